Context: an optimization exercise on an open-source flow, tuned for small area, a short achievable clock period and few clock cycles. The choices shown serve that exercise and are no tape-out recipe.
RTL that was checked went through simulation tests only; none was proved equivalent to the original.
Runs are listed by start time; runs that overlapped did not see each other's results, and the first one shown may already differ from the original design.
Some runs may be left out. An edit can pass the tests and still lose a function that they never use.
Function not checked in runs 2 to 4, 8 to 15 and 22: the RTL went through the layout flow alone.
Power and IR drop assume default switching activity.

==> flow/design.v <==
module convolution(outr,outi,a,b);
    input [15:0] a, b;
    output [17:0] outr, outi;
    wire signed [7:0] a_rea, a_ima, b_rea, b_ima;
    assign a_rea = a[15:8]; assign a_ima = a[7:0];
    assign b_rea = b[15:8]; assign b_ima = b[7:0];
    assign outr = a_rea*b_rea - a_ima*b_ima;
    assign outi = a_rea*b_ima + a_ima*b_rea;
endmodule
module correlation(outr,outi,a,b);
    input [15:0] a, b;
    output signed [17:0] outr, outi;
    wire signed [7:0] a_rea, a_ima, b_rea, b_ima;
    assign a_rea = a[15:8]; assign a_ima = a[7:0];
    assign b_rea = b[15:8]; assign b_ima = b[7:0];
    assign outr = a_rea*b_rea + a_ima*b_ima;
    assign outi = a_ima*b_rea - a_rea*b_ima;
endmodule
module CONVCOR(
	clk,
	rst_n,
	in_valid,
	in_a,
	in_b,
	in_mode,
	out_valid,
	out
);
input              clk;
input              rst_n;
input              in_valid;
input 	[15:0]     in_a;
input 	[15:0]     in_b;
input 	           in_mode;
output  reg        out_valid;
output  reg [35:0] out;
reg signed [15:0] a0, a1, a2;
reg signed [15:0] b0, b1, b2;
reg sta;
reg [1:0] cnt;
reg [5:0] start;
reg rst;
wire signed [17:0] out11r, out21r, out22r, out31r, out32r, out33r, out41r, out42r, out51r;
wire signed [17:0] out11i, out21i, out22i, out31i, out32i, out33i, out41i, out42i, out51i;
wire signed [17:0] crrout1r, crrout2r, crrout3r, crrout1i, crrout2i, crrout3i;
convolution cnv11(out11r,out11i,a0,b0);
convolution cnv21(out21r,out21i,a0,b1);
convolution cnv22(out22r,out22i,a1,b0);
convolution cnv31(out31r,out31i,a0,b2);
convolution cnv32(out32r,out32i,a1,b1);
convolution cnv33(out33r,out33i,a2,b0);
convolution cnv41(out41r,out41i,a1,b2);
convolution cnv42(out42r,out42i,a2,b1);
convolution cnv51(out51r,out51i,a2,b2);
correlation crr1(crrout1r,crrout1i,a0,b0);
correlation crr2(crrout2r,crrout2i,a1,b1);
correlation crr3(crrout3r,crrout3i,a2,b2);
always@(posedge clk) begin
    if(in_mode) sta = 1;
    if(rst_n == 0 || rst) begin
        out_valid = 0;
        out = 0;
        a0 = 0; a1 = 0; a2 = 0;
        b0 = 0; b1 = 0; b2 = 0;
        sta = 0;
        cnt = 0;
        start = 0;
        rst = 0;
    end
    if(in_valid) begin
        cnt = cnt+1;
        case(cnt)
            1: begin a0 = in_a; b0 = in_b; end
            2: begin a1 = in_a; b1 = in_b; end
            3: begin a2 = in_a; b2 = in_b; end
        endcase
    end
    if(cnt >= 3) begin
        start = start+1;
        case(sta)
            0: begin
	        case(start)
                    2: begin
	                out_valid = 1;
	                out[35:18] = out11r;
	                out[17:0] = out11i;
	            end
	            3: begin
	                out_valid = 1;
	                out[35:18] = out21r+out22r;
	                out[17:0] = out21i+out22i;
	            end
	            4: begin
	                out_valid = 1;
	                out[35:18] = out31r+out32r+out33r;
	                out[17:0] = out31i+out32i+out33i;
	            end
	            5: begin
	                out_valid = 1;
	                out[35:18] = out41r+out42r;
	                out[17:0] = out41i+out42i;
	            end
	            6: begin
	                out_valid = 1;
	                out[35:18] = out51r;
	                out[17:0] = out51i;
	            end
                    7: begin
                        out_valid = 0;
                        rst = 1;
                    end
                endcase
            end
            1: begin
                if(start == 2) begin
                    out[35:18] = crrout1r+crrout2r+crrout3r;
                    out[17:0] = crrout1i+crrout2i+crrout3i;
                    out_valid = 1;
                end
                if(start == 3) begin
                    out_valid = 0;
                    rst = 1;
                end
            end
	endcase
    end
end
endmodule
==> flow/run.sh <==
#!/bin/bash
# synth_recipe.tcl (not shown) runs the flow's synth.tcl, then flattens the netlist and writes it again
# the make line also repeats each setting of config.mk as NAME=value (left out here)
make -C /OpenROAD-flow-scripts/flow DESIGN_CONFIG=/design/flow/config.mk WORK_HOME=/design/flow/orfs CLKGATE_MAP_FILE= SYNTH_SCRIPT=/design/flow/synth_recipe.tcl finish
==> flow/config.mk <==
export PLATFORM = sky130hd
export DESIGN_NAME = CONVCOR
export DESIGN_NICKNAME = CONVCOR
export VERILOG_FILES = /design/flow/design.v
export SDC_FILE = /design/flow/constraint.sdc
export NUM_CORES = 4
export LEC_CHECK = 0
export CAP_MARGIN = 20
export CORE_MARGIN = 2
export CORE_UTILIZATION = 35
export PLACE_DENSITY = 0.55
export SLEW_MARGIN = 20
==> flow/constraint.sdc <==
create_clock -name core_clock -period 10.0 [get_ports {clk}]
set_input_delay 2.0000 -clock core_clock [delete_from_list [all_inputs] [get_ports {clk}]]
set_output_delay 2.0000 -clock core_clock [all_outputs]
set_load 0.01 [all_outputs]
==> impl_metrics.env, run 1 <==
export IMPL_outcome="complete, no violations"
export IMPL_drc=0
export IMPL_max_vdd_ir_drop_uv=777
export IMPL_dp_hpwl_mm=327
export IMPL_cts_buffers=17
export IMPL_synth_fa_ha_area_frac=0.560
export IMPL_syn_nets=16680
export IMPL_core_area_um2=321000
export IMPL_synth_compound_area_share=0.0773
export IMPL_max_stage_delay_ns=0.81
export IMPL_grt_pass1_wl_mm=581
export IMPL_synth_warnings=1
export IMPL_multi_input_area_um2=95200
export IMPL_cts_setup_buffers=0
export IMPL_syn2layout_area_growth_pct=6.35
export IMPL_io_pins=73
export IMPL_row_count=208
export IMPL_cts_tree="done"
export IMPL_synth_edf_count=0
export IMPL_grt_pass1_vias=86230
export IMPL_p_leak_nw=59.9
export IMPL_synthSimpleGateAreaFrac=0.142
export IMPL_skew_ns=0.0285
export IMPL_hp_class="register to register"
export IMPL_path_class="register to register"
export IMPL_timing_rr_start="a1[10]$_DFF_P_"
export IMPL_min_to="out[3]$_DFF_P_"
export IMPL_ff2ff_setup_slack_ns=0.56
export IMPL_first_pass_iters=6
export IMPL_portBuffers=72
export IMPL_drtIter0Drc=6987
export IMPL_grt_setup_unrepaired="false"
export IMPL_die_area_um2=327000
export IMPL_syn_inst=12996
export IMPL_gp_congestion=0.975
export IMPL_postRouteAntennaNets=0
export IMPL_hold_path_depth=2
export IMPL_synthMuxAreaShare=0.000975
export IMPL_start_util=0.352
export IMPL_drt_total_wl_mm=389
export IMPL_synthDistinctLibCells=80
export IMPL_root_buffer="clkbuf_16"
export IMPL_max_freq_mhz=106
export IMPL_synth_top_family_by_area="adder cells"
export IMPL_grtUsageTotal=0.243
export IMPL_fin_crit_sh=0.944
export IMPL_vias=84349
export IMPL_vias_per_cell=4.92
export IMPL_worstSkewPairLatency_ns=0.55
export IMPL_htreeDepth=4
export IMPL_synth_xor_area_frac=0.0620
export IMPL_reg2reg_to="out[32]$_DFF_P_"
export IMPL_drv_slew=0
export IMPL_cp_max_fo=26
export IMPL_maxCapViolCount=0
export IMPL_die_w_um=572
export IMPL_cts_resized=0
export IMPL_layout_min_cycle_time_ns=9.44
export IMPL_netlist_area_um2=113000
export IMPL_regArea_um2=3010
export IMPL_clock_sinks=143
export IMPL_post_route_util=0.374
export IMPL_fillers=33323
export IMPL_end_kind="register"
export IMPL_reg2regPathDepth=31
export IMPL_crit_slowest_cell="dfxtp_2"
export IMPL_clk_path_buf_depth=2
export IMPL_fin_nets=16493
export IMPL_antenna_found_initial=35
export IMPL_grt_max_degree=50
export IMPL_p_per_area_nw_per_um2=189
export IMPL_routedWlPerCell_um=22.7
export IMPL_die_height_um=572
export IMPL_worst_hold_slack_ns=0.496
export IMPL_cts_hold_buffers_added=0
export IMPL_hold_viol=0
export IMPL_overflow=0
export IMPL_drive_gt1_frac=0.0344
export IMPL_synthFlopType="dfxtp_1"
export IMPL_cp_required_ns=10.43
export IMPL_worstPathArrival_ns=9.87
export IMPL_ys_seq_elements=143
export IMPL_slew_headroom=0.209
export IMPL_min_from="out[3]$_DFF_P_"
export IMPL_synth_area_per_cell_um2=8.69
export IMPL_worst_slew_pin_slew_ns=1.18
export IMPL_ys_seq_area_frac=0.0253
export IMPL_cpMostUsedCell="fa_1"
export IMPL_clkTransAtPathRegs_ns=0.10
export IMPL_fin_setup_tns_ns=0
export IMPL_total_power_w=0.0227
export IMPL_start_kind="register"
export IMPL_postSynth_asyncResetShare=0
export IMPL_finalSetupViolCount=0
-- layout by cell type (no fill, tap or decap), types with 16 or more instances in the layout --
master / synthesis / routed
a22oi_1: 17 / 17
and2_1: 1320 / 1320
o21a_1: 47 / 47
o21bai_1: 128 / 128
nor3_1: 93 / 91
xnor2_1: 643 / 640
o22ai_1: 32 / 31
a21oi_1: 366 / 366
a22o_1: 104 / 104
nand2_1: 891 / 891
a221oi_1: 17 / 17
dfxtp_1: 143 / 47
nand2b_1: 224 / 224
o41ai_1: 40 / 40
a21o_1: 117 / 117
dfxtp_2: 0 / 87
xor2_1: 155 / 154
ha_1: 1303 / 1303
and3_1: 17 / 16
clkbuf_16: 0 / 17
buf_4: 0 / 252
nand3_1: 56 / 54
a211oi_1: 42 / 42
nor2b_1: 47 / 46
o31ai_1: 17 / 16
o211ai_1: 23 / 23
fa_1: 2345 / 2345
o21ai_1: 149 / 147
a31oi_1: 32 / 32
buf_12: 0 / 19
inv_1: 3430 / 3430
nor2_1: 356 / 352
o21ai_0: 103 / 103
clkdlybuf4s50_1: 0 / 72
diode_2: 0 / 17
-- synthesized netlist by cell type (7+ instances only) --
master,number,area share
a22o_1,104,0.0081
and3_1,17,0.00094
nand2_1,891,0.030
o21bai_1,128,0.0085
o22ai_1,32,0.0018
o41ai_1,40,0.0031
a22oi_1,17,0.0011
o21ai_0,103,0.0046
inv_1,3430,0.11
clkbuf_1,518,0.017
a21oi_1,366,0.016
and2_1,1320,0.073
nand3_1,56,0.0025
a21o_1,117,0.0078
o211ai_1,23,0.0015
nand2b_1,224,0.012
mux2i_1,11,0.00097
a221oi_1,17,0.0013
fa_1,2345,0.42
a211o_1,8,0.00062
dfxtp_1,143,0.025
a221o_1,7,0.00062
or2_1,12,0.00066
buf_2,17,0.00075
nand4_1,7,0.00039
o31ai_1,17,0.0011
buf_1,16,0.00053
o21a_1,47,0.0031
nor2_1,356,0.012
xor2_1,155,0.012
o21ai_1,149,0.0066
xnor2_1,643,0.050
a211oi_1,42,0.0028
nor3_1,93,0.0041
a31oi_1,32,0.0018
nor2b_1,47,0.0026
a21boi_1,8,0.00053
o221ai_1,15,0.0012
nor4_1,15,0.00083
ha_1,1303,0.14
or3_1,15,0.00083
-- layer usage --
layer | track usage | vias up | wire length (um)
li1 | - | 38221 | -
met1 | 0.339 | 42717 | 171000
met2 | 0.379 | 2934 | 170000
met3 | 0.0431 | 461 | 31700
met4 | 0.0842 | 16 | 16400
met5 | 0 | - | 119
-- worst max path at each step --
stage                         startpoint              end
final                     a1[10]$_DFF_P_  out[32]$_DFF_P_
after global routing       b0[7]$_DFF_P_  out[35]$_DFF_P_
after global placement     b0[7]$_DFF_P_  out[32]$_DFF_P_
after detailed placement   b0[7]$_DFF_P_  out[35]$_DFF_P_
after CTS                  b0[7]$_DFF_P_  out[35]$_DFF_P_
after floorplan            b0[7]$_DFF_P_  out[17]$_DFF_P_
-- critical path: cells and delay by family, from the launching register on --
| family | cells | cell delay (ns) |
|---|---|---|
| buffers and inverters | 6 | 0.53 |
| xor gates and xnor gates | 2 | 0.48 |
| and+or+nand+nor | 2 | 0.20 |
| DFF | 1 | 0.81 |
| adders and majority gates | 9 | 3.89 |
| AOI/OAI and AO/OA | 12 | 3.40 |
-- layout make-up --
| type | count | share of cell area |
|---|---|---|
| tap | 4305 | 0.0448 |
| multi-input combinational | 8866 | 0.792 |
| clock inverter | 13 | 0.00122 |
| clock buffer | 19 | 0.00369 |
| inverter | 3436 | 0.107 |
| timing repair buffer | 345 | 0.0251 |
| sequential | 143 | 0.0250 |
| antenna | 17 | 0.000354 |
-- flip-flops by register name, summed over array words and instances, names as in the netlist, 2 cells and up --
register  count
start         6
b0           16
a2           16
a1           16
b1           16
out          36
cnt           2
a0           16
b2           16
-- per-stage QoR --
step,cell area [um2],instances,worst slack (ns)
finish,120000,17144,0.557
CTS,120000,17127,0.704
floorplan,113000,12996,2.03
detailed placement,119000,17095,0.749
global route,120000,17128,0.307
global placement,119000,17093,0.329
-- kinds of logic (layout without fill, tap and decap cells) --
group                    Yosys count  after routing
AO/OA/AOI/OAI                   1328           1328
adder cells (fa/ha/maj)         3648           3648
other                              0             17
XOR/XNOR                         799            799
flip-flops                       143            143
AND/OR/NAND/NOR                 3080           3080
buffers and inverters           3987           3813
multiplexers                      11             11
-- power breakdown --
part	internal [W]	total (W)	switching (W)
registers	0.000627	0.000997	0.000370
logic	0.00764	0.0209	0.0133
clock network	0.000360	0.000741	0.000381
total	0.00863	0.0227	0.0140
Testbench counts, summed over its fixed seeds: cycles 12,972.
==> run 2, diff against run 1 <==
==> flow/design.v (replaced) <==
module CONVCOR(
    clk,
    rst_n,
    in_valid,
    in_a,
    in_b,
    in_mode,
    out_valid,
    out
);
input              clk;
input              rst_n;
input              in_valid;
input      [15:0]  in_a;
input      [15:0]  in_b;
input              in_mode;
output reg         out_valid;
output reg [35:0]  out;
reg [15:0] a0, a1, a2, b0, b1, b2;
reg [1:0]  icnt;      
reg        mode;      
reg        run;       
reg [4:0]  step;      
wire [3:0] p = step[4:1];
wire       h = step[0];
reg [1:0] ia, ib;
reg       pfirst, plast, tdone;
always @(*) begin
    ia = 2'd0; ib = 2'd0; pfirst = 1'b0; plast = 1'b0; tdone = 1'b0;
    if (mode) begin
        case (p)
            4'd0: begin ia = 2'd0; ib = 2'd0; pfirst = 1'b1; end
            4'd1: begin ia = 2'd1; ib = 2'd1; end
            default: begin ia = 2'd2; ib = 2'd2; plast = 1'b1; tdone = 1'b1; end
        endcase
    end else begin
        case (p)
            4'd0: begin ia = 2'd0; ib = 2'd0; pfirst = 1'b1; plast = 1'b1; end
            4'd1: begin ia = 2'd0; ib = 2'd1; pfirst = 1'b1; end
            4'd2: begin ia = 2'd1; ib = 2'd0; plast = 1'b1; end
            4'd3: begin ia = 2'd0; ib = 2'd2; pfirst = 1'b1; end
            4'd4: begin ia = 2'd1; ib = 2'd1; end
            4'd5: begin ia = 2'd2; ib = 2'd0; plast = 1'b1; end
            4'd6: begin ia = 2'd1; ib = 2'd2; pfirst = 1'b1; end
            4'd7: begin ia = 2'd2; ib = 2'd1; plast = 1'b1; end
            default: begin ia = 2'd2; ib = 2'd2; pfirst = 1'b1; plast = 1'b1; tdone = 1'b1; end
        endcase
    end
end
wire [15:0] sa = (ia == 2'd0) ? a0 : (ia == 2'd1) ? a1 : a2;
wire [15:0] sb = (ib == 2'd0) ? b0 : (ib == 2'd1) ? b1 : b2;
wire signed [7:0] ar = sa[15:8];
wire signed [7:0] ai = sa[7:0];
wire signed [4:0] brs = h ? {sb[15], sb[15:12]} : {1'b0, sb[11:8]};
wire signed [4:0] bin = h ? {sb[7],  sb[7:4]}   : {1'b0, sb[3:0]};
wire signed [4:0] bis = mode ? -bin : bin;
wire signed [13:0] tre = ar * brs - ai * bis;
wire signed [13:0] tim = ar * bis + ai * brs;
wire signed [17:0] tre_s = h ? {tre, 4'b0} : {{4{tre[13]}}, tre};
wire signed [17:0] tim_s = h ? {tim, 4'b0} : {{4{tim[13]}}, tim};
wire clr = pfirst & ~h;
wire signed [17:0] acc_re = clr ? 18'sd0 : out[35:18];
wire signed [17:0] acc_im = clr ? 18'sd0 : out[17:0];
always @(posedge clk) begin
    if (!rst_n) begin
        icnt <= 2'd0;
        run <= 1'b0;
        out_valid <= 1'b0;
    end else begin
        out_valid <= run & h & plast;
        if (in_valid) begin
            icnt <= (icnt == 2'd2) ? 2'd0 : icnt + 2'd1;
            if (icnt == 2'd0) begin
                run <= 1'b1;
                step <= 5'd0;
            end
        end
        if (run) begin
            step <= step + 5'd1;
            if (h & tdone) run <= 1'b0;
        end
    end
end
always @(posedge clk) begin
    if (in_valid) begin
        case (icnt)
            2'd0: begin a0 <= in_a; b0 <= in_b; mode <= in_mode; end
            2'd1: begin a1 <= in_a; b1 <= in_b; end
            default: begin a2 <= in_a; b2 <= in_b; end
        endcase
    end
    if (run) begin
        out[35:18] <= acc_re + tre_s;
        out[17:0]  <= acc_im + tim_s;
    end
end
endmodule
==> impl_metrics.env, run 2 <==
export IMPL_critical_path_top_delay_family="adder cells"
export IMPL_mostFrequentLayoutCells="inv_1 (237), fa_1 (152), edfxtp_1 (138)"
export IMPL_postRouteAntennaNets=0
export IMPL_overflow=0
export IMPL_fin_nets=1759
export IMPL_reg2regPathDepth=36
export IMPL_htreeDepth=4
export IMPL_cts_resized=0
export IMPL_worst_slew_pin_slew_ns=0.940
export IMPL_max_freq_mhz=108
export IMPL_antenna_cells=0
export IMPL_postSynth_asyncResetShare=0
export IMPL_outcome="complete, no violations"
export IMPL_cts_tree="done"
export IMPL_largest_reg_flops=36
export IMPL_grtUsageTotal=0.166
export IMPL_grt_pass1_vias=10368
export IMPL_post_synth_top_count_cell="inv_1"
export IMPL_dp_hpwl_mm=24.9
export IMPL_cts_buffers=17
export IMPL_path_buf_inv=7
export IMPL_hold_path_depth=2
export IMPL_reg2reg_to="out[35]$_DFFE_PP_"
export IMPL_hold_viol=0
export IMPL_worst_hold_slack_ns=0.633
export IMPL_drive_gt1_frac=0.0681
export IMPL_grt_setup_unrepaired="false"
export IMPL_routedWlPerCell_um=16.0
export IMPL_path_class="register to register"
export IMPL_row_count=73
export IMPL_worstSkewPairLatency_ns=0.46
export IMPL_clk_path_buf_depth=2
export IMPL_min_to="icnt[0]$_SDFFE_PN0P_"
export IMPL_cp_required_ns=10.22
export IMPL_die_w_um=205
export IMPL_core_area_um2=39700
export IMPL_clkTransAtPathRegs_ns=0.07
export IMPL_start_kind="register"
export IMPL_cpMostUsedCell="fa_1"
export IMPL_syn_inst=1374
export IMPL_synthFlopType="edfxtp_1"
export IMPL_layout_min_cycle_time_ns=9.30
export IMPL_cts_setup_buffers=0
export IMPL_synthTopCellsByArea="edfxtp_1 (29%), fa_1 (22%), ha_1 (10%)"
export IMPL_drt_total_wl_mm=31.9
export IMPL_hp_class="register to register"
export IMPL_synth_largest_area_cell="edfxtp_1"
export IMPL_netlist_area_um2=14100
export IMPL_antenna_found_initial=0
export IMPL_max_stage_delay_ns=0.53
export IMPL_synth_top_area_share=0.294
export IMPL_min_from="icnt[0]$_SDFFE_PN0P_"
export IMPL_skew_ns=0.0190
export IMPL_cts_hold_buffers_added=0
export IMPL_synth_warnings=1
export IMPL_crit_slowest_cell="edfxtp_1"
export IMPL_die_height_um=205
export IMPL_start_util=0.355
export IMPL_root_buffer="clkbuf_16"
export IMPL_ff2ff_setup_slack_ns=0.70
export IMPL_drc=0
export IMPL_fin_setup_tns_ns=0
export IMPL_synth_area_per_cell_um2=10.3
export IMPL_slew_headroom=0.369
export IMPL_drv_slew=0
export IMPL_vias=9566
export IMPL_cp_max_fo=13
export IMPL_synth_common_cells="inv_1 (237), fa_1 (152), edfxtp_1 (138)"
export IMPL_clock_sinks=148
export IMPL_fin_crit_sh=0.930
export IMPL_finalSetupViolCount=0
export IMPL_ys_seq_elements=148
export IMPL_syn2layout_area_growth_pct=14.5
export IMPL_io_pins=73
export IMPL_synth_edf_count=138
export IMPL_ys_seq_area_frac=0.308
export IMPL_gp_congestion=0.885
export IMPL_vias_per_cell=4.80
export IMPL_grt_pass1_wl_mm=53.8
export IMPL_worstPathArrival_ns=9.52
export IMPL_drtIter0Drc=531
export IMPL_end_kind="register"
export IMPL_maxCapViolCount=0
export IMPL_grt_max_degree=49
export IMPL_timing_rr_start="mode$_DFFE_PP_"
export IMPL_first_pass_iters=5
export IMPL_syn_nets=1678
export IMPL_critPathLaunch="mode$_DFFE_PP_"
export IMPL_layout_cells_most_common="inv_1"
export IMPL_portBuffers=72
export IMPL_post_route_util=0.407
export IMPL_die_area_um2=41900
export IMPL_synthDistinctLibCells=69
## run 2: how the worst max path moves through the flow
stage                        end  slack (ns)  cells after the start
4_1_cts        out[35]$_DFFE_PP_        0.37                     33
2_1_floorplan  out[35]$_DFFE_PP_        1.45                     34
3_5_place_dp   out[35]$_DFFE_PP_        0.43                     34
6_report       out[35]$_DFFE_PP_        0.70                     36
5_1_grt        out[35]$_DFFE_PP_        0.04                     36
3_3_place_gp   out[35]$_DFFE_PP_        0.62                     32
## run 2: kinds of logic after synthesis
group           synth area share
xor+xnor                  0.0430
flops                      0.308
compound gates            0.0866
simple gates               0.129
fa+ha+maj                  0.319
buf+inv                   0.0729
mux                       0.0421
## run 2: routing by layer
| metal | wire (um) | global-route usage |
|---|---|---|
| met4 | 663 | 0.0489 |
| met2 | 15800 | 0.291 |
| met5 | 0 | 0 |
| met3 | 1170 | 0.0345 |
| met1 | 14200 | 0.204 |
## run 2: final cells by class
cell class | instances | area [um2]
Clock buffer | 20 | 447
Clock inverter | 12 | 144
Fill cell | 3903 | 23600
Inverter | 238 | 893
Multi-Input combinational cell | 958 | 8790
Sequential cell | 148 | 4350
Tap cell | 525 | 657
Timing Repair Buffer | 92 | 871
## run 2: metrics by stage
stage,std cells,setup WS (ns),cell area [um2]
finish,1993,0.699,16200
global route,1993,0.0386,16200
CTS,1993,0.368,16100
detailed placement,1961,0.431,15500
global placement,1961,0.620,15500
floorplan,1374,1.45,14100
## run 2: worst register-to-register path: cells and delay by family (launching register included)
| family | cells | cell delay [ns] |
|---|---|---|
| adders and majority gates | 8 | 3.14 |
| AOI/OAI and AO/OA | 12 | 2.85 |
| buffers and inverters | 7 | 1.03 |
| and+or+nand+nor | 5 | 0.83 |
| DFF | 1 | 0.53 |
| xor gates and xnor gates | 3 | 0.41 |
| muxes | 1 | 0.27 |
Power of run 2 is left out: the tool's default activity adds up to more than one toggle a clock period on the data nets, which glitch-free logic cannot reach.
==> run 3, diff against run 2 <==
==> flow/design.v (replaced) <==
module CONVCOR(
    clk,
    rst_n,
    in_valid,
    in_a,
    in_b,
    in_mode,
    out_valid,
    out
);
input              clk;
input              rst_n;
input              in_valid;
input      [15:0]  in_a;
input      [15:0]  in_b;
input              in_mode;
output reg         out_valid;
output reg [35:0]  out;
reg [15:0] a0, a1, a2, b0, b1, b2;
reg [1:0]  icnt;     
reg        mode;     
reg        busy;     
reg [3:0]  st;       
wire [3:0] cs = busy ? st : 4'd0;
wire       md = busy ? mode : in_mode;
reg  [1:0] ia, ib;
reg        sclr, svld, slast;
always @(*) begin
    ia = 2'd0; ib = 2'd0; sclr = 1'b0; svld = 1'b0; slast = 1'b0;
    if (md) begin
        case (cs)
            4'd0: begin ia = 2'd0; ib = 2'd0; sclr = 1'b1; end
            4'd1: begin ia = 2'd1; ib = 2'd1; end
            default: begin ia = 2'd2; ib = 2'd2; svld = 1'b1; slast = 1'b1; end
        endcase
    end else begin
        case (cs)
            4'd0: begin ia = 2'd0; ib = 2'd0; sclr = 1'b1; svld = 1'b1; end
            4'd1: begin ia = 2'd0; ib = 2'd1; sclr = 1'b1; end
            4'd2: begin ia = 2'd1; ib = 2'd0; svld = 1'b1; end
            4'd3: begin ia = 2'd0; ib = 2'd2; sclr = 1'b1; end
            4'd4: begin ia = 2'd1; ib = 2'd1; end
            4'd5: begin ia = 2'd2; ib = 2'd0; svld = 1'b1; end
            4'd6: begin ia = 2'd1; ib = 2'd2; sclr = 1'b1; end
            4'd7: begin ia = 2'd2; ib = 2'd1; svld = 1'b1; end
            default: begin ia = 2'd2; ib = 2'd2; sclr = 1'b1; svld = 1'b1; slast = 1'b1; end
        endcase
    end
end
wire pa = !busy | mode;
wire pb = !busy | mode | (st == 4'd1);
wire [15:0] sa = pa ? in_a : (ia == 2'd0) ? a0 : (ia == 2'd1) ? a1 : a2;
wire [15:0] sb = pb ? in_b : (ib == 2'd0) ? b0 : (ib == 2'd1) ? b1 : b2;
wire [8:0] ebr = {sb[15:8], 1'b0};
wire [8:0] ebi = {sb[7:0], 1'b0};
wire [3:0] br_n_d, br_o_d, br_t_d, bi_n_d, bi_o_d, bi_t_d;
genvar gk;
generate
    for (gk = 0; gk < 4; gk = gk + 1) begin : benc
        assign br_n_d[gk] = ebr[2*gk+2];
        assign br_o_d[gk] = ebr[2*gk+1] ^ ebr[2*gk];
        assign br_t_d[gk] = (ebr[2*gk+2] & ~ebr[2*gk+1] & ~ebr[2*gk]) | (~ebr[2*gk+2] & ebr[2*gk+1] & ebr[2*gk]);
        assign bi_n_d[gk] = ebi[2*gk+2] ^ md;
        assign bi_o_d[gk] = ebi[2*gk+1] ^ ebi[2*gk];
        assign bi_t_d[gk] = (ebi[2*gk+2] & ~ebi[2*gk+1] & ~ebi[2*gk]) | (~ebi[2*gk+2] & ebi[2*gk+1] & ebi[2*gk]);
    end
endgenerate
reg [7:0] xr, xi;
reg [3:0] br_n, br_o, br_t, bi_n, bi_o, bi_t;
reg       clr1, vld1;
always @(posedge clk) begin
    if (!rst_n) begin
        icnt <= 2'd0;
        busy <= 1'b0;
        vld1 <= 1'b0;
        out_valid <= 1'b0;
    end else begin
        if (in_valid)
            icnt <= (icnt == 2'd2) ? 2'd0 : icnt + 2'd1;
        if (busy | (in_valid & (icnt == 2'd0))) begin
            st <= cs + 4'd1;
            busy <= ~slast;
        end
        vld1 <= (busy | (in_valid & (icnt == 2'd0))) & svld;
        out_valid <= vld1;
    end
end
always @(posedge clk) begin
    if (in_valid) begin
        case (icnt)
            2'd0: begin a0 <= in_a; b0 <= in_b; mode <= in_mode; end
            2'd1: begin a1 <= in_a; b1 <= in_b; end
            default: begin a2 <= in_a; b2 <= in_b; end
        endcase
    end
    xr <= sa[15:8];
    xi <= sa[7:0];
    br_n <= br_n_d; br_o <= br_o_d; br_t <= br_t_d;
    bi_n <= bi_n_d; bi_o <= bi_o_d; bi_t <= bi_t_d;
    clr1 <= sclr;
end
wire [17:0] acc_re = clr1 ? 18'd0 : out[35:18];
wire [17:0] acc_im = clr1 ? 18'd0 : out[17:0];
wire [8:0] sum_re_xr_br_m0 = br_o[0] ? {xr[7], xr} : (br_t[0] ? {xr, 1'b0} : 9'd0);
wire sum_re_xr_br_g0 = br_n[0];
wire [8:0] sum_re_xr_br_r0 = sum_re_xr_br_m0 ^ {9{sum_re_xr_br_g0}};
wire [8:0] sum_re_xr_br_m1 = br_o[1] ? {xr[7], xr} : (br_t[1] ? {xr, 1'b0} : 9'd0);
wire sum_re_xr_br_g1 = br_n[1];
wire [8:0] sum_re_xr_br_r1 = sum_re_xr_br_m1 ^ {9{sum_re_xr_br_g1}};
wire [8:0] sum_re_xr_br_m2 = br_o[2] ? {xr[7], xr} : (br_t[2] ? {xr, 1'b0} : 9'd0);
wire sum_re_xr_br_g2 = br_n[2];
wire [8:0] sum_re_xr_br_r2 = sum_re_xr_br_m2 ^ {9{sum_re_xr_br_g2}};
wire [8:0] sum_re_xr_br_m3 = br_o[3] ? {xr[7], xr} : (br_t[3] ? {xr, 1'b0} : 9'd0);
wire sum_re_xr_br_g3 = br_n[3];
wire [8:0] sum_re_xr_br_r3 = sum_re_xr_br_m3 ^ {9{sum_re_xr_br_g3}};
wire [8:0] sum_re_xi_bi_m0 = bi_o[0] ? {xi[7], xi} : (bi_t[0] ? {xi, 1'b0} : 9'd0);
wire sum_re_xi_bi_g0 = ~bi_n[0];
wire [8:0] sum_re_xi_bi_r0 = sum_re_xi_bi_m0 ^ {9{sum_re_xi_bi_g0}};
wire [8:0] sum_re_xi_bi_m1 = bi_o[1] ? {xi[7], xi} : (bi_t[1] ? {xi, 1'b0} : 9'd0);
wire sum_re_xi_bi_g1 = ~bi_n[1];
wire [8:0] sum_re_xi_bi_r1 = sum_re_xi_bi_m1 ^ {9{sum_re_xi_bi_g1}};
wire [8:0] sum_re_xi_bi_m2 = bi_o[2] ? {xi[7], xi} : (bi_t[2] ? {xi, 1'b0} : 9'd0);
wire sum_re_xi_bi_g2 = ~bi_n[2];
wire [8:0] sum_re_xi_bi_r2 = sum_re_xi_bi_m2 ^ {9{sum_re_xi_bi_g2}};
wire [8:0] sum_re_xi_bi_m3 = bi_o[3] ? {xi[7], xi} : (bi_t[3] ? {xi, 1'b0} : 9'd0);
wire sum_re_xi_bi_g3 = ~bi_n[3];
wire [8:0] sum_re_xi_bi_r3 = sum_re_xi_bi_m3 ^ {9{sum_re_xi_bi_g3}};
wire sum_re_w1 = sum_re_xr_br_r0[6] ^ sum_re_xr_br_r1[4] ^ sum_re_xr_br_r2[2];
wire sum_re_w2 = (sum_re_xr_br_r0[6] & sum_re_xr_br_r1[4]) | (sum_re_xr_br_r0[6] & sum_re_xr_br_r2[2]) | (sum_re_xr_br_r1[4] & sum_re_xr_br_r2[2]);
wire sum_re_w3 = sum_re_xr_br_r0[7] ^ sum_re_xr_br_r1[5];
wire sum_re_w4 = sum_re_xr_br_r0[7] & sum_re_xr_br_r1[5];
wire sum_re_w5 = ~sum_re_xr_br_r0[8] ^ sum_re_xr_br_r1[6];
wire sum_re_w6 = ~sum_re_xr_br_r0[8] & sum_re_xr_br_r1[6];
wire sum_re_w7 = sum_re_xr_br_r0[2] ^ sum_re_xr_br_r1[0];
wire sum_re_w8 = sum_re_xr_br_r0[2] & sum_re_xr_br_r1[0];
wire sum_re_w9 = sum_re_xr_br_r0[4] ^ sum_re_xr_br_r1[2] ^ sum_re_xr_br_r2[0];
wire sum_re_w10 = (sum_re_xr_br_r0[4] & sum_re_xr_br_r1[2]) | (sum_re_xr_br_r0[4] & sum_re_xr_br_r2[0]) | (sum_re_xr_br_r1[2] & sum_re_xr_br_r2[0]);
wire sum_re_w11 = sum_re_xr_br_g2 ^ sum_re_xi_bi_r0[4];
wire sum_re_w12 = sum_re_xr_br_g2 & sum_re_xi_bi_r0[4];
wire sum_re_w13 = sum_re_xr_br_r0[5] ^ sum_re_xr_br_r1[3] ^ sum_re_xr_br_r2[1];
wire sum_re_w14 = (sum_re_xr_br_r0[5] & sum_re_xr_br_r1[3]) | (sum_re_xr_br_r0[5] & sum_re_xr_br_r2[1]) | (sum_re_xr_br_r1[3] & sum_re_xr_br_r2[1]);
wire sum_re_w15 = sum_re_xi_bi_r0[5] ^ sum_re_xi_bi_r1[3];
wire sum_re_w16 = sum_re_xi_bi_r0[5] & sum_re_xi_bi_r1[3];
wire sum_re_w17 = sum_re_w1 ^ sum_re_xr_br_r3[0] ^ sum_re_xr_br_g3;
wire sum_re_w18 = (sum_re_w1 & sum_re_xr_br_r3[0]) | (sum_re_w1 & sum_re_xr_br_g3) | (sum_re_xr_br_r3[0] & sum_re_xr_br_g3);
wire sum_re_w19 = sum_re_xi_bi_r0[6] ^ sum_re_xi_bi_r1[4] ^ sum_re_xi_bi_r2[2];
wire sum_re_w20 = (sum_re_xi_bi_r0[6] & sum_re_xi_bi_r1[4]) | (sum_re_xi_bi_r0[6] & sum_re_xi_bi_r2[2]) | (sum_re_xi_bi_r1[4] & sum_re_xi_bi_r2[2]);
wire sum_re_w21 = sum_re_xi_bi_r3[0] ^ sum_re_xi_bi_g3;
wire sum_re_w22 = sum_re_xi_bi_r3[0] & sum_re_xi_bi_g3;
wire sum_re_w23 = sum_re_w2 ^ sum_re_w3 ^ sum_re_xr_br_r2[3];
wire sum_re_w24 = (sum_re_w2 & sum_re_w3) | (sum_re_w2 & sum_re_xr_br_r2[3]) | (sum_re_w3 & sum_re_xr_br_r2[3]);
wire sum_re_w25 = sum_re_xr_br_r3[1] ^ sum_re_xi_bi_r0[7] ^ sum_re_xi_bi_r1[5];
wire sum_re_w26 = (sum_re_xr_br_r3[1] & sum_re_xi_bi_r0[7]) | (sum_re_xr_br_r3[1] & sum_re_xi_bi_r1[5]) | (sum_re_xi_bi_r0[7] & sum_re_xi_bi_r1[5]);
wire sum_re_w27 = sum_re_xi_bi_r2[3] ^ sum_re_xi_bi_r3[1] ^ acc_re[7];
wire sum_re_w28 = (sum_re_xi_bi_r2[3] & sum_re_xi_bi_r3[1]) | (sum_re_xi_bi_r2[3] & acc_re[7]) | (sum_re_xi_bi_r3[1] & acc_re[7]);
wire sum_re_w29 = sum_re_w4 ^ sum_re_w5 ^ sum_re_xr_br_r2[4];
wire sum_re_w30 = (sum_re_w4 & sum_re_w5) | (sum_re_w4 & sum_re_xr_br_r2[4]) | (sum_re_w5 & sum_re_xr_br_r2[4]);
wire sum_re_w31 = sum_re_xr_br_r3[2] ^ ~sum_re_xi_bi_r0[8] ^ sum_re_xi_bi_r1[6];
wire sum_re_w32 = (sum_re_xr_br_r3[2] & ~sum_re_xi_bi_r0[8]) | (sum_re_xr_br_r3[2] & sum_re_xi_bi_r1[6]) | (~sum_re_xi_bi_r0[8] & sum_re_xi_bi_r1[6]);
wire sum_re_w33 = sum_re_xi_bi_r2[4] ^ sum_re_xi_bi_r3[2] ^ acc_re[8];
wire sum_re_w34 = (sum_re_xi_bi_r2[4] & sum_re_xi_bi_r3[2]) | (sum_re_xi_bi_r2[4] & acc_re[8]) | (sum_re_xi_bi_r3[2] & acc_re[8]);
wire sum_re_w35 = sum_re_w6 ^ sum_re_xr_br_r1[7] ^ sum_re_xr_br_r2[5];
wire sum_re_w36 = (sum_re_w6 & sum_re_xr_br_r1[7]) | (sum_re_w6 & sum_re_xr_br_r2[5]) | (sum_re_xr_br_r1[7] & sum_re_xr_br_r2[5]);
wire sum_re_w37 = sum_re_xr_br_r3[3] ^ sum_re_xi_bi_r1[7] ^ sum_re_xi_bi_r2[5];
wire sum_re_w38 = (sum_re_xr_br_r3[3] & sum_re_xi_bi_r1[7]) | (sum_re_xr_br_r3[3] & sum_re_xi_bi_r2[5]) | (sum_re_xi_bi_r1[7] & sum_re_xi_bi_r2[5]);
wire sum_re_w39 = sum_re_xi_bi_r3[3] ^ acc_re[9] ^ 1'b1;
wire sum_re_w40 = (sum_re_xi_bi_r3[3] & acc_re[9]) | (sum_re_xi_bi_r3[3] & 1'b1) | (acc_re[9] & 1'b1);
wire sum_re_w41 = ~sum_re_xr_br_r1[8] ^ sum_re_xr_br_r2[6] ^ sum_re_xr_br_r3[4];
wire sum_re_w42 = (~sum_re_xr_br_r1[8] & sum_re_xr_br_r2[6]) | (~sum_re_xr_br_r1[8] & sum_re_xr_br_r3[4]) | (sum_re_xr_br_r2[6] & sum_re_xr_br_r3[4]);
wire sum_re_w43 = ~sum_re_xi_bi_r1[8] ^ sum_re_xi_bi_r2[6] ^ sum_re_xi_bi_r3[4];
wire sum_re_w44 = (~sum_re_xi_bi_r1[8] & sum_re_xi_bi_r2[6]) | (~sum_re_xi_bi_r1[8] & sum_re_xi_bi_r3[4]) | (sum_re_xi_bi_r2[6] & sum_re_xi_bi_r3[4]);
wire sum_re_w45 = acc_re[10] ^ 1'b1;
wire sum_re_w46 = acc_re[10] & 1'b1;
wire sum_re_w47 = sum_re_xr_br_r2[7] ^ sum_re_xr_br_r3[5] ^ sum_re_xi_bi_r2[7];
wire sum_re_w48 = (sum_re_xr_br_r2[7] & sum_re_xr_br_r3[5]) | (sum_re_xr_br_r2[7] & sum_re_xi_bi_r2[7]) | (sum_re_xr_br_r3[5] & sum_re_xi_bi_r2[7]);
wire sum_re_w49 = ~sum_re_xr_br_r2[8] ^ sum_re_xr_br_r3[6];
wire sum_re_w50 = ~sum_re_xr_br_r2[8] & sum_re_xr_br_r3[6];
wire sum_re_w51 = sum_re_xr_br_r0[0] ^ sum_re_xr_br_g0;
wire sum_re_w52 = sum_re_xr_br_r0[0] & sum_re_xr_br_g0;
wire sum_re_w53 = sum_re_w7 ^ sum_re_xr_br_g1 ^ sum_re_xi_bi_r0[2];
wire sum_re_w54 = (sum_re_w7 & sum_re_xr_br_g1) | (sum_re_w7 & sum_re_xi_bi_r0[2]) | (sum_re_xr_br_g1 & sum_re_xi_bi_r0[2]);
wire sum_re_w55 = sum_re_w8 ^ sum_re_xr_br_r0[3] ^ sum_re_xr_br_r1[1];
wire sum_re_w56 = (sum_re_w8 & sum_re_xr_br_r0[3]) | (sum_re_w8 & sum_re_xr_br_r1[1]) | (sum_re_xr_br_r0[3] & sum_re_xr_br_r1[1]);
wire sum_re_w57 = sum_re_xi_bi_r0[3] ^ sum_re_xi_bi_r1[1];
wire sum_re_w58 = sum_re_xi_bi_r0[3] & sum_re_xi_bi_r1[1];
wire sum_re_w59 = sum_re_w9 ^ sum_re_w11 ^ sum_re_xi_bi_r1[2];
wire sum_re_w60 = (sum_re_w9 & sum_re_w11) | (sum_re_w9 & sum_re_xi_bi_r1[2]) | (sum_re_w11 & sum_re_xi_bi_r1[2]);
wire sum_re_w61 = sum_re_xi_bi_r2[0] ^ sum_re_xi_bi_g2 ^ acc_re[4];
wire sum_re_w62 = (sum_re_xi_bi_r2[0] & sum_re_xi_bi_g2) | (sum_re_xi_bi_r2[0] & acc_re[4]) | (sum_re_xi_bi_g2 & acc_re[4]);
wire sum_re_w63 = sum_re_w10 ^ sum_re_w12 ^ sum_re_w13;
wire sum_re_w64 = (sum_re_w10 & sum_re_w12) | (sum_re_w10 & sum_re_w13) | (sum_re_w12 & sum_re_w13);
wire sum_re_w65 = sum_re_w15 ^ sum_re_xi_bi_r2[1] ^ acc_re[5];
wire sum_re_w66 = (sum_re_w15 & sum_re_xi_bi_r2[1]) | (sum_re_w15 & acc_re[5]) | (sum_re_xi_bi_r2[1] & acc_re[5]);
wire sum_re_w67 = sum_re_w14 ^ sum_re_w16 ^ sum_re_w17;
wire sum_re_w68 = (sum_re_w14 & sum_re_w16) | (sum_re_w14 & sum_re_w17) | (sum_re_w16 & sum_re_w17);
wire sum_re_w69 = sum_re_w19 ^ sum_re_w21 ^ acc_re[6];
wire sum_re_w70 = (sum_re_w19 & sum_re_w21) | (sum_re_w19 & acc_re[6]) | (sum_re_w21 & acc_re[6]);
wire sum_re_w71 = sum_re_w18 ^ sum_re_w20 ^ sum_re_w22;
wire sum_re_w72 = (sum_re_w18 & sum_re_w20) | (sum_re_w18 & sum_re_w22) | (sum_re_w20 & sum_re_w22);
wire sum_re_w73 = sum_re_w23 ^ sum_re_w25 ^ sum_re_w27;
wire sum_re_w74 = (sum_re_w23 & sum_re_w25) | (sum_re_w23 & sum_re_w27) | (sum_re_w25 & sum_re_w27);
wire sum_re_w75 = sum_re_w24 ^ sum_re_w26 ^ sum_re_w28;
wire sum_re_w76 = (sum_re_w24 & sum_re_w26) | (sum_re_w24 & sum_re_w28) | (sum_re_w26 & sum_re_w28);
wire sum_re_w77 = sum_re_w29 ^ sum_re_w31 ^ sum_re_w33;
wire sum_re_w78 = (sum_re_w29 & sum_re_w31) | (sum_re_w29 & sum_re_w33) | (sum_re_w31 & sum_re_w33);
wire sum_re_w79 = sum_re_w30 ^ sum_re_w32 ^ sum_re_w34;
wire sum_re_w80 = (sum_re_w30 & sum_re_w32) | (sum_re_w30 & sum_re_w34) | (sum_re_w32 & sum_re_w34);
wire sum_re_w81 = sum_re_w35 ^ sum_re_w37 ^ sum_re_w39;
wire sum_re_w82 = (sum_re_w35 & sum_re_w37) | (sum_re_w35 & sum_re_w39) | (sum_re_w37 & sum_re_w39);
wire sum_re_w83 = sum_re_w36 ^ sum_re_w38 ^ sum_re_w40;
wire sum_re_w84 = (sum_re_w36 & sum_re_w38) | (sum_re_w36 & sum_re_w40) | (sum_re_w38 & sum_re_w40);
wire sum_re_w85 = sum_re_w41 ^ sum_re_w43 ^ sum_re_w45;
wire sum_re_w86 = (sum_re_w41 & sum_re_w43) | (sum_re_w41 & sum_re_w45) | (sum_re_w43 & sum_re_w45);
wire sum_re_w87 = sum_re_w42 ^ sum_re_w44 ^ sum_re_w46;
wire sum_re_w88 = (sum_re_w42 & sum_re_w44) | (sum_re_w42 & sum_re_w46) | (sum_re_w44 & sum_re_w46);
wire sum_re_w89 = sum_re_w47 ^ sum_re_xi_bi_r3[5] ^ acc_re[11];
wire sum_re_w90 = (sum_re_w47 & sum_re_xi_bi_r3[5]) | (sum_re_w47 & acc_re[11]) | (sum_re_xi_bi_r3[5] & acc_re[11]);
wire sum_re_w91 = sum_re_w48 ^ sum_re_w49 ^ ~sum_re_xi_bi_r2[8];
wire sum_re_w92 = (sum_re_w48 & sum_re_w49) | (sum_re_w48 & ~sum_re_xi_bi_r2[8]) | (sum_re_w49 & ~sum_re_xi_bi_r2[8]);
wire sum_re_w93 = sum_re_xi_bi_r3[6] ^ acc_re[12] ^ 1'b1;
wire sum_re_w94 = (sum_re_xi_bi_r3[6] & acc_re[12]) | (sum_re_xi_bi_r3[6] & 1'b1) | (acc_re[12] & 1'b1);
wire sum_re_w95 = sum_re_w50 ^ sum_re_xr_br_r3[7] ^ sum_re_xi_bi_r3[7];
wire sum_re_w96 = (sum_re_w50 & sum_re_xr_br_r3[7]) | (sum_re_w50 & sum_re_xi_bi_r3[7]) | (sum_re_xr_br_r3[7] & sum_re_xi_bi_r3[7]);
wire sum_re_w97 = ~sum_re_xr_br_r3[8] ^ ~sum_re_xi_bi_r3[8];
wire sum_re_w98 = ~sum_re_xr_br_r3[8] & ~sum_re_xi_bi_r3[8];
wire sum_re_w99 = sum_re_w51 ^ sum_re_xi_bi_r0[0];
wire sum_re_w100 = sum_re_w51 & sum_re_xi_bi_r0[0];
wire sum_re_w101 = sum_re_w52 ^ sum_re_xr_br_r0[1] ^ sum_re_xi_bi_r0[1];
wire sum_re_w102 = (sum_re_w52 & sum_re_xr_br_r0[1]) | (sum_re_w52 & sum_re_xi_bi_r0[1]) | (sum_re_xr_br_r0[1] & sum_re_xi_bi_r0[1]);
wire sum_re_w103 = sum_re_w53 ^ sum_re_xi_bi_r1[0] ^ sum_re_xi_bi_g1;
wire sum_re_w104 = (sum_re_w53 & sum_re_xi_bi_r1[0]) | (sum_re_w53 & sum_re_xi_bi_g1) | (sum_re_xi_bi_r1[0] & sum_re_xi_bi_g1);
wire sum_re_w105 = sum_re_w54 ^ sum_re_w55 ^ sum_re_w57;
wire sum_re_w106 = (sum_re_w54 & sum_re_w55) | (sum_re_w54 & sum_re_w57) | (sum_re_w55 & sum_re_w57);
wire sum_re_w107 = sum_re_w56 ^ sum_re_w58 ^ sum_re_w59;
wire sum_re_w108 = (sum_re_w56 & sum_re_w58) | (sum_re_w56 & sum_re_w59) | (sum_re_w58 & sum_re_w59);
wire sum_re_w109 = sum_re_w60 ^ sum_re_w62 ^ sum_re_w63;
wire sum_re_w110 = (sum_re_w60 & sum_re_w62) | (sum_re_w60 & sum_re_w63) | (sum_re_w62 & sum_re_w63);
wire sum_re_w111 = sum_re_w64 ^ sum_re_w66 ^ sum_re_w67;
wire sum_re_w112 = (sum_re_w64 & sum_re_w66) | (sum_re_w64 & sum_re_w67) | (sum_re_w66 & sum_re_w67);
wire sum_re_w113 = sum_re_w68 ^ sum_re_w70 ^ sum_re_w71;
wire sum_re_w114 = (sum_re_w68 & sum_re_w70) | (sum_re_w68 & sum_re_w71) | (sum_re_w70 & sum_re_w71);
wire sum_re_w115 = sum_re_w72 ^ sum_re_w74 ^ sum_re_w75;
wire sum_re_w116 = (sum_re_w72 & sum_re_w74) | (sum_re_w72 & sum_re_w75) | (sum_re_w74 & sum_re_w75);
wire sum_re_w117 = sum_re_w76 ^ sum_re_w78 ^ sum_re_w79;
wire sum_re_w118 = (sum_re_w76 & sum_re_w78) | (sum_re_w76 & sum_re_w79) | (sum_re_w78 & sum_re_w79);
wire sum_re_w119 = sum_re_w80 ^ sum_re_w82 ^ sum_re_w83;
wire sum_re_w120 = (sum_re_w80 & sum_re_w82) | (sum_re_w80 & sum_re_w83) | (sum_re_w82 & sum_re_w83);
wire sum_re_w121 = sum_re_w84 ^ sum_re_w86 ^ sum_re_w87;
wire sum_re_w122 = (sum_re_w84 & sum_re_w86) | (sum_re_w84 & sum_re_w87) | (sum_re_w86 & sum_re_w87);
wire sum_re_w123 = sum_re_w88 ^ sum_re_w90 ^ sum_re_w91;
wire sum_re_w124 = (sum_re_w88 & sum_re_w90) | (sum_re_w88 & sum_re_w91) | (sum_re_w90 & sum_re_w91);
wire sum_re_w125 = sum_re_w92 ^ sum_re_w94 ^ sum_re_w95;
wire sum_re_w126 = (sum_re_w92 & sum_re_w94) | (sum_re_w92 & sum_re_w95) | (sum_re_w94 & sum_re_w95);
wire sum_re_w127 = sum_re_w96 ^ sum_re_w97 ^ acc_re[14];
wire sum_re_w128 = (sum_re_w96 & sum_re_w97) | (sum_re_w96 & acc_re[14]) | (sum_re_w97 & acc_re[14]);
wire sum_re_w129 = sum_re_w99 ^ sum_re_xi_bi_g0;
wire sum_re_w130 = sum_re_w99 & sum_re_xi_bi_g0;
wire sum_re_w131 = sum_re_w100 ^ sum_re_w101 ^ acc_re[1];
wire sum_re_w132 = (sum_re_w100 & sum_re_w101) | (sum_re_w100 & acc_re[1]) | (sum_re_w101 & acc_re[1]);
wire sum_re_w133 = sum_re_w102 ^ sum_re_w103 ^ acc_re[2];
wire sum_re_w134 = (sum_re_w102 & sum_re_w103) | (sum_re_w102 & acc_re[2]) | (sum_re_w103 & acc_re[2]);
wire sum_re_w135 = sum_re_w104 ^ sum_re_w105 ^ acc_re[3];
wire sum_re_w136 = (sum_re_w104 & sum_re_w105) | (sum_re_w104 & acc_re[3]) | (sum_re_w105 & acc_re[3]);
wire sum_re_w137 = sum_re_w106 ^ sum_re_w107 ^ sum_re_w61;
wire sum_re_w138 = (sum_re_w106 & sum_re_w107) | (sum_re_w106 & sum_re_w61) | (sum_re_w107 & sum_re_w61);
wire sum_re_w139 = sum_re_w108 ^ sum_re_w109 ^ sum_re_w65;
wire sum_re_w140 = (sum_re_w108 & sum_re_w109) | (sum_re_w108 & sum_re_w65) | (sum_re_w109 & sum_re_w65);
wire sum_re_w141 = sum_re_w110 ^ sum_re_w111 ^ sum_re_w69;
wire sum_re_w142 = (sum_re_w110 & sum_re_w111) | (sum_re_w110 & sum_re_w69) | (sum_re_w111 & sum_re_w69);
wire sum_re_w143 = sum_re_w112 ^ sum_re_w113 ^ sum_re_w73;
wire sum_re_w144 = (sum_re_w112 & sum_re_w113) | (sum_re_w112 & sum_re_w73) | (sum_re_w113 & sum_re_w73);
wire sum_re_w145 = sum_re_w114 ^ sum_re_w115 ^ sum_re_w77;
wire sum_re_w146 = (sum_re_w114 & sum_re_w115) | (sum_re_w114 & sum_re_w77) | (sum_re_w115 & sum_re_w77);
wire sum_re_w147 = sum_re_w116 ^ sum_re_w117 ^ sum_re_w81;
wire sum_re_w148 = (sum_re_w116 & sum_re_w117) | (sum_re_w116 & sum_re_w81) | (sum_re_w117 & sum_re_w81);
wire sum_re_w149 = sum_re_w118 ^ sum_re_w119 ^ sum_re_w85;
wire sum_re_w150 = (sum_re_w118 & sum_re_w119) | (sum_re_w118 & sum_re_w85) | (sum_re_w119 & sum_re_w85);
wire sum_re_w151 = sum_re_w120 ^ sum_re_w121 ^ sum_re_w89;
wire sum_re_w152 = (sum_re_w120 & sum_re_w121) | (sum_re_w120 & sum_re_w89) | (sum_re_w121 & sum_re_w89);
wire sum_re_w153 = sum_re_w122 ^ sum_re_w123 ^ sum_re_w93;
wire sum_re_w154 = (sum_re_w122 & sum_re_w123) | (sum_re_w122 & sum_re_w93) | (sum_re_w123 & sum_re_w93);
wire sum_re_w155 = sum_re_w124 ^ sum_re_w125 ^ acc_re[13];
wire sum_re_w156 = (sum_re_w124 & sum_re_w125) | (sum_re_w124 & acc_re[13]) | (sum_re_w125 & acc_re[13]);
wire sum_re_w157 = sum_re_w126 ^ sum_re_w127 ^ 1'b1;
wire sum_re_w158 = (sum_re_w126 & sum_re_w127) | (sum_re_w126 & 1'b1) | (sum_re_w127 & 1'b1);
wire sum_re_w159 = sum_re_w128 ^ sum_re_w98 ^ acc_re[15];
wire sum_re_w160 = (sum_re_w128 & sum_re_w98) | (sum_re_w128 & acc_re[15]) | (sum_re_w98 & acc_re[15]);
wire sum_re_w161 = acc_re[16] ^ 1'b1;
wire sum_re_w162 = acc_re[16] & 1'b1;
wire sum_re_w163 = acc_re[17] ^ 1'b1;
wire sum_re_w164 = acc_re[17] & 1'b1;
wire [17:0] sum_re_s = {sum_re_w162, sum_re_w160, sum_re_w158, sum_re_w156, sum_re_w154, sum_re_w152, sum_re_w150, sum_re_w148, sum_re_w146, sum_re_w144, sum_re_w142, sum_re_w140, sum_re_w138, sum_re_w136, sum_re_w134, sum_re_w132, sum_re_w130, sum_re_w129};
wire [17:0] sum_re_c = {sum_re_w163, sum_re_w161, sum_re_w159, sum_re_w157, sum_re_w155, sum_re_w153, sum_re_w151, sum_re_w149, sum_re_w147, sum_re_w145, sum_re_w143, sum_re_w141, sum_re_w139, sum_re_w137, sum_re_w135, sum_re_w133, sum_re_w131, acc_re[0]};
wire [17:0] sum_re = sum_re_s + sum_re_c;
wire [8:0] sum_im_xr_bi_m0 = bi_o[0] ? {xr[7], xr} : (bi_t[0] ? {xr, 1'b0} : 9'd0);
wire sum_im_xr_bi_g0 = bi_n[0];
wire [8:0] sum_im_xr_bi_r0 = sum_im_xr_bi_m0 ^ {9{sum_im_xr_bi_g0}};
wire [8:0] sum_im_xr_bi_m1 = bi_o[1] ? {xr[7], xr} : (bi_t[1] ? {xr, 1'b0} : 9'd0);
wire sum_im_xr_bi_g1 = bi_n[1];
wire [8:0] sum_im_xr_bi_r1 = sum_im_xr_bi_m1 ^ {9{sum_im_xr_bi_g1}};
wire [8:0] sum_im_xr_bi_m2 = bi_o[2] ? {xr[7], xr} : (bi_t[2] ? {xr, 1'b0} : 9'd0);
wire sum_im_xr_bi_g2 = bi_n[2];
wire [8:0] sum_im_xr_bi_r2 = sum_im_xr_bi_m2 ^ {9{sum_im_xr_bi_g2}};
wire [8:0] sum_im_xr_bi_m3 = bi_o[3] ? {xr[7], xr} : (bi_t[3] ? {xr, 1'b0} : 9'd0);
wire sum_im_xr_bi_g3 = bi_n[3];
wire [8:0] sum_im_xr_bi_r3 = sum_im_xr_bi_m3 ^ {9{sum_im_xr_bi_g3}};
wire [8:0] sum_im_xi_br_m0 = br_o[0] ? {xi[7], xi} : (br_t[0] ? {xi, 1'b0} : 9'd0);
wire sum_im_xi_br_g0 = br_n[0];
wire [8:0] sum_im_xi_br_r0 = sum_im_xi_br_m0 ^ {9{sum_im_xi_br_g0}};
wire [8:0] sum_im_xi_br_m1 = br_o[1] ? {xi[7], xi} : (br_t[1] ? {xi, 1'b0} : 9'd0);
wire sum_im_xi_br_g1 = br_n[1];
wire [8:0] sum_im_xi_br_r1 = sum_im_xi_br_m1 ^ {9{sum_im_xi_br_g1}};
wire [8:0] sum_im_xi_br_m2 = br_o[2] ? {xi[7], xi} : (br_t[2] ? {xi, 1'b0} : 9'd0);
wire sum_im_xi_br_g2 = br_n[2];
wire [8:0] sum_im_xi_br_r2 = sum_im_xi_br_m2 ^ {9{sum_im_xi_br_g2}};
wire [8:0] sum_im_xi_br_m3 = br_o[3] ? {xi[7], xi} : (br_t[3] ? {xi, 1'b0} : 9'd0);
wire sum_im_xi_br_g3 = br_n[3];
wire [8:0] sum_im_xi_br_r3 = sum_im_xi_br_m3 ^ {9{sum_im_xi_br_g3}};
wire sum_im_w1 = sum_im_xr_bi_r0[6] ^ sum_im_xr_bi_r1[4] ^ sum_im_xr_bi_r2[2];
wire sum_im_w2 = (sum_im_xr_bi_r0[6] & sum_im_xr_bi_r1[4]) | (sum_im_xr_bi_r0[6] & sum_im_xr_bi_r2[2]) | (sum_im_xr_bi_r1[4] & sum_im_xr_bi_r2[2]);
wire sum_im_w3 = sum_im_xr_bi_r0[7] ^ sum_im_xr_bi_r1[5];
wire sum_im_w4 = sum_im_xr_bi_r0[7] & sum_im_xr_bi_r1[5];
wire sum_im_w5 = ~sum_im_xr_bi_r0[8] ^ sum_im_xr_bi_r1[6];
wire sum_im_w6 = ~sum_im_xr_bi_r0[8] & sum_im_xr_bi_r1[6];
wire sum_im_w7 = sum_im_xr_bi_r0[2] ^ sum_im_xr_bi_r1[0];
wire sum_im_w8 = sum_im_xr_bi_r0[2] & sum_im_xr_bi_r1[0];
wire sum_im_w9 = sum_im_xr_bi_r0[4] ^ sum_im_xr_bi_r1[2] ^ sum_im_xr_bi_r2[0];
wire sum_im_w10 = (sum_im_xr_bi_r0[4] & sum_im_xr_bi_r1[2]) | (sum_im_xr_bi_r0[4] & sum_im_xr_bi_r2[0]) | (sum_im_xr_bi_r1[2] & sum_im_xr_bi_r2[0]);
wire sum_im_w11 = sum_im_xr_bi_g2 ^ sum_im_xi_br_r0[4];
wire sum_im_w12 = sum_im_xr_bi_g2 & sum_im_xi_br_r0[4];
wire sum_im_w13 = sum_im_xr_bi_r0[5] ^ sum_im_xr_bi_r1[3] ^ sum_im_xr_bi_r2[1];
wire sum_im_w14 = (sum_im_xr_bi_r0[5] & sum_im_xr_bi_r1[3]) | (sum_im_xr_bi_r0[5] & sum_im_xr_bi_r2[1]) | (sum_im_xr_bi_r1[3] & sum_im_xr_bi_r2[1]);
wire sum_im_w15 = sum_im_xi_br_r0[5] ^ sum_im_xi_br_r1[3];
wire sum_im_w16 = sum_im_xi_br_r0[5] & sum_im_xi_br_r1[3];
wire sum_im_w17 = sum_im_w1 ^ sum_im_xr_bi_r3[0] ^ sum_im_xr_bi_g3;
wire sum_im_w18 = (sum_im_w1 & sum_im_xr_bi_r3[0]) | (sum_im_w1 & sum_im_xr_bi_g3) | (sum_im_xr_bi_r3[0] & sum_im_xr_bi_g3);
wire sum_im_w19 = sum_im_xi_br_r0[6] ^ sum_im_xi_br_r1[4] ^ sum_im_xi_br_r2[2];
wire sum_im_w20 = (sum_im_xi_br_r0[6] & sum_im_xi_br_r1[4]) | (sum_im_xi_br_r0[6] & sum_im_xi_br_r2[2]) | (sum_im_xi_br_r1[4] & sum_im_xi_br_r2[2]);
wire sum_im_w21 = sum_im_xi_br_r3[0] ^ sum_im_xi_br_g3;
wire sum_im_w22 = sum_im_xi_br_r3[0] & sum_im_xi_br_g3;
wire sum_im_w23 = sum_im_w2 ^ sum_im_w3 ^ sum_im_xr_bi_r2[3];
wire sum_im_w24 = (sum_im_w2 & sum_im_w3) | (sum_im_w2 & sum_im_xr_bi_r2[3]) | (sum_im_w3 & sum_im_xr_bi_r2[3]);
wire sum_im_w25 = sum_im_xr_bi_r3[1] ^ sum_im_xi_br_r0[7] ^ sum_im_xi_br_r1[5];
wire sum_im_w26 = (sum_im_xr_bi_r3[1] & sum_im_xi_br_r0[7]) | (sum_im_xr_bi_r3[1] & sum_im_xi_br_r1[5]) | (sum_im_xi_br_r0[7] & sum_im_xi_br_r1[5]);
wire sum_im_w27 = sum_im_xi_br_r2[3] ^ sum_im_xi_br_r3[1] ^ acc_im[7];
wire sum_im_w28 = (sum_im_xi_br_r2[3] & sum_im_xi_br_r3[1]) | (sum_im_xi_br_r2[3] & acc_im[7]) | (sum_im_xi_br_r3[1] & acc_im[7]);
wire sum_im_w29 = sum_im_w4 ^ sum_im_w5 ^ sum_im_xr_bi_r2[4];
wire sum_im_w30 = (sum_im_w4 & sum_im_w5) | (sum_im_w4 & sum_im_xr_bi_r2[4]) | (sum_im_w5 & sum_im_xr_bi_r2[4]);
wire sum_im_w31 = sum_im_xr_bi_r3[2] ^ ~sum_im_xi_br_r0[8] ^ sum_im_xi_br_r1[6];
wire sum_im_w32 = (sum_im_xr_bi_r3[2] & ~sum_im_xi_br_r0[8]) | (sum_im_xr_bi_r3[2] & sum_im_xi_br_r1[6]) | (~sum_im_xi_br_r0[8] & sum_im_xi_br_r1[6]);
wire sum_im_w33 = sum_im_xi_br_r2[4] ^ sum_im_xi_br_r3[2] ^ acc_im[8];
wire sum_im_w34 = (sum_im_xi_br_r2[4] & sum_im_xi_br_r3[2]) | (sum_im_xi_br_r2[4] & acc_im[8]) | (sum_im_xi_br_r3[2] & acc_im[8]);
wire sum_im_w35 = sum_im_w6 ^ sum_im_xr_bi_r1[7] ^ sum_im_xr_bi_r2[5];
wire sum_im_w36 = (sum_im_w6 & sum_im_xr_bi_r1[7]) | (sum_im_w6 & sum_im_xr_bi_r2[5]) | (sum_im_xr_bi_r1[7] & sum_im_xr_bi_r2[5]);
wire sum_im_w37 = sum_im_xr_bi_r3[3] ^ sum_im_xi_br_r1[7] ^ sum_im_xi_br_r2[5];
wire sum_im_w38 = (sum_im_xr_bi_r3[3] & sum_im_xi_br_r1[7]) | (sum_im_xr_bi_r3[3] & sum_im_xi_br_r2[5]) | (sum_im_xi_br_r1[7] & sum_im_xi_br_r2[5]);
wire sum_im_w39 = sum_im_xi_br_r3[3] ^ acc_im[9] ^ 1'b1;
wire sum_im_w40 = (sum_im_xi_br_r3[3] & acc_im[9]) | (sum_im_xi_br_r3[3] & 1'b1) | (acc_im[9] & 1'b1);
wire sum_im_w41 = ~sum_im_xr_bi_r1[8] ^ sum_im_xr_bi_r2[6] ^ sum_im_xr_bi_r3[4];
wire sum_im_w42 = (~sum_im_xr_bi_r1[8] & sum_im_xr_bi_r2[6]) | (~sum_im_xr_bi_r1[8] & sum_im_xr_bi_r3[4]) | (sum_im_xr_bi_r2[6] & sum_im_xr_bi_r3[4]);
wire sum_im_w43 = ~sum_im_xi_br_r1[8] ^ sum_im_xi_br_r2[6] ^ sum_im_xi_br_r3[4];
wire sum_im_w44 = (~sum_im_xi_br_r1[8] & sum_im_xi_br_r2[6]) | (~sum_im_xi_br_r1[8] & sum_im_xi_br_r3[4]) | (sum_im_xi_br_r2[6] & sum_im_xi_br_r3[4]);
wire sum_im_w45 = acc_im[10] ^ 1'b1;
wire sum_im_w46 = acc_im[10] & 1'b1;
wire sum_im_w47 = sum_im_xr_bi_r2[7] ^ sum_im_xr_bi_r3[5] ^ sum_im_xi_br_r2[7];
wire sum_im_w48 = (sum_im_xr_bi_r2[7] & sum_im_xr_bi_r3[5]) | (sum_im_xr_bi_r2[7] & sum_im_xi_br_r2[7]) | (sum_im_xr_bi_r3[5] & sum_im_xi_br_r2[7]);
wire sum_im_w49 = ~sum_im_xr_bi_r2[8] ^ sum_im_xr_bi_r3[6];
wire sum_im_w50 = ~sum_im_xr_bi_r2[8] & sum_im_xr_bi_r3[6];
wire sum_im_w51 = sum_im_xr_bi_r0[0] ^ sum_im_xr_bi_g0;
wire sum_im_w52 = sum_im_xr_bi_r0[0] & sum_im_xr_bi_g0;
wire sum_im_w53 = sum_im_w7 ^ sum_im_xr_bi_g1 ^ sum_im_xi_br_r0[2];
wire sum_im_w54 = (sum_im_w7 & sum_im_xr_bi_g1) | (sum_im_w7 & sum_im_xi_br_r0[2]) | (sum_im_xr_bi_g1 & sum_im_xi_br_r0[2]);
wire sum_im_w55 = sum_im_w8 ^ sum_im_xr_bi_r0[3] ^ sum_im_xr_bi_r1[1];
wire sum_im_w56 = (sum_im_w8 & sum_im_xr_bi_r0[3]) | (sum_im_w8 & sum_im_xr_bi_r1[1]) | (sum_im_xr_bi_r0[3] & sum_im_xr_bi_r1[1]);
wire sum_im_w57 = sum_im_xi_br_r0[3] ^ sum_im_xi_br_r1[1];
wire sum_im_w58 = sum_im_xi_br_r0[3] & sum_im_xi_br_r1[1];
wire sum_im_w59 = sum_im_w9 ^ sum_im_w11 ^ sum_im_xi_br_r1[2];
wire sum_im_w60 = (sum_im_w9 & sum_im_w11) | (sum_im_w9 & sum_im_xi_br_r1[2]) | (sum_im_w11 & sum_im_xi_br_r1[2]);
wire sum_im_w61 = sum_im_xi_br_r2[0] ^ sum_im_xi_br_g2 ^ acc_im[4];
wire sum_im_w62 = (sum_im_xi_br_r2[0] & sum_im_xi_br_g2) | (sum_im_xi_br_r2[0] & acc_im[4]) | (sum_im_xi_br_g2 & acc_im[4]);
wire sum_im_w63 = sum_im_w10 ^ sum_im_w12 ^ sum_im_w13;
wire sum_im_w64 = (sum_im_w10 & sum_im_w12) | (sum_im_w10 & sum_im_w13) | (sum_im_w12 & sum_im_w13);
wire sum_im_w65 = sum_im_w15 ^ sum_im_xi_br_r2[1] ^ acc_im[5];
wire sum_im_w66 = (sum_im_w15 & sum_im_xi_br_r2[1]) | (sum_im_w15 & acc_im[5]) | (sum_im_xi_br_r2[1] & acc_im[5]);
wire sum_im_w67 = sum_im_w14 ^ sum_im_w16 ^ sum_im_w17;
wire sum_im_w68 = (sum_im_w14 & sum_im_w16) | (sum_im_w14 & sum_im_w17) | (sum_im_w16 & sum_im_w17);
wire sum_im_w69 = sum_im_w19 ^ sum_im_w21 ^ acc_im[6];
wire sum_im_w70 = (sum_im_w19 & sum_im_w21) | (sum_im_w19 & acc_im[6]) | (sum_im_w21 & acc_im[6]);
wire sum_im_w71 = sum_im_w18 ^ sum_im_w20 ^ sum_im_w22;
wire sum_im_w72 = (sum_im_w18 & sum_im_w20) | (sum_im_w18 & sum_im_w22) | (sum_im_w20 & sum_im_w22);
wire sum_im_w73 = sum_im_w23 ^ sum_im_w25 ^ sum_im_w27;
wire sum_im_w74 = (sum_im_w23 & sum_im_w25) | (sum_im_w23 & sum_im_w27) | (sum_im_w25 & sum_im_w27);
wire sum_im_w75 = sum_im_w24 ^ sum_im_w26 ^ sum_im_w28;
wire sum_im_w76 = (sum_im_w24 & sum_im_w26) | (sum_im_w24 & sum_im_w28) | (sum_im_w26 & sum_im_w28);
wire sum_im_w77 = sum_im_w29 ^ sum_im_w31 ^ sum_im_w33;
wire sum_im_w78 = (sum_im_w29 & sum_im_w31) | (sum_im_w29 & sum_im_w33) | (sum_im_w31 & sum_im_w33);
wire sum_im_w79 = sum_im_w30 ^ sum_im_w32 ^ sum_im_w34;
wire sum_im_w80 = (sum_im_w30 & sum_im_w32) | (sum_im_w30 & sum_im_w34) | (sum_im_w32 & sum_im_w34);
wire sum_im_w81 = sum_im_w35 ^ sum_im_w37 ^ sum_im_w39;
wire sum_im_w82 = (sum_im_w35 & sum_im_w37) | (sum_im_w35 & sum_im_w39) | (sum_im_w37 & sum_im_w39);
wire sum_im_w83 = sum_im_w36 ^ sum_im_w38 ^ sum_im_w40;
wire sum_im_w84 = (sum_im_w36 & sum_im_w38) | (sum_im_w36 & sum_im_w40) | (sum_im_w38 & sum_im_w40);
wire sum_im_w85 = sum_im_w41 ^ sum_im_w43 ^ sum_im_w45;
wire sum_im_w86 = (sum_im_w41 & sum_im_w43) | (sum_im_w41 & sum_im_w45) | (sum_im_w43 & sum_im_w45);
wire sum_im_w87 = sum_im_w42 ^ sum_im_w44 ^ sum_im_w46;
wire sum_im_w88 = (sum_im_w42 & sum_im_w44) | (sum_im_w42 & sum_im_w46) | (sum_im_w44 & sum_im_w46);
wire sum_im_w89 = sum_im_w47 ^ sum_im_xi_br_r3[5] ^ acc_im[11];
wire sum_im_w90 = (sum_im_w47 & sum_im_xi_br_r3[5]) | (sum_im_w47 & acc_im[11]) | (sum_im_xi_br_r3[5] & acc_im[11]);
wire sum_im_w91 = sum_im_w48 ^ sum_im_w49 ^ ~sum_im_xi_br_r2[8];
wire sum_im_w92 = (sum_im_w48 & sum_im_w49) | (sum_im_w48 & ~sum_im_xi_br_r2[8]) | (sum_im_w49 & ~sum_im_xi_br_r2[8]);
wire sum_im_w93 = sum_im_xi_br_r3[6] ^ acc_im[12] ^ 1'b1;
wire sum_im_w94 = (sum_im_xi_br_r3[6] & acc_im[12]) | (sum_im_xi_br_r3[6] & 1'b1) | (acc_im[12] & 1'b1);
wire sum_im_w95 = sum_im_w50 ^ sum_im_xr_bi_r3[7] ^ sum_im_xi_br_r3[7];
wire sum_im_w96 = (sum_im_w50 & sum_im_xr_bi_r3[7]) | (sum_im_w50 & sum_im_xi_br_r3[7]) | (sum_im_xr_bi_r3[7] & sum_im_xi_br_r3[7]);
wire sum_im_w97 = ~sum_im_xr_bi_r3[8] ^ ~sum_im_xi_br_r3[8];
wire sum_im_w98 = ~sum_im_xr_bi_r3[8] & ~sum_im_xi_br_r3[8];
wire sum_im_w99 = sum_im_w51 ^ sum_im_xi_br_r0[0];
wire sum_im_w100 = sum_im_w51 & sum_im_xi_br_r0[0];
wire sum_im_w101 = sum_im_w52 ^ sum_im_xr_bi_r0[1] ^ sum_im_xi_br_r0[1];
wire sum_im_w102 = (sum_im_w52 & sum_im_xr_bi_r0[1]) | (sum_im_w52 & sum_im_xi_br_r0[1]) | (sum_im_xr_bi_r0[1] & sum_im_xi_br_r0[1]);
wire sum_im_w103 = sum_im_w53 ^ sum_im_xi_br_r1[0] ^ sum_im_xi_br_g1;
wire sum_im_w104 = (sum_im_w53 & sum_im_xi_br_r1[0]) | (sum_im_w53 & sum_im_xi_br_g1) | (sum_im_xi_br_r1[0] & sum_im_xi_br_g1);
wire sum_im_w105 = sum_im_w54 ^ sum_im_w55 ^ sum_im_w57;
wire sum_im_w106 = (sum_im_w54 & sum_im_w55) | (sum_im_w54 & sum_im_w57) | (sum_im_w55 & sum_im_w57);
wire sum_im_w107 = sum_im_w56 ^ sum_im_w58 ^ sum_im_w59;
wire sum_im_w108 = (sum_im_w56 & sum_im_w58) | (sum_im_w56 & sum_im_w59) | (sum_im_w58 & sum_im_w59);
wire sum_im_w109 = sum_im_w60 ^ sum_im_w62 ^ sum_im_w63;
wire sum_im_w110 = (sum_im_w60 & sum_im_w62) | (sum_im_w60 & sum_im_w63) | (sum_im_w62 & sum_im_w63);
wire sum_im_w111 = sum_im_w64 ^ sum_im_w66 ^ sum_im_w67;
wire sum_im_w112 = (sum_im_w64 & sum_im_w66) | (sum_im_w64 & sum_im_w67) | (sum_im_w66 & sum_im_w67);
wire sum_im_w113 = sum_im_w68 ^ sum_im_w70 ^ sum_im_w71;
wire sum_im_w114 = (sum_im_w68 & sum_im_w70) | (sum_im_w68 & sum_im_w71) | (sum_im_w70 & sum_im_w71);
wire sum_im_w115 = sum_im_w72 ^ sum_im_w74 ^ sum_im_w75;
wire sum_im_w116 = (sum_im_w72 & sum_im_w74) | (sum_im_w72 & sum_im_w75) | (sum_im_w74 & sum_im_w75);
wire sum_im_w117 = sum_im_w76 ^ sum_im_w78 ^ sum_im_w79;
wire sum_im_w118 = (sum_im_w76 & sum_im_w78) | (sum_im_w76 & sum_im_w79) | (sum_im_w78 & sum_im_w79);
wire sum_im_w119 = sum_im_w80 ^ sum_im_w82 ^ sum_im_w83;
wire sum_im_w120 = (sum_im_w80 & sum_im_w82) | (sum_im_w80 & sum_im_w83) | (sum_im_w82 & sum_im_w83);
wire sum_im_w121 = sum_im_w84 ^ sum_im_w86 ^ sum_im_w87;
wire sum_im_w122 = (sum_im_w84 & sum_im_w86) | (sum_im_w84 & sum_im_w87) | (sum_im_w86 & sum_im_w87);
wire sum_im_w123 = sum_im_w88 ^ sum_im_w90 ^ sum_im_w91;
wire sum_im_w124 = (sum_im_w88 & sum_im_w90) | (sum_im_w88 & sum_im_w91) | (sum_im_w90 & sum_im_w91);
wire sum_im_w125 = sum_im_w92 ^ sum_im_w94 ^ sum_im_w95;
wire sum_im_w126 = (sum_im_w92 & sum_im_w94) | (sum_im_w92 & sum_im_w95) | (sum_im_w94 & sum_im_w95);
wire sum_im_w127 = sum_im_w96 ^ sum_im_w97 ^ acc_im[14];
wire sum_im_w128 = (sum_im_w96 & sum_im_w97) | (sum_im_w96 & acc_im[14]) | (sum_im_w97 & acc_im[14]);
wire sum_im_w129 = sum_im_w99 ^ sum_im_xi_br_g0;
wire sum_im_w130 = sum_im_w99 & sum_im_xi_br_g0;
wire sum_im_w131 = sum_im_w100 ^ sum_im_w101 ^ acc_im[1];
wire sum_im_w132 = (sum_im_w100 & sum_im_w101) | (sum_im_w100 & acc_im[1]) | (sum_im_w101 & acc_im[1]);
wire sum_im_w133 = sum_im_w102 ^ sum_im_w103 ^ acc_im[2];
wire sum_im_w134 = (sum_im_w102 & sum_im_w103) | (sum_im_w102 & acc_im[2]) | (sum_im_w103 & acc_im[2]);
wire sum_im_w135 = sum_im_w104 ^ sum_im_w105 ^ acc_im[3];
wire sum_im_w136 = (sum_im_w104 & sum_im_w105) | (sum_im_w104 & acc_im[3]) | (sum_im_w105 & acc_im[3]);
wire sum_im_w137 = sum_im_w106 ^ sum_im_w107 ^ sum_im_w61;
wire sum_im_w138 = (sum_im_w106 & sum_im_w107) | (sum_im_w106 & sum_im_w61) | (sum_im_w107 & sum_im_w61);
wire sum_im_w139 = sum_im_w108 ^ sum_im_w109 ^ sum_im_w65;
wire sum_im_w140 = (sum_im_w108 & sum_im_w109) | (sum_im_w108 & sum_im_w65) | (sum_im_w109 & sum_im_w65);
wire sum_im_w141 = sum_im_w110 ^ sum_im_w111 ^ sum_im_w69;
wire sum_im_w142 = (sum_im_w110 & sum_im_w111) | (sum_im_w110 & sum_im_w69) | (sum_im_w111 & sum_im_w69);
wire sum_im_w143 = sum_im_w112 ^ sum_im_w113 ^ sum_im_w73;
wire sum_im_w144 = (sum_im_w112 & sum_im_w113) | (sum_im_w112 & sum_im_w73) | (sum_im_w113 & sum_im_w73);
wire sum_im_w145 = sum_im_w114 ^ sum_im_w115 ^ sum_im_w77;
wire sum_im_w146 = (sum_im_w114 & sum_im_w115) | (sum_im_w114 & sum_im_w77) | (sum_im_w115 & sum_im_w77);
wire sum_im_w147 = sum_im_w116 ^ sum_im_w117 ^ sum_im_w81;
wire sum_im_w148 = (sum_im_w116 & sum_im_w117) | (sum_im_w116 & sum_im_w81) | (sum_im_w117 & sum_im_w81);
wire sum_im_w149 = sum_im_w118 ^ sum_im_w119 ^ sum_im_w85;
wire sum_im_w150 = (sum_im_w118 & sum_im_w119) | (sum_im_w118 & sum_im_w85) | (sum_im_w119 & sum_im_w85);
wire sum_im_w151 = sum_im_w120 ^ sum_im_w121 ^ sum_im_w89;
wire sum_im_w152 = (sum_im_w120 & sum_im_w121) | (sum_im_w120 & sum_im_w89) | (sum_im_w121 & sum_im_w89);
wire sum_im_w153 = sum_im_w122 ^ sum_im_w123 ^ sum_im_w93;
wire sum_im_w154 = (sum_im_w122 & sum_im_w123) | (sum_im_w122 & sum_im_w93) | (sum_im_w123 & sum_im_w93);
wire sum_im_w155 = sum_im_w124 ^ sum_im_w125 ^ acc_im[13];
wire sum_im_w156 = (sum_im_w124 & sum_im_w125) | (sum_im_w124 & acc_im[13]) | (sum_im_w125 & acc_im[13]);
wire sum_im_w157 = sum_im_w126 ^ sum_im_w127 ^ 1'b1;
wire sum_im_w158 = (sum_im_w126 & sum_im_w127) | (sum_im_w126 & 1'b1) | (sum_im_w127 & 1'b1);
wire sum_im_w159 = sum_im_w128 ^ sum_im_w98 ^ acc_im[15];
wire sum_im_w160 = (sum_im_w128 & sum_im_w98) | (sum_im_w128 & acc_im[15]) | (sum_im_w98 & acc_im[15]);
wire sum_im_w161 = acc_im[16] ^ 1'b1;
wire sum_im_w162 = acc_im[16] & 1'b1;
wire sum_im_w163 = acc_im[17] ^ 1'b1;
wire sum_im_w164 = acc_im[17] & 1'b1;
wire [17:0] sum_im_s = {sum_im_w162, sum_im_w160, sum_im_w158, sum_im_w156, sum_im_w154, sum_im_w152, sum_im_w150, sum_im_w148, sum_im_w146, sum_im_w144, sum_im_w142, sum_im_w140, sum_im_w138, sum_im_w136, sum_im_w134, sum_im_w132, sum_im_w130, sum_im_w129};
wire [17:0] sum_im_c = {sum_im_w163, sum_im_w161, sum_im_w159, sum_im_w157, sum_im_w155, sum_im_w153, sum_im_w151, sum_im_w149, sum_im_w147, sum_im_w145, sum_im_w143, sum_im_w141, sum_im_w139, sum_im_w137, sum_im_w135, sum_im_w133, sum_im_w131, acc_im[0]};
wire [17:0] sum_im = sum_im_s + sum_im_c;
always @(posedge clk) begin
    out <= {sum_re, sum_im};
end
endmodule
==> impl_metrics.env, run 3 <==
export IMPL_layout_cells_most_common="inv_1"
export IMPL_regArea_um2=4670
export IMPL_cts_hold_buffers_added=0
export IMPL_multi_input_area_um2=8850
export IMPL_fin_crit_sh=0.587
export IMPL_outcome="complete, no violations"
export IMPL_crit_slowest_cell="dfxtp_1"
export IMPL_cts_buffers=17
export IMPL_synth_largest_area_cell="edfxtp_1"
export IMPL_grtUsageTotal=0.172
export IMPL_clk_path_buf_depth=2
export IMPL_hold_path_depth=1
export IMPL_postRouteAntennaNets=0
export IMPL_maxCapViolCount=0
export IMPL_synth_warnings=1
export IMPL_grt_setup_unrepaired="false"
export IMPL_grt_pass1_vias=10317
export IMPL_grt_max_degree=37
export IMPL_synthFlopType="edfxtp_1"
export IMPL_synth_area_per_cell_um2=9.87
export IMPL_synth_top_area_share=0.207
export IMPL_gp_congestion=0.851
export IMPL_drive_gt1_frac=0.0554
export IMPL_vias_per_cell=4.95
export IMPL_ys_seq_elements=183
export IMPL_end_kind="register"
export IMPL_hp_class="register to register"
export IMPL_hold_viol=0
export IMPL_antenna_found_initial=1
export IMPL_cts_resized=0
export IMPL_vias=10170
export IMPL_synthDistinctLibCells=68
export IMPL_drc=0
export IMPL_postSynth_asyncResetShare=0
export IMPL_cpMostUsedCell="fa_1"
export IMPL_layout_min_cycle_time_ns=5.87
export IMPL_die_height_um=209
export IMPL_slew_headroom=0.249
export IMPL_cp_required_ns=10.38
export IMPL_synth_edf_count=101
export IMPL_first_pass_iters=6
export IMPL_routedWlPerCell_um=17.7
export IMPL_overflow=0
export IMPL_reg2regPathDepth=19
export IMPL_mostFrequentLayoutCells="inv_1 (201), nand2_1 (165), xnor2_1 (141)"
export IMPL_crit_chain="nor2b_1 > a22oi_1 > xnor2_1 > fa_1 > fa_1 > inv_1 > fa_1 > inv_1 > fa_1 > inv_1 > fa_1 > inv_1 > ha_1 > and4_1 > a21o_1 > a2111oi_0 > a311oi_1 > o41ai_1 > xnor2_1"
export IMPL_dp_hpwl_mm=26.7
export IMPL_start_util=0.352
export IMPL_antenna_cells=0
export IMPL_start_kind="register"
export IMPL_fin_nets=1733
export IMPL_drv_slew=0
export IMPL_cp_max_fo=29
export IMPL_netlist_area_um2=14700
export IMPL_finalSetupViolCount=0
export IMPL_fin_setup_tns_ns=0
export IMPL_drtIter0Drc=815
export IMPL_synthTopCellsByArea="edfxtp_1 (21%), fa_1 (17%), dfxtp_1 (11%)"
export IMPL_grt_pass1_wl_mm=58.6
export IMPL_clkTransAtPathRegs_ns=0.08
export IMPL_portBuffers=72
export IMPL_synth_common_cells="inv_1 (201), nand2_1 (165), xnor2_1 (141)"
export IMPL_fillers=4123
export IMPL_die_w_um=209
export IMPL_drt_total_wl_mm=36.4
export IMPL_max_stage_delay_ns=0.86
export IMPL_post_synth_top_count_cell="inv_1"
export IMPL_ys_seq_area_frac=0.318
export IMPL_worstPathArrival_ns=6.25
export IMPL_cts_setup_buffers=0
export IMPL_root_buffer="clkbuf_16"
export IMPL_die_area_um2=43600
export IMPL_worst_slew_pin_slew_ns=1.12
export IMPL_io_pins=73
export IMPL_path_class="register to register"
export IMPL_htreeDepth=4
export IMPL_max_freq_mhz=170
export IMPL_skew_ns=0.0127
export IMPL_clock_sinks=183
export IMPL_core_area_um2=41700
export IMPL_syn_inst=1488
export IMPL_cts_tree="done"
export IMPL_syn_nets=1717
export IMPL_largest_reg_flops=36
export IMPL_worstSkewPairLatency_ns=0.45
export IMPL_row_count=75
export IMPL_syn2layout_area_growth_pct=11.8
==> run 3: changes by cell type in the layout (fill, tap and decap cells not counted), sizes merged, moves of 12 or more <==
cell	previous run	this run
inv	243	213
fa	152	124
o21ai	43	97
nand2	103	166
xor2	12	47
xnor2	53	141
ha	116	69
dfxtp	10	82
nor2	132	41
a22oi	1	61
nor2b	50	35
a21oi	57	31
edfxtp	138	101
a211oi	8	20
==> run 3: cells by family after synthesis <==
group | Yosys count | synth area share
simple gates | 298 | 0.0932
buf+inv | 296 | 0.0798
compound gates | 281 | 0.133
fa+ha+maj | 193 | 0.228
xor+xnor | 188 | 0.112
flops | 183 | 0.318
mux | 49 | 0.0353
==> run 3: critical path, delay by kind of cell (launching register included) <==
| kind | cells | cell delay (ns) |
|---|---|---|
| adders and majority gates | 6 | 2.44 |
| AOI/OAI and AO/OA | 5 | 1.45 |
| DFF | 1 | 0.86 |
| and+or+nand+nor | 2 | 0.46 |
| buffers and inverters | 4 | 0.29 |
| xor gates and xnor gates | 2 | 0.28 |
==> run 3: final cells by class <==
class,instances,share of cell area
Multi-Input combinational cell,1009,0.539
Sequential cell,183,0.285
Timing Repair Buffer,88,0.0512
Inverter,205,0.0469
Tap cell,539,0.0411
Clock buffer,17,0.0259
Clock inverter,15,0.0106
==> run 3: final timing paths <==
check	start	endpoint	slack [ns]
hold reg to reg	vld1$_SDFF_PN0_	out_valid$_SDFF_PN0_	0.44
hold / removal	vld1$_SDFF_PN0_	out_valid$_SDFF_PN0_	0.44
setup reg to reg	bi_o[2]$_DFF_P_	out[15]$_DFF_P_	4.13
setup / recovery	bi_o[2]$_DFF_P_	out[15]$_DFF_P_	4.13
==> run 3: layer usage <==
metal | up-vias | routed length (um) | track usage
met5 | - | 0 | 0
li1 | 4917 | - | -
met1 | 4968 | 16900 | 0.238
met3 | 36 | 1710 | 0.0287
met4 | 0 | 587 | 0.0399
met2 | 249 | 17200 | 0.283
==> run 3: per-stage QoR <==
step | std cells | setup WS [ns] | instance area (um2) | utilization | hold WS, ns
after floorplan | 1488 | 4.45 | 14700 | - | 0.412
after global placement | 2024 | 4.39 | 15800 | 0.379 | 0.436
after detailed placement | 2024 | 4.28 | 15800 | 0.379 | 0.444
after CTS | 2056 | 4.24 | 16400 | 0.394 | 0.453
after global routing | 2056 | 3.73 | 16400 | 0.394 | 0.469
final | 2056 | 4.13 | 16400 | 0.394 | 0.445
Power of run 3 is left out for the same reason.
==> run 4, diff against run 3 <==
--- a/flow/config.mk
+++ b/flow/config.mk
@@ -5,8 +5,10 @@
 export SDC_FILE = /design/flow/constraint.sdc
 export NUM_CORES = 4
 export LEC_CHECK = 0
+export ABC_CLOCK_PERIOD_IN_PS = 3000
 export CAP_MARGIN = 20
 export CORE_MARGIN = 2
 export CORE_UTILIZATION = 35
 export PLACE_DENSITY = 0.55
+export SETUP_SLACK_MARGIN = 5
 export SLEW_MARGIN = 20
==> impl_metrics.env, run 4 <==
export IMPL_outcome="complete, no violations"
export IMPL_vias_per_cell=4.95
export IMPL_fin_crit_sh=0.484
export IMPL_overflow=0
export IMPL_layout_cells_most_common="inv_1"
export IMPL_drive_gt1_frac=0.120
export IMPL_syn_nets=1717
export IMPL_row_count=75
export IMPL_synth_edf_count=101
export IMPL_cts_tree="done"
export IMPL_synth_area_per_cell_um2=9.87
export IMPL_design_area_um2=17000
export IMPL_layout_min_cycle_time_ns=4.84
export IMPL_path_class="register to register"
export IMPL_io_pins=73
export IMPL_worstPathArrival_ns=5.18
export IMPL_synthTopCellsByArea="edfxtp_1 (21%), fa_1 (17%), dfxtp_1 (11%)"
export IMPL_cp_required_ns=10.34
export IMPL_grt_pass1_vias=10537
export IMPL_start_util=0.352
export IMPL_skew_ns=0.0213
export IMPL_ys_seq_area_frac=0.318
export IMPL_fin_setup_tns_ns=0
export IMPL_drt_total_wl_mm=37.1
export IMPL_clock_sinks=183
export IMPL_postSynth_asyncResetShare=0
export IMPL_die_height_um=209
export IMPL_end_kind="register"
export IMPL_synthDistinctLibCells=68
export IMPL_synth_largest_area_cell="edfxtp_1"
export IMPL_first_pass_iters=5
export IMPL_max_freq_mhz=207
export IMPL_htreeDepth=4
export IMPL_portBuffers=72
export IMPL_syn2layout_area_growth_pct=16.1
export IMPL_slew_headroom=0.492
export IMPL_synth_warnings=1
export IMPL_synthFlopType="edfxtp_1"
export IMPL_root_buffer="clkbuf_16"
export IMPL_largest_reg_flops=36
export IMPL_grt_max_degree=37
export IMPL_cp_max_fo=16
export IMPL_grt_pass1_wl_mm=58.7
export IMPL_fin_nets=1772
export IMPL_routedWlPerCell_um=17.7
export IMPL_grt_setup_unrepaired="true"
export IMPL_start_kind="register"
export IMPL_synth_top_area_share=0.207
export IMPL_antenna_found_initial=0
export IMPL_netlist_area_um2=14700
export IMPL_syn_inst=1488
export IMPL_antenna_cells=0
export IMPL_cts_buffers=17
export IMPL_die_w_um=209
export IMPL_placed_area_um2=15800
export IMPL_synth_common_cells="inv_1 (201), nand2_1 (165), xnor2_1 (141)"
export IMPL_postRouteAntennaNets=0
export IMPL_hold_viol=0
export IMPL_worstSkewPairLatency_ns=0.47
export IMPL_preCtsSetupSlack_ns=4.14
export IMPL_clkTransAtPathRegs_ns=0.07
export IMPL_worst_slew_pin_slew_ns=0.759
export IMPL_core_area_um2=41700
export IMPL_maxCapViolCount=0
export IMPL_hp_class="register to register"
export IMPL_die_area_um2=43600
export IMPL_vias=10370
export IMPL_finalSetupViolCount=0
export IMPL_fin_ws_ns=5.16
export IMPL_gp_congestion=0.824
export IMPL_dp_hpwl_mm=26.3
export IMPL_fillers=4121
export IMPL_ys_seq_elements=183
export IMPL_clk_path_buf_depth=2
export IMPL_drv_slew=0
export IMPL_mostFrequentLayoutCells="inv_1 (201), nand2_1 (165), xnor2_1 (139)"
export IMPL_drc=0
export IMPL_drtIter0Drc=752
export IMPL_post_synth_top_count_cell="inv_1"
export IMPL_grtUsageTotal=0.173
## run 4: cell types whose count changed in the layout (fill, tap and decap cells not counted), sizes merged
cell	previous run	this run
clkbuf	17	19
inv	213	212
clkinvlp	2	0
clkinv	5	7
buf	16	54
## run 4: final timing paths
path                   startpoint              endpoint  slack (ns)  cells after the start
hold / removal    vld1$_SDFF_PN0_  out_valid$_SDFF_PN0_        0.45                      1
setup reg to reg    xr[0]$_DFF_P_       out[17]$_DFF_P_        5.16                     15
hold reg to reg   vld1$_SDFF_PN0_  out_valid$_SDFF_PN0_        0.45                      1
setup / recovery    xr[0]$_DFF_P_       out[17]$_DFF_P_        5.16                     15
## run 4: logic make-up (layout without fill, tap and decap cells)
family / Yosys count / count (layout) / share of synthesized area
buffers and inverters: 296 / 364 / 0.0798
adder cells (fa/ha/maj): 193 / 193 / 0.228
multiplexers: 49 / 49 / 0.0353
AND/OR/NAND/NOR: 298 / 298 / 0.0932
AO/OA/AOI/OAI: 281 / 281 / 0.133
XOR/XNOR: 188 / 188 / 0.112
flip-flops: 183 / 183 / 0.318
## run 4: per-stage QoR
| stage | hold slack (ns) | util | instances |
|---|---|---|---|
| global route | 0.471 | 0.409 | 2095 |
| detailed placement | 0.439 | 0.379 | 2022 |
| global placement | 0.430 | 0.379 | 2022 |
| finish | 0.447 | 0.409 | 2095 |
| CTS | 0.455 | 0.399 | 2068 |
| floorplan | 0.412 | - | 1488 |
## run 4: critical path, stage by stage, from the launching register on
cell	delay (ns)
dfxtp_2	0.58
nand2_1	0.08
o21ai_0	0.21
xnor2_1	0.13
fa_1	0.54
fa_1	0.54
fa_1	0.55
inv_1	0.05
fa_1	0.45
ha_1	0.38
and4_4	0.28
a21o_1	0.18
a2111oi_4	0.06
a311oi_4	0.38
o221ai_2	0.14
xor2_1	0.17
## run 4: layer usage
layer	track usage	up-vias	routed length, um
li1	-	4986	-
met1	0.233	5092	17300
met2	0.286	234	17600
met3	0.0239	58	1340
met4	0.0603	0	890
met5	0	-	0
## run 4: area by class of cell
type                    instances  area, um2  area share
inverters                     205        772      0.0453
multi-input cells            1009       9080       0.533
repair buffers                127       1150      0.0676
flip-flops and latches        183       4780       0.280
clock inverters                14        134     0.00786
well taps                     539        674      0.0396
clock buffers                  18        450      0.0264
## run 4: what timing repair did
action                                  CTS  global route
endpoints found under the setup margin   20            16
buffers inserted                         14            27
hold buffers                              0             0
gates resized for setup                  62            50
pin swaps                                 2            15
Power of run 4 is left out for the same reason.
==> run 5, diff against run 4 <==
==> flow/design.v (replaced) <==
module CONVCOR(
    clk,
    rst_n,
    in_valid,
    in_a,
    in_b,
    in_mode,
    out_valid,
    out
);
input              clk;
input              rst_n;
input              in_valid;
input      [15:0]  in_a;
input      [15:0]  in_b;
input              in_mode;
output reg         out_valid;
output reg [35:0]  out;
reg [15:0] ra0, ra1, ra2, rb0, rb1, rb2;
reg [1:0]  icnt;     
reg        mode;     
reg        busy;     
reg [3:0]  st;       
wire [3:0] cs = busy ? st : 4'd0;
wire       md = busy ? mode : in_mode;
reg  [1:0] ia, ib;
reg        sclr, svld, slast;
always @(*) begin
    ia = 2'd0; ib = 2'd0; sclr = 1'b0; svld = 1'b0; slast = 1'b0;
    if (md) begin
        case (cs)
            4'd0: sclr = 1'b1;
            4'd1: ;
            default: begin svld = 1'b1; slast = 1'b1; end
        endcase
    end else begin
        case (cs)
            4'd0: begin ia = 2'd0; ib = 2'd0; sclr = 1'b1; svld = 1'b1; end   
            4'd1: begin ia = 2'd3; ib = 2'd0; sclr = 1'b1; end                
            4'd2: begin ia = 2'd3; ib = 2'd2; svld = 1'b1; end                
            4'd3: begin ia = 2'd1; ib = 2'd3; sclr = 1'b1; end                
            4'd4: begin ia = 2'd1; ib = 2'd1; end                             
            4'd5: begin ia = 2'd1; ib = 2'd2; svld = 1'b1; end                
            4'd6: begin ia = 2'd2; ib = 2'd3; sclr = 1'b1; end                
            4'd7: begin ia = 2'd2; ib = 2'd1; svld = 1'b1; end                
            default: begin ia = 2'd1; ib = 2'd1; sclr = 1'b1; svld = 1'b1; slast = 1'b1; end  
        endcase
    end
end
reg [15:0] sa, sb;
always @(*) begin
    case (ia)
        2'd0: sa = in_a;
        2'd1: sa = ra0;
        2'd2: sa = ra1;
        default: sa = ra2;
    endcase
    case (ib)
        2'd0: sb = in_b;
        2'd1: sb = rb0;
        2'd2: sb = rb1;
        default: sb = rb2;
    endcase
end
wire [8:0] ebr = {sb[15:8], 1'b0};
wire [8:0] ebi = {sb[7:0], 1'b0};
wire [3:0] br_n_d, br_o_d, br_t_d, bi_n_d, bi_o_d, bi_t_d;
wire [7:0] nre_d, nim_d;
genvar gk;
generate
    for (gk = 0; gk < 4; gk = gk + 1) begin : benc
        assign br_n_d[gk] = ebr[2*gk+2];
        assign br_o_d[gk] = ebr[2*gk+1] ^ ebr[2*gk];
        assign br_t_d[gk] = (ebr[2*gk+2] & ~ebr[2*gk+1] & ~ebr[2*gk]) | (~ebr[2*gk+2] & ebr[2*gk+1] & ebr[2*gk]);
        assign bi_n_d[gk] = ebi[2*gk+2] ^ md;
        assign bi_o_d[gk] = ebi[2*gk+1] ^ ebi[2*gk];
        assign bi_t_d[gk] = (ebi[2*gk+2] & ~ebi[2*gk+1] & ~ebi[2*gk]) | (~ebi[2*gk+2] & ebi[2*gk+1] & ebi[2*gk]);
        assign nre_d[2*gk]   = br_n_d[gk] ^ ~bi_n_d[gk];
        assign nre_d[2*gk+1] = br_n_d[gk] & ~bi_n_d[gk];
        assign nim_d[2*gk]   = bi_n_d[gk] ^ br_n_d[gk];
        assign nim_d[2*gk+1] = bi_n_d[gk] & br_n_d[gk];
    end
endgenerate
reg [7:0] xr, xi;
reg [3:0] br_n, br_o, br_t, bi_n, bi_o, bi_t;
reg [7:0] nre, nim;
reg       clr1, vld1, clr2, vld2;
wire step = busy | (in_valid & (icnt == 2'd0));
always @(posedge clk) begin
    if (!rst_n) begin
        icnt <= 2'd0;
        busy <= 1'b0;
        vld1 <= 1'b0;
        vld2 <= 1'b0;
        out_valid <= 1'b0;
    end else begin
        if (in_valid)
            icnt <= (icnt == 2'd2) ? 2'd0 : icnt + 2'd1;
        if (step) begin
            st <= cs + 4'd1;
            busy <= ~slast;
        end
        vld1 <= step & svld;
        vld2 <= vld1;
        out_valid <= vld2;
    end
end
always @(posedge clk) begin
    if (in_valid & (icnt == 2'd0))
        mode <= in_mode;
    ra0 <= ra1; ra1 <= ra2; ra2 <= in_valid ? in_a : ra0;
    rb0 <= rb1; rb1 <= rb2; rb2 <= in_valid ? in_b : rb0;
    xr <= sa[15:8];
    xi <= sa[7:0];
    br_n <= br_n_d; br_o <= br_o_d; br_t <= br_t_d;
    bi_n <= bi_n_d; bi_o <= bi_o_d; bi_t <= bi_t_d;
    nre <= nre_d; nim <= nim_d;
    clr1 <= sclr;
    clr2 <= clr1;
end
wire [8:0] sre_xr_br_r0 = (br_o[0] ? {xr[7], xr} : br_t[0] ? {xr, 1'b0} : 9'd0) ^ {9{br_n[0]}};
wire [8:0] sre_xr_br_r1 = (br_o[1] ? {xr[7], xr} : br_t[1] ? {xr, 1'b0} : 9'd0) ^ {9{br_n[1]}};
wire [8:0] sre_xr_br_r2 = (br_o[2] ? {xr[7], xr} : br_t[2] ? {xr, 1'b0} : 9'd0) ^ {9{br_n[2]}};
wire [8:0] sre_xr_br_r3 = (br_o[3] ? {xr[7], xr} : br_t[3] ? {xr, 1'b0} : 9'd0) ^ {9{br_n[3]}};
wire [8:0] sre_xi_bi_r0 = (bi_o[0] ? {xi[7], xi} : bi_t[0] ? {xi, 1'b0} : 9'd0) ^ {9{~bi_n[0]}};
wire [8:0] sre_xi_bi_r1 = (bi_o[1] ? {xi[7], xi} : bi_t[1] ? {xi, 1'b0} : 9'd0) ^ {9{~bi_n[1]}};
wire [8:0] sre_xi_bi_r2 = (bi_o[2] ? {xi[7], xi} : bi_t[2] ? {xi, 1'b0} : 9'd0) ^ {9{~bi_n[2]}};
wire [8:0] sre_xi_bi_r3 = (bi_o[3] ? {xi[7], xi} : bi_t[3] ? {xi, 1'b0} : 9'd0) ^ {9{~bi_n[3]}};
wire sre_w1 = sre_xr_br_r0[4] ^ sre_xr_br_r1[2];
wire sre_w2 = sre_xr_br_r0[4] & sre_xr_br_r1[2];
wire sre_w3 = sre_xr_br_r0[5] ^ sre_xr_br_r1[3] ^ sre_xr_br_r2[1];
wire sre_w4 = (sre_xr_br_r0[5] & sre_xr_br_r1[3]) | (sre_xr_br_r0[5] & sre_xr_br_r2[1]) | (sre_xr_br_r1[3] & sre_xr_br_r2[1]);
wire sre_w5 = sre_xr_br_r0[6] ^ sre_xr_br_r1[4] ^ sre_xr_br_r2[2];
wire sre_w6 = (sre_xr_br_r0[6] & sre_xr_br_r1[4]) | (sre_xr_br_r0[6] & sre_xr_br_r2[2]) | (sre_xr_br_r1[4] & sre_xr_br_r2[2]);
wire sre_w7 = sre_xr_br_r3[0] ^ sre_xi_bi_r0[6] ^ sre_xi_bi_r1[4];
wire sre_w8 = (sre_xr_br_r3[0] & sre_xi_bi_r0[6]) | (sre_xr_br_r3[0] & sre_xi_bi_r1[4]) | (sre_xi_bi_r0[6] & sre_xi_bi_r1[4]);
wire sre_w9 = sre_xr_br_r0[7] ^ sre_xr_br_r1[5] ^ sre_xr_br_r2[3];
wire sre_w10 = (sre_xr_br_r0[7] & sre_xr_br_r1[5]) | (sre_xr_br_r0[7] & sre_xr_br_r2[3]) | (sre_xr_br_r1[5] & sre_xr_br_r2[3]);
wire sre_w11 = sre_xr_br_r3[1] ^ sre_xi_bi_r0[7] ^ sre_xi_bi_r1[5];
wire sre_w12 = (sre_xr_br_r3[1] & sre_xi_bi_r0[7]) | (sre_xr_br_r3[1] & sre_xi_bi_r1[5]) | (sre_xi_bi_r0[7] & sre_xi_bi_r1[5]);
wire sre_w13 = sre_xi_bi_r2[3] ^ sre_xi_bi_r3[1];
wire sre_w14 = sre_xi_bi_r2[3] & sre_xi_bi_r3[1];
wire sre_w15 = ~sre_xr_br_r0[8] ^ sre_xr_br_r1[6] ^ sre_xr_br_r2[4];
wire sre_w16 = (~sre_xr_br_r0[8] & sre_xr_br_r1[6]) | (~sre_xr_br_r0[8] & sre_xr_br_r2[4]) | (sre_xr_br_r1[6] & sre_xr_br_r2[4]);
wire sre_w17 = sre_xr_br_r3[2] ^ ~sre_xi_bi_r0[8] ^ sre_xi_bi_r1[6];
wire sre_w18 = (sre_xr_br_r3[2] & ~sre_xi_bi_r0[8]) | (sre_xr_br_r3[2] & sre_xi_bi_r1[6]) | (~sre_xi_bi_r0[8] & sre_xi_bi_r1[6]);
wire sre_w19 = sre_xi_bi_r2[4] ^ sre_xi_bi_r3[2];
wire sre_w20 = sre_xi_bi_r2[4] & sre_xi_bi_r3[2];
wire sre_w21 = sre_xr_br_r1[7] ^ sre_xr_br_r2[5] ^ sre_xr_br_r3[3];
wire sre_w22 = (sre_xr_br_r1[7] & sre_xr_br_r2[5]) | (sre_xr_br_r1[7] & sre_xr_br_r3[3]) | (sre_xr_br_r2[5] & sre_xr_br_r3[3]);
wire sre_w23 = sre_xi_bi_r1[7] ^ sre_xi_bi_r2[5] ^ sre_xi_bi_r3[3];
wire sre_w24 = (sre_xi_bi_r1[7] & sre_xi_bi_r2[5]) | (sre_xi_bi_r1[7] & sre_xi_bi_r3[3]) | (sre_xi_bi_r2[5] & sre_xi_bi_r3[3]);
wire sre_w25 = ~sre_xr_br_r1[8] ^ sre_xr_br_r2[6] ^ sre_xr_br_r3[4];
wire sre_w26 = (~sre_xr_br_r1[8] & sre_xr_br_r2[6]) | (~sre_xr_br_r1[8] & sre_xr_br_r3[4]) | (sre_xr_br_r2[6] & sre_xr_br_r3[4]);
wire sre_w27 = ~sre_xi_bi_r1[8] ^ sre_xi_bi_r2[6];
wire sre_w28 = ~sre_xi_bi_r1[8] & sre_xi_bi_r2[6];
wire sre_w29 = sre_xr_br_r0[2] ^ sre_xr_br_r1[0];
wire sre_w30 = sre_xr_br_r0[2] & sre_xr_br_r1[0];
wire sre_w31 = sre_xr_br_r0[3] ^ sre_xr_br_r1[1] ^ sre_xi_bi_r0[3];
wire sre_w32 = (sre_xr_br_r0[3] & sre_xr_br_r1[1]) | (sre_xr_br_r0[3] & sre_xi_bi_r0[3]) | (sre_xr_br_r1[1] & sre_xi_bi_r0[3]);
wire sre_w33 = sre_w1 ^ sre_xr_br_r2[0] ^ sre_xi_bi_r0[4];
wire sre_w34 = (sre_w1 & sre_xr_br_r2[0]) | (sre_w1 & sre_xi_bi_r0[4]) | (sre_xr_br_r2[0] & sre_xi_bi_r0[4]);
wire sre_w35 = sre_xi_bi_r1[2] ^ sre_xi_bi_r2[0];
wire sre_w36 = sre_xi_bi_r1[2] & sre_xi_bi_r2[0];
wire sre_w37 = sre_w2 ^ sre_w3 ^ sre_xi_bi_r0[5];
wire sre_w38 = (sre_w2 & sre_w3) | (sre_w2 & sre_xi_bi_r0[5]) | (sre_w3 & sre_xi_bi_r0[5]);
wire sre_w39 = sre_xi_bi_r1[3] ^ sre_xi_bi_r2[1] ^ nre[5];
wire sre_w40 = (sre_xi_bi_r1[3] & sre_xi_bi_r2[1]) | (sre_xi_bi_r1[3] & nre[5]) | (sre_xi_bi_r2[1] & nre[5]);
wire sre_w41 = sre_w4 ^ sre_w5 ^ sre_w7;
wire sre_w42 = (sre_w4 & sre_w5) | (sre_w4 & sre_w7) | (sre_w5 & sre_w7);
wire sre_w43 = sre_xi_bi_r2[2] ^ sre_xi_bi_r3[0] ^ nre[6];
wire sre_w44 = (sre_xi_bi_r2[2] & sre_xi_bi_r3[0]) | (sre_xi_bi_r2[2] & nre[6]) | (sre_xi_bi_r3[0] & nre[6]);
wire sre_w45 = sre_w6 ^ sre_w8 ^ sre_w9;
wire sre_w46 = (sre_w6 & sre_w8) | (sre_w6 & sre_w9) | (sre_w8 & sre_w9);
wire sre_w47 = sre_w11 ^ sre_w13 ^ nre[7];
wire sre_w48 = (sre_w11 & sre_w13) | (sre_w11 & nre[7]) | (sre_w13 & nre[7]);
wire sre_w49 = sre_w10 ^ sre_w12 ^ sre_w14;
wire sre_w50 = (sre_w10 & sre_w12) | (sre_w10 & sre_w14) | (sre_w12 & sre_w14);
wire sre_w51 = sre_w15 ^ sre_w17 ^ sre_w19;
wire sre_w52 = (sre_w15 & sre_w17) | (sre_w15 & sre_w19) | (sre_w17 & sre_w19);
wire sre_w53 = sre_w16 ^ sre_w18 ^ sre_w20;
wire sre_w54 = (sre_w16 & sre_w18) | (sre_w16 & sre_w20) | (sre_w18 & sre_w20);
wire sre_w55 = sre_w21 ^ sre_w23 ^ 1'b1;
wire sre_w56 = (sre_w21 & sre_w23) | (sre_w21 & 1'b1) | (sre_w23 & 1'b1);
wire sre_w57 = sre_w22 ^ sre_w24 ^ sre_w25;
wire sre_w58 = (sre_w22 & sre_w24) | (sre_w22 & sre_w25) | (sre_w24 & sre_w25);
wire sre_w59 = sre_w27 ^ sre_xi_bi_r3[4] ^ 1'b1;
wire sre_w60 = (sre_w27 & sre_xi_bi_r3[4]) | (sre_w27 & 1'b1) | (sre_xi_bi_r3[4] & 1'b1);
wire sre_w61 = sre_w26 ^ sre_w28 ^ sre_xr_br_r2[7];
wire sre_w62 = (sre_w26 & sre_w28) | (sre_w26 & sre_xr_br_r2[7]) | (sre_w28 & sre_xr_br_r2[7]);
wire sre_w63 = sre_xr_br_r3[5] ^ sre_xi_bi_r2[7] ^ sre_xi_bi_r3[5];
wire sre_w64 = (sre_xr_br_r3[5] & sre_xi_bi_r2[7]) | (sre_xr_br_r3[5] & sre_xi_bi_r3[5]) | (sre_xi_bi_r2[7] & sre_xi_bi_r3[5]);
wire sre_w65 = ~sre_xr_br_r2[8] ^ sre_xr_br_r3[6] ^ ~sre_xi_bi_r2[8];
wire sre_w66 = (~sre_xr_br_r2[8] & sre_xr_br_r3[6]) | (~sre_xr_br_r2[8] & ~sre_xi_bi_r2[8]) | (sre_xr_br_r3[6] & ~sre_xi_bi_r2[8]);
wire sre_w67 = sre_xi_bi_r3[6] ^ 1'b1;
wire sre_w68 = sre_xi_bi_r3[6] & 1'b1;
wire sre_w69 = sre_w29 ^ sre_xi_bi_r0[2];
wire sre_w70 = sre_w29 & sre_xi_bi_r0[2];
wire sre_w71 = sre_w30 ^ sre_w31 ^ sre_xi_bi_r1[1];
wire sre_w72 = (sre_w30 & sre_w31) | (sre_w30 & sre_xi_bi_r1[1]) | (sre_w31 & sre_xi_bi_r1[1]);
wire sre_w73 = sre_w32 ^ sre_w33 ^ sre_w35;
wire sre_w74 = (sre_w32 & sre_w33) | (sre_w32 & sre_w35) | (sre_w33 & sre_w35);
wire sre_w75 = sre_w34 ^ sre_w36 ^ sre_w37;
wire sre_w76 = (sre_w34 & sre_w36) | (sre_w34 & sre_w37) | (sre_w36 & sre_w37);
wire sre_w77 = sre_w38 ^ sre_w40 ^ sre_w41;
wire sre_w78 = (sre_w38 & sre_w40) | (sre_w38 & sre_w41) | (sre_w40 & sre_w41);
wire sre_w79 = sre_w42 ^ sre_w44 ^ sre_w45;
wire sre_w80 = (sre_w42 & sre_w44) | (sre_w42 & sre_w45) | (sre_w44 & sre_w45);
wire sre_w81 = sre_w46 ^ sre_w48 ^ sre_w49;
wire sre_w82 = (sre_w46 & sre_w48) | (sre_w46 & sre_w49) | (sre_w48 & sre_w49);
wire sre_w83 = sre_w50 ^ sre_w52 ^ sre_w53;
wire sre_w84 = (sre_w50 & sre_w52) | (sre_w50 & sre_w53) | (sre_w52 & sre_w53);
wire sre_w85 = sre_w54 ^ sre_w56 ^ sre_w57;
wire sre_w86 = (sre_w54 & sre_w56) | (sre_w54 & sre_w57) | (sre_w56 & sre_w57);
wire sre_w87 = sre_w58 ^ sre_w60 ^ sre_w61;
wire sre_w88 = (sre_w58 & sre_w60) | (sre_w58 & sre_w61) | (sre_w60 & sre_w61);
wire sre_w89 = sre_w62 ^ sre_w64 ^ sre_w65;
wire sre_w90 = (sre_w62 & sre_w64) | (sre_w62 & sre_w65) | (sre_w64 & sre_w65);
wire sre_w91 = sre_w66 ^ sre_w68 ^ sre_xr_br_r3[7];
wire sre_w92 = (sre_w66 & sre_w68) | (sre_w66 & sre_xr_br_r3[7]) | (sre_w68 & sre_xr_br_r3[7]);
wire sre_w93 = ~sre_xr_br_r3[8] ^ ~sre_xi_bi_r3[8];
wire sre_w94 = ~sre_xr_br_r3[8] & ~sre_xi_bi_r3[8];
wire sre_w95 = sre_xr_br_r0[0] ^ sre_xi_bi_r0[0];
wire sre_w96 = sre_xr_br_r0[0] & sre_xi_bi_r0[0];
wire sre_w97 = sre_xr_br_r0[1] ^ sre_xi_bi_r0[1] ^ nre[1];
wire sre_w98 = (sre_xr_br_r0[1] & sre_xi_bi_r0[1]) | (sre_xr_br_r0[1] & nre[1]) | (sre_xi_bi_r0[1] & nre[1]);
wire sre_w99 = sre_w69 ^ sre_xi_bi_r1[0] ^ nre[2];
wire sre_w100 = (sre_w69 & sre_xi_bi_r1[0]) | (sre_w69 & nre[2]) | (sre_xi_bi_r1[0] & nre[2]);
wire sre_w101 = sre_w70 ^ sre_w71 ^ nre[3];
wire sre_w102 = (sre_w70 & sre_w71) | (sre_w70 & nre[3]) | (sre_w71 & nre[3]);
wire sre_w103 = sre_w72 ^ sre_w73 ^ nre[4];
wire sre_w104 = (sre_w72 & sre_w73) | (sre_w72 & nre[4]) | (sre_w73 & nre[4]);
wire sre_w105 = sre_w74 ^ sre_w75 ^ sre_w39;
wire sre_w106 = (sre_w74 & sre_w75) | (sre_w74 & sre_w39) | (sre_w75 & sre_w39);
wire sre_w107 = sre_w76 ^ sre_w77 ^ sre_w43;
wire sre_w108 = (sre_w76 & sre_w77) | (sre_w76 & sre_w43) | (sre_w77 & sre_w43);
wire sre_w109 = sre_w78 ^ sre_w79 ^ sre_w47;
wire sre_w110 = (sre_w78 & sre_w79) | (sre_w78 & sre_w47) | (sre_w79 & sre_w47);
wire sre_w111 = sre_w80 ^ sre_w81 ^ sre_w51;
wire sre_w112 = (sre_w80 & sre_w81) | (sre_w80 & sre_w51) | (sre_w81 & sre_w51);
wire sre_w113 = sre_w82 ^ sre_w83 ^ sre_w55;
wire sre_w114 = (sre_w82 & sre_w83) | (sre_w82 & sre_w55) | (sre_w83 & sre_w55);
wire sre_w115 = sre_w84 ^ sre_w85 ^ sre_w59;
wire sre_w116 = (sre_w84 & sre_w85) | (sre_w84 & sre_w59) | (sre_w85 & sre_w59);
wire sre_w117 = sre_w86 ^ sre_w87 ^ sre_w63;
wire sre_w118 = (sre_w86 & sre_w87) | (sre_w86 & sre_w63) | (sre_w87 & sre_w63);
wire sre_w119 = sre_w88 ^ sre_w89 ^ sre_w67;
wire sre_w120 = (sre_w88 & sre_w89) | (sre_w88 & sre_w67) | (sre_w89 & sre_w67);
wire sre_w121 = sre_w90 ^ sre_w91 ^ sre_xi_bi_r3[7];
wire sre_w122 = (sre_w90 & sre_w91) | (sre_w90 & sre_xi_bi_r3[7]) | (sre_w91 & sre_xi_bi_r3[7]);
wire sre_w123 = sre_w92 ^ sre_w93 ^ 1'b1;
wire sre_w124 = (sre_w92 & sre_w93) | (sre_w92 & 1'b1) | (sre_w93 & 1'b1);
wire [17:0] sre_s = {1'b1, 1'b1, sre_w124, sre_w122, sre_w120, sre_w118, sre_w116, sre_w114, sre_w112, sre_w110, sre_w108, sre_w106, sre_w104, sre_w102, sre_w100, sre_w98, sre_w96, sre_w95};
wire [17:0] sre_c = {1'b0, 1'b0, sre_w94, sre_w123, sre_w121, sre_w119, sre_w117, sre_w115, sre_w113, sre_w111, sre_w109, sre_w107, sre_w105, sre_w103, sre_w101, sre_w99, sre_w97, nre[0]};
wire [8:0] sim_xr_bi_r0 = (bi_o[0] ? {xr[7], xr} : bi_t[0] ? {xr, 1'b0} : 9'd0) ^ {9{bi_n[0]}};
wire [8:0] sim_xr_bi_r1 = (bi_o[1] ? {xr[7], xr} : bi_t[1] ? {xr, 1'b0} : 9'd0) ^ {9{bi_n[1]}};
wire [8:0] sim_xr_bi_r2 = (bi_o[2] ? {xr[7], xr} : bi_t[2] ? {xr, 1'b0} : 9'd0) ^ {9{bi_n[2]}};
wire [8:0] sim_xr_bi_r3 = (bi_o[3] ? {xr[7], xr} : bi_t[3] ? {xr, 1'b0} : 9'd0) ^ {9{bi_n[3]}};
wire [8:0] sim_xi_br_r0 = (br_o[0] ? {xi[7], xi} : br_t[0] ? {xi, 1'b0} : 9'd0) ^ {9{br_n[0]}};
wire [8:0] sim_xi_br_r1 = (br_o[1] ? {xi[7], xi} : br_t[1] ? {xi, 1'b0} : 9'd0) ^ {9{br_n[1]}};
wire [8:0] sim_xi_br_r2 = (br_o[2] ? {xi[7], xi} : br_t[2] ? {xi, 1'b0} : 9'd0) ^ {9{br_n[2]}};
wire [8:0] sim_xi_br_r3 = (br_o[3] ? {xi[7], xi} : br_t[3] ? {xi, 1'b0} : 9'd0) ^ {9{br_n[3]}};
wire sim_w1 = sim_xr_bi_r0[4] ^ sim_xr_bi_r1[2];
wire sim_w2 = sim_xr_bi_r0[4] & sim_xr_bi_r1[2];
wire sim_w3 = sim_xr_bi_r0[5] ^ sim_xr_bi_r1[3] ^ sim_xr_bi_r2[1];
wire sim_w4 = (sim_xr_bi_r0[5] & sim_xr_bi_r1[3]) | (sim_xr_bi_r0[5] & sim_xr_bi_r2[1]) | (sim_xr_bi_r1[3] & sim_xr_bi_r2[1]);
wire sim_w5 = sim_xr_bi_r0[6] ^ sim_xr_bi_r1[4] ^ sim_xr_bi_r2[2];
wire sim_w6 = (sim_xr_bi_r0[6] & sim_xr_bi_r1[4]) | (sim_xr_bi_r0[6] & sim_xr_bi_r2[2]) | (sim_xr_bi_r1[4] & sim_xr_bi_r2[2]);
wire sim_w7 = sim_xr_bi_r3[0] ^ sim_xi_br_r0[6] ^ sim_xi_br_r1[4];
wire sim_w8 = (sim_xr_bi_r3[0] & sim_xi_br_r0[6]) | (sim_xr_bi_r3[0] & sim_xi_br_r1[4]) | (sim_xi_br_r0[6] & sim_xi_br_r1[4]);
wire sim_w9 = sim_xr_bi_r0[7] ^ sim_xr_bi_r1[5] ^ sim_xr_bi_r2[3];
wire sim_w10 = (sim_xr_bi_r0[7] & sim_xr_bi_r1[5]) | (sim_xr_bi_r0[7] & sim_xr_bi_r2[3]) | (sim_xr_bi_r1[5] & sim_xr_bi_r2[3]);
wire sim_w11 = sim_xr_bi_r3[1] ^ sim_xi_br_r0[7] ^ sim_xi_br_r1[5];
wire sim_w12 = (sim_xr_bi_r3[1] & sim_xi_br_r0[7]) | (sim_xr_bi_r3[1] & sim_xi_br_r1[5]) | (sim_xi_br_r0[7] & sim_xi_br_r1[5]);
wire sim_w13 = sim_xi_br_r2[3] ^ sim_xi_br_r3[1];
wire sim_w14 = sim_xi_br_r2[3] & sim_xi_br_r3[1];
wire sim_w15 = ~sim_xr_bi_r0[8] ^ sim_xr_bi_r1[6] ^ sim_xr_bi_r2[4];
wire sim_w16 = (~sim_xr_bi_r0[8] & sim_xr_bi_r1[6]) | (~sim_xr_bi_r0[8] & sim_xr_bi_r2[4]) | (sim_xr_bi_r1[6] & sim_xr_bi_r2[4]);
wire sim_w17 = sim_xr_bi_r3[2] ^ ~sim_xi_br_r0[8] ^ sim_xi_br_r1[6];
wire sim_w18 = (sim_xr_bi_r3[2] & ~sim_xi_br_r0[8]) | (sim_xr_bi_r3[2] & sim_xi_br_r1[6]) | (~sim_xi_br_r0[8] & sim_xi_br_r1[6]);
wire sim_w19 = sim_xi_br_r2[4] ^ sim_xi_br_r3[2];
wire sim_w20 = sim_xi_br_r2[4] & sim_xi_br_r3[2];
wire sim_w21 = sim_xr_bi_r1[7] ^ sim_xr_bi_r2[5] ^ sim_xr_bi_r3[3];
wire sim_w22 = (sim_xr_bi_r1[7] & sim_xr_bi_r2[5]) | (sim_xr_bi_r1[7] & sim_xr_bi_r3[3]) | (sim_xr_bi_r2[5] & sim_xr_bi_r3[3]);
wire sim_w23 = sim_xi_br_r1[7] ^ sim_xi_br_r2[5] ^ sim_xi_br_r3[3];
wire sim_w24 = (sim_xi_br_r1[7] & sim_xi_br_r2[5]) | (sim_xi_br_r1[7] & sim_xi_br_r3[3]) | (sim_xi_br_r2[5] & sim_xi_br_r3[3]);
wire sim_w25 = ~sim_xr_bi_r1[8] ^ sim_xr_bi_r2[6] ^ sim_xr_bi_r3[4];
wire sim_w26 = (~sim_xr_bi_r1[8] & sim_xr_bi_r2[6]) | (~sim_xr_bi_r1[8] & sim_xr_bi_r3[4]) | (sim_xr_bi_r2[6] & sim_xr_bi_r3[4]);
wire sim_w27 = ~sim_xi_br_r1[8] ^ sim_xi_br_r2[6];
wire sim_w28 = ~sim_xi_br_r1[8] & sim_xi_br_r2[6];
wire sim_w29 = sim_xr_bi_r0[2] ^ sim_xr_bi_r1[0];
wire sim_w30 = sim_xr_bi_r0[2] & sim_xr_bi_r1[0];
wire sim_w31 = sim_xr_bi_r0[3] ^ sim_xr_bi_r1[1] ^ sim_xi_br_r0[3];
wire sim_w32 = (sim_xr_bi_r0[3] & sim_xr_bi_r1[1]) | (sim_xr_bi_r0[3] & sim_xi_br_r0[3]) | (sim_xr_bi_r1[1] & sim_xi_br_r0[3]);
wire sim_w33 = sim_w1 ^ sim_xr_bi_r2[0] ^ sim_xi_br_r0[4];
wire sim_w34 = (sim_w1 & sim_xr_bi_r2[0]) | (sim_w1 & sim_xi_br_r0[4]) | (sim_xr_bi_r2[0] & sim_xi_br_r0[4]);
wire sim_w35 = sim_xi_br_r1[2] ^ sim_xi_br_r2[0];
wire sim_w36 = sim_xi_br_r1[2] & sim_xi_br_r2[0];
wire sim_w37 = sim_w2 ^ sim_w3 ^ sim_xi_br_r0[5];
wire sim_w38 = (sim_w2 & sim_w3) | (sim_w2 & sim_xi_br_r0[5]) | (sim_w3 & sim_xi_br_r0[5]);
wire sim_w39 = sim_xi_br_r1[3] ^ sim_xi_br_r2[1] ^ nim[5];
wire sim_w40 = (sim_xi_br_r1[3] & sim_xi_br_r2[1]) | (sim_xi_br_r1[3] & nim[5]) | (sim_xi_br_r2[1] & nim[5]);
wire sim_w41 = sim_w4 ^ sim_w5 ^ sim_w7;
wire sim_w42 = (sim_w4 & sim_w5) | (sim_w4 & sim_w7) | (sim_w5 & sim_w7);
wire sim_w43 = sim_xi_br_r2[2] ^ sim_xi_br_r3[0] ^ nim[6];
wire sim_w44 = (sim_xi_br_r2[2] & sim_xi_br_r3[0]) | (sim_xi_br_r2[2] & nim[6]) | (sim_xi_br_r3[0] & nim[6]);
wire sim_w45 = sim_w6 ^ sim_w8 ^ sim_w9;
wire sim_w46 = (sim_w6 & sim_w8) | (sim_w6 & sim_w9) | (sim_w8 & sim_w9);
wire sim_w47 = sim_w11 ^ sim_w13 ^ nim[7];
wire sim_w48 = (sim_w11 & sim_w13) | (sim_w11 & nim[7]) | (sim_w13 & nim[7]);
wire sim_w49 = sim_w10 ^ sim_w12 ^ sim_w14;
wire sim_w50 = (sim_w10 & sim_w12) | (sim_w10 & sim_w14) | (sim_w12 & sim_w14);
wire sim_w51 = sim_w15 ^ sim_w17 ^ sim_w19;
wire sim_w52 = (sim_w15 & sim_w17) | (sim_w15 & sim_w19) | (sim_w17 & sim_w19);
wire sim_w53 = sim_w16 ^ sim_w18 ^ sim_w20;
wire sim_w54 = (sim_w16 & sim_w18) | (sim_w16 & sim_w20) | (sim_w18 & sim_w20);
wire sim_w55 = sim_w21 ^ sim_w23 ^ 1'b1;
wire sim_w56 = (sim_w21 & sim_w23) | (sim_w21 & 1'b1) | (sim_w23 & 1'b1);
wire sim_w57 = sim_w22 ^ sim_w24 ^ sim_w25;
wire sim_w58 = (sim_w22 & sim_w24) | (sim_w22 & sim_w25) | (sim_w24 & sim_w25);
wire sim_w59 = sim_w27 ^ sim_xi_br_r3[4] ^ 1'b1;
wire sim_w60 = (sim_w27 & sim_xi_br_r3[4]) | (sim_w27 & 1'b1) | (sim_xi_br_r3[4] & 1'b1);
wire sim_w61 = sim_w26 ^ sim_w28 ^ sim_xr_bi_r2[7];
wire sim_w62 = (sim_w26 & sim_w28) | (sim_w26 & sim_xr_bi_r2[7]) | (sim_w28 & sim_xr_bi_r2[7]);
wire sim_w63 = sim_xr_bi_r3[5] ^ sim_xi_br_r2[7] ^ sim_xi_br_r3[5];
wire sim_w64 = (sim_xr_bi_r3[5] & sim_xi_br_r2[7]) | (sim_xr_bi_r3[5] & sim_xi_br_r3[5]) | (sim_xi_br_r2[7] & sim_xi_br_r3[5]);
wire sim_w65 = ~sim_xr_bi_r2[8] ^ sim_xr_bi_r3[6] ^ ~sim_xi_br_r2[8];
wire sim_w66 = (~sim_xr_bi_r2[8] & sim_xr_bi_r3[6]) | (~sim_xr_bi_r2[8] & ~sim_xi_br_r2[8]) | (sim_xr_bi_r3[6] & ~sim_xi_br_r2[8]);
wire sim_w67 = sim_xi_br_r3[6] ^ 1'b1;
wire sim_w68 = sim_xi_br_r3[6] & 1'b1;
wire sim_w69 = sim_w29 ^ sim_xi_br_r0[2];
wire sim_w70 = sim_w29 & sim_xi_br_r0[2];
wire sim_w71 = sim_w30 ^ sim_w31 ^ sim_xi_br_r1[1];
wire sim_w72 = (sim_w30 & sim_w31) | (sim_w30 & sim_xi_br_r1[1]) | (sim_w31 & sim_xi_br_r1[1]);
wire sim_w73 = sim_w32 ^ sim_w33 ^ sim_w35;
wire sim_w74 = (sim_w32 & sim_w33) | (sim_w32 & sim_w35) | (sim_w33 & sim_w35);
wire sim_w75 = sim_w34 ^ sim_w36 ^ sim_w37;
wire sim_w76 = (sim_w34 & sim_w36) | (sim_w34 & sim_w37) | (sim_w36 & sim_w37);
wire sim_w77 = sim_w38 ^ sim_w40 ^ sim_w41;
wire sim_w78 = (sim_w38 & sim_w40) | (sim_w38 & sim_w41) | (sim_w40 & sim_w41);
wire sim_w79 = sim_w42 ^ sim_w44 ^ sim_w45;
wire sim_w80 = (sim_w42 & sim_w44) | (sim_w42 & sim_w45) | (sim_w44 & sim_w45);
wire sim_w81 = sim_w46 ^ sim_w48 ^ sim_w49;
wire sim_w82 = (sim_w46 & sim_w48) | (sim_w46 & sim_w49) | (sim_w48 & sim_w49);
wire sim_w83 = sim_w50 ^ sim_w52 ^ sim_w53;
wire sim_w84 = (sim_w50 & sim_w52) | (sim_w50 & sim_w53) | (sim_w52 & sim_w53);
wire sim_w85 = sim_w54 ^ sim_w56 ^ sim_w57;
wire sim_w86 = (sim_w54 & sim_w56) | (sim_w54 & sim_w57) | (sim_w56 & sim_w57);
wire sim_w87 = sim_w58 ^ sim_w60 ^ sim_w61;
wire sim_w88 = (sim_w58 & sim_w60) | (sim_w58 & sim_w61) | (sim_w60 & sim_w61);
wire sim_w89 = sim_w62 ^ sim_w64 ^ sim_w65;
wire sim_w90 = (sim_w62 & sim_w64) | (sim_w62 & sim_w65) | (sim_w64 & sim_w65);
wire sim_w91 = sim_w66 ^ sim_w68 ^ sim_xr_bi_r3[7];
wire sim_w92 = (sim_w66 & sim_w68) | (sim_w66 & sim_xr_bi_r3[7]) | (sim_w68 & sim_xr_bi_r3[7]);
wire sim_w93 = ~sim_xr_bi_r3[8] ^ ~sim_xi_br_r3[8];
wire sim_w94 = ~sim_xr_bi_r3[8] & ~sim_xi_br_r3[8];
wire sim_w95 = sim_xr_bi_r0[0] ^ sim_xi_br_r0[0];
wire sim_w96 = sim_xr_bi_r0[0] & sim_xi_br_r0[0];
wire sim_w97 = sim_xr_bi_r0[1] ^ sim_xi_br_r0[1] ^ nim[1];
wire sim_w98 = (sim_xr_bi_r0[1] & sim_xi_br_r0[1]) | (sim_xr_bi_r0[1] & nim[1]) | (sim_xi_br_r0[1] & nim[1]);
wire sim_w99 = sim_w69 ^ sim_xi_br_r1[0] ^ nim[2];
wire sim_w100 = (sim_w69 & sim_xi_br_r1[0]) | (sim_w69 & nim[2]) | (sim_xi_br_r1[0] & nim[2]);
wire sim_w101 = sim_w70 ^ sim_w71 ^ nim[3];
wire sim_w102 = (sim_w70 & sim_w71) | (sim_w70 & nim[3]) | (sim_w71 & nim[3]);
wire sim_w103 = sim_w72 ^ sim_w73 ^ nim[4];
wire sim_w104 = (sim_w72 & sim_w73) | (sim_w72 & nim[4]) | (sim_w73 & nim[4]);
wire sim_w105 = sim_w74 ^ sim_w75 ^ sim_w39;
wire sim_w106 = (sim_w74 & sim_w75) | (sim_w74 & sim_w39) | (sim_w75 & sim_w39);
wire sim_w107 = sim_w76 ^ sim_w77 ^ sim_w43;
wire sim_w108 = (sim_w76 & sim_w77) | (sim_w76 & sim_w43) | (sim_w77 & sim_w43);
wire sim_w109 = sim_w78 ^ sim_w79 ^ sim_w47;
wire sim_w110 = (sim_w78 & sim_w79) | (sim_w78 & sim_w47) | (sim_w79 & sim_w47);
wire sim_w111 = sim_w80 ^ sim_w81 ^ sim_w51;
wire sim_w112 = (sim_w80 & sim_w81) | (sim_w80 & sim_w51) | (sim_w81 & sim_w51);
wire sim_w113 = sim_w82 ^ sim_w83 ^ sim_w55;
wire sim_w114 = (sim_w82 & sim_w83) | (sim_w82 & sim_w55) | (sim_w83 & sim_w55);
wire sim_w115 = sim_w84 ^ sim_w85 ^ sim_w59;
wire sim_w116 = (sim_w84 & sim_w85) | (sim_w84 & sim_w59) | (sim_w85 & sim_w59);
wire sim_w117 = sim_w86 ^ sim_w87 ^ sim_w63;
wire sim_w118 = (sim_w86 & sim_w87) | (sim_w86 & sim_w63) | (sim_w87 & sim_w63);
wire sim_w119 = sim_w88 ^ sim_w89 ^ sim_w67;
wire sim_w120 = (sim_w88 & sim_w89) | (sim_w88 & sim_w67) | (sim_w89 & sim_w67);
wire sim_w121 = sim_w90 ^ sim_w91 ^ sim_xi_br_r3[7];
wire sim_w122 = (sim_w90 & sim_w91) | (sim_w90 & sim_xi_br_r3[7]) | (sim_w91 & sim_xi_br_r3[7]);
wire sim_w123 = sim_w92 ^ sim_w93 ^ 1'b1;
wire sim_w124 = (sim_w92 & sim_w93) | (sim_w92 & 1'b1) | (sim_w93 & 1'b1);
wire [17:0] sim_s = {1'b1, 1'b1, sim_w124, sim_w122, sim_w120, sim_w118, sim_w116, sim_w114, sim_w112, sim_w110, sim_w108, sim_w106, sim_w104, sim_w102, sim_w100, sim_w98, sim_w96, sim_w95};
wire [17:0] sim_c = {1'b0, 1'b0, sim_w94, sim_w123, sim_w121, sim_w119, sim_w117, sim_w115, sim_w113, sim_w111, sim_w109, sim_w107, sim_w105, sim_w103, sim_w101, sim_w99, sim_w97, nim[0]};
reg [17:0] pre_s, pre_c, pim_s, pim_c;
always @(posedge clk) begin
    pre_s <= sre_s; pre_c <= sre_c;
    pim_s <= sim_s; pim_c <= sim_c;
end
wire [17:0] acc_re = clr2 ? 18'd0 : out[35:18];
wire [17:0] acc_im = clr2 ? 18'd0 : out[17:0];
always @(posedge clk) begin
    out[35:18] <= acc_re + pre_s + pre_c;
    out[17:0]  <= acc_im + pim_s + pim_c;
end
endmodule
==> impl_metrics.env, run 5 <==
export IMPL_fin_crit_sh=0.413
export IMPL_clock_sinks=265
export IMPL_grt_pass1_vias=11207
export IMPL_cp_required_ns=10.43
export IMPL_routedWlPerCell_um=17.5
export IMPL_synth_common_cells="dfxtp_1 (260), inv_1 (141), nand2_1 (141)"
export IMPL_die_w_um=213
export IMPL_netlist_area_um2=15200
export IMPL_critical_path_top_delay_family="adder cells"
export IMPL_synth_largest_area_cell="dfxtp_1"
export IMPL_worstSkewPairLatency_ns=0.59
export IMPL_clkTransAtPathRegs_ns=0.06
export IMPL_die_height_um=213
export IMPL_io_pins=73
export IMPL_portBuffers=72
export IMPL_slew_headroom=0.296
export IMPL_row_count=76
export IMPL_crit_chain="nor2b_1 > a22oi_1 > xor2_1 > fa_1 > inv_1 > fa_1 > inv_1 > fa_1 > inv_1 > fa_1"
export IMPL_start_util=0.354
export IMPL_vias=10527
export IMPL_cp_max_fo=23
export IMPL_layout_min_cycle_time_ns=4.13
export IMPL_max_freq_mhz=242
export IMPL_fin_nets=1784
export IMPL_cts_resized=0
export IMPL_synthFlopType="dfxtp_1"
export IMPL_start_kind="register"
export IMPL_gp_congestion=0.838
export IMPL_cts_buffers=30
export IMPL_fillers=4289
export IMPL_htreeDepth=1
export IMPL_syn_inst=1520
export IMPL_core_area_um2=43000
export IMPL_worst_slew_pin_slew_ns=1.06
export IMPL_cts_tree="done"
export IMPL_skew_ns=0.0435
export IMPL_maxCapViolCount=0
export IMPL_drive_gt1_frac=0.0760
export IMPL_syn_nets=1761
export IMPL_hp_class="register to register"
export IMPL_grt_setup_unrepaired="false"
export IMPL_dp_hpwl_mm=26.5
export IMPL_die_area_um2=45200
export IMPL_hold_viol=0
export IMPL_syn2layout_area_growth_pct=14.4
export IMPL_drt_total_wl_mm=37.6
export IMPL_vias_per_cell=4.90
export IMPL_fin_setup_tns_ns=0
export IMPL_ys_seq_elements=265
export IMPL_post_synth_top_count_cell="dfxtp_1"
export IMPL_finalSetupViolCount=0
export IMPL_grt_pass1_wl_mm=61.2
export IMPL_drtIter0Drc=644
export IMPL_cpMostUsedCell="fa_1"
export IMPL_end_kind="register"
export IMPL_antenna_cells=0
export IMPL_mostFrequentLayoutCells="dfxtp_1 (259), nand2_1 (141), inv_1 (141)"
export IMPL_outcome="complete, no violations"
export IMPL_drc=0
export IMPL_largest_reg_flops=36
export IMPL_synth_area_per_cell_um2=10.0
export IMPL_synthTopCellsByArea="dfxtp_1 (34%), fa_1 (17%), ha_1 (6.0%)"
export IMPL_synth_warnings=1
export IMPL_root_buffer="clkbuf_16"
export IMPL_synth_edf_count=5
export IMPL_drv_slew=0
export IMPL_postSynth_asyncResetShare=0
export IMPL_path_class="register to register"
export IMPL_cts_hold_buffers_added=0
export IMPL_grt_max_degree=41
export IMPL_antenna_found_initial=0
export IMPL_grtUsageTotal=0.173
export IMPL_max_stage_delay_ns=0.80
export IMPL_ys_seq_area_frac=0.352
export IMPL_crit_slowest_cell="nor2b_1"
export IMPL_layout_cells_most_common="dfxtp_1"
export IMPL_synthDistinctLibCells=63
export IMPL_postRouteAntennaNets=0
export IMPL_clk_path_buf_depth=3
export IMPL_path_buf_inv=3
export IMPL_worstPathArrival_ns=4.56
export IMPL_synth_top_area_share=0.342
export IMPL_cts_setup_buffers=0
export IMPL_first_pass_iters=5
export IMPL_overflow=0
==> run 5: changes by cell type after synthesis, sizes merged, moves of 16 or more <==
| cell | previous run | this run |
|---|---|---|
| nand2b | 30 | 14 |
| xnor2 | 141 | 96 |
| a211oi | 20 | 4 |
| edfxtp | 101 | 5 |
| nand2 | 166 | 142 |
| a222oi | 0 | 16 |
| xor2 | 47 | 87 |
| inv | 205 | 141 |
| a21o | 26 | 6 |
| mux2i | 42 | 8 |
| mux2 | 7 | 32 |
| dfxtp | 82 | 260 |
==> run 5: through the flow <==
step / instances / hold slack (ns) / worst slack, ns / instance area, um2 / util
3_3_place_gp: 2096 / 0.319 / 5.73 / 16400 / 0.382
4_1_cts: 2150 / 0.332 / 5.92 / 17400 / 0.405
6_report: 2150 / 0.330 / 5.87 / 17400 / 0.405
5_1_grt: 2150 / 0.334 / 5.70 / 17400 / 0.405
2_1_floorplan: 1520 / 0.310 / 6.43 / 15200 / -
3_5_place_dp: 2096 / 0.321 / 5.94 / 16400 / 0.382
==> run 5: final timing paths <==
kind	start	endpoint	slack (ns)	cells past startpoint
setup / recovery	bi_o[2]$_DFF_P_	pim_c[6]$_DFF_P_	5.87	10
hold / removal	clr1$_DFF_P_	clr2$_DFF_P_	0.33	0
setup reg to reg	bi_o[2]$_DFF_P_	pim_c[6]$_DFF_P_	5.87	10
hold reg to reg	clr1$_DFF_P_	clr2$_DFF_P_	0.33	0
==> run 5: area by class of cell <==
class / instances / area (um2) / share of cell area
Multi-Input combinational cell: 1015 / 8970 / 0.515
Sequential cell: 265 / 5360 / 0.307
Clock buffer: 42 / 886 / 0.0508
Timing Repair Buffer: 90 / 856 / 0.0491
Tap cell: 585 / 732 / 0.0420
Inverter: 141 / 529 / 0.0304
Clock inverter: 12 / 98.8 / 0.00567
==> run 5: routing by layer <==
metal,GRT usage,vias up,routed length [um],part of all wire
met2,0.291,308,17300,0.46
met3,0.0260,63,2140,0.057
met5,0,-,0,0
met4,0.0511,0,1060,0.028
li1,-,5035,-,-
met1,0.231,5121,17100,0.46
==> run 5: kinds of logic (layout without fill, tap and decap cells) <==
group / after synthesis / in the layout / synth area share
flip-flops: 265 / 265 / 0.352
buffers and inverters: 240 / 285 / 0.0601
adder cells (fa/ha/maj): 205 / 205 / 0.233
AND/OR/NAND/NOR: 294 / 294 / 0.0909
XOR/XNOR: 183 / 183 / 0.105
AO/OA/AOI/OAI: 293 / 293 / 0.130
multiplexers: 40 / 40 / 0.0289
Testbench counts for the RTL of run 5, summed over its fixed seeds: cycles 16,262.
Power of run 5 is not shown: the default activity estimate is doubtful for this run.
==> run 6, diff against run 5 <==
==> flow/flow/run.sh (new file) <==
#!/bin/bash
set -euo pipefail
SETUP_MARGIN=${SETUP_MARGIN:-7}
sed "s/SETUP_SLACK_MARGIN=[0-9.]*/SETUP_SLACK_MARGIN=${SETUP_MARGIN}/" standard.sh > standard_margin.sh
grep -q "SETUP_SLACK_MARGIN=${SETUP_MARGIN}" standard_margin.sh
bash standard_margin.sh > standard.log 2>&1
==> flow/standard.sh (new file) <==
#!/bin/bash
# synth_recipe.tcl (not shown) runs the flow's synth.tcl, then flattens the netlist and writes it again
# the make line also repeats each setting of config.mk as NAME=value (left out here)
make -C /OpenROAD-flow-scripts/flow DESIGN_CONFIG=/design/flow/config.mk WORK_HOME=/design/flow/orfs CLKGATE_MAP_FILE= SYNTH_SCRIPT=/design/flow/synth_recipe.tcl "${@:-finish}"
removed: flow/run.sh
==> impl_metrics.env, run 6 <==
export IMPL_outcome="complete, no violations"
export IMPL_cts_buffers=31
export IMPL_die_area_um2=45200
export IMPL_synth_area_per_cell_um2=10.0
export IMPL_die_height_um=213
export IMPL_layout_min_cycle_time_ns=3.15
export IMPL_drt_total_wl_mm=41.4
export IMPL_skew_ns=0.0139
export IMPL_synth_warnings=1
export IMPL_grt_pass1_wl_mm=64.7
export IMPL_crit_chain="buf_4 > o21ai_1 > xor2_1 > fa_1 > inv_1 > fa_1 > inv_1 > fa_1 > inv_1 > fa_2"
export IMPL_clk_path_buf_depth=3
export IMPL_dp_cells=2092
export IMPL_synthDistinctLibCells=63
export IMPL_synthFlopType="dfxtp_1"
export IMPL_vias_per_cell=5.01
export IMPL_syn_inst=1520
export IMPL_root_buffer="clkbuf_16"
export IMPL_synth_top_family_by_area="adder cells"
export IMPL_start_util=0.354
export IMPL_max_freq_mhz=317
export IMPL_post_route_util=0.466
export IMPL_antenna_found_initial=0
export IMPL_io_pins=73
export IMPL_finalSetupViolCount=0
export IMPL_synth_edf_count=5
export IMPL_ys_seq_area_frac=0.352
export IMPL_fin_setup_tns_ns=0
export IMPL_synth_compound_area_share=0.130
export IMPL_overflow=0
export IMPL_postSynth_asyncResetShare=0
export IMPL_grt_max_degree=33
export IMPL_fin_crit_sh=0.315
export IMPL_die_w_um=213
export IMPL_grtUsageTotal=0.184
export IMPL_synth_largest_area_cell="dfxtp_1"
export IMPL_regArea_um2=5520
export IMPL_portBuffers=72
export IMPL_largest_reg_flops=36
export IMPL_synth_xor_area_frac=0.105
export IMPL_drive_gt1_frac=0.315
export IMPL_hp_class="register to register"
export IMPL_post_synth_top_count_cell="dfxtp_1"
export IMPL_syn_nets=1761
export IMPL_multi_input_area_um2=9840
export IMPL_drc=0
export IMPL_fillers=4012
export IMPL_layout_cells_most_common="dfxtp_1"
export IMPL_synthTopCellsByArea="dfxtp_1 (34%), fa_1 (17%), ha_1 (6.0%)"
export IMPL_slew_headroom=0.646
export IMPL_mostFrequentLayoutCells="dfxtp_1 (190), nand2_1 (135), inv_1 (119)"
export IMPL_start_kind="register"
export IMPL_syn2layout_area_growth_pct=31.5
export IMPL_routedWlPerCell_um=18.1
export IMPL_max_stage_delay_ns=0.55
export IMPL_synthMuxAreaShare=0.0289
export IMPL_grt_pass1_vias=11956
export IMPL_crit_slowest_cell="fa_1"
export IMPL_critical_path_top_delay_family="adder cells"
export IMPL_ff2ff_setup_slack_ns=6.85
export IMPL_clkTransAtPathRegs_ns=0.06
export IMPL_end_kind="register"
export IMPL_design_area_um2=20000
export IMPL_netlist_area_um2=15200
export IMPL_gp_congestion=0.818
export IMPL_clock_sinks=265
export IMPL_synthSimpleGateAreaFrac=0.0909
export IMPL_path_buf_inv=4
export IMPL_dp_hpwl_mm=25.8
export IMPL_row_count=76
export IMPL_antenna_cells=0
export IMPL_synth_common_cells="dfxtp_1 (260), inv_1 (141), nand2_1 (141)"
export IMPL_grt_setup_unrepaired="true"
export IMPL_vias=11472
export IMPL_drtIter0Drc=862
export IMPL_fin_cells=2292
export IMPL_postRouteAntennaNets=0
export IMPL_core_area_um2=43000
export IMPL_synth_fa_ha_area_frac=0.233
export IMPL_hold_viol=0
export IMPL_drv_slew=0
export IMPL_worstPathArrival_ns=3.68
export IMPL_path_class="register to register"
export IMPL_maxCapViolCount=0
export IMPL_htreeDepth=1
export IMPL_worstSkewPairLatency_ns=0.59
export IMPL_cp_required_ns=10.53
export IMPL_placed_area_um2=16500
export IMPL_fin_nets=1924
export IMPL_cts_tree="done"
export IMPL_synth_top_area_share=0.342
export IMPL_first_pass_iters=7
export IMPL_worst_slew_pin_slew_ns=0.526
export IMPL_cp_max_fo=6
export IMPL_ys_seq_elements=265
run 6: cell type report:
type	count	share of cell area
multi-input combinational	1015	0.491
clock buffer	47	0.0463
clock inverter	10	0.00475
timing repair buffer	229	0.119
sequential	265	0.276
inverter	141	0.0264
tap	585	0.0365
run 6: path summary, 6_finish.rpt:
| check | start | to | depth (start not counted) |
|---|---|---|---|
| worst max-delay path | bi_o[0]$_DFF_P_ | pre_c[6]$_DFF_P_ | 10 |
| worst min-delay path | clr1$_DFF_P_ | clr2$_DFF_P_ | 0 |
| worst max register to register | bi_o[0]$_DFF_P_ | pre_c[6]$_DFF_P_ | 10 |
| worst min register to register | clr1$_DFF_P_ | clr2$_DFF_P_ | 0 |
run 6: cells by family (layout without fill, tap and decap cells):
group	Yosys count	count (layout)
compound gates	293	293
xor+xnor	183	183
fa+ha+maj	205	205
buf+inv	240	427
flops	265	265
mux	40	40
simple gates	294	294
run 6: metrics by stage:
stage	hold slack, ns	setup WS (ns)
6_report	0.322	6.85
5_1_grt	0.332	6.76
4_1_cts	0.323	6.89
3_5_place_dp	0.312	5.18
3_3_place_gp	0.309	5.24
2_1_floorplan	0.309	6.95
run 6: repair_timing:
action / CTS / global route
gates cloned: 4 / 2
buffers inserted: 91 / 46
setup endpoints to repair: 154 / 96
resized for setup: 362 / 166
pin swaps: 32 / 93
hold buffers: 0 / 0
run 6: metal layers:
metal | track usage | share of wire
met1 | 0.236 | 0.42
met2 | 0.299 | 0.46
met3 | 0.0326 | 0.066
met4 | 0.0883 | 0.045
met5 | 0 | 0
run 6: worst register-to-register path: stages (launching register included):
cell	delay (ns)
dfxtp_4	0.41
buf_4	0.19
o21ai_1	0.10
xor2_1	0.19
fa_1	0.55
inv_1	0.06
fa_1	0.53
inv_1	0.05
fa_1	0.47
inv_1	0.05
fa_2	0.51
Power of run 6 is not shown: the default activity estimate is doubtful for this run.
==> run 7, diff against run 6 <==
==> flow/flow/run.sh (replaced) <==
#!/bin/bash
set -euo pipefail
SETUP_MARGIN=${SETUP_MARGIN:-6.6}
sed "s/SETUP_SLACK_MARGIN=[0-9.]*/SETUP_SLACK_MARGIN=${SETUP_MARGIN}/" standard.sh > standard_margin.sh
grep -q "SETUP_SLACK_MARGIN=${SETUP_MARGIN}" standard_margin.sh
bash standard_margin.sh > standard.log 2>&1
==> impl_metrics.env, run 7 <==
export IMPL_maxCapViolCount=0
export IMPL_hold_viol=0
export IMPL_first_pass_iters=6
export IMPL_antenna_found_initial=1
export IMPL_worstPathArrival_ns=3.83
export IMPL_die_w_um=213
export IMPL_synth_common_cells="dfxtp_1 (260), inv_1 (141), nand2_1 (141)"
export IMPL_multi_input_area_um2=9070
export IMPL_met1_usage=0.223
export IMPL_cp_required_ns=10.50
export IMPL_synth_warnings=1
export IMPL_cts_hold_buffers_added=0
export IMPL_synth_area_per_cell_um2=10.0
export IMPL_drc=0
export IMPL_path_class="register to register"
export IMPL_die_area_um2=45200
export IMPL_grt_pass1_vias=10953
export IMPL_synth_edf_count=5
export IMPL_synth_top_area_share=0.342
export IMPL_overflow=0
export IMPL_grtUsageTotal=0.168
export IMPL_worstSkewPairLatency_ns=0.58
export IMPL_drtIter0Drc=763
export IMPL_clock_sinks=265
export IMPL_postSynth_asyncResetShare=0
export IMPL_core_area_um2=43000
export IMPL_worst_slew_pin_slew_ns=0.648
export IMPL_routedWlPerCell_um=17.2
export IMPL_synthFlopType="dfxtp_1"
export IMPL_vias=10684
export IMPL_drt_total_wl_mm=37.2
export IMPL_end_kind="register"
export IMPL_drv_slew=0
export IMPL_antenna_cells=0
export IMPL_synthDistinctLibCells=63
export IMPL_drive_gt1_frac=0.115
export IMPL_syn_nets=1761
export IMPL_ys_seq_area_frac=0.352
export IMPL_use_met3=0.0217
export IMPL_io_pins=73
export IMPL_postRouteAntennaNets=0
export IMPL_regArea_um2=5440
export IMPL_cp_max_fo=4
export IMPL_post_synth_top_count_cell="dfxtp_1"
export IMPL_gp_congestion=0.832
export IMPL_synthTopCellsByArea="dfxtp_1 (34%), fa_1 (17%), ha_1 (6.0%)"
export IMPL_dp_hpwl_mm=26.1
export IMPL_fin_crit_sh=0.333
export IMPL_fin_setup_tns_ns=0
export IMPL_outcome="complete, no violations"
export IMPL_row_count=76
export IMPL_start_util=0.354
export IMPL_portBuffers=72
export IMPL_netlist_area_um2=15200
export IMPL_syn_inst=1520
export IMPL_die_height_um=213
export IMPL_syn2layout_area_growth_pct=16.8
export IMPL_top_usage_layer="met2"
export IMPL_synth_largest_area_cell="dfxtp_1"
export IMPL_root_buffer="clkbuf_16"
export IMPL_use_met2=0.284
export IMPL_largest_reg_flops=36
export IMPL_fin_nets=1803
export IMPL_clk_path_buf_depth=3
export IMPL_cts_tree="done"
export IMPL_ys_seq_elements=265
export IMPL_fillers=4221
export IMPL_finalSetupViolCount=0
export IMPL_max_freq_mhz=300
export IMPL_start_kind="register"
export IMPL_vias_per_cell=4.93
export IMPL_grt_setup_unrepaired="true"
export IMPL_layout_min_cycle_time_ns=3.33
export IMPL_skew_ns=0.0170
export IMPL_mostFrequentLayoutCells="dfxtp_1 (228), inv_1 (141), nand2_1 (140)"
export IMPL_htreeDepth=1
export IMPL_grt_pass1_wl_mm=59.7
export IMPL_clkTransAtPathRegs_ns=0.07
export IMPL_hp_class="register to register"
export IMPL_slew_headroom=0.563
export IMPL_grt_max_degree=41
export IMPL_layout_cells_most_common="dfxtp_1"
export IMPL_cts_buffers=29
run 7: repair_timing:
action                     CTS  global route
gates resized for setup     85            33
buffers inserted            10            12
cloned                       0             0
setup endpoints to repair  146            64
run 7: through the flow:
| stage | instances | worst slack (ns) | hold slack [ns] | utilization | instance area [um2] |
|---|---|---|---|---|---|
| final | 2169 | 6.67 | 0.328 | 0.414 | 17800 |
| after floorplan | 1520 | 6.56 | 0.310 | - | 15200 |
| after global placement | 2094 | 5.76 | 0.319 | 0.382 | 16400 |
| after detailed placement | 2094 | 5.74 | 0.312 | 0.382 | 16400 |
| after CTS | 2157 | 6.61 | 0.328 | 0.409 | 17600 |
| after global routing | 2169 | 6.55 | 0.336 | 0.414 | 17800 |
run 7: routing by layer:
layer  up-vias  part of all wire
met1      5200              0.45
met3        66             0.054
li1       5085                 -
met5         -                 0
met4         0             0.032
met2       333              0.47
run 7: path summary, 6_finish.rpt:
kind	slack [ns]	startpoint	endpoint	cells past startpoint
worst min register to register	0.33	nre[0]$_DFF_P_	pre_c[0]$_DFF_P_	0
worst max register to register	6.67	out[1]$_DFF_P_	out[17]$_DFF_P_	10
worst min-delay path	0.33	nre[0]$_DFF_P_	pre_c[0]$_DFF_P_	0
worst max-delay path	6.67	out[1]$_DFF_P_	out[17]$_DFF_P_	10
run 7: layout make-up:
| class | count | area share |
|---|---|---|
| Clock inverter | 14 | 0.0128 |
| Multi-Input combinational cell | 1015 | 0.510 |
| Tap cell | 585 | 0.0412 |
| Inverter | 141 | 0.0298 |
| Clock buffer | 39 | 0.0446 |
| Sequential cell | 265 | 0.306 |
| Timing Repair Buffer | 110 | 0.0556 |
run 7: kinds of logic (layout without fill, tap and decap cells):
family / after synthesis / count (layout) / share of synthesized area
AND/OR/NAND/NOR: 294 / 294 / 0.0909
AO/OA/AOI/OAI: 293 / 293 / 0.130
flip-flops: 265 / 265 / 0.352
buffers and inverters: 240 / 304 / 0.0601
adder cells (fa/ha/maj): 205 / 205 / 0.233
XOR/XNOR: 183 / 183 / 0.105
multiplexers: 40 / 40 / 0.0289
run 7: worst max-delay path, cell delays in order (launching register included):
cell and delay (ns):
dfxtp_1 0.38, nor2b_2 0.17, fa_1 0.46, ha_4 0.21, fa_1 0.47, a21o_1 0.19, a311o_1 0.38, o31a_1 0.34
a211o_1 0.29, a31oi_1 0.21, xor2_1 0.15
Power of run 7 is not shown: the default activity estimate is doubtful for this run.
==> run 8, diff against run 7 <==
--- a/flow/design.v
+++ b/flow/design.v
@@ -65,7 +65,6 @@
 wire [8:0] ebr = {sb[15:8], 1'b0};
 wire [8:0] ebi = {sb[7:0], 1'b0};
 wire [3:0] br_n_d, br_o_d, br_t_d, bi_n_d, bi_o_d, bi_t_d;
-wire [7:0] nre_d, nim_d;
 genvar gk;
 generate
     for (gk = 0; gk < 4; gk = gk + 1) begin : benc
@@ -75,15 +74,10 @@
         assign bi_n_d[gk] = ebi[2*gk+2] ^ md;
         assign bi_o_d[gk] = ebi[2*gk+1] ^ ebi[2*gk];
         assign bi_t_d[gk] = (ebi[2*gk+2] & ~ebi[2*gk+1] & ~ebi[2*gk]) | (~ebi[2*gk+2] & ebi[2*gk+1] & ebi[2*gk]);
-        assign nre_d[2*gk]   = br_n_d[gk] ^ ~bi_n_d[gk];
-        assign nre_d[2*gk+1] = br_n_d[gk] & ~bi_n_d[gk];
-        assign nim_d[2*gk]   = bi_n_d[gk] ^ br_n_d[gk];
-        assign nim_d[2*gk+1] = bi_n_d[gk] & br_n_d[gk];
     end
 endgenerate
 reg [7:0] xr, xi;
 reg [3:0] br_n, br_o, br_t, bi_n, bi_o, bi_t;
-reg [7:0] nre, nim;
 reg       clr1, vld1, clr2, vld2;
 wire step = busy | (in_valid & (icnt == 2'd0));
 always @(posedge clk) begin
@@ -114,10 +108,18 @@
     xi <= sa[7:0];
     br_n <= br_n_d; br_o <= br_o_d; br_t <= br_t_d;
     bi_n <= bi_n_d; bi_o <= bi_o_d; bi_t <= bi_t_d;
-    nre <= nre_d; nim <= nim_d;
     clr1 <= sclr;
     clr2 <= clr1;
 end
+wire [7:0] nre, nim;
+generate
+    for (gk = 0; gk < 4; gk = gk + 1) begin : nrow
+        assign nre[2*gk]   = br_n[gk] ^ ~bi_n[gk];
+        assign nre[2*gk+1] = br_n[gk] & ~bi_n[gk];
+        assign nim[2*gk]   = bi_n[gk] ^ br_n[gk];
+        assign nim[2*gk+1] = bi_n[gk] & br_n[gk];
+    end
+endgenerate
 wire [8:0] sre_xr_br_r0 = (br_o[0] ? {xr[7], xr} : br_t[0] ? {xr, 1'b0} : 9'd0) ^ {9{br_n[0]}};
 wire [8:0] sre_xr_br_r1 = (br_o[1] ? {xr[7], xr} : br_t[1] ? {xr, 1'b0} : 9'd0) ^ {9{br_n[1]}};
 wire [8:0] sre_xr_br_r2 = (br_o[2] ? {xr[7], xr} : br_t[2] ? {xr, 1'b0} : 9'd0) ^ {9{br_n[2]}};
==> flow/flow/run.sh (replaced) <==
#!/bin/bash
set -euo pipefail
SETUP_MARGIN=${SETUP_MARGIN:-6.3}
sed "s/SETUP_SLACK_MARGIN=[0-9.]*/SETUP_SLACK_MARGIN=${SETUP_MARGIN}/" standard.sh > standard_margin.sh
grep -q "SETUP_SLACK_MARGIN=${SETUP_MARGIN}" standard_margin.sh
bash standard_margin.sh > standard.log 2>&1
==> impl_metrics.env, run 8 <==
export IMPL_hp_class="register to register"
export IMPL_die_height_um=211
export IMPL_synth_edf_count=5
export IMPL_end_kind="register"
export IMPL_cts_buffers=28
export IMPL_netlist_area_um2=15000
export IMPL_grt_max_degree=37
export IMPL_ys_seq_area_frac=0.336
export IMPL_layout_cells_most_common="dfxtp_1"
export IMPL_first_pass_iters=7
export IMPL_grt_pass1_vias=10884
export IMPL_reg2reg_to="pre_c[6]$_DFF_P_"
export IMPL_fin_setup_tns_ns=0
export IMPL_cts_hold_buffers_added=0
export IMPL_start_kind="register"
export IMPL_cp_required_ns=10.43
export IMPL_portBuffers=72
export IMPL_slew_headroom=0.369
export IMPL_core_area_um2=42100
export IMPL_dp_hpwl_mm=24.9
export IMPL_htreeDepth=1
export IMPL_timing_rr_start="bi_n[1]$_DFF_P_"
export IMPL_routedWlPerCell_um=16.9
export IMPL_drtIter0Drc=711
export IMPL_cts_tree="done"
export IMPL_drc=0
export IMPL_preCtsSetupSlack_ns=5.70
export IMPL_worstSkewPairLatency_ns=0.59
export IMPL_max_stage_delay_ns=0.56
export IMPL_synth_common_cells="dfxtp_1 (244), inv_1 (152), nand2_1 (142)"
export IMPL_hold_viol=0
export IMPL_ys_seq_elements=249
export IMPL_antenna_found_initial=0
export IMPL_outcome="complete, no violations"
export IMPL_overflow=0
export IMPL_start_util=0.355
export IMPL_grtUsageTotal=0.163
export IMPL_finalSetupViolCount=0
export IMPL_reg2regPathDepth=10
export IMPL_worst_slew_pin_slew_ns=0.945
export IMPL_die_w_um=211
export IMPL_critical_path_top_delay_family="adder cells"
export IMPL_crit_chain="buf_4 > inv_1 > xnor2_1 > fa_1 > inv_1 > fa_1 > inv_1 > fa_1 > inv_1 > fa_1"
export IMPL_cp_max_fo=11
export IMPL_fin_cells=2084
export IMPL_synthDistinctLibCells=69
export IMPL_postSynth_asyncResetShare=0
export IMPL_fin_ws_ns=6.42
export IMPL_vias_per_cell=5.02
export IMPL_clock_sinks=249
export IMPL_syn2layout_area_growth_pct=14.6
export IMPL_synth_top_area_share=0.326
export IMPL_drt_total_wl_mm=35.3
export IMPL_largest_reg_flops=36
export IMPL_post_synth_top_count_cell="dfxtp_1"
export IMPL_layout_min_cycle_time_ns=3.58
export IMPL_min_from="clr1$_DFF_P_"
export IMPL_skew_ns=0.0436
export IMPL_max_freq_mhz=279
export IMPL_row_count=75
export IMPL_synthTopCellsByArea="dfxtp_1 (33%), fa_1 (18%), xnor2_1 (8.2%)"
export IMPL_syn_nets=1742
export IMPL_drv_slew=0
export IMPL_worstPathArrival_ns=4.01
export IMPL_synth_largest_area_cell="dfxtp_1"
export IMPL_path_class="register to register"
export IMPL_ff2ff_setup_slack_ns=6.42
export IMPL_mostFrequentLayoutCells="dfxtp_1 (227), inv_1 (151), nand2_1 (141), xnor2_1 (141), fa_1 (132)"
export IMPL_synth_warnings=1
export IMPL_postRouteAntennaNets=0
export IMPL_grt_setup_unrepaired="true"
export IMPL_syn_inst=1504
export IMPL_synth_area_per_cell_um2=9.96
export IMPL_io_pins=73
export IMPL_hold_path_depth=0
export IMPL_root_buffer="clkbuf_16"
export IMPL_dp_cells=2032
export IMPL_worst_hold_slack_ns=0.334
export IMPL_grt_pass1_wl_mm=57.9
export IMPL_gp_congestion=0.797
export IMPL_clkTransAtPathRegs_ns=0.06
export IMPL_path_buf_inv=5
export IMPL_drive_gt1_frac=0.0945
export IMPL_fin_nets=1763
export IMPL_synthFlopType="dfxtp_1"
export IMPL_antenna_cells=0
export IMPL_maxCapViolCount=0
export IMPL_die_area_um2=44500
export IMPL_vias=10452
export IMPL_fin_crit_sh=0.358
export IMPL_min_to="clr2$_DFF_P_"
export IMPL_crit_slowest_cell="fa_1"
export IMPL_clk_path_buf_depth=3
-- run 8: cell types whose count changed after synthesis, moves of 5 or more --
cell | before | now
xnor2_1 | 96 | 141
o22ai_1 | 7 | 2
inv_1 | 141 | 152
dfxtp_1 | 260 | 244
and2_1 | 13 | 8
xor2_1 | 87 | 40
a21o_1 | 6 | 13
buf_2 | 8 | 3
-- run 8: cell families after synthesis --
family / Yosys count / share of synthesized area
buffers and inverters: 251 / 0.0650
DFF: 249 / 0.336
and+or+nand+nor: 286 / 0.0891
adders and majority gates: 202 / 0.235
AOI/OAI and AO/OA: 289 / 0.135
muxes: 46 / 0.0338
xor gates and xnor gates: 181 / 0.106
-- run 8: worst max-delay path by stage --
stage	slack, ns	depth (start not counted)	endpoint	start
2_1_floorplan	6.38	10	pim_c[6]$_DFF_P_	br_n[0]$_DFF_P_
3_3_place_gp	5.70	5	xi[1]$_DFF_P_	in_mode
3_5_place_dp	5.70	5	xi[1]$_DFF_P_	in_mode
4_1_cts	6.30	8	pre_c[5]$_DFF_P_	xr[0]$_DFF_P_
5_1_grt	6.26	10	pre_c[6]$_DFF_P_	bi_n[0]$_DFF_P_
6_report	6.42	10	pre_c[6]$_DFF_P_	bi_n[1]$_DFF_P_
-- run 8: metrics by stage --
| stage | instance area [um2] | utilization |
|---|---|---|
| floorplan | 15000 | - |
| global placement | 16100 | 0.382 |
| detailed placement | 16100 | 0.382 |
| CTS | 17100 | 0.407 |
| global route | 17200 | 0.407 |
| finish | 17200 | 0.407 |
-- run 8: routing by layer --
layer / GRT usage / share of wire / routed length [um] / vias up
met5: 0 / 0 / 0 / -
met4: 0.0420 / 0.023 / 825 / 0
met3: 0.0257 / 0.051 / 1800 / 57
met2: 0.273 / 0.47 / 16600 / 261
met1: 0.219 / 0.46 / 16100 / 5145
li1: - / - / - / 4989
-- run 8: layout make-up --
class | instances | area (um2)
fill | 4123 | 25000
multi-input combinational | 1004 | 9020
sequential | 249 | 5060
timing repair buffer | 88 | 845
clock buffer | 39 | 823
tap | 539 | 674
inverter | 154 | 587
clock inverter | 11 | 161
-- run 8: worst reg2reg max path, delay by kind of cell (launching register included) --
family,cells,cell delay [ns]
xor gates and xnor gates,1,0.21
adders and majority gates,4,2.04
buffers and inverters,5,0.86
DFF,1,0.30
-- run 8: repair_timing --
item / 4_1_cts / 5_1_grt
gates resized for setup: 17 / 18
setup buffers: 2 / 0
setup endpoints to repair: 33 / 24
Power of run 8 is not shown: the default activity estimate is doubtful for this run.
==> run 9, diff against run 8 <==
==> flow/flow/run.sh (replaced) <==
#!/bin/bash
set -euo pipefail
SETUP_MARGIN=${SETUP_MARGIN:-6.6}
sed "s/SETUP_SLACK_MARGIN=[0-9.]*/SETUP_SLACK_MARGIN=${SETUP_MARGIN}/" standard.sh > standard_margin.sh
grep -q "SETUP_SLACK_MARGIN=${SETUP_MARGIN}" standard_margin.sh
bash standard_margin.sh > standard.log 2>&1
==> impl_metrics.env, run 9 <==
export IMPL_drc=0
export IMPL_ys_seq_elements=249
export IMPL_synth_largest_area_cell="dfxtp_1"
export IMPL_drtIter0Drc=986
export IMPL_placed_area_um2=16100
export IMPL_ys_seq_area_frac=0.336
export IMPL_max_freq_mhz=301
export IMPL_grtUsageTotal=0.169
export IMPL_reg2reg_to="pre_c[6]$_DFF_P_"
export IMPL_grt_pass1_wl_mm=59.4
export IMPL_mostFrequentLayoutCells="dfxtp_1 (218), inv_1 (150), nand2_1 (141)"
export IMPL_syn_nets=1742
export IMPL_cpMostUsedCell="fa_1"
export IMPL_synthSimpleGateAreaFrac=0.0891
export IMPL_synthDistinctLibCells=69
export IMPL_layout_cells_most_common="dfxtp_1"
export IMPL_reg2regPathDepth=11
export IMPL_clkTransAtPathRegs_ns=0.06
export IMPL_io_pins=73
export IMPL_synthMuxAreaShare=0.0338
export IMPL_vias=10624
export IMPL_hold_path_depth=0
export IMPL_crit_chain="buf_12 > nor2b_4 > a22oi_1 > xor2_1 > fa_1 > inv_1 > fa_1 > inv_1 > fa_1 > inv_1 > fa_1"
export IMPL_max_stage_delay_ns=0.55
export IMPL_antenna_found_initial=0
export IMPL_use_met2=0.279
export IMPL_synth_top_family_by_area="adder cells"
export IMPL_met1_usage=0.234
export IMPL_cts_tree="done"
export IMPL_fin_cells=2117
export IMPL_clk_path_buf_depth=3
export IMPL_row_count=75
export IMPL_outcome="complete, no violations"
export IMPL_post_synth_top_count_cell="dfxtp_1"
export IMPL_fin_crit_sh=0.332
export IMPL_top_usage_layer="met2"
export IMPL_dp_cells=2035
export IMPL_min_to="clr2$_DFF_P_"
export IMPL_synthTopCellsByArea="dfxtp_1 (33%), fa_1 (18%), xnor2_1 (8.2%)"
export IMPL_layout_min_cycle_time_ns=3.32
export IMPL_min_from="clr1$_DFF_P_"
export IMPL_fin_setup_tns_ns=0
export IMPL_synth_compound_area_share=0.135
export IMPL_hp_class="register to register"
export IMPL_routedWlPerCell_um=17.7
export IMPL_vias_per_cell=5.02
export IMPL_grt_max_degree=37
export IMPL_timing_rr_start="br_o[2]$_DFF_P_"
export IMPL_dp_hpwl_mm=25.6
export IMPL_synth_fa_ha_area_frac=0.235
export IMPL_worst_slew_pin_slew_ns=0.912
export IMPL_portBuffers=72
export IMPL_largest_reg_flops=36
export IMPL_drv_slew=0
export IMPL_die_height_um=211
export IMPL_drt_total_wl_mm=37.5
export IMPL_syn_inst=1504
export IMPL_cts_buffers=28
export IMPL_cp_max_fo=21
export IMPL_skew_ns=0.0286
export IMPL_cp_required_ns=10.43
export IMPL_worstPathArrival_ns=3.75
export IMPL_synth_edf_count=5
export IMPL_synth_warnings=1
export IMPL_gp_congestion=0.822
export IMPL_synth_xor_area_frac=0.106
export IMPL_die_w_um=211
export IMPL_hold_viol=0
export IMPL_syn2layout_area_growth_pct=17.9
export IMPL_first_pass_iters=6
export IMPL_start_util=0.355
export IMPL_fin_nets=1794
export IMPL_postSynth_asyncResetShare=0
export IMPL_cts_hold_buffers_added=0
export IMPL_start_kind="register"
export IMPL_root_buffer="clkbuf_16"
export IMPL_drive_gt1_frac=0.125
export IMPL_synthFlopType="dfxtp_1"
export IMPL_worstSkewPairLatency_ns=0.57
export IMPL_overflow=0
export IMPL_crit_slowest_cell="fa_1"
export IMPL_die_area_um2=44500
export IMPL_synth_area_per_cell_um2=9.96
export IMPL_ff2ff_setup_slack_ns=6.68
export IMPL_grt_pass1_vias=10778
export IMPL_postRouteAntennaNets=0
export IMPL_grt_setup_unrepaired="true"
export IMPL_slew_headroom=0.391
export IMPL_design_area_um2=17700
export IMPL_end_kind="register"
export IMPL_finalSetupViolCount=0
export IMPL_path_class="register to register"
export IMPL_maxCapViolCount=0
export IMPL_synth_top_area_share=0.326
export IMPL_use_met3=0.0260
export IMPL_clock_sinks=249
export IMPL_core_area_um2=42100
export IMPL_synth_common_cells="dfxtp_1 (244), inv_1 (152), nand2_1 (142)"
export IMPL_htreeDepth=1
export IMPL_antenna_cells=0
export IMPL_netlist_area_um2=15000
==> run 9: cell counts after synthesis <==
No cell type changed its count.
==> run 9: worst max-delay path by stage <==
| stage | cells past startpoint | startpoint | endpoint | slack (ns) |
|---|---|---|---|---|
| 2_1_floorplan | 11 | bi_n[3]$_DFF_P_ | pim_c[6]$_DFF_P_ | 6.54 |
| 3_3_place_gp | 5 | in_mode | xr[7]$_DFF_P_ | 5.66 |
| 3_5_place_dp | 5 | in_mode | xi[0]$_DFF_P_ | 5.69 |
| 4_1_cts | 9 | bi_o[0]$_DFF_P_ | pre_c[6]$_DFF_P_ | 6.60 |
| 5_1_grt | 9 | bi_t[2]$_DFF_P_ | pim_c[7]$_DFF_P_ | 6.60 |
| 6_report | 11 | br_o[2]$_DFF_P_ | pre_c[6]$_DFF_P_ | 6.68 |
==> run 9: repair_timing <==
item,4_1_cts,5_1_grt
endpoints found under the setup margin,101,37
pin swaps,2,3
gates resized for setup,86,32
cloned,0,1
setup buffers,18,11
==> run 9: cell families (layout without fill, tap and decap cells) <==
| kind of cell | count (synthesis) | in the layout |
|---|---|---|
| AOI/OAI and AO/OA | 289 | 289 |
| xor gates and xnor gates | 181 | 181 |
| adders and majority gates | 202 | 202 |
| buffers and inverters | 251 | 325 |
| DFF | 249 | 249 |
| muxes | 46 | 46 |
| and+or+nand+nor | 286 | 286 |
==> run 9: critical path: cells and delay by family (launching register included) <==
| family | cells | cell delay, ns |
|---|---|---|
| adder cells (fa/ha/maj) | 4 | 2.02 |
| buffers and inverters | 4 | 0.31 |
| XOR/XNOR | 1 | 0.18 |
| AO/OA/AOI/OAI | 1 | 0.11 |
| flip-flops | 1 | 0.32 |
| AND/OR/NAND/NOR | 1 | 0.21 |
==> run 9: layout make-up <==
| type | instances | area [um2] |
|---|---|---|
| clock inverter | 19 | 305 |
| clock buffer | 33 | 759 |
| tap | 539 | 674 |
| multi-input combinational | 1004 | 9070 |
| sequential | 249 | 5100 |
| timing repair buffer | 119 | 1140 |
| inverter | 154 | 596 |
| fill | 4097 | 24500 |
==> run 9: layer usage <==
metal / part of all wire / wire length, um
met4: 0.025 / 924
met3: 0.056 / 2120
met2: 0.46 / 17200
met1: 0.46 / 17300
met5: 0 / 0
==> run 9: through the flow <==
step / util / hold slack [ns] / setup slack [ns]
6_report: 0.419 / 0.332 / 6.68
5_1_grt: 0.419 / 0.343 / 6.60
4_1_cts: 0.413 / 0.330 / 6.60
3_5_place_dp: 0.383 / 0.328 / 5.69
3_3_place_gp: 0.382 / 0.311 / 5.66
2_1_floorplan: - / 0.310 / 6.54
Power of run 9 is not shown: the default activity estimate is doubtful for this run.
==> run 10, diff against run 9 <==
--- a/flow/config.mk
+++ b/flow/config.mk
@@ -8,7 +8,7 @@
 export ABC_CLOCK_PERIOD_IN_PS = 3000
 export CAP_MARGIN = 20
 export CORE_MARGIN = 2
-export CORE_UTILIZATION = 35
-export PLACE_DENSITY = 0.55
+export CORE_UTILIZATION = 50
+export PLACE_DENSITY = 0.7
 export SETUP_SLACK_MARGIN = 5
 export SLEW_MARGIN = 20
==> impl_metrics.env, run 10 <==
export IMPL_layout_cells_most_common="dfxtp_1"
export IMPL_grt_setup_unrepaired="true"
export IMPL_synthFlopType="dfxtp_1"
export IMPL_clkTransAtPathRegs_ns=0.06
export IMPL_cts_buffers=26
export IMPL_crit_slowest_cell="dfxtp_2"
export IMPL_max_freq_mhz=302
export IMPL_fin_crit_sh=0.332
export IMPL_cp_max_fo=10
export IMPL_synth_area_per_cell_um2=9.96
export IMPL_syn_nets=1742
export IMPL_reg2reg_to="pre_c[6]$_DFF_P_"
export IMPL_critical_path_top_delay_family="adder cells"
export IMPL_start_util=0.507
export IMPL_hold_viol=0
export IMPL_drive_gt1_frac=0.118
export IMPL_synth_largest_area_cell="dfxtp_1"
export IMPL_postRouteAntennaNets=0
export IMPL_outcome="complete, no violations"
export IMPL_min_to="clr2$_DFF_P_"
export IMPL_synthDistinctLibCells=69
export IMPL_syn2layout_area_growth_pct=15.4
export IMPL_vias=10684
export IMPL_max_stage_delay_ns=0.58
export IMPL_maxCapViolCount=0
export IMPL_synth_warnings=1
export IMPL_timing_rr_start="bi_n[0]$_DFF_P_"
export IMPL_dp_hpwl_mm=23.0
export IMPL_io_pins=73
export IMPL_root_buffer="clkbuf_16"
export IMPL_synth_top_area_share=0.326
export IMPL_multi_input_area_um2=9050
export IMPL_path_buf_inv=5
export IMPL_ys_seq_elements=249
export IMPL_vias_per_cell=5.47
export IMPL_ff2ff_setup_slack_ns=6.68
export IMPL_htreeDepth=1
export IMPL_synthTopCellsByArea="dfxtp_1 (33%), fa_1 (18%), xnor2_1 (8.2%)"
export IMPL_largest_reg_flops=36
export IMPL_skew_ns=0.0154
export IMPL_row_count=63
export IMPL_fin_nets=1782
export IMPL_drc=0
export IMPL_mostFrequentLayoutCells="dfxtp_1 (216), inv_1 (150), nand2_1 (141), xnor2_1 (141), fa_1 (132)"
export IMPL_grt_pass1_wl_mm=54.2
export IMPL_grtUsageTotal=0.215
export IMPL_post_synth_top_count_cell="dfxtp_1"
export IMPL_cpMostUsedCell="fa_1"
export IMPL_end_kind="register"
export IMPL_finalSetupViolCount=0
export IMPL_critPathLaunch="bi_n[0]$_DFF_P_"
export IMPL_grt_max_degree=37
export IMPL_cp_required_ns=10.43
export IMPL_start_kind="register"
export IMPL_die_height_um=177
export IMPL_fillers=2478
export IMPL_portBuffers=72
export IMPL_worst_slew_pin_slew_ns=0.869
export IMPL_worstSkewPairLatency_ns=0.56
export IMPL_clk_path_buf_depth=3
export IMPL_syn_inst=1504
export IMPL_crit_chain="clkinvlp_4 > buf_4 > xnor2_1 > fa_1 > inv_1 > fa_1 > inv_1 > fa_1 > inv_1 > fa_1"
export IMPL_fin_setup_tns_ns=0
export IMPL_drv_slew=0
export IMPL_cts_hold_buffers_added=0
export IMPL_die_area_um2=31400
export IMPL_clock_sinks=249
export IMPL_routedWlPerCell_um=17.0
export IMPL_slew_headroom=0.420
export IMPL_antenna_found_initial=0
export IMPL_synth_edf_count=5
export IMPL_hp_class="register to register"
export IMPL_ys_seq_area_frac=0.336
export IMPL_drtIter0Drc=969
export IMPL_postSynth_asyncResetShare=0
export IMPL_path_class="register to register"
export IMPL_layout_min_cycle_time_ns=3.32
export IMPL_drt_total_wl_mm=33.3
export IMPL_hold_path_depth=0
export IMPL_worstPathArrival_ns=3.75
export IMPL_core_area_um2=29600
export IMPL_grt_pass1_vias=10658
export IMPL_cts_tree="done"
export IMPL_synth_common_cells="dfxtp_1 (244), inv_1 (152), nand2_1 (142)"
export IMPL_antenna_cells=0
export IMPL_regArea_um2=5100
export IMPL_first_pass_iters=8
export IMPL_gp_congestion=0.882
export IMPL_netlist_area_um2=15000
export IMPL_overflow=0
export IMPL_min_from="clr1$_DFF_P_"
export IMPL_reg2regPathDepth=10
export IMPL_die_w_um=177
[run 10: cell types whose count changed in the layout (fill, tap and decap cells not counted), sizes merged]
cell      before  now
buf           46   37
clkinv         9    7
inv          151  152
bufinv         7    8
clkbuf        34   31
clkinvlp       6    4
[run 10: stage by stage]
step,worst slack (ns),hold WS [ns],util,instance area (um2),instances
after global placement,5.77,0.316,0.538,15900,1883
after floorplan,6.54,0.310,-,15000,1504
after global routing,6.56,0.348,0.585,17300,1954
after CTS,6.56,0.338,0.580,17200,1947
final,6.68,0.344,0.585,17300,1954
after detailed placement,5.81,0.318,0.538,15900,1884
[run 10: what timing repair did]
item                                    in CTS  in global routing
gates resized for setup                     84                 26
endpoints found under the setup margin     100                 44
gates cloned                                 0                  0
pin swaps                                    0                  2
buffers inserted                            15                  7
[run 10: final cells by class]
cell class | instances | share of cell area
multi-input combinational | 1004 | 0.524
sequential | 249 | 0.295
timing repair buffer | 109 | 0.0576
clock buffer | 31 | 0.0416
inverter | 154 | 0.0345
tap | 390 | 0.0282
clock inverter | 17 | 0.0193
[run 10: worst register-to-register path, stage by stage (launching register included)]
cell	delay [ns]
dfxtp_2	0.58
clkinvlp_4	0.17
buf_4	0.17
xnor2_1	0.14
fa_1	0.51
inv_1	0.06
fa_1	0.52
inv_1	0.05
fa_1	0.52
inv_1	0.05
fa_1	0.43
[run 10: routing by layer]
metal / GRT usage / vias to the layer above / routed length, um / share of wire
li1: - / 5027 / - / -
met1: 0.286 / 5184 / 14000 / 0.42
met2: 0.365 / 406 / 16000 / 0.48
met3: 0.0322 / 67 / 2360 / 0.071
met4: 0.0589 / 0 / 939 / 0.028
met5: 0 / - / 0 / 0
[run 10: how the worst max path moves through the flow]
stage,endpoint,depth (start not counted),slack (ns)
6_report,pre_c[6]$_DFF_P_,10,6.68
5_1_grt,pre_c[6]$_DFF_P_,10,6.56
4_1_cts,pim_c[6]$_DFF_P_,10,6.56
3_5_place_dp,xi[5]$_DFF_P_,5,5.81
3_3_place_gp,xr[2]$_DFF_P_,5,5.77
2_1_floorplan,pim_c[6]$_DFF_P_,11,6.54
[run 10: logic make-up after synthesis]
kind of cell | after synthesis | synth area share
muxes | 46 | 0.0338
DFF | 249 | 0.336
buffers and inverters | 251 | 0.0650
AOI/OAI and AO/OA | 289 | 0.135
and+or+nand+nor | 286 | 0.0891
xor gates and xnor gates | 181 | 0.106
adders and majority gates | 202 | 0.235
Power of run 10 is not shown: the default activity estimate is doubtful for this run.
==> run 11, diff against run 10 <==
--- a/flow/config.mk
+++ b/flow/config.mk
@@ -8,7 +8,8 @@
 export ABC_CLOCK_PERIOD_IN_PS = 3000
 export CAP_MARGIN = 20
 export CORE_MARGIN = 2
-export CORE_UTILIZATION = 50
-export PLACE_DENSITY = 0.7
+export CORE_UTILIZATION = 35
+export CTS_BUF_LIST = sky130_fd_sc_hd__clkbuf_4 sky130_fd_sc_hd__clkbuf_8
+export PLACE_DENSITY = 0.55
 export SETUP_SLACK_MARGIN = 5
 export SLEW_MARGIN = 20
==> impl_metrics.env, run 11 <==
export IMPL_outcome="complete, no violations"
export IMPL_dp_cells=2035
export IMPL_post_synth_top_count_cell="dfxtp_1"
export IMPL_critPathLaunch="bi_n[1]$_DFF_P_"
export IMPL_fin_setup_tns_ns=0
export IMPL_die_w_um=211
export IMPL_syn_inst=1504
export IMPL_die_area_um2=44500
export IMPL_drv_slew=0
export IMPL_fin_crit_sh=0.337
export IMPL_drtIter0Drc=906
export IMPL_timing_rr_start="bi_n[1]$_DFF_P_"
export IMPL_cp_max_fo=10
export IMPL_syn_nets=1742
export IMPL_grt_pass1_wl_mm=60.1
export IMPL_antenna_found_initial=0
export IMPL_grt_setup_unrepaired="true"
export IMPL_ff2ff_setup_slack_ns=6.63
export IMPL_maxCapViolCount=0
export IMPL_synth_common_cells="dfxtp_1 (244), inv_1 (152), nand2_1 (142)"
export IMPL_vias=10779
export IMPL_cp_required_ns=10.46
export IMPL_cts_hold_buffers_added=0
export IMPL_htreeDepth=2
export IMPL_routedWlPerCell_um=17.7
export IMPL_postRouteAntennaNets=0
export IMPL_hp_class="register to register"
export IMPL_endpoint="pim_c[10]$_DFF_P_"
export IMPL_clock_sinks=249
export IMPL_fin_nets=1810
export IMPL_synthDistinctLibCells=69
export IMPL_synthFlopType="dfxtp_1"
export IMPL_postSynth_asyncResetShare=0
export IMPL_mostFrequentLayoutCells="dfxtp_1 (217), inv_1 (150), nand2_1 (141)"
export IMPL_ys_seq_area_frac=0.336
export IMPL_first_pass_iters=7
export IMPL_end_kind="register"
export IMPL_largest_reg_flops=36
export IMPL_die_height_um=211
export IMPL_netlist_area_um2=15000
export IMPL_cts_tree="done"
export IMPL_grt_max_degree=37
export IMPL_skew_ns=0.0212
export IMPL_ys_seq_elements=249
export IMPL_worst_slew_pin_slew_ns=0.887
export IMPL_finalSetupViolCount=0
export IMPL_clkTransAtPathRegs_ns=0.06
export IMPL_synth_area_per_cell_um2=9.96
export IMPL_io_pins=73
export IMPL_vias_per_cell=5.03
export IMPL_synth_largest_area_cell="dfxtp_1"
export IMPL_syn2layout_area_growth_pct=16.8
export IMPL_synth_edf_count=5
export IMPL_gp_congestion=0.822
export IMPL_reg2regPathDepth=10
export IMPL_worstSkewPairLatency_ns=0.60
export IMPL_clk_path_buf_depth=3
export IMPL_layout_min_cycle_time_ns=3.37
export IMPL_grt_pass1_vias=10934
export IMPL_drt_total_wl_mm=37.9
export IMPL_row_count=75
export IMPL_core_area_um2=42100
export IMPL_drc=0
export IMPL_start_kind="register"
export IMPL_overflow=0
export IMPL_antenna_cells=0
export IMPL_reg2reg_to="pim_c[10]$_DFF_P_"
export IMPL_fin_cells=2142
export IMPL_synth_top_area_share=0.326
export IMPL_fin_ws_ns=6.63
export IMPL_preCtsSetupSlack_ns=5.69
export IMPL_path_class="register to register"
export IMPL_min_from="clr1$_DFF_P_"
export IMPL_synth_warnings=1
export IMPL_cts_buffers=43
export IMPL_post_route_util=0.415
export IMPL_max_freq_mhz=297
export IMPL_start_util=0.355
export IMPL_hold_viol=0
export IMPL_dp_hpwl_mm=25.6
export IMPL_root_buffer="clkbuf_8"
export IMPL_worstPathArrival_ns=3.82
export IMPL_layout_cells_most_common="dfxtp_1"
export IMPL_synthTopCellsByArea="dfxtp_1 (33%), fa_1 (18%), xnor2_1 (8.2%)"
export IMPL_slew_headroom=0.408
export IMPL_portBuffers=72
export IMPL_grtUsageTotal=0.173
export IMPL_drive_gt1_frac=0.140
run 11: cell counts after synthesis:
No cell type changed its count.
run 11: layout make-up:
type | count | area [um2]
fill | 4150 | 24600
multi-input combinational | 1005 | 9080
sequential | 249 | 5100
timing repair buffer | 119 | 1130
clock buffer | 65 | 801
tap | 539 | 674
inverter | 154 | 596
clock inverter | 11 | 113
run 11: worst min path at each step:
stage / slack [ns] / depth (start not counted) / to
2_1_floorplan: 0.31 / 0 / clr2$_DFF_P_
3_3_place_gp: 0.31 / 0 / clr2$_DFF_P_
3_5_place_dp: 0.33 / 0 / clr2$_DFF_P_
4_1_cts: 0.34 / 0 / clr2$_DFF_P_
5_1_grt: 0.34 / 0 / clr2$_DFF_P_
6_report: 0.33 / 0 / clr2$_DFF_P_
run 11: worst max-delay path, stage by stage (launching register included):
cell and delay, ns:
dfxtp_1 0.33, buf_6 0.23, clkinvlp_4 0.22, buf_12 0.18, xnor2_1 0.13, fa_1 0.49, inv_1 0.06, fa_1 0.51
fa_1 0.56, inv_1 0.05, fa_1 0.44
run 11: cells by family after synthesis:
kind of cell | after synthesis | synth area share
AO/OA/AOI/OAI | 289 | 0.135
AND/OR/NAND/NOR | 286 | 0.0891
buffers and inverters | 251 | 0.0650
flip-flops | 249 | 0.336
adder cells (fa/ha/maj) | 202 | 0.235
XOR/XNOR | 181 | 0.106
multiplexers | 46 | 0.0338
run 11: stage by stage:
step / hold WS (ns) / cell area (um2)
final: 0.332 / 17500
after global routing: 0.341 / 17500
after CTS: 0.338 / 17200
after detailed placement: 0.328 / 16100
after global placement: 0.311 / 16100
after floorplan: 0.310 / 15000
run 11: repair_timing:
action | CTS | global route
pin swaps | 2 | 3
gates cloned | 0 | 2
setup buffers | 15 | 14
setup endpoints to repair | 100 | 47
resized for setup | 82 | 35
run 11: layer usage:
layer | wire length [um] | vias up | GRT usage
met1 | 17300 | 5272 | 0.235
met3 | 2260 | 55 | 0.0296
met2 | 17500 | 352 | 0.278
met5 | 0 | - | 0
met4 | 853 | 0 | 0.0566
li1 | - | 5100 | -
Power of run 11 is not shown: the default activity estimate is doubtful for this run.
==> run 12, diff against run 11 <==
==> flow/flow/run.sh (replaced) <==
#!/bin/bash
# The standard layout (standard.sh, with the standard synthesis
# unchanged), with two make variables changed:
#  - BUFFER_PORTS_ARGS: every input and output port still gets a buffer, but a
#    plain buffer cell instead of the delay buffer that buffer_ports picks.
# Each tool's output goes to the ORFS logs under orfs/ and to standard.log here.
set -euo pipefail
SETUP_MARGIN=${SETUP_MARGIN:-6.6}
PORT_BUF=${PORT_BUF:-sky130_fd_sc_hd__buf_2}
sed -e "s/SETUP_SLACK_MARGIN=[0-9.]*/SETUP_SLACK_MARGIN=${SETUP_MARGIN} BUFFER_PORTS_ARGS='-buffer_cell ${PORT_BUF}'/" standard.sh > standard_margin.sh
grep -q "SETUP_SLACK_MARGIN=${SETUP_MARGIN} " standard_margin.sh
bash standard_margin.sh > standard.log 2>&1
--- a/flow/config.mk
+++ b/flow/config.mk
@@ -9,7 +9,6 @@
 export CAP_MARGIN = 20
 export CORE_MARGIN = 2
 export CORE_UTILIZATION = 35
-export CTS_BUF_LIST = sky130_fd_sc_hd__clkbuf_4 sky130_fd_sc_hd__clkbuf_8
 export PLACE_DENSITY = 0.55
 export SETUP_SLACK_MARGIN = 5
 export SLEW_MARGIN = 20
==> impl_metrics.env, run 12 <==
export IMPL_grt_pass1_vias=10611
export IMPL_clock_sinks=249
export IMPL_synth_edf_count=5
export IMPL_met1_usage=0.231
export IMPL_worstSkewPairLatency_ns=0.57
export IMPL_worstPathArrival_ns=3.75
export IMPL_layout_min_cycle_time_ns=3.32
export IMPL_synth_largest_area_cell="dfxtp_1"
export IMPL_min_to="clr2$_DFF_P_"
export IMPL_drc=0
export IMPL_cts_buffers=28
export IMPL_critical_path_top_delay_family="adder cells"
export IMPL_min_from="clr1$_DFF_P_"
export IMPL_first_pass_iters=8
export IMPL_mostFrequentLayoutCells="dfxtp_1 (215), inv_1 (150), nand2_1 (141)"
export IMPL_antenna_cells=0
export IMPL_synth_warnings=1
export IMPL_drtIter0Drc=704
export IMPL_reg2regPathDepth=10
export IMPL_fin_setup_tns_ns=0
export IMPL_postSynth_asyncResetShare=0
export IMPL_ff2ff_setup_slack_ns=6.68
export IMPL_synth_common_cells="dfxtp_1 (244), inv_1 (152), nand2_1 (142)"
export IMPL_fin_crit_sh=0.332
export IMPL_largest_reg_flops=36
export IMPL_core_area_um2=42100
export IMPL_grtUsageTotal=0.167
export IMPL_hp_class="register to register"
export IMPL_start_kind="register"
export IMPL_layout_cells_most_common="dfxtp_1"
export IMPL_reg2reg_to="pim_c[6]$_DFF_P_"
export IMPL_hold_path_depth=0
export IMPL_drt_total_wl_mm=37.1
export IMPL_maxCapViolCount=0
export IMPL_vias_per_cell=5.03
export IMPL_crit_chain="nor2b_4 > a22oi_1 > xnor2_1 > fa_1 > inv_1 > fa_1 > inv_1 > fa_1 > inv_1 > fa_1"
export IMPL_cts_hold_buffers_added=0
export IMPL_gp_congestion=0.862
export IMPL_worst_slew_pin_slew_ns=0.882
export IMPL_slew_headroom=0.409
export IMPL_routedWlPerCell_um=17.6
export IMPL_max_freq_mhz=301
export IMPL_dp_hpwl_mm=25.4
export IMPL_synth_area_per_cell_um2=9.96
export IMPL_max_stage_delay_ns=0.53
export IMPL_synthTopCellsByArea="dfxtp_1 (33%), fa_1 (18%), xnor2_1 (8.2%)"
export IMPL_fillers=4107
export IMPL_use_met2=0.274
export IMPL_start_util=0.355
export IMPL_grt_max_degree=37
export IMPL_vias=10601
export IMPL_end_kind="register"
export IMPL_netlist_area_um2=15000
export IMPL_ys_seq_elements=249
export IMPL_synthFlopType="dfxtp_1"
export IMPL_cpMostUsedCell="fa_1"
export IMPL_post_synth_top_count_cell="dfxtp_1"
export IMPL_outcome="complete, no violations"
export IMPL_cp_max_fo=7
export IMPL_path_class="register to register"
export IMPL_clk_path_buf_depth=3
export IMPL_cp_required_ns=10.43
export IMPL_syn_nets=1742
export IMPL_die_height_um=211
export IMPL_drv_slew=0
export IMPL_postRouteAntennaNets=0
export IMPL_synth_top_area_share=0.326
export IMPL_synthDistinctLibCells=69
export IMPL_finalSetupViolCount=0
export IMPL_use_met3=0.0274
export IMPL_portBuffers=72
export IMPL_skew_ns=0.0224
export IMPL_timing_rr_start="bi_t[2]$_DFF_P_"
export IMPL_overflow=0
export IMPL_drive_gt1_frac=0.167
export IMPL_cts_tree="done"
export IMPL_hold_viol=0
export IMPL_syn_inst=1504
export IMPL_grt_pass1_wl_mm=58.5
export IMPL_row_count=75
export IMPL_grt_setup_unrepaired="true"
export IMPL_antenna_found_initial=0
export IMPL_ys_seq_area_frac=0.336
export IMPL_io_pins=73
export IMPL_root_buffer="clkbuf_16"
export IMPL_clkTransAtPathRegs_ns=0.07
export IMPL_die_area_um2=44500
export IMPL_path_buf_inv=3
export IMPL_crit_slowest_cell="fa_1"
export IMPL_htreeDepth=1
export IMPL_syn2layout_area_growth_pct=14.0
export IMPL_top_usage_layer="met2"
export IMPL_fin_nets=1785
export IMPL_die_w_um=211
[run 12: cell counts after synthesis]
No cell type changed its count.
[run 12: kinds of logic (layout without fill, tap and decap cells)]
group                      count (synthesis)  in the layout  synth area share
AOI/OAI and AO/OA                        289            289             0.135
muxes                                     46             46            0.0338
DFF                                      249            249             0.336
and+or+nand+nor                          286            286            0.0891
adders and majority gates                202            202             0.235
buffers and inverters                    251            314            0.0650
xor gates and xnor gates                 181            181             0.106
[run 12: how the worst max path moves through the flow]
stage,start,to,slack (ns),depth (start not counted)
6_report,bi_t[2]$_DFF_P_,pim_c[6]$_DFF_P_,6.68,10
5_1_grt,bi_t[2]$_DFF_P_,pim_c[6]$_DFF_P_,6.52,10
4_1_cts,bi_n[3]$_DFF_P_,pim_c[6]$_DFF_P_,6.55,9
3_5_place_dp,in_mode,xr[2]$_DFF_P_,5.96,5
3_3_place_gp,br_o[3]$_DFF_P_,pre_c[10]$_DFF_P_,5.75,9
2_1_floorplan,bi_n[3]$_DFF_P_,pim_c[6]$_DFF_P_,6.54,11
[run 12: layout make-up]
cell class,count,area [um2],share of cell area
inverters,154,596,0.0349
repair buffers,110,721,0.0422
multi-input cells,1004,9070,0.531
flip-flops and latches,249,5110,0.299
clock inverters,12,113,0.00659
clock buffers,38,788,0.0462
well taps,539,674,0.0395
[run 12: routing by layer]
layer | vias to the layer above | share of wire | wire (um)
li1 | 5027 | - | -
met1 | 5165 | 0.45 | 16800
met2 | 363 | 0.47 | 17300
met3 | 46 | 0.061 | 2250
met4 | 0 | 0.019 | 712
met5 | - | 0 | 0
[run 12: worst register-to-register path: stages (launching register included)]
cell     delay, ns
dfxtp_1       0.46
nor2b_4       0.30
a22oi_1       0.11
xnor2_1       0.17
fa_1          0.53
inv_1         0.05
fa_1          0.49
inv_1         0.05
fa_1          0.52
inv_1         0.05
fa_1          0.45
[run 12: timing repair]
action,in CTS,in global routing
resized for setup,48,31
gates cloned,0,1
setup buffers,16,9
pin swaps,1,0
endpoints found under the setup margin,54,27
[run 12: metrics by stage]
step,hold WS [ns],setup WS [ns],instances,util,area (um2)
final,0.327,6.68,2106,0.405,17100
after global routing,0.341,6.52,2106,0.405,17100
after CTS,0.331,6.55,2096,0.401,16900
after detailed placement,0.316,5.96,2030,0.373,15700
after global placement,0.316,5.75,2030,0.373,15700
after floorplan,0.310,6.54,1504,-,15000
Power of run 12 is not shown: the default activity estimate is doubtful for this run.
==> run 13, diff against run 12 <==
--- a/flow/design.v
+++ b/flow/design.v
@@ -78,6 +78,7 @@
 endgenerate
 reg [7:0] xr, xi;
 reg [3:0] br_n, br_o, br_t, bi_n, bi_o, bi_t;
+reg [3:0] br_m_n, br_m_o, br_m_t, bi_m_n, bi_m_o, bi_m_t;
 reg       clr1, vld1, clr2, vld2;
 wire step = busy | (in_valid & (icnt == 2'd0));
 always @(posedge clk) begin
@@ -108,6 +109,8 @@
     xi <= sa[7:0];
     br_n <= br_n_d; br_o <= br_o_d; br_t <= br_t_d;
     bi_n <= bi_n_d; bi_o <= bi_o_d; bi_t <= bi_t_d;
+    br_m_n <= ~br_n_d; br_m_o <= ~br_o_d; br_m_t <= ~br_t_d;
+    bi_m_n <= ~bi_n_d; bi_m_o <= ~bi_o_d; bi_m_t <= ~bi_t_d;
     clr1 <= sclr;
     clr2 <= clr1;
 end
@@ -116,18 +119,18 @@
     for (gk = 0; gk < 4; gk = gk + 1) begin : nrow
         assign nre[2*gk]   = br_n[gk] ^ ~bi_n[gk];
         assign nre[2*gk+1] = br_n[gk] & ~bi_n[gk];
-        assign nim[2*gk]   = bi_n[gk] ^ br_n[gk];
-        assign nim[2*gk+1] = bi_n[gk] & br_n[gk];
+        assign nim[2*gk]   = bi_m_n[gk] ^ br_m_n[gk];
+        assign nim[2*gk+1] = ~bi_m_n[gk] & ~br_m_n[gk];
     end
 endgenerate
-wire [8:0] sre_xr_br_r0 = (br_o[0] ? {xr[7], xr} : br_t[0] ? {xr, 1'b0} : 9'd0) ^ {9{br_n[0]}};
-wire [8:0] sre_xr_br_r1 = (br_o[1] ? {xr[7], xr} : br_t[1] ? {xr, 1'b0} : 9'd0) ^ {9{br_n[1]}};
-wire [8:0] sre_xr_br_r2 = (br_o[2] ? {xr[7], xr} : br_t[2] ? {xr, 1'b0} : 9'd0) ^ {9{br_n[2]}};
-wire [8:0] sre_xr_br_r3 = (br_o[3] ? {xr[7], xr} : br_t[3] ? {xr, 1'b0} : 9'd0) ^ {9{br_n[3]}};
-wire [8:0] sre_xi_bi_r0 = (bi_o[0] ? {xi[7], xi} : bi_t[0] ? {xi, 1'b0} : 9'd0) ^ {9{~bi_n[0]}};
-wire [8:0] sre_xi_bi_r1 = (bi_o[1] ? {xi[7], xi} : bi_t[1] ? {xi, 1'b0} : 9'd0) ^ {9{~bi_n[1]}};
-wire [8:0] sre_xi_bi_r2 = (bi_o[2] ? {xi[7], xi} : bi_t[2] ? {xi, 1'b0} : 9'd0) ^ {9{~bi_n[2]}};
-wire [8:0] sre_xi_bi_r3 = (bi_o[3] ? {xi[7], xi} : bi_t[3] ? {xi, 1'b0} : 9'd0) ^ {9{~bi_n[3]}};
+wire [8:0] sre_xr_br_r0 = (br_o[0] ? {xr[7], xr} : br_t[0] ? {xr, 1'b0} : 9'd0) ^ {9{(br_n[0])}};
+wire [8:0] sre_xr_br_r1 = (br_o[1] ? {xr[7], xr} : br_t[1] ? {xr, 1'b0} : 9'd0) ^ {9{(br_n[1])}};
+wire [8:0] sre_xr_br_r2 = (br_o[2] ? {xr[7], xr} : br_t[2] ? {xr, 1'b0} : 9'd0) ^ {9{(br_n[2])}};
+wire [8:0] sre_xr_br_r3 = (br_o[3] ? {xr[7], xr} : br_t[3] ? {xr, 1'b0} : 9'd0) ^ {9{(br_n[3])}};
+wire [8:0] sre_xi_bi_r0 = (bi_o[0] ? {xi[7], xi} : bi_t[0] ? {xi, 1'b0} : 9'd0) ^ {9{(~bi_n[0])}};
+wire [8:0] sre_xi_bi_r1 = (bi_o[1] ? {xi[7], xi} : bi_t[1] ? {xi, 1'b0} : 9'd0) ^ {9{(~bi_n[1])}};
+wire [8:0] sre_xi_bi_r2 = (bi_o[2] ? {xi[7], xi} : bi_t[2] ? {xi, 1'b0} : 9'd0) ^ {9{(~bi_n[2])}};
+wire [8:0] sre_xi_bi_r3 = (bi_o[3] ? {xi[7], xi} : bi_t[3] ? {xi, 1'b0} : 9'd0) ^ {9{(~bi_n[3])}};
 wire sre_w1 = sre_xr_br_r0[4] ^ sre_xr_br_r1[2];
 wire sre_w2 = sre_xr_br_r0[4] & sre_xr_br_r1[2];
 wire sre_w3 = sre_xr_br_r0[5] ^ sre_xr_br_r1[3] ^ sre_xr_br_r2[1];
@@ -254,58 +257,58 @@
 wire sre_w124 = (sre_w92 & sre_w93) | (sre_w92 & 1'b1) | (sre_w93 & 1'b1);
 wire [17:0] sre_s = {1'b1, 1'b1, sre_w124, sre_w122, sre_w120, sre_w118, sre_w116, sre_w114, sre_w112, sre_w110, sre_w108, sre_w106, sre_w104, sre_w102, sre_w100, sre_w98, sre_w96, sre_w95};
 wire [17:0] sre_c = {1'b0, 1'b0, sre_w94, sre_w123, sre_w121, sre_w119, sre_w117, sre_w115, sre_w113, sre_w111, sre_w109, sre_w107, sre_w105, sre_w103, sre_w101, sre_w99, sre_w97, nre[0]};
-wire [8:0] sim_xr_bi_r0 = (bi_o[0] ? {xr[7], xr} : bi_t[0] ? {xr, 1'b0} : 9'd0) ^ {9{bi_n[0]}};
-wire [8:0] sim_xr_bi_r1 = (bi_o[1] ? {xr[7], xr} : bi_t[1] ? {xr, 1'b0} : 9'd0) ^ {9{bi_n[1]}};
-wire [8:0] sim_xr_bi_r2 = (bi_o[2] ? {xr[7], xr} : bi_t[2] ? {xr, 1'b0} : 9'd0) ^ {9{bi_n[2]}};
-wire [8:0] sim_xr_bi_r3 = (bi_o[3] ? {xr[7], xr} : bi_t[3] ? {xr, 1'b0} : 9'd0) ^ {9{bi_n[3]}};
-wire [8:0] sim_xi_br_r0 = (br_o[0] ? {xi[7], xi} : br_t[0] ? {xi, 1'b0} : 9'd0) ^ {9{br_n[0]}};
-wire [8:0] sim_xi_br_r1 = (br_o[1] ? {xi[7], xi} : br_t[1] ? {xi, 1'b0} : 9'd0) ^ {9{br_n[1]}};
-wire [8:0] sim_xi_br_r2 = (br_o[2] ? {xi[7], xi} : br_t[2] ? {xi, 1'b0} : 9'd0) ^ {9{br_n[2]}};
-wire [8:0] sim_xi_br_r3 = (br_o[3] ? {xi[7], xi} : br_t[3] ? {xi, 1'b0} : 9'd0) ^ {9{br_n[3]}};
-wire sim_w1 = sim_xr_bi_r0[4] ^ sim_xr_bi_r1[2];
-wire sim_w2 = sim_xr_bi_r0[4] & sim_xr_bi_r1[2];
-wire sim_w3 = sim_xr_bi_r0[5] ^ sim_xr_bi_r1[3] ^ sim_xr_bi_r2[1];
-wire sim_w4 = (sim_xr_bi_r0[5] & sim_xr_bi_r1[3]) | (sim_xr_bi_r0[5] & sim_xr_bi_r2[1]) | (sim_xr_bi_r1[3] & sim_xr_bi_r2[1]);
-wire sim_w5 = sim_xr_bi_r0[6] ^ sim_xr_bi_r1[4] ^ sim_xr_bi_r2[2];
-wire sim_w6 = (sim_xr_bi_r0[6] & sim_xr_bi_r1[4]) | (sim_xr_bi_r0[6] & sim_xr_bi_r2[2]) | (sim_xr_bi_r1[4] & sim_xr_bi_r2[2]);
-wire sim_w7 = sim_xr_bi_r3[0] ^ sim_xi_br_r0[6] ^ sim_xi_br_r1[4];
-wire sim_w8 = (sim_xr_bi_r3[0] & sim_xi_br_r0[6]) | (sim_xr_bi_r3[0] & sim_xi_br_r1[4]) | (sim_xi_br_r0[6] & sim_xi_br_r1[4]);
-wire sim_w9 = sim_xr_bi_r0[7] ^ sim_xr_bi_r1[5] ^ sim_xr_bi_r2[3];
-wire sim_w10 = (sim_xr_bi_r0[7] & sim_xr_bi_r1[5]) | (sim_xr_bi_r0[7] & sim_xr_bi_r2[3]) | (sim_xr_bi_r1[5] & sim_xr_bi_r2[3]);
-wire sim_w11 = sim_xr_bi_r3[1] ^ sim_xi_br_r0[7] ^ sim_xi_br_r1[5];
-wire sim_w12 = (sim_xr_bi_r3[1] & sim_xi_br_r0[7]) | (sim_xr_bi_r3[1] & sim_xi_br_r1[5]) | (sim_xi_br_r0[7] & sim_xi_br_r1[5]);
-wire sim_w13 = sim_xi_br_r2[3] ^ sim_xi_br_r3[1];
-wire sim_w14 = sim_xi_br_r2[3] & sim_xi_br_r3[1];
-wire sim_w15 = ~sim_xr_bi_r0[8] ^ sim_xr_bi_r1[6] ^ sim_xr_bi_r2[4];
-wire sim_w16 = (~sim_xr_bi_r0[8] & sim_xr_bi_r1[6]) | (~sim_xr_bi_r0[8] & sim_xr_bi_r2[4]) | (sim_xr_bi_r1[6] & sim_xr_bi_r2[4]);
-wire sim_w17 = sim_xr_bi_r3[2] ^ ~sim_xi_br_r0[8] ^ sim_xi_br_r1[6];
-wire sim_w18 = (sim_xr_bi_r3[2] & ~sim_xi_br_r0[8]) | (sim_xr_bi_r3[2] & sim_xi_br_r1[6]) | (~sim_xi_br_r0[8] & sim_xi_br_r1[6]);
-wire sim_w19 = sim_xi_br_r2[4] ^ sim_xi_br_r3[2];
-wire sim_w20 = sim_xi_br_r2[4] & sim_xi_br_r3[2];
-wire sim_w21 = sim_xr_bi_r1[7] ^ sim_xr_bi_r2[5] ^ sim_xr_bi_r3[3];
-wire sim_w22 = (sim_xr_bi_r1[7] & sim_xr_bi_r2[5]) | (sim_xr_bi_r1[7] & sim_xr_bi_r3[3]) | (sim_xr_bi_r2[5] & sim_xr_bi_r3[3]);
-wire sim_w23 = sim_xi_br_r1[7] ^ sim_xi_br_r2[5] ^ sim_xi_br_r3[3];
-wire sim_w24 = (sim_xi_br_r1[7] & sim_xi_br_r2[5]) | (sim_xi_br_r1[7] & sim_xi_br_r3[3]) | (sim_xi_br_r2[5] & sim_xi_br_r3[3]);
-wire sim_w25 = ~sim_xr_bi_r1[8] ^ sim_xr_bi_r2[6] ^ sim_xr_bi_r3[4];
-wire sim_w26 = (~sim_xr_bi_r1[8] & sim_xr_bi_r2[6]) | (~sim_xr_bi_r1[8] & sim_xr_bi_r3[4]) | (sim_xr_bi_r2[6] & sim_xr_bi_r3[4]);
-wire sim_w27 = ~sim_xi_br_r1[8] ^ sim_xi_br_r2[6];
-wire sim_w28 = ~sim_xi_br_r1[8] & sim_xi_br_r2[6];
-wire sim_w29 = sim_xr_bi_r0[2] ^ sim_xr_bi_r1[0];
-wire sim_w30 = sim_xr_bi_r0[2] & sim_xr_bi_r1[0];
-wire sim_w31 = sim_xr_bi_r0[3] ^ sim_xr_bi_r1[1] ^ sim_xi_br_r0[3];
-wire sim_w32 = (sim_xr_bi_r0[3] & sim_xr_bi_r1[1]) | (sim_xr_bi_r0[3] & sim_xi_br_r0[3]) | (sim_xr_bi_r1[1] & sim_xi_br_r0[3]);
-wire sim_w33 = sim_w1 ^ sim_xr_bi_r2[0] ^ sim_xi_br_r0[4];
-wire sim_w34 = (sim_w1 & sim_xr_bi_r2[0]) | (sim_w1 & sim_xi_br_r0[4]) | (sim_xr_bi_r2[0] & sim_xi_br_r0[4]);
-wire sim_w35 = sim_xi_br_r1[2] ^ sim_xi_br_r2[0];
-wire sim_w36 = sim_xi_br_r1[2] & sim_xi_br_r2[0];
-wire sim_w37 = sim_w2 ^ sim_w3 ^ sim_xi_br_r0[5];
-wire sim_w38 = (sim_w2 & sim_w3) | (sim_w2 & sim_xi_br_r0[5]) | (sim_w3 & sim_xi_br_r0[5]);
-wire sim_w39 = sim_xi_br_r1[3] ^ sim_xi_br_r2[1] ^ nim[5];
-wire sim_w40 = (sim_xi_br_r1[3] & sim_xi_br_r2[1]) | (sim_xi_br_r1[3] & nim[5]) | (sim_xi_br_r2[1] & nim[5]);
+wire [8:0] sim_xr_bi_m_r0 = (~bi_m_o[0] ? {xr[7], xr} : ~bi_m_t[0] ? {xr, 1'b0} : 9'd0) ^ {9{(~bi_m_n[0])}};
+wire [8:0] sim_xr_bi_m_r1 = (~bi_m_o[1] ? {xr[7], xr} : ~bi_m_t[1] ? {xr, 1'b0} : 9'd0) ^ {9{(~bi_m_n[1])}};
+wire [8:0] sim_xr_bi_m_r2 = (~bi_m_o[2] ? {xr[7], xr} : ~bi_m_t[2] ? {xr, 1'b0} : 9'd0) ^ {9{(~bi_m_n[2])}};
+wire [8:0] sim_xr_bi_m_r3 = (~bi_m_o[3] ? {xr[7], xr} : ~bi_m_t[3] ? {xr, 1'b0} : 9'd0) ^ {9{(~bi_m_n[3])}};
+wire [8:0] sim_xi_br_m_r0 = (~br_m_o[0] ? {xi[7], xi} : ~br_m_t[0] ? {xi, 1'b0} : 9'd0) ^ {9{(~br_m_n[0])}};
+wire [8:0] sim_xi_br_m_r1 = (~br_m_o[1] ? {xi[7], xi} : ~br_m_t[1] ? {xi, 1'b0} : 9'd0) ^ {9{(~br_m_n[1])}};
+wire [8:0] sim_xi_br_m_r2 = (~br_m_o[2] ? {xi[7], xi} : ~br_m_t[2] ? {xi, 1'b0} : 9'd0) ^ {9{(~br_m_n[2])}};
+wire [8:0] sim_xi_br_m_r3 = (~br_m_o[3] ? {xi[7], xi} : ~br_m_t[3] ? {xi, 1'b0} : 9'd0) ^ {9{(~br_m_n[3])}};
+wire sim_w1 = sim_xr_bi_m_r0[4] ^ sim_xr_bi_m_r1[2];
+wire sim_w2 = sim_xr_bi_m_r0[4] & sim_xr_bi_m_r1[2];
+wire sim_w3 = sim_xr_bi_m_r0[5] ^ sim_xr_bi_m_r1[3] ^ sim_xr_bi_m_r2[1];
+wire sim_w4 = (sim_xr_bi_m_r0[5] & sim_xr_bi_m_r1[3]) | (sim_xr_bi_m_r0[5] & sim_xr_bi_m_r2[1]) | (sim_xr_bi_m_r1[3] & sim_xr_bi_m_r2[1]);
+wire sim_w5 = sim_xr_bi_m_r0[6] ^ sim_xr_bi_m_r1[4] ^ sim_xr_bi_m_r2[2];
+wire sim_w6 = (sim_xr_bi_m_r0[6] & sim_xr_bi_m_r1[4]) | (sim_xr_bi_m_r0[6] & sim_xr_bi_m_r2[2]) | (sim_xr_bi_m_r1[4] & sim_xr_bi_m_r2[2]);
+wire sim_w7 = sim_xr_bi_m_r3[0] ^ sim_xi_br_m_r0[6] ^ sim_xi_br_m_r1[4];
+wire sim_w8 = (sim_xr_bi_m_r3[0] & sim_xi_br_m_r0[6]) | (sim_xr_bi_m_r3[0] & sim_xi_br_m_r1[4]) | (sim_xi_br_m_r0[6] & sim_xi_br_m_r1[4]);
+wire sim_w9 = sim_xr_bi_m_r0[7] ^ sim_xr_bi_m_r1[5] ^ sim_xr_bi_m_r2[3];
+wire sim_w10 = (sim_xr_bi_m_r0[7] & sim_xr_bi_m_r1[5]) | (sim_xr_bi_m_r0[7] & sim_xr_bi_m_r2[3]) | (sim_xr_bi_m_r1[5] & sim_xr_bi_m_r2[3]);
+wire sim_w11 = sim_xr_bi_m_r3[1] ^ sim_xi_br_m_r0[7] ^ sim_xi_br_m_r1[5];
+wire sim_w12 = (sim_xr_bi_m_r3[1] & sim_xi_br_m_r0[7]) | (sim_xr_bi_m_r3[1] & sim_xi_br_m_r1[5]) | (sim_xi_br_m_r0[7] & sim_xi_br_m_r1[5]);
+wire sim_w13 = sim_xi_br_m_r2[3] ^ sim_xi_br_m_r3[1];
+wire sim_w14 = sim_xi_br_m_r2[3] & sim_xi_br_m_r3[1];
+wire sim_w15 = ~sim_xr_bi_m_r0[8] ^ sim_xr_bi_m_r1[6] ^ sim_xr_bi_m_r2[4];
+wire sim_w16 = (~sim_xr_bi_m_r0[8] & sim_xr_bi_m_r1[6]) | (~sim_xr_bi_m_r0[8] & sim_xr_bi_m_r2[4]) | (sim_xr_bi_m_r1[6] & sim_xr_bi_m_r2[4]);
+wire sim_w17 = sim_xr_bi_m_r3[2] ^ ~sim_xi_br_m_r0[8] ^ sim_xi_br_m_r1[6];
+wire sim_w18 = (sim_xr_bi_m_r3[2] & ~sim_xi_br_m_r0[8]) | (sim_xr_bi_m_r3[2] & sim_xi_br_m_r1[6]) | (~sim_xi_br_m_r0[8] & sim_xi_br_m_r1[6]);
+wire sim_w19 = sim_xi_br_m_r2[4] ^ sim_xi_br_m_r3[2];
+wire sim_w20 = sim_xi_br_m_r2[4] & sim_xi_br_m_r3[2];
+wire sim_w21 = sim_xr_bi_m_r1[7] ^ sim_xr_bi_m_r2[5] ^ sim_xr_bi_m_r3[3];
+wire sim_w22 = (sim_xr_bi_m_r1[7] & sim_xr_bi_m_r2[5]) | (sim_xr_bi_m_r1[7] & sim_xr_bi_m_r3[3]) | (sim_xr_bi_m_r2[5] & sim_xr_bi_m_r3[3]);
+wire sim_w23 = sim_xi_br_m_r1[7] ^ sim_xi_br_m_r2[5] ^ sim_xi_br_m_r3[3];
+wire sim_w24 = (sim_xi_br_m_r1[7] & sim_xi_br_m_r2[5]) | (sim_xi_br_m_r1[7] & sim_xi_br_m_r3[3]) | (sim_xi_br_m_r2[5] & sim_xi_br_m_r3[3]);
+wire sim_w25 = ~sim_xr_bi_m_r1[8] ^ sim_xr_bi_m_r2[6] ^ sim_xr_bi_m_r3[4];
+wire sim_w26 = (~sim_xr_bi_m_r1[8] & sim_xr_bi_m_r2[6]) | (~sim_xr_bi_m_r1[8] & sim_xr_bi_m_r3[4]) | (sim_xr_bi_m_r2[6] & sim_xr_bi_m_r3[4]);
+wire sim_w27 = ~sim_xi_br_m_r1[8] ^ sim_xi_br_m_r2[6];
+wire sim_w28 = ~sim_xi_br_m_r1[8] & sim_xi_br_m_r2[6];
+wire sim_w29 = sim_xr_bi_m_r0[2] ^ sim_xr_bi_m_r1[0];
+wire sim_w30 = sim_xr_bi_m_r0[2] & sim_xr_bi_m_r1[0];
+wire sim_w31 = sim_xr_bi_m_r0[3] ^ sim_xr_bi_m_r1[1] ^ sim_xi_br_m_r0[3];
+wire sim_w32 = (sim_xr_bi_m_r0[3] & sim_xr_bi_m_r1[1]) | (sim_xr_bi_m_r0[3] & sim_xi_br_m_r0[3]) | (sim_xr_bi_m_r1[1] & sim_xi_br_m_r0[3]);
+wire sim_w33 = sim_w1 ^ sim_xr_bi_m_r2[0] ^ sim_xi_br_m_r0[4];
+wire sim_w34 = (sim_w1 & sim_xr_bi_m_r2[0]) | (sim_w1 & sim_xi_br_m_r0[4]) | (sim_xr_bi_m_r2[0] & sim_xi_br_m_r0[4]);
+wire sim_w35 = sim_xi_br_m_r1[2] ^ sim_xi_br_m_r2[0];
+wire sim_w36 = sim_xi_br_m_r1[2] & sim_xi_br_m_r2[0];
+wire sim_w37 = sim_w2 ^ sim_w3 ^ sim_xi_br_m_r0[5];
+wire sim_w38 = (sim_w2 & sim_w3) | (sim_w2 & sim_xi_br_m_r0[5]) | (sim_w3 & sim_xi_br_m_r0[5]);
+wire sim_w39 = sim_xi_br_m_r1[3] ^ sim_xi_br_m_r2[1] ^ nim[5];
+wire sim_w40 = (sim_xi_br_m_r1[3] & sim_xi_br_m_r2[1]) | (sim_xi_br_m_r1[3] & nim[5]) | (sim_xi_br_m_r2[1] & nim[5]);
 wire sim_w41 = sim_w4 ^ sim_w5 ^ sim_w7;
 wire sim_w42 = (sim_w4 & sim_w5) | (sim_w4 & sim_w7) | (sim_w5 & sim_w7);
-wire sim_w43 = sim_xi_br_r2[2] ^ sim_xi_br_r3[0] ^ nim[6];
-wire sim_w44 = (sim_xi_br_r2[2] & sim_xi_br_r3[0]) | (sim_xi_br_r2[2] & nim[6]) | (sim_xi_br_r3[0] & nim[6]);
+wire sim_w43 = sim_xi_br_m_r2[2] ^ sim_xi_br_m_r3[0] ^ nim[6];
+wire sim_w44 = (sim_xi_br_m_r2[2] & sim_xi_br_m_r3[0]) | (sim_xi_br_m_r2[2] & nim[6]) | (sim_xi_br_m_r3[0] & nim[6]);
 wire sim_w45 = sim_w6 ^ sim_w8 ^ sim_w9;
 wire sim_w46 = (sim_w6 & sim_w8) | (sim_w6 & sim_w9) | (sim_w8 & sim_w9);
 wire sim_w47 = sim_w11 ^ sim_w13 ^ nim[7];
@@ -320,20 +323,20 @@
 wire sim_w56 = (sim_w21 & sim_w23) | (sim_w21 & 1'b1) | (sim_w23 & 1'b1);
 wire sim_w57 = sim_w22 ^ sim_w24 ^ sim_w25;
 wire sim_w58 = (sim_w22 & sim_w24) | (sim_w22 & sim_w25) | (sim_w24 & sim_w25);
-wire sim_w59 = sim_w27 ^ sim_xi_br_r3[4] ^ 1'b1;
-wire sim_w60 = (sim_w27 & sim_xi_br_r3[4]) | (sim_w27 & 1'b1) | (sim_xi_br_r3[4] & 1'b1);
-wire sim_w61 = sim_w26 ^ sim_w28 ^ sim_xr_bi_r2[7];
-wire sim_w62 = (sim_w26 & sim_w28) | (sim_w26 & sim_xr_bi_r2[7]) | (sim_w28 & sim_xr_bi_r2[7]);
-wire sim_w63 = sim_xr_bi_r3[5] ^ sim_xi_br_r2[7] ^ sim_xi_br_r3[5];
-wire sim_w64 = (sim_xr_bi_r3[5] & sim_xi_br_r2[7]) | (sim_xr_bi_r3[5] & sim_xi_br_r3[5]) | (sim_xi_br_r2[7] & sim_xi_br_r3[5]);
-wire sim_w65 = ~sim_xr_bi_r2[8] ^ sim_xr_bi_r3[6] ^ ~sim_xi_br_r2[8];
-wire sim_w66 = (~sim_xr_bi_r2[8] & sim_xr_bi_r3[6]) | (~sim_xr_bi_r2[8] & ~sim_xi_br_r2[8]) | (sim_xr_bi_r3[6] & ~sim_xi_br_r2[8]);
-wire sim_w67 = sim_xi_br_r3[6] ^ 1'b1;
-wire sim_w68 = sim_xi_br_r3[6] & 1'b1;
-wire sim_w69 = sim_w29 ^ sim_xi_br_r0[2];
-wire sim_w70 = sim_w29 & sim_xi_br_r0[2];
-wire sim_w71 = sim_w30 ^ sim_w31 ^ sim_xi_br_r1[1];
-wire sim_w72 = (sim_w30 & sim_w31) | (sim_w30 & sim_xi_br_r1[1]) | (sim_w31 & sim_xi_br_r1[1]);
+wire sim_w59 = sim_w27 ^ sim_xi_br_m_r3[4] ^ 1'b1;
+wire sim_w60 = (sim_w27 & sim_xi_br_m_r3[4]) | (sim_w27 & 1'b1) | (sim_xi_br_m_r3[4] & 1'b1);
+wire sim_w61 = sim_w26 ^ sim_w28 ^ sim_xr_bi_m_r2[7];
+wire sim_w62 = (sim_w26 & sim_w28) | (sim_w26 & sim_xr_bi_m_r2[7]) | (sim_w28 & sim_xr_bi_m_r2[7]);
+wire sim_w63 = sim_xr_bi_m_r3[5] ^ sim_xi_br_m_r2[7] ^ sim_xi_br_m_r3[5];
+wire sim_w64 = (sim_xr_bi_m_r3[5] & sim_xi_br_m_r2[7]) | (sim_xr_bi_m_r3[5] & sim_xi_br_m_r3[5]) | (sim_xi_br_m_r2[7] & sim_xi_br_m_r3[5]);
+wire sim_w65 = ~sim_xr_bi_m_r2[8] ^ sim_xr_bi_m_r3[6] ^ ~sim_xi_br_m_r2[8];
+wire sim_w66 = (~sim_xr_bi_m_r2[8] & sim_xr_bi_m_r3[6]) | (~sim_xr_bi_m_r2[8] & ~sim_xi_br_m_r2[8]) | (sim_xr_bi_m_r3[6] & ~sim_xi_br_m_r2[8]);
+wire sim_w67 = sim_xi_br_m_r3[6] ^ 1'b1;
+wire sim_w68 = sim_xi_br_m_r3[6] & 1'b1;
+wire sim_w69 = sim_w29 ^ sim_xi_br_m_r0[2];
+wire sim_w70 = sim_w29 & sim_xi_br_m_r0[2];
+wire sim_w71 = sim_w30 ^ sim_w31 ^ sim_xi_br_m_r1[1];
+wire sim_w72 = (sim_w30 & sim_w31) | (sim_w30 & sim_xi_br_m_r1[1]) | (sim_w31 & sim_xi_br_m_r1[1]);
 wire sim_w73 = sim_w32 ^ sim_w33 ^ sim_w35;
 wire sim_w74 = (sim_w32 & sim_w33) | (sim_w32 & sim_w35) | (sim_w33 & sim_w35);
 wire sim_w75 = sim_w34 ^ sim_w36 ^ sim_w37;
@@ -352,16 +355,16 @@
 wire sim_w88 = (sim_w58 & sim_w60) | (sim_w58 & sim_w61) | (sim_w60 & sim_w61);
 wire sim_w89 = sim_w62 ^ sim_w64 ^ sim_w65;
 wire sim_w90 = (sim_w62 & sim_w64) | (sim_w62 & sim_w65) | (sim_w64 & sim_w65);
-wire sim_w91 = sim_w66 ^ sim_w68 ^ sim_xr_bi_r3[7];
-wire sim_w92 = (sim_w66 & sim_w68) | (sim_w66 & sim_xr_bi_r3[7]) | (sim_w68 & sim_xr_bi_r3[7]);
-wire sim_w93 = ~sim_xr_bi_r3[8] ^ ~sim_xi_br_r3[8];
-wire sim_w94 = ~sim_xr_bi_r3[8] & ~sim_xi_br_r3[8];
-wire sim_w95 = sim_xr_bi_r0[0] ^ sim_xi_br_r0[0];
-wire sim_w96 = sim_xr_bi_r0[0] & sim_xi_br_r0[0];
-wire sim_w97 = sim_xr_bi_r0[1] ^ sim_xi_br_r0[1] ^ nim[1];
-wire sim_w98 = (sim_xr_bi_r0[1] & sim_xi_br_r0[1]) | (sim_xr_bi_r0[1] & nim[1]) | (sim_xi_br_r0[1] & nim[1]);
-wire sim_w99 = sim_w69 ^ sim_xi_br_r1[0] ^ nim[2];
-wire sim_w100 = (sim_w69 & sim_xi_br_r1[0]) | (sim_w69 & nim[2]) | (sim_xi_br_r1[0] & nim[2]);
+wire sim_w91 = sim_w66 ^ sim_w68 ^ sim_xr_bi_m_r3[7];
+wire sim_w92 = (sim_w66 & sim_w68) | (sim_w66 & sim_xr_bi_m_r3[7]) | (sim_w68 & sim_xr_bi_m_r3[7]);
+wire sim_w93 = ~sim_xr_bi_m_r3[8] ^ ~sim_xi_br_m_r3[8];
+wire sim_w94 = ~sim_xr_bi_m_r3[8] & ~sim_xi_br_m_r3[8];
+wire sim_w95 = sim_xr_bi_m_r0[0] ^ sim_xi_br_m_r0[0];
+wire sim_w96 = sim_xr_bi_m_r0[0] & sim_xi_br_m_r0[0];
+wire sim_w97 = sim_xr_bi_m_r0[1] ^ sim_xi_br_m_r0[1] ^ nim[1];
+wire sim_w98 = (sim_xr_bi_m_r0[1] & sim_xi_br_m_r0[1]) | (sim_xr_bi_m_r0[1] & nim[1]) | (sim_xi_br_m_r0[1] & nim[1]);
+wire sim_w99 = sim_w69 ^ sim_xi_br_m_r1[0] ^ nim[2];
+wire sim_w100 = (sim_w69 & sim_xi_br_m_r1[0]) | (sim_w69 & nim[2]) | (sim_xi_br_m_r1[0] & nim[2]);
 wire sim_w101 = sim_w70 ^ sim_w71 ^ nim[3];
 wire sim_w102 = (sim_w70 & sim_w71) | (sim_w70 & nim[3]) | (sim_w71 & nim[3]);
 wire sim_w103 = sim_w72 ^ sim_w73 ^ nim[4];
@@ -382,8 +385,8 @@
 wire sim_w118 = (sim_w86 & sim_w87) | (sim_w86 & sim_w63) | (sim_w87 & sim_w63);
 wire sim_w119 = sim_w88 ^ sim_w89 ^ sim_w67;
 wire sim_w120 = (sim_w88 & sim_w89) | (sim_w88 & sim_w67) | (sim_w89 & sim_w67);
-wire sim_w121 = sim_w90 ^ sim_w91 ^ sim_xi_br_r3[7];
-wire sim_w122 = (sim_w90 & sim_w91) | (sim_w90 & sim_xi_br_r3[7]) | (sim_w91 & sim_xi_br_r3[7]);
+wire sim_w121 = sim_w90 ^ sim_w91 ^ sim_xi_br_m_r3[7];
+wire sim_w122 = (sim_w90 & sim_w91) | (sim_w90 & sim_xi_br_m_r3[7]) | (sim_w91 & sim_xi_br_m_r3[7]);
 wire sim_w123 = sim_w92 ^ sim_w93 ^ 1'b1;
 wire sim_w124 = (sim_w92 & sim_w93) | (sim_w92 & 1'b1) | (sim_w93 & 1'b1);
 wire [17:0] sim_s = {1'b1, 1'b1, sim_w124, sim_w122, sim_w120, sim_w118, sim_w116, sim_w114, sim_w112, sim_w110, sim_w108, sim_w106, sim_w104, sim_w102, sim_w100, sim_w98, sim_w96, sim_w95};
==> impl_metrics.env, run 13 <==
export IMPL_fin_nets=1865
export IMPL_routedWlPerCell_um=16.6
export IMPL_hp_class="register to register"
export IMPL_drc=0
export IMPL_worst_slew_pin_slew_ns=0.897
export IMPL_post_synth_top_count_cell="dfxtp_1"
export IMPL_grt_pass1_wl_mm=59.3
export IMPL_crit_slowest_cell="fa_1"
export IMPL_cts_tree="done"
export IMPL_portBuffers=72
export IMPL_fillers=4488
export IMPL_drt_total_wl_mm=37.3
export IMPL_drive_gt1_frac=0.149
export IMPL_use_met3=0.0211
export IMPL_largest_reg_flops=36
export IMPL_cpMostUsedCell="fa_1"
export IMPL_drtIter0Drc=626
export IMPL_use_met2=0.257
export IMPL_start_util=0.352
export IMPL_skew_ns=0.0116
export IMPL_core_area_um2=45100
export IMPL_regArea_um2=5590
export IMPL_synth_edf_count=5
export IMPL_gp_congestion=0.861
export IMPL_postSynth_asyncResetShare=0
export IMPL_max_stage_delay_ns=0.59
export IMPL_vias=10828
export IMPL_start_kind="register"
export IMPL_syn_nets=1835
export IMPL_synthTopCellsByArea="dfxtp_1 (34%), fa_1 (17%), xnor2_1 (8.4%)"
export IMPL_die_area_um2=47000
export IMPL_die_height_um=217
export IMPL_multi_input_area_um2=9390
export IMPL_fin_setup_tns_ns=0
export IMPL_reg2regPathDepth=8
export IMPL_worstSkewPairLatency_ns=0.57
export IMPL_syn_inst=1597
export IMPL_synth_largest_area_cell="dfxtp_1"
export IMPL_cp_num_cells=8
export IMPL_ff2ff_setup_slack_ns=6.70
export IMPL_synthDistinctLibCells=86
export IMPL_worstPathArrival_ns=3.75
export IMPL_met1_usage=0.220
export IMPL_synth_top_area_share=0.338
export IMPL_antenna_found_initial=0
export IMPL_path_class="register to register"
export IMPL_first_pass_iters=5
export IMPL_grt_pass1_vias=10828
export IMPL_layout_cells_most_common="dfxtp_1"
export IMPL_drv_slew=0
export IMPL_preCtsSetupSlack_ns=5.97
export IMPL_clkTransAtPathRegs_ns=0.06
export IMPL_hold_viol=0
export IMPL_cp_required_ns=10.45
export IMPL_clk_path_buf_depth=3
export IMPL_synthFlopType="dfxtp_1"
export IMPL_clock_sinks=273
export IMPL_io_pins=73
export IMPL_slew_headroom=0.402
export IMPL_mostFrequentLayoutCells="dfxtp_1 (235), inv_1 (169), xnor2_1 (153)"
export IMPL_maxCapViolCount=0
export IMPL_critical_path_top_delay_family="adder cells"
export IMPL_outcome="complete, no violations"
export IMPL_vias_per_cell=4.81
export IMPL_crit_chain="nand2_1 > o21ai_0 > xnor2_1 > fa_1 > inv_1 > fa_1 > fa_1 > fa_1"
export IMPL_root_buffer="clkbuf_16"
export IMPL_max_freq_mhz=303
export IMPL_hold_path_depth=0
export IMPL_htreeDepth=1
export IMPL_netlist_area_um2=15900
export IMPL_synth_common_cells="dfxtp_1 (268), inv_1 (169), nand2_1 (153), xnor2_1 (153), fa_1 (132)"
export IMPL_fin_ws_ns=6.70
export IMPL_ys_seq_area_frac=0.348
export IMPL_synth_warnings=1
export IMPL_path_buf_inv=1
export IMPL_worst_hold_slack_ns=0.342
export IMPL_grt_setup_unrepaired="true"
export IMPL_ys_seq_elements=273
export IMPL_cp_max_fo=16
export IMPL_grt_max_degree=37
export IMPL_syn2layout_area_growth_pct=12.9
export IMPL_synth_area_per_cell_um2=9.93
export IMPL_cts_buffers=30
export IMPL_dp_hpwl_mm=28.5
export IMPL_grtUsageTotal=0.158
export IMPL_layout_min_cycle_time_ns=3.30
export IMPL_top_usage_layer="met2"
export IMPL_finalSetupViolCount=0
export IMPL_end_kind="register"
export IMPL_row_count=78
export IMPL_overflow=0
export IMPL_fin_crit_sh=0.330
export IMPL_die_w_um=217
export IMPL_postRouteAntennaNets=0
export IMPL_antenna_cells=0
run 13: timing repair:
item | 4_1_cts | 5_1_grt
cloned | 0 | 1
pin swaps | 0 | 2
hold endpoints to repair | 0 | 0
resized for setup | 27 | 43
setup buffers | 0 | 6
endpoints found under the setup margin | 55 | 57
hold buffers | 0 | 0
run 13: worst paths after layout:
check | startpoint | to
worst min register to register | rb1[5]$_DFF_P_ | rb0[5]$_DFF_P_
worst min-delay path | rb1[5]$_DFF_P_ | rb0[5]$_DFF_P_
worst max-delay path | xr[0]$_DFF_P_ | pre_c[5]$_DFF_P_
worst max register to register | xr[0]$_DFF_P_ | pre_c[5]$_DFF_P_
run 13: cell families (layout without fill, tap and decap cells):
logic type,after synthesis,in the layout,share of synthesized area
buffers and inverters,263,315,0.0650
and+or+nand+nor,333,333,0.101
xor gates and xnor gates,187,187,0.104
DFF,273,273,0.348
AOI/OAI and AO/OA,299,299,0.132
adders and majority gates,202,202,0.222
muxes,40,40,0.0288
run 13: layout make-up:
cell class	instances	share of cell area
clock buffer	39	0.0478
clock inverter	15	0.00901
inverter	179	0.0379
multi-input combinational	1061	0.524
sequential	273	0.312
tap	600	0.0419
timing repair buffer	82	0.0274
run 13: worst reg2reg max path, stage by stage (launching register included):
cell and delay (ns):
dfxtp_2 0.55, nand2_1 0.09, o21ai_0 0.28, xnor2_1 0.14
fa_1 0.55, inv_1 0.05, fa_1 0.52, fa_1 0.59
fa_1 0.41
run 13: metal layers:
| metal | vias to the layer above | wire [um] |
|---|---|---|
| met2 | 248 | 16800 |
| li1 | 5323 | - |
| met5 | - | 0 |
| met4 | 0 | 901 |
| met3 | 60 | 1680 |
| met1 | 5197 | 17900 |
run 13: per-stage QoR:
step | area, um2 | util | cells
detailed placement | 16600 | 0.369 | 2188
finish | 17900 | 0.397 | 2249
floorplan | 15900 | - | 1597
global placement | 16600 | 0.369 | 2188
global route | 17900 | 0.397 | 2249
CTS | 17700 | 0.393 | 2242
Power of run 13 is not shown: the default activity estimate is doubtful for this run.
==> run 14, diff against run 13 <==
==> flow/design.v: back to that of run 8 <==
--- a/flow/flow/run.sh
+++ b/flow/flow/run.sh
@@ -5,7 +5,7 @@
 #    plain buffer cell instead of the delay buffer that buffer_ports picks.
 # Each tool's output goes to the ORFS logs under orfs/ and to standard.log here.
 set -euo pipefail
-SETUP_MARGIN=${SETUP_MARGIN:-6.6}
+SETUP_MARGIN=${SETUP_MARGIN:-6.8}
 PORT_BUF=${PORT_BUF:-sky130_fd_sc_hd__buf_2}
 sed -e "s/SETUP_SLACK_MARGIN=[0-9.]*/SETUP_SLACK_MARGIN=${SETUP_MARGIN} BUFFER_PORTS_ARGS='-buffer_cell ${PORT_BUF}'/" standard.sh > standard_margin.sh
 grep -q "SETUP_SLACK_MARGIN=${SETUP_MARGIN} " standard_margin.sh
==> impl_metrics.env, run 14 <==
export IMPL_fin_crit_sh=0.315
export IMPL_portBuffers=72
export IMPL_vias=11054
export IMPL_reg2regPathDepth=11
export IMPL_drive_gt1_frac=0.245
export IMPL_drt_total_wl_mm=40.6
export IMPL_grtUsageTotal=0.181
export IMPL_cp_required_ns=10.49
export IMPL_antenna_found_initial=2
export IMPL_synth_compound_area_share=0.135
export IMPL_grt_pass1_wl_mm=63.0
export IMPL_ff2ff_setup_slack_ns=6.85
export IMPL_synth_warnings=1
export IMPL_synth_top_family_by_area="adder cells"
export IMPL_largest_reg_flops=36
export IMPL_syn2layout_area_growth_pct=21.7
export IMPL_die_w_um=211
export IMPL_routedWlPerCell_um=18.5
export IMPL_hold_viol=0
export IMPL_layout_min_cycle_time_ns=3.15
export IMPL_clock_sinks=249
export IMPL_drv_slew=0
export IMPL_hp_class="register to register"
export IMPL_reg2reg_to="out[33]$_DFF_P_"
export IMPL_synthMuxAreaShare=0.0338
export IMPL_core_area_um2=42100
export IMPL_synth_xor_area_frac=0.106
export IMPL_outcome="complete, no violations"
export IMPL_clkTransAtPathRegs_ns=0.06
export IMPL_die_area_um2=44500
export IMPL_mostFrequentLayoutCells="dfxtp_1 (209), inv_1 (143), nand2_1 (139)"
export IMPL_overflow=0
export IMPL_synth_fa_ha_area_frac=0.235
export IMPL_synthDistinctLibCells=69
export IMPL_cp_max_fo=18
export IMPL_synthTopCellsByArea="dfxtp_1 (33%), fa_1 (18%), xnor2_1 (8.2%)"
export IMPL_cts_buffers=28
export IMPL_ys_seq_area_frac=0.336
export IMPL_grt_pass1_vias=11269
export IMPL_ys_seq_elements=249
export IMPL_path_class="register to register"
export IMPL_io_pins=73
export IMPL_synthFlopType="dfxtp_1"
export IMPL_synth_top_area_share=0.326
export IMPL_synth_common_cells="dfxtp_1 (244), inv_1 (152), nand2_1 (142)"
export IMPL_crit_chain="buf_12 > nor2b_1 > fa_1 > ha_2 > fa_2 > nand3_2 > a211o_1 > a31o_4 > o21ai_2 > or4b_2 > nand4b_1"
export IMPL_post_synth_top_count_cell="dfxtp_1"
export IMPL_finalSetupViolCount=0
export IMPL_wl_met3_mm=2.60
export IMPL_start_util=0.355
export IMPL_synth_edf_count=5
export IMPL_synthSimpleGateAreaFrac=0.0891
export IMPL_row_count=75
export IMPL_timing_rr_start="clr2$_DFF_P_"
export IMPL_fin_setup_tns_ns=0
export IMPL_antenna_cells=0
export IMPL_worstSkewPairLatency_ns=0.58
export IMPL_maxCapViolCount=0
export IMPL_fin_nets=1869
export IMPL_met1_length_mm=18.1
export IMPL_clk_path_buf_depth=3
export IMPL_hold_path_depth=0
export IMPL_grt_max_degree=37
export IMPL_end_kind="register"
export IMPL_drc=0
export IMPL_layout_cells_most_common="dfxtp_1"
export IMPL_postRouteAntennaNets=0
export IMPL_postSynth_asyncResetShare=0
export IMPL_gp_congestion=0.845
export IMPL_first_pass_iters=8
export IMPL_worstPathArrival_ns=3.64
export IMPL_syn_nets=1742
export IMPL_cts_hold_buffers_added=0
export IMPL_critical_path_top_delay_family="adder cells"
export IMPL_syn_inst=1504
export IMPL_root_buffer="clkbuf_16"
export IMPL_fillers=3993
export IMPL_routed_top_layer="met5"
export IMPL_drtIter0Drc=851
export IMPL_max_freq_mhz=317
export IMPL_min_to="clr2$_DFF_P_"
export IMPL_synth_area_per_cell_um2=9.96
export IMPL_wl_met2_mm=18.6
export IMPL_grt_setup_unrepaired="true"
export IMPL_vias_per_cell=5.04
export IMPL_synth_largest_area_cell="dfxtp_1"
export IMPL_path_buf_inv=1
export IMPL_worst_slew_pin_slew_ns=0.933
export IMPL_crit_slowest_cell="or4b_2"
export IMPL_die_height_um=211
export IMPL_netlist_area_um2=15000
export IMPL_start_kind="register"
export IMPL_max_stage_delay_ns=0.63
export IMPL_cts_tree="done"
export IMPL_dp_hpwl_mm=26.8
export IMPL_skew_ns=0.0325
export IMPL_min_from="clr1$_DFF_P_"
export IMPL_slew_headroom=0.375
export IMPL_htreeDepth=1
[run 14: cell types whose count changed in the layout (fill, tap and decap cells not counted), moves of 15 or more]
cell     change
inv_1       -26
nor2b_1     -16
dfxtp_4     +15
buf_4       +90
xnor2_1     -18
o22ai_1     -34
dfxtp_1     -26
a22oi_1     +29
[run 14: area by class of cell]
cell class,instances,area [um2],share of cell area
Inverter,154,606,0.0332
Sequential cell,249,5150,0.283
Clock buffer,34,763,0.0419
Clock inverter,18,253,0.0139
Tap cell,539,674,0.0370
Multi-Input combinational cell,1004,9290,0.510
Timing Repair Buffer,194,1480,0.0814
[run 14: worst register-to-register path, cell delays in order, from the launching register on]
cell and delay [ns]:
dfxtp_4 0.38, buf_12 0.16, nor2b_1 0.16, fa_1 0.43
ha_2 0.21, fa_2 0.41, nand3_2 0.11, a211o_1 0.17
a31o_4 0.19, o21ai_2 0.11, or4b_2 0.63, nand4b_1 0.11
[run 14: how the worst max path moves through the flow]
stage,from,end,slack [ns],cells after the start
detailed placement,bi_o[2]$_DFF_P_,pim_c[6]$_DFF_P_,5.92,10
global placement,bi_o[2]$_DFF_P_,pim_c[6]$_DFF_P_,6.03,10
floorplan,bi_n[2]$_DFF_P_,pim_c[6]$_DFF_P_,6.75,11
CTS,xr[3]$_DFF_P_,pim_c[6]$_DFF_P_,6.75,10
global route,clr2$_DFF_P_,out[15]$_DFF_P_,6.75,11
finish,clr2$_DFF_P_,out[33]$_DFF_P_,6.85,11
[run 14: cells by family (layout without fill, tap and decap cells)]
group | count (synthesis) | after routing
adder cells (fa/ha/maj) | 202 | 202
AO/OA/AOI/OAI | 289 | 289
flip-flops | 249 | 249
XOR/XNOR | 181 | 181
AND/OR/NAND/NOR | 286 | 286
multiplexers | 46 | 46
buffers and inverters | 251 | 400
[run 14: through the flow]
stage          setup WS, ns  utilization  hold slack [ns]  std cells  cell area [um2]
2_1_floorplan          6.75            -            0.310       1504            15100
3_3_place_gp           6.03        0.374            0.317       2032            15800
3_5_place_dp           5.92        0.374            0.323       2032            15800
4_1_cts                6.75        0.416            0.333       2141            17500
5_1_grt                6.75        0.433            0.335       2192            18200
6_report               6.85        0.433            0.330       2192            18200
[run 14: routing by layer]
layer	vias to the layer above	global-route usage
met2	377	0.299
met1	5378	0.239
met4	2	0.0576
met3	91	0.0351
li1	5206	-
met5	-	0
[run 14: timing repair]
action / CTS / global route
setup buffers: 56 / 51
setup endpoints to repair: 58 / 44
gates resized for setup: 96 / 83
pin swaps: 3 / 32
gates cloned: 1 / 0
Power of run 14 is not shown: the default activity estimate is doubtful for this run.
==> run 15, diff against run 14 <==
--- a/flow/design.v
+++ b/flow/design.v
@@ -21,21 +21,17 @@
 reg        mode;     
 reg        busy;     
 reg [3:0]  st;       
-wire [3:0] cs = busy ? st : 4'd0;
 wire       md = busy ? mode : in_mode;
 reg  [1:0] ia, ib;
 reg        sclr, svld, slast;
 always @(*) begin
     ia = 2'd0; ib = 2'd0; sclr = 1'b0; svld = 1'b0; slast = 1'b0;
-    if (md) begin
-        case (cs)
-            4'd0: sclr = 1'b1;
-            4'd1: ;
-            default: begin svld = 1'b1; slast = 1'b1; end
-        endcase
+    if (!busy) begin
+        sclr = 1'b1; svld = ~in_mode;
+    end else if (mode) begin
+        if (st != 4'd1) begin svld = 1'b1; slast = 1'b1; end
     end else begin
-        case (cs)
-            4'd0: begin ia = 2'd0; ib = 2'd0; sclr = 1'b1; svld = 1'b1; end   
+        case (st)
             4'd1: begin ia = 2'd3; ib = 2'd0; sclr = 1'b1; end                
             4'd2: begin ia = 2'd3; ib = 2'd2; svld = 1'b1; end                
             4'd3: begin ia = 2'd1; ib = 2'd3; sclr = 1'b1; end                
@@ -78,6 +74,7 @@
 endgenerate
 reg [7:0] xr, xi;
 reg [3:0] br_n, br_o, br_t, bi_n, bi_o, bi_t;
+reg [3:0] br_m_n, br_m_o, br_m_t, bi_m_n, bi_m_o, bi_m_t;
 reg       clr1, vld1, clr2, vld2;
 wire step = busy | (in_valid & (icnt == 2'd0));
 always @(posedge clk) begin
@@ -91,7 +88,7 @@
         if (in_valid)
             icnt <= (icnt == 2'd2) ? 2'd0 : icnt + 2'd1;
         if (step) begin
-            st <= cs + 4'd1;
+            st <= busy ? st + 4'd1 : 4'd1;
             busy <= ~slast;
         end
         vld1 <= step & svld;
@@ -108,6 +105,8 @@
     xi <= sa[7:0];
     br_n <= br_n_d; br_o <= br_o_d; br_t <= br_t_d;
     bi_n <= bi_n_d; bi_o <= bi_o_d; bi_t <= bi_t_d;
+    br_m_n <= ~br_n_d; br_m_o <= ~br_o_d; br_m_t <= ~br_t_d;
+    bi_m_n <= ~bi_n_d; bi_m_o <= ~bi_o_d; bi_m_t <= ~bi_t_d;
     clr1 <= sclr;
     clr2 <= clr1;
 end
@@ -116,18 +115,18 @@
     for (gk = 0; gk < 4; gk = gk + 1) begin : nrow
         assign nre[2*gk]   = br_n[gk] ^ ~bi_n[gk];
         assign nre[2*gk+1] = br_n[gk] & ~bi_n[gk];
-        assign nim[2*gk]   = bi_n[gk] ^ br_n[gk];
-        assign nim[2*gk+1] = bi_n[gk] & br_n[gk];
+        assign nim[2*gk]   = bi_m_n[gk] ^ br_m_n[gk];
+        assign nim[2*gk+1] = ~bi_m_n[gk] & ~br_m_n[gk];
     end
 endgenerate
-wire [8:0] sre_xr_br_r0 = (br_o[0] ? {xr[7], xr} : br_t[0] ? {xr, 1'b0} : 9'd0) ^ {9{br_n[0]}};
-wire [8:0] sre_xr_br_r1 = (br_o[1] ? {xr[7], xr} : br_t[1] ? {xr, 1'b0} : 9'd0) ^ {9{br_n[1]}};
-wire [8:0] sre_xr_br_r2 = (br_o[2] ? {xr[7], xr} : br_t[2] ? {xr, 1'b0} : 9'd0) ^ {9{br_n[2]}};
-wire [8:0] sre_xr_br_r3 = (br_o[3] ? {xr[7], xr} : br_t[3] ? {xr, 1'b0} : 9'd0) ^ {9{br_n[3]}};
-wire [8:0] sre_xi_bi_r0 = (bi_o[0] ? {xi[7], xi} : bi_t[0] ? {xi, 1'b0} : 9'd0) ^ {9{~bi_n[0]}};
-wire [8:0] sre_xi_bi_r1 = (bi_o[1] ? {xi[7], xi} : bi_t[1] ? {xi, 1'b0} : 9'd0) ^ {9{~bi_n[1]}};
-wire [8:0] sre_xi_bi_r2 = (bi_o[2] ? {xi[7], xi} : bi_t[2] ? {xi, 1'b0} : 9'd0) ^ {9{~bi_n[2]}};
-wire [8:0] sre_xi_bi_r3 = (bi_o[3] ? {xi[7], xi} : bi_t[3] ? {xi, 1'b0} : 9'd0) ^ {9{~bi_n[3]}};
+wire [8:0] sre_xr_br_r0 = (br_o[0] ? {xr[7], xr} : br_t[0] ? {xr, 1'b0} : 9'd0) ^ {9{(br_n[0])}};
+wire [8:0] sre_xr_br_r1 = (br_o[1] ? {xr[7], xr} : br_t[1] ? {xr, 1'b0} : 9'd0) ^ {9{(br_n[1])}};
+wire [8:0] sre_xr_br_r2 = (br_o[2] ? {xr[7], xr} : br_t[2] ? {xr, 1'b0} : 9'd0) ^ {9{(br_n[2])}};
+wire [8:0] sre_xr_br_r3 = (br_o[3] ? {xr[7], xr} : br_t[3] ? {xr, 1'b0} : 9'd0) ^ {9{(br_n[3])}};
+wire [8:0] sre_xi_bi_r0 = (bi_o[0] ? {xi[7], xi} : bi_t[0] ? {xi, 1'b0} : 9'd0) ^ {9{(~bi_n[0])}};
+wire [8:0] sre_xi_bi_r1 = (bi_o[1] ? {xi[7], xi} : bi_t[1] ? {xi, 1'b0} : 9'd0) ^ {9{(~bi_n[1])}};
+wire [8:0] sre_xi_bi_r2 = (bi_o[2] ? {xi[7], xi} : bi_t[2] ? {xi, 1'b0} : 9'd0) ^ {9{(~bi_n[2])}};
+wire [8:0] sre_xi_bi_r3 = (bi_o[3] ? {xi[7], xi} : bi_t[3] ? {xi, 1'b0} : 9'd0) ^ {9{(~bi_n[3])}};
 wire sre_w1 = sre_xr_br_r0[4] ^ sre_xr_br_r1[2];
 wire sre_w2 = sre_xr_br_r0[4] & sre_xr_br_r1[2];
 wire sre_w3 = sre_xr_br_r0[5] ^ sre_xr_br_r1[3] ^ sre_xr_br_r2[1];
@@ -254,58 +253,58 @@
 wire sre_w124 = (sre_w92 & sre_w93) | (sre_w92 & 1'b1) | (sre_w93 & 1'b1);
 wire [17:0] sre_s = {1'b1, 1'b1, sre_w124, sre_w122, sre_w120, sre_w118, sre_w116, sre_w114, sre_w112, sre_w110, sre_w108, sre_w106, sre_w104, sre_w102, sre_w100, sre_w98, sre_w96, sre_w95};
 wire [17:0] sre_c = {1'b0, 1'b0, sre_w94, sre_w123, sre_w121, sre_w119, sre_w117, sre_w115, sre_w113, sre_w111, sre_w109, sre_w107, sre_w105, sre_w103, sre_w101, sre_w99, sre_w97, nre[0]};
-wire [8:0] sim_xr_bi_r0 = (bi_o[0] ? {xr[7], xr} : bi_t[0] ? {xr, 1'b0} : 9'd0) ^ {9{bi_n[0]}};
-wire [8:0] sim_xr_bi_r1 = (bi_o[1] ? {xr[7], xr} : bi_t[1] ? {xr, 1'b0} : 9'd0) ^ {9{bi_n[1]}};
-wire [8:0] sim_xr_bi_r2 = (bi_o[2] ? {xr[7], xr} : bi_t[2] ? {xr, 1'b0} : 9'd0) ^ {9{bi_n[2]}};
-wire [8:0] sim_xr_bi_r3 = (bi_o[3] ? {xr[7], xr} : bi_t[3] ? {xr, 1'b0} : 9'd0) ^ {9{bi_n[3]}};
-wire [8:0] sim_xi_br_r0 = (br_o[0] ? {xi[7], xi} : br_t[0] ? {xi, 1'b0} : 9'd0) ^ {9{br_n[0]}};
-wire [8:0] sim_xi_br_r1 = (br_o[1] ? {xi[7], xi} : br_t[1] ? {xi, 1'b0} : 9'd0) ^ {9{br_n[1]}};
-wire [8:0] sim_xi_br_r2 = (br_o[2] ? {xi[7], xi} : br_t[2] ? {xi, 1'b0} : 9'd0) ^ {9{br_n[2]}};
-wire [8:0] sim_xi_br_r3 = (br_o[3] ? {xi[7], xi} : br_t[3] ? {xi, 1'b0} : 9'd0) ^ {9{br_n[3]}};
-wire sim_w1 = sim_xr_bi_r0[4] ^ sim_xr_bi_r1[2];
-wire sim_w2 = sim_xr_bi_r0[4] & sim_xr_bi_r1[2];
-wire sim_w3 = sim_xr_bi_r0[5] ^ sim_xr_bi_r1[3] ^ sim_xr_bi_r2[1];
-wire sim_w4 = (sim_xr_bi_r0[5] & sim_xr_bi_r1[3]) | (sim_xr_bi_r0[5] & sim_xr_bi_r2[1]) | (sim_xr_bi_r1[3] & sim_xr_bi_r2[1]);
-wire sim_w5 = sim_xr_bi_r0[6] ^ sim_xr_bi_r1[4] ^ sim_xr_bi_r2[2];
-wire sim_w6 = (sim_xr_bi_r0[6] & sim_xr_bi_r1[4]) | (sim_xr_bi_r0[6] & sim_xr_bi_r2[2]) | (sim_xr_bi_r1[4] & sim_xr_bi_r2[2]);
-wire sim_w7 = sim_xr_bi_r3[0] ^ sim_xi_br_r0[6] ^ sim_xi_br_r1[4];
-wire sim_w8 = (sim_xr_bi_r3[0] & sim_xi_br_r0[6]) | (sim_xr_bi_r3[0] & sim_xi_br_r1[4]) | (sim_xi_br_r0[6] & sim_xi_br_r1[4]);
-wire sim_w9 = sim_xr_bi_r0[7] ^ sim_xr_bi_r1[5] ^ sim_xr_bi_r2[3];
-wire sim_w10 = (sim_xr_bi_r0[7] & sim_xr_bi_r1[5]) | (sim_xr_bi_r0[7] & sim_xr_bi_r2[3]) | (sim_xr_bi_r1[5] & sim_xr_bi_r2[3]);
-wire sim_w11 = sim_xr_bi_r3[1] ^ sim_xi_br_r0[7] ^ sim_xi_br_r1[5];
-wire sim_w12 = (sim_xr_bi_r3[1] & sim_xi_br_r0[7]) | (sim_xr_bi_r3[1] & sim_xi_br_r1[5]) | (sim_xi_br_r0[7] & sim_xi_br_r1[5]);
-wire sim_w13 = sim_xi_br_r2[3] ^ sim_xi_br_r3[1];
-wire sim_w14 = sim_xi_br_r2[3] & sim_xi_br_r3[1];
-wire sim_w15 = ~sim_xr_bi_r0[8] ^ sim_xr_bi_r1[6] ^ sim_xr_bi_r2[4];
-wire sim_w16 = (~sim_xr_bi_r0[8] & sim_xr_bi_r1[6]) | (~sim_xr_bi_r0[8] & sim_xr_bi_r2[4]) | (sim_xr_bi_r1[6] & sim_xr_bi_r2[4]);
-wire sim_w17 = sim_xr_bi_r3[2] ^ ~sim_xi_br_r0[8] ^ sim_xi_br_r1[6];
-wire sim_w18 = (sim_xr_bi_r3[2] & ~sim_xi_br_r0[8]) | (sim_xr_bi_r3[2] & sim_xi_br_r1[6]) | (~sim_xi_br_r0[8] & sim_xi_br_r1[6]);
-wire sim_w19 = sim_xi_br_r2[4] ^ sim_xi_br_r3[2];
-wire sim_w20 = sim_xi_br_r2[4] & sim_xi_br_r3[2];
-wire sim_w21 = sim_xr_bi_r1[7] ^ sim_xr_bi_r2[5] ^ sim_xr_bi_r3[3];
-wire sim_w22 = (sim_xr_bi_r1[7] & sim_xr_bi_r2[5]) | (sim_xr_bi_r1[7] & sim_xr_bi_r3[3]) | (sim_xr_bi_r2[5] & sim_xr_bi_r3[3]);
-wire sim_w23 = sim_xi_br_r1[7] ^ sim_xi_br_r2[5] ^ sim_xi_br_r3[3];
-wire sim_w24 = (sim_xi_br_r1[7] & sim_xi_br_r2[5]) | (sim_xi_br_r1[7] & sim_xi_br_r3[3]) | (sim_xi_br_r2[5] & sim_xi_br_r3[3]);
-wire sim_w25 = ~sim_xr_bi_r1[8] ^ sim_xr_bi_r2[6] ^ sim_xr_bi_r3[4];
-wire sim_w26 = (~sim_xr_bi_r1[8] & sim_xr_bi_r2[6]) | (~sim_xr_bi_r1[8] & sim_xr_bi_r3[4]) | (sim_xr_bi_r2[6] & sim_xr_bi_r3[4]);
-wire sim_w27 = ~sim_xi_br_r1[8] ^ sim_xi_br_r2[6];
-wire sim_w28 = ~sim_xi_br_r1[8] & sim_xi_br_r2[6];
-wire sim_w29 = sim_xr_bi_r0[2] ^ sim_xr_bi_r1[0];
-wire sim_w30 = sim_xr_bi_r0[2] & sim_xr_bi_r1[0];
-wire sim_w31 = sim_xr_bi_r0[3] ^ sim_xr_bi_r1[1] ^ sim_xi_br_r0[3];
-wire sim_w32 = (sim_xr_bi_r0[3] & sim_xr_bi_r1[1]) | (sim_xr_bi_r0[3] & sim_xi_br_r0[3]) | (sim_xr_bi_r1[1] & sim_xi_br_r0[3]);
-wire sim_w33 = sim_w1 ^ sim_xr_bi_r2[0] ^ sim_xi_br_r0[4];
-wire sim_w34 = (sim_w1 & sim_xr_bi_r2[0]) | (sim_w1 & sim_xi_br_r0[4]) | (sim_xr_bi_r2[0] & sim_xi_br_r0[4]);
-wire sim_w35 = sim_xi_br_r1[2] ^ sim_xi_br_r2[0];
-wire sim_w36 = sim_xi_br_r1[2] & sim_xi_br_r2[0];
-wire sim_w37 = sim_w2 ^ sim_w3 ^ sim_xi_br_r0[5];
-wire sim_w38 = (sim_w2 & sim_w3) | (sim_w2 & sim_xi_br_r0[5]) | (sim_w3 & sim_xi_br_r0[5]);
-wire sim_w39 = sim_xi_br_r1[3] ^ sim_xi_br_r2[1] ^ nim[5];
-wire sim_w40 = (sim_xi_br_r1[3] & sim_xi_br_r2[1]) | (sim_xi_br_r1[3] & nim[5]) | (sim_xi_br_r2[1] & nim[5]);
+wire [8:0] sim_xr_bi_m_r0 = (~bi_m_o[0] ? {xr[7], xr} : ~bi_m_t[0] ? {xr, 1'b0} : 9'd0) ^ {9{(~bi_m_n[0])}};
+wire [8:0] sim_xr_bi_m_r1 = (~bi_m_o[1] ? {xr[7], xr} : ~bi_m_t[1] ? {xr, 1'b0} : 9'd0) ^ {9{(~bi_m_n[1])}};
+wire [8:0] sim_xr_bi_m_r2 = (~bi_m_o[2] ? {xr[7], xr} : ~bi_m_t[2] ? {xr, 1'b0} : 9'd0) ^ {9{(~bi_m_n[2])}};
+wire [8:0] sim_xr_bi_m_r3 = (~bi_m_o[3] ? {xr[7], xr} : ~bi_m_t[3] ? {xr, 1'b0} : 9'd0) ^ {9{(~bi_m_n[3])}};
+wire [8:0] sim_xi_br_m_r0 = (~br_m_o[0] ? {xi[7], xi} : ~br_m_t[0] ? {xi, 1'b0} : 9'd0) ^ {9{(~br_m_n[0])}};
+wire [8:0] sim_xi_br_m_r1 = (~br_m_o[1] ? {xi[7], xi} : ~br_m_t[1] ? {xi, 1'b0} : 9'd0) ^ {9{(~br_m_n[1])}};
+wire [8:0] sim_xi_br_m_r2 = (~br_m_o[2] ? {xi[7], xi} : ~br_m_t[2] ? {xi, 1'b0} : 9'd0) ^ {9{(~br_m_n[2])}};
+wire [8:0] sim_xi_br_m_r3 = (~br_m_o[3] ? {xi[7], xi} : ~br_m_t[3] ? {xi, 1'b0} : 9'd0) ^ {9{(~br_m_n[3])}};
+wire sim_w1 = sim_xr_bi_m_r0[4] ^ sim_xr_bi_m_r1[2];
+wire sim_w2 = sim_xr_bi_m_r0[4] & sim_xr_bi_m_r1[2];
+wire sim_w3 = sim_xr_bi_m_r0[5] ^ sim_xr_bi_m_r1[3] ^ sim_xr_bi_m_r2[1];
+wire sim_w4 = (sim_xr_bi_m_r0[5] & sim_xr_bi_m_r1[3]) | (sim_xr_bi_m_r0[5] & sim_xr_bi_m_r2[1]) | (sim_xr_bi_m_r1[3] & sim_xr_bi_m_r2[1]);
+wire sim_w5 = sim_xr_bi_m_r0[6] ^ sim_xr_bi_m_r1[4] ^ sim_xr_bi_m_r2[2];
+wire sim_w6 = (sim_xr_bi_m_r0[6] & sim_xr_bi_m_r1[4]) | (sim_xr_bi_m_r0[6] & sim_xr_bi_m_r2[2]) | (sim_xr_bi_m_r1[4] & sim_xr_bi_m_r2[2]);
+wire sim_w7 = sim_xr_bi_m_r3[0] ^ sim_xi_br_m_r0[6] ^ sim_xi_br_m_r1[4];
+wire sim_w8 = (sim_xr_bi_m_r3[0] & sim_xi_br_m_r0[6]) | (sim_xr_bi_m_r3[0] & sim_xi_br_m_r1[4]) | (sim_xi_br_m_r0[6] & sim_xi_br_m_r1[4]);
+wire sim_w9 = sim_xr_bi_m_r0[7] ^ sim_xr_bi_m_r1[5] ^ sim_xr_bi_m_r2[3];
+wire sim_w10 = (sim_xr_bi_m_r0[7] & sim_xr_bi_m_r1[5]) | (sim_xr_bi_m_r0[7] & sim_xr_bi_m_r2[3]) | (sim_xr_bi_m_r1[5] & sim_xr_bi_m_r2[3]);
+wire sim_w11 = sim_xr_bi_m_r3[1] ^ sim_xi_br_m_r0[7] ^ sim_xi_br_m_r1[5];
+wire sim_w12 = (sim_xr_bi_m_r3[1] & sim_xi_br_m_r0[7]) | (sim_xr_bi_m_r3[1] & sim_xi_br_m_r1[5]) | (sim_xi_br_m_r0[7] & sim_xi_br_m_r1[5]);
+wire sim_w13 = sim_xi_br_m_r2[3] ^ sim_xi_br_m_r3[1];
+wire sim_w14 = sim_xi_br_m_r2[3] & sim_xi_br_m_r3[1];
+wire sim_w15 = ~sim_xr_bi_m_r0[8] ^ sim_xr_bi_m_r1[6] ^ sim_xr_bi_m_r2[4];
+wire sim_w16 = (~sim_xr_bi_m_r0[8] & sim_xr_bi_m_r1[6]) | (~sim_xr_bi_m_r0[8] & sim_xr_bi_m_r2[4]) | (sim_xr_bi_m_r1[6] & sim_xr_bi_m_r2[4]);
+wire sim_w17 = sim_xr_bi_m_r3[2] ^ ~sim_xi_br_m_r0[8] ^ sim_xi_br_m_r1[6];
+wire sim_w18 = (sim_xr_bi_m_r3[2] & ~sim_xi_br_m_r0[8]) | (sim_xr_bi_m_r3[2] & sim_xi_br_m_r1[6]) | (~sim_xi_br_m_r0[8] & sim_xi_br_m_r1[6]);
+wire sim_w19 = sim_xi_br_m_r2[4] ^ sim_xi_br_m_r3[2];
+wire sim_w20 = sim_xi_br_m_r2[4] & sim_xi_br_m_r3[2];
+wire sim_w21 = sim_xr_bi_m_r1[7] ^ sim_xr_bi_m_r2[5] ^ sim_xr_bi_m_r3[3];
+wire sim_w22 = (sim_xr_bi_m_r1[7] & sim_xr_bi_m_r2[5]) | (sim_xr_bi_m_r1[7] & sim_xr_bi_m_r3[3]) | (sim_xr_bi_m_r2[5] & sim_xr_bi_m_r3[3]);
+wire sim_w23 = sim_xi_br_m_r1[7] ^ sim_xi_br_m_r2[5] ^ sim_xi_br_m_r3[3];
+wire sim_w24 = (sim_xi_br_m_r1[7] & sim_xi_br_m_r2[5]) | (sim_xi_br_m_r1[7] & sim_xi_br_m_r3[3]) | (sim_xi_br_m_r2[5] & sim_xi_br_m_r3[3]);
+wire sim_w25 = ~sim_xr_bi_m_r1[8] ^ sim_xr_bi_m_r2[6] ^ sim_xr_bi_m_r3[4];
+wire sim_w26 = (~sim_xr_bi_m_r1[8] & sim_xr_bi_m_r2[6]) | (~sim_xr_bi_m_r1[8] & sim_xr_bi_m_r3[4]) | (sim_xr_bi_m_r2[6] & sim_xr_bi_m_r3[4]);
+wire sim_w27 = ~sim_xi_br_m_r1[8] ^ sim_xi_br_m_r2[6];
+wire sim_w28 = ~sim_xi_br_m_r1[8] & sim_xi_br_m_r2[6];
+wire sim_w29 = sim_xr_bi_m_r0[2] ^ sim_xr_bi_m_r1[0];
+wire sim_w30 = sim_xr_bi_m_r0[2] & sim_xr_bi_m_r1[0];
+wire sim_w31 = sim_xr_bi_m_r0[3] ^ sim_xr_bi_m_r1[1] ^ sim_xi_br_m_r0[3];
+wire sim_w32 = (sim_xr_bi_m_r0[3] & sim_xr_bi_m_r1[1]) | (sim_xr_bi_m_r0[3] & sim_xi_br_m_r0[3]) | (sim_xr_bi_m_r1[1] & sim_xi_br_m_r0[3]);
+wire sim_w33 = sim_w1 ^ sim_xr_bi_m_r2[0] ^ sim_xi_br_m_r0[4];
+wire sim_w34 = (sim_w1 & sim_xr_bi_m_r2[0]) | (sim_w1 & sim_xi_br_m_r0[4]) | (sim_xr_bi_m_r2[0] & sim_xi_br_m_r0[4]);
+wire sim_w35 = sim_xi_br_m_r1[2] ^ sim_xi_br_m_r2[0];
+wire sim_w36 = sim_xi_br_m_r1[2] & sim_xi_br_m_r2[0];
+wire sim_w37 = sim_w2 ^ sim_w3 ^ sim_xi_br_m_r0[5];
+wire sim_w38 = (sim_w2 & sim_w3) | (sim_w2 & sim_xi_br_m_r0[5]) | (sim_w3 & sim_xi_br_m_r0[5]);
+wire sim_w39 = sim_xi_br_m_r1[3] ^ sim_xi_br_m_r2[1] ^ nim[5];
+wire sim_w40 = (sim_xi_br_m_r1[3] & sim_xi_br_m_r2[1]) | (sim_xi_br_m_r1[3] & nim[5]) | (sim_xi_br_m_r2[1] & nim[5]);
 wire sim_w41 = sim_w4 ^ sim_w5 ^ sim_w7;
 wire sim_w42 = (sim_w4 & sim_w5) | (sim_w4 & sim_w7) | (sim_w5 & sim_w7);
-wire sim_w43 = sim_xi_br_r2[2] ^ sim_xi_br_r3[0] ^ nim[6];
-wire sim_w44 = (sim_xi_br_r2[2] & sim_xi_br_r3[0]) | (sim_xi_br_r2[2] & nim[6]) | (sim_xi_br_r3[0] & nim[6]);
+wire sim_w43 = sim_xi_br_m_r2[2] ^ sim_xi_br_m_r3[0] ^ nim[6];
+wire sim_w44 = (sim_xi_br_m_r2[2] & sim_xi_br_m_r3[0]) | (sim_xi_br_m_r2[2] & nim[6]) | (sim_xi_br_m_r3[0] & nim[6]);
 wire sim_w45 = sim_w6 ^ sim_w8 ^ sim_w9;
 wire sim_w46 = (sim_w6 & sim_w8) | (sim_w6 & sim_w9) | (sim_w8 & sim_w9);
 wire sim_w47 = sim_w11 ^ sim_w13 ^ nim[7];
@@ -320,20 +319,20 @@
 wire sim_w56 = (sim_w21 & sim_w23) | (sim_w21 & 1'b1) | (sim_w23 & 1'b1);
 wire sim_w57 = sim_w22 ^ sim_w24 ^ sim_w25;
 wire sim_w58 = (sim_w22 & sim_w24) | (sim_w22 & sim_w25) | (sim_w24 & sim_w25);
-wire sim_w59 = sim_w27 ^ sim_xi_br_r3[4] ^ 1'b1;
-wire sim_w60 = (sim_w27 & sim_xi_br_r3[4]) | (sim_w27 & 1'b1) | (sim_xi_br_r3[4] & 1'b1);
-wire sim_w61 = sim_w26 ^ sim_w28 ^ sim_xr_bi_r2[7];
-wire sim_w62 = (sim_w26 & sim_w28) | (sim_w26 & sim_xr_bi_r2[7]) | (sim_w28 & sim_xr_bi_r2[7]);
-wire sim_w63 = sim_xr_bi_r3[5] ^ sim_xi_br_r2[7] ^ sim_xi_br_r3[5];
-wire sim_w64 = (sim_xr_bi_r3[5] & sim_xi_br_r2[7]) | (sim_xr_bi_r3[5] & sim_xi_br_r3[5]) | (sim_xi_br_r2[7] & sim_xi_br_r3[5]);
-wire sim_w65 = ~sim_xr_bi_r2[8] ^ sim_xr_bi_r3[6] ^ ~sim_xi_br_r2[8];
-wire sim_w66 = (~sim_xr_bi_r2[8] & sim_xr_bi_r3[6]) | (~sim_xr_bi_r2[8] & ~sim_xi_br_r2[8]) | (sim_xr_bi_r3[6] & ~sim_xi_br_r2[8]);
-wire sim_w67 = sim_xi_br_r3[6] ^ 1'b1;
-wire sim_w68 = sim_xi_br_r3[6] & 1'b1;
-wire sim_w69 = sim_w29 ^ sim_xi_br_r0[2];
-wire sim_w70 = sim_w29 & sim_xi_br_r0[2];
-wire sim_w71 = sim_w30 ^ sim_w31 ^ sim_xi_br_r1[1];
-wire sim_w72 = (sim_w30 & sim_w31) | (sim_w30 & sim_xi_br_r1[1]) | (sim_w31 & sim_xi_br_r1[1]);
+wire sim_w59 = sim_w27 ^ sim_xi_br_m_r3[4] ^ 1'b1;
+wire sim_w60 = (sim_w27 & sim_xi_br_m_r3[4]) | (sim_w27 & 1'b1) | (sim_xi_br_m_r3[4] & 1'b1);
+wire sim_w61 = sim_w26 ^ sim_w28 ^ sim_xr_bi_m_r2[7];
+wire sim_w62 = (sim_w26 & sim_w28) | (sim_w26 & sim_xr_bi_m_r2[7]) | (sim_w28 & sim_xr_bi_m_r2[7]);
+wire sim_w63 = sim_xr_bi_m_r3[5] ^ sim_xi_br_m_r2[7] ^ sim_xi_br_m_r3[5];
+wire sim_w64 = (sim_xr_bi_m_r3[5] & sim_xi_br_m_r2[7]) | (sim_xr_bi_m_r3[5] & sim_xi_br_m_r3[5]) | (sim_xi_br_m_r2[7] & sim_xi_br_m_r3[5]);
+wire sim_w65 = ~sim_xr_bi_m_r2[8] ^ sim_xr_bi_m_r3[6] ^ ~sim_xi_br_m_r2[8];
+wire sim_w66 = (~sim_xr_bi_m_r2[8] & sim_xr_bi_m_r3[6]) | (~sim_xr_bi_m_r2[8] & ~sim_xi_br_m_r2[8]) | (sim_xr_bi_m_r3[6] & ~sim_xi_br_m_r2[8]);
+wire sim_w67 = sim_xi_br_m_r3[6] ^ 1'b1;
+wire sim_w68 = sim_xi_br_m_r3[6] & 1'b1;
+wire sim_w69 = sim_w29 ^ sim_xi_br_m_r0[2];
+wire sim_w70 = sim_w29 & sim_xi_br_m_r0[2];
+wire sim_w71 = sim_w30 ^ sim_w31 ^ sim_xi_br_m_r1[1];
+wire sim_w72 = (sim_w30 & sim_w31) | (sim_w30 & sim_xi_br_m_r1[1]) | (sim_w31 & sim_xi_br_m_r1[1]);
 wire sim_w73 = sim_w32 ^ sim_w33 ^ sim_w35;
 wire sim_w74 = (sim_w32 & sim_w33) | (sim_w32 & sim_w35) | (sim_w33 & sim_w35);
 wire sim_w75 = sim_w34 ^ sim_w36 ^ sim_w37;
@@ -352,16 +351,16 @@
 wire sim_w88 = (sim_w58 & sim_w60) | (sim_w58 & sim_w61) | (sim_w60 & sim_w61);
 wire sim_w89 = sim_w62 ^ sim_w64 ^ sim_w65;
 wire sim_w90 = (sim_w62 & sim_w64) | (sim_w62 & sim_w65) | (sim_w64 & sim_w65);
-wire sim_w91 = sim_w66 ^ sim_w68 ^ sim_xr_bi_r3[7];
-wire sim_w92 = (sim_w66 & sim_w68) | (sim_w66 & sim_xr_bi_r3[7]) | (sim_w68 & sim_xr_bi_r3[7]);
-wire sim_w93 = ~sim_xr_bi_r3[8] ^ ~sim_xi_br_r3[8];
-wire sim_w94 = ~sim_xr_bi_r3[8] & ~sim_xi_br_r3[8];
-wire sim_w95 = sim_xr_bi_r0[0] ^ sim_xi_br_r0[0];
-wire sim_w96 = sim_xr_bi_r0[0] & sim_xi_br_r0[0];
-wire sim_w97 = sim_xr_bi_r0[1] ^ sim_xi_br_r0[1] ^ nim[1];
-wire sim_w98 = (sim_xr_bi_r0[1] & sim_xi_br_r0[1]) | (sim_xr_bi_r0[1] & nim[1]) | (sim_xi_br_r0[1] & nim[1]);
-wire sim_w99 = sim_w69 ^ sim_xi_br_r1[0] ^ nim[2];
-wire sim_w100 = (sim_w69 & sim_xi_br_r1[0]) | (sim_w69 & nim[2]) | (sim_xi_br_r1[0] & nim[2]);
+wire sim_w91 = sim_w66 ^ sim_w68 ^ sim_xr_bi_m_r3[7];
+wire sim_w92 = (sim_w66 & sim_w68) | (sim_w66 & sim_xr_bi_m_r3[7]) | (sim_w68 & sim_xr_bi_m_r3[7]);
+wire sim_w93 = ~sim_xr_bi_m_r3[8] ^ ~sim_xi_br_m_r3[8];
+wire sim_w94 = ~sim_xr_bi_m_r3[8] & ~sim_xi_br_m_r3[8];
+wire sim_w95 = sim_xr_bi_m_r0[0] ^ sim_xi_br_m_r0[0];
+wire sim_w96 = sim_xr_bi_m_r0[0] & sim_xi_br_m_r0[0];
+wire sim_w97 = sim_xr_bi_m_r0[1] ^ sim_xi_br_m_r0[1] ^ nim[1];
+wire sim_w98 = (sim_xr_bi_m_r0[1] & sim_xi_br_m_r0[1]) | (sim_xr_bi_m_r0[1] & nim[1]) | (sim_xi_br_m_r0[1] & nim[1]);
+wire sim_w99 = sim_w69 ^ sim_xi_br_m_r1[0] ^ nim[2];
+wire sim_w100 = (sim_w69 & sim_xi_br_m_r1[0]) | (sim_w69 & nim[2]) | (sim_xi_br_m_r1[0] & nim[2]);
 wire sim_w101 = sim_w70 ^ sim_w71 ^ nim[3];
 wire sim_w102 = (sim_w70 & sim_w71) | (sim_w70 & nim[3]) | (sim_w71 & nim[3]);
 wire sim_w103 = sim_w72 ^ sim_w73 ^ nim[4];
@@ -382,8 +381,8 @@
 wire sim_w118 = (sim_w86 & sim_w87) | (sim_w86 & sim_w63) | (sim_w87 & sim_w63);
 wire sim_w119 = sim_w88 ^ sim_w89 ^ sim_w67;
 wire sim_w120 = (sim_w88 & sim_w89) | (sim_w88 & sim_w67) | (sim_w89 & sim_w67);
-wire sim_w121 = sim_w90 ^ sim_w91 ^ sim_xi_br_r3[7];
-wire sim_w122 = (sim_w90 & sim_w91) | (sim_w90 & sim_xi_br_r3[7]) | (sim_w91 & sim_xi_br_r3[7]);
+wire sim_w121 = sim_w90 ^ sim_w91 ^ sim_xi_br_m_r3[7];
+wire sim_w122 = (sim_w90 & sim_w91) | (sim_w90 & sim_xi_br_m_r3[7]) | (sim_w91 & sim_xi_br_m_r3[7]);
 wire sim_w123 = sim_w92 ^ sim_w93 ^ 1'b1;
 wire sim_w124 = (sim_w92 & sim_w93) | (sim_w92 & 1'b1) | (sim_w93 & 1'b1);
 wire [17:0] sim_s = {1'b1, 1'b1, sim_w124, sim_w122, sim_w120, sim_w118, sim_w116, sim_w114, sim_w112, sim_w110, sim_w108, sim_w106, sim_w104, sim_w102, sim_w100, sim_w98, sim_w96, sim_w95};
--- a/flow/flow/run.sh
+++ b/flow/flow/run.sh
@@ -5,7 +5,7 @@
 #    plain buffer cell instead of the delay buffer that buffer_ports picks.
 # Each tool's output goes to the ORFS logs under orfs/ and to standard.log here.
 set -euo pipefail
-SETUP_MARGIN=${SETUP_MARGIN:-6.8}
+SETUP_MARGIN=${SETUP_MARGIN:-6.6}
 PORT_BUF=${PORT_BUF:-sky130_fd_sc_hd__buf_2}
 sed -e "s/SETUP_SLACK_MARGIN=[0-9.]*/SETUP_SLACK_MARGIN=${SETUP_MARGIN} BUFFER_PORTS_ARGS='-buffer_cell ${PORT_BUF}'/" standard.sh > standard_margin.sh
 grep -q "SETUP_SLACK_MARGIN=${SETUP_MARGIN} " standard_margin.sh
==> impl_metrics.env, run 15 <==
export IMPL_outcome="complete, no violations"
export IMPL_grtUsageTotal=0.153
export IMPL_drive_gt1_frac=0.152
export IMPL_end_kind="register"
export IMPL_regArea_um2=5570
export IMPL_drt_total_wl_mm=35.7
export IMPL_syn2layout_area_growth_pct=14.1
export IMPL_synthMuxAreaShare=0.0423
export IMPL_layout_min_cycle_time_ns=3.30
export IMPL_cts_buffers=31
export IMPL_layout_cells_most_common="dfxtp_1"
export IMPL_ys_seq_elements=273
export IMPL_fillers=4381
export IMPL_dp_hpwl_mm=27.2
export IMPL_worst_hold_slack_ns=0.345
export IMPL_synth_top_area_share=0.344
export IMPL_post_synth_top_count_cell="dfxtp_1"
export IMPL_maxCapViolCount=0
export IMPL_synth_compound_area_share=0.118
export IMPL_root_buffer="clkbuf_16"
export IMPL_design_area_um2=17800
export IMPL_die_w_um=215
export IMPL_die_area_um2=46300
export IMPL_ys_seq_area_frac=0.353
export IMPL_min_to="ra1[10]$_DFF_P_"
export IMPL_slew_headroom=0.361
export IMPL_vias_per_cell=4.73
export IMPL_path_class="register to register"
export IMPL_fin_setup_tns_ns=0
export IMPL_reg2regPathDepth=12
export IMPL_grt_max_degree=37
export IMPL_finalSetupViolCount=0
export IMPL_use_met3=0.0235
export IMPL_top_usage_layer="met2"
export IMPL_crit_slowest_cell="fa_1"
export IMPL_multi_input_area_um2=9190
export IMPL_postSynth_asyncResetShare=0
export IMPL_met1_usage=0.219
export IMPL_cp_required_ns=10.47
export IMPL_synth_common_cells="dfxtp_1 (268), inv_1 (178), nand2_1 (177)"
export IMPL_routedWlPerCell_um=16.0
export IMPL_syn_inst=1574
export IMPL_placed_area_um2=16500
export IMPL_worstPathArrival_ns=3.76
export IMPL_drtIter0Drc=585
export IMPL_min_from="ra2[10]$_DFF_P_"
export IMPL_syn_nets=1810
export IMPL_hp_class="register to register"
export IMPL_synthSimpleGateAreaFrac=0.0923
export IMPL_fin_nets=1852
export IMPL_synth_warnings=1
export IMPL_synth_largest_area_cell="dfxtp_1"
export IMPL_start_kind="register"
export IMPL_htreeDepth=1
export IMPL_synth_edf_count=5
export IMPL_synthFlopType="dfxtp_1"
export IMPL_clk_path_buf_depth=3
export IMPL_cp_max_fo=6
export IMPL_grt_pass1_vias=10670
export IMPL_synthDistinctLibCells=60
export IMPL_first_pass_iters=5
export IMPL_start_util=0.354
export IMPL_grt_pass1_wl_mm=57.7
export IMPL_max_stage_delay_ns=0.47
export IMPL_use_met2=0.241
export IMPL_row_count=77
export IMPL_io_pins=73
export IMPL_antenna_found_initial=0
export IMPL_skew_ns=0.0149
export IMPL_core_area_um2=44100
export IMPL_synth_xor_area_frac=0.105
export IMPL_drc=0
export IMPL_ff2ff_setup_slack_ns=6.70
export IMPL_fin_crit_sh=0.330
export IMPL_hold_path_depth=0
export IMPL_vias=10565
export IMPL_crit_chain="buf_12 > nand2b_1 > fa_1 > inv_1 > ha_2 > fa_2 > a211o_1 > a2111oi_4 > o31ai_4 > a31oi_4 > mux2i_1 > a2111oi_2"
export IMPL_synth_area_per_cell_um2=9.92
export IMPL_reg2reg_to="out[35]$_DFF_P_"
export IMPL_clkTransAtPathRegs_ns=0.06
export IMPL_timing_rr_start="clr2$_DFF_P_"
export IMPL_post_route_util=0.404
export IMPL_die_height_um=215
export IMPL_portBuffers=72
export IMPL_cts_tree="done"
export IMPL_synth_fa_ha_area_frac=0.224
export IMPL_worst_slew_pin_slew_ns=0.958
export IMPL_worstSkewPairLatency_ns=0.58
export IMPL_postRouteAntennaNets=0
export IMPL_hold_viol=0
export IMPL_mostFrequentLayoutCells="dfxtp_1 (236), inv_1 (178), nand2_1 (177)"
export IMPL_largest_reg_flops=36
export IMPL_synthTopCellsByArea="dfxtp_1 (34%), fa_1 (17%), xnor2_1 (9.0%)"
export IMPL_clock_sinks=273
export IMPL_netlist_area_um2=15600
export IMPL_grt_setup_unrepaired="true"
export IMPL_synth_top_family_by_area="adder cells"
export IMPL_gp_congestion=0.900
export IMPL_antenna_cells=0
export IMPL_drv_slew=0
export IMPL_overflow=0
export IMPL_max_freq_mhz=303
[run 15: cell count changes in the layout (fill, tap and decap cells not counted), sizes merged, moves of 24 or more]
cell,change
a22oi,-41
buf,-108
dfxtp,+24
inv,+36
nand2,+34
nor2,-30
o22ai,+34
[run 15: worst max-delay path by stage]
stage | to | slack, ns | startpoint | depth (start not counted)
after global placement | st[3]$_SDFFCE_PN0P_ | 6.18 | in_valid | 4
final | out[35]$_DFF_P_ | 6.70 | clr2$_DFF_P_ | 12
after detailed placement | st[3]$_SDFFCE_PN0P_ | 6.18 | in_valid | 4
after CTS | out[35]$_DFF_P_ | 6.59 | clr2$_DFF_P_ | 12
after global routing | out[35]$_DFF_P_ | 6.54 | clr2$_DFF_P_ | 12
after floorplan | out[35]$_DFF_P_ | 6.61 | clr2$_DFF_P_ | 12
[run 15: kinds of logic (layout without fill, tap and decap cells)]
kind of cell | Yosys count | in the layout
muxes | 61 | 61
buffers and inverters | 265 | 331
DFF | 273 | 273
AOI/OAI and AO/OA | 281 | 281
and+or+nand+nor | 306 | 306
adders and majority gates | 200 | 200
xor gates and xnor gates | 188 | 188
[run 15: layout make-up]
class,count,share of cell area
Tap cell,592,0.0416
Sequential cell,273,0.313
Inverter,188,0.0397
Clock buffer,38,0.0497
Clock inverter,19,0.0115
Multi-Input combinational cell,1036,0.516
Timing Repair Buffer,86,0.0289
[run 15: worst max-delay path: cells and delay by family, from the launching register on]
kind	cells	cell delay (ns)
AO/OA/AOI/OAI	5	1.37
adder cells (fa/ha/maj)	3	1.02
flip-flops	1	0.36
AND/OR/NAND/NOR	1	0.15
multiplexers	1	0.11
buffers and inverters	2	0.18
[run 15: metrics by stage]
step,worst slack (ns),cells
floorplan,6.61,1574
global placement,6.18,2167
detailed placement,6.18,2167
CTS,6.59,2230
global route,6.54,2232
finish,6.70,2232
[run 15: what timing repair did]
item / CTS / global route
endpoints found under the setup margin: 25 / 30
gates resized for setup: 29 / 36
endpoints found under the hold margin: 0 / 0
setup buffers: 5 / 2
gates cloned: 1 / 0
pin swaps: 6 / 4
hold buffers: 0 / 0
[run 15: per-layer routing]
layer	up-vias	routed length [um]
met3	51	1650
met1	5025	17700
met2	268	15600
met4	0	776
met5	-	0
li1	5221	-
Power of run 15 is not shown: the default activity estimate is doubtful for this run.
==> run 16, diff against run 15 <==
--- a/flow/design.v
+++ b/flow/design.v
@@ -74,7 +74,6 @@
 endgenerate
 reg [7:0] xr, xi;
 reg [3:0] br_n, br_o, br_t, bi_n, bi_o, bi_t;
-reg [3:0] br_m_n, br_m_o, br_m_t, bi_m_n, bi_m_o, bi_m_t;
 reg       clr1, vld1, clr2, vld2;
 wire step = busy | (in_valid & (icnt == 2'd0));
 always @(posedge clk) begin
@@ -105,8 +104,6 @@
     xi <= sa[7:0];
     br_n <= br_n_d; br_o <= br_o_d; br_t <= br_t_d;
     bi_n <= bi_n_d; bi_o <= bi_o_d; bi_t <= bi_t_d;
-    br_m_n <= ~br_n_d; br_m_o <= ~br_o_d; br_m_t <= ~br_t_d;
-    bi_m_n <= ~bi_n_d; bi_m_o <= ~bi_o_d; bi_m_t <= ~bi_t_d;
     clr1 <= sclr;
     clr2 <= clr1;
 end
@@ -115,18 +112,18 @@
     for (gk = 0; gk < 4; gk = gk + 1) begin : nrow
         assign nre[2*gk]   = br_n[gk] ^ ~bi_n[gk];
         assign nre[2*gk+1] = br_n[gk] & ~bi_n[gk];
-        assign nim[2*gk]   = bi_m_n[gk] ^ br_m_n[gk];
-        assign nim[2*gk+1] = ~bi_m_n[gk] & ~br_m_n[gk];
+        assign nim[2*gk]   = bi_n[gk] ^ br_n[gk];
+        assign nim[2*gk+1] = bi_n[gk] & br_n[gk];
     end
 endgenerate
-wire [8:0] sre_xr_br_r0 = (br_o[0] ? {xr[7], xr} : br_t[0] ? {xr, 1'b0} : 9'd0) ^ {9{(br_n[0])}};
-wire [8:0] sre_xr_br_r1 = (br_o[1] ? {xr[7], xr} : br_t[1] ? {xr, 1'b0} : 9'd0) ^ {9{(br_n[1])}};
-wire [8:0] sre_xr_br_r2 = (br_o[2] ? {xr[7], xr} : br_t[2] ? {xr, 1'b0} : 9'd0) ^ {9{(br_n[2])}};
-wire [8:0] sre_xr_br_r3 = (br_o[3] ? {xr[7], xr} : br_t[3] ? {xr, 1'b0} : 9'd0) ^ {9{(br_n[3])}};
-wire [8:0] sre_xi_bi_r0 = (bi_o[0] ? {xi[7], xi} : bi_t[0] ? {xi, 1'b0} : 9'd0) ^ {9{(~bi_n[0])}};
-wire [8:0] sre_xi_bi_r1 = (bi_o[1] ? {xi[7], xi} : bi_t[1] ? {xi, 1'b0} : 9'd0) ^ {9{(~bi_n[1])}};
-wire [8:0] sre_xi_bi_r2 = (bi_o[2] ? {xi[7], xi} : bi_t[2] ? {xi, 1'b0} : 9'd0) ^ {9{(~bi_n[2])}};
-wire [8:0] sre_xi_bi_r3 = (bi_o[3] ? {xi[7], xi} : bi_t[3] ? {xi, 1'b0} : 9'd0) ^ {9{(~bi_n[3])}};
+wire [8:0] sre_xr_br_r0 = (br_o[0] ? {xr[7], xr} : br_t[0] ? {xr, 1'b0} : 9'd0) ^ {9{br_n[0]}};
+wire [8:0] sre_xr_br_r1 = (br_o[1] ? {xr[7], xr} : br_t[1] ? {xr, 1'b0} : 9'd0) ^ {9{br_n[1]}};
+wire [8:0] sre_xr_br_r2 = (br_o[2] ? {xr[7], xr} : br_t[2] ? {xr, 1'b0} : 9'd0) ^ {9{br_n[2]}};
+wire [8:0] sre_xr_br_r3 = (br_o[3] ? {xr[7], xr} : br_t[3] ? {xr, 1'b0} : 9'd0) ^ {9{br_n[3]}};
+wire [8:0] sre_xi_bi_r0 = (bi_o[0] ? {xi[7], xi} : bi_t[0] ? {xi, 1'b0} : 9'd0) ^ {9{~bi_n[0]}};
+wire [8:0] sre_xi_bi_r1 = (bi_o[1] ? {xi[7], xi} : bi_t[1] ? {xi, 1'b0} : 9'd0) ^ {9{~bi_n[1]}};
+wire [8:0] sre_xi_bi_r2 = (bi_o[2] ? {xi[7], xi} : bi_t[2] ? {xi, 1'b0} : 9'd0) ^ {9{~bi_n[2]}};
+wire [8:0] sre_xi_bi_r3 = (bi_o[3] ? {xi[7], xi} : bi_t[3] ? {xi, 1'b0} : 9'd0) ^ {9{~bi_n[3]}};
 wire sre_w1 = sre_xr_br_r0[4] ^ sre_xr_br_r1[2];
 wire sre_w2 = sre_xr_br_r0[4] & sre_xr_br_r1[2];
 wire sre_w3 = sre_xr_br_r0[5] ^ sre_xr_br_r1[3] ^ sre_xr_br_r2[1];
@@ -253,58 +250,58 @@
 wire sre_w124 = (sre_w92 & sre_w93) | (sre_w92 & 1'b1) | (sre_w93 & 1'b1);
 wire [17:0] sre_s = {1'b1, 1'b1, sre_w124, sre_w122, sre_w120, sre_w118, sre_w116, sre_w114, sre_w112, sre_w110, sre_w108, sre_w106, sre_w104, sre_w102, sre_w100, sre_w98, sre_w96, sre_w95};
 wire [17:0] sre_c = {1'b0, 1'b0, sre_w94, sre_w123, sre_w121, sre_w119, sre_w117, sre_w115, sre_w113, sre_w111, sre_w109, sre_w107, sre_w105, sre_w103, sre_w101, sre_w99, sre_w97, nre[0]};
-wire [8:0] sim_xr_bi_m_r0 = (~bi_m_o[0] ? {xr[7], xr} : ~bi_m_t[0] ? {xr, 1'b0} : 9'd0) ^ {9{(~bi_m_n[0])}};
-wire [8:0] sim_xr_bi_m_r1 = (~bi_m_o[1] ? {xr[7], xr} : ~bi_m_t[1] ? {xr, 1'b0} : 9'd0) ^ {9{(~bi_m_n[1])}};
-wire [8:0] sim_xr_bi_m_r2 = (~bi_m_o[2] ? {xr[7], xr} : ~bi_m_t[2] ? {xr, 1'b0} : 9'd0) ^ {9{(~bi_m_n[2])}};
-wire [8:0] sim_xr_bi_m_r3 = (~bi_m_o[3] ? {xr[7], xr} : ~bi_m_t[3] ? {xr, 1'b0} : 9'd0) ^ {9{(~bi_m_n[3])}};
-wire [8:0] sim_xi_br_m_r0 = (~br_m_o[0] ? {xi[7], xi} : ~br_m_t[0] ? {xi, 1'b0} : 9'd0) ^ {9{(~br_m_n[0])}};
-wire [8:0] sim_xi_br_m_r1 = (~br_m_o[1] ? {xi[7], xi} : ~br_m_t[1] ? {xi, 1'b0} : 9'd0) ^ {9{(~br_m_n[1])}};
-wire [8:0] sim_xi_br_m_r2 = (~br_m_o[2] ? {xi[7], xi} : ~br_m_t[2] ? {xi, 1'b0} : 9'd0) ^ {9{(~br_m_n[2])}};
-wire [8:0] sim_xi_br_m_r3 = (~br_m_o[3] ? {xi[7], xi} : ~br_m_t[3] ? {xi, 1'b0} : 9'd0) ^ {9{(~br_m_n[3])}};
-wire sim_w1 = sim_xr_bi_m_r0[4] ^ sim_xr_bi_m_r1[2];
-wire sim_w2 = sim_xr_bi_m_r0[4] & sim_xr_bi_m_r1[2];
-wire sim_w3 = sim_xr_bi_m_r0[5] ^ sim_xr_bi_m_r1[3] ^ sim_xr_bi_m_r2[1];
-wire sim_w4 = (sim_xr_bi_m_r0[5] & sim_xr_bi_m_r1[3]) | (sim_xr_bi_m_r0[5] & sim_xr_bi_m_r2[1]) | (sim_xr_bi_m_r1[3] & sim_xr_bi_m_r2[1]);
-wire sim_w5 = sim_xr_bi_m_r0[6] ^ sim_xr_bi_m_r1[4] ^ sim_xr_bi_m_r2[2];
-wire sim_w6 = (sim_xr_bi_m_r0[6] & sim_xr_bi_m_r1[4]) | (sim_xr_bi_m_r0[6] & sim_xr_bi_m_r2[2]) | (sim_xr_bi_m_r1[4] & sim_xr_bi_m_r2[2]);
-wire sim_w7 = sim_xr_bi_m_r3[0] ^ sim_xi_br_m_r0[6] ^ sim_xi_br_m_r1[4];
-wire sim_w8 = (sim_xr_bi_m_r3[0] & sim_xi_br_m_r0[6]) | (sim_xr_bi_m_r3[0] & sim_xi_br_m_r1[4]) | (sim_xi_br_m_r0[6] & sim_xi_br_m_r1[4]);
-wire sim_w9 = sim_xr_bi_m_r0[7] ^ sim_xr_bi_m_r1[5] ^ sim_xr_bi_m_r2[3];
-wire sim_w10 = (sim_xr_bi_m_r0[7] & sim_xr_bi_m_r1[5]) | (sim_xr_bi_m_r0[7] & sim_xr_bi_m_r2[3]) | (sim_xr_bi_m_r1[5] & sim_xr_bi_m_r2[3]);
-wire sim_w11 = sim_xr_bi_m_r3[1] ^ sim_xi_br_m_r0[7] ^ sim_xi_br_m_r1[5];
-wire sim_w12 = (sim_xr_bi_m_r3[1] & sim_xi_br_m_r0[7]) | (sim_xr_bi_m_r3[1] & sim_xi_br_m_r1[5]) | (sim_xi_br_m_r0[7] & sim_xi_br_m_r1[5]);
-wire sim_w13 = sim_xi_br_m_r2[3] ^ sim_xi_br_m_r3[1];
-wire sim_w14 = sim_xi_br_m_r2[3] & sim_xi_br_m_r3[1];
-wire sim_w15 = ~sim_xr_bi_m_r0[8] ^ sim_xr_bi_m_r1[6] ^ sim_xr_bi_m_r2[4];
-wire sim_w16 = (~sim_xr_bi_m_r0[8] & sim_xr_bi_m_r1[6]) | (~sim_xr_bi_m_r0[8] & sim_xr_bi_m_r2[4]) | (sim_xr_bi_m_r1[6] & sim_xr_bi_m_r2[4]);
-wire sim_w17 = sim_xr_bi_m_r3[2] ^ ~sim_xi_br_m_r0[8] ^ sim_xi_br_m_r1[6];
-wire sim_w18 = (sim_xr_bi_m_r3[2] & ~sim_xi_br_m_r0[8]) | (sim_xr_bi_m_r3[2] & sim_xi_br_m_r1[6]) | (~sim_xi_br_m_r0[8] & sim_xi_br_m_r1[6]);
-wire sim_w19 = sim_xi_br_m_r2[4] ^ sim_xi_br_m_r3[2];
-wire sim_w20 = sim_xi_br_m_r2[4] & sim_xi_br_m_r3[2];
-wire sim_w21 = sim_xr_bi_m_r1[7] ^ sim_xr_bi_m_r2[5] ^ sim_xr_bi_m_r3[3];
-wire sim_w22 = (sim_xr_bi_m_r1[7] & sim_xr_bi_m_r2[5]) | (sim_xr_bi_m_r1[7] & sim_xr_bi_m_r3[3]) | (sim_xr_bi_m_r2[5] & sim_xr_bi_m_r3[3]);
-wire sim_w23 = sim_xi_br_m_r1[7] ^ sim_xi_br_m_r2[5] ^ sim_xi_br_m_r3[3];
-wire sim_w24 = (sim_xi_br_m_r1[7] & sim_xi_br_m_r2[5]) | (sim_xi_br_m_r1[7] & sim_xi_br_m_r3[3]) | (sim_xi_br_m_r2[5] & sim_xi_br_m_r3[3]);
-wire sim_w25 = ~sim_xr_bi_m_r1[8] ^ sim_xr_bi_m_r2[6] ^ sim_xr_bi_m_r3[4];
-wire sim_w26 = (~sim_xr_bi_m_r1[8] & sim_xr_bi_m_r2[6]) | (~sim_xr_bi_m_r1[8] & sim_xr_bi_m_r3[4]) | (sim_xr_bi_m_r2[6] & sim_xr_bi_m_r3[4]);
-wire sim_w27 = ~sim_xi_br_m_r1[8] ^ sim_xi_br_m_r2[6];
-wire sim_w28 = ~sim_xi_br_m_r1[8] & sim_xi_br_m_r2[6];
-wire sim_w29 = sim_xr_bi_m_r0[2] ^ sim_xr_bi_m_r1[0];
-wire sim_w30 = sim_xr_bi_m_r0[2] & sim_xr_bi_m_r1[0];
-wire sim_w31 = sim_xr_bi_m_r0[3] ^ sim_xr_bi_m_r1[1] ^ sim_xi_br_m_r0[3];
-wire sim_w32 = (sim_xr_bi_m_r0[3] & sim_xr_bi_m_r1[1]) | (sim_xr_bi_m_r0[3] & sim_xi_br_m_r0[3]) | (sim_xr_bi_m_r1[1] & sim_xi_br_m_r0[3]);
-wire sim_w33 = sim_w1 ^ sim_xr_bi_m_r2[0] ^ sim_xi_br_m_r0[4];
-wire sim_w34 = (sim_w1 & sim_xr_bi_m_r2[0]) | (sim_w1 & sim_xi_br_m_r0[4]) | (sim_xr_bi_m_r2[0] & sim_xi_br_m_r0[4]);
-wire sim_w35 = sim_xi_br_m_r1[2] ^ sim_xi_br_m_r2[0];
-wire sim_w36 = sim_xi_br_m_r1[2] & sim_xi_br_m_r2[0];
-wire sim_w37 = sim_w2 ^ sim_w3 ^ sim_xi_br_m_r0[5];
-wire sim_w38 = (sim_w2 & sim_w3) | (sim_w2 & sim_xi_br_m_r0[5]) | (sim_w3 & sim_xi_br_m_r0[5]);
-wire sim_w39 = sim_xi_br_m_r1[3] ^ sim_xi_br_m_r2[1] ^ nim[5];
-wire sim_w40 = (sim_xi_br_m_r1[3] & sim_xi_br_m_r2[1]) | (sim_xi_br_m_r1[3] & nim[5]) | (sim_xi_br_m_r2[1] & nim[5]);
+wire [8:0] sim_xr_bi_r0 = (bi_o[0] ? {xr[7], xr} : bi_t[0] ? {xr, 1'b0} : 9'd0) ^ {9{bi_n[0]}};
+wire [8:0] sim_xr_bi_r1 = (bi_o[1] ? {xr[7], xr} : bi_t[1] ? {xr, 1'b0} : 9'd0) ^ {9{bi_n[1]}};
+wire [8:0] sim_xr_bi_r2 = (bi_o[2] ? {xr[7], xr} : bi_t[2] ? {xr, 1'b0} : 9'd0) ^ {9{bi_n[2]}};
+wire [8:0] sim_xr_bi_r3 = (bi_o[3] ? {xr[7], xr} : bi_t[3] ? {xr, 1'b0} : 9'd0) ^ {9{bi_n[3]}};
+wire [8:0] sim_xi_br_r0 = (br_o[0] ? {xi[7], xi} : br_t[0] ? {xi, 1'b0} : 9'd0) ^ {9{br_n[0]}};
+wire [8:0] sim_xi_br_r1 = (br_o[1] ? {xi[7], xi} : br_t[1] ? {xi, 1'b0} : 9'd0) ^ {9{br_n[1]}};
+wire [8:0] sim_xi_br_r2 = (br_o[2] ? {xi[7], xi} : br_t[2] ? {xi, 1'b0} : 9'd0) ^ {9{br_n[2]}};
+wire [8:0] sim_xi_br_r3 = (br_o[3] ? {xi[7], xi} : br_t[3] ? {xi, 1'b0} : 9'd0) ^ {9{br_n[3]}};
+wire sim_w1 = sim_xr_bi_r0[4] ^ sim_xr_bi_r1[2];
+wire sim_w2 = sim_xr_bi_r0[4] & sim_xr_bi_r1[2];
+wire sim_w3 = sim_xr_bi_r0[5] ^ sim_xr_bi_r1[3] ^ sim_xr_bi_r2[1];
+wire sim_w4 = (sim_xr_bi_r0[5] & sim_xr_bi_r1[3]) | (sim_xr_bi_r0[5] & sim_xr_bi_r2[1]) | (sim_xr_bi_r1[3] & sim_xr_bi_r2[1]);
+wire sim_w5 = sim_xr_bi_r0[6] ^ sim_xr_bi_r1[4] ^ sim_xr_bi_r2[2];
+wire sim_w6 = (sim_xr_bi_r0[6] & sim_xr_bi_r1[4]) | (sim_xr_bi_r0[6] & sim_xr_bi_r2[2]) | (sim_xr_bi_r1[4] & sim_xr_bi_r2[2]);
+wire sim_w7 = sim_xr_bi_r3[0] ^ sim_xi_br_r0[6] ^ sim_xi_br_r1[4];
+wire sim_w8 = (sim_xr_bi_r3[0] & sim_xi_br_r0[6]) | (sim_xr_bi_r3[0] & sim_xi_br_r1[4]) | (sim_xi_br_r0[6] & sim_xi_br_r1[4]);
+wire sim_w9 = sim_xr_bi_r0[7] ^ sim_xr_bi_r1[5] ^ sim_xr_bi_r2[3];
+wire sim_w10 = (sim_xr_bi_r0[7] & sim_xr_bi_r1[5]) | (sim_xr_bi_r0[7] & sim_xr_bi_r2[3]) | (sim_xr_bi_r1[5] & sim_xr_bi_r2[3]);
+wire sim_w11 = sim_xr_bi_r3[1] ^ sim_xi_br_r0[7] ^ sim_xi_br_r1[5];
+wire sim_w12 = (sim_xr_bi_r3[1] & sim_xi_br_r0[7]) | (sim_xr_bi_r3[1] & sim_xi_br_r1[5]) | (sim_xi_br_r0[7] & sim_xi_br_r1[5]);
+wire sim_w13 = sim_xi_br_r2[3] ^ sim_xi_br_r3[1];
+wire sim_w14 = sim_xi_br_r2[3] & sim_xi_br_r3[1];
+wire sim_w15 = ~sim_xr_bi_r0[8] ^ sim_xr_bi_r1[6] ^ sim_xr_bi_r2[4];
+wire sim_w16 = (~sim_xr_bi_r0[8] & sim_xr_bi_r1[6]) | (~sim_xr_bi_r0[8] & sim_xr_bi_r2[4]) | (sim_xr_bi_r1[6] & sim_xr_bi_r2[4]);
+wire sim_w17 = sim_xr_bi_r3[2] ^ ~sim_xi_br_r0[8] ^ sim_xi_br_r1[6];
+wire sim_w18 = (sim_xr_bi_r3[2] & ~sim_xi_br_r0[8]) | (sim_xr_bi_r3[2] & sim_xi_br_r1[6]) | (~sim_xi_br_r0[8] & sim_xi_br_r1[6]);
+wire sim_w19 = sim_xi_br_r2[4] ^ sim_xi_br_r3[2];
+wire sim_w20 = sim_xi_br_r2[4] & sim_xi_br_r3[2];
+wire sim_w21 = sim_xr_bi_r1[7] ^ sim_xr_bi_r2[5] ^ sim_xr_bi_r3[3];
+wire sim_w22 = (sim_xr_bi_r1[7] & sim_xr_bi_r2[5]) | (sim_xr_bi_r1[7] & sim_xr_bi_r3[3]) | (sim_xr_bi_r2[5] & sim_xr_bi_r3[3]);
+wire sim_w23 = sim_xi_br_r1[7] ^ sim_xi_br_r2[5] ^ sim_xi_br_r3[3];
+wire sim_w24 = (sim_xi_br_r1[7] & sim_xi_br_r2[5]) | (sim_xi_br_r1[7] & sim_xi_br_r3[3]) | (sim_xi_br_r2[5] & sim_xi_br_r3[3]);
+wire sim_w25 = ~sim_xr_bi_r1[8] ^ sim_xr_bi_r2[6] ^ sim_xr_bi_r3[4];
+wire sim_w26 = (~sim_xr_bi_r1[8] & sim_xr_bi_r2[6]) | (~sim_xr_bi_r1[8] & sim_xr_bi_r3[4]) | (sim_xr_bi_r2[6] & sim_xr_bi_r3[4]);
+wire sim_w27 = ~sim_xi_br_r1[8] ^ sim_xi_br_r2[6];
+wire sim_w28 = ~sim_xi_br_r1[8] & sim_xi_br_r2[6];
+wire sim_w29 = sim_xr_bi_r0[2] ^ sim_xr_bi_r1[0];
+wire sim_w30 = sim_xr_bi_r0[2] & sim_xr_bi_r1[0];
+wire sim_w31 = sim_xr_bi_r0[3] ^ sim_xr_bi_r1[1] ^ sim_xi_br_r0[3];
+wire sim_w32 = (sim_xr_bi_r0[3] & sim_xr_bi_r1[1]) | (sim_xr_bi_r0[3] & sim_xi_br_r0[3]) | (sim_xr_bi_r1[1] & sim_xi_br_r0[3]);
+wire sim_w33 = sim_w1 ^ sim_xr_bi_r2[0] ^ sim_xi_br_r0[4];
+wire sim_w34 = (sim_w1 & sim_xr_bi_r2[0]) | (sim_w1 & sim_xi_br_r0[4]) | (sim_xr_bi_r2[0] & sim_xi_br_r0[4]);
+wire sim_w35 = sim_xi_br_r1[2] ^ sim_xi_br_r2[0];
+wire sim_w36 = sim_xi_br_r1[2] & sim_xi_br_r2[0];
+wire sim_w37 = sim_w2 ^ sim_w3 ^ sim_xi_br_r0[5];
+wire sim_w38 = (sim_w2 & sim_w3) | (sim_w2 & sim_xi_br_r0[5]) | (sim_w3 & sim_xi_br_r0[5]);
+wire sim_w39 = sim_xi_br_r1[3] ^ sim_xi_br_r2[1] ^ nim[5];
+wire sim_w40 = (sim_xi_br_r1[3] & sim_xi_br_r2[1]) | (sim_xi_br_r1[3] & nim[5]) | (sim_xi_br_r2[1] & nim[5]);
 wire sim_w41 = sim_w4 ^ sim_w5 ^ sim_w7;
 wire sim_w42 = (sim_w4 & sim_w5) | (sim_w4 & sim_w7) | (sim_w5 & sim_w7);
-wire sim_w43 = sim_xi_br_m_r2[2] ^ sim_xi_br_m_r3[0] ^ nim[6];
-wire sim_w44 = (sim_xi_br_m_r2[2] & sim_xi_br_m_r3[0]) | (sim_xi_br_m_r2[2] & nim[6]) | (sim_xi_br_m_r3[0] & nim[6]);
+wire sim_w43 = sim_xi_br_r2[2] ^ sim_xi_br_r3[0] ^ nim[6];
+wire sim_w44 = (sim_xi_br_r2[2] & sim_xi_br_r3[0]) | (sim_xi_br_r2[2] & nim[6]) | (sim_xi_br_r3[0] & nim[6]);
 wire sim_w45 = sim_w6 ^ sim_w8 ^ sim_w9;
 wire sim_w46 = (sim_w6 & sim_w8) | (sim_w6 & sim_w9) | (sim_w8 & sim_w9);
 wire sim_w47 = sim_w11 ^ sim_w13 ^ nim[7];
@@ -319,20 +316,20 @@
 wire sim_w56 = (sim_w21 & sim_w23) | (sim_w21 & 1'b1) | (sim_w23 & 1'b1);
 wire sim_w57 = sim_w22 ^ sim_w24 ^ sim_w25;
 wire sim_w58 = (sim_w22 & sim_w24) | (sim_w22 & sim_w25) | (sim_w24 & sim_w25);
-wire sim_w59 = sim_w27 ^ sim_xi_br_m_r3[4] ^ 1'b1;
-wire sim_w60 = (sim_w27 & sim_xi_br_m_r3[4]) | (sim_w27 & 1'b1) | (sim_xi_br_m_r3[4] & 1'b1);
-wire sim_w61 = sim_w26 ^ sim_w28 ^ sim_xr_bi_m_r2[7];
-wire sim_w62 = (sim_w26 & sim_w28) | (sim_w26 & sim_xr_bi_m_r2[7]) | (sim_w28 & sim_xr_bi_m_r2[7]);
-wire sim_w63 = sim_xr_bi_m_r3[5] ^ sim_xi_br_m_r2[7] ^ sim_xi_br_m_r3[5];
-wire sim_w64 = (sim_xr_bi_m_r3[5] & sim_xi_br_m_r2[7]) | (sim_xr_bi_m_r3[5] & sim_xi_br_m_r3[5]) | (sim_xi_br_m_r2[7] & sim_xi_br_m_r3[5]);
-wire sim_w65 = ~sim_xr_bi_m_r2[8] ^ sim_xr_bi_m_r3[6] ^ ~sim_xi_br_m_r2[8];
-wire sim_w66 = (~sim_xr_bi_m_r2[8] & sim_xr_bi_m_r3[6]) | (~sim_xr_bi_m_r2[8] & ~sim_xi_br_m_r2[8]) | (sim_xr_bi_m_r3[6] & ~sim_xi_br_m_r2[8]);
-wire sim_w67 = sim_xi_br_m_r3[6] ^ 1'b1;
-wire sim_w68 = sim_xi_br_m_r3[6] & 1'b1;
-wire sim_w69 = sim_w29 ^ sim_xi_br_m_r0[2];
-wire sim_w70 = sim_w29 & sim_xi_br_m_r0[2];
-wire sim_w71 = sim_w30 ^ sim_w31 ^ sim_xi_br_m_r1[1];
-wire sim_w72 = (sim_w30 & sim_w31) | (sim_w30 & sim_xi_br_m_r1[1]) | (sim_w31 & sim_xi_br_m_r1[1]);
+wire sim_w59 = sim_w27 ^ sim_xi_br_r3[4] ^ 1'b1;
+wire sim_w60 = (sim_w27 & sim_xi_br_r3[4]) | (sim_w27 & 1'b1) | (sim_xi_br_r3[4] & 1'b1);
+wire sim_w61 = sim_w26 ^ sim_w28 ^ sim_xr_bi_r2[7];
+wire sim_w62 = (sim_w26 & sim_w28) | (sim_w26 & sim_xr_bi_r2[7]) | (sim_w28 & sim_xr_bi_r2[7]);
+wire sim_w63 = sim_xr_bi_r3[5] ^ sim_xi_br_r2[7] ^ sim_xi_br_r3[5];
+wire sim_w64 = (sim_xr_bi_r3[5] & sim_xi_br_r2[7]) | (sim_xr_bi_r3[5] & sim_xi_br_r3[5]) | (sim_xi_br_r2[7] & sim_xi_br_r3[5]);
+wire sim_w65 = ~sim_xr_bi_r2[8] ^ sim_xr_bi_r3[6] ^ ~sim_xi_br_r2[8];
+wire sim_w66 = (~sim_xr_bi_r2[8] & sim_xr_bi_r3[6]) | (~sim_xr_bi_r2[8] & ~sim_xi_br_r2[8]) | (sim_xr_bi_r3[6] & ~sim_xi_br_r2[8]);
+wire sim_w67 = sim_xi_br_r3[6] ^ 1'b1;
+wire sim_w68 = sim_xi_br_r3[6] & 1'b1;
+wire sim_w69 = sim_w29 ^ sim_xi_br_r0[2];
+wire sim_w70 = sim_w29 & sim_xi_br_r0[2];
+wire sim_w71 = sim_w30 ^ sim_w31 ^ sim_xi_br_r1[1];
+wire sim_w72 = (sim_w30 & sim_w31) | (sim_w30 & sim_xi_br_r1[1]) | (sim_w31 & sim_xi_br_r1[1]);
 wire sim_w73 = sim_w32 ^ sim_w33 ^ sim_w35;
 wire sim_w74 = (sim_w32 & sim_w33) | (sim_w32 & sim_w35) | (sim_w33 & sim_w35);
 wire sim_w75 = sim_w34 ^ sim_w36 ^ sim_w37;
@@ -351,16 +348,16 @@
 wire sim_w88 = (sim_w58 & sim_w60) | (sim_w58 & sim_w61) | (sim_w60 & sim_w61);
 wire sim_w89 = sim_w62 ^ sim_w64 ^ sim_w65;
 wire sim_w90 = (sim_w62 & sim_w64) | (sim_w62 & sim_w65) | (sim_w64 & sim_w65);
-wire sim_w91 = sim_w66 ^ sim_w68 ^ sim_xr_bi_m_r3[7];
-wire sim_w92 = (sim_w66 & sim_w68) | (sim_w66 & sim_xr_bi_m_r3[7]) | (sim_w68 & sim_xr_bi_m_r3[7]);
-wire sim_w93 = ~sim_xr_bi_m_r3[8] ^ ~sim_xi_br_m_r3[8];
-wire sim_w94 = ~sim_xr_bi_m_r3[8] & ~sim_xi_br_m_r3[8];
-wire sim_w95 = sim_xr_bi_m_r0[0] ^ sim_xi_br_m_r0[0];
-wire sim_w96 = sim_xr_bi_m_r0[0] & sim_xi_br_m_r0[0];
-wire sim_w97 = sim_xr_bi_m_r0[1] ^ sim_xi_br_m_r0[1] ^ nim[1];
-wire sim_w98 = (sim_xr_bi_m_r0[1] & sim_xi_br_m_r0[1]) | (sim_xr_bi_m_r0[1] & nim[1]) | (sim_xi_br_m_r0[1] & nim[1]);
-wire sim_w99 = sim_w69 ^ sim_xi_br_m_r1[0] ^ nim[2];
-wire sim_w100 = (sim_w69 & sim_xi_br_m_r1[0]) | (sim_w69 & nim[2]) | (sim_xi_br_m_r1[0] & nim[2]);
+wire sim_w91 = sim_w66 ^ sim_w68 ^ sim_xr_bi_r3[7];
+wire sim_w92 = (sim_w66 & sim_w68) | (sim_w66 & sim_xr_bi_r3[7]) | (sim_w68 & sim_xr_bi_r3[7]);
+wire sim_w93 = ~sim_xr_bi_r3[8] ^ ~sim_xi_br_r3[8];
+wire sim_w94 = ~sim_xr_bi_r3[8] & ~sim_xi_br_r3[8];
+wire sim_w95 = sim_xr_bi_r0[0] ^ sim_xi_br_r0[0];
+wire sim_w96 = sim_xr_bi_r0[0] & sim_xi_br_r0[0];
+wire sim_w97 = sim_xr_bi_r0[1] ^ sim_xi_br_r0[1] ^ nim[1];
+wire sim_w98 = (sim_xr_bi_r0[1] & sim_xi_br_r0[1]) | (sim_xr_bi_r0[1] & nim[1]) | (sim_xi_br_r0[1] & nim[1]);
+wire sim_w99 = sim_w69 ^ sim_xi_br_r1[0] ^ nim[2];
+wire sim_w100 = (sim_w69 & sim_xi_br_r1[0]) | (sim_w69 & nim[2]) | (sim_xi_br_r1[0] & nim[2]);
 wire sim_w101 = sim_w70 ^ sim_w71 ^ nim[3];
 wire sim_w102 = (sim_w70 & sim_w71) | (sim_w70 & nim[3]) | (sim_w71 & nim[3]);
 wire sim_w103 = sim_w72 ^ sim_w73 ^ nim[4];
@@ -381,8 +378,8 @@
 wire sim_w118 = (sim_w86 & sim_w87) | (sim_w86 & sim_w63) | (sim_w87 & sim_w63);
 wire sim_w119 = sim_w88 ^ sim_w89 ^ sim_w67;
 wire sim_w120 = (sim_w88 & sim_w89) | (sim_w88 & sim_w67) | (sim_w89 & sim_w67);
-wire sim_w121 = sim_w90 ^ sim_w91 ^ sim_xi_br_m_r3[7];
-wire sim_w122 = (sim_w90 & sim_w91) | (sim_w90 & sim_xi_br_m_r3[7]) | (sim_w91 & sim_xi_br_m_r3[7]);
+wire sim_w121 = sim_w90 ^ sim_w91 ^ sim_xi_br_r3[7];
+wire sim_w122 = (sim_w90 & sim_w91) | (sim_w90 & sim_xi_br_r3[7]) | (sim_w91 & sim_xi_br_r3[7]);
 wire sim_w123 = sim_w92 ^ sim_w93 ^ 1'b1;
 wire sim_w124 = (sim_w92 & sim_w93) | (sim_w92 & 1'b1) | (sim_w93 & 1'b1);
 wire [17:0] sim_s = {1'b1, 1'b1, sim_w124, sim_w122, sim_w120, sim_w118, sim_w116, sim_w114, sim_w112, sim_w110, sim_w108, sim_w106, sim_w104, sim_w102, sim_w100, sim_w98, sim_w96, sim_w95};
==> impl_metrics.env, run 16 <==
export IMPL_drtIter0Drc=646
export IMPL_drive_gt1_frac=0.162
export IMPL_synthFlopType="dfxtp_1"
export IMPL_die_area_um2=44300
export IMPL_syn_nets=1735
export IMPL_synthTopCellsByArea="dfxtp_1 (33%), fa_1 (18%), xnor2_1 (8.3%)"
export IMPL_cp_required_ns=10.43
export IMPL_io_pins=73
export IMPL_fin_setup_tns_ns=0
export IMPL_vias=10365
export IMPL_hold_viol=0
export IMPL_syn2layout_area_growth_pct=14.2
export IMPL_antenna_found_initial=0
export IMPL_overflow=0
export IMPL_synth_largest_area_cell="dfxtp_1"
export IMPL_maxCapViolCount=0
export IMPL_drt_total_wl_mm=36.2
export IMPL_cts_buffers=28
export IMPL_fin_crit_sh=0.327
export IMPL_largest_reg_flops=36
export IMPL_start_kind="register"
export IMPL_layout_cells_most_common="dfxtp_1"
export IMPL_drv_slew=0
export IMPL_mostFrequentLayoutCells="dfxtp_1 (212), nand2_1 (150), xnor2_1 (142)"
export IMPL_synthDistinctLibCells=62
export IMPL_grt_pass1_vias=10545
export IMPL_fin_nets=1777
export IMPL_cp_max_fo=10
export IMPL_cts_tree="done"
export IMPL_synth_warnings=1
export IMPL_worst_slew_pin_slew_ns=1.03
export IMPL_gp_congestion=0.860
export IMPL_end_kind="register"
export IMPL_start_util=0.355
export IMPL_first_pass_iters=6
export IMPL_postSynth_asyncResetShare=0
export IMPL_clock_sinks=249
export IMPL_antenna_cells=0
export IMPL_layout_min_cycle_time_ns=3.27
export IMPL_worstSkewPairLatency_ns=0.58
export IMPL_ys_seq_elements=249
export IMPL_postRouteAntennaNets=0
export IMPL_finalSetupViolCount=0
export IMPL_synth_top_area_share=0.327
export IMPL_die_w_um=211
export IMPL_synth_area_per_cell_um2=9.96
export IMPL_outcome="complete, no violations"
export IMPL_worstPathArrival_ns=3.70
export IMPL_drc=0
export IMPL_hp_class="register to register"
export IMPL_root_buffer="clkbuf_16"
export IMPL_die_height_um=211
export IMPL_syn_inst=1499
export IMPL_grt_setup_unrepaired="true"
export IMPL_routedWlPerCell_um=17.3
export IMPL_dp_hpwl_mm=25.8
export IMPL_row_count=75
export IMPL_grtUsageTotal=0.165
export IMPL_post_synth_top_count_cell="dfxtp_1"
export IMPL_synth_edf_count=5
export IMPL_portBuffers=72
export IMPL_path_class="register to register"
export IMPL_netlist_area_um2=14900
export IMPL_ys_seq_area_frac=0.337
export IMPL_max_freq_mhz=306
export IMPL_core_area_um2=42000
export IMPL_slew_headroom=0.312
export IMPL_clk_path_buf_depth=3
export IMPL_skew_ns=0.0341
export IMPL_cts_hold_buffers_added=0
export IMPL_grt_max_degree=44
export IMPL_vias_per_cell=4.95
export IMPL_synth_common_cells="dfxtp_1 (244), nand2_1 (150), xnor2_1 (142)"
export IMPL_clkTransAtPathRegs_ns=0.06
export IMPL_htreeDepth=1
export IMPL_grt_pass1_wl_mm=57.9
## run 16: final timing paths
| check | from | endpoint | slack (ns) | cells past startpoint |
|---|---|---|---|---|
| max | br_t[1]$_DFF_P_ | pim_c[6]$_DFF_P_ | 6.73 | 10 |
| min | clr1$_SDFF_PN1_ | clr2$_DFF_P_ | 0.32 | 0 |
| max reg2reg | br_t[1]$_DFF_P_ | pim_c[6]$_DFF_P_ | 6.73 | 10 |
| min reg2reg | clr1$_SDFF_PN1_ | clr2$_DFF_P_ | 0.32 | 0 |
## run 16: what timing repair did
| item | in CTS | in global routing |
|---|---|---|
| setup buffers | 15 | 19 |
| setup endpoints to repair | 47 | 27 |
| resized for setup | 54 | 29 |
| pin swaps | 0 | 2 |
| gates cloned | 0 | 0 |
## run 16: layout make-up
type | count | area [um2]
clock inverter | 9 | 129
fill | 4108 | 25000
inverter | 135 | 524
timing repair buffer | 114 | 717
sequential | 249 | 5130
clock buffer | 37 | 807
multi-input combinational | 1013 | 9070
tap | 539 | 674
## run 16: cell families (layout without fill, tap and decap cells)
family / Yosys count / after routing / synth area share
xor gates and xnor gates: 183 / 183 / 0.107
buffers and inverters: 237 / 295 / 0.0618
adders and majority gates: 200 / 200 / 0.234
and+or+nand+nor: 293 / 293 / 0.0937
DFF: 249 / 249 / 0.337
AOI/OAI and AO/OA: 283 / 283 / 0.127
muxes: 54 / 54 / 0.0389
## run 16: worst max-delay path, stage by stage (launching register included)
cell and delay, ns:
dfxtp_4 0.43, nor2b_2 0.22, a22oi_1 0.09, xor2_1 0.17, fa_1 0.54, inv_1 0.05, fa_1 0.53, inv_1 0.05
fa_1 0.53, inv_1 0.06, fa_1 0.44
## run 16: routing by layer
metal	up-vias	part of all wire	GRT usage
met5	-	0	0
met4	0	0.037	0.0510
met3	66	0.060	0.0276
met2	321	0.44	0.264
met1	4983	0.46	0.227
li1	4995	-	-
## run 16: per-stage QoR
| step | instance area, um2 | std cells | hold WS (ns) | setup WS (ns) | util |
|---|---|---|---|---|---|
| final | 17000 | 2096 | 0.325 | 6.73 | 0.406 |
| after global routing | 17000 | 2096 | 0.352 | 6.57 | 0.406 |
| after CTS | 16800 | 2077 | 0.328 | 6.60 | 0.399 |
| after detailed placement | 15600 | 2016 | 0.316 | 6.05 | 0.371 |
| after global placement | 15600 | 2016 | 0.314 | 6.09 | 0.371 |
| after floorplan | 14900 | 1499 | 0.310 | 6.54 | - |
Testbench counts for the RTL of run 16, summed over its fixed seeds: cycles 16,262.
Power of run 16 is not shown: the default activity estimate is doubtful for this run.
==> run 17, diff against run 16 <==
--- a/flow/config.mk
+++ b/flow/config.mk
@@ -5,7 +5,7 @@
 export SDC_FILE = /design/flow/constraint.sdc
 export NUM_CORES = 4
 export LEC_CHECK = 0
-export ABC_CLOCK_PERIOD_IN_PS = 3000
+export ABC_AREA = 1
 export CAP_MARGIN = 20
 export CORE_MARGIN = 2
 export CORE_UTILIZATION = 35
==> impl_metrics.env, run 17 <==
export IMPL_cp_required_ns=10.45
export IMPL_worstPathArrival_ns=3.82
export IMPL_synthTopCellsByArea="dfxtp_1 (32%), fa_1 (17%), xor2_1 (9.7%)"
export IMPL_drv_slew=0
export IMPL_cts_tree="done"
export IMPL_grt_pass1_wl_mm=67.0
export IMPL_overflow=0
export IMPL_worst_slew_pin_slew_ns=0.900
export IMPL_cts_hold_buffers_added=0
export IMPL_synth_edf_count=5
export IMPL_fin_crit_sh=0.337
export IMPL_dp_hpwl_mm=29.4
export IMPL_start_kind="register"
export IMPL_synthDistinctLibCells=34
export IMPL_postRouteAntennaNets=0
export IMPL_ff2ff_setup_slack_ns=6.63
export IMPL_slew_headroom=0.400
export IMPL_first_pass_iters=6
export IMPL_hold_viol=0
export IMPL_vias_per_cell=4.81
export IMPL_cpMostUsedCell="fa_1"
export IMPL_io_pins=73
export IMPL_maxCapViolCount=0
export IMPL_clk_path_buf_depth=3
export IMPL_fin_setup_tns_ns=0
export IMPL_gp_congestion=0.920
export IMPL_dp_cells=2411
export IMPL_fillers=4283
export IMPL_antenna_cells=0
export IMPL_clkTransAtPathRegs_ns=0.06
export IMPL_row_count=76
export IMPL_core_area_um2=43100
export IMPL_finalSetupViolCount=0
export IMPL_portBuffers=72
export IMPL_regArea_um2=5130
export IMPL_netlist_area_um2=15300
export IMPL_syn2layout_area_growth_pct=18.6
export IMPL_clock_sinks=249
export IMPL_vias=12311
export IMPL_reg2reg_to="pre_c[6]$_DFF_P_"
export IMPL_skew_ns=0.0151
export IMPL_layout_cells_most_common="nand2_1"
export IMPL_grt_max_degree=36
export IMPL_antenna_found_initial=0
export IMPL_reg2regPathDepth=11
export IMPL_routedWlPerCell_um=16.8
export IMPL_synth_top_area_share=0.319
export IMPL_multi_input_area_um2=8770
export IMPL_die_w_um=213
export IMPL_worstSkewPairLatency_ns=0.58
export IMPL_worst_hold_slack_ns=0.331
export IMPL_crit_slowest_cell="fa_1"
export IMPL_grtUsageTotal=0.191
export IMPL_fin_cells=2559
export IMPL_timing_rr_start="br_o[2]$_DFF_P_"
export IMPL_syn_inst=1822
export IMPL_hp_class="register to register"
export IMPL_max_freq_mhz=297
export IMPL_largest_reg_flops=36
export IMPL_synth_area_per_cell_um2=8.40
export IMPL_min_to="clr2$_DFF_P_"
export IMPL_ys_seq_elements=249
export IMPL_mostFrequentLayoutCells="nand2_1 (306), inv_1 (282), dfxtp_1 (209)"
export IMPL_root_buffer="clkbuf_16"
export IMPL_die_height_um=213
export IMPL_start_util=0.355
export IMPL_synth_warnings=1
export IMPL_synth_common_cells="inv_1 (312), nand2_1 (306), dfxtp_1 (244)"
export IMPL_end_kind="register"
export IMPL_outcome="complete, no violations"
export IMPL_syn_nets=2058
export IMPL_min_from="clr1$_SDFF_PN1_"
export IMPL_layout_min_cycle_time_ns=3.37
export IMPL_hold_path_depth=0
export IMPL_drc=0
export IMPL_postSynth_asyncResetShare=0
export IMPL_grt_setup_unrepaired="true"
export IMPL_synthFlopType="dfxtp_1"
export IMPL_die_area_um2=45400
export IMPL_max_stage_delay_ns=0.56
export IMPL_drt_total_wl_mm=43.0
export IMPL_post_synth_top_count_cell="inv_1"
export IMPL_htreeDepth=1
export IMPL_drive_gt1_frac=0.171
export IMPL_crit_chain="clkinvlp_4 > o21ai_1 > o21ai_1 > xor2_1 > fa_1 > inv_1 > fa_1 > inv_1 > fa_1 > inv_1 > fa_1"
export IMPL_path_class="register to register"
export IMPL_grt_pass1_vias=12167
export IMPL_drtIter0Drc=900
export IMPL_ys_seq_area_frac=0.329
export IMPL_fin_nets=2187
export IMPL_cp_max_fo=6
export IMPL_synth_largest_area_cell="dfxtp_1"
export IMPL_cts_buffers=29
run 17: critical path: cells and delay by family (launching register included):
family                   cells  cell delay [ns]
AO/OA/AOI/OAI                2             0.23
XOR/XNOR                     1             0.20
buffers and inverters        4             0.38
adder cells (fa/ha/maj)      4             2.01
flip-flops                   1             0.41
run 17: routing by layer:
layer / wire (um) / vias to the layer above / track usage
met4: 1900 / 0 / 0.0786
met5: 0 / - / 0
met1: 18800 / 5790 / 0.255
li1: - / 5901 / -
met3: 3050 / 137 / 0.0319
met2: 19200 / 483 / 0.306
run 17: final cells by class:
class / instances / area share
clock inverters: 15 / 0.00869
well taps: 585 / 0.0403
repair inverters: 15 / 0.00538
inverters: 329 / 0.0735
clock buffers: 39 / 0.0454
repair buffers: 159 / 0.0602
multi-input cells: 1168 / 0.483
flip-flops and latches: 249 / 0.283
run 17: worst max-delay path by stage:
stage / from / end / slack (ns) / depth (start not counted)
final: br_o[2]$_DFF_P_ / pre_c[6]$_DFF_P_ / 6.63 / 11
after global placement: in_valid / st[0]$_SDFFCE_PN1P_ / 6.09 / 5
after floorplan: bi_o[1]$_DFF_P_ / pre_c[6]$_DFF_P_ / 6.62 / 13
after global routing: bi_t[1]$_DFF_P_ / pim_c[10]$_DFF_P_ / 6.55 / 11
after CTS: bi_n[1]$_DFF_P_ / pre_c[6]$_DFF_P_ / 6.58 / 9
after detailed placement: in_valid / st[3]$_SDFFCE_PN0P_ / 6.05 / 5
run 17: repair_timing:
item / in CTS / in global routing
gates cloned: 13 / 2
pin swaps: 0 / 21
setup buffers: 38 / 41
resized for setup: 61 / 120
endpoints found under the setup margin: 39 / 36
run 17: cell families (layout without fill, tap and decap cells):
kind of cell	count (synthesis)	after routing	synth area share
simple gates	494	494	0.139
buf+inv	405	557	0.102
compound gates	292	292	0.0977
flops	249	249	0.329
fa+ha+maj	200	200	0.228
xor+xnor	182	182	0.104
run 17: through the flow:
step,cell area [um2],setup WS (ns),utilization
after detailed placement,16100,6.05,0.374
after CTS,17600,6.58,0.409
after floorplan,15300,6.62,-
after global placement,16100,6.09,0.374
final,18100,6.63,0.421
after global routing,18100,6.55,0.421
Power of run 17 is not shown: the default activity estimate is doubtful for this run.
==> run 18, diff against run 17 <==
--- a/flow/config.mk
+++ b/flow/config.mk
@@ -5,7 +5,7 @@
 export SDC_FILE = /design/flow/constraint.sdc
 export NUM_CORES = 4
 export LEC_CHECK = 0
-export ABC_AREA = 1
+export ABC_CLOCK_PERIOD_IN_PS = 2000
 export CAP_MARGIN = 20
 export CORE_MARGIN = 2
 export CORE_UTILIZATION = 35
==> impl_metrics.env, run 18 <==
export IMPL_synth_common_cells="dfxtp_1 (244), nand2_1 (150), xnor2_1 (142)"
export IMPL_drive_gt1_frac=0.162
export IMPL_grt_pass1_vias=10545
export IMPL_timing_rr_start="br_t[1]$_DFF_P_"
export IMPL_design_area_um2=17000
export IMPL_vias=10365
export IMPL_synth_warnings=1
export IMPL_cts_buffers=28
export IMPL_row_count=75
export IMPL_syn2layout_area_growth_pct=14.2
export IMPL_skew_ns=0.0341
export IMPL_syn_inst=1499
export IMPL_min_from="clr1$_SDFF_PN1_"
export IMPL_ys_seq_area_frac=0.337
export IMPL_postRouteAntennaNets=0
export IMPL_worstSkewPairLatency_ns=0.58
export IMPL_clock_sinks=249
export IMPL_layout_min_cycle_time_ns=3.27
export IMPL_hold_viol=0
export IMPL_synth_edf_count=5
export IMPL_core_area_um2=42000
export IMPL_slew_headroom=0.312
export IMPL_worst_slew_pin_slew_ns=1.03
export IMPL_routedWlPerCell_um=17.3
export IMPL_placed_area_um2=15600
export IMPL_worstPathArrival_ns=3.70
export IMPL_antenna_cells=0
export IMPL_start_util=0.355
export IMPL_largest_reg_flops=36
export IMPL_die_w_um=211
export IMPL_grt_setup_unrepaired="true"
export IMPL_end_kind="register"
export IMPL_hp_class="register to register"
export IMPL_fin_nets=1777
export IMPL_root_buffer="clkbuf_16"
export IMPL_max_freq_mhz=306
export IMPL_fin_crit_sh=0.327
export IMPL_clkTransAtPathRegs_ns=0.06
export IMPL_synth_area_per_cell_um2=9.96
export IMPL_mostFrequentLayoutCells="dfxtp_1 (212), nand2_1 (150), xnor2_1 (142)"
export IMPL_cp_max_fo=10
export IMPL_drtIter0Drc=646
export IMPL_postSynth_asyncResetShare=0
export IMPL_vias_per_cell=4.95
export IMPL_portBuffers=72
export IMPL_start_kind="register"
export IMPL_synthFlopType="dfxtp_1"
export IMPL_synth_largest_area_cell="dfxtp_1"
export IMPL_grt_max_degree=44
export IMPL_clk_path_buf_depth=3
export IMPL_fillers=4108
export IMPL_drv_slew=0
export IMPL_htreeDepth=1
export IMPL_cts_hold_buffers_added=0
export IMPL_maxCapViolCount=0
export IMPL_ff2ff_setup_slack_ns=6.73
export IMPL_overflow=0
export IMPL_outcome="complete, no violations"
export IMPL_grt_pass1_wl_mm=57.9
export IMPL_synthDistinctLibCells=62
export IMPL_die_area_um2=44300
export IMPL_grtUsageTotal=0.165
export IMPL_first_pass_iters=6
export IMPL_netlist_area_um2=14900
export IMPL_synthTopCellsByArea="dfxtp_1 (33%), fa_1 (18%), xnor2_1 (8.3%)"
export IMPL_cp_required_ns=10.43
export IMPL_syn_nets=1735
export IMPL_drc=0
export IMPL_io_pins=73
export IMPL_post_synth_top_count_cell="dfxtp_1"
export IMPL_ys_seq_elements=249
export IMPL_path_class="register to register"
export IMPL_finalSetupViolCount=0
export IMPL_dp_hpwl_mm=25.8
export IMPL_fin_setup_tns_ns=0
export IMPL_critPathLaunch="br_t[1]$_DFF_P_"
export IMPL_cts_tree="done"
export IMPL_gp_congestion=0.860
export IMPL_drt_total_wl_mm=36.2
export IMPL_layout_cells_most_common="dfxtp_1"
export IMPL_synth_top_area_share=0.327
export IMPL_antenna_found_initial=0
export IMPL_die_height_um=211
## run 18: logic make-up after synthesis
family,Yosys count,synth area share
adder cells (fa/ha/maj),200,0.234
XOR/XNOR,183,0.107
multiplexers,54,0.0389
AO/OA/AOI/OAI,283,0.127
flip-flops,249,0.337
AND/OR/NAND/NOR,293,0.0937
buffers and inverters,237,0.0618
## run 18: cell type report
| class | instances | area (um2) | area share |
|---|---|---|---|
| Timing Repair Buffer | 114 | 717 | 0.0421 |
| Clock inverter | 9 | 129 | 0.00756 |
| Sequential cell | 249 | 5130 | 0.301 |
| Inverter | 135 | 524 | 0.0308 |
| Clock buffer | 37 | 807 | 0.0473 |
| Tap cell | 539 | 674 | 0.0396 |
| Multi-Input combinational cell | 1013 | 9070 | 0.532 |
## run 18: path summary, 6_finish.rpt
check / cells after the start / to
max: 10 / pim_c[6]$_DFF_P_
min: 0 / clr2$_DFF_P_
max reg2reg: 10 / pim_c[6]$_DFF_P_
min reg2reg: 0 / clr2$_DFF_P_
## run 18: critical path, cell delays in order, from the launching register on
cell	delay, ns
dfxtp_4	0.43
nor2b_2	0.22
a22oi_1	0.09
xor2_1	0.17
fa_1	0.54
inv_1	0.05
fa_1	0.53
inv_1	0.05
fa_1	0.53
inv_1	0.06
fa_1	0.44
## run 18: layer usage
layer / share of wire / wire length (um) / up-vias / GRT usage
met2: 0.44 / 16100 / 321 / 0.264
met4: 0.037 / 1350 / 0 / 0.0510
li1: - / - / 4995 / -
met3: 0.060 / 2170 / 66 / 0.0276
met5: 0 / 0 / - / 0
met1: 0.46 / 16600 / 4983 / 0.227
## run 18: per-stage QoR
step	instances	hold WS [ns]	utilization	setup slack, ns
after floorplan	1499	0.310	-	6.54
after global placement	2016	0.314	0.371	6.09
after detailed placement	2016	0.316	0.371	6.05
after CTS	2077	0.328	0.399	6.60
after global routing	2096	0.352	0.406	6.57
final	2096	0.325	0.406	6.73
## run 18: repair_timing
action                     CTS  global route
setup buffers               15            19
pin swaps                    0             2
gates resized for setup     54            29
setup endpoints to repair   47            27
Power of run 18 is not shown: the default activity estimate is doubtful for this run.
==> run 19, diff against run 18 <==
--- a/flow/flow/run.sh
+++ b/flow/flow/run.sh
@@ -5,7 +5,7 @@
 #    plain buffer cell instead of the delay buffer that buffer_ports picks.
 # Each tool's output goes to the ORFS logs under orfs/ and to standard.log here.
 set -euo pipefail
-SETUP_MARGIN=${SETUP_MARGIN:-6.6}
+SETUP_MARGIN=${SETUP_MARGIN:-6.5}
 PORT_BUF=${PORT_BUF:-sky130_fd_sc_hd__buf_2}
 sed -e "s/SETUP_SLACK_MARGIN=[0-9.]*/SETUP_SLACK_MARGIN=${SETUP_MARGIN} BUFFER_PORTS_ARGS='-buffer_cell ${PORT_BUF}'/" standard.sh > standard_margin.sh
 grep -q "SETUP_SLACK_MARGIN=${SETUP_MARGIN} " standard_margin.sh
--- a/flow/config.mk
+++ b/flow/config.mk
@@ -5,7 +5,7 @@
 export SDC_FILE = /design/flow/constraint.sdc
 export NUM_CORES = 4
 export LEC_CHECK = 0
-export ABC_CLOCK_PERIOD_IN_PS = 2000
+export ABC_CLOCK_PERIOD_IN_PS = 3000
 export CAP_MARGIN = 20
 export CORE_MARGIN = 2
 export CORE_UTILIZATION = 35
==> impl_metrics.env, run 19 <==
export IMPL_die_height_um=211
export IMPL_end_kind="register"
export IMPL_layout_cells_most_common="dfxtp_1"
export IMPL_start_util=0.355
export IMPL_synth_common_cells="dfxtp_1 (244), nand2_1 (150), xnor2_1 (142)"
export IMPL_post_synth_top_count_cell="dfxtp_1"
export IMPL_io_pins=73
export IMPL_hp_class="register to register"
export IMPL_min_from="clr1$_SDFF_PN1_"
export IMPL_synth_top_area_share=0.327
export IMPL_hold_viol=0
export IMPL_overflow=0
export IMPL_reg2reg_to="pim_c[6]$_DFF_P_"
export IMPL_grtUsageTotal=0.166
export IMPL_drc=0
export IMPL_postSynth_asyncResetShare=0
export IMPL_row_count=75
export IMPL_clk_path_buf_depth=3
export IMPL_drt_total_wl_mm=36.1
export IMPL_worst_slew_pin_slew_ns=1.00
export IMPL_die_area_um2=44300
export IMPL_max_stage_delay_ns=0.60
export IMPL_cts_buffers=28
export IMPL_antenna_found_initial=0
export IMPL_clkTransAtPathRegs_ns=0.06
export IMPL_portBuffers=72
export IMPL_ff2ff_setup_slack_ns=6.60
export IMPL_drive_gt1_frac=0.154
export IMPL_placed_area_um2=15600
export IMPL_worstPathArrival_ns=3.82
export IMPL_core_area_um2=42000
export IMPL_synth_area_per_cell_um2=9.96
export IMPL_post_route_util=0.401
export IMPL_drtIter0Drc=632
export IMPL_grt_pass1_vias=10484
export IMPL_fin_setup_tns_ns=0
export IMPL_reg2regPathDepth=10
export IMPL_cts_hold_buffers_added=0
export IMPL_critPathLaunch="xr[3]$_DFF_P_"
export IMPL_dp_hpwl_mm=26.2
export IMPL_postRouteAntennaNets=0
export IMPL_endpoint="pim_c[6]$_DFF_P_"
export IMPL_cts_tree="done"
export IMPL_syn2layout_area_growth_pct=13.1
export IMPL_synth_edf_count=5
export IMPL_path_buf_inv=3
export IMPL_layout_min_cycle_time_ns=3.40
export IMPL_first_pass_iters=5
export IMPL_synth_warnings=1
export IMPL_drv_slew=0
export IMPL_fin_nets=1764
export IMPL_ys_seq_elements=249
export IMPL_grt_pass1_wl_mm=57.7
export IMPL_cp_max_fo=16
export IMPL_antenna_cells=0
export IMPL_path_class="register to register"
export IMPL_mostFrequentLayoutCells="dfxtp_1 (215), nand2_1 (150), xnor2_1 (142)"
export IMPL_critical_path_top_delay_family="adder cells"
export IMPL_vias_per_cell=4.92
export IMPL_synth_largest_area_cell="dfxtp_1"
export IMPL_ys_seq_area_frac=0.337
export IMPL_root_buffer="clkbuf_16"
export IMPL_die_w_um=211
export IMPL_synthTopCellsByArea="dfxtp_1 (33%), fa_1 (18%), xnor2_1 (8.3%)"
export IMPL_hold_path_depth=0
export IMPL_timing_rr_start="xr[3]$_DFF_P_"
export IMPL_crit_slowest_cell="dfxtp_2"
export IMPL_fin_crit_sh=0.340
export IMPL_grt_setup_unrepaired="true"
export IMPL_outcome="complete, no violations"
export IMPL_syn_nets=1735
export IMPL_crit_chain="nand2_1 > o21ai_0 > xnor2_1 > fa_1 > inv_1 > fa_1 > inv_1 > fa_1 > inv_1 > fa_1"
export IMPL_vias=10272
export IMPL_worstSkewPairLatency_ns=0.59
export IMPL_synthFlopType="dfxtp_1"
export IMPL_maxCapViolCount=0
export IMPL_skew_ns=0.0458
export IMPL_htreeDepth=1
export IMPL_cp_required_ns=10.42
export IMPL_max_freq_mhz=294
export IMPL_finalSetupViolCount=0
export IMPL_netlist_area_um2=14900
export IMPL_grt_max_degree=44
export IMPL_routedWlPerCell_um=17.3
export IMPL_syn_inst=1499
export IMPL_cpMostUsedCell="fa_1"
export IMPL_synthDistinctLibCells=62
export IMPL_gp_congestion=0.889
export IMPL_design_area_um2=16900
export IMPL_start_kind="register"
export IMPL_largest_reg_flops=36
export IMPL_slew_headroom=0.333
export IMPL_clock_sinks=249
export IMPL_cp_num_cells=10
## run 19: logic make-up after synthesis
family	Yosys count	share of synthesized area
XOR/XNOR	183	0.107
multiplexers	54	0.0389
AND/OR/NAND/NOR	293	0.0937
buffers and inverters	237	0.0618
adder cells (fa/ha/maj)	200	0.234
flip-flops	249	0.337
AO/OA/AOI/OAI	283	0.127
## run 19: how the worst min path moves through the flow
stage,to
floorplan,clr2$_DFF_P_
global placement,clr2$_DFF_P_
detailed placement,clr2$_DFF_P_
CTS,clr2$_DFF_P_
global route,clr2$_DFF_P_
finish,clr2$_DFF_P_
## run 19: stage by stage
stage | instances | setup slack [ns] | hold WS (ns)
final | 2087 | 6.60 | 0.328
after global routing | 2087 | 6.48 | 0.331
after CTS | 2079 | 6.51 | 0.326
after detailed placement | 2019 | 5.95 | 0.312
after global placement | 2019 | 6.04 | 0.313
after floorplan | 1499 | 6.51 | 0.310
## run 19: layer usage
metal	vias to the layer above	share of wire	global-route usage	routed length [um]
met5	-	0	0	0
met2	279	0.45	0.274	16200
li1	4977	-	-	-
met1	4947	0.46	0.221	16600
met4	0	0.032	0.0478	1160
met3	69	0.059	0.0319	2130
## run 19: area by class of cell
type / count / area (um2)
Tap cell: 539 / 674
Clock buffer: 37 / 795
Clock inverter: 13 / 149
Sequential cell: 249 / 5090
Multi-Input combinational cell: 1013 / 9040
Timing Repair Buffer: 101 / 607
Fill cell: 4131 / 25200
Inverter: 135 / 524
## run 19: repair_timing
action,4_1_cts,5_1_grt
endpoints found under the setup margin,41,24
resized for setup,40,22
buffers inserted,10,8
Power of run 19 is not shown: the default activity estimate is doubtful for this run.
==> run 20, diff against run 19 <==
--- a/flow/flow/run.sh
+++ b/flow/flow/run.sh
@@ -5,7 +5,7 @@
 #    plain buffer cell instead of the delay buffer that buffer_ports picks.
 # Each tool's output goes to the ORFS logs under orfs/ and to standard.log here.
 set -euo pipefail
-SETUP_MARGIN=${SETUP_MARGIN:-6.5}
+SETUP_MARGIN=${SETUP_MARGIN:-6.6}
 PORT_BUF=${PORT_BUF:-sky130_fd_sc_hd__buf_2}
 sed -e "s/SETUP_SLACK_MARGIN=[0-9.]*/SETUP_SLACK_MARGIN=${SETUP_MARGIN} BUFFER_PORTS_ARGS='-buffer_cell ${PORT_BUF}'/" standard.sh > standard_margin.sh
 grep -q "SETUP_SLACK_MARGIN=${SETUP_MARGIN} " standard_margin.sh
--- a/flow/config.mk
+++ b/flow/config.mk
@@ -9,6 +9,8 @@
 export CAP_MARGIN = 20
 export CORE_MARGIN = 2
 export CORE_UTILIZATION = 35
+export CTS_CLUSTER_DIAMETER = 100
+export CTS_CLUSTER_SIZE = 24
 export PLACE_DENSITY = 0.55
 export SETUP_SLACK_MARGIN = 5
 export SLEW_MARGIN = 20
==> impl_metrics.env, run 20 <==
export IMPL_grtUsageTotal=0.163
export IMPL_ff2ff_setup_slack_ns=6.65
export IMPL_crit_slowest_cell="dfxtp_2"
export IMPL_fin_setup_tns_ns=0
export IMPL_max_stage_delay_ns=0.67
export IMPL_slew_headroom=0.323
export IMPL_hp_class="register to register"
export IMPL_ys_seq_elements=249
export IMPL_drive_gt1_frac=0.145
export IMPL_synthTopCellsByArea="dfxtp_1 (33%), fa_1 (18%), xnor2_1 (8.3%)"
export IMPL_grt_max_degree=44
export IMPL_post_route_util=0.391
export IMPL_synth_top_area_share=0.327
export IMPL_worstSkewPairLatency_ns=0.51
export IMPL_dp_hpwl_mm=25.8
export IMPL_crit_chain="a22oi_1 > xnor2_1 > fa_1 > inv_1 > fa_1 > inv_1 > fa_1 > inv_1 > fa_1"
export IMPL_synth_common_cells="dfxtp_1 (244), nand2_1 (150), xnor2_1 (142)"
export IMPL_htreeDepth=1
export IMPL_skew_ns=0.0255
export IMPL_grt_pass1_vias=10400
export IMPL_fin_crit_sh=0.335
export IMPL_syn2layout_area_growth_pct=10.2
export IMPL_synthFlopType="dfxtp_1"
export IMPL_layout_min_cycle_time_ns=3.35
export IMPL_worst_slew_pin_slew_ns=1.01
export IMPL_clock_sinks=249
export IMPL_start_util=0.355
export IMPL_core_area_um2=42000
export IMPL_antenna_cells=0
export IMPL_syn_nets=1735
export IMPL_netlist_area_um2=14900
export IMPL_finalSetupViolCount=0
export IMPL_synth_warnings=1
export IMPL_synthDistinctLibCells=62
export IMPL_hold_viol=0
export IMPL_largest_reg_flops=36
export IMPL_drtIter0Drc=684
export IMPL_post_synth_top_count_cell="dfxtp_1"
export IMPL_drc=0
export IMPL_routedWlPerCell_um=17.3
export IMPL_postSynth_asyncResetShare=0
export IMPL_vias=10220
export IMPL_root_buffer="clkbuf_16"
export IMPL_die_area_um2=44300
export IMPL_synth_largest_area_cell="dfxtp_1"
export IMPL_outcome="complete, no violations"
export IMPL_antenna_found_initial=0
export IMPL_synth_edf_count=5
export IMPL_mostFrequentLayoutCells="dfxtp_1 (212), nand2_1 (150), xnor2_1 (142)"
export IMPL_die_w_um=211
export IMPL_clk_path_buf_depth=3
export IMPL_grt_pass1_wl_mm=57.3
export IMPL_postRouteAntennaNets=0
export IMPL_cts_buffers=15
export IMPL_drv_slew=0
export IMPL_first_pass_iters=6
export IMPL_end_kind="register"
export IMPL_io_pins=73
export IMPL_die_height_um=211
export IMPL_cpMostUsedCell="fa_1"
export IMPL_worstPathArrival_ns=3.74
export IMPL_overflow=0
export IMPL_cp_max_fo=16
export IMPL_cts_tree="done"
export IMPL_fin_nets=1754
export IMPL_synth_area_per_cell_um2=9.96
export IMPL_ys_seq_area_frac=0.337
export IMPL_maxCapViolCount=0
export IMPL_layout_cells_most_common="dfxtp_1"
export IMPL_drt_total_wl_mm=35.6
export IMPL_design_area_um2=16400
export IMPL_start_kind="register"
export IMPL_placed_area_um2=15600
export IMPL_gp_congestion=0.860
export IMPL_grt_setup_unrepaired="true"
export IMPL_cp_required_ns=10.40
export IMPL_max_freq_mhz=299
export IMPL_syn_inst=1499
export IMPL_vias_per_cell=4.96
export IMPL_row_count=75
export IMPL_portBuffers=72
export IMPL_clkTransAtPathRegs_ns=0.10
export IMPL_path_class="register to register"
-- run 20: cell counts after synthesis --
Identical to the previous run, type by type.
-- run 20: worst paths after layout --
kind | startpoint | endpoint | depth (start not counted)
worst max-delay path | xr[1]$_DFF_P_ | pim_c[6]$_DFF_P_ | 9
worst min-delay path | clr1$_SDFF_PN1_ | clr2$_DFF_P_ | 0
worst max register to register | xr[1]$_DFF_P_ | pim_c[6]$_DFF_P_ | 9
worst min register to register | clr1$_SDFF_PN1_ | clr2$_DFF_P_ | 0
-- run 20: kinds of logic (layout without fill, tap and decap cells) --
family,after synthesis,in the layout,synth area share
AOI/OAI and AO/OA,283,283,0.127
xor gates and xnor gates,183,183,0.107
adders and majority gates,200,200,0.234
buffers and inverters,237,260,0.0618
DFF,249,249,0.337
muxes,54,54,0.0389
and+or+nand+nor,293,293,0.0937
-- run 20: layout make-up --
| cell class | count | area (um2) |
|---|---|---|
| fillers | 4162 | 25600 |
| flip-flops and latches | 249 | 5120 |
| clock buffers | 17 | 393 |
| well taps | 539 | 674 |
| repair buffers | 104 | 619 |
| inverters | 135 | 524 |
| multi-input cells | 1013 | 9060 |
| clock inverters | 4 | 50.0 |
-- run 20: metal layers --
| layer | vias to the layer above | track usage | share of wire |
|---|---|---|---|
| met5 | - | 0 | 0 |
| met4 | 0 | 0.0469 | 0.029 |
| met3 | 44 | 0.0240 | 0.056 |
| met2 | 290 | 0.264 | 0.45 |
| met1 | 4956 | 0.227 | 0.47 |
| li1 | 4930 | - | - |
-- run 20: critical path: cells and delay by family (launching register included) --
family / cells / cell delay [ns]
adder cells (fa/ha/maj): 4 / 2.01
buffers and inverters: 3 / 0.16
XOR/XNOR: 1 / 0.19
flip-flops: 1 / 0.67
AO/OA/AOI/OAI: 1 / 0.19
-- run 20: per-stage QoR --
| stage | hold slack, ns | setup WS (ns) | instances |
|---|---|---|---|
| after floorplan | 0.310 | 6.54 | 1499 |
| after global placement | 0.314 | 6.09 | 2016 |
| after global routing | 0.361 | 6.56 | 2061 |
| final | 0.337 | 6.65 | 2061 |
| after detailed placement | 0.316 | 6.05 | 2016 |
| after CTS | 0.341 | 6.58 | 2050 |
-- run 20: what timing repair did --
item / in CTS / in global routing
endpoints found under the hold margin: 0 / 0
hold buffers: 0 / 0
resized for setup: 47 / 31
setup buffers: 13 / 11
pin swaps: 0 / 2
endpoints found under the setup margin: 45 / 32
gates cloned: 0 / 0
Power of run 20 is not shown: the default activity estimate is doubtful for this run.
==> run 21, diff against run 20 <==
--- a/flow/config.mk
+++ b/flow/config.mk
@@ -9,8 +9,8 @@
 export CAP_MARGIN = 20
 export CORE_MARGIN = 2
 export CORE_UTILIZATION = 35
-export CTS_CLUSTER_DIAMETER = 100
-export CTS_CLUSTER_SIZE = 24
+export CTS_CLUSTER_DIAMETER = 80
+export CTS_CLUSTER_SIZE = 18
 export PLACE_DENSITY = 0.55
 export SETUP_SLACK_MARGIN = 5
 export SLEW_MARGIN = 20
==> impl_metrics.env, run 21 <==
export IMPL_mostFrequentLayoutCells="dfxtp_1 (212), nand2_1 (150), xnor2_1 (142)"
export IMPL_start_kind="register"
export IMPL_worstSkewPairLatency_ns=0.53
export IMPL_die_height_um=211
export IMPL_ys_seq_area_frac=0.337
export IMPL_drv_slew=0
export IMPL_postSynth_asyncResetShare=0
export IMPL_synth_top_area_share=0.327
export IMPL_grt_max_degree=44
export IMPL_end_kind="register"
export IMPL_row_count=75
export IMPL_synth_common_cells="dfxtp_1 (244), nand2_1 (150), xnor2_1 (142)"
export IMPL_reg2regPathDepth=10
export IMPL_syn_nets=1735
export IMPL_overflow=0
export IMPL_start_util=0.355
export IMPL_postRouteAntennaNets=0
export IMPL_fin_crit_sh=0.331
export IMPL_cp_max_fo=10
export IMPL_slew_headroom=0.318
export IMPL_outcome="complete, no violations"
export IMPL_antenna_cells=0
export IMPL_synth_area_per_cell_um2=9.96
export IMPL_skew_ns=0.0214
export IMPL_routedWlPerCell_um=17.3
export IMPL_synth_edf_count=5
export IMPL_max_freq_mhz=302
export IMPL_antenna_found_initial=0
export IMPL_fillers=4137
export IMPL_die_w_um=211
export IMPL_layout_min_cycle_time_ns=3.31
export IMPL_syn2layout_area_growth_pct=11.6
export IMPL_dp_hpwl_mm=25.8
export IMPL_synthDistinctLibCells=62
export IMPL_drt_total_wl_mm=35.9
export IMPL_ys_seq_elements=249
export IMPL_largest_reg_flops=36
export IMPL_post_synth_top_count_cell="dfxtp_1"
export IMPL_worst_slew_pin_slew_ns=1.02
export IMPL_cts_buffers=21
export IMPL_clk_path_buf_depth=3
export IMPL_ff2ff_setup_slack_ns=6.69
export IMPL_synth_warnings=1
export IMPL_synthTopCellsByArea="dfxtp_1 (33%), fa_1 (18%), xnor2_1 (8.3%)"
export IMPL_first_pass_iters=5
export IMPL_cts_tree="done"
export IMPL_hold_viol=0
export IMPL_fin_nets=1761
export IMPL_hp_class="register to register"
export IMPL_synth_largest_area_cell="dfxtp_1"
export IMPL_cts_hold_buffers_added=0
export IMPL_layout_cells_most_common="dfxtp_1"
export IMPL_clkTransAtPathRegs_ns=0.07
export IMPL_path_class="register to register"
export IMPL_gp_congestion=0.860
export IMPL_io_pins=73
export IMPL_drive_gt1_frac=0.153
export IMPL_drc=0
export IMPL_reg2reg_to="pre_c[6]$_DFF_P_"
export IMPL_critPathLaunch="bi_n[0]$_DFF_P_"
export IMPL_drtIter0Drc=744
export IMPL_netlist_area_um2=14900
export IMPL_timing_rr_start="bi_n[0]$_DFF_P_"
export IMPL_endpoint="pre_c[6]$_DFF_P_"
export IMPL_finalSetupViolCount=0
export IMPL_worstPathArrival_ns=3.70
export IMPL_clock_sinks=249
export IMPL_vias=10316
export IMPL_grt_pass1_vias=10492
export IMPL_grtUsageTotal=0.164
export IMPL_die_area_um2=44300
export IMPL_grt_setup_unrepaired="true"
export IMPL_synthFlopType="dfxtp_1"
export IMPL_fin_setup_tns_ns=0
export IMPL_grt_pass1_wl_mm=57.6
export IMPL_syn_inst=1499
export IMPL_vias_per_cell=4.98
export IMPL_portBuffers=72
export IMPL_root_buffer="clkbuf_16"
export IMPL_cp_required_ns=10.40
export IMPL_htreeDepth=1
export IMPL_core_area_um2=42000
export IMPL_maxCapViolCount=0
[run 21: repair_timing]
action / 4_1_cts / 5_1_grt
gates resized for setup: 52 / 30
setup buffers: 16 / 9
pin swaps: 0 / 2
setup endpoints to repair: 47 / 29
hold endpoints to repair: 0 / 0
[run 21: cell families (layout without fill, tap and decap cells)]
| group | after synthesis | count (layout) | synth area share |
|---|---|---|---|
| adders and majority gates | 200 | 200 | 0.234 |
| muxes | 54 | 54 | 0.0389 |
| and+or+nand+nor | 293 | 293 | 0.0937 |
| DFF | 249 | 249 | 0.337 |
| AOI/OAI and AO/OA | 283 | 283 | 0.127 |
| buffers and inverters | 237 | 272 | 0.0618 |
| xor gates and xnor gates | 183 | 183 | 0.107 |
[run 21: how the worst min path moves through the flow]
stage                     from           end  cells past startpoint
3_5_place_dp   clr1$_SDFF_PN1_  clr2$_DFF_P_                      0
5_1_grt        clr1$_SDFF_PN1_  clr2$_DFF_P_                      0
2_1_floorplan  clr1$_SDFF_PN1_  clr2$_DFF_P_                      0
3_3_place_gp   clr1$_SDFF_PN1_  clr2$_DFF_P_                      0
6_report       clr1$_SDFF_PN1_  clr2$_DFF_P_                      0
4_1_cts        clr1$_SDFF_PN1_  clr2$_DFF_P_                      0
[run 21: metal layers]
| metal | track usage | share of wire | vias up |
|---|---|---|---|
| li1 | - | - | 4956 |
| met5 | 0 | 0 | - |
| met2 | 0.262 | 0.44 | 288 |
| met4 | 0.0520 | 0.034 | 0 |
| met3 | 0.0244 | 0.057 | 53 |
| met1 | 0.229 | 0.47 | 5019 |
[run 21: area by class of cell]
type,instances,area [um2],share of cell area
multi-input cells,1013,9080,0.545
inverters,135,524,0.0315
clock inverters,11,101,0.00609
repair buffers,105,627,0.0376
clock buffers,21,526,0.0316
well taps,539,674,0.0405
flip-flops and latches,249,5120,0.308
[run 21: worst max-delay path, cell delays in order (launching register included)]
cell,delay (ns)
dfxtp_2,0.51
clkinvlp_4,0.14
buf_4,0.19
xnor2_1,0.16
fa_1,0.51
inv_1,0.06
fa_1,0.53
inv_1,0.05
fa_1,0.53
inv_1,0.05
fa_1,0.44
[run 21: stage by stage]
| step | setup WS [ns] | hold WS, ns | cell area, um2 | cells | utilization |
|---|---|---|---|---|---|
| 4_1_cts | 6.61 | 0.331 | 16500 | 2064 | 0.392 |
| 5_1_grt | 6.55 | 0.350 | 16700 | 2073 | 0.396 |
| 6_report | 6.69 | 0.327 | 16700 | 2073 | 0.396 |
| 3_5_place_dp | 6.05 | 0.316 | 15600 | 2016 | 0.371 |
| 2_1_floorplan | 6.54 | 0.310 | 14900 | 1499 | - |
| 3_3_place_gp | 6.09 | 0.314 | 15600 | 2016 | 0.371 |
Power of run 21 is not shown: the default activity estimate is doubtful for this run.
==> run 22, diff against run 21 <==
==> flow/design.v (replaced) <==
module CONVCOR(
    clk,
    rst_n,
    in_valid,
    in_a,
    in_b,
    in_mode,
    out_valid,
    out
);
input              clk;
input              rst_n;
input              in_valid;
input      [15:0]  in_a;
input      [15:0]  in_b;
input              in_mode;
output reg         out_valid;
output reg [35:0]  out;
reg [15:0] ra0, ra1, ra2, rb0, rb1, rb2;
reg [1:0]  icnt;     
reg        mode;     
reg        busy;     
reg [3:0]  st;       
wire       md = busy ? mode : in_mode;
reg  [1:0] ia, ib;
reg        sclr, svld, slast;
always @(*) begin
    ia = 2'd0; ib = 2'd0; sclr = 1'b0; svld = 1'b0; slast = 1'b0;
    if (!busy) begin
        sclr = 1'b1; svld = ~in_mode;
    end else if (mode) begin
        if (st != 4'd1) begin svld = 1'b1; slast = 1'b1; end
    end else begin
        case (st)
            4'd1: begin ia = 2'd3; ib = 2'd0; sclr = 1'b1; end                
            4'd2: begin ia = 2'd3; ib = 2'd2; svld = 1'b1; end                
            4'd3: begin ia = 2'd1; ib = 2'd3; sclr = 1'b1; end                
            4'd4: begin ia = 2'd1; ib = 2'd1; end                             
            4'd5: begin ia = 2'd1; ib = 2'd2; svld = 1'b1; end                
            4'd6: begin ia = 2'd2; ib = 2'd3; sclr = 1'b1; end                
            4'd7: begin ia = 2'd2; ib = 2'd1; svld = 1'b1; end                
            default: begin ia = 2'd1; ib = 2'd1; sclr = 1'b1; svld = 1'b1; slast = 1'b1; end  
        endcase
    end
end
reg [15:0] sa, sb;
always @(*) begin
    case (ia)
        2'd0: sa = in_a;
        2'd1: sa = ra0;
        2'd2: sa = ra1;
        default: sa = ra2;
    endcase
    case (ib)
        2'd0: sb = in_b;
        2'd1: sb = rb0;
        2'd2: sb = rb1;
        default: sb = rb2;
    endcase
end
wire [8:0] ebr = {sb[15:8], 1'b0};
wire [8:0] ebi = {sb[7:0], 1'b0};
wire [3:0] br_n_d, br_o_d, br_t_d, bi_n_d, bi_o_d, bi_t_d;
genvar gk;
generate
    for (gk = 0; gk < 4; gk = gk + 1) begin : benc
        assign br_n_d[gk] = ebr[2*gk+2];
        assign br_o_d[gk] = ebr[2*gk+1] ^ ebr[2*gk];
        assign br_t_d[gk] = (ebr[2*gk+2] & ~ebr[2*gk+1] & ~ebr[2*gk]) | (~ebr[2*gk+2] & ebr[2*gk+1] & ebr[2*gk]);
        assign bi_n_d[gk] = ebi[2*gk+2] ^ md;
        assign bi_o_d[gk] = ebi[2*gk+1] ^ ebi[2*gk];
        assign bi_t_d[gk] = (ebi[2*gk+2] & ~ebi[2*gk+1] & ~ebi[2*gk]) | (~ebi[2*gk+2] & ebi[2*gk+1] & ebi[2*gk]);
    end
endgenerate
reg [7:0] xr, xi;
reg [3:0] br_n, br_o, br_t, bi_n, bi_o, bi_t;
reg       clr1, vld1;
wire step = busy | (in_valid & (icnt == 2'd0));
always @(posedge clk) begin
    if (!rst_n) begin
        icnt <= 2'd0;
        busy <= 1'b0;
        vld1 <= 1'b0;
        out_valid <= 1'b0;
    end else begin
        if (in_valid)
            icnt <= (icnt == 2'd2) ? 2'd0 : icnt + 2'd1;
        if (step) begin
            st <= busy ? st + 4'd1 : 4'd1;
            busy <= ~slast;
        end
        vld1 <= step & svld;
        out_valid <= vld1;
    end
end
always @(posedge clk) begin
    if (in_valid & (icnt == 2'd0))
        mode <= in_mode;
    ra0 <= ra1; ra1 <= ra2; ra2 <= in_valid ? in_a : ra0;
    rb0 <= rb1; rb1 <= rb2; rb2 <= in_valid ? in_b : rb0;
    xr <= sa[15:8];
    xi <= sa[7:0];
    br_n <= br_n_d; br_o <= br_o_d; br_t <= br_t_d;
    bi_n <= bi_n_d; bi_o <= bi_o_d; bi_t <= bi_t_d;
    clr1 <= sclr;
end
wire [17:0] acc_re = clr1 ? 18'd0 : out[35:18];
wire [17:0] acc_im = clr1 ? 18'd0 : out[17:0];
wire [7:0] nre, nim;
generate
    for (gk = 0; gk < 4; gk = gk + 1) begin : nrow
        assign nre[2*gk]   = br_n[gk] ^ ~bi_n[gk];
        assign nre[2*gk+1] = br_n[gk] & ~bi_n[gk];
        assign nim[2*gk]   = bi_n[gk] ^ br_n[gk];
        assign nim[2*gk+1] = bi_n[gk] & br_n[gk];
    end
endgenerate
wire [8:0] sre_xr_br_r0 = (br_o[0] ? {xr[7], xr} : br_t[0] ? {xr, 1'b0} : 9'd0) ^ {9{br_n[0]}};
wire [8:0] sre_xr_br_r1 = (br_o[1] ? {xr[7], xr} : br_t[1] ? {xr, 1'b0} : 9'd0) ^ {9{br_n[1]}};
wire [8:0] sre_xr_br_r2 = (br_o[2] ? {xr[7], xr} : br_t[2] ? {xr, 1'b0} : 9'd0) ^ {9{br_n[2]}};
wire [8:0] sre_xr_br_r3 = (br_o[3] ? {xr[7], xr} : br_t[3] ? {xr, 1'b0} : 9'd0) ^ {9{br_n[3]}};
wire [8:0] sre_xi_bi_r0 = (bi_o[0] ? {xi[7], xi} : bi_t[0] ? {xi, 1'b0} : 9'd0) ^ {9{~bi_n[0]}};
wire [8:0] sre_xi_bi_r1 = (bi_o[1] ? {xi[7], xi} : bi_t[1] ? {xi, 1'b0} : 9'd0) ^ {9{~bi_n[1]}};
wire [8:0] sre_xi_bi_r2 = (bi_o[2] ? {xi[7], xi} : bi_t[2] ? {xi, 1'b0} : 9'd0) ^ {9{~bi_n[2]}};
wire [8:0] sre_xi_bi_r3 = (bi_o[3] ? {xi[7], xi} : bi_t[3] ? {xi, 1'b0} : 9'd0) ^ {9{~bi_n[3]}};
wire sre_w1 = sre_xr_br_r0[6] ^ sre_xr_br_r1[4];
wire sre_w2 = sre_xr_br_r0[6] & sre_xr_br_r1[4];
wire sre_w3 = sre_xr_br_r0[7] ^ sre_xr_br_r1[5] ^ sre_xr_br_r2[3];
wire sre_w4 = (sre_xr_br_r0[7] & sre_xr_br_r1[5]) | (sre_xr_br_r0[7] & sre_xr_br_r2[3]) | (sre_xr_br_r1[5] & sre_xr_br_r2[3]);
wire sre_w5 = ~sre_xr_br_r0[8] ^ sre_xr_br_r1[6];
wire sre_w6 = ~sre_xr_br_r0[8] & sre_xr_br_r1[6];
wire sre_w7 = sre_xr_br_r0[4] ^ sre_xr_br_r1[2] ^ sre_xr_br_r2[0];
wire sre_w8 = (sre_xr_br_r0[4] & sre_xr_br_r1[2]) | (sre_xr_br_r0[4] & sre_xr_br_r2[0]) | (sre_xr_br_r1[2] & sre_xr_br_r2[0]);
wire sre_w9 = sre_xr_br_r0[5] ^ sre_xr_br_r1[3] ^ sre_xr_br_r2[1];
wire sre_w10 = (sre_xr_br_r0[5] & sre_xr_br_r1[3]) | (sre_xr_br_r0[5] & sre_xr_br_r2[1]) | (sre_xr_br_r1[3] & sre_xr_br_r2[1]);
wire sre_w11 = sre_xi_bi_r0[5] ^ sre_xi_bi_r1[3];
wire sre_w12 = sre_xi_bi_r0[5] & sre_xi_bi_r1[3];
wire sre_w13 = sre_w1 ^ sre_xr_br_r2[2] ^ sre_xr_br_r3[0];
wire sre_w14 = (sre_w1 & sre_xr_br_r2[2]) | (sre_w1 & sre_xr_br_r3[0]) | (sre_xr_br_r2[2] & sre_xr_br_r3[0]);
wire sre_w15 = sre_xi_bi_r0[6] ^ sre_xi_bi_r1[4] ^ sre_xi_bi_r2[2];
wire sre_w16 = (sre_xi_bi_r0[6] & sre_xi_bi_r1[4]) | (sre_xi_bi_r0[6] & sre_xi_bi_r2[2]) | (sre_xi_bi_r1[4] & sre_xi_bi_r2[2]);
wire sre_w17 = sre_xi_bi_r3[0] ^ nre[6];
wire sre_w18 = sre_xi_bi_r3[0] & nre[6];
wire sre_w19 = sre_w2 ^ sre_w3 ^ sre_xr_br_r3[1];
wire sre_w20 = (sre_w2 & sre_w3) | (sre_w2 & sre_xr_br_r3[1]) | (sre_w3 & sre_xr_br_r3[1]);
wire sre_w21 = sre_xi_bi_r0[7] ^ sre_xi_bi_r1[5] ^ sre_xi_bi_r2[3];
wire sre_w22 = (sre_xi_bi_r0[7] & sre_xi_bi_r1[5]) | (sre_xi_bi_r0[7] & sre_xi_bi_r2[3]) | (sre_xi_bi_r1[5] & sre_xi_bi_r2[3]);
wire sre_w23 = sre_xi_bi_r3[1] ^ nre[7] ^ acc_re[7];
wire sre_w24 = (sre_xi_bi_r3[1] & nre[7]) | (sre_xi_bi_r3[1] & acc_re[7]) | (nre[7] & acc_re[7]);
wire sre_w25 = sre_w4 ^ sre_w5 ^ sre_xr_br_r2[4];
wire sre_w26 = (sre_w4 & sre_w5) | (sre_w4 & sre_xr_br_r2[4]) | (sre_w5 & sre_xr_br_r2[4]);
wire sre_w27 = sre_xr_br_r3[2] ^ ~sre_xi_bi_r0[8] ^ sre_xi_bi_r1[6];
wire sre_w28 = (sre_xr_br_r3[2] & ~sre_xi_bi_r0[8]) | (sre_xr_br_r3[2] & sre_xi_bi_r1[6]) | (~sre_xi_bi_r0[8] & sre_xi_bi_r1[6]);
wire sre_w29 = sre_xi_bi_r2[4] ^ sre_xi_bi_r3[2] ^ acc_re[8];
wire sre_w30 = (sre_xi_bi_r2[4] & sre_xi_bi_r3[2]) | (sre_xi_bi_r2[4] & acc_re[8]) | (sre_xi_bi_r3[2] & acc_re[8]);
wire sre_w31 = sre_w6 ^ sre_xr_br_r1[7] ^ sre_xr_br_r2[5];
wire sre_w32 = (sre_w6 & sre_xr_br_r1[7]) | (sre_w6 & sre_xr_br_r2[5]) | (sre_xr_br_r1[7] & sre_xr_br_r2[5]);
wire sre_w33 = sre_xr_br_r3[3] ^ sre_xi_bi_r1[7] ^ sre_xi_bi_r2[5];
wire sre_w34 = (sre_xr_br_r3[3] & sre_xi_bi_r1[7]) | (sre_xr_br_r3[3] & sre_xi_bi_r2[5]) | (sre_xi_bi_r1[7] & sre_xi_bi_r2[5]);
wire sre_w35 = sre_xi_bi_r3[3] ^ acc_re[9] ^ 1'b1;
wire sre_w36 = (sre_xi_bi_r3[3] & acc_re[9]) | (sre_xi_bi_r3[3] & 1'b1) | (acc_re[9] & 1'b1);
wire sre_w37 = ~sre_xr_br_r1[8] ^ sre_xr_br_r2[6] ^ sre_xr_br_r3[4];
wire sre_w38 = (~sre_xr_br_r1[8] & sre_xr_br_r2[6]) | (~sre_xr_br_r1[8] & sre_xr_br_r3[4]) | (sre_xr_br_r2[6] & sre_xr_br_r3[4]);
wire sre_w39 = ~sre_xi_bi_r1[8] ^ sre_xi_bi_r2[6] ^ sre_xi_bi_r3[4];
wire sre_w40 = (~sre_xi_bi_r1[8] & sre_xi_bi_r2[6]) | (~sre_xi_bi_r1[8] & sre_xi_bi_r3[4]) | (sre_xi_bi_r2[6] & sre_xi_bi_r3[4]);
wire sre_w41 = acc_re[10] ^ 1'b1;
wire sre_w42 = acc_re[10] & 1'b1;
wire sre_w43 = sre_xr_br_r2[7] ^ sre_xr_br_r3[5] ^ sre_xi_bi_r2[7];
wire sre_w44 = (sre_xr_br_r2[7] & sre_xr_br_r3[5]) | (sre_xr_br_r2[7] & sre_xi_bi_r2[7]) | (sre_xr_br_r3[5] & sre_xi_bi_r2[7]);
wire sre_w45 = ~sre_xr_br_r2[8] ^ sre_xr_br_r3[6];
wire sre_w46 = ~sre_xr_br_r2[8] & sre_xr_br_r3[6];
wire sre_w47 = sre_xr_br_r0[2] ^ sre_xr_br_r1[0] ^ sre_xi_bi_r0[2];
wire sre_w48 = (sre_xr_br_r0[2] & sre_xr_br_r1[0]) | (sre_xr_br_r0[2] & sre_xi_bi_r0[2]) | (sre_xr_br_r1[0] & sre_xi_bi_r0[2]);
wire sre_w49 = sre_xr_br_r0[3] ^ sre_xr_br_r1[1] ^ sre_xi_bi_r0[3];
wire sre_w50 = (sre_xr_br_r0[3] & sre_xr_br_r1[1]) | (sre_xr_br_r0[3] & sre_xi_bi_r0[3]) | (sre_xr_br_r1[1] & sre_xi_bi_r0[3]);
wire sre_w51 = sre_xi_bi_r1[1] ^ nre[3];
wire sre_w52 = sre_xi_bi_r1[1] & nre[3];
wire sre_w53 = sre_w7 ^ sre_xi_bi_r0[4] ^ sre_xi_bi_r1[2];
wire sre_w54 = (sre_w7 & sre_xi_bi_r0[4]) | (sre_w7 & sre_xi_bi_r1[2]) | (sre_xi_bi_r0[4] & sre_xi_bi_r1[2]);
wire sre_w55 = sre_xi_bi_r2[0] ^ nre[4] ^ acc_re[4];
wire sre_w56 = (sre_xi_bi_r2[0] & nre[4]) | (sre_xi_bi_r2[0] & acc_re[4]) | (nre[4] & acc_re[4]);
wire sre_w57 = sre_w8 ^ sre_w9 ^ sre_w11;
wire sre_w58 = (sre_w8 & sre_w9) | (sre_w8 & sre_w11) | (sre_w9 & sre_w11);
wire sre_w59 = sre_xi_bi_r2[1] ^ nre[5] ^ acc_re[5];
wire sre_w60 = (sre_xi_bi_r2[1] & nre[5]) | (sre_xi_bi_r2[1] & acc_re[5]) | (nre[5] & acc_re[5]);
wire sre_w61 = sre_w10 ^ sre_w12 ^ sre_w13;
wire sre_w62 = (sre_w10 & sre_w12) | (sre_w10 & sre_w13) | (sre_w12 & sre_w13);
wire sre_w63 = sre_w15 ^ sre_w17 ^ acc_re[6];
wire sre_w64 = (sre_w15 & sre_w17) | (sre_w15 & acc_re[6]) | (sre_w17 & acc_re[6]);
wire sre_w65 = sre_w14 ^ sre_w16 ^ sre_w18;
wire sre_w66 = (sre_w14 & sre_w16) | (sre_w14 & sre_w18) | (sre_w16 & sre_w18);
wire sre_w67 = sre_w19 ^ sre_w21 ^ sre_w23;
wire sre_w68 = (sre_w19 & sre_w21) | (sre_w19 & sre_w23) | (sre_w21 & sre_w23);
wire sre_w69 = sre_w20 ^ sre_w22 ^ sre_w24;
wire sre_w70 = (sre_w20 & sre_w22) | (sre_w20 & sre_w24) | (sre_w22 & sre_w24);
wire sre_w71 = sre_w25 ^ sre_w27 ^ sre_w29;
wire sre_w72 = (sre_w25 & sre_w27) | (sre_w25 & sre_w29) | (sre_w27 & sre_w29);
wire sre_w73 = sre_w26 ^ sre_w28 ^ sre_w30;
wire sre_w74 = (sre_w26 & sre_w28) | (sre_w26 & sre_w30) | (sre_w28 & sre_w30);
wire sre_w75 = sre_w31 ^ sre_w33 ^ sre_w35;
wire sre_w76 = (sre_w31 & sre_w33) | (sre_w31 & sre_w35) | (sre_w33 & sre_w35);
wire sre_w77 = sre_w32 ^ sre_w34 ^ sre_w36;
wire sre_w78 = (sre_w32 & sre_w34) | (sre_w32 & sre_w36) | (sre_w34 & sre_w36);
wire sre_w79 = sre_w37 ^ sre_w39 ^ sre_w41;
wire sre_w80 = (sre_w37 & sre_w39) | (sre_w37 & sre_w41) | (sre_w39 & sre_w41);
wire sre_w81 = sre_w38 ^ sre_w40 ^ sre_w42;
wire sre_w82 = (sre_w38 & sre_w40) | (sre_w38 & sre_w42) | (sre_w40 & sre_w42);
wire sre_w83 = sre_w43 ^ sre_xi_bi_r3[5] ^ acc_re[11];
wire sre_w84 = (sre_w43 & sre_xi_bi_r3[5]) | (sre_w43 & acc_re[11]) | (sre_xi_bi_r3[5] & acc_re[11]);
wire sre_w85 = sre_w44 ^ sre_w45 ^ ~sre_xi_bi_r2[8];
wire sre_w86 = (sre_w44 & sre_w45) | (sre_w44 & ~sre_xi_bi_r2[8]) | (sre_w45 & ~sre_xi_bi_r2[8]);
wire sre_w87 = sre_xi_bi_r3[6] ^ acc_re[12] ^ 1'b1;
wire sre_w88 = (sre_xi_bi_r3[6] & acc_re[12]) | (sre_xi_bi_r3[6] & 1'b1) | (acc_re[12] & 1'b1);
wire sre_w89 = sre_w46 ^ sre_xr_br_r3[7] ^ sre_xi_bi_r3[7];
wire sre_w90 = (sre_w46 & sre_xr_br_r3[7]) | (sre_w46 & sre_xi_bi_r3[7]) | (sre_xr_br_r3[7] & sre_xi_bi_r3[7]);
wire sre_w91 = ~sre_xr_br_r3[8] ^ ~sre_xi_bi_r3[8];
wire sre_w92 = ~sre_xr_br_r3[8] & ~sre_xi_bi_r3[8];
wire sre_w93 = sre_xr_br_r0[0] ^ sre_xi_bi_r0[0];
wire sre_w94 = sre_xr_br_r0[0] & sre_xi_bi_r0[0];
wire sre_w95 = sre_xr_br_r0[1] ^ sre_xi_bi_r0[1] ^ nre[1];
wire sre_w96 = (sre_xr_br_r0[1] & sre_xi_bi_r0[1]) | (sre_xr_br_r0[1] & nre[1]) | (sre_xi_bi_r0[1] & nre[1]);
wire sre_w97 = sre_w47 ^ sre_xi_bi_r1[0] ^ nre[2];
wire sre_w98 = (sre_w47 & sre_xi_bi_r1[0]) | (sre_w47 & nre[2]) | (sre_xi_bi_r1[0] & nre[2]);
wire sre_w99 = sre_w48 ^ sre_w49 ^ sre_w51;
wire sre_w100 = (sre_w48 & sre_w49) | (sre_w48 & sre_w51) | (sre_w49 & sre_w51);
wire sre_w101 = sre_w50 ^ sre_w52 ^ sre_w53;
wire sre_w102 = (sre_w50 & sre_w52) | (sre_w50 & sre_w53) | (sre_w52 & sre_w53);
wire sre_w103 = sre_w54 ^ sre_w56 ^ sre_w57;
wire sre_w104 = (sre_w54 & sre_w56) | (sre_w54 & sre_w57) | (sre_w56 & sre_w57);
wire sre_w105 = sre_w58 ^ sre_w60 ^ sre_w61;
wire sre_w106 = (sre_w58 & sre_w60) | (sre_w58 & sre_w61) | (sre_w60 & sre_w61);
wire sre_w107 = sre_w62 ^ sre_w64 ^ sre_w65;
wire sre_w108 = (sre_w62 & sre_w64) | (sre_w62 & sre_w65) | (sre_w64 & sre_w65);
wire sre_w109 = sre_w66 ^ sre_w68 ^ sre_w69;
wire sre_w110 = (sre_w66 & sre_w68) | (sre_w66 & sre_w69) | (sre_w68 & sre_w69);
wire sre_w111 = sre_w70 ^ sre_w72 ^ sre_w73;
wire sre_w112 = (sre_w70 & sre_w72) | (sre_w70 & sre_w73) | (sre_w72 & sre_w73);
wire sre_w113 = sre_w74 ^ sre_w76 ^ sre_w77;
wire sre_w114 = (sre_w74 & sre_w76) | (sre_w74 & sre_w77) | (sre_w76 & sre_w77);
wire sre_w115 = sre_w78 ^ sre_w80 ^ sre_w81;
wire sre_w116 = (sre_w78 & sre_w80) | (sre_w78 & sre_w81) | (sre_w80 & sre_w81);
wire sre_w117 = sre_w82 ^ sre_w84 ^ sre_w85;
wire sre_w118 = (sre_w82 & sre_w84) | (sre_w82 & sre_w85) | (sre_w84 & sre_w85);
wire sre_w119 = sre_w86 ^ sre_w88 ^ sre_w89;
wire sre_w120 = (sre_w86 & sre_w88) | (sre_w86 & sre_w89) | (sre_w88 & sre_w89);
wire sre_w121 = sre_w90 ^ sre_w91 ^ acc_re[14];
wire sre_w122 = (sre_w90 & sre_w91) | (sre_w90 & acc_re[14]) | (sre_w91 & acc_re[14]);
wire sre_w123 = sre_w93 ^ nre[0];
wire sre_w124 = sre_w93 & nre[0];
wire sre_w125 = sre_w94 ^ sre_w95 ^ acc_re[1];
wire sre_w126 = (sre_w94 & sre_w95) | (sre_w94 & acc_re[1]) | (sre_w95 & acc_re[1]);
wire sre_w127 = sre_w96 ^ sre_w97 ^ acc_re[2];
wire sre_w128 = (sre_w96 & sre_w97) | (sre_w96 & acc_re[2]) | (sre_w97 & acc_re[2]);
wire sre_w129 = sre_w98 ^ sre_w99 ^ acc_re[3];
wire sre_w130 = (sre_w98 & sre_w99) | (sre_w98 & acc_re[3]) | (sre_w99 & acc_re[3]);
wire sre_w131 = sre_w100 ^ sre_w101 ^ sre_w55;
wire sre_w132 = (sre_w100 & sre_w101) | (sre_w100 & sre_w55) | (sre_w101 & sre_w55);
wire sre_w133 = sre_w102 ^ sre_w103 ^ sre_w59;
wire sre_w134 = (sre_w102 & sre_w103) | (sre_w102 & sre_w59) | (sre_w103 & sre_w59);
wire sre_w135 = sre_w104 ^ sre_w105 ^ sre_w63;
wire sre_w136 = (sre_w104 & sre_w105) | (sre_w104 & sre_w63) | (sre_w105 & sre_w63);
wire sre_w137 = sre_w106 ^ sre_w107 ^ sre_w67;
wire sre_w138 = (sre_w106 & sre_w107) | (sre_w106 & sre_w67) | (sre_w107 & sre_w67);
wire sre_w139 = sre_w108 ^ sre_w109 ^ sre_w71;
wire sre_w140 = (sre_w108 & sre_w109) | (sre_w108 & sre_w71) | (sre_w109 & sre_w71);
wire sre_w141 = sre_w110 ^ sre_w111 ^ sre_w75;
wire sre_w142 = (sre_w110 & sre_w111) | (sre_w110 & sre_w75) | (sre_w111 & sre_w75);
wire sre_w143 = sre_w112 ^ sre_w113 ^ sre_w79;
wire sre_w144 = (sre_w112 & sre_w113) | (sre_w112 & sre_w79) | (sre_w113 & sre_w79);
wire sre_w145 = sre_w114 ^ sre_w115 ^ sre_w83;
wire sre_w146 = (sre_w114 & sre_w115) | (sre_w114 & sre_w83) | (sre_w115 & sre_w83);
wire sre_w147 = sre_w116 ^ sre_w117 ^ sre_w87;
wire sre_w148 = (sre_w116 & sre_w117) | (sre_w116 & sre_w87) | (sre_w117 & sre_w87);
wire sre_w149 = sre_w118 ^ sre_w119 ^ acc_re[13];
wire sre_w150 = (sre_w118 & sre_w119) | (sre_w118 & acc_re[13]) | (sre_w119 & acc_re[13]);
wire sre_w151 = sre_w120 ^ sre_w121 ^ 1'b1;
wire sre_w152 = (sre_w120 & sre_w121) | (sre_w120 & 1'b1) | (sre_w121 & 1'b1);
wire sre_w153 = sre_w122 ^ sre_w92 ^ acc_re[15];
wire sre_w154 = (sre_w122 & sre_w92) | (sre_w122 & acc_re[15]) | (sre_w92 & acc_re[15]);
wire sre_w155 = acc_re[16] ^ 1'b1;
wire sre_w156 = acc_re[16] & 1'b1;
wire sre_w157 = acc_re[17] ^ 1'b1;
wire sre_w158 = acc_re[17] & 1'b1;
wire [17:0] sre_s = {sre_w156, sre_w154, sre_w152, sre_w150, sre_w148, sre_w146, sre_w144, sre_w142, sre_w140, sre_w138, sre_w136, sre_w134, sre_w132, sre_w130, sre_w128, sre_w126, sre_w124, sre_w123};
wire [17:0] sre_c = {sre_w157, sre_w155, sre_w153, sre_w151, sre_w149, sre_w147, sre_w145, sre_w143, sre_w141, sre_w139, sre_w137, sre_w135, sre_w133, sre_w131, sre_w129, sre_w127, sre_w125, acc_re[0]};
wire [8:0] sim_xr_bi_r0 = (bi_o[0] ? {xr[7], xr} : bi_t[0] ? {xr, 1'b0} : 9'd0) ^ {9{bi_n[0]}};
wire [8:0] sim_xr_bi_r1 = (bi_o[1] ? {xr[7], xr} : bi_t[1] ? {xr, 1'b0} : 9'd0) ^ {9{bi_n[1]}};
wire [8:0] sim_xr_bi_r2 = (bi_o[2] ? {xr[7], xr} : bi_t[2] ? {xr, 1'b0} : 9'd0) ^ {9{bi_n[2]}};
wire [8:0] sim_xr_bi_r3 = (bi_o[3] ? {xr[7], xr} : bi_t[3] ? {xr, 1'b0} : 9'd0) ^ {9{bi_n[3]}};
wire [8:0] sim_xi_br_r0 = (br_o[0] ? {xi[7], xi} : br_t[0] ? {xi, 1'b0} : 9'd0) ^ {9{br_n[0]}};
wire [8:0] sim_xi_br_r1 = (br_o[1] ? {xi[7], xi} : br_t[1] ? {xi, 1'b0} : 9'd0) ^ {9{br_n[1]}};
wire [8:0] sim_xi_br_r2 = (br_o[2] ? {xi[7], xi} : br_t[2] ? {xi, 1'b0} : 9'd0) ^ {9{br_n[2]}};
wire [8:0] sim_xi_br_r3 = (br_o[3] ? {xi[7], xi} : br_t[3] ? {xi, 1'b0} : 9'd0) ^ {9{br_n[3]}};
wire sim_w1 = sim_xr_bi_r0[6] ^ sim_xr_bi_r1[4];
wire sim_w2 = sim_xr_bi_r0[6] & sim_xr_bi_r1[4];
wire sim_w3 = sim_xr_bi_r0[7] ^ sim_xr_bi_r1[5] ^ sim_xr_bi_r2[3];
wire sim_w4 = (sim_xr_bi_r0[7] & sim_xr_bi_r1[5]) | (sim_xr_bi_r0[7] & sim_xr_bi_r2[3]) | (sim_xr_bi_r1[5] & sim_xr_bi_r2[3]);
wire sim_w5 = ~sim_xr_bi_r0[8] ^ sim_xr_bi_r1[6];
wire sim_w6 = ~sim_xr_bi_r0[8] & sim_xr_bi_r1[6];
wire sim_w7 = sim_xr_bi_r0[4] ^ sim_xr_bi_r1[2] ^ sim_xr_bi_r2[0];
wire sim_w8 = (sim_xr_bi_r0[4] & sim_xr_bi_r1[2]) | (sim_xr_bi_r0[4] & sim_xr_bi_r2[0]) | (sim_xr_bi_r1[2] & sim_xr_bi_r2[0]);
wire sim_w9 = sim_xr_bi_r0[5] ^ sim_xr_bi_r1[3] ^ sim_xr_bi_r2[1];
wire sim_w10 = (sim_xr_bi_r0[5] & sim_xr_bi_r1[3]) | (sim_xr_bi_r0[5] & sim_xr_bi_r2[1]) | (sim_xr_bi_r1[3] & sim_xr_bi_r2[1]);
wire sim_w11 = sim_xi_br_r0[5] ^ sim_xi_br_r1[3];
wire sim_w12 = sim_xi_br_r0[5] & sim_xi_br_r1[3];
wire sim_w13 = sim_w1 ^ sim_xr_bi_r2[2] ^ sim_xr_bi_r3[0];
wire sim_w14 = (sim_w1 & sim_xr_bi_r2[2]) | (sim_w1 & sim_xr_bi_r3[0]) | (sim_xr_bi_r2[2] & sim_xr_bi_r3[0]);
wire sim_w15 = sim_xi_br_r0[6] ^ sim_xi_br_r1[4] ^ sim_xi_br_r2[2];
wire sim_w16 = (sim_xi_br_r0[6] & sim_xi_br_r1[4]) | (sim_xi_br_r0[6] & sim_xi_br_r2[2]) | (sim_xi_br_r1[4] & sim_xi_br_r2[2]);
wire sim_w17 = sim_xi_br_r3[0] ^ nim[6];
wire sim_w18 = sim_xi_br_r3[0] & nim[6];
wire sim_w19 = sim_w2 ^ sim_w3 ^ sim_xr_bi_r3[1];
wire sim_w20 = (sim_w2 & sim_w3) | (sim_w2 & sim_xr_bi_r3[1]) | (sim_w3 & sim_xr_bi_r3[1]);
wire sim_w21 = sim_xi_br_r0[7] ^ sim_xi_br_r1[5] ^ sim_xi_br_r2[3];
wire sim_w22 = (sim_xi_br_r0[7] & sim_xi_br_r1[5]) | (sim_xi_br_r0[7] & sim_xi_br_r2[3]) | (sim_xi_br_r1[5] & sim_xi_br_r2[3]);
wire sim_w23 = sim_xi_br_r3[1] ^ nim[7] ^ acc_im[7];
wire sim_w24 = (sim_xi_br_r3[1] & nim[7]) | (sim_xi_br_r3[1] & acc_im[7]) | (nim[7] & acc_im[7]);
wire sim_w25 = sim_w4 ^ sim_w5 ^ sim_xr_bi_r2[4];
wire sim_w26 = (sim_w4 & sim_w5) | (sim_w4 & sim_xr_bi_r2[4]) | (sim_w5 & sim_xr_bi_r2[4]);
wire sim_w27 = sim_xr_bi_r3[2] ^ ~sim_xi_br_r0[8] ^ sim_xi_br_r1[6];
wire sim_w28 = (sim_xr_bi_r3[2] & ~sim_xi_br_r0[8]) | (sim_xr_bi_r3[2] & sim_xi_br_r1[6]) | (~sim_xi_br_r0[8] & sim_xi_br_r1[6]);
wire sim_w29 = sim_xi_br_r2[4] ^ sim_xi_br_r3[2] ^ acc_im[8];
wire sim_w30 = (sim_xi_br_r2[4] & sim_xi_br_r3[2]) | (sim_xi_br_r2[4] & acc_im[8]) | (sim_xi_br_r3[2] & acc_im[8]);
wire sim_w31 = sim_w6 ^ sim_xr_bi_r1[7] ^ sim_xr_bi_r2[5];
wire sim_w32 = (sim_w6 & sim_xr_bi_r1[7]) | (sim_w6 & sim_xr_bi_r2[5]) | (sim_xr_bi_r1[7] & sim_xr_bi_r2[5]);
wire sim_w33 = sim_xr_bi_r3[3] ^ sim_xi_br_r1[7] ^ sim_xi_br_r2[5];
wire sim_w34 = (sim_xr_bi_r3[3] & sim_xi_br_r1[7]) | (sim_xr_bi_r3[3] & sim_xi_br_r2[5]) | (sim_xi_br_r1[7] & sim_xi_br_r2[5]);
wire sim_w35 = sim_xi_br_r3[3] ^ acc_im[9] ^ 1'b1;
wire sim_w36 = (sim_xi_br_r3[3] & acc_im[9]) | (sim_xi_br_r3[3] & 1'b1) | (acc_im[9] & 1'b1);
wire sim_w37 = ~sim_xr_bi_r1[8] ^ sim_xr_bi_r2[6] ^ sim_xr_bi_r3[4];
wire sim_w38 = (~sim_xr_bi_r1[8] & sim_xr_bi_r2[6]) | (~sim_xr_bi_r1[8] & sim_xr_bi_r3[4]) | (sim_xr_bi_r2[6] & sim_xr_bi_r3[4]);
wire sim_w39 = ~sim_xi_br_r1[8] ^ sim_xi_br_r2[6] ^ sim_xi_br_r3[4];
wire sim_w40 = (~sim_xi_br_r1[8] & sim_xi_br_r2[6]) | (~sim_xi_br_r1[8] & sim_xi_br_r3[4]) | (sim_xi_br_r2[6] & sim_xi_br_r3[4]);
wire sim_w41 = acc_im[10] ^ 1'b1;
wire sim_w42 = acc_im[10] & 1'b1;
wire sim_w43 = sim_xr_bi_r2[7] ^ sim_xr_bi_r3[5] ^ sim_xi_br_r2[7];
wire sim_w44 = (sim_xr_bi_r2[7] & sim_xr_bi_r3[5]) | (sim_xr_bi_r2[7] & sim_xi_br_r2[7]) | (sim_xr_bi_r3[5] & sim_xi_br_r2[7]);
wire sim_w45 = ~sim_xr_bi_r2[8] ^ sim_xr_bi_r3[6];
wire sim_w46 = ~sim_xr_bi_r2[8] & sim_xr_bi_r3[6];
wire sim_w47 = sim_xr_bi_r0[2] ^ sim_xr_bi_r1[0] ^ sim_xi_br_r0[2];
wire sim_w48 = (sim_xr_bi_r0[2] & sim_xr_bi_r1[0]) | (sim_xr_bi_r0[2] & sim_xi_br_r0[2]) | (sim_xr_bi_r1[0] & sim_xi_br_r0[2]);
wire sim_w49 = sim_xr_bi_r0[3] ^ sim_xr_bi_r1[1] ^ sim_xi_br_r0[3];
wire sim_w50 = (sim_xr_bi_r0[3] & sim_xr_bi_r1[1]) | (sim_xr_bi_r0[3] & sim_xi_br_r0[3]) | (sim_xr_bi_r1[1] & sim_xi_br_r0[3]);
wire sim_w51 = sim_xi_br_r1[1] ^ nim[3];
wire sim_w52 = sim_xi_br_r1[1] & nim[3];
wire sim_w53 = sim_w7 ^ sim_xi_br_r0[4] ^ sim_xi_br_r1[2];
wire sim_w54 = (sim_w7 & sim_xi_br_r0[4]) | (sim_w7 & sim_xi_br_r1[2]) | (sim_xi_br_r0[4] & sim_xi_br_r1[2]);
wire sim_w55 = sim_xi_br_r2[0] ^ nim[4] ^ acc_im[4];
wire sim_w56 = (sim_xi_br_r2[0] & nim[4]) | (sim_xi_br_r2[0] & acc_im[4]) | (nim[4] & acc_im[4]);
wire sim_w57 = sim_w8 ^ sim_w9 ^ sim_w11;
wire sim_w58 = (sim_w8 & sim_w9) | (sim_w8 & sim_w11) | (sim_w9 & sim_w11);
wire sim_w59 = sim_xi_br_r2[1] ^ nim[5] ^ acc_im[5];
wire sim_w60 = (sim_xi_br_r2[1] & nim[5]) | (sim_xi_br_r2[1] & acc_im[5]) | (nim[5] & acc_im[5]);
wire sim_w61 = sim_w10 ^ sim_w12 ^ sim_w13;
wire sim_w62 = (sim_w10 & sim_w12) | (sim_w10 & sim_w13) | (sim_w12 & sim_w13);
wire sim_w63 = sim_w15 ^ sim_w17 ^ acc_im[6];
wire sim_w64 = (sim_w15 & sim_w17) | (sim_w15 & acc_im[6]) | (sim_w17 & acc_im[6]);
wire sim_w65 = sim_w14 ^ sim_w16 ^ sim_w18;
wire sim_w66 = (sim_w14 & sim_w16) | (sim_w14 & sim_w18) | (sim_w16 & sim_w18);
wire sim_w67 = sim_w19 ^ sim_w21 ^ sim_w23;
wire sim_w68 = (sim_w19 & sim_w21) | (sim_w19 & sim_w23) | (sim_w21 & sim_w23);
wire sim_w69 = sim_w20 ^ sim_w22 ^ sim_w24;
wire sim_w70 = (sim_w20 & sim_w22) | (sim_w20 & sim_w24) | (sim_w22 & sim_w24);
wire sim_w71 = sim_w25 ^ sim_w27 ^ sim_w29;
wire sim_w72 = (sim_w25 & sim_w27) | (sim_w25 & sim_w29) | (sim_w27 & sim_w29);
wire sim_w73 = sim_w26 ^ sim_w28 ^ sim_w30;
wire sim_w74 = (sim_w26 & sim_w28) | (sim_w26 & sim_w30) | (sim_w28 & sim_w30);
wire sim_w75 = sim_w31 ^ sim_w33 ^ sim_w35;
wire sim_w76 = (sim_w31 & sim_w33) | (sim_w31 & sim_w35) | (sim_w33 & sim_w35);
wire sim_w77 = sim_w32 ^ sim_w34 ^ sim_w36;
wire sim_w78 = (sim_w32 & sim_w34) | (sim_w32 & sim_w36) | (sim_w34 & sim_w36);
wire sim_w79 = sim_w37 ^ sim_w39 ^ sim_w41;
wire sim_w80 = (sim_w37 & sim_w39) | (sim_w37 & sim_w41) | (sim_w39 & sim_w41);
wire sim_w81 = sim_w38 ^ sim_w40 ^ sim_w42;
wire sim_w82 = (sim_w38 & sim_w40) | (sim_w38 & sim_w42) | (sim_w40 & sim_w42);
wire sim_w83 = sim_w43 ^ sim_xi_br_r3[5] ^ acc_im[11];
wire sim_w84 = (sim_w43 & sim_xi_br_r3[5]) | (sim_w43 & acc_im[11]) | (sim_xi_br_r3[5] & acc_im[11]);
wire sim_w85 = sim_w44 ^ sim_w45 ^ ~sim_xi_br_r2[8];
wire sim_w86 = (sim_w44 & sim_w45) | (sim_w44 & ~sim_xi_br_r2[8]) | (sim_w45 & ~sim_xi_br_r2[8]);
wire sim_w87 = sim_xi_br_r3[6] ^ acc_im[12] ^ 1'b1;
wire sim_w88 = (sim_xi_br_r3[6] & acc_im[12]) | (sim_xi_br_r3[6] & 1'b1) | (acc_im[12] & 1'b1);
wire sim_w89 = sim_w46 ^ sim_xr_bi_r3[7] ^ sim_xi_br_r3[7];
wire sim_w90 = (sim_w46 & sim_xr_bi_r3[7]) | (sim_w46 & sim_xi_br_r3[7]) | (sim_xr_bi_r3[7] & sim_xi_br_r3[7]);
wire sim_w91 = ~sim_xr_bi_r3[8] ^ ~sim_xi_br_r3[8];
wire sim_w92 = ~sim_xr_bi_r3[8] & ~sim_xi_br_r3[8];
wire sim_w93 = sim_xr_bi_r0[0] ^ sim_xi_br_r0[0];
wire sim_w94 = sim_xr_bi_r0[0] & sim_xi_br_r0[0];
wire sim_w95 = sim_xr_bi_r0[1] ^ sim_xi_br_r0[1] ^ nim[1];
wire sim_w96 = (sim_xr_bi_r0[1] & sim_xi_br_r0[1]) | (sim_xr_bi_r0[1] & nim[1]) | (sim_xi_br_r0[1] & nim[1]);
wire sim_w97 = sim_w47 ^ sim_xi_br_r1[0] ^ nim[2];
wire sim_w98 = (sim_w47 & sim_xi_br_r1[0]) | (sim_w47 & nim[2]) | (sim_xi_br_r1[0] & nim[2]);
wire sim_w99 = sim_w48 ^ sim_w49 ^ sim_w51;
wire sim_w100 = (sim_w48 & sim_w49) | (sim_w48 & sim_w51) | (sim_w49 & sim_w51);
wire sim_w101 = sim_w50 ^ sim_w52 ^ sim_w53;
wire sim_w102 = (sim_w50 & sim_w52) | (sim_w50 & sim_w53) | (sim_w52 & sim_w53);
wire sim_w103 = sim_w54 ^ sim_w56 ^ sim_w57;
wire sim_w104 = (sim_w54 & sim_w56) | (sim_w54 & sim_w57) | (sim_w56 & sim_w57);
wire sim_w105 = sim_w58 ^ sim_w60 ^ sim_w61;
wire sim_w106 = (sim_w58 & sim_w60) | (sim_w58 & sim_w61) | (sim_w60 & sim_w61);
wire sim_w107 = sim_w62 ^ sim_w64 ^ sim_w65;
wire sim_w108 = (sim_w62 & sim_w64) | (sim_w62 & sim_w65) | (sim_w64 & sim_w65);
wire sim_w109 = sim_w66 ^ sim_w68 ^ sim_w69;
wire sim_w110 = (sim_w66 & sim_w68) | (sim_w66 & sim_w69) | (sim_w68 & sim_w69);
wire sim_w111 = sim_w70 ^ sim_w72 ^ sim_w73;
wire sim_w112 = (sim_w70 & sim_w72) | (sim_w70 & sim_w73) | (sim_w72 & sim_w73);
wire sim_w113 = sim_w74 ^ sim_w76 ^ sim_w77;
wire sim_w114 = (sim_w74 & sim_w76) | (sim_w74 & sim_w77) | (sim_w76 & sim_w77);
wire sim_w115 = sim_w78 ^ sim_w80 ^ sim_w81;
wire sim_w116 = (sim_w78 & sim_w80) | (sim_w78 & sim_w81) | (sim_w80 & sim_w81);
wire sim_w117 = sim_w82 ^ sim_w84 ^ sim_w85;
wire sim_w118 = (sim_w82 & sim_w84) | (sim_w82 & sim_w85) | (sim_w84 & sim_w85);
wire sim_w119 = sim_w86 ^ sim_w88 ^ sim_w89;
wire sim_w120 = (sim_w86 & sim_w88) | (sim_w86 & sim_w89) | (sim_w88 & sim_w89);
wire sim_w121 = sim_w90 ^ sim_w91 ^ acc_im[14];
wire sim_w122 = (sim_w90 & sim_w91) | (sim_w90 & acc_im[14]) | (sim_w91 & acc_im[14]);
wire sim_w123 = sim_w93 ^ nim[0];
wire sim_w124 = sim_w93 & nim[0];
wire sim_w125 = sim_w94 ^ sim_w95 ^ acc_im[1];
wire sim_w126 = (sim_w94 & sim_w95) | (sim_w94 & acc_im[1]) | (sim_w95 & acc_im[1]);
wire sim_w127 = sim_w96 ^ sim_w97 ^ acc_im[2];
wire sim_w128 = (sim_w96 & sim_w97) | (sim_w96 & acc_im[2]) | (sim_w97 & acc_im[2]);
wire sim_w129 = sim_w98 ^ sim_w99 ^ acc_im[3];
wire sim_w130 = (sim_w98 & sim_w99) | (sim_w98 & acc_im[3]) | (sim_w99 & acc_im[3]);
wire sim_w131 = sim_w100 ^ sim_w101 ^ sim_w55;
wire sim_w132 = (sim_w100 & sim_w101) | (sim_w100 & sim_w55) | (sim_w101 & sim_w55);
wire sim_w133 = sim_w102 ^ sim_w103 ^ sim_w59;
wire sim_w134 = (sim_w102 & sim_w103) | (sim_w102 & sim_w59) | (sim_w103 & sim_w59);
wire sim_w135 = sim_w104 ^ sim_w105 ^ sim_w63;
wire sim_w136 = (sim_w104 & sim_w105) | (sim_w104 & sim_w63) | (sim_w105 & sim_w63);
wire sim_w137 = sim_w106 ^ sim_w107 ^ sim_w67;
wire sim_w138 = (sim_w106 & sim_w107) | (sim_w106 & sim_w67) | (sim_w107 & sim_w67);
wire sim_w139 = sim_w108 ^ sim_w109 ^ sim_w71;
wire sim_w140 = (sim_w108 & sim_w109) | (sim_w108 & sim_w71) | (sim_w109 & sim_w71);
wire sim_w141 = sim_w110 ^ sim_w111 ^ sim_w75;
wire sim_w142 = (sim_w110 & sim_w111) | (sim_w110 & sim_w75) | (sim_w111 & sim_w75);
wire sim_w143 = sim_w112 ^ sim_w113 ^ sim_w79;
wire sim_w144 = (sim_w112 & sim_w113) | (sim_w112 & sim_w79) | (sim_w113 & sim_w79);
wire sim_w145 = sim_w114 ^ sim_w115 ^ sim_w83;
wire sim_w146 = (sim_w114 & sim_w115) | (sim_w114 & sim_w83) | (sim_w115 & sim_w83);
wire sim_w147 = sim_w116 ^ sim_w117 ^ sim_w87;
wire sim_w148 = (sim_w116 & sim_w117) | (sim_w116 & sim_w87) | (sim_w117 & sim_w87);
wire sim_w149 = sim_w118 ^ sim_w119 ^ acc_im[13];
wire sim_w150 = (sim_w118 & sim_w119) | (sim_w118 & acc_im[13]) | (sim_w119 & acc_im[13]);
wire sim_w151 = sim_w120 ^ sim_w121 ^ 1'b1;
wire sim_w152 = (sim_w120 & sim_w121) | (sim_w120 & 1'b1) | (sim_w121 & 1'b1);
wire sim_w153 = sim_w122 ^ sim_w92 ^ acc_im[15];
wire sim_w154 = (sim_w122 & sim_w92) | (sim_w122 & acc_im[15]) | (sim_w92 & acc_im[15]);
wire sim_w155 = acc_im[16] ^ 1'b1;
wire sim_w156 = acc_im[16] & 1'b1;
wire sim_w157 = acc_im[17] ^ 1'b1;
wire sim_w158 = acc_im[17] & 1'b1;
wire [17:0] sim_s = {sim_w156, sim_w154, sim_w152, sim_w150, sim_w148, sim_w146, sim_w144, sim_w142, sim_w140, sim_w138, sim_w136, sim_w134, sim_w132, sim_w130, sim_w128, sim_w126, sim_w124, sim_w123};
wire [17:0] sim_c = {sim_w157, sim_w155, sim_w153, sim_w151, sim_w149, sim_w147, sim_w145, sim_w143, sim_w141, sim_w139, sim_w137, sim_w135, sim_w133, sim_w131, sim_w129, sim_w127, sim_w125, acc_im[0]};
always @(posedge clk) begin
    out[35:18] <= sre_s + sre_c;
    out[17:0]  <= sim_s + sim_c;
end
endmodule
--- a/flow/flow/run.sh
+++ b/flow/flow/run.sh
@@ -5,7 +5,7 @@
 #    plain buffer cell instead of the delay buffer that buffer_ports picks.
 # Each tool's output goes to the ORFS logs under orfs/ and to standard.log here.
 set -euo pipefail
-SETUP_MARGIN=${SETUP_MARGIN:-6.6}
+SETUP_MARGIN=${SETUP_MARGIN:-5.6}
 PORT_BUF=${PORT_BUF:-sky130_fd_sc_hd__buf_2}
 sed -e "s/SETUP_SLACK_MARGIN=[0-9.]*/SETUP_SLACK_MARGIN=${SETUP_MARGIN} BUFFER_PORTS_ARGS='-buffer_cell ${PORT_BUF}'/" standard.sh > standard_margin.sh
 grep -q "SETUP_SLACK_MARGIN=${SETUP_MARGIN} " standard_margin.sh
==> impl_metrics.env, run 22 <==
export IMPL_outcome="complete, no violations"
export IMPL_overflow=0
export IMPL_synth_top_area_share=0.260
export IMPL_maxCapViolCount=0
export IMPL_die_height_um=202
export IMPL_post_synth_top_count_cell="inv_1"
export IMPL_max_freq_mhz=212
export IMPL_die_area_um2=40700
export IMPL_core_area_um2=38600
export IMPL_postSynth_asyncResetShare=0
export IMPL_grt_pass1_wl_mm=59.6
export IMPL_grt_setup_unrepaired="true"
export IMPL_largest_reg_flops=36
export IMPL_design_area_um2=16800
export IMPL_worst_slew_pin_slew_ns=1.01
export IMPL_dp_hpwl_mm=25.8
export IMPL_syn2layout_area_growth_pct=22.5
export IMPL_fin_nets=1853
export IMPL_vias_per_cell=4.92
export IMPL_syn_inst=1502
export IMPL_ys_seq_elements=183
export IMPL_finalSetupViolCount=0
export IMPL_grt_pass1_vias=10836
export IMPL_mostFrequentLayoutCells="inv_1 (182), nand2_1 (149), dfxtp_1 (146)"
export IMPL_fillers=3674
export IMPL_preCtsSetupSlack_ns=4.50
export IMPL_clock_sinks=183
export IMPL_vias=10566
export IMPL_root_buffer="clkbuf_16"
export IMPL_crit_slowest_cell="fa_1"
export IMPL_drc=0
export IMPL_crit_chain="inv_2 > xnor2_2 > fa_1 > fa_1 > fa_1 > inv_1 > fa_1 > ha_1 > o21a_4 > o21ai_4 > o31ai_4 > a41o_1 > a211oi_2 > o21bai_2 > xnor2_1"
export IMPL_critical_path_top_delay_family="adder cells"
export IMPL_drive_gt1_frac=0.272
export IMPL_post_route_util=0.434
export IMPL_synth_common_cells="inv_1 (204), dfxtp_1 (178), nand2_1 (155)"
export IMPL_reg2regPathDepth=15
export IMPL_gp_congestion=0.875
export IMPL_synth_warnings=1
export IMPL_netlist_area_um2=13700
export IMPL_cp_max_fo=11
export IMPL_io_pins=73
export IMPL_die_w_um=202
export IMPL_antenna_found_initial=1
export IMPL_htreeDepth=4
export IMPL_grtUsageTotal=0.189
export IMPL_grt_max_degree=37
export IMPL_hold_path_depth=0
export IMPL_postRouteAntennaNets=0
export IMPL_cts_hold_buffers_added=0
export IMPL_fin_ws_ns=5.28
export IMPL_end_kind="register"
export IMPL_worstSkewPairLatency_ns=0.45
export IMPL_skew_ns=0.0126
export IMPL_cts_tree="done"
export IMPL_first_pass_iters=6
export IMPL_cpMostUsedCell="fa_1"
export IMPL_ys_seq_area_frac=0.271
export IMPL_synth_area_per_cell_um2=9.11
export IMPL_synthFlopType="dfxtp_1"
export IMPL_syn_nets=1738
export IMPL_path_class="register to register"
export IMPL_drv_slew=0
export IMPL_layout_cells_most_common="inv_1"
export IMPL_hp_class="register to register"
export IMPL_cp_num_cells=15
export IMPL_clk_path_buf_depth=2
export IMPL_slew_headroom=0.324
export IMPL_start_kind="register"
export IMPL_path_buf_inv=2
export IMPL_worstPathArrival_ns=5.06
export IMPL_fin_setup_tns_ns=0
export IMPL_max_stage_delay_ns=0.57
export IMPL_routedWlPerCell_um=17.6
export IMPL_cp_required_ns=10.34
export IMPL_cts_buffers=17
export IMPL_start_util=0.354
export IMPL_portBuffers=72
export IMPL_drt_total_wl_mm=37.8
export IMPL_placed_area_um2=14600
export IMPL_layout_min_cycle_time_ns=4.72
export IMPL_drtIter0Drc=913
export IMPL_fin_crit_sh=0.472
export IMPL_synth_edf_count=5
export IMPL_synth_largest_area_cell="dfxtp_1"
export IMPL_synthDistinctLibCells=58
export IMPL_hold_viol=0
export IMPL_row_count=72
export IMPL_clkTransAtPathRegs_ns=0.08
export IMPL_synthTopCellsByArea="dfxtp_1 (26%), fa_1 (19%), xnor2_1 (9.0%)"
[run 22: changes by cell type after synthesis, sizes merged, moves of 22 or more]
cell | before | now
mux2i | 22 | 0
inv | 133 | 206
o21ai | 110 | 83
nor2 | 27 | 50
nor2b | 51 | 27
dfxtp | 244 | 178
[run 22: timing repair]
| item | in CTS | in global routing |
|---|---|---|
| setup endpoints to repair | 25 | 21 |
| gates resized for setup | 148 | 69 |
| buffers inserted | 88 | 21 |
| pin swaps | 63 | 55 |
| gates cloned | 1 | 0 |
[run 22: worst reg2reg max path, delay by kind of cell, from the launching register on]
| kind | cells | cell delay, ns |
|---|---|---|
| xor gates and xnor gates | 2 | 0.34 |
| DFF | 1 | 0.49 |
| buffers and inverters | 2 | 0.24 |
| AOI/OAI and AO/OA | 6 | 1.17 |
| adders and majority gates | 5 | 2.36 |
[run 22: final timing paths]
kind	start	slack, ns	to
max	bi_n[2]$_DFF_P_	5.28	out[17]$_DFF_P_
min	rb2[15]$_DFF_P_	0.35	rb1[15]$_DFF_P_
max reg2reg	bi_n[2]$_DFF_P_	5.28	out[17]$_DFF_P_
min reg2reg	rb2[15]$_DFF_P_	0.35	rb1[15]$_DFF_P_
[run 22: cell type report]
type | instances | area, um2 | share of cell area
antenna | 1 | 2.50 | 0.000149
clock inverter | 12 | 184 | 0.0110
multi-input combinational | 1014 | 9510 | 0.567
tap | 518 | 648 | 0.0387
sequential | 183 | 3830 | 0.229
clock buffer | 20 | 437 | 0.0260
inverter | 206 | 781 | 0.0466
timing repair buffer | 195 | 1370 | 0.0818
[run 22: per-stage QoR]
step / hold WS, ns / instances
global route: 0.356 / 2149
detailed placement: 0.335 / 2006
CTS: 0.353 / 2127
global placement: 0.332 / 2006
finish: 0.351 / 2149
floorplan: 0.331 / 1502
[run 22: kinds of logic (layout without fill, tap and decap cells)]
family          after synthesis  in the layout  share of synthesized area
simple gates                307            307                      0.105
buf+inv                     305            433                     0.0850
compound gates              288            288                      0.139
fa+ha+maj                   200            200                      0.254
xor+xnor                    187            187                      0.120
flops                       183            183                      0.271
mux                          32             32                     0.0263
other cells                   0              1                          0
[run 22: routing by layer]
layer	GRT usage	part of all wire	routed length, um	vias up
met4	0.0825	0.043	1630	0
li1	-	-	-	5068
met1	0.240	0.44	16700	5122
met3	0.0387	0.052	1960	75
met5	0	0	0	-
met2	0.311	0.47	17600	301
Power of run 22 is left out: the tool's default activity adds up to more than one toggle a clock period on the data nets, which glitch-free logic cannot reach.
==> run 23, diff against run 22 <==
==> flow/design.v: back to that of run 16 <==
--- a/flow/flow/run.sh
+++ b/flow/flow/run.sh
@@ -5,7 +5,7 @@
 #    plain buffer cell instead of the delay buffer that buffer_ports picks.
 # Each tool's output goes to the ORFS logs under orfs/ and to standard.log here.
 set -euo pipefail
-SETUP_MARGIN=${SETUP_MARGIN:-5.6}
+SETUP_MARGIN=${SETUP_MARGIN:-6.6}
 PORT_BUF=${PORT_BUF:-sky130_fd_sc_hd__buf_2}
 sed -e "s/SETUP_SLACK_MARGIN=[0-9.]*/SETUP_SLACK_MARGIN=${SETUP_MARGIN} BUFFER_PORTS_ARGS='-buffer_cell ${PORT_BUF}'/" standard.sh > standard_margin.sh
 grep -q "SETUP_SLACK_MARGIN=${SETUP_MARGIN} " standard_margin.sh
--- a/flow/config.mk
+++ b/flow/config.mk
@@ -8,9 +8,9 @@
 export ABC_CLOCK_PERIOD_IN_PS = 3000
 export CAP_MARGIN = 20
 export CORE_MARGIN = 2
-export CORE_UTILIZATION = 35
+export CORE_UTILIZATION = 40
 export CTS_CLUSTER_DIAMETER = 80
 export CTS_CLUSTER_SIZE = 18
-export PLACE_DENSITY = 0.55
+export PLACE_DENSITY = 0.62
 export SETUP_SLACK_MARGIN = 5
 export SLEW_MARGIN = 20
==> impl_metrics.env, run 23 <==
export IMPL_drc=0
export IMPL_worst_slew_pin_slew_ns=0.876
export IMPL_cp_required_ns=10.38
export IMPL_reg2reg_to="pre_c[10]$_DFF_P_"
export IMPL_cp_max_fo=19
export IMPL_portBuffers=72
export IMPL_fin_crit_sh=0.336
export IMPL_reg2regPathDepth=9
export IMPL_die_height_um=197
export IMPL_regArea_um2=5110
export IMPL_fin_nets=1757
export IMPL_first_pass_iters=6
export IMPL_drive_gt1_frac=0.148
export IMPL_maxCapViolCount=0
export IMPL_synth_top_area_share=0.327
export IMPL_hold_viol=0
export IMPL_syn_nets=1735
export IMPL_worstPathArrival_ns=3.74
export IMPL_layout_min_cycle_time_ns=3.36
export IMPL_routedWlPerCell_um=17.5
export IMPL_synth_area_per_cell_um2=9.96
export IMPL_synthDistinctLibCells=62
export IMPL_drt_total_wl_mm=34.9
export IMPL_slew_headroom=0.416
export IMPL_grt_setup_unrepaired="true"
export IMPL_outcome="complete, no violations"
export IMPL_endpoint="pre_c[10]$_DFF_P_"
export IMPL_ff2ff_setup_slack_ns=6.64
export IMPL_vias=10321
export IMPL_root_buffer="clkbuf_16"
export IMPL_path_class="register to register"
export IMPL_end_kind="register"
export IMPL_worstSkewPairLatency_ns=0.52
export IMPL_multi_input_area_um2=9050
export IMPL_die_area_um2=38900
export IMPL_critPathLaunch="br_o[3]$_DFF_P_"
export IMPL_clk_path_buf_depth=3
export IMPL_clkTransAtPathRegs_ns=0.08
export IMPL_antenna_found_initial=0
export IMPL_grt_pass1_vias=10503
export IMPL_syn2layout_area_growth_pct=10.7
export IMPL_netlist_area_um2=14900
export IMPL_post_synth_top_count_cell="dfxtp_1"
export IMPL_start_util=0.407
export IMPL_ys_seq_area_frac=0.337
export IMPL_clock_sinks=249
export IMPL_postRouteAntennaNets=0
export IMPL_drtIter0Drc=508
export IMPL_synth_common_cells="dfxtp_1 (244), nand2_1 (150), xnor2_1 (142)"
export IMPL_grtUsageTotal=0.184
export IMPL_postSynth_asyncResetShare=0
export IMPL_cts_tree="done"
export IMPL_cts_buffers=20
export IMPL_hp_class="register to register"
export IMPL_syn_inst=1499
export IMPL_vias_per_cell=5.17
export IMPL_fillers=3446
export IMPL_mostFrequentLayoutCells="dfxtp_1 (214), nand2_1 (150), xnor2_1 (142)"
export IMPL_gp_congestion=0.909
export IMPL_skew_ns=0.0159
export IMPL_grt_pass1_wl_mm=56.3
export IMPL_row_count=70
export IMPL_fin_setup_tns_ns=0
export IMPL_dp_hpwl_mm=25.4
export IMPL_start_kind="register"
export IMPL_drv_slew=0
export IMPL_io_pins=73
export IMPL_grt_max_degree=44
export IMPL_max_freq_mhz=298
export IMPL_htreeDepth=1
export IMPL_finalSetupViolCount=0
export IMPL_die_w_um=197
export IMPL_synthFlopType="dfxtp_1"
export IMPL_layout_cells_most_common="dfxtp_1"
export IMPL_ys_seq_elements=249
export IMPL_core_area_um2=36700
export IMPL_synth_edf_count=5
export IMPL_largest_reg_flops=36
export IMPL_synth_warnings=1
export IMPL_synth_largest_area_cell="dfxtp_1"
export IMPL_synthTopCellsByArea="dfxtp_1 (33%), fa_1 (18%), xnor2_1 (8.3%)"
export IMPL_timing_rr_start="br_o[3]$_DFF_P_"
export IMPL_overflow=0
export IMPL_antenna_cells=0
-- run 23: cell types whose count changed after synthesis, sizes merged, moves of 11 or more --
cell,previous run,this run
a21oi,47,27
a221oi,13,1
dfxtp,178,244
inv,206,133
mux2i,0,22
nand2b,31,20
nor2,50,27
nor2b,27,51
o21ai,83,110
o22ai,23,11
-- run 23: cell families (layout without fill, tap and decap cells) --
logic type,count (synthesis),in the layout,synth area share
adders and majority gates,200,200,0.234
buffers and inverters,237,268,0.0618
DFF,249,249,0.337
xor gates and xnor gates,183,183,0.107
AOI/OAI and AO/OA,283,283,0.127
muxes,54,54,0.0389
and+or+nand+nor,293,293,0.0937
-- run 23: how the worst min path moves through the flow --
stage / start / to / slack (ns) / cells after the start
2_1_floorplan: clr1$_SDFF_PN1_ / clr2$_DFF_P_ / 0.31 / 0
3_3_place_gp: clr1$_SDFF_PN1_ / clr2$_DFF_P_ / 0.32 / 0
3_5_place_dp: clr1$_SDFF_PN1_ / clr2$_DFF_P_ / 0.31 / 0
4_1_cts: clr1$_SDFF_PN1_ / clr2$_DFF_P_ / 0.33 / 0
5_1_grt: ra1[12]$_DFF_P_ / ra0[12]$_DFF_P_ / 0.35 / 0
6_report: clr1$_SDFF_PN1_ / clr2$_DFF_P_ / 0.33 / 0
-- run 23: per-stage QoR --
| stage | utilization | hold slack (ns) | instances | worst slack [ns] | instance area [um2] |
|---|---|---|---|---|---|
| floorplan | - | 0.310 | 1499 | 6.54 | 14900 |
| global placement | 0.424 | 0.316 | 1948 | 6.21 | 15500 |
| detailed placement | 0.424 | 0.312 | 1948 | 6.09 | 15500 |
| CTS | 0.447 | 0.331 | 1993 | 6.55 | 16400 |
| global route | 0.450 | 0.352 | 1998 | 6.54 | 16500 |
| finish | 0.450 | 0.331 | 1998 | 6.64 | 16500 |
-- run 23: what timing repair did --
action,4_1_cts,5_1_grt
buffers inserted,14,5
endpoints found under the setup margin,44,27
gates resized for setup,44,31
hold buffers,0,0
-- run 23: worst max-delay path, stage by stage, from the launching register on --
cell	delay (ns)
dfxtp_2	0.43
nor2b_4	0.33
a22oi_1	0.13
xnor2_1	0.18
fa_1	0.56
inv_1	0.06
fa_1	0.50
fa_1	0.54
inv_1	0.05
fa_1	0.44
-- run 23: layer usage --
metal  wire, um  vias up  global-route usage  share of wire
li1           -     4961                   -              -
met1      15900     4970               0.253           0.46
met2      15500      328               0.292           0.44
met3       2310       62              0.0280          0.066
met4       1180        0              0.0685          0.034
met5          0        -                   0              0
-- run 23: cell type report --
type,instances,share of cell area
clock buffers,25,0.0345
flip-flops and latches,249,0.309
repair buffers,102,0.0370
multi-input cells,1013,0.548
clock inverters,6,0.00401
inverters,135,0.0317
well taps,468,0.0354
Testbench counts for the RTL of run 23, summed over its fixed seeds: cycles 16,262.
Power of run 23 is not shown: the default activity estimate is doubtful for this run.
==> run 24, diff against run 23 <==
--- a/flow/flow/run.sh
+++ b/flow/flow/run.sh
@@ -5,7 +5,7 @@
 #    plain buffer cell instead of the delay buffer that buffer_ports picks.
 # Each tool's output goes to the ORFS logs under orfs/ and to standard.log here.
 set -euo pipefail
-SETUP_MARGIN=${SETUP_MARGIN:-6.6}
+SETUP_MARGIN=${SETUP_MARGIN:-6.7}
 PORT_BUF=${PORT_BUF:-sky130_fd_sc_hd__buf_2}
 sed -e "s/SETUP_SLACK_MARGIN=[0-9.]*/SETUP_SLACK_MARGIN=${SETUP_MARGIN} BUFFER_PORTS_ARGS='-buffer_cell ${PORT_BUF}'/" standard.sh > standard_margin.sh
 grep -q "SETUP_SLACK_MARGIN=${SETUP_MARGIN} " standard_margin.sh
--- a/flow/config.mk
+++ b/flow/config.mk
@@ -8,9 +8,10 @@
 export ABC_CLOCK_PERIOD_IN_PS = 3000
 export CAP_MARGIN = 20
 export CORE_MARGIN = 2
-export CORE_UTILIZATION = 40
+export CORE_UTILIZATION = 35
 export CTS_CLUSTER_DIAMETER = 80
 export CTS_CLUSTER_SIZE = 18
-export PLACE_DENSITY = 0.62
+export PLACE_DENSITY = 0.55
 export SETUP_SLACK_MARGIN = 5
 export SLEW_MARGIN = 20
+export TNS_END_PERCENT = 60
==> impl_metrics.env, run 24 <==
export IMPL_portBuffers=72
export IMPL_io_pins=73
export IMPL_fin_crit_sh=0.319
export IMPL_worstPathArrival_ns=3.59
export IMPL_layout_cells_most_common="dfxtp_1"
export IMPL_postRouteAntennaNets=0
export IMPL_cts_buffers=19
export IMPL_syn_inst=1499
export IMPL_synthFlopType="dfxtp_1"
export IMPL_mostFrequentLayoutCells="dfxtp_1 (211), nand2_1 (150), xnor2_1 (141)"
export IMPL_netlist_area_um2=14900
export IMPL_crit_chain="nor2b_4 > a22oi_1 > xor2_1 > fa_1 > inv_1 > fa_1 > inv_1 > fa_1 > inv_1 > fa_1"
export IMPL_synth_warnings=1
export IMPL_slew_headroom=0.487
export IMPL_crit_slowest_cell="fa_1"
export IMPL_row_count=75
export IMPL_cts_hold_buffers_added=0
export IMPL_worstSkewPairLatency_ns=0.52
export IMPL_die_area_um2=44300
export IMPL_cpMostUsedCell="fa_1"
export IMPL_clock_sinks=249
export IMPL_drc=0
export IMPL_finalSetupViolCount=0
export IMPL_core_area_um2=42000
export IMPL_fin_setup_tns_ns=0
export IMPL_start_util=0.355
export IMPL_clk_path_buf_depth=3
export IMPL_routedWlPerCell_um=17.7
export IMPL_layout_min_cycle_time_ns=3.19
export IMPL_first_pass_iters=5
export IMPL_vias_per_cell=4.95
export IMPL_grt_pass1_wl_mm=58.3
export IMPL_ys_seq_area_frac=0.337
export IMPL_synth_largest_area_cell="dfxtp_1"
export IMPL_synthTopCellsByArea="dfxtp_1 (33%), fa_1 (18%), xnor2_1 (8.3%)"
export IMPL_htreeDepth=1
export IMPL_skew_ns=0.0127
export IMPL_max_freq_mhz=314
export IMPL_ff2ff_setup_slack_ns=6.81
export IMPL_gp_congestion=0.871
export IMPL_die_w_um=211
export IMPL_post_synth_top_count_cell="dfxtp_1"
export IMPL_root_buffer="clkbuf_16"
export IMPL_hp_class="register to register"
export IMPL_synth_edf_count=5
export IMPL_syn2layout_area_growth_pct=13.6
export IMPL_drive_gt1_frac=0.173
export IMPL_path_class="register to register"
export IMPL_overflow=0
export IMPL_fin_nets=1795
export IMPL_largest_reg_flops=36
export IMPL_vias=10430
export IMPL_cp_required_ns=10.41
export IMPL_worst_slew_pin_slew_ns=0.769
export IMPL_antenna_found_initial=0
export IMPL_synth_area_per_cell_um2=9.96
export IMPL_hold_viol=0
export IMPL_synth_top_area_share=0.327
export IMPL_postSynth_asyncResetShare=0
export IMPL_die_height_um=211
export IMPL_cp_max_fo=7
export IMPL_cts_tree="done"
export IMPL_grtUsageTotal=0.166
export IMPL_syn_nets=1735
export IMPL_grt_pass1_vias=10443
export IMPL_drtIter0Drc=642
export IMPL_drv_slew=0
export IMPL_ys_seq_elements=249
export IMPL_clkTransAtPathRegs_ns=0.08
export IMPL_outcome="complete, no violations"
export IMPL_synthDistinctLibCells=62
export IMPL_grt_setup_unrepaired="true"
export IMPL_grt_max_degree=44
export IMPL_antenna_cells=0
export IMPL_max_stage_delay_ns=0.55
export IMPL_end_kind="register"
export IMPL_start_kind="register"
export IMPL_maxCapViolCount=0
export IMPL_synth_common_cells="dfxtp_1 (244), nand2_1 (150), xnor2_1 (142)"
export IMPL_drt_total_wl_mm=37.2
export IMPL_dp_hpwl_mm=26.0
run 24: cell counts after synthesis:
No cell type changed its count.
run 24: kinds of logic (layout without fill, tap and decap cells):
| kind of cell | after synthesis | after routing | synth area share |
|---|---|---|---|
| DFF | 249 | 249 | 0.337 |
| buffers and inverters | 237 | 304 | 0.0618 |
| muxes | 54 | 54 | 0.0389 |
| and+or+nand+nor | 293 | 293 | 0.0937 |
| xor gates and xnor gates | 183 | 183 | 0.107 |
| adders and majority gates | 200 | 200 | 0.234 |
| AOI/OAI and AO/OA | 283 | 283 | 0.127 |
run 24: final cells by class:
| type | count | area [um2] |
|---|---|---|
| clock buffer | 22 | 487 |
| clock inverter | 6 | 85.1 |
| fill | 4172 | 25100 |
| inverter | 135 | 527 |
| multi-input combinational | 1013 | 9090 |
| sequential | 249 | 5140 |
| tap | 539 | 674 |
| timing repair buffer | 141 | 950 |
run 24: repair_timing:
| action | in CTS | in global routing |
|---|---|---|
| buffers inserted | 18 | 40 |
| pin swaps | 0 | 3 |
| endpoints found under the setup margin | 48 | 39 |
| gates resized for setup | 60 | 47 |
run 24: routing by layer:
metal | GRT usage | wire (um) | vias up
met1 | 0.232 | 17400 | 5052
met2 | 0.277 | 16900 | 303
met5 | 0 | 0 | -
met4 | 0.0367 | 981 | 0
met3 | 0.0201 | 1910 | 42
li1 | - | - | 5033
run 24: path summary, 6_finish.rpt:
| check | from | endpoint | cells past startpoint |
|---|---|---|---|
| worst max-delay path | br_t[2]$_DFF_P_ | pre_c[6]$_DFF_P_ | 10 |
| worst min-delay path | clr1$_SDFF_PN1_ | clr2$_DFF_P_ | 0 |
| worst max register to register | br_t[2]$_DFF_P_ | pre_c[6]$_DFF_P_ | 10 |
| worst min register to register | clr1$_SDFF_PN1_ | clr2$_DFF_P_ | 0 |
run 24: critical path, delay by kind of cell (launching register included):
family,cells,cell delay [ns]
adders and majority gates,4,1.99
DFF,1,0.38
AOI/OAI and AO/OA,1,0.11
and+or+nand+nor,1,0.26
buffers and inverters,3,0.15
xor gates and xnor gates,1,0.18
run 24: per-stage QoR:
stage	std cells	hold slack [ns]	area [um2]	utilization	worst slack (ns)
2_1_floorplan	1499	0.310	15000	-	6.66
3_3_place_gp	2019	0.312	15600	0.372	6.08
3_5_place_dp	2019	0.319	15600	0.372	6.10
4_1_cts	2065	0.339	16500	0.392	6.65
5_1_grt	2105	0.350	17000	0.403	6.68
6_report	2105	0.336	17000	0.403	6.81
Power of run 24 is not shown: the default activity estimate is doubtful for this run.
==> run 25, diff against run 24 <==
--- a/flow/config.mk
+++ b/flow/config.mk
@@ -14,4 +14,4 @@
 export PLACE_DENSITY = 0.55
 export SETUP_SLACK_MARGIN = 5
 export SLEW_MARGIN = 20
-export TNS_END_PERCENT = 60
+export TNS_END_PERCENT = 30
==> impl_metrics.env, run 25 <==
export IMPL_synth_common_cells="dfxtp_1 (244), nand2_1 (150), xnor2_1 (142)"
export IMPL_clk_path_buf_depth=3
export IMPL_largest_reg_flops=36
export IMPL_grt_setup_unrepaired="true"
export IMPL_reg2regPathDepth=8
export IMPL_fin_nets=1790
export IMPL_worst_hold_slack_ns=0.336
export IMPL_synthTopCellsByArea="dfxtp_1 (33%), fa_1 (18%), xnor2_1 (8.3%)"
export IMPL_ys_seq_area_frac=0.337
export IMPL_slew_headroom=0.424
export IMPL_cp_max_fo=16
export IMPL_mostFrequentLayoutCells="dfxtp_1 (213), nand2_1 (150), xnor2_1 (141)"
export IMPL_maxCapViolCount=0
export IMPL_drtIter0Drc=657
export IMPL_dp_hpwl_mm=26.0
export IMPL_cts_hold_buffers_added=0
export IMPL_synth_area_per_cell_um2=9.96
export IMPL_first_pass_iters=6
export IMPL_crit_slowest_cell="dfxtp_1"
export IMPL_end_kind="register"
export IMPL_grt_pass1_wl_mm=58.3
export IMPL_row_count=75
export IMPL_clkTransAtPathRegs_ns=0.08
export IMPL_portBuffers=72
export IMPL_syn2layout_area_growth_pct=13.3
export IMPL_start_kind="register"
export IMPL_finalSetupViolCount=0
export IMPL_layout_cells_most_common="dfxtp_1"
export IMPL_critPathLaunch="xi[1]$_DFF_P_"
export IMPL_die_w_um=211
export IMPL_cts_buffers=19
export IMPL_skew_ns=0.0134
export IMPL_drive_gt1_frac=0.168
export IMPL_syn_inst=1499
export IMPL_crit_chain="a22oi_1 > xnor2_1 > ha_1 > inv_1 > fa_1 > fa_1 > inv_1 > fa_1"
export IMPL_antenna_found_initial=0
export IMPL_core_area_um2=42000
export IMPL_fin_setup_tns_ns=0
export IMPL_drt_total_wl_mm=37.0
export IMPL_layout_min_cycle_time_ns=3.34
export IMPL_grtUsageTotal=0.166
export IMPL_gp_congestion=0.871
export IMPL_endpoint="pre_c[9]$_DFF_P_"
export IMPL_io_pins=73
export IMPL_postSynth_asyncResetShare=0
export IMPL_path_class="register to register"
export IMPL_cp_required_ns=10.40
export IMPL_synth_top_area_share=0.327
export IMPL_fin_crit_sh=0.334
export IMPL_antenna_cells=0
export IMPL_syn_nets=1735
export IMPL_start_util=0.355
export IMPL_cpMostUsedCell="fa_1"
export IMPL_synthFlopType="dfxtp_1"
export IMPL_root_buffer="clkbuf_16"
export IMPL_multi_input_area_um2=9080
export IMPL_postRouteAntennaNets=0
export IMPL_clock_sinks=249
export IMPL_synthDistinctLibCells=62
export IMPL_worst_slew_pin_slew_ns=0.862
export IMPL_synth_warnings=1
export IMPL_vias_per_cell=4.95
export IMPL_overflow=0
export IMPL_fillers=4171
export IMPL_post_synth_top_count_cell="dfxtp_1"
export IMPL_grt_max_degree=44
export IMPL_die_area_um2=44300
export IMPL_worstSkewPairLatency_ns=0.52
export IMPL_ys_seq_elements=249
export IMPL_vias=10391
export IMPL_hp_class="register to register"
export IMPL_die_height_um=211
export IMPL_grt_pass1_vias=10443
export IMPL_timing_rr_start="xi[1]$_DFF_P_"
export IMPL_synth_largest_area_cell="dfxtp_1"
export IMPL_htreeDepth=1
export IMPL_hold_viol=0
export IMPL_worstPathArrival_ns=3.74
export IMPL_ff2ff_setup_slack_ns=6.66
export IMPL_reg2reg_to="pre_c[9]$_DFF_P_"
export IMPL_cts_tree="done"
export IMPL_max_stage_delay_ns=0.88
export IMPL_drv_slew=0
export IMPL_netlist_area_um2=14900
export IMPL_routedWlPerCell_um=17.6
export IMPL_synth_edf_count=5
export IMPL_outcome="complete, no violations"
export IMPL_drc=0
export IMPL_regArea_um2=5140
export IMPL_max_freq_mhz=299
-- run 25: cell counts after synthesis --
No cell type changed its count.
-- run 25: worst min path at each step --
stage | from | depth (start not counted) | end
floorplan | clr1$_SDFF_PN1_ | 0 | clr2$_DFF_P_
global placement | clr1$_SDFF_PN1_ | 0 | clr2$_DFF_P_
detailed placement | clr1$_SDFF_PN1_ | 0 | clr2$_DFF_P_
CTS | clr1$_SDFF_PN1_ | 0 | clr2$_DFF_P_
global route | clr1$_SDFF_PN1_ | 0 | clr2$_DFF_P_
finish | clr1$_SDFF_PN1_ | 0 | clr2$_DFF_P_
-- run 25: stage by stage --
stage	setup slack [ns]	utilization	area (um2)	instances
floorplan	6.66	-	15000	1499
global placement	6.08	0.372	15600	2019
detailed placement	6.10	0.372	15600	2019
CTS	6.65	0.392	16500	2065
global route	6.59	0.402	16900	2100
finish	6.66	0.402	16900	2100
-- run 25: cell families after synthesis --
group	Yosys count	synth area share
xor+xnor	183	0.107
flops	249	0.337
fa+ha+maj	200	0.234
simple gates	293	0.0937
compound gates	283	0.127
mux	54	0.0389
buf+inv	237	0.0618
-- run 25: cell type report --
class | instances | area share
multi-input cells | 1013 | 0.537
inverters | 135 | 0.0312
clock inverters | 6 | 0.00503
flip-flops and latches | 249 | 0.304
clock buffers | 22 | 0.0288
repair buffers | 136 | 0.0539
well taps | 539 | 0.0399
-- run 25: metal layers --
layer,global-route usage,vias up,routed length (um)
met2,0.277,308,16800
met4,0.0367,0,1010
met3,0.0201,44,2160
met5,0,-,0
li1,-,5021,-
met1,0.232,5018,17100
-- run 25: worst max-delay path: cells and delay by family, from the launching register on --
family                     cells  cell delay [ns]
adders and majority gates      4             1.69
DFF                            1             0.88
AOI/OAI and AO/OA              1             0.19
xor gates and xnor gates       1             0.36
buffers and inverters          2             0.10
-- run 25: repair_timing --
item                       CTS  global route
setup endpoints to repair   48            39
gates resized for setup     60            44
gates cloned                 0             0
pin swaps                    0             3
buffers inserted            18            35
Power of run 25 is not shown: the default activity estimate is doubtful for this run.
==> run 26, diff against run 25 <==
--- a/flow/config.mk
+++ b/flow/config.mk
@@ -14,4 +14,3 @@
 export PLACE_DENSITY = 0.55
 export SETUP_SLACK_MARGIN = 5
 export SLEW_MARGIN = 20
-export TNS_END_PERCENT = 30
==> impl_metrics.env, run 26 <==
export IMPL_synth_warnings=1
export IMPL_netlist_area_um2=14900
export IMPL_vias=10393
export IMPL_layout_cells_most_common="dfxtp_1"
export IMPL_htreeDepth=1
export IMPL_portBuffers=72
export IMPL_cts_tree="done"
export IMPL_synth_area_per_cell_um2=9.96
export IMPL_grt_max_degree=44
export IMPL_end_kind="register"
export IMPL_finalSetupViolCount=0
export IMPL_synthTopCellsByArea="dfxtp_1 (33%), fa_1 (18%), xnor2_1 (8.3%)"
export IMPL_reg2regPathDepth=10
export IMPL_syn2layout_area_growth_pct=13.3
export IMPL_layout_min_cycle_time_ns=3.21
export IMPL_largest_reg_flops=36
export IMPL_post_synth_top_count_cell="dfxtp_1"
export IMPL_skew_ns=0.0145
export IMPL_outcome="complete, no violations"
export IMPL_drc=0
export IMPL_drt_total_wl_mm=36.9
export IMPL_row_count=75
export IMPL_fin_setup_tns_ns=0
export IMPL_first_pass_iters=6
export IMPL_grt_setup_unrepaired="true"
export IMPL_start_kind="register"
export IMPL_worstPathArrival_ns=3.60
export IMPL_synth_edf_count=5
export IMPL_slew_headroom=0.489
export IMPL_cts_buffers=19
export IMPL_ys_seq_area_frac=0.337
export IMPL_cp_max_fo=16
export IMPL_die_area_um2=44300
export IMPL_start_util=0.355
export IMPL_synthDistinctLibCells=62
export IMPL_postSynth_asyncResetShare=0
export IMPL_synth_top_area_share=0.327
export IMPL_io_pins=73
export IMPL_maxCapViolCount=0
export IMPL_routedWlPerCell_um=17.6
export IMPL_grt_pass1_wl_mm=58.3
export IMPL_die_height_um=211
export IMPL_ys_seq_elements=249
export IMPL_drtIter0Drc=590
export IMPL_hp_class="register to register"
export IMPL_cp_required_ns=10.39
export IMPL_root_buffer="clkbuf_16"
export IMPL_path_class="register to register"
export IMPL_die_w_um=211
export IMPL_clock_sinks=249
export IMPL_max_freq_mhz=312
export IMPL_grt_pass1_vias=10459
export IMPL_antenna_cells=0
export IMPL_grtUsageTotal=0.166
export IMPL_worst_slew_pin_slew_ns=0.766
export IMPL_drv_slew=0
export IMPL_fin_crit_sh=0.321
export IMPL_overflow=0
export IMPL_syn_inst=1499
export IMPL_fin_nets=1791
export IMPL_postRouteAntennaNets=0
export IMPL_synth_largest_area_cell="dfxtp_1"
export IMPL_clk_path_buf_depth=3
export IMPL_synthFlopType="dfxtp_1"
export IMPL_gp_congestion=0.871
export IMPL_worstSkewPairLatency_ns=0.52
export IMPL_syn_nets=1735
export IMPL_clkTransAtPathRegs_ns=0.08
export IMPL_dp_hpwl_mm=26.0
export IMPL_hold_path_depth=0
export IMPL_synth_common_cells="dfxtp_1 (244), nand2_1 (150), xnor2_1 (142)"
export IMPL_drive_gt1_frac=0.170
export IMPL_mostFrequentLayoutCells="dfxtp_1 (210), nand2_1 (150), xnor2_1 (141)"
export IMPL_vias_per_cell=4.95
export IMPL_core_area_um2=42000
export IMPL_antenna_found_initial=0
export IMPL_hold_viol=0
## run 26: cell counts after synthesis
No cell type changed its count.
## run 26: timing repair
action,in CTS,in global routing
setup endpoints to repair,48,37
hold buffers,0,0
setup buffers,18,36
pin swaps,0,3
resized for setup,63,41
## run 26: final cells by class
type                       instances  area (um2)
multi-input combinational       1013        9090
tap                              539         674
inverter                         135         524
sequential                       249        5140
clock buffer                      22         487
timing repair buffer             137         916
fill                            4166       25100
clock inverter                     6        85.1
## run 26: cell families after synthesis
group / synth area share
simple gates: 0.0937
compound gates: 0.127
flops: 0.337
buf+inv: 0.0618
fa+ha+maj: 0.234
xor+xnor: 0.107
mux: 0.0389
## run 26: worst paths after layout
| path | slack (ns) | end | startpoint |
|---|---|---|---|
| worst max-delay path | 6.79 | pim_c[6]$_DFF_P_ | br_o[1]$_DFF_P_ |
| worst min-delay path | 0.34 | clr2$_DFF_P_ | clr1$_SDFF_PN1_ |
| worst max register to register | 6.79 | pim_c[6]$_DFF_P_ | br_o[1]$_DFF_P_ |
| worst min register to register | 0.34 | clr2$_DFF_P_ | clr1$_SDFF_PN1_ |
## run 26: stage by stage
step | instance area (um2) | hold slack, ns | setup WS, ns | std cells | util
after floorplan | 15000 | 0.310 | 6.66 | 1499 | -
after global placement | 15600 | 0.312 | 6.08 | 2019 | 0.372
after detailed placement | 15600 | 0.319 | 6.10 | 2019 | 0.372
after CTS | 16500 | 0.339 | 6.70 | 2065 | 0.392
after global routing | 16900 | 0.350 | 6.67 | 2101 | 0.402
final | 16900 | 0.336 | 6.79 | 2101 | 0.402
## run 26: critical path: stages, from the launching register on
cell,delay (ns)
dfxtp_4,0.42
nor2b_2,0.17
a22oi_1,0.09
xor2_1,0.17
fa_1,0.54
inv_1,0.05
fa_1,0.52
inv_1,0.05
fa_1,0.55
inv_1,0.06
fa_1,0.43
## run 26: layer usage
layer  wire length, um  global-route usage  vias to the layer above
met5                 0                   0                        -
met4               981              0.0376                        0
met3              2110              0.0201                       40
met2             16700               0.276                      303
met1             17200               0.232                     5023
li1                  -                   -                     5027
Power of run 26 is not shown: the default activity estimate is doubtful for this run.

-- port drivers added, routing unchanged --
The results above use ideal ports. As a check the final layouts listed here were re-extracted and re-timed, cells and wires unchanged. Step 1 (the two cells are an assumption about what drives the block):
set clk [get_ports {clk}]
set_driving_cell -lib_cell sky130_fd_sc_hd__clkbuf_16 $clk
set_driving_cell -lib_cell sky130_fd_sc_hd__buf_2 [delete_from_list [all_inputs] $clk]
Step 2 also shifts input and output timing later by t, the mid clock arrival at the registers, as if the neighbouring blocks saw the same clock. a / b / c = ideal ports / drivers / drivers and shift; a / b = the first two.
| run | t, ns | setup WS [ns] | worst hold slack (ns) | worst slew at a driven data input, ns | cell pins on the clock port's net |
|---|---|---|---|---|---|
| run 1 | 0.621 | 0.557 / 0.557 / 0.557 | 0.496 / 0.496 / 0.496 | 0.19 | 1 |
| run 2 | 0.508 | 0.699 / 0.699 / 0.699 | 0.633 / 0.633 / 0.633 | 0.04 | 1 |
| run 3 | 0.496 | 4.128 / 4.128 / 4.128 | 0.445 / 0.445 / 0.445 | 0.06 | 1 |
| run 4 | 0.506 | 5.159 / 5.159 / 5.159 | 0.447 / 0.447 / 0.447 | 0.06 | 1 |
| run 5 | 0.623 | 5.870 / 5.870 / 5.870 | 0.330 / 0.330 / 0.330 | 0.04 | 1 |
| run 6 | 0.635 | 6.846 / 6.846 / 6.462 | 0.322 / 0.322 / 0.322 | 0.04 | 1 |
| run 7 | 0.628 | 6.669 / 6.669 / 6.175 | 0.328 / 0.328 / 0.328 | 0.04 | 1 |
| run 8 | 0.619 | 6.421 / 6.421 / 5.847 | 0.334 / 0.334 / 0.334 | 0.05 | 1 |
| run 9 | 0.611 | 6.682 / 6.673 / 6.135 | 0.332 / 0.332 / 0.332 | 0.04 | 1 |
| run 10 | 0.605 | 6.683 / 6.683 / 6.151 | 0.344 / 0.344 / 0.344 | 0.04 | 1 |
| run 11 | 0.639 | 6.634 / 6.634 / 6.111 | 0.332 / 0.332 / 0.332 | 0.04 | 1 |
| run 12 | 0.611 | 6.676 / 6.676 / 6.129 | 0.327 / 0.327 / 0.327 | 0.06 | 1 |
| run 13 | 0.623 | 6.704 / 6.704 / 6.215 | 0.342 / 0.342 / 0.342 | 0.07 | 1 |
| run 14 | 0.611 | 6.847 / 6.847 / 6.508 | 0.330 / 0.330 / 0.330 | 0.06 | 1 |
| run 15 | 0.620 | 6.704 / 6.704 / 6.194 | 0.345 / 0.345 / 0.345 | 0.07 | 1 |
| run 16 | 0.619 | 6.728 / 6.728 / 6.227 | 0.325 / 0.325 / 0.325 | 0.06 | 1 |
| run 17 | 0.624 | 6.629 / 6.629 / 6.295 | 0.331 / 0.331 / 0.331 | 0.06 | 1 |
| run 18 | 0.619 | 6.728 / 6.728 / 6.227 | 0.325 / 0.325 / 0.325 | 0.06 | 1 |
| run 19 | 0.613 | 6.600 / 6.600 / 6.200 | 0.328 / 0.328 / 0.328 | 0.05 | 1 |
| run 20 | 0.553 | 6.655 / 6.655 / 6.444 | 0.337 / 0.337 / 0.337 | 0.06 | 1 |
| run 21 | 0.574 | 6.693 / 6.693 / 6.430 | 0.327 / 0.327 / 0.327 | 0.06 | 1 |
| run 22 | 0.504 | 5.283 / 5.283 / 5.283 | 0.351 / 0.351 / 0.351 | 0.03 | 1 |
| run 23 | 0.566 | 6.641 / 6.641 / 6.222 | 0.331 / 0.331 / 0.331 | 0.05 | 1 |
| run 24 | 0.568 | 6.812 / 6.812 / 6.403 | 0.336 / 0.336 / 0.336 | 0.05 | 1 |
| run 25 | 0.567 | 6.658 / 6.658 / 6.403 | 0.336 / 0.336 / 0.336 | 0.05 | 1 |
| run 26 | 0.566 | 6.794 / 6.794 / 6.404 | 0.336 / 0.336 / 0.336 | 0.05 | 1 |
After both steps every run listed still meets setup and hold. The setup slack of run 8, which loses most, moves by 0.000 ns with the drivers and by -0.574 ns with both steps.
